Background: an optimization exercise with open tools, aiming at small area and a short achievable clock period. Do not read the settings as production practice.
RTL that was checked went through simulation tests only; none was proved equivalent to the original.
Order is by start time. A run may have started before the one above it ended, and the first run may already hold edits.
The series may have gaps, and a smaller design here may also do less where the tests do not look.
Only the layout flow was run in runs 3 to 10, 13, 17, 18, 22, 26 and 34; the RTL was not checked for function there.
No activity file was given, so power comes from the tool's default toggle rates.

### flow/run.sh
#!/bin/bash
# synth_recipe.tcl (not shown) runs the flow's synth.tcl, then flattens the netlist and writes it again
# the make line also repeats each setting of config.mk as NAME=value (left out here)
make -C /OpenROAD-flow-scripts/flow DESIGN_CONFIG=/design/flow/config.mk WORK_HOME=/design/flow/orfs CLKGATE_MAP_FILE= SYNTH_SCRIPT=/design/flow/synth_recipe.tcl finish
### flow/config.mk
export PLATFORM = sky130hd
export DESIGN_NAME = pe_array
export DESIGN_NICKNAME = pe_array
export VERILOG_FILES = /design/flow/design.v
export SDC_FILE = /design/flow/constraint.sdc
export NUM_CORES = 4
export LEC_CHECK = 0
export CAP_MARGIN = 20
export CORE_MARGIN = 2
export CORE_UTILIZATION = 40
export SLEW_MARGIN = 20
### flow/constraint.sdc
create_clock -name core_clock -period 4.5 [get_ports {clk}]
set_input_delay 0.9000 -clock core_clock [delete_from_list [all_inputs] [get_ports {clk}]]
set_output_delay 0.9000 -clock core_clock [all_outputs]
set_load 0.01 [all_outputs]
### flow/design.v
`timescale 10ns / 1ns
(* use_dsp = "yes" *) module mac_unit#(parameter WIDTH =4)(    
    input wire [WIDTH-1:0] w,                         
    input wire [WIDTH-1:0] i,                         
    input wire [(WIDTH*3)-1:0] pre_psum,              
    input wire clk,                           
    input wire reset,                         
    output wire [(WIDTH*3)-1:0] new_psum              
    );   
reg [(WIDTH*3)-1:0] acc;                              
reg [(WIDTH*3)-1:0] pre_psum_reg;                     
reg [17:0] w_reg;                                     
reg [17:0] i_reg;                                     
always @(posedge clk) begin
    if (reset) begin                                  
          w_reg <= 18'h0;
          i_reg <= 18'h0;
          acc <= 0;
          pre_psum_reg <= 0;
    end
    else begin
          w_reg <= w;
          i_reg <= i;
          pre_psum_reg <= pre_psum;                   
          acc <= pre_psum_reg + ( w_reg * i_reg) ;    
    end
end
assign new_psum = acc;  
endmodule
`timescale 10ns / 1ns
module pe_array  #(parameter WIDTH =4,k = {WIDTH*3{1'b0}})(       
input wire [WIDTH-1:0] sw_output_1,                             
input wire [WIDTH-1:0] sw_output_2,
input wire [WIDTH-1:0] sw_output_3,
input wire [WIDTH-1:0] sw_output_4,
input wire [WIDTH-1:0] sw_output_5,
input wire [WIDTH-1:0] sw_output_6,
input wire [WIDTH-1:0] sw_output_7,
input wire [WIDTH-1:0] sw_output_8,
input wire [WIDTH-1:0] sw_output_9,
input wire [WIDTH-1:0] sw_output_10,
input wire [WIDTH-1:0] sw_output_11,
input wire [WIDTH-1:0] sw_output_12,
input wire [WIDTH-1:0] sw_output_13,
input wire [WIDTH-1:0] sw_output_14,
input wire [WIDTH-1:0] sw_output_15,
input wire [WIDTH-1:0] sw_output_16,
input wire [WIDTH-1:0] sw_output_17,
input wire [WIDTH-1:0] sw_output_18,
input wire [WIDTH-1:0] sw_output_19,
input wire [WIDTH-1:0] sw_output_20,
input wire [WIDTH-1:0] sw_output_21,
input wire [WIDTH-1:0] sw_output_22,
input wire [WIDTH-1:0] sw_output_23,
input wire [WIDTH-1:0] sw_output_24,
input wire [WIDTH-1:0] sw_output_25,
input wire [WIDTH-1:0] sw_output_26,
input wire [WIDTH-1:0] sw_output_27,
input wire [WIDTH-1:0] sw_output_28,
input wire [WIDTH-1:0] sw_output_29,
input wire [WIDTH-1:0] sw_output_30,
input wire [WIDTH-1:0] sw_output_31,
input wire [WIDTH-1:0] sw_output_32,
input wire [WIDTH-1:0] sw_output_33,
input wire [WIDTH-1:0] sw_output_34,
input wire [WIDTH-1:0] sw_output_35,
input wire [WIDTH-1:0] sw_output_36,
input wire [WIDTH-1:0] sw_output_37,
input wire [WIDTH-1:0] sw_output_38,
input wire [WIDTH-1:0] sw_output_39,
input wire [WIDTH-1:0] sw_output_40,
input wire [WIDTH-1:0] sw_output_41,
input wire [WIDTH-1:0] sw_output_42,
input wire [WIDTH-1:0] sw_output_43,
input wire [WIDTH-1:0] sw_output_44,
input wire [WIDTH-1:0] sw_output_45,
input wire [WIDTH-1:0] sw_output_46,
input wire [WIDTH-1:0] sw_output_47,
input wire [WIDTH-1:0] sw_output_48,
input wire [WIDTH-1:0] sw_output_49,
input wire [WIDTH-1:0] sw_output_50,
input wire [WIDTH-1:0] sw_output_51,
input wire [WIDTH-1:0] sw_output_52,
input wire [WIDTH-1:0] sw_output_53,
input wire [WIDTH-1:0] sw_output_54,
input wire [WIDTH-1:0] sw_output_55,
input wire [WIDTH-1:0] sw_output_56,
input wire [WIDTH-1:0] sw_output_57,
input wire [WIDTH-1:0] sw_output_58,
input wire [WIDTH-1:0] sw_output_59,
input wire [WIDTH-1:0] sw_output_60,
input wire [WIDTH-1:0] sw_output_61,
input wire [WIDTH-1:0] sw_output_62,
input wire [WIDTH-1:0] sw_output_63,
input wire [WIDTH-1:0] sw_output_64,
input wire [WIDTH-1:0] sw_output_65,          
input wire [WIDTH-1:0] sw_output_66,
input wire [WIDTH-1:0] sw_output_67,
input wire [WIDTH-1:0] sw_output_68,
input wire [WIDTH-1:0] sw_output_69,
input wire [WIDTH-1:0] sw_output_70,
input wire [WIDTH-1:0] sw_output_71,
input wire [WIDTH-1:0] sw_output_72,
input wire [WIDTH-1:0] sw_output_73,
input wire [WIDTH-1:0] sw_output_74,
input wire [WIDTH-1:0] sw_output_75,
input wire [WIDTH-1:0] sw_output_76,
input wire [WIDTH-1:0] sw_output_77,
input wire [WIDTH-1:0] sw_output_78,
input wire [WIDTH-1:0] sw_output_79,
input wire [WIDTH-1:0] sw_output_80,
input wire [WIDTH-1:0] sw_output_81,
input wire [WIDTH-1:0] sw_output_82,
input wire [WIDTH-1:0] sw_output_83,
input wire [WIDTH-1:0] sw_output_84,
input wire [WIDTH-1:0] sw_output_85,
input wire [WIDTH-1:0] sw_output_86,
input wire [WIDTH-1:0] sw_output_87,
input wire [WIDTH-1:0] sw_output_88,
input wire [WIDTH-1:0] sw_output_89,
input wire [WIDTH-1:0] sw_output_90,
input wire [WIDTH-1:0] sw_output_91,
input wire [WIDTH-1:0] sw_output_92,
input wire [WIDTH-1:0] sw_output_93,
input wire [WIDTH-1:0] sw_output_94,
input wire [WIDTH-1:0] sw_output_95,
input wire [WIDTH-1:0] sw_output_96,
input wire [WIDTH-1:0] sw_output_97,
input wire [WIDTH-1:0] sw_output_98,
input wire [WIDTH-1:0] sw_output_99,
input wire [WIDTH-1:0] sw_output_100,
input wire [WIDTH-1:0] sw_output_101,
input wire [WIDTH-1:0] sw_output_102,
input wire [WIDTH-1:0] sw_output_103,
input wire [WIDTH-1:0] sw_output_104,
input wire [WIDTH-1:0] sw_output_105,
input wire [WIDTH-1:0] sw_output_106,
input wire [WIDTH-1:0] sw_output_107,
input wire [WIDTH-1:0] sw_output_108,
input wire [WIDTH-1:0] sw_output_109,
input wire [WIDTH-1:0] sw_output_110,
input wire [WIDTH-1:0] sw_output_111,
input wire [WIDTH-1:0] sw_output_112,
input wire [WIDTH-1:0] sw_output_113,
input wire [WIDTH-1:0] sw_output_114,
input wire [WIDTH-1:0] sw_output_115,
input wire [WIDTH-1:0] sw_output_116,
input wire [WIDTH-1:0] sw_output_117,
input wire [WIDTH-1:0] sw_output_118,
input wire [WIDTH-1:0] sw_output_119,
input wire [WIDTH-1:0] sw_output_120,
input wire [WIDTH-1:0] sw_output_121,
input wire [WIDTH-1:0] sw_output_122,
input wire [WIDTH-1:0] sw_output_123,
input wire [WIDTH-1:0] sw_output_124,
input wire [WIDTH-1:0] sw_output_125,
input wire [WIDTH-1:0] sw_output_126,
input wire [WIDTH-1:0] sw_output_127,
input wire [WIDTH-1:0] sw_output_128,
input wire [WIDTH-1:0] sw_output_129,
input wire [WIDTH-1:0] sw_output_130,
input wire [WIDTH-1:0] sw_output_131,
input wire [WIDTH-1:0] sw_output_132,
input wire [WIDTH-1:0] sw_output_133,
input wire [WIDTH-1:0] sw_output_134,
input wire [WIDTH-1:0] sw_output_135,
input wire [WIDTH-1:0] sw_output_136,
input wire [WIDTH-1:0] sw_output_137,
input wire [WIDTH-1:0] sw_output_138,
input wire [WIDTH-1:0] sw_output_139,
input wire [WIDTH-1:0] sw_output_140,
input wire [WIDTH-1:0] sw_output_141,
input wire [WIDTH-1:0] sw_output_142,
input wire [WIDTH-1:0] sw_output_143,
input wire [WIDTH-1:0] sw_output_144,
input wire [WIDTH-1:0] sw_output_145,
input wire [WIDTH-1:0] sw_output_146,
input wire [WIDTH-1:0] sw_output_147,
input wire [WIDTH-1:0] sw_output_148,
input wire [WIDTH-1:0] sw_output_149,
input wire [WIDTH-1:0] sw_output_150,
input wire [WIDTH-1:0] sw_output_151,
input wire [WIDTH-1:0] sw_output_152,
input wire [WIDTH-1:0] sw_output_153,
input wire [WIDTH-1:0] sw_output_154,
input wire [WIDTH-1:0] sw_output_155,
input wire [WIDTH-1:0] sw_output_156,
input wire [WIDTH-1:0] sw_output_157,
input wire [WIDTH-1:0] sw_output_158,
input wire [WIDTH-1:0] sw_output_159,
input wire [WIDTH-1:0] sw_output_160,
input wire [WIDTH-1:0] sw_output_161,
input wire [WIDTH-1:0] sw_output_162, 
input wire clk,
input wire reset,  
input wire pe_array_enable,                                                    
output wire [(WIDTH*3)-1 :0] final_output_1,                                   
output wire [(WIDTH*3)-1:0] final_output_2,
output wire [(WIDTH*3)-1:0] final_output_3,
output wire [(WIDTH*3)-1:0] final_output_4,
output wire [(WIDTH*3)-1:0] final_output_5,
output wire [(WIDTH*3)-1:0] final_output_6,
output wire [(WIDTH*3)-1:0] final_output_7,
output wire [(WIDTH*3)-1:0] final_output_8,
output wire [(WIDTH*3)-1:0] final_output_9
);
wire [(WIDTH*3)-1:0] out_array_1 [8:0];
wire [(WIDTH*3)-1:0] out_array_2 [8:0];
wire [(WIDTH*3)-1:0] out_array_3 [8:0];
wire [(WIDTH*3)-1:0] out_array_4 [8:0];
wire [(WIDTH*3)-1:0] out_array_5 [8:0];
wire [(WIDTH*3)-1:0] out_array_6 [8:0];
wire [(WIDTH*3)-1:0] out_array_7 [8:0];
wire [(WIDTH*3)-1:0] out_array_8 [8:0]; 
wire [(WIDTH*3)-1:0] out_array_9 [8:0];    
  mac_unit mac_unit_1 (                 
    .w(sw_output_1),
    .i(sw_output_82),
    .pre_psum(k),
    .clk(clk),
    .reset(reset),
    .new_psum(out_array_1[0])
  );
    mac_unit mac_unit_2 (                 
    .w(sw_output_2),
    .i(sw_output_83),
    .pre_psum(out_array_1[0]),
    .clk(clk),
    .reset(reset),
    .new_psum(out_array_1[1])
  );
    mac_unit mac_unit_3 (                 
    .w(sw_output_3),
    .i(sw_output_84),
    .pre_psum(out_array_1[1]),
    .clk(clk),
    .reset(reset),
    .new_psum(out_array_1[2])
  ); 
     mac_unit mac_unit_4 (                 
    .w(sw_output_4),
    .i(sw_output_85),
    .pre_psum(out_array_1[2]),
    .clk(clk),
    .reset(reset),
    .new_psum(out_array_1[3])
  );    
       mac_unit mac_unit_5 (                 
    .w(sw_output_5),
    .i(sw_output_86),
    .pre_psum(out_array_1[3]),
    .clk(clk),
    .reset(reset),
    .new_psum(out_array_1[4])
  ); 
       mac_unit mac_unit_6 (                 
    .w(sw_output_6),
    .i(sw_output_87),
    .pre_psum(out_array_1[4]),
    .clk(clk),
    .reset(reset),
    .new_psum(out_array_1[5])
  ); 
       mac_unit mac_unit_7 (                 
    .w(sw_output_7),
    .i(sw_output_88),
    .pre_psum(out_array_1[5]),
    .clk(clk),
    .reset(reset),
    .new_psum(out_array_1[6])
  ); 
       mac_unit mac_unit_8 (                 
    .w(sw_output_8),
    .i(sw_output_89),
    .pre_psum(out_array_1[6]),
    .clk(clk),
    .reset(reset),
    .new_psum(out_array_1[7])
  );   
  mac_unit mac_unit_9 (                 
    .w(sw_output_9),
    .i(sw_output_90),
    .pre_psum(out_array_1[7]),
    .clk(clk),
    .reset(reset),
    .new_psum(out_array_1[8])
  );
    mac_unit mac_unit_10 (                 
    .w(sw_output_10),
    .i(sw_output_91),
    .pre_psum(k),
    .clk(clk),
    .reset(reset),
    .new_psum(out_array_2[0])
  );
    mac_unit mac_unit_11 (                 
    .w(sw_output_11),
    .i(sw_output_92),
    .pre_psum(out_array_2[0]),
    .clk(clk),
    .reset(reset),
    .new_psum(out_array_2[1])
  ); 
     mac_unit mac_unit_12 (                 
    .w(sw_output_12),
    .i(sw_output_93),
    .pre_psum(out_array_2[1]),
    .clk(clk),
    .reset(reset),
    .new_psum(out_array_2[2])
  ); 
       mac_unit mac_unit_13 (                 
    .w(sw_output_13),
    .i(sw_output_94),
    .pre_psum(out_array_2[2]),
    .clk(clk),
    .reset(reset),
    .new_psum(out_array_2[3])
  ); 
       mac_unit mac_unit_14 (                 
    .w(sw_output_14),
    .i(sw_output_95),
    .pre_psum(out_array_2[3]),
    .clk(clk),
    .reset(reset),
    .new_psum(out_array_2[4])
  ); 
       mac_unit mac_unit_15 (                 
    .w(sw_output_15),
    .i(sw_output_96),
    .pre_psum(out_array_2[4]),
    .clk(clk),
    .reset(reset),
    .new_psum(out_array_2[5])
  ); 
       mac_unit mac_unit_16 (                 
    .w(sw_output_16),
    .i(sw_output_97),
    .pre_psum(out_array_2[5]),
    .clk(clk),
    .reset(reset),
    .new_psum(out_array_2[6])
  ); 
  mac_unit mac_unit_17 (                 
    .w(sw_output_17),
    .i(sw_output_98),
    .pre_psum(out_array_2[6]),
    .clk(clk),
    .reset(reset),
    .new_psum(out_array_2[7])
  );
    mac_unit mac_unit_18 (                 
    .w(sw_output_18),
    .i(sw_output_99),
    .pre_psum(out_array_2[7]),
    .clk(clk),
    .reset(reset),
    .new_psum(out_array_2[8])
  );
    mac_unit mac_unit_19 (                 
    .w(sw_output_19),
    .i(sw_output_100),
    .pre_psum(k),
    .clk(clk),
    .reset(reset),
    .new_psum(out_array_3[0])
  ); 
     mac_unit mac_unit_20 (                 
    .w(sw_output_20),
    .i(sw_output_101),
    .pre_psum(out_array_3[0]),
    .clk(clk),
    .reset(reset),
    .new_psum(out_array_3[1])
  ); 
       mac_unit mac_unit_21 (                 
    .w(sw_output_21),
    .i(sw_output_102),
    .pre_psum(out_array_3[1]),
    .clk(clk),
    .reset(reset),
    .new_psum(out_array_3[2])
  ); 
       mac_unit mac_unit_22 (                 
    .w(sw_output_22),
    .i(sw_output_103),
    .pre_psum(out_array_3[2]),
    .clk(clk),
    .reset(reset),
    .new_psum(out_array_3[3])
  ); 
       mac_unit mac_unit_23 (                 
    .w(sw_output_23),
    .i(sw_output_104),
    .pre_psum(out_array_3[3]),
    .clk(clk),
    .reset(reset),
    .new_psum(out_array_3[4])
  ); 
       mac_unit mac_unit_24 (                 
    .w(sw_output_24),
    .i(sw_output_105),
    .pre_psum(out_array_3[4]),
    .clk(clk),
    .reset(reset),
    .new_psum(out_array_3[5])
  ); 
  mac_unit mac_unit_25 (                 
    .w(sw_output_25),
    .i(sw_output_106),
    .pre_psum(out_array_3[5]),
    .clk(clk),
    .reset(reset),
    .new_psum(out_array_3[6])
  );
    mac_unit mac_unit_26 (                 
    .w(sw_output_26),
    .i(sw_output_107),
    .pre_psum(out_array_3[6]),
    .clk(clk),
    .reset(reset),
    .new_psum(out_array_3[7])
  );
    mac_unit mac_unit_27 (                 
    .w(sw_output_27),
    .i(sw_output_108),
    .pre_psum(out_array_3[7]),
    .clk(clk),
    .reset(reset),
    .new_psum(out_array_3[8])
  ); 
     mac_unit mac_unit_28 (                 
    .w(sw_output_28),
    .i(sw_output_109),
    .pre_psum(k),
    .clk(clk),
    .reset(reset),
    .new_psum(out_array_4[0])
  ); 
       mac_unit mac_unit_29 (                 
    .w(sw_output_29),
    .i(sw_output_110),
    .pre_psum(out_array_4[0]),
    .clk(clk),
    .reset(reset),
    .new_psum(out_array_4[1])
  ); 
       mac_unit mac_unit_30 (                 
    .w(sw_output_30),
    .i(sw_output_111),
    .pre_psum(out_array_4[1]),
    .clk(clk),
    .reset(reset),
    .new_psum(out_array_4[2])
  ); 
       mac_unit mac_unit_31 (                 
    .w(sw_output_31),
    .i(sw_output_112),
    .pre_psum(out_array_4[2]),
    .clk(clk),
    .reset(reset),
    .new_psum(out_array_4[3])
  ); 
       mac_unit mac_unit_32 (                 
    .w(sw_output_32),
    .i(sw_output_113),
    .pre_psum(out_array_4[3]),
    .clk(clk),
    .reset(reset),
    .new_psum(out_array_4[4])
  ); 
  mac_unit mac_unit_33 (                 
    .w(sw_output_33),
    .i(sw_output_114),
    .pre_psum(out_array_4[4]),
    .clk(clk),
    .reset(reset),
    .new_psum(out_array_4[5])
  );
    mac_unit mac_unit_34 (                 
    .w(sw_output_34),
    .i(sw_output_115),
    .pre_psum(out_array_4[5]),
    .clk(clk),
    .reset(reset),
    .new_psum(out_array_4[6])
  );
    mac_unit mac_unit_35 (                 
    .w(sw_output_35),
    .i(sw_output_116),
    .pre_psum(out_array_4[6]),
    .clk(clk),
    .reset(reset),
    .new_psum(out_array_4[7])
  ); 
     mac_unit mac_unit_36 (                 
    .w(sw_output_36),
    .i(sw_output_117),
    .pre_psum(out_array_4[7]),
    .clk(clk),
    .reset(reset),
    .new_psum(out_array_4[8])
  );
       mac_unit mac_unit_37 (                 
    .w(sw_output_37),
    .i(sw_output_118),
    .pre_psum(k),
    .clk(clk),
    .reset(reset),
    .new_psum(out_array_5[0])
  ); 
       mac_unit mac_unit_38 (                 
    .w(sw_output_38),
    .i(sw_output_119),
    .pre_psum(out_array_5[0]),
    .clk(clk),
    .reset(reset),
    .new_psum(out_array_5[1])
  ); 
       mac_unit mac_unit_39 (                 
    .w(sw_output_39),
    .i(sw_output_120),
    .pre_psum(out_array_5[1]),
    .clk(clk),
    .reset(reset),
    .new_psum(out_array_5[2])
  ); 
       mac_unit mac_unit_40 (                 
    .w(sw_output_40),
    .i(sw_output_121),
    .pre_psum(out_array_5[2]),
    .clk(clk),
    .reset(reset),
    .new_psum(out_array_5[3])
  ); 
  mac_unit mac_unit_41 (                 
    .w(sw_output_41),
    .i(sw_output_122),
    .pre_psum(out_array_5[3]),
    .clk(clk),
    .reset(reset),
    .new_psum(out_array_5[4])
  );
    mac_unit mac_unit_42 (                 
    .w(sw_output_42),
    .i(sw_output_123),
    .pre_psum(out_array_5[4]),
    .clk(clk),
    .reset(reset),
    .new_psum(out_array_5[5])
  );
    mac_unit mac_unit_43 (                 
    .w(sw_output_43),
    .i(sw_output_124),
    .pre_psum(out_array_5[5]),
    .clk(clk),
    .reset(reset),
    .new_psum(out_array_5[6])
  ); 
     mac_unit mac_unit_44 (                 
    .w(sw_output_44),
    .i(sw_output_125),
    .pre_psum(out_array_5[6]),
    .clk(clk),
    .reset(reset),
    .new_psum(out_array_5[7])
  ); 
       mac_unit mac_unit_45 (                 
    .w(sw_output_45),
    .i(sw_output_126),
    .pre_psum(out_array_5[7]),
    .clk(clk),
    .reset(reset),
    .new_psum(out_array_5[8])
  ); 
       mac_unit mac_unit_46 (                 
    .w(sw_output_46),
    .i(sw_output_127),
    .pre_psum(k),
    .clk(clk),
    .reset(reset),
    .new_psum(out_array_6[0])
  ); 
       mac_unit mac_unit_47 (                 
    .w(sw_output_47),
    .i(sw_output_128),
    .pre_psum(out_array_6[0]),
    .clk(clk),
    .reset(reset),
    .new_psum(out_array_6[1])
  ); 
       mac_unit mac_unit_48 (                 
    .w(sw_output_48),
    .i(sw_output_129),
    .pre_psum(out_array_6[1]),
    .clk(clk),
    .reset(reset),
    .new_psum(out_array_6[2])
  ); 
  mac_unit mac_unit_49 (                 
    .w(sw_output_49),
    .i(sw_output_130),
    .pre_psum(out_array_6[2]),
    .clk(clk),
    .reset(reset),
    .new_psum(out_array_6[3])
  );
    mac_unit mac_unit_50 (                 
    .w(sw_output_50),
    .i(sw_output_131),
    .pre_psum(out_array_6[3]),
    .clk(clk),
    .reset(reset),
    .new_psum(out_array_6[4])
  );
    mac_unit mac_unit_51 (                 
    .w(sw_output_51),
    .i(sw_output_132),
    .pre_psum(out_array_6[4]),
    .clk(clk),
    .reset(reset),
    .new_psum(out_array_6[5])
  ); 
     mac_unit mac_unit_52 (                 
    .w(sw_output_52),
    .i(sw_output_133),
    .pre_psum(out_array_6[5]),
    .clk(clk),
    .reset(reset),
    .new_psum(out_array_6[6])
  ); 
       mac_unit mac_unit_53 (                 
    .w(sw_output_53),
    .i(sw_output_134),
    .pre_psum(out_array_6[6]),
    .clk(clk),
    .reset(reset),
    .new_psum(out_array_6[7])
  ); 
       mac_unit mac_unit_54 (                 
    .w(sw_output_54),
    .i(sw_output_135),
    .pre_psum(out_array_6[7]),
    .clk(clk),
    .reset(reset),
    .new_psum(out_array_6[8])
  ); 
       mac_unit mac_unit_55 (                 
    .w(sw_output_55),
    .i(sw_output_136),
    .pre_psum(k),
    .clk(clk),
    .reset(reset),
    .new_psum(out_array_7[0])
  ); 
       mac_unit mac_unit_56 (                 
    .w(sw_output_56),
    .i(sw_output_137),
    .pre_psum(out_array_7[0]),
    .clk(clk),
    .reset(reset),
    .new_psum(out_array_7[1])
  ); 
  mac_unit mac_unit_57 (                 
    .w(sw_output_57),
    .i(sw_output_138),
    .pre_psum(out_array_7[1]),
    .clk(clk),
    .reset(reset),
    .new_psum(out_array_7[2])
  );
    mac_unit mac_unit_58 (                 
    .w(sw_output_58),
    .i(sw_output_139),
    .pre_psum(out_array_7[2]),
    .clk(clk),
    .reset(reset),
    .new_psum(out_array_7[3])
  );
    mac_unit mac_unit_59 (                 
    .w(sw_output_59),
    .i(sw_output_140),
    .pre_psum(out_array_7[3]),
    .clk(clk),
    .reset(reset),
    .new_psum(out_array_7[4])
  ); 
     mac_unit mac_unit_60 (                 
    .w(sw_output_60),
    .i(sw_output_141),
    .pre_psum(out_array_7[4]),
    .clk(clk),
    .reset(reset),
    .new_psum(out_array_7[5])
  ); 
       mac_unit mac_unit_61 (                 
    .w(sw_output_61),
    .i(sw_output_142),
    .pre_psum(out_array_7[5]),
    .clk(clk),
    .reset(reset),
    .new_psum(out_array_7[6])
  ); 
       mac_unit mac_unit_62 (                 
    .w(sw_output_62),
    .i(sw_output_143),
    .pre_psum(out_array_7[6]),
    .clk(clk),
    .reset(reset),
    .new_psum(out_array_7[7])
  ); 
       mac_unit mac_unit_63 (                 
    .w(sw_output_63),
    .i(sw_output_144),
    .pre_psum(out_array_7[7]),
    .clk(clk),
    .reset(reset),
    .new_psum(out_array_7[8])
  ); 
       mac_unit mac_unit_64 (                 
    .w(sw_output_64),
    .i(sw_output_145),
    .pre_psum(k),
    .clk(clk),
    .reset(reset),
    .new_psum(out_array_8[0])
  ); 
    mac_unit mac_unit_65 (                 
    .w(sw_output_65),
    .i(sw_output_146),
    .pre_psum(out_array_8[0]),
    .clk(clk),
    .reset(reset),
    .new_psum(out_array_8[1])
  ); 
    mac_unit mac_unit_66 (                 
    .w(sw_output_66),
    .i(sw_output_147),
    .pre_psum(out_array_8[1]),
    .clk(clk),
    .reset(reset),
    .new_psum(out_array_8[2])
  ); 
    mac_unit mac_unit_67 (                 
    .w(sw_output_67),
    .i(sw_output_148),
    .pre_psum(out_array_8[2]),
    .clk(clk),
    .reset(reset),
    .new_psum(out_array_8[3])
  ); 
    mac_unit mac_unit_68 (                 
    .w(sw_output_68),
    .i(sw_output_149),
    .pre_psum(out_array_8[3]),
    .clk(clk),
    .reset(reset),
    .new_psum(out_array_8[4])
  ); 
    mac_unit mac_unit_69 (                 
    .w(sw_output_69),
    .i(sw_output_150),
    .pre_psum(out_array_8[4]),
    .clk(clk),
    .reset(reset),
    .new_psum(out_array_8[5])
  ); 
    mac_unit mac_unit_70 (                 
    .w(sw_output_70),
    .i(sw_output_151),
    .pre_psum(out_array_8[5]),
    .clk(clk),
    .reset(reset),
    .new_psum(out_array_8[6])
  ); 
    mac_unit mac_unit_71 (                 
    .w(sw_output_71),
    .i(sw_output_152),
    .pre_psum(out_array_8[6]),
    .clk(clk),
    .reset(reset),
    .new_psum(out_array_8[7])
  ); 
    mac_unit mac_unit_72 (                 
    .w(sw_output_72),
    .i(sw_output_153),
    .pre_psum(out_array_8[7]),
    .clk(clk),
    .reset(reset),
    .new_psum(out_array_8[8])
  ); 
    mac_unit mac_unit_73 (                 
    .w(sw_output_73),
    .i(sw_output_154),
    .pre_psum(k),
    .clk(clk),
    .reset(reset),
    .new_psum(out_array_9[0])
  ); 
    mac_unit mac_unit_74 (                 
    .w(sw_output_74),
    .i(sw_output_155),
    .pre_psum(out_array_9[0]),
    .clk(clk),
    .reset(reset),
    .new_psum(out_array_9[1])
  ); 
    mac_unit mac_unit_75 (                 
    .w(sw_output_75),
    .i(sw_output_156),
    .pre_psum(out_array_9[1]),
    .clk(clk),
    .reset(reset),
    .new_psum(out_array_9[2])
  ); 
    mac_unit mac_unit_76 (                 
    .w(sw_output_76),
    .i(sw_output_157),
    .pre_psum(out_array_9[2]),
    .clk(clk),
    .reset(reset),
    .new_psum(out_array_9[3])
  ); 
    mac_unit mac_unit_77 (                 
    .w(sw_output_77),
    .i(sw_output_158),
    .pre_psum(out_array_9[3]),
    .clk(clk),
    .reset(reset),
    .new_psum(out_array_9[4])
  ); 
    mac_unit mac_unit_78 (                 
    .w(sw_output_78),
    .i(sw_output_159),
    .pre_psum(out_array_9[4]),
    .clk(clk),
    .reset(reset),
    .new_psum(out_array_9[5])
  ); 
    mac_unit mac_unit_79 (                 
    .w(sw_output_79),
    .i(sw_output_160),
    .pre_psum(out_array_9[5]),
    .clk(clk),
    .reset(reset),
    .new_psum(out_array_9[6])
  ); 
    mac_unit mac_unit_80 (                 
    .w(sw_output_80),
    .i(sw_output_161),
    .pre_psum(out_array_9[6]),
    .clk(clk),
    .reset(reset),
    .new_psum(out_array_9[7])
  ); 
    mac_unit mac_unit_81 (                 
    .w(sw_output_81),
    .i(sw_output_162),
    .pre_psum(out_array_9[7]),
    .clk(clk),
    .reset(reset),
    .new_psum(out_array_9[8])
  ); 
assign final_output_1 = (pe_array_enable == 1'b0) ? {(WIDTH*3){1'b0}} : out_array_1[8];      
assign final_output_2 = (pe_array_enable == 1'b0) ? {(WIDTH*3){1'b0}} : out_array_2[8];
assign final_output_3 = (pe_array_enable == 1'b0) ? {(WIDTH*3){1'b0}} : out_array_3[8];  
assign final_output_4 = (pe_array_enable == 1'b0) ? {(WIDTH*3){1'b0}} : out_array_4[8];  
assign final_output_5 = (pe_array_enable == 1'b0) ? {(WIDTH*3){1'b0}} : out_array_5[8];  
assign final_output_6 = (pe_array_enable == 1'b0) ? {(WIDTH*3){1'b0}} : out_array_6[8];  
assign final_output_7 = (pe_array_enable == 1'b0) ? {(WIDTH*3){1'b0}} : out_array_7[8];       
assign final_output_8 = (pe_array_enable == 1'b0) ? {(WIDTH*3){1'b0}} : out_array_8[8];
assign final_output_9 = (pe_array_enable == 1'b0) ? {(WIDTH*3){1'b0}} : out_array_9[8];
endmodule
==> flow_summary_export.csv, run 1 <==
group,metric,value,unit
run_status,status,"no timing/DRC/antenna violations",
clock_tree,clkTransAtPathRegs,0.06,ns
setup_path,arrival,4.87,ns
routing,drt_iter0_markers,2713,
final_layout,drive_gt1_frac,0.04322,
logic_synthesis,syn-cell-area,128500,um2
routing,dr.pass1.iters,5,
logic_synthesis,synthSimpleGateAreaFrac,0.2140,
setup_path,start_kind,"flip-flop",
run,cap_violations,0,
power_and_ir_drop,internal_power,37.81,mW
timing,rsz0062_at_grt,"false",
routing,post_drt_wl_per_cell,14.29,um
timing,fmax,242.8,MHz
timing,post-route-period-util,0.9152,
logic_synthesis,synth_seq_cells,2376,
setup_path,reg2reg_setup_slack,0.38,ns
global_route,grt_use_total,0.1569,
logic_synthesis,ys_warn_count,2,
setup_path,cp-end-kind,"flip-flop",
timing,hold_viol_final,0,
timing,relSlewSlack,0.4034,
logic_synthesis,synth_top_area_share,0.3701,
logic_synthesis,synth_edf_count,0,
timing,fin_tns_setup,0,ns
setup_path,critPathRequiredTime,5.25,ns
clock_tree,cts.sinks,2376,
floorplanning,core.rowCount,208,
floorplanning,die_h,570.8,um
floorplanning,dieWidth,570.8,um
setup_path,path_class,"reg2reg",
floorplanning,dieArea,325800,um2
power_and_ir_drop,power_leakage,71.89,nW
logic_synthesis,yosysTopAreaCell,"dfxtp_1",
timing,maxSlewViolCount,0,
floorplanning,core_area,320400,um2
logic_synthesis,ys_top_cells_by_area,"dfxtp_1, ha_1, fa_1",
global_route,grt_pass1_vias,80880,
power_and_ir_drop,seq_power_share,0.450,
global_route,antenna_found_initial,60,
clock_tree,holdBufCountCts,0,
place,io_buffers,758,
logic_synthesis,synth.most_common_cell,"dfxtp_1",
global_route,grt_pass1_wl,416000,um
logic_synthesis,ys_types,55,
final_layout,syn_to_final_growth,16.94,%
clock_tree,h-tree-depth,5,
logic_synthesis,synth_xor_area_frac,0.01220,
setup_path,crit_chain,"and2_1, fa_1, fa_1, ha_1, ha_1, fa_1, inv_1, fa_1, nor2b_1, o31ai_1, a21oi_1, mux2_2",
clock_tree,post_cts_buffers,0,
timing,period_minus_slack,4.119,ns
logic_synthesis,synth_mux_area_frac,0.006221,
min_path,hold_path.class,"reg2reg",
place,gp_congestion,0.8230,
logic_synthesis,postSynth.asyncResetShare,0,
setup_path,crit_buf_inv,1,
floorplanning,initial_core_util,0.4011,
routing,drtAntennaViolNets,0,
power_and_ir_drop,sw_frac_of_total,0.2364,
setup_path,cp_max_fo,4,
clock_tree,numCtsBuffers,278,
logic_synthesis,yosys-top-cells-count,"dfxtp_1, nor2b_1, ha_1",
power_and_ir_drop,combPwrFrac,0.084,
setup_path,cp_slowest_stage_delay,0.57,ns
power_and_ir_drop,clkPwrFrac,0.466,
clock_tree,clockBufferDepth,4,
routing,drc,0,
logic_synthesis,synth_ff_type,"dfxtp_1",
routing,vias_per_cell,4.495,
final_layout,fin_cells,17890,
routing,routed_wl,255700,um
place,dp_hpwl,201000,um
logic_synthesis,synthesis.instances,12570,
logic_synthesis,synth_adder_area_share,0.2974,
timing,skew,0.02894,ns
logic_synthesis,synth_top_family_by_area,"adder cells",
clock_tree,cts_tree,"built",
global_route,grt_max_degree,139,
setup_path,cp_common_cell,"fa_1",
logic_synthesis,yosysSeqAreaShare,0.3701,
timing,setup_viol_count_final,0,
setup_path,cp_top_family,"adder cells",
final_layout,finalNetCount,16540,
logic_synthesis,synth_area_per_cell,10.22,um2
clock_tree,cts.repair.resized,0,
timing,tightest_slew,0.8950,ns
clock_tree,root_buffer,"clkbuf_16",
power_and_ir_drop,switchingPower,11.71,mW
routing,detailroute.via_count,80410,
global_route,grt_overflow,0,
power_and_ir_drop,p_per_area,329.5,nW/um2
power_and_ir_drop,vdd.ir_drop.worst,293.3,uV
clock_tree,worstSkewPairLatency,0.88,ns
logic_synthesis,synth-compound-area-share,0.04538,
floorplanning,io-pin-count,759,
setup_path,cp_slowest_cell,"fa_1",
place,placed_cells,17370,
kinds of logic after synthesis:
family,after synthesis
AND/OR/NAND/NOR,4711
adder cells (fa/ha/maj),2547
flip-flops,2376
buffers and inverters,1824
AO/OA/AOI/OAI,865
XOR/XNOR,179
multiplexers,72
per-layer routing:
layer / track usage / wire [um]
met5: 0 / 116
met4: 0.04505 / 7142
met3: 0.02506 / 10290
met2: 0.2663 / 118800
met1: 0.2050 / 119400
power by group through the flow:
stage	logic [mW]	clock network, mW	registers, mW
3_5_place_dp	4.22	0	22.8
3_3_place_gp	4.18	0	22.8
4_1_cts	4.28	23.9	22.3
2_1_floorplan	2.81	0	22.6
6_report	4.14	23.1	22.3
5_1_grt	4.85	24.7	22.4
through the flow:
step                cell area (um2)  utilization  power, mW  hold WS, ns  setup WS, ns
floorplan                    128500            -      25.38       0.4138        0.6359
global placement             140800       0.4394      26.94       0.4160        0.4623
detailed placement           140800       0.4394      26.99       0.4204        0.3820
CTS                          150200       0.4689      50.46       0.4125        0.3666
global route                 150300       0.4690      51.91       0.4238        0.1284
finish                       150300       0.4691      49.52       0.4154        0.3815
final timing paths:
| check | from | endpoint | cells past startpoint |
|---|---|---|---|
| setup / recovery | mac_unit_24.w_reg[1] | mac_unit_24.acc[11] | 12 |
| hold / removal | mac_unit_1.acc[5] | mac_unit_2.pre_psum_reg[5] | 1 |
| setup reg to reg | mac_unit_24.w_reg[1] | mac_unit_24.acc[11] | 12 |
| hold reg to reg | mac_unit_1.acc[5] | mac_unit_2.pre_psum_reg[5] | 1 |
layout by cell type, fill, tap and decap left out, types with 21 or more instances in the layout:
master	count
or3_1	37
and2_1	1069
xnor2_1	75
a211oi_1	75
nor2b_1	1950
nand2_1	508
a21o_1	150
clkdlybuf4s50_1	756
clkbuf_1	44
nor2_1	440
ha_1	1701
or4_1	24
o21ai_0	134
mux2_2	63
fa_1	846
dfxtp_1	2376
bufinv_16	27
buf_12	21
clkbuf_8	44
inv_1	1504
o311ai_0	35
nand3_1	88
clkbuf_16	281
o211a_1	31
a21oi_1	235
xor2_1	104
buf_4	33
nor3b_1	112
nor4b_1	126
o21a_1	43
clkinv_2	42
nor3_1	131
nand2b_1	82
and3_1	55
o211ai_1	33
diode_2	25
final cells by class:
class                   count  area (um2)
clock buffers             369        7802
inverters                1504        5645
repair buffers            811        8263
well taps                4305        5386
multi-input cells        8374       73920
diodes                     25       62.56
flip-flops and latches   2376       47570
clock inverters           125        1642
fillers                 30010      170100
==> run 2, diff against run 1 <==
==> flow/design.v (replaced) <==
module mac_unit #(parameter PW = 8, parameter W = 9) (
  input  wire [3:0]    w,
  input  wire [3:0]    i,
  input  wire          kill,    
  input  wire          mask,    
  input  wire [PW-1:0] psum,
  input  wire          clk,
  output reg  [W-1:0]  sum
);
wire [3:0] wk = kill ? 4'd0 : w;
wire [PW-1:0] pk = mask ? {PW{1'b0}} : psum;
always @(posedge clk) sum <= pk + wk * i;
endmodule
module pe_array (
  input wire [3:0] sw_output_1,
  input wire [3:0] sw_output_2,
  input wire [3:0] sw_output_3,
  input wire [3:0] sw_output_4,
  input wire [3:0] sw_output_5,
  input wire [3:0] sw_output_6,
  input wire [3:0] sw_output_7,
  input wire [3:0] sw_output_8,
  input wire [3:0] sw_output_9,
  input wire [3:0] sw_output_10,
  input wire [3:0] sw_output_11,
  input wire [3:0] sw_output_12,
  input wire [3:0] sw_output_13,
  input wire [3:0] sw_output_14,
  input wire [3:0] sw_output_15,
  input wire [3:0] sw_output_16,
  input wire [3:0] sw_output_17,
  input wire [3:0] sw_output_18,
  input wire [3:0] sw_output_19,
  input wire [3:0] sw_output_20,
  input wire [3:0] sw_output_21,
  input wire [3:0] sw_output_22,
  input wire [3:0] sw_output_23,
  input wire [3:0] sw_output_24,
  input wire [3:0] sw_output_25,
  input wire [3:0] sw_output_26,
  input wire [3:0] sw_output_27,
  input wire [3:0] sw_output_28,
  input wire [3:0] sw_output_29,
  input wire [3:0] sw_output_30,
  input wire [3:0] sw_output_31,
  input wire [3:0] sw_output_32,
  input wire [3:0] sw_output_33,
  input wire [3:0] sw_output_34,
  input wire [3:0] sw_output_35,
  input wire [3:0] sw_output_36,
  input wire [3:0] sw_output_37,
  input wire [3:0] sw_output_38,
  input wire [3:0] sw_output_39,
  input wire [3:0] sw_output_40,
  input wire [3:0] sw_output_41,
  input wire [3:0] sw_output_42,
  input wire [3:0] sw_output_43,
  input wire [3:0] sw_output_44,
  input wire [3:0] sw_output_45,
  input wire [3:0] sw_output_46,
  input wire [3:0] sw_output_47,
  input wire [3:0] sw_output_48,
  input wire [3:0] sw_output_49,
  input wire [3:0] sw_output_50,
  input wire [3:0] sw_output_51,
  input wire [3:0] sw_output_52,
  input wire [3:0] sw_output_53,
  input wire [3:0] sw_output_54,
  input wire [3:0] sw_output_55,
  input wire [3:0] sw_output_56,
  input wire [3:0] sw_output_57,
  input wire [3:0] sw_output_58,
  input wire [3:0] sw_output_59,
  input wire [3:0] sw_output_60,
  input wire [3:0] sw_output_61,
  input wire [3:0] sw_output_62,
  input wire [3:0] sw_output_63,
  input wire [3:0] sw_output_64,
  input wire [3:0] sw_output_65,
  input wire [3:0] sw_output_66,
  input wire [3:0] sw_output_67,
  input wire [3:0] sw_output_68,
  input wire [3:0] sw_output_69,
  input wire [3:0] sw_output_70,
  input wire [3:0] sw_output_71,
  input wire [3:0] sw_output_72,
  input wire [3:0] sw_output_73,
  input wire [3:0] sw_output_74,
  input wire [3:0] sw_output_75,
  input wire [3:0] sw_output_76,
  input wire [3:0] sw_output_77,
  input wire [3:0] sw_output_78,
  input wire [3:0] sw_output_79,
  input wire [3:0] sw_output_80,
  input wire [3:0] sw_output_81,
  input wire [3:0] sw_output_82,
  input wire [3:0] sw_output_83,
  input wire [3:0] sw_output_84,
  input wire [3:0] sw_output_85,
  input wire [3:0] sw_output_86,
  input wire [3:0] sw_output_87,
  input wire [3:0] sw_output_88,
  input wire [3:0] sw_output_89,
  input wire [3:0] sw_output_90,
  input wire [3:0] sw_output_91,
  input wire [3:0] sw_output_92,
  input wire [3:0] sw_output_93,
  input wire [3:0] sw_output_94,
  input wire [3:0] sw_output_95,
  input wire [3:0] sw_output_96,
  input wire [3:0] sw_output_97,
  input wire [3:0] sw_output_98,
  input wire [3:0] sw_output_99,
  input wire [3:0] sw_output_100,
  input wire [3:0] sw_output_101,
  input wire [3:0] sw_output_102,
  input wire [3:0] sw_output_103,
  input wire [3:0] sw_output_104,
  input wire [3:0] sw_output_105,
  input wire [3:0] sw_output_106,
  input wire [3:0] sw_output_107,
  input wire [3:0] sw_output_108,
  input wire [3:0] sw_output_109,
  input wire [3:0] sw_output_110,
  input wire [3:0] sw_output_111,
  input wire [3:0] sw_output_112,
  input wire [3:0] sw_output_113,
  input wire [3:0] sw_output_114,
  input wire [3:0] sw_output_115,
  input wire [3:0] sw_output_116,
  input wire [3:0] sw_output_117,
  input wire [3:0] sw_output_118,
  input wire [3:0] sw_output_119,
  input wire [3:0] sw_output_120,
  input wire [3:0] sw_output_121,
  input wire [3:0] sw_output_122,
  input wire [3:0] sw_output_123,
  input wire [3:0] sw_output_124,
  input wire [3:0] sw_output_125,
  input wire [3:0] sw_output_126,
  input wire [3:0] sw_output_127,
  input wire [3:0] sw_output_128,
  input wire [3:0] sw_output_129,
  input wire [3:0] sw_output_130,
  input wire [3:0] sw_output_131,
  input wire [3:0] sw_output_132,
  input wire [3:0] sw_output_133,
  input wire [3:0] sw_output_134,
  input wire [3:0] sw_output_135,
  input wire [3:0] sw_output_136,
  input wire [3:0] sw_output_137,
  input wire [3:0] sw_output_138,
  input wire [3:0] sw_output_139,
  input wire [3:0] sw_output_140,
  input wire [3:0] sw_output_141,
  input wire [3:0] sw_output_142,
  input wire [3:0] sw_output_143,
  input wire [3:0] sw_output_144,
  input wire [3:0] sw_output_145,
  input wire [3:0] sw_output_146,
  input wire [3:0] sw_output_147,
  input wire [3:0] sw_output_148,
  input wire [3:0] sw_output_149,
  input wire [3:0] sw_output_150,
  input wire [3:0] sw_output_151,
  input wire [3:0] sw_output_152,
  input wire [3:0] sw_output_153,
  input wire [3:0] sw_output_154,
  input wire [3:0] sw_output_155,
  input wire [3:0] sw_output_156,
  input wire [3:0] sw_output_157,
  input wire [3:0] sw_output_158,
  input wire [3:0] sw_output_159,
  input wire [3:0] sw_output_160,
  input wire [3:0] sw_output_161,
  input wire [3:0] sw_output_162,
  input wire clk,
  input wire reset,
  input wire pe_array_enable,
  output wire [11:0] final_output_1,
  output wire [11:0] final_output_2,
  output wire [11:0] final_output_3,
  output wire [11:0] final_output_4,
  output wire [11:0] final_output_5,
  output wire [11:0] final_output_6,
  output wire [11:0] final_output_7,
  output wire [11:0] final_output_8,
  output wire [11:0] final_output_9
);
reg reset_d;
always @(posedge clk) reset_d <= reset;
wire mask = reset | reset_d;
wire [7:0] s_0_0;
mac_unit #(.PW(1), .W(8)) pe_0_0 (.w(sw_output_1), .i(sw_output_82), .kill(reset), .mask(mask), .psum(1'b0), .sum(s_0_0), .clk(clk));
reg [7:0] d_0_0;
always @(posedge clk) d_0_0 <= s_0_0;
wire [8:0] s_0_1;
mac_unit #(.PW(8), .W(9)) pe_0_1 (.w(sw_output_2), .i(sw_output_83), .kill(reset), .mask(mask), .psum(d_0_0), .sum(s_0_1), .clk(clk));
reg [8:0] d_0_1;
always @(posedge clk) d_0_1 <= s_0_1;
wire [9:0] s_0_2;
mac_unit #(.PW(9), .W(10)) pe_0_2 (.w(sw_output_3), .i(sw_output_84), .kill(reset), .mask(mask), .psum(d_0_1), .sum(s_0_2), .clk(clk));
reg [9:0] d_0_2;
always @(posedge clk) d_0_2 <= s_0_2;
wire [9:0] s_0_3;
mac_unit #(.PW(10), .W(10)) pe_0_3 (.w(sw_output_4), .i(sw_output_85), .kill(reset), .mask(mask), .psum(d_0_2), .sum(s_0_3), .clk(clk));
reg [9:0] d_0_3;
always @(posedge clk) d_0_3 <= s_0_3;
wire [10:0] s_0_4;
mac_unit #(.PW(10), .W(11)) pe_0_4 (.w(sw_output_5), .i(sw_output_86), .kill(reset), .mask(mask), .psum(d_0_3), .sum(s_0_4), .clk(clk));
reg [10:0] d_0_4;
always @(posedge clk) d_0_4 <= s_0_4;
wire [10:0] s_0_5;
mac_unit #(.PW(11), .W(11)) pe_0_5 (.w(sw_output_6), .i(sw_output_87), .kill(reset), .mask(mask), .psum(d_0_4), .sum(s_0_5), .clk(clk));
reg [10:0] d_0_5;
always @(posedge clk) d_0_5 <= s_0_5;
wire [10:0] s_0_6;
mac_unit #(.PW(11), .W(11)) pe_0_6 (.w(sw_output_7), .i(sw_output_88), .kill(reset), .mask(mask), .psum(d_0_5), .sum(s_0_6), .clk(clk));
reg [10:0] d_0_6;
always @(posedge clk) d_0_6 <= s_0_6;
wire [10:0] s_0_7;
mac_unit #(.PW(11), .W(11)) pe_0_7 (.w(sw_output_8), .i(sw_output_89), .kill(reset), .mask(mask), .psum(d_0_6), .sum(s_0_7), .clk(clk));
reg [10:0] d_0_7;
always @(posedge clk) d_0_7 <= s_0_7;
wire [10:0] s_0_8;
mac_unit #(.PW(11), .W(11)) pe_0_8 (.w(sw_output_9), .i(sw_output_90), .kill(reset), .mask(mask), .psum(d_0_7), .sum(s_0_8), .clk(clk));
reg [10:0] o_0;
always @(posedge clk) o_0 <= reset ? 11'd0 : s_0_8;
assign final_output_1 = {1'b0, o_0 & {11{pe_array_enable}}};
wire [7:0] s_1_0;
mac_unit #(.PW(1), .W(8)) pe_1_0 (.w(sw_output_10), .i(sw_output_91), .kill(reset), .mask(mask), .psum(1'b0), .sum(s_1_0), .clk(clk));
reg [7:0] d_1_0;
always @(posedge clk) d_1_0 <= s_1_0;
wire [8:0] s_1_1;
mac_unit #(.PW(8), .W(9)) pe_1_1 (.w(sw_output_11), .i(sw_output_92), .kill(reset), .mask(mask), .psum(d_1_0), .sum(s_1_1), .clk(clk));
reg [8:0] d_1_1;
always @(posedge clk) d_1_1 <= s_1_1;
wire [9:0] s_1_2;
mac_unit #(.PW(9), .W(10)) pe_1_2 (.w(sw_output_12), .i(sw_output_93), .kill(reset), .mask(mask), .psum(d_1_1), .sum(s_1_2), .clk(clk));
reg [9:0] d_1_2;
always @(posedge clk) d_1_2 <= s_1_2;
wire [9:0] s_1_3;
mac_unit #(.PW(10), .W(10)) pe_1_3 (.w(sw_output_13), .i(sw_output_94), .kill(reset), .mask(mask), .psum(d_1_2), .sum(s_1_3), .clk(clk));
reg [9:0] d_1_3;
always @(posedge clk) d_1_3 <= s_1_3;
wire [10:0] s_1_4;
mac_unit #(.PW(10), .W(11)) pe_1_4 (.w(sw_output_14), .i(sw_output_95), .kill(reset), .mask(mask), .psum(d_1_3), .sum(s_1_4), .clk(clk));
reg [10:0] d_1_4;
always @(posedge clk) d_1_4 <= s_1_4;
wire [10:0] s_1_5;
mac_unit #(.PW(11), .W(11)) pe_1_5 (.w(sw_output_15), .i(sw_output_96), .kill(reset), .mask(mask), .psum(d_1_4), .sum(s_1_5), .clk(clk));
reg [10:0] d_1_5;
always @(posedge clk) d_1_5 <= s_1_5;
wire [10:0] s_1_6;
mac_unit #(.PW(11), .W(11)) pe_1_6 (.w(sw_output_16), .i(sw_output_97), .kill(reset), .mask(mask), .psum(d_1_5), .sum(s_1_6), .clk(clk));
reg [10:0] d_1_6;
always @(posedge clk) d_1_6 <= s_1_6;
wire [10:0] s_1_7;
mac_unit #(.PW(11), .W(11)) pe_1_7 (.w(sw_output_17), .i(sw_output_98), .kill(reset), .mask(mask), .psum(d_1_6), .sum(s_1_7), .clk(clk));
reg [10:0] d_1_7;
always @(posedge clk) d_1_7 <= s_1_7;
wire [10:0] s_1_8;
mac_unit #(.PW(11), .W(11)) pe_1_8 (.w(sw_output_18), .i(sw_output_99), .kill(reset), .mask(mask), .psum(d_1_7), .sum(s_1_8), .clk(clk));
reg [10:0] o_1;
always @(posedge clk) o_1 <= reset ? 11'd0 : s_1_8;
assign final_output_2 = {1'b0, o_1 & {11{pe_array_enable}}};
wire [7:0] s_2_0;
mac_unit #(.PW(1), .W(8)) pe_2_0 (.w(sw_output_19), .i(sw_output_100), .kill(reset), .mask(mask), .psum(1'b0), .sum(s_2_0), .clk(clk));
reg [7:0] d_2_0;
always @(posedge clk) d_2_0 <= s_2_0;
wire [8:0] s_2_1;
mac_unit #(.PW(8), .W(9)) pe_2_1 (.w(sw_output_20), .i(sw_output_101), .kill(reset), .mask(mask), .psum(d_2_0), .sum(s_2_1), .clk(clk));
reg [8:0] d_2_1;
always @(posedge clk) d_2_1 <= s_2_1;
wire [9:0] s_2_2;
mac_unit #(.PW(9), .W(10)) pe_2_2 (.w(sw_output_21), .i(sw_output_102), .kill(reset), .mask(mask), .psum(d_2_1), .sum(s_2_2), .clk(clk));
reg [9:0] d_2_2;
always @(posedge clk) d_2_2 <= s_2_2;
wire [9:0] s_2_3;
mac_unit #(.PW(10), .W(10)) pe_2_3 (.w(sw_output_22), .i(sw_output_103), .kill(reset), .mask(mask), .psum(d_2_2), .sum(s_2_3), .clk(clk));
reg [9:0] d_2_3;
always @(posedge clk) d_2_3 <= s_2_3;
wire [10:0] s_2_4;
mac_unit #(.PW(10), .W(11)) pe_2_4 (.w(sw_output_23), .i(sw_output_104), .kill(reset), .mask(mask), .psum(d_2_3), .sum(s_2_4), .clk(clk));
reg [10:0] d_2_4;
always @(posedge clk) d_2_4 <= s_2_4;
wire [10:0] s_2_5;
mac_unit #(.PW(11), .W(11)) pe_2_5 (.w(sw_output_24), .i(sw_output_105), .kill(reset), .mask(mask), .psum(d_2_4), .sum(s_2_5), .clk(clk));
reg [10:0] d_2_5;
always @(posedge clk) d_2_5 <= s_2_5;
wire [10:0] s_2_6;
mac_unit #(.PW(11), .W(11)) pe_2_6 (.w(sw_output_25), .i(sw_output_106), .kill(reset), .mask(mask), .psum(d_2_5), .sum(s_2_6), .clk(clk));
reg [10:0] d_2_6;
always @(posedge clk) d_2_6 <= s_2_6;
wire [10:0] s_2_7;
mac_unit #(.PW(11), .W(11)) pe_2_7 (.w(sw_output_26), .i(sw_output_107), .kill(reset), .mask(mask), .psum(d_2_6), .sum(s_2_7), .clk(clk));
reg [10:0] d_2_7;
always @(posedge clk) d_2_7 <= s_2_7;
wire [10:0] s_2_8;
mac_unit #(.PW(11), .W(11)) pe_2_8 (.w(sw_output_27), .i(sw_output_108), .kill(reset), .mask(mask), .psum(d_2_7), .sum(s_2_8), .clk(clk));
reg [10:0] o_2;
always @(posedge clk) o_2 <= reset ? 11'd0 : s_2_8;
assign final_output_3 = {1'b0, o_2 & {11{pe_array_enable}}};
wire [7:0] s_3_0;
mac_unit #(.PW(1), .W(8)) pe_3_0 (.w(sw_output_28), .i(sw_output_109), .kill(reset), .mask(mask), .psum(1'b0), .sum(s_3_0), .clk(clk));
reg [7:0] d_3_0;
always @(posedge clk) d_3_0 <= s_3_0;
wire [8:0] s_3_1;
mac_unit #(.PW(8), .W(9)) pe_3_1 (.w(sw_output_29), .i(sw_output_110), .kill(reset), .mask(mask), .psum(d_3_0), .sum(s_3_1), .clk(clk));
reg [8:0] d_3_1;
always @(posedge clk) d_3_1 <= s_3_1;
wire [9:0] s_3_2;
mac_unit #(.PW(9), .W(10)) pe_3_2 (.w(sw_output_30), .i(sw_output_111), .kill(reset), .mask(mask), .psum(d_3_1), .sum(s_3_2), .clk(clk));
reg [9:0] d_3_2;
always @(posedge clk) d_3_2 <= s_3_2;
wire [9:0] s_3_3;
mac_unit #(.PW(10), .W(10)) pe_3_3 (.w(sw_output_31), .i(sw_output_112), .kill(reset), .mask(mask), .psum(d_3_2), .sum(s_3_3), .clk(clk));
reg [9:0] d_3_3;
always @(posedge clk) d_3_3 <= s_3_3;
wire [10:0] s_3_4;
mac_unit #(.PW(10), .W(11)) pe_3_4 (.w(sw_output_32), .i(sw_output_113), .kill(reset), .mask(mask), .psum(d_3_3), .sum(s_3_4), .clk(clk));
reg [10:0] d_3_4;
always @(posedge clk) d_3_4 <= s_3_4;
wire [10:0] s_3_5;
mac_unit #(.PW(11), .W(11)) pe_3_5 (.w(sw_output_33), .i(sw_output_114), .kill(reset), .mask(mask), .psum(d_3_4), .sum(s_3_5), .clk(clk));
reg [10:0] d_3_5;
always @(posedge clk) d_3_5 <= s_3_5;
wire [10:0] s_3_6;
mac_unit #(.PW(11), .W(11)) pe_3_6 (.w(sw_output_34), .i(sw_output_115), .kill(reset), .mask(mask), .psum(d_3_5), .sum(s_3_6), .clk(clk));
reg [10:0] d_3_6;
always @(posedge clk) d_3_6 <= s_3_6;
wire [10:0] s_3_7;
mac_unit #(.PW(11), .W(11)) pe_3_7 (.w(sw_output_35), .i(sw_output_116), .kill(reset), .mask(mask), .psum(d_3_6), .sum(s_3_7), .clk(clk));
reg [10:0] d_3_7;
always @(posedge clk) d_3_7 <= s_3_7;
wire [10:0] s_3_8;
mac_unit #(.PW(11), .W(11)) pe_3_8 (.w(sw_output_36), .i(sw_output_117), .kill(reset), .mask(mask), .psum(d_3_7), .sum(s_3_8), .clk(clk));
reg [10:0] o_3;
always @(posedge clk) o_3 <= reset ? 11'd0 : s_3_8;
assign final_output_4 = {1'b0, o_3 & {11{pe_array_enable}}};
wire [7:0] s_4_0;
mac_unit #(.PW(1), .W(8)) pe_4_0 (.w(sw_output_37), .i(sw_output_118), .kill(reset), .mask(mask), .psum(1'b0), .sum(s_4_0), .clk(clk));
reg [7:0] d_4_0;
always @(posedge clk) d_4_0 <= s_4_0;
wire [8:0] s_4_1;
mac_unit #(.PW(8), .W(9)) pe_4_1 (.w(sw_output_38), .i(sw_output_119), .kill(reset), .mask(mask), .psum(d_4_0), .sum(s_4_1), .clk(clk));
reg [8:0] d_4_1;
always @(posedge clk) d_4_1 <= s_4_1;
wire [9:0] s_4_2;
mac_unit #(.PW(9), .W(10)) pe_4_2 (.w(sw_output_39), .i(sw_output_120), .kill(reset), .mask(mask), .psum(d_4_1), .sum(s_4_2), .clk(clk));
reg [9:0] d_4_2;
always @(posedge clk) d_4_2 <= s_4_2;
wire [9:0] s_4_3;
mac_unit #(.PW(10), .W(10)) pe_4_3 (.w(sw_output_40), .i(sw_output_121), .kill(reset), .mask(mask), .psum(d_4_2), .sum(s_4_3), .clk(clk));
reg [9:0] d_4_3;
always @(posedge clk) d_4_3 <= s_4_3;
wire [10:0] s_4_4;
mac_unit #(.PW(10), .W(11)) pe_4_4 (.w(sw_output_41), .i(sw_output_122), .kill(reset), .mask(mask), .psum(d_4_3), .sum(s_4_4), .clk(clk));
reg [10:0] d_4_4;
always @(posedge clk) d_4_4 <= s_4_4;
wire [10:0] s_4_5;
mac_unit #(.PW(11), .W(11)) pe_4_5 (.w(sw_output_42), .i(sw_output_123), .kill(reset), .mask(mask), .psum(d_4_4), .sum(s_4_5), .clk(clk));
reg [10:0] d_4_5;
always @(posedge clk) d_4_5 <= s_4_5;
wire [10:0] s_4_6;
mac_unit #(.PW(11), .W(11)) pe_4_6 (.w(sw_output_43), .i(sw_output_124), .kill(reset), .mask(mask), .psum(d_4_5), .sum(s_4_6), .clk(clk));
reg [10:0] d_4_6;
always @(posedge clk) d_4_6 <= s_4_6;
wire [10:0] s_4_7;
mac_unit #(.PW(11), .W(11)) pe_4_7 (.w(sw_output_44), .i(sw_output_125), .kill(reset), .mask(mask), .psum(d_4_6), .sum(s_4_7), .clk(clk));
reg [10:0] d_4_7;
always @(posedge clk) d_4_7 <= s_4_7;
wire [10:0] s_4_8;
mac_unit #(.PW(11), .W(11)) pe_4_8 (.w(sw_output_45), .i(sw_output_126), .kill(reset), .mask(mask), .psum(d_4_7), .sum(s_4_8), .clk(clk));
reg [10:0] o_4;
always @(posedge clk) o_4 <= reset ? 11'd0 : s_4_8;
assign final_output_5 = {1'b0, o_4 & {11{pe_array_enable}}};
wire [7:0] s_5_0;
mac_unit #(.PW(1), .W(8)) pe_5_0 (.w(sw_output_46), .i(sw_output_127), .kill(reset), .mask(mask), .psum(1'b0), .sum(s_5_0), .clk(clk));
reg [7:0] d_5_0;
always @(posedge clk) d_5_0 <= s_5_0;
wire [8:0] s_5_1;
mac_unit #(.PW(8), .W(9)) pe_5_1 (.w(sw_output_47), .i(sw_output_128), .kill(reset), .mask(mask), .psum(d_5_0), .sum(s_5_1), .clk(clk));
reg [8:0] d_5_1;
always @(posedge clk) d_5_1 <= s_5_1;
wire [9:0] s_5_2;
mac_unit #(.PW(9), .W(10)) pe_5_2 (.w(sw_output_48), .i(sw_output_129), .kill(reset), .mask(mask), .psum(d_5_1), .sum(s_5_2), .clk(clk));
reg [9:0] d_5_2;
always @(posedge clk) d_5_2 <= s_5_2;
wire [9:0] s_5_3;
mac_unit #(.PW(10), .W(10)) pe_5_3 (.w(sw_output_49), .i(sw_output_130), .kill(reset), .mask(mask), .psum(d_5_2), .sum(s_5_3), .clk(clk));
reg [9:0] d_5_3;
always @(posedge clk) d_5_3 <= s_5_3;
wire [10:0] s_5_4;
mac_unit #(.PW(10), .W(11)) pe_5_4 (.w(sw_output_50), .i(sw_output_131), .kill(reset), .mask(mask), .psum(d_5_3), .sum(s_5_4), .clk(clk));
reg [10:0] d_5_4;
always @(posedge clk) d_5_4 <= s_5_4;
wire [10:0] s_5_5;
mac_unit #(.PW(11), .W(11)) pe_5_5 (.w(sw_output_51), .i(sw_output_132), .kill(reset), .mask(mask), .psum(d_5_4), .sum(s_5_5), .clk(clk));
reg [10:0] d_5_5;
always @(posedge clk) d_5_5 <= s_5_5;
wire [10:0] s_5_6;
mac_unit #(.PW(11), .W(11)) pe_5_6 (.w(sw_output_52), .i(sw_output_133), .kill(reset), .mask(mask), .psum(d_5_5), .sum(s_5_6), .clk(clk));
reg [10:0] d_5_6;
always @(posedge clk) d_5_6 <= s_5_6;
wire [10:0] s_5_7;
mac_unit #(.PW(11), .W(11)) pe_5_7 (.w(sw_output_53), .i(sw_output_134), .kill(reset), .mask(mask), .psum(d_5_6), .sum(s_5_7), .clk(clk));
reg [10:0] d_5_7;
always @(posedge clk) d_5_7 <= s_5_7;
wire [10:0] s_5_8;
mac_unit #(.PW(11), .W(11)) pe_5_8 (.w(sw_output_54), .i(sw_output_135), .kill(reset), .mask(mask), .psum(d_5_7), .sum(s_5_8), .clk(clk));
reg [10:0] o_5;
always @(posedge clk) o_5 <= reset ? 11'd0 : s_5_8;
assign final_output_6 = {1'b0, o_5 & {11{pe_array_enable}}};
wire [7:0] s_6_0;
mac_unit #(.PW(1), .W(8)) pe_6_0 (.w(sw_output_55), .i(sw_output_136), .kill(reset), .mask(mask), .psum(1'b0), .sum(s_6_0), .clk(clk));
reg [7:0] d_6_0;
always @(posedge clk) d_6_0 <= s_6_0;
wire [8:0] s_6_1;
mac_unit #(.PW(8), .W(9)) pe_6_1 (.w(sw_output_56), .i(sw_output_137), .kill(reset), .mask(mask), .psum(d_6_0), .sum(s_6_1), .clk(clk));
reg [8:0] d_6_1;
always @(posedge clk) d_6_1 <= s_6_1;
wire [9:0] s_6_2;
mac_unit #(.PW(9), .W(10)) pe_6_2 (.w(sw_output_57), .i(sw_output_138), .kill(reset), .mask(mask), .psum(d_6_1), .sum(s_6_2), .clk(clk));
reg [9:0] d_6_2;
always @(posedge clk) d_6_2 <= s_6_2;
wire [9:0] s_6_3;
mac_unit #(.PW(10), .W(10)) pe_6_3 (.w(sw_output_58), .i(sw_output_139), .kill(reset), .mask(mask), .psum(d_6_2), .sum(s_6_3), .clk(clk));
reg [9:0] d_6_3;
always @(posedge clk) d_6_3 <= s_6_3;
wire [10:0] s_6_4;
mac_unit #(.PW(10), .W(11)) pe_6_4 (.w(sw_output_59), .i(sw_output_140), .kill(reset), .mask(mask), .psum(d_6_3), .sum(s_6_4), .clk(clk));
reg [10:0] d_6_4;
always @(posedge clk) d_6_4 <= s_6_4;
wire [10:0] s_6_5;
mac_unit #(.PW(11), .W(11)) pe_6_5 (.w(sw_output_60), .i(sw_output_141), .kill(reset), .mask(mask), .psum(d_6_4), .sum(s_6_5), .clk(clk));
reg [10:0] d_6_5;
always @(posedge clk) d_6_5 <= s_6_5;
wire [10:0] s_6_6;
mac_unit #(.PW(11), .W(11)) pe_6_6 (.w(sw_output_61), .i(sw_output_142), .kill(reset), .mask(mask), .psum(d_6_5), .sum(s_6_6), .clk(clk));
reg [10:0] d_6_6;
always @(posedge clk) d_6_6 <= s_6_6;
wire [10:0] s_6_7;
mac_unit #(.PW(11), .W(11)) pe_6_7 (.w(sw_output_62), .i(sw_output_143), .kill(reset), .mask(mask), .psum(d_6_6), .sum(s_6_7), .clk(clk));
reg [10:0] d_6_7;
always @(posedge clk) d_6_7 <= s_6_7;
wire [10:0] s_6_8;
mac_unit #(.PW(11), .W(11)) pe_6_8 (.w(sw_output_63), .i(sw_output_144), .kill(reset), .mask(mask), .psum(d_6_7), .sum(s_6_8), .clk(clk));
reg [10:0] o_6;
always @(posedge clk) o_6 <= reset ? 11'd0 : s_6_8;
assign final_output_7 = {1'b0, o_6 & {11{pe_array_enable}}};
wire [7:0] s_7_0;
mac_unit #(.PW(1), .W(8)) pe_7_0 (.w(sw_output_64), .i(sw_output_145), .kill(reset), .mask(mask), .psum(1'b0), .sum(s_7_0), .clk(clk));
reg [7:0] d_7_0;
always @(posedge clk) d_7_0 <= s_7_0;
wire [8:0] s_7_1;
mac_unit #(.PW(8), .W(9)) pe_7_1 (.w(sw_output_65), .i(sw_output_146), .kill(reset), .mask(mask), .psum(d_7_0), .sum(s_7_1), .clk(clk));
reg [8:0] d_7_1;
always @(posedge clk) d_7_1 <= s_7_1;
wire [9:0] s_7_2;
mac_unit #(.PW(9), .W(10)) pe_7_2 (.w(sw_output_66), .i(sw_output_147), .kill(reset), .mask(mask), .psum(d_7_1), .sum(s_7_2), .clk(clk));
reg [9:0] d_7_2;
always @(posedge clk) d_7_2 <= s_7_2;
wire [9:0] s_7_3;
mac_unit #(.PW(10), .W(10)) pe_7_3 (.w(sw_output_67), .i(sw_output_148), .kill(reset), .mask(mask), .psum(d_7_2), .sum(s_7_3), .clk(clk));
reg [9:0] d_7_3;
always @(posedge clk) d_7_3 <= s_7_3;
wire [10:0] s_7_4;
mac_unit #(.PW(10), .W(11)) pe_7_4 (.w(sw_output_68), .i(sw_output_149), .kill(reset), .mask(mask), .psum(d_7_3), .sum(s_7_4), .clk(clk));
reg [10:0] d_7_4;
always @(posedge clk) d_7_4 <= s_7_4;
wire [10:0] s_7_5;
mac_unit #(.PW(11), .W(11)) pe_7_5 (.w(sw_output_69), .i(sw_output_150), .kill(reset), .mask(mask), .psum(d_7_4), .sum(s_7_5), .clk(clk));
reg [10:0] d_7_5;
always @(posedge clk) d_7_5 <= s_7_5;
wire [10:0] s_7_6;
mac_unit #(.PW(11), .W(11)) pe_7_6 (.w(sw_output_70), .i(sw_output_151), .kill(reset), .mask(mask), .psum(d_7_5), .sum(s_7_6), .clk(clk));
reg [10:0] d_7_6;
always @(posedge clk) d_7_6 <= s_7_6;
wire [10:0] s_7_7;
mac_unit #(.PW(11), .W(11)) pe_7_7 (.w(sw_output_71), .i(sw_output_152), .kill(reset), .mask(mask), .psum(d_7_6), .sum(s_7_7), .clk(clk));
reg [10:0] d_7_7;
always @(posedge clk) d_7_7 <= s_7_7;
wire [10:0] s_7_8;
mac_unit #(.PW(11), .W(11)) pe_7_8 (.w(sw_output_72), .i(sw_output_153), .kill(reset), .mask(mask), .psum(d_7_7), .sum(s_7_8), .clk(clk));
reg [10:0] o_7;
always @(posedge clk) o_7 <= reset ? 11'd0 : s_7_8;
assign final_output_8 = {1'b0, o_7 & {11{pe_array_enable}}};
wire [7:0] s_8_0;
mac_unit #(.PW(1), .W(8)) pe_8_0 (.w(sw_output_73), .i(sw_output_154), .kill(reset), .mask(mask), .psum(1'b0), .sum(s_8_0), .clk(clk));
reg [7:0] d_8_0;
always @(posedge clk) d_8_0 <= s_8_0;
wire [8:0] s_8_1;
mac_unit #(.PW(8), .W(9)) pe_8_1 (.w(sw_output_74), .i(sw_output_155), .kill(reset), .mask(mask), .psum(d_8_0), .sum(s_8_1), .clk(clk));
reg [8:0] d_8_1;
always @(posedge clk) d_8_1 <= s_8_1;
wire [9:0] s_8_2;
mac_unit #(.PW(9), .W(10)) pe_8_2 (.w(sw_output_75), .i(sw_output_156), .kill(reset), .mask(mask), .psum(d_8_1), .sum(s_8_2), .clk(clk));
reg [9:0] d_8_2;
always @(posedge clk) d_8_2 <= s_8_2;
wire [9:0] s_8_3;
mac_unit #(.PW(10), .W(10)) pe_8_3 (.w(sw_output_76), .i(sw_output_157), .kill(reset), .mask(mask), .psum(d_8_2), .sum(s_8_3), .clk(clk));
reg [9:0] d_8_3;
always @(posedge clk) d_8_3 <= s_8_3;
wire [10:0] s_8_4;
mac_unit #(.PW(10), .W(11)) pe_8_4 (.w(sw_output_77), .i(sw_output_158), .kill(reset), .mask(mask), .psum(d_8_3), .sum(s_8_4), .clk(clk));
reg [10:0] d_8_4;
always @(posedge clk) d_8_4 <= s_8_4;
wire [10:0] s_8_5;
mac_unit #(.PW(11), .W(11)) pe_8_5 (.w(sw_output_78), .i(sw_output_159), .kill(reset), .mask(mask), .psum(d_8_4), .sum(s_8_5), .clk(clk));
reg [10:0] d_8_5;
always @(posedge clk) d_8_5 <= s_8_5;
wire [10:0] s_8_6;
mac_unit #(.PW(11), .W(11)) pe_8_6 (.w(sw_output_79), .i(sw_output_160), .kill(reset), .mask(mask), .psum(d_8_5), .sum(s_8_6), .clk(clk));
reg [10:0] d_8_6;
always @(posedge clk) d_8_6 <= s_8_6;
wire [10:0] s_8_7;
mac_unit #(.PW(11), .W(11)) pe_8_7 (.w(sw_output_80), .i(sw_output_161), .kill(reset), .mask(mask), .psum(d_8_6), .sum(s_8_7), .clk(clk));
reg [10:0] d_8_7;
always @(posedge clk) d_8_7 <= s_8_7;
wire [10:0] s_8_8;
mac_unit #(.PW(11), .W(11)) pe_8_8 (.w(sw_output_81), .i(sw_output_162), .kill(reset), .mask(mask), .psum(d_8_7), .sum(s_8_8), .clk(clk));
reg [10:0] o_8;
always @(posedge clk) o_8 <= reset ? 11'd0 : s_8_8;
assign final_output_9 = {1'b0, o_8 & {11{pe_array_enable}}};
endmodule
==> run 2 against run 1 <==
Sequential power decreased by 22%. Utilization up 4.9 points. Die area decreased by 22%. Combinational power up 110%. Flip-flop and latch count down 719. Final cell count is 12% lower. Sequential share of layout area shrank 5.9 points. Critical endpoint is now pe_3_4.sum[9]. Hold slack got worse by 0.13 ns. Clock skew increased by 0.015 ns. First-iteration DRC count decreased by 8.0%. Power fell by 17%. Non-clock buffer count is 1350 higher. Still clean.
==> flow_summary_export.csv, run 2 <==
group,metric,value,unit
setup_path,arrival,4.97,ns
floorplanning,die_h,503.6,um
place,placed_area,122200,um2
routing,vias_per_cell,4.686,
routing,drtAntennaViolNets,0,
clock_tree,root_buffer,"clkbuf_16",
setup_path,crit_chain,"clkdlybuf4s50_1, nor2b_4, nand2_1, fa_2, buf_12, inv_1, fa_1, ha_1, a21o_1, a21oi_2, o21bai_1, a21oi_1, xnor2_1, ha_1, a21oi_1, nor2b_1, a41oi_1, o21ai_1, mux2i_1",
setup_path,cp_slowest_cell,"fa_2",
clock_tree,cts.sinks,1657,
floorplanning,dieWidth,503.6,um
routing,highest_layer,"met5",
final_layout,multi_input_area,64730,um2
logic_synthesis,synth_ff_type,"dfxtp_1",
setup_path,cp_slowest_stage_delay,0.73,ns
place,dp_hpwl,196900,um
logic_synthesis,synth_edf_count,0,
clock_tree,clockBufferDepth,3,
logic_synthesis,synth_top_family_by_area,"adder cells",
clock_tree,worstSkewPairLatency,0.80,ns
final_layout,drive_gt1_frac,0.1521,
setup_path,critPathRequiredTime,5.17,ns
final_layout,syn_to_final_growth,28.84,%
timing,tightest_slew,0.9091,ns
final_layout,final_common_cell,"and2_1",
floorplanning,dieArea,253600,um2
logic_synthesis,syn-cell-area,99830,um2
run,cap_violations,0,
power_and_ir_drop,p_per_area,319.9,nW/um2
power_and_ir_drop,vdd.ir_drop.worst,355.3,uV
global_route,grt_max_degree,85,
logic_synthesis,synthSimpleGateAreaFrac,0.1919,
logic_synthesis,synthesis.instances,10140,
timing,rsz0062_at_grt,"false",
global_route,grt_use_total,0.1857,
timing,fin_tns_setup,0,ns
final_layout,fillCellCount,22380,
floorplanning,initial_core_util,0.4018,
timing,setup_viol_count_final,0,
final_layout,layout_common_cells,"and2_1, dfxtp_1, ha_1",
timing,hold_viol_final,0,
logic_synthesis,synth-compound-area-share,0.1046,
routing,met3RoutedLength,9588,um
clock_tree,clkTransAtPathRegs,0.06,ns
routing,drc,0,
logic_synthesis,ys_types,59,
logic_synthesis,synth_mux_area_frac,0.005026,
logic_synthesis,ys_top_cells_by_area,"dfxtp_1, ha_1, and2_1",
global_route,grt_pass1_vias,77350,
timing,relSlewSlack,0.3939,
clock_tree,holdBufCountCts,0,
timing,period_minus_slack,4.298,ns
final_layout,regArea,33180,um2
global_route,grt_pass1_wl,384300,um
routing,detailroute.via_count,74180,
power_and_ir_drop,power_leakage,64.19,nW
routing,dr.pass1.iters,6,
timing,skew,0.04413,ns
routing,drt_iter0_markers,2497,
logic_synthesis,synth_seq_cells,1657,
logic_synthesis,synth_top_area_share,0.3323,
timing,post-route-period-util,0.9550,
setup_path,cp_max_fo,3,
routing,routed_wl,236500,um
floorplanning,io-pin-count,759,
floorplanning,core_area,248400,um2
clock_tree,post_cts_buffers,0,
logic_synthesis,synth_xor_area_frac,0.06720,
logic_synthesis,synth_area_per_cell,9.849,um2
logic_synthesis,synth.most_common_cell,"and2_1",
final_layout,design_area,128600,um2
setup_path,start_kind,"input port",
min_path,hold_path.class,"reg2reg",
clock_tree,cts.repair.resized,0,
floorplanning,core.rowCount,183,
logic_synthesis,yosysTopAreaCell,"dfxtp_1",
clock_tree,h-tree-depth,4,
setup_path,path_class,"in2reg",
logic_synthesis,yosysSeqAreaShare,0.3323,
place,gp_congestion,0.8788,
global_route,antenna_found_initial,69,
timing,fmax,232.7,MHz
global_route,grt_overflow,0,
run_status,status,"no timing/DRC/antenna violations",
setup_path,cp-end-kind,"flip-flop",
routing,post_drt_wl_per_cell,14.94,um
place,io_buffers,749,
logic_synthesis,postSynth.asyncResetShare,0,
setup_path,reg2reg_setup_slack,1.28,ns
logic_synthesis,yosys-top-cells-count,"and2_1, dfxtp_1, ha_1",
clock_tree,numCtsBuffers,180,
logic_synthesis,ys_warn_count,7,
timing,maxSlewViolCount,0,
clock_tree,cts_tree,"built",
final_layout,finalNetCount,14920,
timing,whs,0.2865,ns
routing,wl_met2,112800,um
routing,met1_length,106000,um
logic_synthesis,synth_adder_area_share,0.2745,
[run 2: cell count changes in the layout (fill, tap and decap cells not counted), moves of 166 or more]
cell / before / now
a21oi_1: 235 / 441
xor2_1: 104 / 279
xnor2_1: 75 / 487
and2_1: 1069 / 1702
o21bai_1: 0 / 166
buf_4: 33 / 1388
inv_1: 1504 / 467
fa_1: 846 / 387
nor2b_1: 1950 / 482
dfxtp_1: 2376 / 1656
[run 2: layout make-up]
class / instances / area share
antenna: 30 / 0.0005837
clock buffer: 238 / 0.03921
clock inverter: 94 / 0.009893
inverter: 467 / 0.01363
multi-input combinational: 7852 / 0.5032
sequential: 1657 / 0.2579
tap: 3330 / 0.03239
timing repair buffer: 2161 / 0.1432
[run 2: report_power, final]
group          leakage [nW]  total, mW  internal [mW]  switching, mW
clock network          3.07       15.4           9.18           6.21
registers              13.7       17.3           16.8          0.456
logic                  47.4       8.49           4.51           3.98
total                  64.2       41.1           30.5           10.6
[run 2: through the flow]
step / utilization / power (mW) / setup slack (ns) / instances
floorplan: - / 22.24 / -0.01603 / 10140
detailed placement: 0.4920 / 26.13 / -0.7293 / 15470
finish: 0.5177 / 41.15 / 0.2024 / 15830
global route: 0.5176 / 43.51 / 0.02490 / 15820
CTS: 0.5174 / 41.78 / 0.1396 / 15800
global placement: 0.4920 / 25.93 / -0.8612 / 15470
[run 2: kinds of logic (layout without fill, tap and decap cells)]
kind of cell | Yosys count | after routing
buf+inv | 635 | 2960
other cells | 1 | 39
compound gates | 1608 | 1608
fa+ha+maj | 1953 | 1953
flops | 1657 | 1657
simple gates | 3466 | 3466
xor+xnor | 766 | 766
mux | 50 | 50
[run 2: critical path: cells and delay by family]
kind                     cells  cell delay (ns)
AO/OA/AOI/OAI                7             0.96
XOR/XNOR                     1             0.18
adder cells (fa/ha/maj)      4             1.82
buffers and inverters        3             0.66
multiplexers                 1             0.14
AND/OR/NAND/NOR              3             0.31
[run 2: worst paths after layout]
path	startpoint	to	cells past startpoint
max	sw_output_113[3]	pe_3_4.sum[9]	19
min	pe_8_1.sum[3]	d_8_1[3]	0
max reg2reg	reset_d	pe_0_8.sum[10]	11
min reg2reg	pe_8_1.sum[3]	d_8_1[3]	0
[run 2: per-layer routing]
| metal | track usage | vias to the layer above |
|---|---|---|
| met5 | 0 | - |
| met3 | 0.03303 | 389 |
| li1 | - | 38450 |
| met2 | 0.3247 | 986 |
| met4 | 0.06124 | 50 |
| met1 | 0.2294 | 34310 |
==> run 3, diff against run 2 <==
==> flow/design.v (replaced) <==
module mac_1_8 (
  input  wire [3:0] w,
  input  wire [3:0] i,
  input  wire [0:0] psum,
  input  wire mask,
  input  wire kill,
  output wire [7:0] sum
);
wire [0:0] pk = mask ? 1'd0 : psum;
wire [15:0] pp;
genvar a, b;
generate for (a = 0; a < 4; a = a + 1) begin : ga
  for (b = 0; b < 4; b = b + 1) begin : gb
    assign pp[4*a+b] = w[a] & i[b] & ~kill;
  end
end endgenerate
wire t1 = pp[3] ^ pp[6];
wire t2 = pp[3] & pp[6];
wire t3 = pp[7] ^ pp[10];
wire t4 = pp[7] & pp[10];
wire t5 = pp[2] ^ pp[5];
wire t6 = pp[2] & pp[5];
wire t7 = pp[9] ^ pp[12] ^ t1;
wire t8 = (pp[9] & pp[12]) | (pp[9] & t1) | (pp[12] & t1);
wire t9 = pp[13] ^ t3 ^ t2;
wire t10 = (pp[13] & t3) | (pp[13] & t2) | (t3 & t2);
wire t11 = pp[11] ^ pp[14] ^ t4;
wire t12 = (pp[11] & pp[14]) | (pp[11] & t4) | (pp[14] & t4);
wire [7:0] r0 = {1'b0, pp[15], t11, t9, t7, pp[8], pp[1], pp[0]};
wire [7:0] r1 = {1'b0, t12, t10, t8, t6, t5, pp[4], pk[0]};
wire t13 = pp[0] ^ pk[0];
wire t14 = pp[0] & pk[0];
wire t15 = pp[1] ^ pp[4] ^ t14;
wire t16 = (pp[1] & pp[4]) | (pp[1] & t14) | (pp[4] & t14);
wire t17 = pp[8] ^ t5 ^ t16;
wire t18 = (pp[8] & t5) | (pp[8] & t16) | (t5 & t16);
wire t19 = t7 ^ t6 ^ t18;
wire t20 = (t7 & t6) | (t7 & t18) | (t6 & t18);
wire t21 = t9 ^ t8 ^ t20;
wire t22 = (t9 & t8) | (t9 & t20) | (t8 & t20);
wire t23 = t11 ^ t10 ^ t22;
wire t24 = (t11 & t10) | (t11 & t22) | (t10 & t22);
wire t25 = pp[15] ^ t12 ^ t24;
wire t26 = (pp[15] & t12) | (pp[15] & t24) | (t12 & t24);
assign sum = {t26, t25, t23, t21, t19, t17, t15, t13};
endmodule
module mac_8_9 (
  input  wire [3:0] w,
  input  wire [3:0] i,
  input  wire [7:0] psum,
  input  wire mask,
  input  wire kill,
  output wire [8:0] sum
);
wire [7:0] pk = mask ? 8'd0 : psum;
wire [15:0] pp;
genvar a, b;
generate for (a = 0; a < 4; a = a + 1) begin : ga
  for (b = 0; b < 4; b = b + 1) begin : gb
    assign pp[4*a+b] = w[a] & i[b] & ~kill;
  end
end endgenerate
wire t1 = pp[3] ^ pp[6];
wire t2 = pp[3] & pp[6];
wire t3 = pp[7] ^ pp[10];
wire t4 = pp[7] & pp[10];
wire t5 = pp[2] ^ pp[5];
wire t6 = pp[2] & pp[5];
wire t7 = pp[9] ^ pp[12] ^ pk[3];
wire t8 = (pp[9] & pp[12]) | (pp[9] & pk[3]) | (pp[12] & pk[3]);
wire t9 = pp[13] ^ pk[4] ^ t3;
wire t10 = (pp[13] & pk[4]) | (pp[13] & t3) | (pk[4] & t3);
wire t11 = pp[11] ^ pp[14] ^ pk[5];
wire t12 = (pp[11] & pp[14]) | (pp[11] & pk[5]) | (pp[14] & pk[5]);
wire t13 = pp[1] ^ pp[4];
wire t14 = pp[1] & pp[4];
wire t15 = pp[8] ^ pk[2] ^ t5;
wire t16 = (pp[8] & pk[2]) | (pp[8] & t5) | (pk[2] & t5);
wire t17 = t1 ^ t7 ^ t6;
wire t18 = (t1 & t7) | (t1 & t6) | (t7 & t6);
wire t19 = t2 ^ t9 ^ t8;
wire t20 = (t2 & t9) | (t2 & t8) | (t9 & t8);
wire t21 = t4 ^ t11 ^ t10;
wire t22 = (t4 & t11) | (t4 & t10) | (t11 & t10);
wire t23 = pp[15] ^ pk[6] ^ t12;
wire t24 = (pp[15] & pk[6]) | (pp[15] & t12) | (pk[6] & t12);
wire [8:0] r0 = {1'b0, pk[7], t23, t21, t19, t17, t15, pk[1], pp[0]};
wire [8:0] r1 = {1'b0, t24, t22, t20, t18, t16, t14, t13, pk[0]};
wire t25 = pp[0] ^ pk[0];
wire t26 = pp[0] & pk[0];
wire t27 = pk[1] ^ t13 ^ t26;
wire t28 = (pk[1] & t13) | (pk[1] & t26) | (t13 & t26);
wire t29 = t15 ^ t14 ^ t28;
wire t30 = (t15 & t14) | (t15 & t28) | (t14 & t28);
wire t31 = t17 ^ t16 ^ t30;
wire t32 = (t17 & t16) | (t17 & t30) | (t16 & t30);
wire t33 = t19 ^ t18 ^ t32;
wire t34 = (t19 & t18) | (t19 & t32) | (t18 & t32);
wire t35 = t21 ^ t20 ^ t34;
wire t36 = (t21 & t20) | (t21 & t34) | (t20 & t34);
wire t37 = t23 ^ t22 ^ t36;
wire t38 = (t23 & t22) | (t23 & t36) | (t22 & t36);
wire t39 = pk[7] ^ t24 ^ t38;
wire t40 = (pk[7] & t24) | (pk[7] & t38) | (t24 & t38);
assign sum = {t40, t39, t37, t35, t33, t31, t29, t27, t25};
endmodule
module mac_9_10 (
  input  wire [3:0] w,
  input  wire [3:0] i,
  input  wire [8:0] psum,
  input  wire mask,
  input  wire kill,
  output wire [9:0] sum
);
wire [8:0] pk = mask ? 9'd0 : psum;
wire [15:0] pp;
genvar a, b;
generate for (a = 0; a < 4; a = a + 1) begin : ga
  for (b = 0; b < 4; b = b + 1) begin : gb
    assign pp[4*a+b] = w[a] & i[b] & ~kill;
  end
end endgenerate
wire t1 = pp[3] ^ pp[6];
wire t2 = pp[3] & pp[6];
wire t3 = pp[7] ^ pp[10];
wire t4 = pp[7] & pp[10];
wire t5 = pp[2] ^ pp[5];
wire t6 = pp[2] & pp[5];
wire t7 = pp[9] ^ pp[12] ^ pk[3];
wire t8 = (pp[9] & pp[12]) | (pp[9] & pk[3]) | (pp[12] & pk[3]);
wire t9 = pp[13] ^ pk[4] ^ t3;
wire t10 = (pp[13] & pk[4]) | (pp[13] & t3) | (pk[4] & t3);
wire t11 = pp[11] ^ pp[14] ^ pk[5];
wire t12 = (pp[11] & pp[14]) | (pp[11] & pk[5]) | (pp[14] & pk[5]);
wire t13 = pp[1] ^ pp[4];
wire t14 = pp[1] & pp[4];
wire t15 = pp[8] ^ pk[2] ^ t5;
wire t16 = (pp[8] & pk[2]) | (pp[8] & t5) | (pk[2] & t5);
wire t17 = t1 ^ t7 ^ t6;
wire t18 = (t1 & t7) | (t1 & t6) | (t7 & t6);
wire t19 = t2 ^ t9 ^ t8;
wire t20 = (t2 & t9) | (t2 & t8) | (t9 & t8);
wire t21 = t4 ^ t11 ^ t10;
wire t22 = (t4 & t11) | (t4 & t10) | (t11 & t10);
wire t23 = pp[15] ^ pk[6] ^ t12;
wire t24 = (pp[15] & pk[6]) | (pp[15] & t12) | (pk[6] & t12);
wire [9:0] r0 = {1'b0, pk[8], pk[7], t23, t21, t19, t17, t15, pk[1], pp[0]};
wire [9:0] r1 = {1'b0, 1'b0, t24, t22, t20, t18, t16, t14, t13, pk[0]};
wire t25 = pp[0] ^ pk[0];
wire t26 = pp[0] & pk[0];
wire t27 = pk[1] ^ t13 ^ t26;
wire t28 = (pk[1] & t13) | (pk[1] & t26) | (t13 & t26);
wire t29 = t15 ^ t14 ^ t28;
wire t30 = (t15 & t14) | (t15 & t28) | (t14 & t28);
wire t31 = t17 ^ t16 ^ t30;
wire t32 = (t17 & t16) | (t17 & t30) | (t16 & t30);
wire t33 = t19 ^ t18 ^ t32;
wire t34 = (t19 & t18) | (t19 & t32) | (t18 & t32);
wire t35 = t21 ^ t20 ^ t34;
wire t36 = (t21 & t20) | (t21 & t34) | (t20 & t34);
wire t37 = t23 ^ t22 ^ t36;
wire t38 = (t23 & t22) | (t23 & t36) | (t22 & t36);
wire t39 = pk[7] ^ t24 ^ t38;
wire t40 = (pk[7] & t24) | (pk[7] & t38) | (t24 & t38);
wire t41 = pk[8] ^ t40;
wire t42 = pk[8] & t40;
assign sum = {t42, t41, t39, t37, t35, t33, t31, t29, t27, t25};
endmodule
module mac_10_10 (
  input  wire [3:0] w,
  input  wire [3:0] i,
  input  wire [9:0] psum,
  input  wire mask,
  input  wire kill,
  output wire [9:0] sum
);
wire [9:0] pk = mask ? 10'd0 : psum;
wire [15:0] pp;
genvar a, b;
generate for (a = 0; a < 4; a = a + 1) begin : ga
  for (b = 0; b < 4; b = b + 1) begin : gb
    assign pp[4*a+b] = w[a] & i[b] & ~kill;
  end
end endgenerate
wire t1 = pp[3] ^ pp[6];
wire t2 = pp[3] & pp[6];
wire t3 = pp[7] ^ pp[10];
wire t4 = pp[7] & pp[10];
wire t5 = pp[2] ^ pp[5];
wire t6 = pp[2] & pp[5];
wire t7 = pp[9] ^ pp[12] ^ pk[3];
wire t8 = (pp[9] & pp[12]) | (pp[9] & pk[3]) | (pp[12] & pk[3]);
wire t9 = pp[13] ^ pk[4] ^ t3;
wire t10 = (pp[13] & pk[4]) | (pp[13] & t3) | (pk[4] & t3);
wire t11 = pp[11] ^ pp[14] ^ pk[5];
wire t12 = (pp[11] & pp[14]) | (pp[11] & pk[5]) | (pp[14] & pk[5]);
wire t13 = pp[1] ^ pp[4];
wire t14 = pp[1] & pp[4];
wire t15 = pp[8] ^ pk[2] ^ t5;
wire t16 = (pp[8] & pk[2]) | (pp[8] & t5) | (pk[2] & t5);
wire t17 = t1 ^ t7 ^ t6;
wire t18 = (t1 & t7) | (t1 & t6) | (t7 & t6);
wire t19 = t2 ^ t9 ^ t8;
wire t20 = (t2 & t9) | (t2 & t8) | (t9 & t8);
wire t21 = t4 ^ t11 ^ t10;
wire t22 = (t4 & t11) | (t4 & t10) | (t11 & t10);
wire t23 = pp[15] ^ pk[6] ^ t12;
wire t24 = (pp[15] & pk[6]) | (pp[15] & t12) | (pk[6] & t12);
wire [9:0] r0 = {pk[9], pk[8], pk[7], t23, t21, t19, t17, t15, pk[1], pp[0]};
wire [9:0] r1 = {1'b0, 1'b0, t24, t22, t20, t18, t16, t14, t13, pk[0]};
wire t25 = pp[0] ^ pk[0];
wire t26 = pp[0] & pk[0];
wire t27 = pk[1] ^ t13 ^ t26;
wire t28 = (pk[1] & t13) | (pk[1] & t26) | (t13 & t26);
wire t29 = t15 ^ t14 ^ t28;
wire t30 = (t15 & t14) | (t15 & t28) | (t14 & t28);
wire t31 = t17 ^ t16 ^ t30;
wire t32 = (t17 & t16) | (t17 & t30) | (t16 & t30);
wire t33 = t19 ^ t18 ^ t32;
wire t34 = (t19 & t18) | (t19 & t32) | (t18 & t32);
wire t35 = t21 ^ t20 ^ t34;
wire t36 = (t21 & t20) | (t21 & t34) | (t20 & t34);
wire t37 = t23 ^ t22 ^ t36;
wire t38 = (t23 & t22) | (t23 & t36) | (t22 & t36);
wire t39 = pk[7] ^ t24 ^ t38;
wire t40 = (pk[7] & t24) | (pk[7] & t38) | (t24 & t38);
wire t41 = pk[8] ^ t40;
wire t42 = pk[8] & t40;
wire t43 = pk[9] ^ t42;
wire t44 = pk[9] & t42;
assign sum = {t43, t41, t39, t37, t35, t33, t31, t29, t27, t25};
endmodule
module mac_10_11 (
  input  wire [3:0] w,
  input  wire [3:0] i,
  input  wire [9:0] psum,
  input  wire mask,
  input  wire kill,
  output wire [10:0] sum
);
wire [9:0] pk = mask ? 10'd0 : psum;
wire [15:0] pp;
genvar a, b;
generate for (a = 0; a < 4; a = a + 1) begin : ga
  for (b = 0; b < 4; b = b + 1) begin : gb
    assign pp[4*a+b] = w[a] & i[b] & ~kill;
  end
end endgenerate
wire t1 = pp[3] ^ pp[6];
wire t2 = pp[3] & pp[6];
wire t3 = pp[7] ^ pp[10];
wire t4 = pp[7] & pp[10];
wire t5 = pp[2] ^ pp[5];
wire t6 = pp[2] & pp[5];
wire t7 = pp[9] ^ pp[12] ^ pk[3];
wire t8 = (pp[9] & pp[12]) | (pp[9] & pk[3]) | (pp[12] & pk[3]);
wire t9 = pp[13] ^ pk[4] ^ t3;
wire t10 = (pp[13] & pk[4]) | (pp[13] & t3) | (pk[4] & t3);
wire t11 = pp[11] ^ pp[14] ^ pk[5];
wire t12 = (pp[11] & pp[14]) | (pp[11] & pk[5]) | (pp[14] & pk[5]);
wire t13 = pp[1] ^ pp[4];
wire t14 = pp[1] & pp[4];
wire t15 = pp[8] ^ pk[2] ^ t5;
wire t16 = (pp[8] & pk[2]) | (pp[8] & t5) | (pk[2] & t5);
wire t17 = t1 ^ t7 ^ t6;
wire t18 = (t1 & t7) | (t1 & t6) | (t7 & t6);
wire t19 = t2 ^ t9 ^ t8;
wire t20 = (t2 & t9) | (t2 & t8) | (t9 & t8);
wire t21 = t4 ^ t11 ^ t10;
wire t22 = (t4 & t11) | (t4 & t10) | (t11 & t10);
wire t23 = pp[15] ^ pk[6] ^ t12;
wire t24 = (pp[15] & pk[6]) | (pp[15] & t12) | (pk[6] & t12);
wire [10:0] r0 = {1'b0, pk[9], pk[8], pk[7], t23, t21, t19, t17, t15, pk[1], pp[0]};
wire [10:0] r1 = {1'b0, 1'b0, 1'b0, t24, t22, t20, t18, t16, t14, t13, pk[0]};
wire t25 = pp[0] ^ pk[0];
wire t26 = pp[0] & pk[0];
wire t27 = pk[1] ^ t13 ^ t26;
wire t28 = (pk[1] & t13) | (pk[1] & t26) | (t13 & t26);
wire t29 = t15 ^ t14 ^ t28;
wire t30 = (t15 & t14) | (t15 & t28) | (t14 & t28);
wire t31 = t17 ^ t16 ^ t30;
wire t32 = (t17 & t16) | (t17 & t30) | (t16 & t30);
wire t33 = t19 ^ t18 ^ t32;
wire t34 = (t19 & t18) | (t19 & t32) | (t18 & t32);
wire t35 = t21 ^ t20 ^ t34;
wire t36 = (t21 & t20) | (t21 & t34) | (t20 & t34);
wire t37 = t23 ^ t22 ^ t36;
wire t38 = (t23 & t22) | (t23 & t36) | (t22 & t36);
wire t39 = pk[7] ^ t24 ^ t38;
wire t40 = (pk[7] & t24) | (pk[7] & t38) | (t24 & t38);
wire t41 = pk[8] ^ t40;
wire t42 = pk[8] & t40;
wire t43 = pk[9] ^ t42;
wire t44 = pk[9] & t42;
assign sum = {t44, t43, t41, t39, t37, t35, t33, t31, t29, t27, t25};
endmodule
module mac_11_11 (
  input  wire [3:0] w,
  input  wire [3:0] i,
  input  wire [10:0] psum,
  input  wire mask,
  input  wire kill,
  output wire [10:0] sum
);
wire [10:0] pk = mask ? 11'd0 : psum;
wire [15:0] pp;
genvar a, b;
generate for (a = 0; a < 4; a = a + 1) begin : ga
  for (b = 0; b < 4; b = b + 1) begin : gb
    assign pp[4*a+b] = w[a] & i[b] & ~kill;
  end
end endgenerate
wire t1 = pp[3] ^ pp[6];
wire t2 = pp[3] & pp[6];
wire t3 = pp[7] ^ pp[10];
wire t4 = pp[7] & pp[10];
wire t5 = pp[2] ^ pp[5];
wire t6 = pp[2] & pp[5];
wire t7 = pp[9] ^ pp[12] ^ pk[3];
wire t8 = (pp[9] & pp[12]) | (pp[9] & pk[3]) | (pp[12] & pk[3]);
wire t9 = pp[13] ^ pk[4] ^ t3;
wire t10 = (pp[13] & pk[4]) | (pp[13] & t3) | (pk[4] & t3);
wire t11 = pp[11] ^ pp[14] ^ pk[5];
wire t12 = (pp[11] & pp[14]) | (pp[11] & pk[5]) | (pp[14] & pk[5]);
wire t13 = pp[1] ^ pp[4];
wire t14 = pp[1] & pp[4];
wire t15 = pp[8] ^ pk[2] ^ t5;
wire t16 = (pp[8] & pk[2]) | (pp[8] & t5) | (pk[2] & t5);
wire t17 = t1 ^ t7 ^ t6;
wire t18 = (t1 & t7) | (t1 & t6) | (t7 & t6);
wire t19 = t2 ^ t9 ^ t8;
wire t20 = (t2 & t9) | (t2 & t8) | (t9 & t8);
wire t21 = t4 ^ t11 ^ t10;
wire t22 = (t4 & t11) | (t4 & t10) | (t11 & t10);
wire t23 = pp[15] ^ pk[6] ^ t12;
wire t24 = (pp[15] & pk[6]) | (pp[15] & t12) | (pk[6] & t12);
wire [10:0] r0 = {pk[10], pk[9], pk[8], pk[7], t23, t21, t19, t17, t15, pk[1], pp[0]};
wire [10:0] r1 = {1'b0, 1'b0, 1'b0, t24, t22, t20, t18, t16, t14, t13, pk[0]};
wire t25 = pp[0] ^ pk[0];
wire t26 = pp[0] & pk[0];
wire t27 = pk[1] ^ t13 ^ t26;
wire t28 = (pk[1] & t13) | (pk[1] & t26) | (t13 & t26);
wire t29 = t15 ^ t14 ^ t28;
wire t30 = (t15 & t14) | (t15 & t28) | (t14 & t28);
wire t31 = t17 ^ t16 ^ t30;
wire t32 = (t17 & t16) | (t17 & t30) | (t16 & t30);
wire t33 = t19 ^ t18 ^ t32;
wire t34 = (t19 & t18) | (t19 & t32) | (t18 & t32);
wire t35 = t21 ^ t20 ^ t34;
wire t36 = (t21 & t20) | (t21 & t34) | (t20 & t34);
wire t37 = t23 ^ t22 ^ t36;
wire t38 = (t23 & t22) | (t23 & t36) | (t22 & t36);
wire t39 = pk[7] ^ t24 ^ t38;
wire t40 = (pk[7] & t24) | (pk[7] & t38) | (t24 & t38);
wire t41 = pk[8] ^ t40;
wire t42 = pk[8] & t40;
wire t43 = pk[9] ^ t42;
wire t44 = pk[9] & t42;
wire t45 = pk[10] ^ t44;
wire t46 = pk[10] & t44;
assign sum = {t45, t43, t41, t39, t37, t35, t33, t31, t29, t27, t25};
endmodule
module pe_array (
  input wire [3:0] sw_output_1,
  input wire [3:0] sw_output_2,
  input wire [3:0] sw_output_3,
  input wire [3:0] sw_output_4,
  input wire [3:0] sw_output_5,
  input wire [3:0] sw_output_6,
  input wire [3:0] sw_output_7,
  input wire [3:0] sw_output_8,
  input wire [3:0] sw_output_9,
  input wire [3:0] sw_output_10,
  input wire [3:0] sw_output_11,
  input wire [3:0] sw_output_12,
  input wire [3:0] sw_output_13,
  input wire [3:0] sw_output_14,
  input wire [3:0] sw_output_15,
  input wire [3:0] sw_output_16,
  input wire [3:0] sw_output_17,
  input wire [3:0] sw_output_18,
  input wire [3:0] sw_output_19,
  input wire [3:0] sw_output_20,
  input wire [3:0] sw_output_21,
  input wire [3:0] sw_output_22,
  input wire [3:0] sw_output_23,
  input wire [3:0] sw_output_24,
  input wire [3:0] sw_output_25,
  input wire [3:0] sw_output_26,
  input wire [3:0] sw_output_27,
  input wire [3:0] sw_output_28,
  input wire [3:0] sw_output_29,
  input wire [3:0] sw_output_30,
  input wire [3:0] sw_output_31,
  input wire [3:0] sw_output_32,
  input wire [3:0] sw_output_33,
  input wire [3:0] sw_output_34,
  input wire [3:0] sw_output_35,
  input wire [3:0] sw_output_36,
  input wire [3:0] sw_output_37,
  input wire [3:0] sw_output_38,
  input wire [3:0] sw_output_39,
  input wire [3:0] sw_output_40,
  input wire [3:0] sw_output_41,
  input wire [3:0] sw_output_42,
  input wire [3:0] sw_output_43,
  input wire [3:0] sw_output_44,
  input wire [3:0] sw_output_45,
  input wire [3:0] sw_output_46,
  input wire [3:0] sw_output_47,
  input wire [3:0] sw_output_48,
  input wire [3:0] sw_output_49,
  input wire [3:0] sw_output_50,
  input wire [3:0] sw_output_51,
  input wire [3:0] sw_output_52,
  input wire [3:0] sw_output_53,
  input wire [3:0] sw_output_54,
  input wire [3:0] sw_output_55,
  input wire [3:0] sw_output_56,
  input wire [3:0] sw_output_57,
  input wire [3:0] sw_output_58,
  input wire [3:0] sw_output_59,
  input wire [3:0] sw_output_60,
  input wire [3:0] sw_output_61,
  input wire [3:0] sw_output_62,
  input wire [3:0] sw_output_63,
  input wire [3:0] sw_output_64,
  input wire [3:0] sw_output_65,
  input wire [3:0] sw_output_66,
  input wire [3:0] sw_output_67,
  input wire [3:0] sw_output_68,
  input wire [3:0] sw_output_69,
  input wire [3:0] sw_output_70,
  input wire [3:0] sw_output_71,
  input wire [3:0] sw_output_72,
  input wire [3:0] sw_output_73,
  input wire [3:0] sw_output_74,
  input wire [3:0] sw_output_75,
  input wire [3:0] sw_output_76,
  input wire [3:0] sw_output_77,
  input wire [3:0] sw_output_78,
  input wire [3:0] sw_output_79,
  input wire [3:0] sw_output_80,
  input wire [3:0] sw_output_81,
  input wire [3:0] sw_output_82,
  input wire [3:0] sw_output_83,
  input wire [3:0] sw_output_84,
  input wire [3:0] sw_output_85,
  input wire [3:0] sw_output_86,
  input wire [3:0] sw_output_87,
  input wire [3:0] sw_output_88,
  input wire [3:0] sw_output_89,
  input wire [3:0] sw_output_90,
  input wire [3:0] sw_output_91,
  input wire [3:0] sw_output_92,
  input wire [3:0] sw_output_93,
  input wire [3:0] sw_output_94,
  input wire [3:0] sw_output_95,
  input wire [3:0] sw_output_96,
  input wire [3:0] sw_output_97,
  input wire [3:0] sw_output_98,
  input wire [3:0] sw_output_99,
  input wire [3:0] sw_output_100,
  input wire [3:0] sw_output_101,
  input wire [3:0] sw_output_102,
  input wire [3:0] sw_output_103,
  input wire [3:0] sw_output_104,
  input wire [3:0] sw_output_105,
  input wire [3:0] sw_output_106,
  input wire [3:0] sw_output_107,
  input wire [3:0] sw_output_108,
  input wire [3:0] sw_output_109,
  input wire [3:0] sw_output_110,
  input wire [3:0] sw_output_111,
  input wire [3:0] sw_output_112,
  input wire [3:0] sw_output_113,
  input wire [3:0] sw_output_114,
  input wire [3:0] sw_output_115,
  input wire [3:0] sw_output_116,
  input wire [3:0] sw_output_117,
  input wire [3:0] sw_output_118,
  input wire [3:0] sw_output_119,
  input wire [3:0] sw_output_120,
  input wire [3:0] sw_output_121,
  input wire [3:0] sw_output_122,
  input wire [3:0] sw_output_123,
  input wire [3:0] sw_output_124,
  input wire [3:0] sw_output_125,
  input wire [3:0] sw_output_126,
  input wire [3:0] sw_output_127,
  input wire [3:0] sw_output_128,
  input wire [3:0] sw_output_129,
  input wire [3:0] sw_output_130,
  input wire [3:0] sw_output_131,
  input wire [3:0] sw_output_132,
  input wire [3:0] sw_output_133,
  input wire [3:0] sw_output_134,
  input wire [3:0] sw_output_135,
  input wire [3:0] sw_output_136,
  input wire [3:0] sw_output_137,
  input wire [3:0] sw_output_138,
  input wire [3:0] sw_output_139,
  input wire [3:0] sw_output_140,
  input wire [3:0] sw_output_141,
  input wire [3:0] sw_output_142,
  input wire [3:0] sw_output_143,
  input wire [3:0] sw_output_144,
  input wire [3:0] sw_output_145,
  input wire [3:0] sw_output_146,
  input wire [3:0] sw_output_147,
  input wire [3:0] sw_output_148,
  input wire [3:0] sw_output_149,
  input wire [3:0] sw_output_150,
  input wire [3:0] sw_output_151,
  input wire [3:0] sw_output_152,
  input wire [3:0] sw_output_153,
  input wire [3:0] sw_output_154,
  input wire [3:0] sw_output_155,
  input wire [3:0] sw_output_156,
  input wire [3:0] sw_output_157,
  input wire [3:0] sw_output_158,
  input wire [3:0] sw_output_159,
  input wire [3:0] sw_output_160,
  input wire [3:0] sw_output_161,
  input wire [3:0] sw_output_162,
  input wire clk,
  input wire reset,
  input wire pe_array_enable,
  output wire [11:0] final_output_1,
  output wire [11:0] final_output_2,
  output wire [11:0] final_output_3,
  output wire [11:0] final_output_4,
  output wire [11:0] final_output_5,
  output wire [11:0] final_output_6,
  output wire [11:0] final_output_7,
  output wire [11:0] final_output_8,
  output wire [11:0] final_output_9
);
reg reset_d;
always @(posedge clk) reset_d <= reset;
wire [7:0] m_0_0;
mac_1_8 pe_0_0 (.w(sw_output_1), .i(sw_output_82), .psum(1'b0), .mask(reset_d), .kill(1'b0), .sum(m_0_0));
reg [7:0] s_0_0;
always @(posedge clk) s_0_0 <= reset ? 8'd0 : m_0_0;
reg [7:0] d_0_0;
always @(posedge clk) d_0_0 <= s_0_0;
wire [8:0] m_0_1;
mac_8_9 pe_0_1 (.w(sw_output_2), .i(sw_output_83), .psum(d_0_0), .mask(reset_d), .kill(1'b0), .sum(m_0_1));
reg [8:0] s_0_1;
always @(posedge clk) s_0_1 <= reset ? 9'd0 : m_0_1;
reg [8:0] d_0_1;
always @(posedge clk) d_0_1 <= s_0_1;
wire [9:0] m_0_2;
mac_9_10 pe_0_2 (.w(sw_output_3), .i(sw_output_84), .psum(d_0_1), .mask(reset_d), .kill(1'b0), .sum(m_0_2));
reg [9:0] s_0_2;
always @(posedge clk) s_0_2 <= reset ? 10'd0 : m_0_2;
reg [9:0] d_0_2;
always @(posedge clk) d_0_2 <= s_0_2;
wire [9:0] m_0_3;
mac_10_10 pe_0_3 (.w(sw_output_4), .i(sw_output_85), .psum(d_0_2), .mask(reset_d), .kill(1'b0), .sum(m_0_3));
reg [9:0] s_0_3;
always @(posedge clk) s_0_3 <= reset ? 10'd0 : m_0_3;
reg [9:0] d_0_3;
always @(posedge clk) d_0_3 <= s_0_3;
wire [10:0] m_0_4;
mac_10_11 pe_0_4 (.w(sw_output_5), .i(sw_output_86), .psum(d_0_3), .mask(reset_d), .kill(1'b0), .sum(m_0_4));
reg [10:0] s_0_4;
always @(posedge clk) s_0_4 <= reset ? 11'd0 : m_0_4;
reg [10:0] d_0_4;
always @(posedge clk) d_0_4 <= s_0_4;
wire [10:0] m_0_5;
mac_11_11 pe_0_5 (.w(sw_output_6), .i(sw_output_87), .psum(d_0_4), .mask(reset_d), .kill(1'b0), .sum(m_0_5));
reg [10:0] s_0_5;
always @(posedge clk) s_0_5 <= reset ? 11'd0 : m_0_5;
reg [10:0] d_0_5;
always @(posedge clk) d_0_5 <= s_0_5;
wire [10:0] m_0_6;
mac_11_11 pe_0_6 (.w(sw_output_7), .i(sw_output_88), .psum(d_0_5), .mask(reset_d), .kill(1'b0), .sum(m_0_6));
reg [10:0] s_0_6;
always @(posedge clk) s_0_6 <= reset ? 11'd0 : m_0_6;
reg [10:0] d_0_6;
always @(posedge clk) d_0_6 <= s_0_6;
wire [10:0] m_0_7;
mac_11_11 pe_0_7 (.w(sw_output_8), .i(sw_output_89), .psum(d_0_6), .mask(reset_d), .kill(1'b0), .sum(m_0_7));
reg [10:0] s_0_7;
always @(posedge clk) s_0_7 <= reset ? 11'd0 : m_0_7;
reg [10:0] d_0_7;
always @(posedge clk) d_0_7 <= s_0_7;
wire [10:0] m_0_8;
mac_11_11 pe_0_8 (.w(sw_output_9), .i(sw_output_90), .psum(d_0_7), .mask(reset_d), .kill(1'b0), .sum(m_0_8));
reg [10:0] s_0_8;
always @(posedge clk) s_0_8 <= reset ? 11'd0 : m_0_8;
reg [10:0] o_0;
always @(posedge clk) o_0 <= reset ? 11'd0 : s_0_8;
assign final_output_1 = {1'b0, o_0 & {11{pe_array_enable}}};
wire [7:0] m_1_0;
mac_1_8 pe_1_0 (.w(sw_output_10), .i(sw_output_91), .psum(1'b0), .mask(reset_d), .kill(1'b0), .sum(m_1_0));
reg [7:0] s_1_0;
always @(posedge clk) s_1_0 <= reset ? 8'd0 : m_1_0;
reg [7:0] d_1_0;
always @(posedge clk) d_1_0 <= s_1_0;
wire [8:0] m_1_1;
mac_8_9 pe_1_1 (.w(sw_output_11), .i(sw_output_92), .psum(d_1_0), .mask(reset_d), .kill(1'b0), .sum(m_1_1));
reg [8:0] s_1_1;
always @(posedge clk) s_1_1 <= reset ? 9'd0 : m_1_1;
reg [8:0] d_1_1;
always @(posedge clk) d_1_1 <= s_1_1;
wire [9:0] m_1_2;
mac_9_10 pe_1_2 (.w(sw_output_12), .i(sw_output_93), .psum(d_1_1), .mask(reset_d), .kill(1'b0), .sum(m_1_2));
reg [9:0] s_1_2;
always @(posedge clk) s_1_2 <= reset ? 10'd0 : m_1_2;
reg [9:0] d_1_2;
always @(posedge clk) d_1_2 <= s_1_2;
wire [9:0] m_1_3;
mac_10_10 pe_1_3 (.w(sw_output_13), .i(sw_output_94), .psum(d_1_2), .mask(reset_d), .kill(1'b0), .sum(m_1_3));
reg [9:0] s_1_3;
always @(posedge clk) s_1_3 <= reset ? 10'd0 : m_1_3;
reg [9:0] d_1_3;
always @(posedge clk) d_1_3 <= s_1_3;
wire [10:0] m_1_4;
mac_10_11 pe_1_4 (.w(sw_output_14), .i(sw_output_95), .psum(d_1_3), .mask(reset_d), .kill(1'b0), .sum(m_1_4));
reg [10:0] s_1_4;
always @(posedge clk) s_1_4 <= reset ? 11'd0 : m_1_4;
reg [10:0] d_1_4;
always @(posedge clk) d_1_4 <= s_1_4;
wire [10:0] m_1_5;
mac_11_11 pe_1_5 (.w(sw_output_15), .i(sw_output_96), .psum(d_1_4), .mask(reset_d), .kill(1'b0), .sum(m_1_5));
reg [10:0] s_1_5;
always @(posedge clk) s_1_5 <= reset ? 11'd0 : m_1_5;
reg [10:0] d_1_5;
always @(posedge clk) d_1_5 <= s_1_5;
wire [10:0] m_1_6;
mac_11_11 pe_1_6 (.w(sw_output_16), .i(sw_output_97), .psum(d_1_5), .mask(reset_d), .kill(1'b0), .sum(m_1_6));
reg [10:0] s_1_6;
always @(posedge clk) s_1_6 <= reset ? 11'd0 : m_1_6;
reg [10:0] d_1_6;
always @(posedge clk) d_1_6 <= s_1_6;
wire [10:0] m_1_7;
mac_11_11 pe_1_7 (.w(sw_output_17), .i(sw_output_98), .psum(d_1_6), .mask(reset_d), .kill(1'b0), .sum(m_1_7));
reg [10:0] s_1_7;
always @(posedge clk) s_1_7 <= reset ? 11'd0 : m_1_7;
reg [10:0] d_1_7;
always @(posedge clk) d_1_7 <= s_1_7;
wire [10:0] m_1_8;
mac_11_11 pe_1_8 (.w(sw_output_18), .i(sw_output_99), .psum(d_1_7), .mask(reset_d), .kill(1'b0), .sum(m_1_8));
reg [10:0] s_1_8;
always @(posedge clk) s_1_8 <= reset ? 11'd0 : m_1_8;
reg [10:0] o_1;
always @(posedge clk) o_1 <= reset ? 11'd0 : s_1_8;
assign final_output_2 = {1'b0, o_1 & {11{pe_array_enable}}};
wire [7:0] m_2_0;
mac_1_8 pe_2_0 (.w(sw_output_19), .i(sw_output_100), .psum(1'b0), .mask(reset_d), .kill(1'b0), .sum(m_2_0));
reg [7:0] s_2_0;
always @(posedge clk) s_2_0 <= reset ? 8'd0 : m_2_0;
reg [7:0] d_2_0;
always @(posedge clk) d_2_0 <= s_2_0;
wire [8:0] m_2_1;
mac_8_9 pe_2_1 (.w(sw_output_20), .i(sw_output_101), .psum(d_2_0), .mask(reset_d), .kill(1'b0), .sum(m_2_1));
reg [8:0] s_2_1;
always @(posedge clk) s_2_1 <= reset ? 9'd0 : m_2_1;
reg [8:0] d_2_1;
always @(posedge clk) d_2_1 <= s_2_1;
wire [9:0] m_2_2;
mac_9_10 pe_2_2 (.w(sw_output_21), .i(sw_output_102), .psum(d_2_1), .mask(reset_d), .kill(1'b0), .sum(m_2_2));
reg [9:0] s_2_2;
always @(posedge clk) s_2_2 <= reset ? 10'd0 : m_2_2;
reg [9:0] d_2_2;
always @(posedge clk) d_2_2 <= s_2_2;
wire [9:0] m_2_3;
mac_10_10 pe_2_3 (.w(sw_output_22), .i(sw_output_103), .psum(d_2_2), .mask(reset_d), .kill(1'b0), .sum(m_2_3));
reg [9:0] s_2_3;
always @(posedge clk) s_2_3 <= reset ? 10'd0 : m_2_3;
reg [9:0] d_2_3;
always @(posedge clk) d_2_3 <= s_2_3;
wire [10:0] m_2_4;
mac_10_11 pe_2_4 (.w(sw_output_23), .i(sw_output_104), .psum(d_2_3), .mask(reset_d), .kill(1'b0), .sum(m_2_4));
reg [10:0] s_2_4;
always @(posedge clk) s_2_4 <= reset ? 11'd0 : m_2_4;
reg [10:0] d_2_4;
always @(posedge clk) d_2_4 <= s_2_4;
wire [10:0] m_2_5;
mac_11_11 pe_2_5 (.w(sw_output_24), .i(sw_output_105), .psum(d_2_4), .mask(reset_d), .kill(1'b0), .sum(m_2_5));
reg [10:0] s_2_5;
always @(posedge clk) s_2_5 <= reset ? 11'd0 : m_2_5;
reg [10:0] d_2_5;
always @(posedge clk) d_2_5 <= s_2_5;
wire [10:0] m_2_6;
mac_11_11 pe_2_6 (.w(sw_output_25), .i(sw_output_106), .psum(d_2_5), .mask(reset_d), .kill(1'b0), .sum(m_2_6));
reg [10:0] s_2_6;
always @(posedge clk) s_2_6 <= reset ? 11'd0 : m_2_6;
reg [10:0] d_2_6;
always @(posedge clk) d_2_6 <= s_2_6;
wire [10:0] m_2_7;
mac_11_11 pe_2_7 (.w(sw_output_26), .i(sw_output_107), .psum(d_2_6), .mask(reset_d), .kill(1'b0), .sum(m_2_7));
reg [10:0] s_2_7;
always @(posedge clk) s_2_7 <= reset ? 11'd0 : m_2_7;
reg [10:0] d_2_7;
always @(posedge clk) d_2_7 <= s_2_7;
wire [10:0] m_2_8;
mac_11_11 pe_2_8 (.w(sw_output_27), .i(sw_output_108), .psum(d_2_7), .mask(reset_d), .kill(1'b0), .sum(m_2_8));
reg [10:0] s_2_8;
always @(posedge clk) s_2_8 <= reset ? 11'd0 : m_2_8;
reg [10:0] o_2;
always @(posedge clk) o_2 <= reset ? 11'd0 : s_2_8;
assign final_output_3 = {1'b0, o_2 & {11{pe_array_enable}}};
wire [7:0] m_3_0;
mac_1_8 pe_3_0 (.w(sw_output_28), .i(sw_output_109), .psum(1'b0), .mask(reset_d), .kill(1'b0), .sum(m_3_0));
reg [7:0] s_3_0;
always @(posedge clk) s_3_0 <= reset ? 8'd0 : m_3_0;
reg [7:0] d_3_0;
always @(posedge clk) d_3_0 <= s_3_0;
wire [8:0] m_3_1;
mac_8_9 pe_3_1 (.w(sw_output_29), .i(sw_output_110), .psum(d_3_0), .mask(reset_d), .kill(1'b0), .sum(m_3_1));
reg [8:0] s_3_1;
always @(posedge clk) s_3_1 <= reset ? 9'd0 : m_3_1;
reg [8:0] d_3_1;
always @(posedge clk) d_3_1 <= s_3_1;
wire [9:0] m_3_2;
mac_9_10 pe_3_2 (.w(sw_output_30), .i(sw_output_111), .psum(d_3_1), .mask(reset_d), .kill(1'b0), .sum(m_3_2));
reg [9:0] s_3_2;
always @(posedge clk) s_3_2 <= reset ? 10'd0 : m_3_2;
reg [9:0] d_3_2;
always @(posedge clk) d_3_2 <= s_3_2;
wire [9:0] m_3_3;
mac_10_10 pe_3_3 (.w(sw_output_31), .i(sw_output_112), .psum(d_3_2), .mask(reset_d), .kill(1'b0), .sum(m_3_3));
reg [9:0] s_3_3;
always @(posedge clk) s_3_3 <= reset ? 10'd0 : m_3_3;
reg [9:0] d_3_3;
always @(posedge clk) d_3_3 <= s_3_3;
wire [10:0] m_3_4;
mac_10_11 pe_3_4 (.w(sw_output_32), .i(sw_output_113), .psum(d_3_3), .mask(reset_d), .kill(1'b0), .sum(m_3_4));
reg [10:0] s_3_4;
always @(posedge clk) s_3_4 <= reset ? 11'd0 : m_3_4;
reg [10:0] d_3_4;
always @(posedge clk) d_3_4 <= s_3_4;
wire [10:0] m_3_5;
mac_11_11 pe_3_5 (.w(sw_output_33), .i(sw_output_114), .psum(d_3_4), .mask(reset_d), .kill(1'b0), .sum(m_3_5));
reg [10:0] s_3_5;
always @(posedge clk) s_3_5 <= reset ? 11'd0 : m_3_5;
reg [10:0] d_3_5;
always @(posedge clk) d_3_5 <= s_3_5;
wire [10:0] m_3_6;
mac_11_11 pe_3_6 (.w(sw_output_34), .i(sw_output_115), .psum(d_3_5), .mask(reset_d), .kill(1'b0), .sum(m_3_6));
reg [10:0] s_3_6;
always @(posedge clk) s_3_6 <= reset ? 11'd0 : m_3_6;
reg [10:0] d_3_6;
always @(posedge clk) d_3_6 <= s_3_6;
wire [10:0] m_3_7;
mac_11_11 pe_3_7 (.w(sw_output_35), .i(sw_output_116), .psum(d_3_6), .mask(reset_d), .kill(1'b0), .sum(m_3_7));
reg [10:0] s_3_7;
always @(posedge clk) s_3_7 <= reset ? 11'd0 : m_3_7;
reg [10:0] d_3_7;
always @(posedge clk) d_3_7 <= s_3_7;
wire [10:0] m_3_8;
mac_11_11 pe_3_8 (.w(sw_output_36), .i(sw_output_117), .psum(d_3_7), .mask(reset_d), .kill(1'b0), .sum(m_3_8));
reg [10:0] s_3_8;
always @(posedge clk) s_3_8 <= reset ? 11'd0 : m_3_8;
reg [10:0] o_3;
always @(posedge clk) o_3 <= reset ? 11'd0 : s_3_8;
assign final_output_4 = {1'b0, o_3 & {11{pe_array_enable}}};
wire [7:0] m_4_0;
mac_1_8 pe_4_0 (.w(sw_output_37), .i(sw_output_118), .psum(1'b0), .mask(reset_d), .kill(1'b0), .sum(m_4_0));
reg [7:0] s_4_0;
always @(posedge clk) s_4_0 <= reset ? 8'd0 : m_4_0;
reg [7:0] d_4_0;
always @(posedge clk) d_4_0 <= s_4_0;
wire [8:0] m_4_1;
mac_8_9 pe_4_1 (.w(sw_output_38), .i(sw_output_119), .psum(d_4_0), .mask(reset_d), .kill(1'b0), .sum(m_4_1));
reg [8:0] s_4_1;
always @(posedge clk) s_4_1 <= reset ? 9'd0 : m_4_1;
reg [8:0] d_4_1;
always @(posedge clk) d_4_1 <= s_4_1;
wire [9:0] m_4_2;
mac_9_10 pe_4_2 (.w(sw_output_39), .i(sw_output_120), .psum(d_4_1), .mask(reset_d), .kill(1'b0), .sum(m_4_2));
reg [9:0] s_4_2;
always @(posedge clk) s_4_2 <= reset ? 10'd0 : m_4_2;
reg [9:0] d_4_2;
always @(posedge clk) d_4_2 <= s_4_2;
wire [9:0] m_4_3;
mac_10_10 pe_4_3 (.w(sw_output_40), .i(sw_output_121), .psum(d_4_2), .mask(reset_d), .kill(1'b0), .sum(m_4_3));
reg [9:0] s_4_3;
always @(posedge clk) s_4_3 <= reset ? 10'd0 : m_4_3;
reg [9:0] d_4_3;
always @(posedge clk) d_4_3 <= s_4_3;
wire [10:0] m_4_4;
mac_10_11 pe_4_4 (.w(sw_output_41), .i(sw_output_122), .psum(d_4_3), .mask(reset_d), .kill(1'b0), .sum(m_4_4));
reg [10:0] s_4_4;
always @(posedge clk) s_4_4 <= reset ? 11'd0 : m_4_4;
reg [10:0] d_4_4;
always @(posedge clk) d_4_4 <= s_4_4;
wire [10:0] m_4_5;
mac_11_11 pe_4_5 (.w(sw_output_42), .i(sw_output_123), .psum(d_4_4), .mask(reset_d), .kill(1'b0), .sum(m_4_5));
reg [10:0] s_4_5;
always @(posedge clk) s_4_5 <= reset ? 11'd0 : m_4_5;
reg [10:0] d_4_5;
always @(posedge clk) d_4_5 <= s_4_5;
wire [10:0] m_4_6;
mac_11_11 pe_4_6 (.w(sw_output_43), .i(sw_output_124), .psum(d_4_5), .mask(reset_d), .kill(1'b0), .sum(m_4_6));
reg [10:0] s_4_6;
always @(posedge clk) s_4_6 <= reset ? 11'd0 : m_4_6;
reg [10:0] d_4_6;
always @(posedge clk) d_4_6 <= s_4_6;
wire [10:0] m_4_7;
mac_11_11 pe_4_7 (.w(sw_output_44), .i(sw_output_125), .psum(d_4_6), .mask(reset_d), .kill(1'b0), .sum(m_4_7));
reg [10:0] s_4_7;
always @(posedge clk) s_4_7 <= reset ? 11'd0 : m_4_7;
reg [10:0] d_4_7;
always @(posedge clk) d_4_7 <= s_4_7;
wire [10:0] m_4_8;
mac_11_11 pe_4_8 (.w(sw_output_45), .i(sw_output_126), .psum(d_4_7), .mask(reset_d), .kill(1'b0), .sum(m_4_8));
reg [10:0] s_4_8;
always @(posedge clk) s_4_8 <= reset ? 11'd0 : m_4_8;
reg [10:0] o_4;
always @(posedge clk) o_4 <= reset ? 11'd0 : s_4_8;
assign final_output_5 = {1'b0, o_4 & {11{pe_array_enable}}};
wire [7:0] m_5_0;
mac_1_8 pe_5_0 (.w(sw_output_46), .i(sw_output_127), .psum(1'b0), .mask(reset_d), .kill(1'b0), .sum(m_5_0));
reg [7:0] s_5_0;
always @(posedge clk) s_5_0 <= reset ? 8'd0 : m_5_0;
reg [7:0] d_5_0;
always @(posedge clk) d_5_0 <= s_5_0;
wire [8:0] m_5_1;
mac_8_9 pe_5_1 (.w(sw_output_47), .i(sw_output_128), .psum(d_5_0), .mask(reset_d), .kill(1'b0), .sum(m_5_1));
reg [8:0] s_5_1;
always @(posedge clk) s_5_1 <= reset ? 9'd0 : m_5_1;
reg [8:0] d_5_1;
always @(posedge clk) d_5_1 <= s_5_1;
wire [9:0] m_5_2;
mac_9_10 pe_5_2 (.w(sw_output_48), .i(sw_output_129), .psum(d_5_1), .mask(reset_d), .kill(1'b0), .sum(m_5_2));
reg [9:0] s_5_2;
always @(posedge clk) s_5_2 <= reset ? 10'd0 : m_5_2;
reg [9:0] d_5_2;
always @(posedge clk) d_5_2 <= s_5_2;
wire [9:0] m_5_3;
mac_10_10 pe_5_3 (.w(sw_output_49), .i(sw_output_130), .psum(d_5_2), .mask(reset_d), .kill(1'b0), .sum(m_5_3));
reg [9:0] s_5_3;
always @(posedge clk) s_5_3 <= reset ? 10'd0 : m_5_3;
reg [9:0] d_5_3;
always @(posedge clk) d_5_3 <= s_5_3;
wire [10:0] m_5_4;
mac_10_11 pe_5_4 (.w(sw_output_50), .i(sw_output_131), .psum(d_5_3), .mask(reset_d), .kill(1'b0), .sum(m_5_4));
reg [10:0] s_5_4;
always @(posedge clk) s_5_4 <= reset ? 11'd0 : m_5_4;
reg [10:0] d_5_4;
always @(posedge clk) d_5_4 <= s_5_4;
wire [10:0] m_5_5;
mac_11_11 pe_5_5 (.w(sw_output_51), .i(sw_output_132), .psum(d_5_4), .mask(reset_d), .kill(1'b0), .sum(m_5_5));
reg [10:0] s_5_5;
always @(posedge clk) s_5_5 <= reset ? 11'd0 : m_5_5;
reg [10:0] d_5_5;
always @(posedge clk) d_5_5 <= s_5_5;
wire [10:0] m_5_6;
mac_11_11 pe_5_6 (.w(sw_output_52), .i(sw_output_133), .psum(d_5_5), .mask(reset_d), .kill(1'b0), .sum(m_5_6));
reg [10:0] s_5_6;
always @(posedge clk) s_5_6 <= reset ? 11'd0 : m_5_6;
reg [10:0] d_5_6;
always @(posedge clk) d_5_6 <= s_5_6;
wire [10:0] m_5_7;
mac_11_11 pe_5_7 (.w(sw_output_53), .i(sw_output_134), .psum(d_5_6), .mask(reset_d), .kill(1'b0), .sum(m_5_7));
reg [10:0] s_5_7;
always @(posedge clk) s_5_7 <= reset ? 11'd0 : m_5_7;
reg [10:0] d_5_7;
always @(posedge clk) d_5_7 <= s_5_7;
wire [10:0] m_5_8;
mac_11_11 pe_5_8 (.w(sw_output_54), .i(sw_output_135), .psum(d_5_7), .mask(reset_d), .kill(1'b0), .sum(m_5_8));
reg [10:0] s_5_8;
always @(posedge clk) s_5_8 <= reset ? 11'd0 : m_5_8;
reg [10:0] o_5;
always @(posedge clk) o_5 <= reset ? 11'd0 : s_5_8;
assign final_output_6 = {1'b0, o_5 & {11{pe_array_enable}}};
wire [7:0] m_6_0;
mac_1_8 pe_6_0 (.w(sw_output_55), .i(sw_output_136), .psum(1'b0), .mask(reset_d), .kill(1'b0), .sum(m_6_0));
reg [7:0] s_6_0;
always @(posedge clk) s_6_0 <= reset ? 8'd0 : m_6_0;
reg [7:0] d_6_0;
always @(posedge clk) d_6_0 <= s_6_0;
wire [8:0] m_6_1;
mac_8_9 pe_6_1 (.w(sw_output_56), .i(sw_output_137), .psum(d_6_0), .mask(reset_d), .kill(1'b0), .sum(m_6_1));
reg [8:0] s_6_1;
always @(posedge clk) s_6_1 <= reset ? 9'd0 : m_6_1;
reg [8:0] d_6_1;
always @(posedge clk) d_6_1 <= s_6_1;
wire [9:0] m_6_2;
mac_9_10 pe_6_2 (.w(sw_output_57), .i(sw_output_138), .psum(d_6_1), .mask(reset_d), .kill(1'b0), .sum(m_6_2));
reg [9:0] s_6_2;
always @(posedge clk) s_6_2 <= reset ? 10'd0 : m_6_2;
reg [9:0] d_6_2;
always @(posedge clk) d_6_2 <= s_6_2;
wire [9:0] m_6_3;
mac_10_10 pe_6_3 (.w(sw_output_58), .i(sw_output_139), .psum(d_6_2), .mask(reset_d), .kill(1'b0), .sum(m_6_3));
reg [9:0] s_6_3;
always @(posedge clk) s_6_3 <= reset ? 10'd0 : m_6_3;
reg [9:0] d_6_3;
always @(posedge clk) d_6_3 <= s_6_3;
wire [10:0] m_6_4;
mac_10_11 pe_6_4 (.w(sw_output_59), .i(sw_output_140), .psum(d_6_3), .mask(reset_d), .kill(1'b0), .sum(m_6_4));
reg [10:0] s_6_4;
always @(posedge clk) s_6_4 <= reset ? 11'd0 : m_6_4;
reg [10:0] d_6_4;
always @(posedge clk) d_6_4 <= s_6_4;
wire [10:0] m_6_5;
mac_11_11 pe_6_5 (.w(sw_output_60), .i(sw_output_141), .psum(d_6_4), .mask(reset_d), .kill(1'b0), .sum(m_6_5));
reg [10:0] s_6_5;
always @(posedge clk) s_6_5 <= reset ? 11'd0 : m_6_5;
reg [10:0] d_6_5;
always @(posedge clk) d_6_5 <= s_6_5;
wire [10:0] m_6_6;
mac_11_11 pe_6_6 (.w(sw_output_61), .i(sw_output_142), .psum(d_6_5), .mask(reset_d), .kill(1'b0), .sum(m_6_6));
reg [10:0] s_6_6;
always @(posedge clk) s_6_6 <= reset ? 11'd0 : m_6_6;
reg [10:0] d_6_6;
always @(posedge clk) d_6_6 <= s_6_6;
wire [10:0] m_6_7;
mac_11_11 pe_6_7 (.w(sw_output_62), .i(sw_output_143), .psum(d_6_6), .mask(reset_d), .kill(1'b0), .sum(m_6_7));
reg [10:0] s_6_7;
always @(posedge clk) s_6_7 <= reset ? 11'd0 : m_6_7;
reg [10:0] d_6_7;
always @(posedge clk) d_6_7 <= s_6_7;
wire [10:0] m_6_8;
mac_11_11 pe_6_8 (.w(sw_output_63), .i(sw_output_144), .psum(d_6_7), .mask(reset_d), .kill(1'b0), .sum(m_6_8));
reg [10:0] s_6_8;
always @(posedge clk) s_6_8 <= reset ? 11'd0 : m_6_8;
reg [10:0] o_6;
always @(posedge clk) o_6 <= reset ? 11'd0 : s_6_8;
assign final_output_7 = {1'b0, o_6 & {11{pe_array_enable}}};
wire [7:0] m_7_0;
mac_1_8 pe_7_0 (.w(sw_output_64), .i(sw_output_145), .psum(1'b0), .mask(reset_d), .kill(1'b0), .sum(m_7_0));
reg [7:0] s_7_0;
always @(posedge clk) s_7_0 <= reset ? 8'd0 : m_7_0;
reg [7:0] d_7_0;
always @(posedge clk) d_7_0 <= s_7_0;
wire [8:0] m_7_1;
mac_8_9 pe_7_1 (.w(sw_output_65), .i(sw_output_146), .psum(d_7_0), .mask(reset_d), .kill(1'b0), .sum(m_7_1));
reg [8:0] s_7_1;
always @(posedge clk) s_7_1 <= reset ? 9'd0 : m_7_1;
reg [8:0] d_7_1;
always @(posedge clk) d_7_1 <= s_7_1;
wire [9:0] m_7_2;
mac_9_10 pe_7_2 (.w(sw_output_66), .i(sw_output_147), .psum(d_7_1), .mask(reset_d), .kill(1'b0), .sum(m_7_2));
reg [9:0] s_7_2;
always @(posedge clk) s_7_2 <= reset ? 10'd0 : m_7_2;
reg [9:0] d_7_2;
always @(posedge clk) d_7_2 <= s_7_2;
wire [9:0] m_7_3;
mac_10_10 pe_7_3 (.w(sw_output_67), .i(sw_output_148), .psum(d_7_2), .mask(reset_d), .kill(1'b0), .sum(m_7_3));
reg [9:0] s_7_3;
always @(posedge clk) s_7_3 <= reset ? 10'd0 : m_7_3;
reg [9:0] d_7_3;
always @(posedge clk) d_7_3 <= s_7_3;
wire [10:0] m_7_4;
mac_10_11 pe_7_4 (.w(sw_output_68), .i(sw_output_149), .psum(d_7_3), .mask(reset_d), .kill(1'b0), .sum(m_7_4));
reg [10:0] s_7_4;
always @(posedge clk) s_7_4 <= reset ? 11'd0 : m_7_4;
reg [10:0] d_7_4;
always @(posedge clk) d_7_4 <= s_7_4;
wire [10:0] m_7_5;
mac_11_11 pe_7_5 (.w(sw_output_69), .i(sw_output_150), .psum(d_7_4), .mask(reset_d), .kill(1'b0), .sum(m_7_5));
reg [10:0] s_7_5;
always @(posedge clk) s_7_5 <= reset ? 11'd0 : m_7_5;
reg [10:0] d_7_5;
always @(posedge clk) d_7_5 <= s_7_5;
wire [10:0] m_7_6;
mac_11_11 pe_7_6 (.w(sw_output_70), .i(sw_output_151), .psum(d_7_5), .mask(reset_d), .kill(1'b0), .sum(m_7_6));
reg [10:0] s_7_6;
always @(posedge clk) s_7_6 <= reset ? 11'd0 : m_7_6;
reg [10:0] d_7_6;
always @(posedge clk) d_7_6 <= s_7_6;
wire [10:0] m_7_7;
mac_11_11 pe_7_7 (.w(sw_output_71), .i(sw_output_152), .psum(d_7_6), .mask(reset_d), .kill(1'b0), .sum(m_7_7));
reg [10:0] s_7_7;
always @(posedge clk) s_7_7 <= reset ? 11'd0 : m_7_7;
reg [10:0] d_7_7;
always @(posedge clk) d_7_7 <= s_7_7;
wire [10:0] m_7_8;
mac_11_11 pe_7_8 (.w(sw_output_72), .i(sw_output_153), .psum(d_7_7), .mask(reset_d), .kill(1'b0), .sum(m_7_8));
reg [10:0] s_7_8;
always @(posedge clk) s_7_8 <= reset ? 11'd0 : m_7_8;
reg [10:0] o_7;
always @(posedge clk) o_7 <= reset ? 11'd0 : s_7_8;
assign final_output_8 = {1'b0, o_7 & {11{pe_array_enable}}};
wire [7:0] m_8_0;
mac_1_8 pe_8_0 (.w(sw_output_73), .i(sw_output_154), .psum(1'b0), .mask(reset_d), .kill(1'b0), .sum(m_8_0));
reg [7:0] s_8_0;
always @(posedge clk) s_8_0 <= reset ? 8'd0 : m_8_0;
reg [7:0] d_8_0;
always @(posedge clk) d_8_0 <= s_8_0;
wire [8:0] m_8_1;
mac_8_9 pe_8_1 (.w(sw_output_74), .i(sw_output_155), .psum(d_8_0), .mask(reset_d), .kill(1'b0), .sum(m_8_1));
reg [8:0] s_8_1;
always @(posedge clk) s_8_1 <= reset ? 9'd0 : m_8_1;
reg [8:0] d_8_1;
always @(posedge clk) d_8_1 <= s_8_1;
wire [9:0] m_8_2;
mac_9_10 pe_8_2 (.w(sw_output_75), .i(sw_output_156), .psum(d_8_1), .mask(reset_d), .kill(1'b0), .sum(m_8_2));
reg [9:0] s_8_2;
always @(posedge clk) s_8_2 <= reset ? 10'd0 : m_8_2;
reg [9:0] d_8_2;
always @(posedge clk) d_8_2 <= s_8_2;
wire [9:0] m_8_3;
mac_10_10 pe_8_3 (.w(sw_output_76), .i(sw_output_157), .psum(d_8_2), .mask(reset_d), .kill(1'b0), .sum(m_8_3));
reg [9:0] s_8_3;
always @(posedge clk) s_8_3 <= reset ? 10'd0 : m_8_3;
reg [9:0] d_8_3;
always @(posedge clk) d_8_3 <= s_8_3;
wire [10:0] m_8_4;
mac_10_11 pe_8_4 (.w(sw_output_77), .i(sw_output_158), .psum(d_8_3), .mask(reset_d), .kill(1'b0), .sum(m_8_4));
reg [10:0] s_8_4;
always @(posedge clk) s_8_4 <= reset ? 11'd0 : m_8_4;
reg [10:0] d_8_4;
always @(posedge clk) d_8_4 <= s_8_4;
wire [10:0] m_8_5;
mac_11_11 pe_8_5 (.w(sw_output_78), .i(sw_output_159), .psum(d_8_4), .mask(reset_d), .kill(1'b0), .sum(m_8_5));
reg [10:0] s_8_5;
always @(posedge clk) s_8_5 <= reset ? 11'd0 : m_8_5;
reg [10:0] d_8_5;
always @(posedge clk) d_8_5 <= s_8_5;
wire [10:0] m_8_6;
mac_11_11 pe_8_6 (.w(sw_output_79), .i(sw_output_160), .psum(d_8_5), .mask(reset_d), .kill(1'b0), .sum(m_8_6));
reg [10:0] s_8_6;
always @(posedge clk) s_8_6 <= reset ? 11'd0 : m_8_6;
reg [10:0] d_8_6;
always @(posedge clk) d_8_6 <= s_8_6;
wire [10:0] m_8_7;
mac_11_11 pe_8_7 (.w(sw_output_80), .i(sw_output_161), .psum(d_8_6), .mask(reset_d), .kill(1'b0), .sum(m_8_7));
reg [10:0] s_8_7;
always @(posedge clk) s_8_7 <= reset ? 11'd0 : m_8_7;
reg [10:0] d_8_7;
always @(posedge clk) d_8_7 <= s_8_7;
wire [10:0] m_8_8;
mac_11_11 pe_8_8 (.w(sw_output_81), .i(sw_output_162), .psum(d_8_7), .mask(reset_d), .kill(1'b0), .sum(m_8_8));
reg [10:0] s_8_8;
always @(posedge clk) s_8_8 <= reset ? 11'd0 : m_8_8;
reg [10:0] o_8;
always @(posedge clk) o_8 <= reset ? 11'd0 : s_8_8;
assign final_output_9 = {1'b0, o_8 & {11{pe_array_enable}}};
endmodule
--- a/flow/config.mk
+++ b/flow/config.mk
@@ -10,2 +10,3 @@
 export CORE_UTILIZATION = 40
+export GPL_TIMING_DRIVEN = 0
 export SLEW_MARGIN = 20
==> run 3 against run 2 <==
The layout now fails its checks (negative setup slack). Die area decreased by 14%. Register-to-register slack got worse by 1.4 ns. Sequential power increased by 5%. Final cell count decreased by 25%. Critical path depth increased by 2. Cell area decreased by 17%. Fmax decreased by 7.7%. Combinational power increased by 21%. Highest routed layer unchanged. Hold slack improved by 0.0079 ns. Area after synthesis decreased by 14%. Utilization decreased by 1.6 points. Non-clock buffer count decreased by 1099.
==> flow_summary_export.csv, run 3 <==
group,metric,value,unit
final_layout,fillCellCount,19310,
clock_tree,clockBufferDepth,3,
global_route,grt_overflow,0,
place,io_buffers,748,
setup_path,cp_slowest_cell,"fa_1",
final_layout,regArea,33170,um2
floorplanning,die_h,467.3,um
place,dp_hpwl,198400,um
setup_path,arrival,5.38,ns
final_layout,layout_common_cells,"dfxtp_1, nor2b_1, and2_1",
clock_tree,h-tree-depth,4,
global_route,grt_max_degree,17,
logic_synthesis,synth_ff_type,"dfxtp_1",
setup_path,critPathRequiredTime,5.22,ns
timing,fmax,214.7,MHz
routing,drtAntennaViolNets,0,
setup_path,crit_buf_inv,9,
final_layout,finalNetCount,11070,
routing,post_drt_wl_per_cell,20.95,um
timing,fin_ws,-0.1576,ns
logic_synthesis,synth_area_per_cell,11.13,um2
setup_path,start_kind,"flip-flop",
timing,hold_viol_final,0,
timing,post-route-period-util,1.035,
final_layout,fin_cells,11830,
power_and_ir_drop,vdd.ir_drop.worst,339.9,uV
place,dp_slack,-1.257,ns
floorplanning,io-pin-count,759,
logic_synthesis,ys_types,15,
timing,fin_tns_setup,-3.105,ns
logic_synthesis,syn-cell-area,85840,um2
routing,dr.pass1.iters,5,
logic_synthesis,yosysSeqAreaShare,0.3864,
clock_tree,worstSkewPairLatency,0.84,ns
setup_path,cp_top_family,"adder cells",
timing,rsz0062_at_grt,"true",
logic_synthesis,ys_top_cells_by_area,"dfxtp_1, fa_1, nor2b_1",
floorplanning,dieArea,218300,um2
setup_path,cp_max_fo,10,
global_route,antenna_found_initial,145,
final_layout,design_area,107400,um2
final_layout,syn_to_final_growth,25.08,%
setup_path,cp-end-kind,"flip-flop",
routing,detailroute.via_count,52450,
run_status,violations,"negative setup slack",
final_layout,multi_input_area,49250,um2
global_route,grt_pass1_wl,361100,um
timing,period_minus_slack,4.658,ns
logic_synthesis,yosys-top-cells-count,"dfxtp_1, fa_1, nor2b_1",
routing,vias_per_cell,4.434,
timing,maxSlewViolCount,0,
setup_path,crit_chain,"buf_12, buf_12, buf_12, buf_12, nand2b_4, fa_1, inv_1, fa_1, inv_1, fa_1, inv_1, fa_2, fa_2, fa_2, inv_2, fa_2, inv_1, ha_2, ha_4, nor2b_1, mux2_4",
clock_tree,root_buffer,"clkbuf_16",
power_and_ir_drop,p_per_area,411.4,nW/um2
routing,routed_wl,247900,um
timing,tightest_slew,1.190,ns
floorplanning,initial_core_util,0.4012,
setup_path,path_class,"reg2reg",
timing,relSlewSlack,0.2067,
logic_synthesis,yosysTopAreaCell,"dfxtp_1",
place,gp_congestion,0.9040,
timing,skew,0.04205,ns
clock_tree,cts.sinks,1657,
logic_synthesis,synth_edf_count,0,
floorplanning,core_area,214000,um2
floorplanning,dieWidth,467.3,um
logic_synthesis,synth.most_common_cell,"dfxtp_1",
run,cap_violations,0,
clock_tree,numCtsBuffers,179,
routing,drc,0,
setup_path,cp_slowest_stage_delay,0.55,ns
logic_synthesis,synthesis.instances,7716,
clock_tree,clkTransAtPathRegs,0.06,ns
place,placed_area,98290,um2
logic_synthesis,synth_seq_cells,1657,
place,placed_cells,11330,
run_status,status,"finished with violations",
clock_tree,holdBufCountCts,0,
logic_synthesis,synth_top_area_share,0.3864,
min_path,hold_path.class,"reg2reg",
global_route,grt_pass1_vias,56180,
timing,whs,0.2944,ns
final_layout,drive_gt1_frac,0.1170,
final_layout,final_common_cell,"dfxtp_1",
global_route,grt_use_total,0.2293,
power_and_ir_drop,power_leakage,47.74,nW
timing,setup_viol_count_final,44,
routing,drt_iter0_markers,2097,
logic_synthesis,ys_warn_count,1,
floorplanning,core.rowCount,170,
clock_tree,cts_tree,"built",
logic_synthesis,postSynth.asyncResetShare,0,
-- run 3: changes by cell type in the layout (fill, tap and decap cells not counted), moves of 216 or more --
cell	delta
nor2_1	-262
fa_2	+223
xor2_1	-279
xnor2_1	-487
and2_1	-658
ha_1	-1101
buf_4	-1298
a21oi_1	-441
nor2b_1	+639
fa_1	+533
o21ai_0	-216
nand2b_1	+242
inv_1	+501
-- run 3: area by class of cell --
type / instances / share of cell area
Timing Repair Buffer: 855 / 0.08255
Clock inverter: 75 / 0.009649
Multi-Input combinational cell: 4806 / 0.4587
Inverter: 1053 / 0.03681
Sequential cell: 1657 / 0.3090
Clock buffer: 255 / 0.04966
Tap cell: 2838 / 0.03307
Antenna cell: 83 / 0.001934
Buffer: 207 / 0.01867
-- run 3: metal layers --
| metal | global-route usage | share of wire |
|---|---|---|
| met5 | 0 | 0.0019 |
| met4 | 0.09526 | 0.041 |
| met3 | 0.04571 | 0.055 |
| met2 | 0.3702 | 0.46 |
| met1 | 0.3004 | 0.44 |
-- run 3: kinds of logic (layout without fill, tap and decap cells) --
kind of cell | after synthesis | count (layout) | share of synthesized area
adder cells (fa/ha/maj) | 1656 | 1656 | 0.3421
buffers and inverters | 1261 | 2445 | 0.05718
multiplexers | 45 | 45 | 0.005903
other | 1 | 92 | 0.00004369
flip-flops | 1657 | 1657 | 0.3864
AND/OR/NAND/NOR | 3096 | 3096 | 0.2083
-- run 3: per-stage QoR --
step	utilization	power, mW
global route	0.5014	47.04
global placement	0.4564	28.36
CTS	0.4955	44.58
floorplan	-	25.12
finish	0.5018	44.17
detailed placement	0.4593	28.63
-- run 3: final timing paths --
kind             from        end  slack, ns  cells past startpoint
max           reset_d  s_0_6[10]      -0.16                     21
min          s_2_0[6]   d_2_0[6]       0.29                      0
min reg2reg  s_2_0[6]   d_2_0[6]       0.29                      0
max reg2reg   reset_d  s_0_6[10]      -0.16                     21
-- run 3: where the power goes --
part | total, mW | switching, mW | internal [mW] | leakage (nW)
Sequential | 18.2 | 0.690 | 17.5 | 13.6
Combinational | 10.3 | 5.24 | 5.07 | 31.0
Clock | 15.6 | 6.20 | 9.42 | 3.13
-- run 3: repair_timing --
action                                 4_1_cts  5_1_grt
setup endpoints to repair                  308      153
gates cloned                                 0        1
endpoints found under the hold margin        0        0
resized for setup                          258      221
setup buffers                               35       50
pin swaps                                   14       67
==> run 4, diff against run 3 <==
--- a/flow/config.mk
+++ b/flow/config.mk
@@ -9,4 +9,5 @@
 export CORE_MARGIN = 2
-export CORE_UTILIZATION = 40
+export CORE_UTILIZATION = 55
 export GPL_TIMING_DRIVEN = 0
+export SETUP_SLACK_MARGIN = 1.0
 export SLEW_MARGIN = 20
==> run 4 against run 3 <==
Still fails the layout checks on negative setup slack. Non-clock buffer count up 90. Critical endpoint is now s_1_4[9]. Combinational power up 8%. Clock power down 3%. Sequential share of layout area down 0.86 points. Fmax down 0.19%. Count of clock-buffer cells in the layout down 20. First-iteration DRC count up 25%.
==> flow_summary_export.csv, run 4 <==
group,metric,value,unit
run_status,status,"finished with violations",
run_status,violations,"negative setup slack",
logic_synthesis,synth_adder_area_share,0.3421,
logic_synthesis,ys_top_cells_by_area,"dfxtp_1, fa_1, nor2b_1",
logic_synthesis,ys_warn_count,1,
place,dp_slack,-1.065,ns
routing,drt_iter0_markers,2612,
final_layout,layout_common_cells,"dfxtp_1, nor2b_1, and2_1",
logic_synthesis,synth_seq_cells,1657,
clock_tree,cts.sinks,1657,
timing,tightest_slew,1.362,ns
min_path,hold_path.class,"reg2reg",
place,dp_hpwl,181900,um
setup_path,rr_worst_depth,22,
routing,post_drt_wl_per_cell,21.41,um
final_layout,final_common_cell,"dfxtp_1",
logic_synthesis,synth_mux_area_frac,0.005903,
timing,setup_viol_count_final,48,
timing,fmax,214.3,MHz
global_route,grt_pass1_vias,56480,
final_layout,fillCellCount,11150,
global_route,antenna_found_initial,124,
power_and_ir_drop,p_per_area,404.4,nW/um2
floorplanning,die_h,399.1,um
logic_synthesis,yosysTopAreaCell,"dfxtp_1",
timing,maxSlewViolCount,0,
logic_synthesis,synthSimpleGateAreaFrac,0.2083,
clock_tree,worstSkewPairLatency,0.81,ns
logic_synthesis,yosys-top-cells-count,"dfxtp_1, fa_1, nor2b_1",
logic_synthesis,yosysSeqAreaShare,0.3864,
routing,highest_layer,"met5",
floorplanning,initial_core_util,0.5553,
timing,period_minus_slack,4.666,ns
setup_path,timing.rr.end,"s_1_4[9]",
floorplanning,dieArea,159200,um2
place,io_buffers,748,
timing,rsz0062_at_grt,"true",
logic_synthesis,synth_xor_area_frac,0,
logic_synthesis,synth_top_family_by_area,"adder cells",
setup_path,cp_max_fo,8,
logic_synthesis,synth-compound-area-share,0,
routing,drtAntennaViolNets,0,
setup_path,reg2reg_setup_slack,-0.17,ns
global_route,grt_overflow,0,
run,cap_violations,0,
logic_synthesis,synth.most_common_cell,"dfxtp_1",
timing,relSlewSlack,0.09198,
timing,post-route-period-util,1.037,
routing,met1_length,98710,um
global_route,grt_max_degree,17,
floorplanning,core.rowCount,144,
setup_path,arrival,5.39,ns
final_layout,fin_cells,11080,
logic_synthesis,synth_edf_count,0,
min_path,hold_start,"s_1_1[3]",
floorplanning,dieWidth,399.1,um
logic_synthesis,ys_types,15,
routing,met3RoutedLength,18070,um
clock_tree,holdBufCountCts,0,
routing,dr.pass1.iters,5,
setup_path,cp-end-kind,"flip-flop",
min_path,hold_path_end,"d_1_1[3]",
logic_synthesis,synth_ff_type,"dfxtp_1",
timing,whs,0.3068,ns
timing,fin_ws,-0.1664,ns
clock_tree,clkTransAtPathRegs,0.06,ns
routing,drc,0,
setup_path,start_kind,"flip-flop",
logic_synthesis,postSynth.asyncResetShare,0,
global_route,grt_pass1_wl,340300,um
clock_tree,numCtsBuffers,176,
logic_synthesis,synth_area_per_cell,11.13,um2
floorplanning,core_area,154600,um2
routing,routed_wl,237300,um
final_layout,finalNetCount,11150,
global_route,grt_use_total,0.2941,
final_layout,drive_gt1_frac,0.2092,
clock_tree,cts_tree,"built",
min_path,whs_path_depth,0,
clock_tree,clockBufferDepth,3,
routing,wl_met2,111400,um
logic_synthesis,synth_top_area_share,0.3864,
routing,detailroute.via_count,53790,
final_layout,syn_to_final_growth,28.67,%
place,gp_congestion,0.9175,
floorplanning,io-pin-count,759,
clock_tree,h-tree-depth,4,
power_and_ir_drop,vdd.ir_drop.worst,413.2,uV
power_and_ir_drop,finalPower,44.67,mW
logic_synthesis,syn-cell-area,85840,um2
setup_path,critPathRequiredTime,5.22,ns
timing,fin_tns_setup,-3.784,ns
routing,vias_per_cell,4.853,
clock_tree,root_buffer,"clkbuf_16",
timing,hold_viol_final,0,
power_and_ir_drop,power_leakage,48.19,nW
setup_path,reg2reg_from,"reset_d",
logic_synthesis,synthesis.instances,7716,
timing,skew,0.02846,ns
place,placed_cells,10530,
setup_path,path_class,"reg2reg",
-- run 4: what timing repair did --
action | CTS | global route
pin swaps | 82 | 271
setup endpoints to repair | 499 | 417
cloned | 3 | 9
setup buffers | 53 | 120
gates resized for setup | 403 | 704
-- run 4: worst max path at each step --
| stage | start | to | slack [ns] | cells past startpoint |
|---|---|---|---|---|
| 6_report | reset_d | s_1_4[9] | -0.17 | 22 |
| 4_1_cts | reset_d | s_6_5[10] | -0.16 | 21 |
| 3_5_place_dp | reset_d | s_6_7[10] | -1.07 | 20 |
| 5_1_grt | reset_d | s_5_6[10] | -0.26 | 21 |
| 2_1_floorplan | sw_output_124[2] | s_4_6[10] | 0.008 | 16 |
| 3_3_place_gp | reset_d | s_5_7[10] | -1.51 | 20 |
-- run 4: layout make-up --
| class | count | area (um2) | share of cell area |
|---|---|---|---|
| sequential | 1657 | 33170 | 0.3003 |
| tap | 2044 | 2557 | 0.02315 |
| clock buffer | 235 | 4979 | 0.04507 |
| inverter | 1053 | 3955 | 0.03581 |
| buffer | 208 | 2217 | 0.02007 |
| antenna | 52 | 130.1 | 0.001178 |
| clock inverter | 85 | 1156 | 0.01047 |
| multi-input combinational | 4806 | 52510 | 0.4754 |
| timing repair buffer | 944 | 9782 | 0.08856 |
-- run 4: cells by family (layout without fill, tap and decap cells) --
logic type               Yosys count  after routing
multiplexers                      45             45
adder cells (fa/ha/maj)         1656           1656
AND/OR/NAND/NOR                 3096           3096
flip-flops                      1657           1657
buffers and inverters           1261           2525
other                              1             61
-- run 4: worst max-delay path: stages, from the launching register on --
cell,delay (ns)
dfxtp_2,0.34
buf_8,0.15
buf_12,0.17
buf_4,0.15
buf_16,0.13
buf_4,0.14
buf_16,0.16
nor2b_1,0.07
ha_1,0.22
fa_2,0.41
fa_2,0.35
inv_2,0.07
fa_2,0.20
inv_2,0.04
fa_2,0.33
fa_2,0.35
fa_2,0.34
inv_2,0.07
fa_2,0.22
inv_2,0.05
ha_4,0.15
ha_2,0.30
nor2b_2,0.17
-- run 4: per-layer routing --
layer / GRT usage / vias to the layer above
met3: 0.07872 / 491
met2: 0.4821 / 1356
met1: 0.3798 / 26800
met4: 0.09472 / 100
li1: - / 25040
met5: 0 / -
-- run 4: metrics by stage --
stage / utilization / cell area [um2]
after floorplan: - / 87780
after global placement: 0.6328 / 97820
after detailed placement: 0.6350 / 98160
after CTS: 0.6892 / 106500
after global routing: 0.7141 / 110400
final: 0.7145 / 110500
-- run 4: power by group --
| part | internal [mW] | total [mW] | switching, mW |
|---|---|---|---|
| Sequential | 17.5 | 18.3 | 0.768 |
| Clock | 9.12 | 15.2 | 6.12 |
| Combinational | 5.64 | 11.1 | 5.46 |
==> run 5: too many edits to list; what changed since run 4 <==
flow/design.v: 1036 -> 1843 lines; modules unchanged: 0
  mac_first: new, 42 lines, not shown
  mac_unit: new, 60 lines, not shown
  pe_array: edited, 674 -> 1741 lines, not shown
  removed: mac_1_8, mac_8_9, mac_9_10, mac_10_10, mac_10_11, mac_11_11
removed: flow/run.sh
==> flow/flow/run.sh (new file) <==
#!/bin/bash
# Standard layout, with plain buffers (instead of delay cells) on the ports.
set -euo pipefail
bash standard.sh "BUFFER_PORTS_ARGS=-buffer_cell sky130_fd_sc_hd__buf_2" finish > standard_flow.log 2>&1
==> flow/standard.sh (new file) <==
#!/bin/bash
# synth_recipe.tcl (not shown) runs the flow's synth.tcl, then flattens the netlist and writes it again
# the make line also repeats each setting of config.mk as NAME=value (left out here)
make -C /OpenROAD-flow-scripts/flow DESIGN_CONFIG=/design/flow/config.mk WORK_HOME=/design/flow/orfs CLKGATE_MAP_FILE= SYNTH_SCRIPT=/design/flow/synth_recipe.tcl "${@:-finish}"
--- a/flow/config.mk
+++ b/flow/config.mk
@@ -9,5 +9,3 @@
 export CORE_MARGIN = 2
-export CORE_UTILIZATION = 55
-export GPL_TIMING_DRIVEN = 0
-export SETUP_SLACK_MARGIN = 1.0
+export CORE_UTILIZATION = 60
 export SLEW_MARGIN = 20
==> run 5 against run 4 <==
Now clean on timing, DRC and antenna. Via count down 13%. Count of clock-buffer cells in the layout is 10 higher. Power fell by 4.4%. Worst setup slack improved by 0.24 ns. Highest routed layer unchanged.
==> flow_summary_export.csv, run 5 <==
group,metric,value,unit
clock_tree,h-tree-depth,4,
global_route,grt_max_degree,100,
clock_tree,cts.sinks,1739,
power_and_ir_drop,p_per_area,441.4,nW/um2
logic_synthesis,synth_seq_cells,1739,
routing,drt_iter0_markers,1574,
timing,rsz0062_at_grt,"true",
floorplanning,initial_core_util,0.6039,
logic_synthesis,ys_types,16,
setup_path,cp-end-kind,"flip-flop",
routing,post_drt_wl_per_cell,16.26,um
final_layout,syn_to_final_growth,18.30,%
floorplanning,dieWidth,373.2,um
place,dp_hpwl,131000,um
timing,skew,0.02702,ns
setup_path,start_kind,"flip-flop",
floorplanning,dieArea,139300,um2
timing,maxSlewViolCount,0,
routing,drtAntennaViolNets,0,
power_and_ir_drop,power_leakage,48.00,nW
setup_path,cp_max_fo,25,
timing,period_minus_slack,4.429,ns
clock_tree,root_buffer,"clkbuf_16",
timing,fmax,225.8,MHz
final_layout,final_common_cell,"dfxtp_1",
logic_synthesis,synth.most_common_cell,"dfxtp_1",
logic_synthesis,syn-cell-area,81800,um2
clock_tree,numCtsBuffers,178,
logic_synthesis,yosysTopAreaCell,"dfxtp_1",
routing,dr.pass1.iters,4,
logic_synthesis,yosysSeqAreaShare,0.4256,
floorplanning,core_area,135500,um2
routing,detailroute.via_count,46530,
floorplanning,io-pin-count,759,
power_and_ir_drop,vdd.ir_drop.worst,298.7,uV
global_route,grt_pass1_vias,50310,
clock_tree,worstSkewPairLatency,0.80,ns
timing,relSlewSlack,0.5823,
final_layout,finalNetCount,10350,
global_route,antenna_found_initial,133,
min_path,hold_path.class,"in2reg",
global_route,grt_pass1_wl,258900,um
logic_synthesis,synth_top_area_share,0.4256,
global_route,grt_overflow,0,
timing,tightest_slew,0.6265,ns
timing,fin_tns_setup,0,ns
timing,setup_viol_count_final,0,
logic_synthesis,synth_area_per_cell,11.87,um2
floorplanning,core.rowCount,135,
global_route,grt_use_total,0.2378,
clock_tree,clkTransAtPathRegs,0.06,ns
timing,whs,0.2774,ns
logic_synthesis,postSynth.asyncResetShare,0,
routing,vias_per_cell,4.642,
logic_synthesis,synth_ff_type,"dfxtp_1",
setup_path,critPathRequiredTime,5.23,ns
logic_synthesis,synth_edf_count,0,
routing,routed_wl,163000,um
run_status,status,"no timing/DRC/antenna violations",
place,gp_congestion,0.8955,
logic_synthesis,ys_warn_count,1,
final_layout,drive_gt1_frac,0.1863,
floorplanning,die_h,373.2,um
final_layout,layout_common_cells,"dfxtp_1, and2_1, inv_1",
logic_synthesis,ys_top_cells_by_area,"dfxtp_1, fa_1, and2_1",
timing,hold_viol_final,0,
clock_tree,cts_tree,"built",
place,io_buffers,749,
logic_synthesis,synthesis.instances,6894,
clock_tree,clockBufferDepth,3,
routing,drc,0,
setup_path,path_class,"reg2reg",
run,cap_violations,0,
logic_synthesis,yosys-top-cells-count,"dfxtp_1, and2_1, fa_1",
timing,post-route-period-util,0.9843,
setup_path,arrival,5.16,ns
[run 5: final timing paths]
path / startpoint / cells past startpoint / slack [ns] / to
worst max-delay path: reset_dd / 15 / 0.07 / s_7_2[7]
worst min-delay path: reset / 1 / 0.28 / reset_d
worst max register to register: reset_dd / 15 / 0.07 / s_7_2[7]
worst min register to register: s_7_1[2] / 0 / 0.31 / d_7_1[2]
[run 5: area by class of cell]
cell class	instances	area [um2]
clock buffer	245	5080
multi-input combinational	3937	42670
tap	1781	2228
inverter	1116	4189
clock inverter	76	993.5
timing repair buffer	1069	6648
sequential	1739	34820
antenna	59	147.6
fill	9903	38690
[run 5: metrics by stage]
step	std cells	setup WS [ns]	power, mW	area, um2	utilization
after floorplan	6902	0.08483	25.29	81830	-
after global placement	9625	-0.2484	27.54	89690	0.6621
after detailed placement	9625	-0.2737	28.00	89690	0.6621
after CTS	9950	-0.008765	43.13	95900	0.7079
after global routing	10010	-0.04430	45.52	96730	0.7140
final	10020	0.07084	42.72	96770	0.7144
[run 5: what timing repair did]
action,CTS,global route
hold buffers,0,0
gates resized for setup,24,161
gates cloned,1,10
pin swaps,1,19
setup endpoints to repair,33,109
setup buffers,3,3
[run 5: kinds of logic after synthesis]
group | Yosys count | share of synthesized area
xor+xnor | 45 | 0.004818
flops | 1739 | 0.4256
simple gates | 2227 | 0.1524
fa+ha+maj | 1656 | 0.3590
buf+inv | 1226 | 0.05811
other cells | 1 | 0.00004584
[run 5: critical path: stages, from the launching register on]
cell	delay, ns
dfxtp_2	0.35
nor2_4	0.07
buf_12	0.13
clkbuf_16	0.17
bufbuf_16	0.31
and2_1	0.18
ha_1	0.22
fa_2	0.40
fa_1	0.41
inv_1	0.08
fa_1	0.17
inv_1	0.06
fa_2	0.39
fa_2	0.40
fa_2	0.40
fa_2	0.58
[run 5: metal layers]
| metal | vias to the layer above | share of wire | track usage |
|---|---|---|---|
| met5 | - | 0.0032 | 0 |
| met1 | 22510 | 0.41 | 0.2965 |
| li1 | 22560 | - | - |
| met4 | 80 | 0.035 | 0.08815 |
| met2 | 991 | 0.48 | 0.3958 |
| met3 | 390 | 0.073 | 0.06669 |
[run 5: power breakdown]
group	switching [mW]	internal, mW	leakage, nW
registers	0.902	19.5	14.4
logic	3.97	3.37	30.6
clock network	6.04	8.96	2.97
total	10.9	31.8	48.0
==> run 6, diff against run 5 <==
--- a/flow/design.v
+++ b/flow/design.v
@@ -28,14 +28,29 @@
 wire t14 = pp[1] & pp[4];
-wire t15 = pp[8] ^ t5 ^ t14;
-wire t16 = (pp[8] & t5) | (pp[8] & t14) | (t5 & t14);
-wire t17 = t7 ^ t6 ^ t16;
-wire t18 = (t7 & t6) | (t7 & t16) | (t6 & t16);
-wire t19 = t9 ^ t8 ^ t18;
-wire t20 = (t9 & t8) | (t9 & t18) | (t8 & t18);
-wire t21 = t11 ^ t10 ^ t20;
-wire t22 = (t11 & t10) | (t11 & t20) | (t10 & t20);
-wire t23 = pp[15] ^ t12 ^ t22;
-wire t24 = (pp[15] & t12) | (pp[15] & t22) | (t12 & t22);
-assign lo = {t24, t23, t21, t19, t17, t15, t13, pp[0]};
-assign cd = 1'b0;
+wire t15 = pp[8] ^ t5;
+wire t16 = pp[8] & t5;
+wire t17 = t7 ^ t6;
+wire t18 = t7 & t6;
+wire t19 = t13 & pp[0];
+wire t20 = t18 | (t17 & t16);
+wire t21 = t17 & t15;
+wire t22 = t16 | (t15 & t14);
+wire t23 = t15 & t19;
+wire t24 = t20 | (t21 & t14);
+wire t25 = t21 & t19;
+wire t26 = t15 ^ t14;
+wire t27 = t17 ^ t22;
+wire t28 = t9 ^ t8;
+wire t29 = t9 & t8;
+wire t30 = t11 ^ t10;
+wire t31 = t11 & t10;
+wire t32 = pp[15] ^ t12;
+wire t33 = pp[15] & t12;
+wire t34 = t31 | (t30 & t29);
+wire t35 = t30 & t28;
+wire t36 = t33 | (t32 & t34);
+wire t37 = t32 & t35;
+wire t38 = t30 ^ t29;
+wire t39 = t32 ^ t34;
+assign lo = {t36, t39, t38, t28, t27, t26, t13, pp[0]};
+assign cd = {t24};
 assign c8 = 1'b0;
@@ -60,4 +75,4 @@
 wire t2 = pp[3] & pp[6];
-wire t3 = pp[7] ^ pp[10];
-wire t4 = pp[7] & pp[10];
+wire t3 = pp[7] ^ pp[10] ^ pp[13];
+wire t4 = (pp[7] & pp[10]) | (pp[7] & pp[13]) | (pp[10] & pp[13]);
 wire t5 = pp[2] ^ pp[5];
@@ -66,4 +81,4 @@
 wire t8 = (pp[9] & pp[12]) | (pp[9] & psum[3]) | (pp[12] & psum[3]);
-wire t9 = pp[13] ^ psum[4] ^ t3;
-wire t10 = (pp[13] & psum[4]) | (pp[13] & t3) | (psum[4] & t3);
+wire t9 = psum[4] ^ cin[0] ^ t3;
+wire t10 = (psum[4] & cin[0]) | (psum[4] & t3) | (cin[0] & t3);
 wire t11 = pp[11] ^ pp[14] ^ psum[5];
@@ -84,19 +99,41 @@
 wire t26 = pp[0] & psum[0];
-wire t27 = psum[1] ^ t13 ^ t26;
-wire t28 = (psum[1] & t13) | (psum[1] & t26) | (t13 & t26);
-wire t29 = t15 ^ t14 ^ t28;
-wire t30 = (t15 & t14) | (t15 & t28) | (t14 & t28);
-wire t31 = t17 ^ t16 ^ t30;
-wire t32 = (t17 & t16) | (t17 & t30) | (t16 & t30);
-wire t33 = t19 ^ t18 ^ t32;
-wire t34 = (t19 & t18) | (t19 & t32) | (t18 & t32);
-wire t35 = t21 ^ t20 ^ t34;
-wire t36 = (t21 & t20) | (t21 & t34) | (t20 & t34);
-wire t37 = t23 ^ t22 ^ t36;
-wire t38 = (t23 & t22) | (t23 & t36) | (t22 & t36);
-wire t39 = psum[7] ^ t24 ^ t38;
-wire t40 = (psum[7] & t24) | (psum[7] & t38) | (t24 & t38);
-assign lo = {t39, t37, t35, t33, t31, t29, t27, t25};
-assign cd = 1'b0;
-assign c8 = t40;
+wire t27 = psum[1] ^ t13;
+wire t28 = psum[1] & t13;
+wire t29 = t15 ^ t14;
+wire t30 = t15 & t14;
+wire t31 = t17 ^ t16;
+wire t32 = t17 & t16;
+wire t33 = t28 | (t27 & t26);
+wire t34 = t27 & t25;
+wire t35 = t32 | (t31 & t30);
+wire t36 = t31 & t29;
+wire t37 = t30 | (t29 & t33);
+wire t38 = t29 & t34;
+wire t39 = t35 | (t36 & t33);
+wire t40 = t36 & t34;
+wire t41 = t27 ^ t26;
+wire t42 = t29 ^ t33;
+wire t43 = t31 ^ t37;
+wire t44 = t19 ^ t18;
+wire t45 = t19 & t18;
+wire t46 = t21 ^ t20;
+wire t47 = t21 & t20;
+wire t48 = t23 ^ t22;
+wire t49 = t23 & t22;
+wire t50 = psum[7] ^ t24;
+wire t51 = psum[7] & t24;
+wire t52 = t47 | (t46 & t45);
+wire t53 = t46 & t44;
+wire t54 = t51 | (t50 & t49);
+wire t55 = t50 & t48;
+wire t56 = t49 | (t48 & t52);
+wire t57 = t48 & t53;
+wire t58 = t54 | (t55 & t52);
+wire t59 = t55 & t53;
+wire t60 = t46 ^ t45;
+wire t61 = t48 ^ t52;
+wire t62 = t50 ^ t56;
+assign lo = {t62, t61, t60, t44, t43, t42, t41, t25};
+assign cd = {t39};
+assign c8 = t58;
 endmodule
@@ -456,3 +493,3 @@
 reg [10:0] o_0;
-always @(posedge clk) o_0 <= oclr ? 11'd0 : {sh_0_8, s_0_8} + {sc8_0_8, 8'd0};
+always @(posedge clk) o_0 <= oclr ? 11'd0 : {sh_0_8, s_0_8} + {sc8_0_8, 8'd0} + (scd_0_8[0] << 4);
 assign final_output_1 = {1'b0, o_0 & {11{pe_array_enable}}};
@@ -629,3 +666,3 @@
 reg [10:0] o_1;
-always @(posedge clk) o_1 <= oclr ? 11'd0 : {sh_1_8, s_1_8} + {sc8_1_8, 8'd0};
+always @(posedge clk) o_1 <= oclr ? 11'd0 : {sh_1_8, s_1_8} + {sc8_1_8, 8'd0} + (scd_1_8[0] << 4);
 assign final_output_2 = {1'b0, o_1 & {11{pe_array_enable}}};
@@ -802,3 +839,3 @@
 reg [10:0] o_2;
-always @(posedge clk) o_2 <= oclr ? 11'd0 : {sh_2_8, s_2_8} + {sc8_2_8, 8'd0};
+always @(posedge clk) o_2 <= oclr ? 11'd0 : {sh_2_8, s_2_8} + {sc8_2_8, 8'd0} + (scd_2_8[0] << 4);
 assign final_output_3 = {1'b0, o_2 & {11{pe_array_enable}}};
@@ -975,3 +1012,3 @@
 reg [10:0] o_3;
-always @(posedge clk) o_3 <= oclr ? 11'd0 : {sh_3_8, s_3_8} + {sc8_3_8, 8'd0};
+always @(posedge clk) o_3 <= oclr ? 11'd0 : {sh_3_8, s_3_8} + {sc8_3_8, 8'd0} + (scd_3_8[0] << 4);
 assign final_output_4 = {1'b0, o_3 & {11{pe_array_enable}}};
@@ -1148,3 +1185,3 @@
 reg [10:0] o_4;
-always @(posedge clk) o_4 <= oclr ? 11'd0 : {sh_4_8, s_4_8} + {sc8_4_8, 8'd0};
+always @(posedge clk) o_4 <= oclr ? 11'd0 : {sh_4_8, s_4_8} + {sc8_4_8, 8'd0} + (scd_4_8[0] << 4);
 assign final_output_5 = {1'b0, o_4 & {11{pe_array_enable}}};
@@ -1321,3 +1358,3 @@
 reg [10:0] o_5;
-always @(posedge clk) o_5 <= oclr ? 11'd0 : {sh_5_8, s_5_8} + {sc8_5_8, 8'd0};
+always @(posedge clk) o_5 <= oclr ? 11'd0 : {sh_5_8, s_5_8} + {sc8_5_8, 8'd0} + (scd_5_8[0] << 4);
 assign final_output_6 = {1'b0, o_5 & {11{pe_array_enable}}};
@@ -1494,3 +1531,3 @@
 reg [10:0] o_6;
-always @(posedge clk) o_6 <= oclr ? 11'd0 : {sh_6_8, s_6_8} + {sc8_6_8, 8'd0};
+always @(posedge clk) o_6 <= oclr ? 11'd0 : {sh_6_8, s_6_8} + {sc8_6_8, 8'd0} + (scd_6_8[0] << 4);
 assign final_output_7 = {1'b0, o_6 & {11{pe_array_enable}}};
@@ -1667,3 +1704,3 @@
 reg [10:0] o_7;
-always @(posedge clk) o_7 <= oclr ? 11'd0 : {sh_7_8, s_7_8} + {sc8_7_8, 8'd0};
+always @(posedge clk) o_7 <= oclr ? 11'd0 : {sh_7_8, s_7_8} + {sc8_7_8, 8'd0} + (scd_7_8[0] << 4);
 assign final_output_8 = {1'b0, o_7 & {11{pe_array_enable}}};
@@ -1840,3 +1877,3 @@
 reg [10:0] o_8;
-always @(posedge clk) o_8 <= oclr ? 11'd0 : {sh_8_8, s_8_8} + {sc8_8_8, 8'd0};
+always @(posedge clk) o_8 <= oclr ? 11'd0 : {sh_8_8, s_8_8} + {sc8_8_8, 8'd0} + (scd_8_8[0] << 4);
 assign final_output_9 = {1'b0, o_8 & {11{pe_array_enable}}};
==> run 6 against run 5 <==
Still clean. Hold slack gained 0.026 ns. Sequential power grew 7%. Critical path depth shrank 3. Area after synthesis grew 12%. Die area grew 12%. First-iteration DRC count grew 23%. Fmax grew 19%. Count of clock-buffer cells in the layout grew 16. Utilization shrank 2.6 points. Critical path type unchanged.
==> flow_summary_export.csv, run 6 <==
group,metric,value,unit
global_route,antenna_found_initial,136,
timing,skew,0.04627,ns
clock_tree,post_cts_buffers,0,
logic_synthesis,yosysTopAreaCell,"dfxtp_1",
clock_tree,worstSkewPairLatency,0.81,ns
routing,drt_iter0_markers,1939,
clock_tree,cts.repair.resized,0,
timing,hold_viol_final,0,
min_path,whs_path_depth,0,
min_path,hold_start,"s_3_1[5]",
final_layout,regArea,37880,um2
clock_tree,cts_tree,"built",
timing,setup_viol_count_final,0,
timing,period_minus_slack,3.735,ns
setup_path,critPathRequiredTime,5.25,ns
clock_tree,clockBufferDepth,3,
clock_tree,root_buffer,"clkbuf_16",
run_status,status,"no timing/DRC/antenna violations",
power_and_ir_drop,vdd.ir_drop.worst,415.5,uV
logic_synthesis,synth_top_area_share,0.4142,
setup_path,reg2reg_setup_slack,0.76,ns
min_path,hold_path_end,"d_3_1[5]",
floorplanning,core_area,151700,um2
final_layout,fin_util,0.6881,
power_and_ir_drop,combPwrFrac,0.177,
logic_synthesis,ys_top_cells_by_area,"dfxtp_1, fa_1, ha_1",
logic_synthesis,postSynth.asyncResetShare,0,
power_and_ir_drop,power_leakage,52.14,nW
global_route,grt_use_total,0.2374,
final_layout,layout_common_cells,"dfxtp_1, and2_1, inv_1",
global_route,grt_pass1_vias,56960,
timing,maxSlewViolCount,0,
floorplanning,dieArea,155500,um2
routing,routed_wl,178100,um
setup_path,rr_worst_depth,12,
final_layout,fillCellCount,11780,
timing,rsz0062_at_grt,"false",
floorplanning,die_h,394.4,um
logic_synthesis,ys_warn_count,1,
routing,vias_per_cell,4.739,
setup_path,start_kind,"flip-flop",
power_and_ir_drop,seq_power_share,0.464,
timing,relSlewSlack,0.4046,
clock_tree,h-tree-depth,4,
clock_tree,numCtsBuffers,194,
logic_synthesis,synth_seq_cells,1892,
final_layout,drive_gt1_frac,0.1215,
setup_path,cp-end-kind,"flip-flop",
logic_synthesis,yosysSeqAreaShare,0.4142,
place,gp_congestion,0.9420,
logic_synthesis,synth_edf_count,0,
power_and_ir_drop,p_per_area,452.5,nW/um2
routing,detailroute.via_count,53300,
routing,post_drt_wl_per_cell,15.83,um
logic_synthesis,yosys-top-cells-count,"dfxtp_1, and2_1, inv_1",
power_and_ir_drop,switchingPower,12.12,mW
place,dp_hpwl,144200,um
run,cap_violations,0,
routing,drc,0,
timing,fin_tns_setup,0,ns
timing,tightest_slew,0.8931,ns
logic_synthesis,synth_ff_type,"dfxtp_1",
final_layout,syn_to_final_growth,14.17,%
logic_synthesis,syn-cell-area,91440,um2
logic_synthesis,synth.most_common_cell,"dfxtp_1",
floorplanning,io-pin-count,759,
clock_tree,cts.sinks,1892,
setup_path,reg2reg_from,"reset_d",
floorplanning,core.rowCount,143,
setup_path,cp_max_fo,63,
global_route,grt_overflow,0,
final_layout,finalNetCount,11450,
setup_path,path_class,"reg2reg",
min_path,hold_path.class,"reg2reg",
floorplanning,dieWidth,394.4,um
place,io_buffers,749,
timing,post-route-period-util,0.8301,
clock_tree,clkTransAtPathRegs,0.06,ns
clock_tree,holdBufCountCts,0,
setup_path,arrival,4.48,ns
logic_synthesis,ys_types,31,
floorplanning,initial_core_util,0.6027,
power_and_ir_drop,internal_power,35.12,mW
power_and_ir_drop,sw_frac_of_total,0.2565,
global_route,grt_pass1_wl,291800,um
setup_path,timing.rr.end,"s_8_4[6]",
routing,dr.pass1.iters,5,
logic_synthesis,synthesis.instances,8128,
routing,drtAntennaViolNets,0,
power_and_ir_drop,clkPwrFrac,0.359,
final_layout,multi_input_area,47790,um2
timing,fmax,267.7,MHz
global_route,grt_max_degree,103,
final_layout,final_common_cell,"dfxtp_1",
logic_synthesis,synth_area_per_cell,11.25,um2
## run 6: cell types whose count changed after synthesis, sizes merged, moves of 76 or more
cell	before	now
o21ai	0	76
a21o	0	162
ha	504	828
dfxtp	1739	1892
fa	1152	990
inv	1116	1332
xnor2	45	198
## run 6: worst max path at each step
stage	from	to	slack [ns]	cells after the start
2_1_floorplan	sw_output_83[1]	s_0_1[6]	0.81	10
3_3_place_gp	sw_output_42[3]	s_4_5[6]	0.45	11
3_5_place_dp	sw_output_45[3]	s_4_8[6]	0.42	11
4_1_cts	reset_d	s_8_4[6]	0.76	12
5_1_grt	reset_d	s_8_4[6]	0.53	12
6_report	reset_d	s_8_4[6]	0.76	12
## run 6: per-layer routing
layer	vias up	wire length, um	GRT usage
li1	26170	-	-
met1	25590	72530	0.2856
met2	996	86530	0.4036
met3	452	11060	0.06032
met4	90	7382	0.1024
met5	-	567	0
## run 6: power by group through the flow
stage / clock, mW / sequential [mW] / combinational [mW]
global placement: 0 / 22.2 / 8.15
finish: 16.9 / 21.9 / 8.37
global route: 18.1 / 22.3 / 9.93
detailed placement: 0 / 22.3 / 8.46
floorplan: 0 / 21.9 / 6.19
CTS: 17.4 / 22.0 / 8.59
## run 6: layout make-up
type                            instances  share of cell area
Sequential cell                      1892              0.3628
Clock buffer                          261             0.05305
Multi-Input combinational cell       4792              0.4577
Timing Repair Buffer                  772             0.03900
Clock inverter                        100             0.01354
Antenna cell                           69            0.001654
Tap cell                             2030             0.02433
Inverter                             1332             0.04789
## run 6: cells by family (layout without fill, tap and decap cells)
group / count (synthesis) / in the layout / synth area share
simple gates: 2470 / 2470 / 0.1504
buf+inv: 1452 / 2465 / 0.06359
mux: 9 / 9 / 0.0009852
xor+xnor: 216 / 216 / 0.02069
flops: 1892 / 1892 / 0.4142
compound gates: 270 / 270 / 0.01998
other cells: 1 / 78 / 0.00004101
fa+ha+maj: 1818 / 1818 / 0.3300
## run 6: stage by stage
step	cells	cell area [um2]	total power, mW	setup slack (ns)	hold WS [ns]
after floorplan	8136	91470	28.08	0.8107	0.3096
after global placement	10820	97270	30.34	0.4472	0.3095
after detailed placement	10820	97270	30.75	0.4243	0.3121
after CTS	11180	104200	47.92	0.7552	0.2678
after global routing	11230	104400	50.32	0.5277	0.2961
final	11250	104400	47.24	0.7647	0.3033
## run 6: worst max-delay path, cell delays in order, from the launching register on
cell	delay (ns)
dfxtp_1	0.33
nor2_4	0.27
buf_12	0.29
buf_4	0.34
nand2_1	0.13
fa_1	0.51
fa_1	0.54
inv_1	0.05
ha_1	0.20
fa_1	0.39
inv_1	0.08
fa_1	0.43
inv_1	0.08
==> run 7: too many edits to list; what changed since run 6 <==
flow/design.v: 1880 -> 1847 lines; modules unchanged: 0
  mac_first: edited, 57 -> 42 lines, not shown
  mac_unit: edited, 82 -> 64 lines, not shown
  pe_array: edited, 1741 -> 1741 lines, not shown
==> run 7 against run 6 <==
Cell area is 1.8% higher. First-iteration DRC count is 5.4% lower. Sequential share of layout area is 2.2 points higher. Clock power rose by 6%. Die area rose by 1.6%. Final cell count is 0.92% lower. Hold slack gained 0.023 ns. Count of clock-buffer cells in the layout rose by 41. Fmax is 22% higher. Flip-flop and latch count rose by 152. Largest cell class unchanged. Largest power group unchanged.
==> flow_summary_export.csv, run 7 <==
group,metric,value,unit
run_status,status,"no timing/DRC/antenna violations",
logic_synthesis,postSynth.asyncResetShare,0,
logic_synthesis,synth_area_per_cell,11.58,um2
logic_synthesis,yosysTopAreaCell,"dfxtp_1",
floorplanning,dieWidth,397.6,um
timing,period_minus_slack,3.063,ns
final_layout,syn_to_final_growth,14.32,%
floorplanning,initial_core_util,0.6040,
power_and_ir_drop,p_per_area,436.2,nW/um2
setup_path,cp-end-kind,"output port",
logic_synthesis,ys_types,27,
routing,routed_wl,172100,um
setup_path,cp_top_family,"buffers and inverters",
final_layout,drive_gt1_frac,0.1310,
final_layout,fillCellCount,11660,
place,io_buffers,749,
clock_tree,numCtsBuffers,208,
clock_tree,worstSkewPairLatency,0.82,ns
timing,setup_viol_count_final,0,
setup_path,critPathRequiredTime,3.60,ns
routing,detailroute.via_count,52030,
clock_tree,root_buffer,"clkbuf_16",
place,placed_cells,10700,
routing,drc,0,
clock_tree,cts.sinks,2044,
logic_synthesis,yosys-top-cells-count,"dfxtp_1, and2_1, inv_1",
clock_tree,holdBufCountCts,0,
setup_path,crit_buf_inv,2,
logic_synthesis,synthesis.instances,8025,
place,dp_slack,0.8820,ns
logic_synthesis,yosysSeqAreaShare,0.4403,
global_route,grt_pass1_vias,55170,
final_layout,fin_util,0.6905,
floorplanning,dieArea,158000,um2
power_and_ir_drop,power_leakage,53.95,nW
power_and_ir_drop,vdd.ir_drop.worst,392.0,uV
timing,rsz0062_at_grt,"false",
routing,drt_iter0_markers,1835,
routing,vias_per_cell,4.668,
setup_path,path_class,"in2out",
timing,maxSlewViolCount,0,
floorplanning,die_h,397.6,um
setup_path,crit_chain,"buf_4, and2_1, buf_2",
logic_synthesis,synth_ff_type,"dfxtp_1",
logic_synthesis,synth_top_area_share,0.4403,
timing,fin_tns_setup,0,ns
timing,hold_viol_final,0,
clock_tree,clockBufferDepth,3,
setup_path,arrival,2.16,ns
timing,fmax,326.5,MHz
min_path,hold_path.class,"reg2reg",
final_layout,finalNetCount,11330,
final_layout,final_common_cell,"dfxtp_1",
clock_tree,post_cts_buffers,0,
clock_tree,h-tree-depth,4,
logic_synthesis,ys_top_cells_by_area,"dfxtp_1, fa_1, and2_1",
floorplanning,io-pin-count,759,
clock_tree,cts.repair.resized,0,
clock_tree,clkTransAtPathRegs,0.06,ns
place,gp_congestion,0.9265,
logic_synthesis,synth_seq_cells,2044,
setup_path,cp_max_fo,81,
timing,skew,0.02960,ns
routing,dr.pass1.iters,5,
logic_synthesis,ys_warn_count,1,
logic_synthesis,syn-cell-area,92930,um2
run,cap_violations,0,
floorplanning,core.rowCount,144,
setup_path,start_kind,"input port",
timing,tightest_slew,1.031,ns
setup_path,cp_slowest_cell,"buf_4",
logic_synthesis,synth.most_common_cell,"dfxtp_1",
global_route,grt_overflow,0,
routing,post_drt_wl_per_cell,15.44,um
final_layout,fin_cells,11150,
place,dp_hpwl,135700,um
timing,relSlewSlack,0.3130,
timing,fin_ws,1.437,ns
global_route,antenna_found_initial,133,
setup_path,cp_slowest_stage_delay,0.60,ns
clock_tree,cts_tree,"built",
timing,post-route-period-util,0.6806,
routing,drtAntennaViolNets,0,
global_route,grt_use_total,0.2257,
global_route,grt_pass1_wl,280400,um
global_route,grt_max_degree,272,
floorplanning,core_area,153900,um2
logic_synthesis,synth_edf_count,0,
final_layout,layout_common_cells,"dfxtp_1, and2_1, inv_1",
[run 7: final cells by class]
| cell class | count | area (um2) | share of cell area |
|---|---|---|---|
| Antenna cell | 58 | 145.1 | 0.001366 |
| Clock buffer | 302 | 6050 | 0.05694 |
| Clock inverter | 87 | 1254 | 0.01180 |
| Inverter | 1368 | 5135 | 0.04833 |
| Multi-Input combinational cell | 4484 | 46310 | 0.4359 |
| Sequential cell | 2044 | 40920 | 0.3852 |
| Tap cell | 2044 | 2557 | 0.02407 |
| Timing Repair Buffer | 758 | 3869 | 0.03641 |
[run 7: report_power, final]
part	switching, mW	total, mW	internal [mW]	leakage, nW
registers	0.734	21.6	20.9	16.8
clock network	7.18	17.9	10.8	3.58
logic	3.73	6.78	3.06	33.6
[run 7: final timing paths]
check,startpoint,to,slack (ns),cells after the start
hold reg to reg,dc8_8_1,sh_8_2,0.33,0
setup reg to reg,dcd_3_7[0],s_3_8[5],1.83,5
hold / removal,dc8_8_1,sh_8_2,0.33,0
setup / recovery,pe_array_enable,final_output_5[10],1.44,3
[run 7: per-stage QoR]
stage	cell area, um2	power, mW	hold slack, ns
final	106200	46.34	0.3258
after global routing	106200	49.23	0.2943
after CTS	106100	47.08	0.2634
after detailed placement	98790	28.93	0.3121
after global placement	98790	28.58	0.3102
after floorplan	92960	26.54	0.3096
[run 7: layer usage]
metal	wire [um]	vias up	track usage	part of all wire
met1	71710	25030	0.2835	0.42
met5	624	-	0	0.0036
met4	5675	100	0.07535	0.033
li1	-	25510	-	-
met3	12790	442	0.06803	0.074
met2	81250	942	0.3721	0.47
[run 7: cell families (layout without fill, tap and decap cells)]
family / count (synthesis) / in the layout / synth area share
multiplexers: 27 / 27 / 0.002908
buffers and inverters: 1505 / 2515 / 0.06166
XOR/XNOR: 63 / 63 / 0.005938
AO/OA/AOI/OAI: 45 / 45 / 0.003635
other: 1 / 67 / 0.00004035
AND/OR/NAND/NOR: 2522 / 2522 / 0.1549
flip-flops: 2044 / 2044 / 0.4403
adder cells (fa/ha/maj): 1818 / 1818 / 0.3306
[run 7: worst register-to-register path, cell delays in order, from the launching register on]
cell and delay [ns]:
dfxtp_1 0.47, fa_1 0.50, fa_1 0.47, ha_1 0.21, fa_1 0.45, fa_1 0.47
==> run 8, diff against run 7 <==
--- a/flow/config.mk
+++ b/flow/config.mk
@@ -10,2 +10,3 @@
 export CORE_UTILIZATION = 60
+export SETUP_SLACK_MARGIN = 1.3
 export SLEW_MARGIN = 20
==> run 8 against run 7 <==
Routed wire length increased by 5.1%. Critical path type unchanged. Largest power group unchanged. Global-route usage increased by 1.2 points. Final cell count about the same. Hold slack about the same. Clock skew decreased by 0.0048 ns. Synthesized cell count unchanged. Critical path depth increased by 1. Count of clock-buffer cells in the layout decreased by 17.
==> flow_summary_export.csv, run 8 <==
group,metric,value,unit
place,dp_hpwl,143500,um
logic_synthesis,postSynth.asyncResetShare,0,
global_route,grt_use_total,0.2380,
logic_synthesis,synth_area_per_cell,11.58,um2
setup_path,crit_cells,4,
place,placed_cells,10700,
routing,vias_per_cell,4.719,
floorplanning,dieArea,158000,um2
timing,relSlewSlack,0.4080,
setup_path,cp-startpoint,"pe_array_enable",
routing,drtAntennaViolNets,0,
routing,drt_iter0_markers,1875,
floorplanning,dieWidth,397.6,um
global_route,grt_pass1_vias,56570,
logic_synthesis,synth.most_common_cell,"dfxtp_1",
power_and_ir_drop,p_per_area,435.5,nW/um2
global_route,grt_overflow,0,
setup_path,rr_worst_depth,7,
setup_path,crit_buf_inv,3,
final_layout,finalNetCount,11330,
final_layout,fin_cells,11140,
power_and_ir_drop,vdd.ir_drop.worst,425.7,uV
power_and_ir_drop,clkPwrFrac,0.386,
setup_path,start_kind,"input port",
logic_synthesis,ys_top_cells_by_area,"dfxtp_1, fa_1, and2_1",
logic_synthesis,synth_edf_count,0,
routing,post_drt_wl_per_cell,16.22,um
logic_synthesis,synth_ff_type,"dfxtp_1",
final_layout,final_common_cell,"dfxtp_1",
run_status,status,"no timing/DRC/antenna violations",
clock_tree,numCtsBuffers,206,
timing,hold_viol_final,0,
logic_synthesis,yosysTopAreaCell,"dfxtp_1",
power_and_ir_drop,power_leakage,53.96,nW
power_and_ir_drop,internal_power,35.04,mW
clock_tree,clockBufferDepth,3,
floorplanning,core.rowCount,144,
clock_tree,worstSkewPairLatency,0.82,ns
logic_synthesis,ys_types,27,
routing,dr.pass1.iters,5,
global_route,antenna_found_initial,125,
logic_synthesis,synth_top_area_share,0.4403,
logic_synthesis,synth_seq_cells,2044,
floorplanning,die_h,397.6,um
timing,fmax,327.8,MHz
final_layout,drive_gt1_frac,0.1592,
min_path,whs_path_depth,0,
global_route,grt_pass1_wl,292600,um
floorplanning,initial_core_util,0.6040,
setup_path,critPathRequiredTime,3.60,ns
routing,drc,0,
min_path,hold_path.class,"reg2reg",
timing,setup_viol_count_final,0,
timing,post-route-period-util,0.6779,
setup_path,path_class,"in2out",
routing,routed_wl,180800,um
logic_synthesis,synthesis.instances,8025,
clock_tree,h-tree-depth,4,
logic_synthesis,yosys-top-cells-count,"dfxtp_1, and2_1, inv_1",
power_and_ir_drop,sw_frac_of_total,0.2500,
clock_tree,cts.repair.resized,0,
setup_path,cp_max_fo,68,
final_layout,regArea,40920,um2
clock_tree,post_cts_buffers,0,
clock_tree,root_buffer,"clkbuf_16",
min_path,hold_start,"dc8_3_1",
logic_synthesis,yosysSeqAreaShare,0.4403,
timing,skew,0.02482,ns
place,gp_congestion,0.9099,
setup_path,cp_slowest_cell,"buf_4",
clock_tree,holdBufCountCts,0,
setup_path,cp_slowest_stage_delay,0.37,ns
final_layout,fillCellCount,11570,
timing,rsz0062_at_grt,"false",
setup_path,reg2reg_from,"d_4_7[5]",
routing,detailroute.via_count,52590,
clock_tree,cts.sinks,2044,
power_and_ir_drop,switchingPower,11.68,mW
timing,period_minus_slack,3.050,ns
global_route,grt_max_degree,257,
setup_path,arrival,2.15,ns
timing,maxSlewViolCount,0,
final_layout,syn_to_final_growth,15.46,%
final_layout,layout_common_cells,"dfxtp_1, and2_1, inv_1",
floorplanning,io-pin-count,759,
power_and_ir_drop,seq_power_share,0.464,
setup_path,cp_top_family,"buffers and inverters",
logic_synthesis,syn-cell-area,92930,um2
final_layout,multi_input_area,47300,um2
clock_tree,cts_tree,"built",
run,cap_violations,0,
setup_path,cp-end-kind,"output port",
timing,fin_tns_setup,0,ns
setup_path,crit_chain,"buf_4, buf_12, and2_1, buf_2",
power_and_ir_drop,combPwrFrac,0.149,
logic_synthesis,ys_warn_count,1,
place,io_buffers,749,
floorplanning,core_area,153900,um2
clock_tree,clkTransAtPathRegs,0.06,ns
timing,tightest_slew,0.8879,ns
-- run 8: cell counts after synthesis --
Identical to the previous run, type by type.
-- run 8: area by class of cell --
class | count | area share
Timing Repair Buffer | 756 | 0.03626
Clock inverter | 90 | 0.01257
Clock buffer | 285 | 0.05562
Multi-Input combinational cell | 4484 | 0.4408
Sequential cell | 2044 | 0.3814
Tap cell | 2044 | 0.02383
Inverter | 1368 | 0.04786
Antenna cell | 73 | 0.001702
-- run 8: worst paths after layout --
| path | endpoint | slack, ns |
|---|---|---|
| max | final_output_7[4] | 1.45 |
| min | sh_3_2 | 0.33 |
| max reg2reg | sc8_4_8 | 1.81 |
| min reg2reg | sh_3_2 | 0.33 |
-- run 8: power groups by stage --
stage               clock (mW)  sequential, mW  combinational, mW
finish                    18.1            21.7               6.98
global route              19.2            22.0               8.37
CTS                       18.5            21.7               7.22
detailed placement           0            22.1               7.11
global placement             0            22.1               6.81
floorplan                    0            21.8               4.89
-- run 8: cell families after synthesis --
logic type	share of synthesized area
AO/OA/AOI/OAI	0.003635
buffers and inverters	0.06166
XOR/XNOR	0.005938
multiplexers	0.002908
adder cells (fa/ha/maj)	0.3306
flip-flops	0.4403
other	0.00004035
AND/OR/NAND/NOR	0.1549
-- run 8: routing by layer --
metal / share of wire / up-vias / track usage
met3: 0.072 / 398 / 0.06942
met4: 0.032 / 76 / 0.08029
met5: 0.0026 / - / 0
met2: 0.50 / 962 / 0.4113
li1: - / 25520 / -
met1: 0.40 / 25640 / 0.2837
-- run 8: worst reg2reg max path, cell delays in order, from the launching register on --
cell,delay (ns)
dfxtp_1,0.31
inv_1,0.14
fa_1,0.57
inv_1,0.05
fa_1,0.54
ha_1,0.29
fa_1,0.41
or2_2,0.27
-- run 8: metrics by stage --
step	power (mW)	area [um2]	utilization	hold slack (ns)	worst slack (ns)
global route	49.56	107200	0.6969	0.2959	1.375
global placement	28.87	99800	0.6486	0.3113	0.9608
CTS	47.43	107100	0.6962	0.2667	1.414
detailed placement	29.21	99800	0.6486	0.3132	0.9615
finish	46.73	107300	0.6974	0.3255	1.450
floorplan	26.65	93950	-	0.3096	1.261
==> run 9, diff against run 8 <==
--- a/flow/config.mk
+++ b/flow/config.mk
@@ -10,3 +10,3 @@
 export CORE_UTILIZATION = 60
-export SETUP_SLACK_MARGIN = 1.3
+export SETUP_SLACK_MARGIN = 2.0
 export SLEW_MARGIN = 20
==> run 9 against run 8 <==
Largest power group unchanged. Area after synthesis unchanged. Clock skew decreased by 0.0037 ns. Die area unchanged. Critical endpoint is now s_8_8[5]. Global-route usage decreased by 0.16 points. Power decreased by 0.31%.
==> flow_summary_export.csv, run 9 <==
group,metric,value,unit
clock_tree,cts_tree,"built",
final_layout,final_common_cell,"dfxtp_1",
clock_tree,clkTransAtPathRegs,0.06,ns
power_and_ir_drop,p_per_area,424.2,nW/um2
logic_synthesis,yosys-top-cells-count,"dfxtp_1, and2_1, inv_1",
logic_synthesis,synthesis.instances,8025,
timing,skew,0.02112,ns
timing,setup_viol_count_final,0,
timing,relSlewSlack,0.3801,
power_and_ir_drop,power_leakage,53.15,nW
place,gp_congestion,0.9112,
timing,fin_ws,1.882,ns
min_path,whs_path_depth,0,
final_layout,drive_gt1_frac,0.2352,
setup_path,reg2reg_from,"d_8_7[3]",
timing,post-route-period-util,0.5818,
run_status,status,"no timing/DRC/antenna violations",
routing,drtAntennaViolNets,0,
clock_tree,cts.sinks,2044,
setup_path,timing.rr.end,"s_8_8[5]",
clock_tree,clockBufferDepth,3,
global_route,grt_use_total,0.2365,
floorplanning,core.rowCount,144,
logic_synthesis,synth_area_per_cell,11.58,um2
floorplanning,dieWidth,397.6,um
place,dp_hpwl,143200,um
logic_synthesis,postSynth.asyncResetShare,0,
min_path,hold_start,"dc8_6_1",
final_layout,syn_to_final_growth,18.17,%
floorplanning,die_h,397.6,um
setup_path,start_kind,"input port",
logic_synthesis,ys_types,27,
setup_path,critPathRequiredTime,5.24,ns
global_route,antenna_found_initial,111,
place,io_buffers,749,
floorplanning,initial_core_util,0.6040,
routing,drt_iter0_markers,1893,
timing,hold_viol_final,0,
routing,detailroute.via_count,52480,
power_and_ir_drop,vdd.ir_drop.worst,359.0,uV
setup_path,arrival,3.36,ns
setup_path,rr_worst_depth,5,
setup_path,cp_common_cell,"fa_2",
clock_tree,numCtsBuffers,207,
logic_synthesis,yosysTopAreaCell,"dfxtp_1",
run,cap_violations,0,
logic_synthesis,ys_top_cells_by_area,"dfxtp_1, fa_1, and2_1",
logic_synthesis,synth_edf_count,0,
logic_synthesis,synth_seq_cells,2044,
routing,post_drt_wl_per_cell,16.32,um
global_route,grt_pass1_vias,56640,
min_path,hold_path_end,"sh_6_2",
final_layout,layout_common_cells,"dfxtp_1, and2_1, inv_1",
logic_synthesis,synth.most_common_cell,"dfxtp_1",
routing,dr.pass1.iters,5,
routing,vias_per_cell,4.712,
setup_path,cp-end-kind,"flip-flop",
logic_synthesis,synth_top_area_share,0.4403,
setup_path,reg2reg_setup_slack,1.96,ns
logic_synthesis,ys_warn_count,1,
timing,fin_tns_setup,0,ns
timing,rsz0062_at_grt,"true",
final_layout,finalNetCount,11340,
clock_tree,worstSkewPairLatency,0.80,ns
final_layout,design_area,109800,um2
global_route,grt_overflow,0,
clock_tree,h-tree-depth,4,
logic_synthesis,synth_ff_type,"dfxtp_1",
min_path,hold_path.class,"reg2reg",
setup_path,crit_chain,"buf_2, and2_4, ha_4, inv_2, fa_2, fa_1, inv_1, fa_2, fa_2",
timing,fmax,382.0,MHz
timing,maxSlewViolCount,0,
routing,routed_wl,181700,um
setup_path,path_class,"in2reg",
floorplanning,core_area,153900,um2
place,placed_area,102100,um2
logic_synthesis,yosysSeqAreaShare,0.4403,
timing,period_minus_slack,2.618,ns
setup_path,cp_max_fo,4,
clock_tree,root_buffer,"clkbuf_16",
global_route,grt_pass1_wl,291300,um
floorplanning,dieArea,158000,um2
power_and_ir_drop,finalPower,46.58,mW
setup_path,cp_slowest_cell,"fa_2",
logic_synthesis,syn-cell-area,92930,um2
routing,drc,0,
timing,tightest_slew,0.9298,ns
place,dp_slack,1.057,ns
setup_path,cp_slowest_stage_delay,0.54,ns
setup_path,cp-startpoint,"sw_output_162[2]",
global_route,grt_max_degree,252,
floorplanning,io-pin-count,759,
[run 9: cell types whose count changed in the layout (fill, tap and decap cells not counted), moves of 82 or more]
cell and change:
ha_2 +102, fa_2 +284, fa_1 -284, ha_4 +82, and2_1 -85, ha_1 -184
and2_4 +82
[run 9: worst max-delay path by stage]
stage | endpoint | slack, ns | depth (start not counted)
floorplan | s_3_3[5] | 1.30 | 8
global placement | scd_2_7[1] | 1.08 | 9
detailed placement | s_7_4[5] | 1.06 | 8
CTS | s_8_8[5] | 1.94 | 9
global route | s_8_8[5] | 1.89 | 9
finish | s_8_8[5] | 1.88 | 9
[run 9: final cells by class]
| type | count | area, um2 |
|---|---|---|
| Sequential cell | 2044 | 40930 |
| Multi-Input combinational cell | 4484 | 49830 |
| Timing Repair Buffer | 765 | 4249 |
| Clock buffer | 289 | 5929 |
| Antenna cell | 58 | 145.1 |
| Clock inverter | 86 | 1031 |
| Fill cell | 11200 | 44050 |
| Tap cell | 2044 | 2557 |
| Inverter | 1368 | 5135 |
[run 9: what timing repair did]
action	CTS	global route
pin swaps	164	92
setup buffers	6	0
hold buffers	0	0
setup endpoints to repair	175	91
gates cloned	1	0
resized for setup	147	70
endpoints found under the hold margin	0	0
[run 9: through the flow]
step                hold WS (ns)  utilization  cells
detailed placement        0.3121       0.6633  10700
CTS                       0.2685       0.7116  11080
floorplan                 0.3096            -   8033
global placement          0.3100       0.6633  10700
global route              0.3039       0.7133  11120
finish                    0.3158       0.7137  11140
[run 9: worst max-delay path, delay by kind of cell]
| family | cells | cell delay [ns] |
|---|---|---|
| fa+ha+maj | 5 | 2.07 |
| simple gates | 1 | 0.16 |
| buf+inv | 3 | 0.22 |
[run 9: cell families after synthesis]
logic type	after synthesis	share of synthesized area
muxes	27	0.002908
adders and majority gates	1818	0.3306
and+or+nand+nor	2522	0.1549
buffers and inverters	1505	0.06166
DFF	2044	0.4403
AOI/OAI and AO/OA	45	0.003635
other	1	0.00004035
xor gates and xnor gates	63	0.005938
[run 9: per-layer routing]
layer  wire, um  global-route usage  vias to the layer above
met5        538                   0                        -
met4       7219             0.08847                       88
met3      11510             0.06172                      417
met2      89020              0.4080                      997
met1      73460              0.2836                    25460
li1           -                   -                    25520
[run 9: report_power, final]
part	total (mW)	leakage (nW)	internal, mW	switching [mW]
sequential	21.7	16.8	20.9	0.778
clock	17.2	3.39	10.2	7.04
combinational	7.69	33.0	3.58	4.11
==> run 10, diff against run 9 <==
--- a/flow/design.v
+++ b/flow/design.v
@@ -14,28 +14,28 @@
 end endgenerate
-wire t1 = pp[3] ^ pp[6];
-wire t2 = pp[3] & pp[6];
-wire t3 = pp[7] ^ pp[10];
-wire t4 = pp[7] & pp[10];
-wire t5 = pp[2] ^ pp[5];
-wire t6 = pp[2] & pp[5];
-wire t7 = pp[9] ^ pp[12] ^ t1;
-wire t8 = (pp[9] & pp[12]) | (pp[9] & t1) | (pp[12] & t1);
-wire t9 = pp[13] ^ t3 ^ t2;
-wire t10 = (pp[13] & t3) | (pp[13] & t2) | (t3 & t2);
-wire t11 = pp[11] ^ pp[14] ^ t4;
-wire t12 = (pp[11] & pp[14]) | (pp[11] & t4) | (pp[14] & t4);
-wire t13 = pp[1] ^ pp[4];
-wire t14 = pp[1] & pp[4];
-wire t15 = pp[8] ^ t5 ^ t14;
-wire t16 = (pp[8] & t5) | (pp[8] & t14) | (t5 & t14);
-wire t17 = t7 ^ t6;
-wire t18 = t7 & t6;
-wire t19 = t9 ^ t8 ^ t18;
-wire t20 = (t9 & t8) | (t9 & t18) | (t8 & t18);
-wire t21 = t11 ^ t10 ^ t20;
-wire t22 = (t11 & t10) | (t11 & t20) | (t10 & t20);
-wire t23 = pp[15] ^ t12;
-wire t24 = pp[15] & t12;
-assign lo = {t24, t23, t21, t19, t17, t15, t13, pp[0]};
-assign cd = {t22, t16};
+wire t1s, t1c;
+ha u1 (.a(pp[3]), .b(pp[6]), .s(t1s), .co(t1c));
+wire t2s, t2c;
+ha u2 (.a(pp[7]), .b(pp[10]), .s(t2s), .co(t2c));
+wire t3s, t3c;
+ha u3 (.a(pp[2]), .b(pp[5]), .s(t3s), .co(t3c));
+wire t4s, t4c;
+fa u4 (.a(pp[9]), .b(pp[12]), .c(t1s), .s(t4s), .co(t4c));
+wire t5s, t5c;
+fa u5 (.a(pp[13]), .b(t2s), .c(t1c), .s(t5s), .co(t5c));
+wire t6s, t6c;
+fa u6 (.a(pp[11]), .b(pp[14]), .c(t2c), .s(t6s), .co(t6c));
+wire t7s, t7c;
+ha u7 (.a(pp[1]), .b(pp[4]), .s(t7s), .co(t7c));
+wire t8s, t8c;
+fa u8 (.a(pp[8]), .b(t3s), .c(t7c), .s(t8s), .co(t8c));
+wire t9s, t9c;
+ha u9 (.a(t4s), .b(t3c), .s(t9s), .co(t9c));
+wire t10s, t10c;
+fa u10 (.a(t5s), .b(t4c), .c(t9c), .s(t10s), .co(t10c));
+wire t11s, t11c;
+fa u11 (.a(t6s), .b(t5c), .c(t10c), .s(t11s), .co(t11c));
+wire t12s, t12c;
+ha u12 (.a(pp[15]), .b(t6c), .s(t12s), .co(t12c));
+assign lo = {t12c, t12s, t11s, t10s, t9s, t8s, t7s, pp[0]};
+assign cd = {t11c, t8c};
 assign c8 = 1'b0;
@@ -58,49 +58,57 @@
 end endgenerate
-wire t1 = pp[3] ^ pp[6] ^ pp[9];
-wire t2 = (pp[3] & pp[6]) | (pp[3] & pp[9]) | (pp[6] & pp[9]);
-wire t3 = pp[7] ^ pp[10];
-wire t4 = pp[7] & pp[10];
-wire t5 = pp[2] ^ pp[5];
-wire t6 = pp[2] & pp[5];
-wire t7 = pp[12] ^ psum[3] ^ cin[0];
-wire t8 = (pp[12] & psum[3]) | (pp[12] & cin[0]) | (psum[3] & cin[0]);
-wire t9 = pp[13] ^ psum[4] ^ t3;
-wire t10 = (pp[13] & psum[4]) | (pp[13] & t3) | (psum[4] & t3);
-wire t11 = pp[11] ^ pp[14] ^ psum[5];
-wire t12 = (pp[11] & pp[14]) | (pp[11] & psum[5]) | (pp[14] & psum[5]);
-wire t13 = pp[15] ^ psum[6];
-wire t14 = pp[15] & psum[6];
-wire t15 = pp[1] ^ pp[4];
-wire t16 = pp[1] & pp[4];
-wire t17 = pp[8] ^ psum[2] ^ t5;
-wire t18 = (pp[8] & psum[2]) | (pp[8] & t5) | (psum[2] & t5);
-wire t19 = t1 ^ t7 ^ t6;
-wire t20 = (t1 & t7) | (t1 & t6) | (t7 & t6);
-wire t21 = t2 ^ t9 ^ t8;
-wire t22 = (t2 & t9) | (t2 & t8) | (t9 & t8);
-wire t23 = t4 ^ t11 ^ t10;
-wire t24 = (t4 & t11) | (t4 & t10) | (t11 & t10);
-wire t25 = cin[1] ^ t13 ^ t12;
-wire t26 = (cin[1] & t13) | (cin[1] & t12) | (t13 & t12);
-wire t27 = psum[7] ^ t14;
-wire t28 = psum[7] & t14;
-wire t29 = pp[0] ^ psum[0];
-wire t30 = pp[0] & psum[0];
-wire t31 = psum[1] ^ t15 ^ t30;
-wire t32 = (psum[1] & t15) | (psum[1] & t30) | (t15 & t30);
-wire t33 = t17 ^ t16 ^ t32;
-wire t34 = (t17 & t16) | (t17 & t32) | (t16 & t32);
-wire t35 = t19 ^ t18;
-wire t36 = t19 & t18;
-wire t37 = t21 ^ t20 ^ t36;
-wire t38 = (t21 & t20) | (t21 & t36) | (t20 & t36);
-wire t39 = t23 ^ t22 ^ t38;
-wire t40 = (t23 & t22) | (t23 & t38) | (t22 & t38);
-wire t41 = t25 ^ t24;
-wire t42 = t25 & t24;
-wire t43 = t27 ^ t26 ^ t42;
-wire t44 = (t27 & t26) | (t27 & t42) | (t26 & t42);
-assign lo = {t43, t41, t39, t37, t35, t33, t31, t29};
-assign cd = {t40, t34};
-assign c8 = t44 | t28;
+wire t1s, t1c;
+fa u1 (.a(pp[3]), .b(pp[6]), .c(pp[9]), .s(t1s), .co(t1c));
+wire t2s, t2c;
+ha u2 (.a(pp[7]), .b(pp[10]), .s(t2s), .co(t2c));
+wire t3s, t3c;
+ha u3 (.a(pp[2]), .b(pp[5]), .s(t3s), .co(t3c));
+wire t4s, t4c;
+fa u4 (.a(pp[12]), .b(psum[3]), .c(cin[0]), .s(t4s), .co(t4c));
+wire t5s, t5c;
+fa u5 (.a(pp[13]), .b(psum[4]), .c(t2s), .s(t5s), .co(t5c));
+wire t6s, t6c;
+fa u6 (.a(pp[11]), .b(pp[14]), .c(psum[5]), .s(t6s), .co(t6c));
+wire t7s, t7c;
+ha u7 (.a(pp[15]), .b(psum[6]), .s(t7s), .co(t7c));
+wire t8s, t8c;
+ha u8 (.a(pp[1]), .b(pp[4]), .s(t8s), .co(t8c));
+wire t9s, t9c;
+fa u9 (.a(pp[8]), .b(psum[2]), .c(t3s), .s(t9s), .co(t9c));
+wire t10s, t10c;
+fa u10 (.a(t1s), .b(t4s), .c(t3c), .s(t10s), .co(t10c));
+wire t11s, t11c;
+fa u11 (.a(t1c), .b(t5s), .c(t4c), .s(t11s), .co(t11c));
+wire t12s, t12c;
+fa u12 (.a(t2c), .b(t6s), .c(t5c), .s(t12s), .co(t12c));
+wire t13s, t13c;
+fa u13 (.a(cin[1]), .b(t7s), .c(t6c), .s(t13s), .co(t13c));
+wire t14s, t14c;
+ha u14 (.a(psum[7]), .b(t7c), .s(t14s), .co(t14c));
+wire t15s, t15c;
+ha u15 (.a(pp[0]), .b(psum[0]), .s(t15s), .co(t15c));
+wire t16s, t16c;
+fa u16 (.a(psum[1]), .b(t8s), .c(t15c), .s(t16s), .co(t16c));
+wire t17s, t17c;
+fa u17 (.a(t9s), .b(t8c), .c(t16c), .s(t17s), .co(t17c));
+wire t18s, t18c;
+ha u18 (.a(t10s), .b(t9c), .s(t18s), .co(t18c));
+wire t19s, t19c;
+fa u19 (.a(t11s), .b(t10c), .c(t18c), .s(t19s), .co(t19c));
+wire t20s, t20c;
+fa u20 (.a(t12s), .b(t11c), .c(t19c), .s(t20s), .co(t20c));
+wire t21s, t21c;
+ha u21 (.a(t13s), .b(t12c), .s(t21s), .co(t21c));
+wire t22s, t22c;
+fa u22 (.a(t14s), .b(t13c), .c(t21c), .s(t22s), .co(t22c));
+assign lo = {t22s, t21s, t20s, t19s, t18s, t17s, t16s, t15s};
+assign cd = {t20c, t17c};
+assign c8 = t22c | t14c;
+endmodule
+module fa (input wire a, input wire b, input wire c, output wire s, output wire co);
+assign s = a ^ b ^ c;
+assign co = (a & b) | (a & c) | (b & c);
+endmodule
+module ha (input wire a, input wire b, output wire s, output wire co);
+assign s = a ^ b;
+assign co = a & b;
 endmodule
--- a/flow/config.mk
+++ b/flow/config.mk
@@ -12 +12,2 @@
 export SLEW_MARGIN = 20
+export SYNTH_HIERARCHICAL = 1
==> run 10 against run 9 <==
Critical path type unchanged. Highest routed layer unchanged. Sequential power barely moved. Cell area fell by 3.6%. Via count shrank 9.3%. Register-to-register slack improved by 0.02 ns. Hold slack worse by 0.00083 ns. Still clean. Clock skew is 0.0041 ns higher. Count of clock-buffer cells in the layout increased by 10. Critical endpoint is now s_1_2[5]. Critical path depth is 2 lower. Non-clock buffer count up 16.
==> flow_summary_export.csv, run 10 <==
group,metric,value,unit
setup_path,critPathRequiredTime,5.24,ns
timing,period_minus_slack,2.609,ns
clock_tree,holdBufCountCts,0,
global_route,grt_overflow,0,
setup_path,rr_worst_depth,5,
power_and_ir_drop,combPwrFrac,0.153,
global_route,grt_max_degree,170,
routing,vias_per_cell,4.845,
final_layout,finalNetCount,10020,
min_path,whs_path_depth,2,
min_path,hold_path.class,"in2reg",
logic_synthesis,ys_warn_count,7,
timing,relSlewSlack,0.4890,
power_and_ir_drop,power_leakage,49.13,nW
timing,fin_tns_setup,0,ns
timing,hold_viol_final,0,
setup_path,cp-end-kind,"flip-flop",
timing,rsz0062_at_grt,"true",
floorplanning,initial_core_util,0.6031,
floorplanning,dieWidth,402.5,um
final_layout,layout_common_cells,"and2_1, dfxtp_1, fa_1",
clock_tree,worstSkewPairLatency,0.82,ns
clock_tree,numCtsBuffers,208,
setup_path,path_class,"in2reg",
setup_path,crit_chain,"buf_8, and2_4, ha_4, fa_1, fa_1, fa_2, fa_2",
clock_tree,root_buffer,"clkbuf_16",
timing,skew,0.02520,ns
power_and_ir_drop,finalPower,46.20,mW
run_status,status,"no timing/DRC/antenna violations",
clock_tree,clkTransAtPathRegs,0.06,ns
place,placed_cells,9391,
final_layout,syn_to_final_growth,11.08,%
clock_tree,h-tree-depth,4,
timing,setup_viol_count_final,0,
place,io_buffers,749,
power_and_ir_drop,switchingPower,11.46,mW
floorplanning,dieArea,162000,um2
timing,fmax,383.3,MHz
routing,drt_iter0_markers,1754,
logic_synthesis,synthesis.instances,7492,
routing,dr.pass1.iters,5,
clock_tree,cts_tree,"built",
place,dp_hpwl,138400,um
logic_synthesis,synth_area_per_cell,12.72,um2
final_layout,fin_cells,9827,
routing,drc,0,
clock_tree,cts.sinks,2044,
routing,routed_wl,176100,um
floorplanning,core_area,158000,um2
clock_tree,clockBufferDepth,3,
setup_path,arrival,3.35,ns
run,cap_violations,0,
global_route,antenna_found_initial,99,
global_route,grt_use_total,0.2240,
floorplanning,io-pin-count,759,
timing,post-route-period-util,0.5798,
final_layout,drive_gt1_frac,0.2445,
power_and_ir_drop,vdd.ir_drop.worst,433.1,uV
setup_path,cp_slowest_cell,"fa_1",
timing,tightest_slew,0.7665,ns
setup_path,cp_slowest_stage_delay,0.55,ns
setup_path,cp_max_fo,4,
routing,detailroute.via_count,47610,
floorplanning,die_h,402.5,um
final_layout,final_common_cell,"and2_1",
power_and_ir_drop,p_per_area,436.4,nW/um2
global_route,grt_pass1_wl,280700,um
power_and_ir_drop,seq_power_share,0.472,
routing,post_drt_wl_per_cell,17.92,um
routing,drtAntennaViolNets,0,
place,gp_congestion,0.8725,
power_and_ir_drop,internal_power,34.74,mW
logic_synthesis,syn-cell-area,95300,um2
timing,maxSlewViolCount,0,
setup_path,start_kind,"input port",
global_route,grt_pass1_vias,51520,
setup_path,reg2reg_setup_slack,1.98,ns
power_and_ir_drop,sw_frac_of_total,0.2480,
power_and_ir_drop,clkPwrFrac,0.376,
floorplanning,core.rowCount,146,
-- run 10: stage by stage --
stage	instance area [um2]	setup WS (ns)	hold WS [ns]	utilization
finish	105900	1.891	0.3150	0.6699
global route	105800	1.907	0.2756	0.6696
CTS	105000	1.961	0.2417	0.6644
detailed placement	97730	1.091	0.3132	0.6185
global placement	97730	1.141	0.3116	0.6185
floorplan	98290	1.248	0.3096	-
-- run 10: worst max-delay path: cells and delay by family --
kind | cells | cell delay, ns
adder cells (fa/ha/maj) | 5 | 2.19
AND/OR/NAND/NOR | 1 | 0.15
buffers and inverters | 1 | 0.10
-- run 10: path summary, 6_finish.rpt --
check / startpoint / endpoint
hold reg to reg: dc8_1_1 / sh_1_2
setup reg to reg: dcd_6_4[0] / s_6_5[5]
setup / recovery: sw_output_93[3] / s_1_2[5]
hold / removal: sw_output_136[0] / s_6_0[0]
-- run 10: power groups by stage --
stage               Combinational, mW  Sequential, mW  Clock [mW]
finish                           7.05            21.8        17.4
global route                     8.28            22.1        18.6
CTS                              7.20            21.8        17.9
detailed placement               7.08            22.2           0
global placement                 6.81            22.1           0
floorplan                        8.50            21.8           0
-- run 10: layout make-up --
class	count	area, um2
fillers	11660	52160
multi-input cells	4502	50270
flip-flops and latches	2044	40950
clock buffers	299	6040
repair buffers	781	4860
well taps	2072	2592
clock inverters	78	998.5
diodes	42	105.1
inverters	9	33.78
-- run 10: layer usage --
layer  global-route usage  wire length (um)  up-vias
met4              0.08726              6907       76
met2               0.3744             84800      949
met1               0.2757             72640    23320
met3              0.06202             11310      407
li1                     -                 -    22860
met5                    0               475        -
-- run 10: timing repair --
item / CTS / global route
gates cloned: 2 / 0
setup endpoints to repair: 139 / 87
pin swaps: 97 / 389
resized for setup: 58 / 203
hold endpoints to repair: 0 / 0
setup buffers: 1 / 13
==> run 11, diff against run 10 <==
--- a/flow/design.v
+++ b/flow/design.v
@@ -15,27 +15,23 @@
 wire t1s, t1c;
-ha u1 (.a(pp[3]), .b(pp[6]), .s(t1s), .co(t1c));
+ha u1 (.a(pp[1]), .b(pp[4]), .s(t1s), .co(t1c));
 wire t2s, t2c;
-ha u2 (.a(pp[7]), .b(pp[10]), .s(t2s), .co(t2c));
+fa u2 (.a(pp[2]), .b(pp[5]), .c(pp[8]), .s(t2s), .co(t2c));
 wire t3s, t3c;
-ha u3 (.a(pp[2]), .b(pp[5]), .s(t3s), .co(t3c));
+ha u3 (.a(t1c), .b(t2s), .s(t3s), .co(t3c));
 wire t4s, t4c;
-fa u4 (.a(pp[9]), .b(pp[12]), .c(t1s), .s(t4s), .co(t4c));
+fa u4 (.a(pp[3]), .b(pp[6]), .c(pp[9]), .s(t4s), .co(t4c));
 wire t5s, t5c;
-fa u5 (.a(pp[13]), .b(t2s), .c(t1c), .s(t5s), .co(t5c));
+fa u5 (.a(pp[12]), .b(t2c), .c(t4s), .s(t5s), .co(t5c));
 wire t6s, t6c;
-fa u6 (.a(pp[11]), .b(pp[14]), .c(t2c), .s(t6s), .co(t6c));
+fa u6 (.a(pp[7]), .b(pp[10]), .c(pp[13]), .s(t6s), .co(t6c));
 wire t7s, t7c;
-ha u7 (.a(pp[1]), .b(pp[4]), .s(t7s), .co(t7c));
+fa u7 (.a(t4c), .b(t6s), .c(t5c), .s(t7s), .co(t7c));
 wire t8s, t8c;
-fa u8 (.a(pp[8]), .b(t3s), .c(t7c), .s(t8s), .co(t8c));
+fa u8 (.a(pp[11]), .b(pp[14]), .c(t6c), .s(t8s), .co(t8c));
 wire t9s, t9c;
-ha u9 (.a(t4s), .b(t3c), .s(t9s), .co(t9c));
+ha u9 (.a(t8s), .b(t7c), .s(t9s), .co(t9c));
 wire t10s, t10c;
-fa u10 (.a(t5s), .b(t4c), .c(t9c), .s(t10s), .co(t10c));
-wire t11s, t11c;
-fa u11 (.a(t6s), .b(t5c), .c(t10c), .s(t11s), .co(t11c));
-wire t12s, t12c;
-ha u12 (.a(pp[15]), .b(t6c), .s(t12s), .co(t12c));
-assign lo = {t12c, t12s, t11s, t10s, t9s, t8s, t7s, pp[0]};
-assign cd = {t11c, t8c};
+ha u10 (.a(pp[15]), .b(t8c), .s(t10s), .co(t10c));
+assign lo = {t10c, t10s, t9s, t7s, t3c, t3s, t1s, pp[0]};
+assign cd = {t9c, t5s};
 assign c8 = 1'b0;
@@ -59,48 +55,44 @@
 wire t1s, t1c;
-fa u1 (.a(pp[3]), .b(pp[6]), .c(pp[9]), .s(t1s), .co(t1c));
+ha u1 (.a(psum[0]), .b(pp[0]), .s(t1s), .co(t1c));
 wire t2s, t2c;
-ha u2 (.a(pp[7]), .b(pp[10]), .s(t2s), .co(t2c));
+fa u2 (.a(psum[1]), .b(pp[1]), .c(pp[4]), .s(t2s), .co(t2c));
 wire t3s, t3c;
-ha u3 (.a(pp[2]), .b(pp[5]), .s(t3s), .co(t3c));
+ha u3 (.a(t1c), .b(t2s), .s(t3s), .co(t3c));
 wire t4s, t4c;
-fa u4 (.a(pp[12]), .b(psum[3]), .c(cin[0]), .s(t4s), .co(t4c));
+fa u4 (.a(psum[2]), .b(pp[2]), .c(pp[5]), .s(t4s), .co(t4c));
 wire t5s, t5c;
-fa u5 (.a(pp[13]), .b(psum[4]), .c(t2s), .s(t5s), .co(t5c));
+fa u5 (.a(pp[8]), .b(t2c), .c(t4s), .s(t5s), .co(t5c));
 wire t6s, t6c;
-fa u6 (.a(pp[11]), .b(pp[14]), .c(psum[5]), .s(t6s), .co(t6c));
+ha u6 (.a(t3c), .b(t5s), .s(t6s), .co(t6c));
 wire t7s, t7c;
-ha u7 (.a(pp[15]), .b(psum[6]), .s(t7s), .co(t7c));
+fa u7 (.a(psum[3]), .b(cin[0]), .c(pp[3]), .s(t7s), .co(t7c));
 wire t8s, t8c;
-ha u8 (.a(pp[1]), .b(pp[4]), .s(t8s), .co(t8c));
+fa u8 (.a(pp[6]), .b(pp[9]), .c(pp[12]), .s(t8s), .co(t8c));
 wire t9s, t9c;
-fa u9 (.a(pp[8]), .b(psum[2]), .c(t3s), .s(t9s), .co(t9c));
+fa u9 (.a(t4c), .b(t7s), .c(t8s), .s(t9s), .co(t9c));
 wire t10s, t10c;
-fa u10 (.a(t1s), .b(t4s), .c(t3c), .s(t10s), .co(t10c));
+ha u10 (.a(t5c), .b(t9s), .s(t10s), .co(t10c));
 wire t11s, t11c;
-fa u11 (.a(t1c), .b(t5s), .c(t4c), .s(t11s), .co(t11c));
+fa u11 (.a(psum[4]), .b(pp[7]), .c(pp[10]), .s(t11s), .co(t11c));
 wire t12s, t12c;
-fa u12 (.a(t2c), .b(t6s), .c(t5c), .s(t12s), .co(t12c));
+fa u12 (.a(pp[13]), .b(t7c), .c(t8c), .s(t12s), .co(t12c));
 wire t13s, t13c;
-fa u13 (.a(cin[1]), .b(t7s), .c(t6c), .s(t13s), .co(t13c));
+fa u13 (.a(t11s), .b(t9c), .c(t12s), .s(t13s), .co(t13c));
 wire t14s, t14c;
-ha u14 (.a(psum[7]), .b(t7c), .s(t14s), .co(t14c));
+ha u14 (.a(t10c), .b(t13s), .s(t14s), .co(t14c));
 wire t15s, t15c;
-ha u15 (.a(pp[0]), .b(psum[0]), .s(t15s), .co(t15c));
+fa u15 (.a(psum[5]), .b(pp[11]), .c(pp[14]), .s(t15s), .co(t15c));
 wire t16s, t16c;
-fa u16 (.a(psum[1]), .b(t8s), .c(t15c), .s(t16s), .co(t16c));
+fa u16 (.a(t11c), .b(t15s), .c(t12c), .s(t16s), .co(t16c));
 wire t17s, t17c;
-fa u17 (.a(t9s), .b(t8c), .c(t16c), .s(t17s), .co(t17c));
+fa u17 (.a(t13c), .b(t16s), .c(t14c), .s(t17s), .co(t17c));
 wire t18s, t18c;
-ha u18 (.a(t10s), .b(t9c), .s(t18s), .co(t18c));
+fa u18 (.a(psum[6]), .b(cin[1]), .c(pp[15]), .s(t18s), .co(t18c));
 wire t19s, t19c;
-fa u19 (.a(t11s), .b(t10c), .c(t18c), .s(t19s), .co(t19c));
+fa u19 (.a(t15c), .b(t18s), .c(t16c), .s(t19s), .co(t19c));
 wire t20s, t20c;
-fa u20 (.a(t12s), .b(t11c), .c(t19c), .s(t20s), .co(t20c));
-wire t21s, t21c;
-ha u21 (.a(t13s), .b(t12c), .s(t21s), .co(t21c));
-wire t22s, t22c;
-fa u22 (.a(t14s), .b(t13c), .c(t21c), .s(t22s), .co(t22c));
-assign lo = {t22s, t21s, t20s, t19s, t18s, t17s, t16s, t15s};
-assign cd = {t20c, t17c};
-assign c8 = t22c | t14c;
+fa u20 (.a(psum[7]), .b(t18c), .c(t19c), .s(t20s), .co(t20c));
+assign lo = {t20s, t19s, t17s, t14s, t6c, t6s, t3s, t1s};
+assign cd = {t17c, t10s};
+assign c8 = t20c;
 endmodule
@@ -290,9 +282,6 @@
 );
-reg reset_d, reset_dd;
-always @(posedge clk) begin
-  reset_d <= reset;
-  reset_dd <= reset_d;
-end
+reg reset_d;
+always @(posedge clk) reset_d <= reset;
 wire dclr = reset | reset_d;
-wire oclr = reset | reset_d;
+wire oclr = dclr;
 wire [7:0] lo_0_0;
==> run 11 against run 10 <==
Still clean on timing, DRC and antenna. Via count shrank 3.0%. Worst setup slack gained 0.043 ns. Final cell count shrank 2.6%. First-iteration DRC count shrank 10%. Sequential share of layout area grew 0.22 points. Clock skew shrank 0.0039 ns. Die area shrank 2.1%. Global-route usage shrank 0.10 points. Clock power grew 4%. Critical path depth is the same. Count of clock-buffer cells in the layout is the same. Routed wire length shrank 3.0%.
==> flow_summary_export.csv, run 11 <==
group,metric,value,unit
routing,drt_iter0_markers,1576,
logic_synthesis,syn-cell-area,93260,um2
min_path,whs_path_depth,0,
setup_path,arrival,3.30,ns
timing,period_minus_slack,2.566,ns
clock_tree,clkTransAtPathRegs,0.06,ns
logic_synthesis,synthesis.instances,7259,
logic_synthesis,ys_warn_count,7,
clock_tree,cts_tree,"built",
final_layout,syn_to_final_growth,12.84,%
floorplanning,dieWidth,398.2,um
routing,detailroute.via_count,46200,
final_layout,fin_util,0.6823,
place,dp_hpwl,132200,um
setup_path,cp-end-kind,"flip-flop",
setup_path,rr_worst_depth,5,
place,placed_area,96830,um2
floorplanning,core_area,154200,um2
timing,fin_tns_setup,0,ns
setup_path,path_class,"in2reg",
power_and_ir_drop,p_per_area,452.3,nW/um2
routing,dr.pass1.iters,5,
final_layout,finalNetCount,9609,
final_layout,final_common_cell,"and2_1",
clock_tree,holdBufCountCts,0,
clock_tree,h-tree-depth,4,
min_path,hold_start,"dc8_5_1",
timing,fmax,389.7,MHz
final_layout,design_area,105200,um2
timing,maxSlewViolCount,0,
place,io_buffers,749,
setup_path,timing.rr.end,"s_4_4[5]",
routing,drc,0,
floorplanning,io-pin-count,759,
setup_path,reg2reg_setup_slack,2.00,ns
clock_tree,root_buffer,"clkbuf_16",
global_route,grt_overflow,0,
global_route,grt_pass1_wl,272900,um
routing,routed_wl,170900,um
run,cap_violations,0,
timing,skew,0.02128,ns
final_layout,layout_common_cells,"and2_1, dfxtp_1, buf_2",
run_status,status,"no timing/DRC/antenna violations",
clock_tree,numCtsBuffers,210,
global_route,antenna_found_initial,99,
timing,relSlewSlack,0.3259,
power_and_ir_drop,power_leakage,46.45,nW
floorplanning,core.rowCount,144,
global_route,grt_max_degree,275,
global_route,grt_use_total,0.2230,
timing,setup_viol_count_final,0,
timing,tightest_slew,1.011,ns
setup_path,start_kind,"input port",
clock_tree,cts.sinks,2044,
final_layout,drive_gt1_frac,0.2806,
setup_path,critPathRequiredTime,5.24,ns
timing,post-route-period-util,0.5702,
min_path,hold_path.class,"reg2reg",
min_path,hold_path_end,"sh_5_2",
timing,rsz0062_at_grt,"true",
routing,drtAntennaViolNets,0,
place,gp_congestion,0.8849,
clock_tree,clockBufferDepth,3,
setup_path,reg2reg_from,"dcd_4_3[0]",
floorplanning,dieArea,158600,um2
power_and_ir_drop,vdd.ir_drop.worst,357.0,uV
floorplanning,die_h,398.2,um
routing,post_drt_wl_per_cell,17.85,um
routing,vias_per_cell,4.826,
floorplanning,initial_core_util,0.6047,
global_route,grt_pass1_vias,51030,
setup_path,cp_max_fo,4,
logic_synthesis,synth_area_per_cell,12.85,um2
clock_tree,worstSkewPairLatency,0.79,ns
timing,hold_viol_final,0,
run 11: cell count changes in the layout (fill, tap and decap cells not counted), sizes merged, moves of 3 or more:
cell	before	now
ha	756	522
fa	1062	1134
or2	73	1
buf	779	765
bufinv	16	29
diode	42	53
inv	17	14
run 11: critical path, stage by stage:
cell and delay (ns):
buf_2 0.12, and2_4 0.16, fa_2 0.39, fa_2 0.57, fa_2 0.47, ha_4 0.18, fa_2 0.52
run 11: power by group:
group | switching, mW | internal [mW]
combinational | 3.72 | 3.97
sequential | 0.921 | 20.9
clock | 7.04 | 11.1
run 11: repair_timing:
action                     CTS  global route
setup endpoints to repair  105            54
resized for setup           75           171
cloned                       6             1
pin swaps                   24           134
setup buffers                0             3
run 11: metal layers:
| layer | vias up | wire length, um | share of wire | GRT usage |
|---|---|---|---|---|
| li1 | 21920 | - | - | - |
| met1 | 22920 | 68610 | 0.40 | 0.2723 |
| met2 | 881 | 84280 | 0.49 | 0.3759 |
| met3 | 414 | 11090 | 0.065 | 0.06100 |
| met4 | 64 | 6490 | 0.038 | 0.08646 |
| met5 | - | 430 | 0.0025 | 0 |
run 11: worst max path at each step:
stage                startpoint            endpoint
6_report       sw_output_122[3]            s_4_4[5]
5_1_grt         sw_output_94[0]            s_1_3[5]
4_1_cts         pe_array_enable  final_output_8[10]
3_5_place_dp    sw_output_45[2]            s_4_8[5]
3_3_place_gp    sw_output_45[1]            s_4_8[5]
2_1_floorplan    sw_output_2[3]            s_0_1[5]
run 11: per-stage QoR:
stage	std cells	hold slack (ns)	setup slack (ns)	power, mW
floorplan	7267	0.3096	1.276	31.30
global placement	9124	0.3117	1.169	29.63
detailed placement	9124	0.3146	1.147	29.95
CTS	9516	0.2871	1.999	48.31
global route	9558	0.3204	1.962	50.43
finish	9573	0.3226	1.934	47.60
run 11: area by class of cell:
type	instances	area, um2
Antenna cell	53	132.6
Timing Repair Buffer	769	4601
Inverter	9	33.78
Fill cell	11380	49000
Clock buffer	299	6095
Multi-Input combinational cell	4268	49590
Tap cell	2044	2557
Clock inverter	87	1282
Sequential cell	2044	40940
==> run 12, diff against run 11 <==
--- a/flow/config.mk
+++ b/flow/config.mk
@@ -10,2 +10,3 @@
 export CORE_UTILIZATION = 60
+export CTS_BUF_LIST = sky130_fd_sc_hd__clkbuf_4
 export SETUP_SLACK_MARGIN = 2.0
==> run 12 against run 11 <==
First-iteration DRC count fell by 8.3%. Power fell by 5.2%. Critical path depth fell by 3. Utilization rose by 1.2 points. Sequential share of layout area fell by 0.63 points. Global-route usage rose by 0.45 points. Sequential power barely moved. Largest cell class unchanged. Count of clock-buffer cells in the layout rose by 476. Register-to-register slack barely moved. Non-clock buffer count rose by 254. Flip-flop and latch count did not move. Highest routed layer unchanged.
==> flow_summary_export.csv, run 12 <==
group,metric,value,unit
setup_path,start_kind,"input port",
setup_path,path_class,"in2out",
setup_path,cp_slowest_stage_delay,0.35,ns
setup_path,cp-startpoint,"pe_array_enable",
final_layout,layout_common_cells,"and2_1, dfxtp_1, clkbuf_4",
min_path,hold_path.class,"in2reg",
min_path,hold_start,"sw_output_161[0]",
setup_path,cp_common_cell,"buf_6",
timing,hold_viol_final,0,
place,dp_hpwl,132200,um
clock_tree,cts_tree,"built",
final_layout,regArea,40990,um2
power_and_ir_drop,power_leakage,48.16,nW
timing,fin_tns_setup,0,ns
final_layout,fillCellCount,11550,
logic_synthesis,synth_area_per_cell,12.85,um2
global_route,grt_overflow,0,
clock_tree,worstSkewPairLatency,1.28,ns
clock_tree,clkTransAtPathRegs,0.06,ns
routing,drt_iter0_markers,1445,
run,cap_violations,0,
timing,period_minus_slack,2.844,ns
timing,maxSlewViolCount,0,
final_layout,final_common_cell,"and2_1",
timing,setup_viol_count_final,0,
power_and_ir_drop,p_per_area,421.4,nW/um2
final_layout,finalNetCount,10210,
clock_tree,numCtsBuffers,557,
power_and_ir_drop,finalPower,45.12,mW
clock_tree,root_buffer,"clkbuf_4",
clock_tree,clockBufferDepth,4,
setup_path,cp_top_family,"buffers and inverters",
floorplanning,initial_core_util,0.6047,
floorplanning,core.rowCount,144,
timing,post-route-period-util,0.6320,
routing,routed_wl,174500,um
global_route,antenna_found_initial,95,
clock_tree,cts.sinks,2044,
logic_synthesis,syn-cell-area,93260,um2
final_layout,syn_to_final_growth,14.82,%
logic_synthesis,ys_warn_count,7,
routing,dr.pass1.iters,5,
setup_path,critPathRequiredTime,3.60,ns
routing,vias_per_cell,4.767,
setup_path,arrival,1.94,ns
floorplanning,dieArea,158600,um2
global_route,grt_use_total,0.2275,
floorplanning,dieWidth,398.2,um
final_layout,multi_input_area,49680,um2
routing,post_drt_wl_per_cell,16.90,um
global_route,grt_pass1_vias,55130,
logic_synthesis,synthesis.instances,7259,
power_and_ir_drop,vdd.ir_drop.worst,266.5,uV
timing,rsz0062_at_grt,"true",
setup_path,crit_chain,"clkbuf_8, buf_6, and2_4, buf_6",
place,gp_congestion,0.8849,
setup_path,reg2reg_from,"d_4_1[3]",
setup_path,cp_slowest_cell,"clkbuf_8",
setup_path,cp_max_fo,42,
place,io_buffers,749,
timing,fmax,351.6,MHz
final_layout,drive_gt1_frac,0.3210,
global_route,grt_max_degree,275,
clock_tree,h-tree-depth,6,
floorplanning,io-pin-count,759,
timing,skew,0.06060,ns
floorplanning,core_area,154200,um2
routing,detailroute.via_count,49230,
floorplanning,die_h,398.2,um
timing,relSlewSlack,0.3068,
timing,tightest_slew,1.040,ns
run_status,status,"no timing/DRC/antenna violations",
routing,drtAntennaViolNets,0,
setup_path,crit_buf_inv,3,
routing,drc,0,
global_route,grt_pass1_wl,280800,um
setup_path,cp-end-kind,"output port",
[run 12: area by class of cell]
class                           count  area share
Multi-Input combinational cell   4268      0.4640
Tap cell                         2044     0.02388
Clock buffer                      775     0.05434
Clock inverter                    101    0.005726
Antenna cell                       62    0.001449
Timing Repair Buffer             1023     0.06748
Inverter                            9   0.0003155
Sequential cell                  2044      0.3828
[run 12: layer usage]
layer | share of wire | track usage | vias up
met5 | 0.0021 | 0 | -
li1 | - | - | 23430
met2 | 0.50 | 0.3801 | 1071
met1 | 0.40 | 0.2684 | 24270
met3 | 0.060 | 0.06836 | 399
met4 | 0.037 | 0.1085 | 58
[run 12: path summary, 6_finish.rpt]
check / end / depth (start not counted) / slack (ns)
setup / recovery: final_output_8[1] / 4 / 1.66
hold / removal: s_8_7[1] / 4 / 0.20
hold reg to reg: sh_4_2 / 0 / 0.32
setup reg to reg: s_4_2[5] / 5 / 2.00
[run 12: worst reg2reg max path: stages, from the launching register on]
cell and delay, ns:
dfxtp_4 0.37, fa_2 0.39, fa_2 0.54, fa_1 0.45, ha_4 0.18, fa_2 0.52
[run 12: power breakdown]
| part | internal [mW] | switching [mW] |
|---|---|---|
| Clock | 8.30 | 7.12 |
| Sequential | 20.9 | 0.921 |
| Combinational | 4.14 | 3.76 |
[run 12: metrics by stage]
| stage | setup slack [ns] | instance area, um2 | cells | hold slack (ns) | utilization |
|---|---|---|---|---|---|
| floorplan | 1.276 | 97620 | 7267 | 0.3096 | - |
| global placement | 1.169 | 96830 | 9124 | 0.3117 | 0.6278 |
| detailed placement | 1.147 | 96830 | 9124 | 0.3146 | 0.6278 |
| CTS | 1.501 | 106500 | 10260 | 0.0006232 | 0.6903 |
| global route | 1.532 | 107000 | 10310 | 0.06509 | 0.6941 |
| finish | 1.656 | 107100 | 10330 | 0.2032 | 0.6943 |
[run 12: repair_timing]
action                                 in CTS  in global routing
hold buffers                              255                  0
buffers inserted                            0                  9
setup endpoints to repair                 106                147
gates resized for setup                   208                143
pin swaps                                  17                153
endpoints found under the hold margin     205                  0
## Run 13: large edit since run 12, in outline
flow/design.v: 1844 -> 1818 lines; modules unchanged: 2
  mac_first: edited, 38 -> 36 lines, not shown
  resolve_0_8_n: new, 18 lines, not shown
  mac_unit: edited, 60 -> 55 lines, not shown
  resolve_0_9: new, 21 lines, not shown
  resolve_1_10: new, 22 lines, not shown
  resolve_2_10: new, 24 lines, not shown
  resolve_2_11: new, 24 lines, not shown
  resolve_3_11: new, 26 lines, not shown
  pe_array: edited, 1738 -> 1584 lines, not shown
--- a/flow/config.mk
+++ b/flow/config.mk
@@ -10,3 +10,2 @@
 export CORE_UTILIZATION = 60
-export CTS_BUF_LIST = sky130_fd_sc_hd__clkbuf_4
 export SETUP_SLACK_MARGIN = 2.0
==> run 13 against run 12 <==
Still clean on timing, DRC and antenna. Combinational power decreased by 8.9%. Non-clock buffer count decreased by 243. Via count decreased by 12%. Register-to-register slack improved by 0.03 ns. Critical endpoint is now s_0_1[7]. Largest cell class unchanged. Largest power group unchanged.
==> flow_summary_export.csv, run 13 <==
group,metric,value,unit
final_layout,finalNetCount,9630,
logic_synthesis,yosysTopAreaCell,"dfxtp_1",
power_and_ir_drop,sw_frac_of_total,0.2470,
run_status,status,"no timing/DRC/antenna violations",
logic_synthesis,ys_top_cells_by_area,"dfxtp_1, fa_1, ha_1",
clock_tree,clockBufferDepth,3,
final_layout,final_common_cell,"dfxtp_1",
timing,rsz0062_at_grt,"true",
floorplanning,core_area,153700,um2
logic_synthesis,synthesis.instances,6916,
logic_synthesis,yosys-top-cells-count,"dfxtp_1, and2_1, fa_1",
setup_path,path_class,"in2reg",
logic_synthesis,yosysSeqAreaShare,0.4030,
floorplanning,core.rowCount,144,
power_and_ir_drop,clkPwrFrac,0.362,
logic_synthesis,syn-cell-area,92590,um2
final_layout,layout_common_cells,"dfxtp_1, and2_1, fa_1",
logic_synthesis,postSynth.asyncResetShare,0,
routing,drt_iter0_markers,1297,
power_and_ir_drop,finalPower,43.61,mW
clock_tree,cts_tree,"built",
clock_tree,numCtsBuffers,194,
final_layout,drive_gt1_frac,0.2485,
global_route,grt_overflow,0,
floorplanning,dieWidth,396.8,um
logic_synthesis,synth_top_area_share,0.4030,
routing,vias_per_cell,4.664,
setup_path,arrival,3.16,ns
global_route,grt_pass1_vias,47030,
place,dp_slack,1.076,ns
final_layout,design_area,99860,um2
power_and_ir_drop,combPwrFrac,0.165,
floorplanning,die_h,396.8,um
logic_synthesis,synth_seq_cells,1864,
clock_tree,worstSkewPairLatency,0.79,ns
global_route,antenna_found_initial,173,
global_route,grt_max_degree,81,
place,gp_congestion,0.8677,
timing,tightest_slew,0.7863,ns
final_layout,syn_to_final_growth,7.853,%
setup_path,critPathRequiredTime,5.16,ns
clock_tree,post_cts_buffers,0,
global_route,grt_use_total,0.2026,
timing,whs,0.2291,ns
routing,dr.pass1.iters,4,
logic_synthesis,synth_edf_count,0,
setup_path,cp_max_fo,4,
logic_synthesis,ys_warn_count,7,
timing,fin_tns_setup,0,ns
min_path,hold_path.class,"in2reg",
routing,drtAntennaViolNets,0,
place,io_buffers,749,
timing,skew,0.02068,ns
timing,setup_viol_count_final,0,
logic_synthesis,synth.most_common_cell,"dfxtp_1",
logic_synthesis,synth_area_per_cell,13.39,um2
global_route,grt_pass1_wl,249800,um
power_and_ir_drop,seq_power_share,0.473,
place,placed_area,92570,um2
power_and_ir_drop,internal_power,32.84,mW
floorplanning,initial_core_util,0.6024,
run,cap_violations,0,
timing,maxSlewViolCount,0,
floorplanning,io-pin-count,759,
logic_synthesis,ys_types,13,
place,placed_cells,8873,
power_and_ir_drop,power_leakage,46.30,nW
routing,routed_wl,155700,um
final_layout,fin_cells,9277,
clock_tree,cts.sinks,1864,
final_layout,fin_util,0.6497,
power_and_ir_drop,p_per_area,436.7,nW/um2
timing,hold_viol_final,0,
power_and_ir_drop,vdd.ir_drop.worst,428.0,uV
clock_tree,clkTransAtPathRegs,0.06,ns
routing,drc,0,
routing,post_drt_wl_per_cell,16.79,um
setup_path,start_kind,"input port",
clock_tree,root_buffer,"clkbuf_16",
timing,relSlewSlack,0.4758,
floorplanning,dieArea,157500,um2
final_layout,fillCellCount,11770,
timing,period_minus_slack,2.505,ns
logic_synthesis,synth_ff_type,"dfxtp_1",
timing,fmax,399.2,MHz
routing,detailroute.via_count,43270,
place,dp_hpwl,125700,um
clock_tree,holdBufCountCts,0,
setup_path,cp-end-kind,"flip-flop",
power_and_ir_drop,switchingPower,10.77,mW
timing,post-route-period-util,0.5567,
clock_tree,h-tree-depth,4,
timing,fin_ws,1.995,ns
-- run 13: cell type report --
type,instances,area [um2],share of cell area
tap,2044,2557,0.02561
clock inverter,55,556.8,0.005576
multi-input combinational,4186,49240,0.4931
antenna,61,152.6,0.001529
timing repair buffer,780,4167,0.04173
clock buffer,287,5856,0.05864
sequential,1864,37320,0.3738
-- run 13: routing by layer --
layer	routed length, um	up-vias	track usage
met5	584	-	0
met3	11230	473	0.06089
met1	67310	20630	0.2628
met4	5624	90	0.07224
li1	-	21160	-
met2	70980	917	0.3224
-- run 13: repair_timing --
action / in CTS / in global routing
pin swaps: 5 / 23
cloned: 0 / 1
endpoints found under the setup margin: 139 / 98
gates resized for setup: 82 / 137
-- run 13: worst paths after layout --
| path | startpoint | slack (ns) | cells past startpoint | endpoint |
|---|---|---|---|---|
| worst min-delay path | reset | 0.23 | 1 | reset_d |
| worst max-delay path | sw_output_2[1] | 1.99 | 7 | s_0_1[7] |
| worst min register to register | d_4_7[10] | 0.32 | 0 | sh_4_8[2] |
| worst max register to register | d_3_3[4] | 2.03 | 5 | s_3_4[7] |
-- run 13: logic make-up (layout without fill, tap and decap cells) --
group / count (synthesis) / in the layout / share of synthesized area
fa+ha+maj: 1953 / 1953 / 0.3559
other cells: 1 / 70 / 0.00004050
flops: 1864 / 1864 / 0.4030
simple gates: 2224 / 2224 / 0.1685
buf+inv: 874 / 1122 / 0.07252
-- run 13: power groups by stage --
stage / Combinational [mW] / Clock [mW] / Sequential (mW)
floorplan: 8.34 / 0 / 20.6
global placement: 7.01 / 0 / 20.9
detailed placement: 7.13 / 0 / 21.0
CTS: 7.37 / 16.2 / 20.7
global route: 8.64 / 16.9 / 20.9
finish: 7.20 / 15.8 / 20.6
-- run 13: per-module statistics from Yosys, one instance, submodules excluded, excerpt --
module / copies in the design / area, um2 / flip-flops and latches / cells inside
resolve_0_8_n: 9 / 50.05 / 0 / 8
resolve_2_11: 9 / 117.6 / 0 / 12
mac_first: 9 / 175.2 / 0 / 26
resolve_0_9: 9 / 56.30 / 0 / 9
mac_unit: 72 / 175.2 / 0 / 26
resolve_3_11: 36 / 117.6 / 0 / 12
fa: 1134 / 20.02 / 0 / 1
ha: 819 / 12.51 / 0 / 1
resolve_1_10: 9 / 62.56 / 0 / 10
-- run 13: critical path: stages --
cell and delay [ns]:
buf_2 0.12, and2_1 0.17, fa_1 0.48, fa_1 0.43
fa_1 0.40, ha_1 0.22, fa_1 0.45
==> run 14, diff against run 13 <==
==> flow/design.v: back to that of run 11 <==
--- a/flow/config.mk
+++ b/flow/config.mk
@@ -10,2 +10,4 @@
 export CORE_UTILIZATION = 60
+export CTS_CLUSTER_DIAMETER = 100
+export CTS_CLUSTER_SIZE = 30
 export SETUP_SLACK_MARGIN = 2.0
==> run 14 against run 13 <==
Combinational power increased by 5.8%. First-iteration DRC count up 33%. Clock power is 45% lower. Worst setup slack lost 0.14 ns. Non-clock buffer count fell by 13. Flip-flop and latch count rose by 180. Global-route usage increased by 1.4 points. Cell area down 0.20%. Hold slack improved by 0.11 ns. Sequential power increased by 6%. Sequential share of layout area increased by 3.7 points. Register-to-register slack worse by 0.07 ns. Critical path type unchanged. Critical endpoint is now s_4_8[5].
==> flow_summary_export.csv, run 14 <==
group,metric,value,unit
min_path,whs_path_depth,0,
timing,fin_tns_setup,0,ns
global_route,grt_max_degree,275,
clock_tree,root_buffer,"clkbuf_16",
setup_path,cp-startpoint,"sw_output_45[1]",
floorplanning,dieWidth,398.2,um
timing,hold_viol_final,0,
setup_path,cp-end-kind,"flip-flop",
final_layout,multi_input_area,49520,um2
floorplanning,die_h,398.2,um
routing,drt_iter0_markers,1731,
routing,routed_wl,166800,um
clock_tree,holdBufCountCts,0,
final_layout,drive_gt1_frac,0.2514,
run_status,status,"no timing/DRC/antenna violations",
power_and_ir_drop,vdd.ir_drop.worst,443.9,uV
timing,rsz0062_at_grt,"true",
floorplanning,core.rowCount,144,
clock_tree,clockBufferDepth,3,
timing,whs,0.3375,ns
setup_path,rr_worst_depth,5,
global_route,grt_pass1_vias,49240,
routing,vias_per_cell,4.853,
setup_path,cp_max_fo,4,
power_and_ir_drop,p_per_area,381.4,nW/um2
logic_synthesis,synth_area_per_cell,12.85,um2
final_layout,syn_to_final_growth,6.864,%
timing,setup_viol_count_final,0,
place,io_buffers,749,
place,dp_hpwl,132200,um
floorplanning,dieArea,158600,um2
clock_tree,clkTransAtPathRegs,0.10,ns
global_route,grt_pass1_wl,265700,um
logic_synthesis,synthesis.instances,7259,
floorplanning,io-pin-count,759,
routing,detailroute.via_count,45010,
floorplanning,initial_core_util,0.6047,
setup_path,start_kind,"input port",
setup_path,reg2reg_from,"d_8_3[3]",
setup_path,path_class,"in2reg",
setup_path,arrival,3.28,ns
timing,tightest_slew,1.021,ns
min_path,hold_path_end,"sh_8_2",
logic_synthesis,ys_warn_count,7,
timing,relSlewSlack,0.3190,
timing,maxSlewViolCount,0,
min_path,hold_path.class,"reg2reg",
final_layout,finalNetCount,9475,
final_layout,fillCellCount,11990,
routing,dr.pass1.iters,5,
clock_tree,numCtsBuffers,78,
global_route,grt_use_total,0.2163,
place,gp_congestion,0.8849,
timing,skew,0.02569,ns
routing,drc,0,
final_layout,layout_common_cells,"and2_1, dfxtp_1, buf_2",
logic_synthesis,syn-cell-area,93260,um2
floorplanning,core_area,154200,um2
routing,post_drt_wl_per_cell,17.98,um
final_layout,regArea,40930,um2
timing,fmax,377.7,MHz
routing,drtAntennaViolNets,0,
setup_path,critPathRequiredTime,5.13,ns
power_and_ir_drop,power_leakage,43.73,nW
clock_tree,cts_tree,"built",
run,cap_violations,0,
global_route,antenna_found_initial,101,
timing,period_minus_slack,2.648,ns
clock_tree,h-tree-depth,3,
final_layout,final_common_cell,"and2_1",
global_route,grt_overflow,0,
timing,post-route-period-util,0.5884,
min_path,hold_start,"dc8_8_1",
setup_path,timing.rr.end,"s_8_4[5]",
clock_tree,cts.sinks,2044,
setup_path,reg2reg_setup_slack,1.96,ns
clock_tree,worstSkewPairLatency,0.70,ns
-- run 14: area by class of cell --
| type | instances | share of cell area |
|---|---|---|
| multi-input combinational | 4268 | 0.4969 |
| antenna | 58 | 0.001456 |
| clock buffer | 82 | 0.02048 |
| tap | 2044 | 0.02566 |
| sequential | 2044 | 0.4107 |
| inverter | 9 | 0.0003390 |
| timing repair buffer | 767 | 0.04399 |
| clock inverter | 3 | 0.0005524 |
-- run 14: worst max path at each step --
stage / cells after the start / end / slack [ns]
3_5_place_dp: 7 / s_4_8[5] / 1.15
5_1_grt: 7 / s_1_4[5] / 1.88
2_1_floorplan: 7 / s_0_1[5] / 1.28
3_3_place_gp: 7 / s_4_8[5] / 1.17
6_report: 7 / s_4_8[5] / 1.85
4_1_cts: 7 / s_4_8[5] / 1.93
-- run 14: what timing repair did --
action	4_1_cts	5_1_grt
gates cloned	6	1
endpoints found under the hold margin	0	0
endpoints found under the setup margin	169	103
buffers inserted	0	1
pin swaps	7	54
resized for setup	57	88
-- run 14: report_power, final --
part	switching [mW]	leakage, nW	internal [mW]	total, mW
Sequential	0.916	16.8	20.8	21.8
Clock	5.29	1.03	3.35	8.64
Combinational	3.69	25.9	3.93	7.62
Total	9.89	43.7	28.1	38.0
-- run 14: per-layer routing --
metal / share of wire / global-route usage
met5: 0.0019 / 0
met4: 0.033 / 0.06961
met2: 0.49 / 0.3690
met3: 0.056 / 0.04676
met1: 0.42 / 0.2743
-- run 14: critical path, cell delays in order --
cell and delay, ns:
buf_2 0.14, and2_4 0.17, fa_2 0.39, fa_2 0.54, fa_1 0.45, ha_4 0.18, fa_2 0.52
-- run 14: metrics by stage --
stage	utilization	setup WS, ns	cells	instance area, um2	total power [mW]
finish	0.6462	1.852	9275	99660	38.01
global route	0.6460	1.882	9261	99620	40.61
CTS	0.6434	1.927	9215	99230	38.70
detailed placement	0.6278	1.147	9124	96830	29.95
global placement	0.6278	1.169	9124	96830	29.63
floorplan	-	1.276	7267	97620	31.30
==> run 15: too many edits to list; what changed since run 14 <==
flow/design.v: 1844 -> 2208 lines; modules unchanged: 2
  mac_first: edited, 38 -> 34 lines, not shown
  resolve_lo_n: new, 18 lines, not shown
  mac_unit: edited, 60 -> 53 lines, not shown
  resolve_lo: new, 19 lines, not shown
  resolve_3_11: new, 24 lines, not shown
  pe_array: edited, 1738 -> 2052 lines, not shown
--- a/flow/config.mk
+++ b/flow/config.mk
@@ -10,4 +10,2 @@
 export CORE_UTILIZATION = 60
-export CTS_CLUSTER_DIAMETER = 100
-export CTS_CLUSTER_SIZE = 30
 export SETUP_SLACK_MARGIN = 2.0
==> run 15 against run 14 <==
Still clean. Count of clock-buffer cells in the layout grew 221. Flip-flop and latch count fell by 63. Combinational power down 11%. Area after synthesis is 0.17% higher. Final cell count is 0.23% lower. Fmax increased by 8.0%. Critical path type is now reg2reg. Critical endpoint is now o_4[10].
==> flow_summary_export.csv, run 15 <==
group,metric,value,unit
run_status,status,"no timing/DRC/antenna violations",
clock_tree,h-tree-depth,4,
timing,fin_tns_setup,0,ns
setup_path,timing.rr.end,"o_4[10]",
setup_path,rr_worst_depth,8,
global_route,grt_use_total,0.2061,
routing,dr.pass1.iters,4,
setup_path,cp_slowest_cell,"fa_2",
power_and_ir_drop,clkPwrFrac,0.372,
logic_synthesis,synth_area_per_cell,13.38,um2
clock_tree,holdBufCountCts,0,
floorplanning,die_h,398.6,um
setup_path,cp_max_fo,1,
timing,fmax,407.9,MHz
clock_tree,cts_tree,"built",
min_path,hold_path.class,"reg2reg",
routing,post_drt_wl_per_cell,17.27,um
floorplanning,dieWidth,398.6,um
logic_synthesis,syn-cell-area,93420,um2
setup_path,cp_slowest_stage_delay,0.41,ns
setup_path,critPathRequiredTime,5.16,ns
power_and_ir_drop,internal_power,34.15,mW
final_layout,final_common_cell,"dfxtp_1",
setup_path,cp-end-kind,"flip-flop",
power_and_ir_drop,sw_frac_of_total,0.2476,
global_route,grt_overflow,0,
timing,post-route-period-util,0.5448,
min_path,hold_start,"dc8_1_1",
routing,drt_iter0_markers,1529,
setup_path,path_class,"reg2reg",
final_layout,layout_common_cells,"dfxtp_1, and2_1, fa_1",
global_route,grt_pass1_vias,47600,
power_and_ir_drop,combPwrFrac,0.149,
min_path,hold_path_end,"sh_1_2",
setup_path,crit_chain,"ha_4, fa_2, fa_2, ha_4, fa_2, ha_4, ha_4, nor2b_4",
floorplanning,core_area,154400,um2
power_and_ir_drop,seq_power_share,0.479,
timing,rsz0062_at_grt,"false",
run,cap_violations,0,
routing,drc,0,
final_layout,design_area,100500,um2
logic_synthesis,ys_warn_count,7,
power_and_ir_drop,p_per_area,451.7,nW/um2
clock_tree,numCtsBuffers,203,
routing,routed_wl,159800,um
clock_tree,clkTransAtPathRegs,0.06,ns
power_and_ir_drop,power_leakage,47.52,nW
timing,period_minus_slack,2.452,ns
min_path,whs_path_depth,0,
routing,drtAntennaViolNets,0,
timing,setup_viol_count_final,0,
global_route,grt_pass1_wl,253900,um
routing,vias_per_cell,4.721,
clock_tree,root_buffer,"clkbuf_16",
timing,tightest_slew,0.9672,ns
place,placed_area,93120,um2
timing,maxSlewViolCount,0,
place,gp_congestion,0.8731,
final_layout,drive_gt1_frac,0.2720,
floorplanning,io-pin-count,759,
final_layout,fillCellCount,11750,
timing,skew,0.01814,ns
place,dp_hpwl,126700,um
global_route,antenna_found_initial,117,
routing,detailroute.via_count,43690,
clock_tree,clockBufferDepth,3,
global_route,grt_max_degree,132,
floorplanning,dieArea,158900,um2
floorplanning,core.rowCount,144,
power_and_ir_drop,vdd.ir_drop.worst,394.1,uV
final_layout,finalNetCount,9406,
final_layout,syn_to_final_growth,7.570,%
clock_tree,worstSkewPairLatency,0.80,ns
floorplanning,initial_core_util,0.6050,
timing,hold_viol_final,0,
setup_path,cp_common_cell,"ha_4",
logic_synthesis,synthesis.instances,6980,
setup_path,reg2reg_from,"s_4_8[4]",
power_and_ir_drop,switchingPower,11.24,mW
timing,relSlewSlack,0.3552,
power_and_ir_drop,finalPower,45.39,mW
setup_path,arrival,3.11,ns
setup_path,start_kind,"flip-flop",
setup_path,reg2reg_setup_slack,2.05,ns
place,io_buffers,749,
clock_tree,cts.sinks,1981,
## run 15: changes by cell type in the layout (fill, tap and decap cells not counted), sizes merged, moves of 126 or more
cell / before / now
and2: 2349 / 1395
and2b: 0 / 513
clkbuf: 83 / 303
nor2b: 0 / 162
ha: 522 / 657
nor3b: 0 / 126
## run 15: area by class of cell
cell class	instances	area, um2	share of cell area
multi-input cells	4060	47290	0.4706
flip-flops and latches	1981	39670	0.3947
clock buffers	303	5937	0.05908
repair buffers	763	4035	0.04015
well taps	2044	2557	0.02545
clock inverters	67	917.1	0.009127
diodes	36	90.09	0.0008965
## run 15: timing repair
action                     CTS  global route
gates resized for setup     54            24
setup endpoints to repair  113           261
pin swaps                   20            21
setup buffers                0             1
cloned                       2             0
## run 15: how the worst max path moves through the flow
stage               end  slack, ns        startpoint
6_report        o_4[10]       2.05          s_4_8[4]
5_1_grt         o_4[10]       1.99          s_4_8[4]
4_1_cts         o_1[10]       1.96        scd_1_8[0]
3_5_place_dp   s_7_3[3]       1.34  sw_output_148[2]
3_3_place_gp   s_7_3[3]       1.36  sw_output_148[2]
2_1_floorplan    o_0[0]       0.45             reset
## run 15: power by group through the flow
stage	sequential [mW]	combinational, mW	clock, mW
after global placement	22.1	6.66	0
after CTS	21.8	6.98	17.4
final	21.7	6.76	16.9
after floorplan	21.8	7.74	0
after global routing	22.1	8.12	18.1
after detailed placement	22.2	6.86	0
## run 15: metal layers
layer / vias up / GRT usage / part of all wire
met3: 423 / 0.06571 / 0.068
met1: 21120 / 0.2601 / 0.43
met2: 855 / 0.3364 / 0.47
met4: 94 / 0.06813 / 0.032
met5: - / 0 / 0.0038
li1: 21190 / - / -
## run 15: worst max-delay path, delay by kind of cell, from the launching register on
kind / cells / cell delay [ns]
flops: 1 / 0.33
simple gates: 1 / 0.11
fa+ha+maj: 7 / 1.89
## run 15: stage by stage
step | instances | utilization | worst slack, ns | hold WS (ns)
floorplan | 6988 | - | 0.4452 | 0.3096
global placement | 8845 | 0.6031 | 1.355 | 0.3117
detailed placement | 8845 | 0.6031 | 1.343 | 0.3121
CTS | 9217 | 0.6493 | 1.955 | 0.2755
global route | 9243 | 0.6506 | 1.992 | 0.3064
finish | 9254 | 0.6508 | 2.048 | 0.3258
==> run 16, diff against run 15 <==
--- a/flow/config.mk
+++ b/flow/config.mk
@@ -10,2 +10,4 @@
 export CORE_UTILIZATION = 60
+export CTS_CLUSTER_DIAMETER = 100
+export CTS_CLUSTER_SIZE = 30
 export SETUP_SLACK_MARGIN = 2.0
==> run 16 against run 15 <==
Worst setup slack worse by 0.015 ns. Flip-flop and latch count is the same. Fmax is 0.60% lower. Sequential share of layout area rose by 1.9 points. Final cell count shrank 3.0%. Critical path type unchanged. Critical endpoint unchanged. Highest routed layer unchanged.
==> flow_summary_export.csv, run 16 <==
group,metric,value,unit
floorplanning,dieWidth,398.6,um
power_and_ir_drop,vdd.ir_drop.worst,280.1,uV
routing,vias_per_cell,4.745,
routing,detailroute.via_count,42580,
setup_path,cp-end-kind,"flip-flop",
timing,setup_viol_count_final,0,
min_path,hold_path_end,"sh_2_2",
floorplanning,die_h,398.6,um
min_path,hold_start,"dc8_2_1",
run,cap_violations,0,
logic_synthesis,synthesis.instances,6980,
final_layout,drive_gt1_frac,0.2504,
final_layout,fillCellCount,12190,
clock_tree,clkTransAtPathRegs,0.11,ns
setup_path,arrival,3.03,ns
floorplanning,core.rowCount,144,
floorplanning,initial_core_util,0.6050,
floorplanning,io-pin-count,759,
global_route,grt_max_degree,132,
power_and_ir_drop,p_per_area,385.6,nW/um2
timing,relSlewSlack,0.3448,
place,dp_hpwl,126700,um
floorplanning,core_area,154400,um2
setup_path,reg2reg_from,"s_4_8[4]",
setup_path,timing.rr.end,"o_4[10]",
clock_tree,numCtsBuffers,76,
final_layout,design_area,95800,um2
logic_synthesis,syn-cell-area,93420,um2
place,io_buffers,749,
clock_tree,worstSkewPairLatency,0.69,ns
power_and_ir_drop,power_leakage,45.19,nW
clock_tree,cts.sinks,1981,
routing,post_drt_wl_per_cell,17.40,um
place,gp_congestion,0.8731,
setup_path,reg2reg_setup_slack,2.03,ns
place,dp_slack,1.343,ns
min_path,hold_path.class,"reg2reg",
timing,maxSlewViolCount,0,
setup_path,critPathRequiredTime,5.07,ns
timing,hold_viol_final,0,
global_route,grt_pass1_wl,248200,um
timing,rsz0062_at_grt,"true",
timing,fin_tns_setup,0,ns
clock_tree,clockBufferDepth,3,
routing,dr.pass1.iters,4,
clock_tree,root_buffer,"clkbuf_16",
min_path,whs_path_depth,0,
global_route,grt_pass1_vias,46270,
routing,drc,0,
routing,drtAntennaViolNets,0,
timing,fin_ws,2.033,ns
timing,tightest_slew,0.9828,ns
routing,drt_iter0_markers,1506,
logic_synthesis,synth_area_per_cell,13.38,um2
setup_path,path_class,"reg2reg",
timing,fmax,405.4,MHz
final_layout,finalNetCount,9279,
final_layout,layout_common_cells,"dfxtp_1, and2_1, fa_1",
global_route,antenna_found_initial,119,
timing,post-route-period-util,0.5481,
global_route,grt_overflow,0,
logic_synthesis,ys_warn_count,7,
floorplanning,dieArea,158900,um2
place,placed_area,93120,um2
timing,skew,0.02188,ns
clock_tree,cts_tree,"built",
setup_path,cp_max_fo,1,
setup_path,start_kind,"flip-flop",
final_layout,final_common_cell,"dfxtp_1",
run_status,status,"no timing/DRC/antenna violations",
final_layout,syn_to_final_growth,2.547,%
routing,routed_wl,156100,um
timing,period_minus_slack,2.467,ns
clock_tree,h-tree-depth,3,
setup_path,rr_worst_depth,8,
global_route,grt_use_total,0.2008,
-- run 16: cell count changes in the layout (fill, tap and decap cells not counted), moves of 16 or more --
cell and change:
bufinv_16 -16, clkbuf_1 -51, clkbuf_16 -122, clkbuf_8 -45, clkinv_2 -29
-- run 16: final cells by class --
class,count,area (um2),area share
antenna,37,92.59,0.0009665
tap,2044,2557,0.02670
clock inverter,5,85.08,0.0008881
sequential,1981,39680,0.4142
timing repair buffer,763,4028,0.04204
multi-input combinational,4060,47310,0.4939
clock buffer,84,2048,0.02138
-- run 16: stage by stage --
| stage | utilization | std cells | power, mW | hold WS, ns |
|---|---|---|---|---|
| floorplan | - | 6988 | 29.55 | 0.3096 |
| global placement | 0.6031 | 8845 | 28.76 | 0.3117 |
| detailed placement | 0.6031 | 8845 | 29.03 | 0.3121 |
| CTS | 0.6189 | 8936 | 37.65 | 0.3393 |
| global route | 0.6202 | 8962 | 39.64 | 0.3447 |
| finish | 0.6204 | 8974 | 36.94 | 0.3340 |
-- run 16: what timing repair did --
action,CTS,global route
setup endpoints to repair,115,60
gates resized for setup,64,22
setup buffers,1,0
gates cloned,1,1
hold buffers,0,0
pin swaps,19,17
-- run 16: worst max-delay path: stages (launching register included) --
cell and delay, ns:
dfxtp_2 0.35, ha_4 0.16, fa_2 0.36, fa_2 0.39
ha_4 0.18, fa_2 0.41, ha_4 0.18, ha_4 0.20
nor2b_4 0.12
-- run 16: power by group --
group / switching [mW] / leakage, nW / internal (mW)
clock network: 5.09 / 1.05 / 3.40
logic: 3.21 / 27.9 / 3.54
registers: 1.26 / 16.3 / 20.4
total: 9.56 / 45.2 / 27.4
-- run 16: how the worst max path moves through the flow --
stage | endpoint | start | cells past startpoint | slack (ns)
floorplan | o_0[0] | reset | 5 | 0.45
global placement | s_7_3[3] | sw_output_148[2] | 6 | 1.36
detailed placement | s_7_3[3] | sw_output_148[2] | 6 | 1.34
CTS | o_1[10] | scd_1_8[0] | 8 | 1.98
global route | o_0[10] | s_0_8[4] | 8 | 1.96
finish | o_4[10] | s_4_8[4] | 8 | 2.03
-- run 16: layer usage --
| layer | track usage | vias to the layer above | wire length [um] |
|---|---|---|---|
| met5 | 0 | - | 595 |
| met1 | 0.2568 | 20700 | 67510 |
| met3 | 0.05747 | 312 | 10450 |
| met4 | 0.05573 | 98 | 4148 |
| met2 | 0.3336 | 721 | 73450 |
| li1 | - | 20740 | - |
==> run 17: too many edits to list; what changed since run 16 <==
flow/design.v: 2208 -> 2209 lines; modules unchanged: 4
  resolve_lo_n: edited, 18 -> 17 lines, not shown
  resolve_lo: edited, 19 -> 18 lines, not shown
  resolve_3_11: edited, 24 -> 23 lines, not shown
  keep_mask: new, 3 lines
  pe_array: edited, 2052 -> 2053 lines, shown in part
==> module keep_mask as of run 17 <==
module keep_mask (input wire a, input wire b, output wire y);
assign y = ~(a | b);
endmodule
==> module pe_array, changes in run 17, first 9 of 1158 lines <==
@@ -178,3 +178,4 @@
 always @(posedge clk) reset_d <= reset;
-wire clr = reset | reset_d;
+wire keep;
+keep_mask km (.a(reset), .b(reset_d), .y(keep));
 wire [7:0] lo_0_0;
@@ -190,3 +191,3 @@
 wire vc8_0_0;
-resolve_lo_n rs_0_0 (.lo(s_0_0), .cd(scd_0_0), .clr(clr), .v(v_0_0), .vc8(vc8_0_0));
--- a/flow/config.mk
+++ b/flow/config.mk
@@ -10,4 +10,4 @@
 export CORE_UTILIZATION = 60
-export CTS_CLUSTER_DIAMETER = 100
-export CTS_CLUSTER_SIZE = 30
+export CTS_CLUSTER_DIAMETER = 80
+export CTS_CLUSTER_SIZE = 24
 export SETUP_SLACK_MARGIN = 2.0
==> run 17 against run 16 <==
Die area up 4.2%. Sequential share of layout area is 1.1 points lower. Combinational power increased by 5.6%. Clock power grew 39%. Worst setup slack lost 0.012 ns. Cell area grew 2.6%. Count of clock-buffer cells in the layout grew 47. Largest cell class unchanged. First-iteration DRC count is 17% higher. Highest routed layer unchanged.
==> flow_summary_export.csv, run 17 <==
group,metric,value,unit
power_and_ir_drop,switchingPower,10.93,mW
setup_path,rr_worst_depth,8,
place,io_buffers,749,
logic_synthesis,synthesis.instances,7777,
timing,fin_tns_setup,0,ns
setup_path,cp-end-kind,"output port",
setup_path,cp_slowest_stage_delay,0.30,ns
setup_path,crit_chain,"bufbuf_16, and2_4, buf_2",
timing,whs,0.3033,ns
clock_tree,worstSkewPairLatency,0.75,ns
power_and_ir_drop,combPwrFrac,0.176,
power_and_ir_drop,power_leakage,45.22,nW
logic_synthesis,synth.most_common_cell,"dfxtp_1",
final_layout,syn_to_final_growth,0.9121,%
power_and_ir_drop,sw_frac_of_total,0.2689,
floorplanning,initial_core_util,0.6052,
logic_synthesis,synth_seq_cells,1981,
timing,hold_viol_final,0,
timing,period_minus_slack,2.478,ns
global_route,grt_pass1_wl,257200,um
clock_tree,cts_tree,"built",
routing,drc,0,
setup_path,cp_slowest_cell,"bufbuf_16",
clock_tree,numCtsBuffers,115,
setup_path,arrival,1.58,ns
setup_path,path_class,"in2out",
logic_synthesis,yosysTopAreaCell,"dfxtp_1",
timing,relSlewSlack,0.5056,
clock_tree,h-tree-depth,3,
global_route,grt_max_degree,187,
final_layout,final_common_cell,"dfxtp_1",
setup_path,critPathRequiredTime,3.60,ns
floorplanning,dieArea,165600,um2
logic_synthesis,synth_top_area_share,0.4072,
timing,rsz0062_at_grt,"true",
logic_synthesis,postSynth.asyncResetShare,0,
power_and_ir_drop,internal_power,29.71,mW
min_path,whs_path_depth,1,
clock_tree,holdBufCountCts,0,
place,placed_area,93880,um2
logic_synthesis,yosysSeqAreaShare,0.4072,
routing,dr.pass1.iters,5,
logic_synthesis,ys_types,15,
logic_synthesis,ys_warn_count,7,
clock_tree,root_buffer,"clkbuf_16",
timing,maxSlewViolCount,0,
timing,setup_viol_count_final,0,
global_route,antenna_found_initial,129,
timing,tightest_slew,0.7398,ns
final_layout,fin_util,0.6107,
run_status,status,"no timing/DRC/antenna violations",
timing,skew,0.01800,ns
logic_synthesis,synth_edf_count,0,
floorplanning,core.rowCount,147,
timing,fin_ws,2.022,ns
run,cap_violations,0,
place,gp_congestion,0.8804,
routing,drtAntennaViolNets,0,
timing,post-route-period-util,0.5507,
global_route,grt_overflow,0,
power_and_ir_drop,seq_power_share,0.534,
final_layout,layout_common_cells,"dfxtp_1, and2_1, buf_2",
floorplanning,dieWidth,406.9,um
floorplanning,io-pin-count,759,
timing,fmax,403.5,MHz
logic_synthesis,yosys-top-cells-count,"dfxtp_1, and2_1, buf_4",
place,dp_hpwl,128600,um
setup_path,start_kind,"input port",
floorplanning,die_h,406.9,um
place,dp_slack,1.435,ns
global_route,grt_use_total,0.2004,
routing,vias_per_cell,4.719,
routing,detailroute.via_count,43820,
logic_synthesis,synth_ff_type,"dfxtp_1",
clock_tree,cts.sinks,1981,
final_layout,finalNetCount,9381,
min_path,hold_path.class,"in2reg",
logic_synthesis,ys_top_cells_by_area,"dfxtp_1, fa_1, and2_1",
final_layout,drive_gt1_frac,0.2735,
global_route,grt_pass1_vias,48270,
power_and_ir_drop,p_per_area,413.4,nW/um2
final_layout,design_area,98290,um2
clock_tree,clkTransAtPathRegs,0.09,ns
routing,drt_iter0_markers,1762,
routing,routed_wl,161300,um
logic_synthesis,syn-cell-area,97400,um2
floorplanning,core_area,160900,um2
clock_tree,clockBufferDepth,3,
setup_path,cp_max_fo,21,
power_and_ir_drop,clkPwrFrac,0.290,
power_and_ir_drop,vdd.ir_drop.worst,388.8,uV
final_layout,fillCellCount,12750,
routing,post_drt_wl_per_cell,17.37,um
logic_synthesis,synth_area_per_cell,12.52,um2
==> run 17: area by class of cell <==
type,count,area (um2),share of cell area
flip-flops and latches,1981,39660,0.4035
multi-input cells,4123,47780,0.4861
clock buffers,131,3050,0.03104
diodes,55,137.6,0.001400
clock inverters,74,902.1,0.009178
well taps,2160,2703,0.02750
repair buffers,763,4054,0.04125
==> run 17: repair_timing <==
| action | 4_1_cts | 5_1_grt |
|---|---|---|
| pin swaps | 7 | 14 |
| resized for setup | 42 | 33 |
| setup buffers | 0 | 0 |
| gates cloned | 1 | 2 |
| endpoints found under the setup margin | 104 | 52 |
==> run 17: worst max-delay path, delay by kind of cell <==
family,cells,cell delay [ns]
buffers and inverters,2,0.44
and+or+nand+nor,1,0.22
==> run 17: path summary, 6_finish.rpt <==
path | endpoint | start | slack [ns]
worst max-delay path | final_output_5[1] | pe_array_enable | 2.02
worst min-delay path | reset_d | reset | 0.30
worst max register to register | o_8[10] | scd_8_8[0] | 2.05
worst min register to register | sh_0_2 | dc8_0_1 | 0.33
==> run 17: per-layer routing <==
layer  vias to the layer above  track usage  routed length, um
li1                      20940            -                  -
met1                     21680       0.2489              66260
met2                       751       0.3367              77800
met3                       356      0.05689              11140
met4                       102      0.06472               5480
met5                         -            0                666
==> run 17: kinds of logic (layout without fill, tap and decap cells) <==
family | count (synthesis) | in the layout | synth area share
adder cells (fa/ha/maj) | 1746 | 1746 | 0.3082
AND/OR/NAND/NOR | 2323 | 2323 | 0.1539
buffers and inverters | 1681 | 968 | 0.1271
other | 10 | 73 | 0.0003854
XOR/XNOR | 36 | 36 | 0.003237
flip-flops | 1981 | 1981 | 0.4072
==> run 17: power by group through the flow <==
stage	logic (mW)	registers (mW)	clock network (mW)
after CTS	7.38	21.8	12.3
after global routing	8.57	22.0	12.9
after global placement	7.10	22.1	0
after floorplan	11.3	21.9	0
after detailed placement	7.28	22.2	0
final	7.14	21.7	11.8
==> run 17: metrics by stage <==
step / std cells / power [mW]
after detailed placement: 9024 / 29.43
final: 9287 / 40.63
after global routing: 9267 / 43.51
after CTS: 9230 / 41.40
after global placement: 9024 / 29.19
after floorplan: 7785 / 33.20
==> run 17: per-module statistics from Yosys, one instance, submodules excluded <==
module        area (um2)  flip-flops and latches  times used  cells
fa                 20.02                       0        1089      1
pe_array           48210                    1981           1   3186
keep_mask          3.754                       0           1      1
resolve_lo_n       60.06                       0           9      8
ha                 12.51                       0         567      1
resolve_lo         66.31                       0          63      9
resolve_3_11       82.58                       0           9     11
mac_first          186.4                       0           9     28
mac_unit           182.7                       0          72     27
==> run 18, diff against run 17 <==
--- a/flow/config.mk
+++ b/flow/config.mk
@@ -10,4 +10,4 @@
 export CORE_UTILIZATION = 60
-export CTS_CLUSTER_DIAMETER = 80
-export CTS_CLUSTER_SIZE = 24
+export CTS_CLUSTER_DIAMETER = 100
+export CTS_CLUSTER_SIZE = 30
 export SETUP_SLACK_MARGIN = 2.0
==> run 18 against run 17 <==
Routed wire length fell by 1.0%. Count of clock-buffer cells in the layout fell by 45. Utilization fell by 1.1 points. Die area did not move. First-iteration DRC count fell by 10%.
==> flow_summary_export.csv, run 18 <==
group,metric,value,unit
logic_synthesis,synth_ff_type,"dfxtp_1",
clock_tree,clkTransAtPathRegs,0.10,ns
routing,dr.pass1.iters,4,
power_and_ir_drop,vdd.ir_drop.worst,416.1,uV
final_layout,fin_cells,9176,
timing,fin_tns_setup,0,ns
setup_path,critPathRequiredTime,3.60,ns
place,dp_hpwl,128600,um
clock_tree,holdBufCountCts,0,
timing,relSlewSlack,0.5040,
floorplanning,io-pin-count,759,
logic_synthesis,synth.most_common_cell,"dfxtp_1",
routing,routed_wl,159700,um
clock_tree,root_buffer,"clkbuf_16",
logic_synthesis,yosysSeqAreaShare,0.4072,
power_and_ir_drop,power_leakage,44.37,nW
floorplanning,initial_core_util,0.6052,
setup_path,cp_slowest_cell,"bufbuf_16",
run_status,status,"no timing/DRC/antenna violations",
logic_synthesis,yosysTopAreaCell,"dfxtp_1",
power_and_ir_drop,finalPower,37.42,mW
floorplanning,die_h,406.9,um
setup_path,cp_slowest_stage_delay,0.31,ns
routing,drtAntennaViolNets,0,
routing,vias_per_cell,4.727,
floorplanning,core.rowCount,147,
timing,hold_viol_final,0,
routing,drc,0,
power_and_ir_drop,seq_power_share,0.580,
clock_tree,clockBufferDepth,3,
setup_path,cp-end-kind,"output port",
final_layout,drive_gt1_frac,0.2619,
clock_tree,worstSkewPairLatency,0.71,ns
power_and_ir_drop,switchingPower,9.893,mW
power_and_ir_drop,p_per_area,387.8,nW/um2
timing,maxSlewViolCount,0,
timing,fmax,403.1,MHz
clock_tree,numCtsBuffers,77,
setup_path,cp-startpoint,"pe_array_enable",
setup_path,timing.rr.end,"o_8[10]",
place,placed_cells,9024,
logic_synthesis,synth_seq_cells,1981,
logic_synthesis,ys_top_cells_by_area,"dfxtp_1, fa_1, and2_1",
run,cap_violations,0,
setup_path,path_class,"in2out",
final_layout,fin_util,0.5996,
power_and_ir_drop,combPwrFrac,0.191,
floorplanning,core_area,160900,um2
setup_path,reg2reg_setup_slack,2.03,ns
clock_tree,cts_tree,"built",
clock_tree,post_cts_buffers,0,
timing,post-route-period-util,0.5513,
floorplanning,dieWidth,406.9,um
setup_path,arrival,1.58,ns
logic_synthesis,synth_edf_count,0,
routing,drt_iter0_markers,1579,
place,gp_congestion,0.8804,
min_path,hold_path.class,"reg2reg",
timing,tightest_slew,0.7440,ns
min_path,hold_path_end,"sh_0_2",
final_layout,final_common_cell,"dfxtp_1",
timing,setup_viol_count_final,0,
global_route,grt_use_total,0.1981,
logic_synthesis,postSynth.asyncResetShare,0,
routing,detailroute.via_count,43370,
setup_path,cp_max_fo,21,
logic_synthesis,ys_types,15,
clock_tree,h-tree-depth,3,
routing,post_drt_wl_per_cell,17.40,um
floorplanning,dieArea,165600,um2
min_path,hold_start,"dc8_0_1",
setup_path,start_kind,"input port",
logic_synthesis,yosys-top-cells-count,"dfxtp_1, and2_1, buf_4",
final_layout,finalNetCount,9343,
clock_tree,cts.sinks,1981,
logic_synthesis,ys_warn_count,7,
timing,period_minus_slack,2.481,ns
power_and_ir_drop,internal_power,27.53,mW
global_route,grt_overflow,0,
setup_path,crit_chain,"bufbuf_16, and2_4, buf_2",
logic_synthesis,synth_top_area_share,0.4072,
logic_synthesis,syn-cell-area,97400,um2
power_and_ir_drop,clkPwrFrac,0.230,
global_route,grt_pass1_wl,254300,um
min_path,whs_path_depth,0,
final_layout,layout_common_cells,"dfxtp_1, and2_1, buf_2",
setup_path,rr_worst_depth,8,
global_route,grt_pass1_vias,47740,
logic_synthesis,synth_area_per_cell,12.52,um2
timing,rsz0062_at_grt,"true",
setup_path,reg2reg_from,"s_8_8[4]",
place,io_buffers,749,
logic_synthesis,synthesis.instances,7777,
final_layout,syn_to_final_growth,-0.9301,%
global_route,antenna_found_initial,129,
power_and_ir_drop,sw_frac_of_total,0.2644,
global_route,grt_max_degree,187,
timing,skew,0.02975,ns
[run 18: critical path: cells and delay by family]
kind | cells | cell delay (ns)
AND/OR/NAND/NOR | 1 | 0.22
buffers and inverters | 2 | 0.45
[run 18: final cells by class]
type                            count  area, um2
Antenna cell                       56      140.1
Clock buffer                       86       2056
Clock inverter                      7      97.59
Fill cell                       12910      64440
Multi-Input combinational cell   4123      47780
Sequential cell                  1981      39670
Tap cell                         2160       2703
Timing Repair Buffer              763       4054
[run 18: routing by layer]
layer | vias up | global-route usage | part of all wire
met5 | - | 0 | 0.0043
met4 | 106 | 0.06368 | 0.033
met3 | 314 | 0.05627 | 0.066
met2 | 674 | 0.3323 | 0.48
met1 | 21510 | 0.2465 | 0.42
li1 | 20770 | - | -
[run 18: stage by stage]
| stage | cell area (um2) | hold WS, ns | worst slack, ns |
|---|---|---|---|
| floorplan | 100200 | 0.3096 | 1.629 |
| global placement | 93880 | 0.3120 | 1.480 |
| detailed placement | 93880 | 0.3143 | 1.435 |
| CTS | 96230 | 0.2889 | 1.972 |
| global route | 96450 | 0.2925 | 1.954 |
| finish | 96490 | 0.3380 | 2.019 |
[run 18: repair_timing]
action | in CTS | in global routing
setup endpoints to repair | 105 | 50
endpoints found under the hold margin | 0 | 0
pin swaps | 11 | 7
cloned | 1 | 2
gates resized for setup | 46 | 27
[run 18: worst max path at each step]
stage                              to  cells after the start  slack, ns
global route                  o_8[10]                      8       1.95
detailed placement  final_output_4[1]                      4       1.44
finish              final_output_5[2]                      3       2.02
global placement    final_output_6[6]                      4       1.48
floorplan                  scd_0_1[0]                      6       1.63
CTS                 final_output_5[1]                      3       1.97
[run 18: cell families (layout without fill, tap and decap cells)]
logic type | Yosys count | in the layout | share of synthesized area
XOR/XNOR | 36 | 36 | 0.003237
other | 10 | 74 | 0.0003854
buffers and inverters | 1681 | 856 | 0.1271
AND/OR/NAND/NOR | 2323 | 2323 | 0.1539
flip-flops | 1981 | 1981 | 0.4072
adder cells (fa/ha/maj) | 1746 | 1746 | 0.3082
[run 18: power by group through the flow]
stage	clock (mW)	combinational [mW]	sequential, mW
after CTS	9.03	7.38	21.8
after floorplan	0	11.3	21.9
after global placement	0	7.10	22.1
final	8.60	7.13	21.7
after detailed placement	0	7.28	22.2
after global routing	9.61	8.57	22.0
[run 18: per-module statistics from Yosys (local to each module, per instance)]
module	copies in the design	cell area, um2	cells
pe_array	1	48210	3186
mac_first	9	186.4	28
mac_unit	72	182.7	27
resolve_3_11	9	82.58	11
resolve_lo	63	66.31	9
resolve_lo_n	9	60.06	8
fa	1089	20.02	1
ha	567	12.51	1
keep_mask	1	3.754	1
==> run 19, diff against run 18 <==
==> flow/design.v: back to that of run 15 <==
--- a/flow/config.mk
+++ b/flow/config.mk
@@ -12,3 +12,3 @@
 export CTS_CLUSTER_SIZE = 30
-export SETUP_SLACK_MARGIN = 2.0
+export SETUP_SLACK_MARGIN = 2.2
 export SLEW_MARGIN = 20
==> run 19 against run 18 <==
Critical path type unchanged. Flip-flop and latch count unchanged. Register-to-register slack better by 0.06 ns. Still clean. Non-clock buffer count up 13.
==> flow_summary_export.csv, run 19 <==
group,metric,value,unit
setup_path,path_class,"in2out",
timing,tightest_slew,0.9622,ns
timing,setup_viol_count_final,0,
timing,skew,0.01905,ns
timing,fmax,405.2,MHz
routing,dr.pass1.iters,5,
global_route,grt_overflow,0,
timing,period_minus_slack,2.468,ns
clock_tree,cts.sinks,1981,
logic_synthesis,ys_warn_count,7,
global_route,grt_pass1_vias,46510,
setup_path,crit_buf_inv,4,
routing,vias_per_cell,4.753,
routing,detailroute.via_count,42720,
floorplanning,initial_core_util,0.6050,
final_layout,final_common_cell,"dfxtp_1",
clock_tree,h-tree-depth,3,
timing,rsz0062_at_grt,"true",
setup_path,crit_cells,5,
global_route,grt_max_degree,132,
power_and_ir_drop,combPwrFrac,0.187,
timing,maxSlewViolCount,0,
setup_path,start_kind,"input port",
floorplanning,io-pin-count,759,
floorplanning,dieArea,158900,um2
global_route,antenna_found_initial,115,
logic_synthesis,syn-cell-area,93420,um2
clock_tree,clockBufferDepth,3,
setup_path,cp_slowest_cell,"buf_16",
logic_synthesis,synthesis.instances,6980,
power_and_ir_drop,clkPwrFrac,0.229,
place,io_buffers,749,
setup_path,critPathRequiredTime,3.60,ns
power_and_ir_drop,power_leakage,45.38,nW
timing,fin_tns_setup,0,ns
timing,hold_viol_final,0,
logic_synthesis,synth_area_per_cell,13.38,um2
routing,drc,0,
global_route,grt_use_total,0.2038,
timing,post-route-period-util,0.5484,
clock_tree,numCtsBuffers,76,
floorplanning,die_h,398.6,um
setup_path,cp-end-kind,"output port",
routing,routed_wl,158800,um
min_path,hold_path.class,"reg2reg",
setup_path,cp_max_fo,8,
run_status,status,"no timing/DRC/antenna violations",
setup_path,rr_worst_depth,8,
routing,drtAntennaViolNets,0,
final_layout,layout_common_cells,"dfxtp_1, and2_1, fa_1",
timing,fin_ws,2.032,ns
final_layout,drive_gt1_frac,0.2736,
setup_path,reg2reg_setup_slack,2.09,ns
power_and_ir_drop,p_per_area,382.8,nW/um2
final_layout,finalNetCount,9293,
setup_path,arrival,1.57,ns
run,cap_violations,0,
clock_tree,root_buffer,"clkbuf_16",
timing,relSlewSlack,0.3586,
floorplanning,dieWidth,398.6,um
power_and_ir_drop,switchingPower,9.622,mW
setup_path,crit_chain,"buf_16, buf_12, buf_16, and2_4, buf_6",
place,dp_hpwl,126700,um
setup_path,reg2reg_from,"scd_3_8[0]",
power_and_ir_drop,seq_power_share,0.585,
setup_path,cp_top_family,"buffers and inverters",
floorplanning,core.rowCount,144,
power_and_ir_drop,vdd.ir_drop.worst,277.2,uV
setup_path,timing.rr.end,"o_3[10]",
routing,post_drt_wl_per_cell,17.67,um
setup_path,cp-startpoint,"pe_array_enable",
global_route,grt_pass1_wl,251100,um
place,dp_slack,1.343,ns
floorplanning,core_area,154400,um2
clock_tree,worstSkewPairLatency,0.69,ns
clock_tree,cts_tree,"built",
routing,drt_iter0_markers,1532,
power_and_ir_drop,sw_frac_of_total,0.2591,
setup_path,cp_common_cell,"buf_16",
place,gp_congestion,0.8731,
power_and_ir_drop,internal_power,27.52,mW
setup_path,cp-endpoint,"final_output_6[7]",
setup_path,cp_slowest_stage_delay,0.14,ns
final_layout,syn_to_final_growth,3.849,%
clock_tree,clkTransAtPathRegs,0.10,ns
[run 19: layout make-up]
cell class                 count  area, um2
timing repair buffer         776       4753
multi-input combinational   4061      47790
tap                         2044       2557
antenna                       37      92.59
fill                       12070      57390
sequential                  1981      39690
clock buffer                  84       2048
clock inverter                 5      85.08
[run 19: metrics by stage]
step / hold WS [ns] / power [mW] / cell area [um2] / instances / utilization
after floorplan: 0.3096 / 29.55 / 93750 / 6988 / -
after detailed placement: 0.3121 / 29.03 / 93120 / 8845 / 0.6031
final: 0.3329 / 37.14 / 97010 / 8988 / 0.6283
after CTS: 0.3393 / 37.78 / 96580 / 8949 / 0.6255
after global routing: 0.3447 / 39.84 / 96980 / 8976 / 0.6281
after global placement: 0.3117 / 28.76 / 93120 / 8845 / 0.6031
[run 19: repair_timing]
action / 4_1_cts / 5_1_grt
pin swaps: 32 / 35
hold buffers: 0 / 0
resized for setup: 236 / 102
buffers inserted: 5 / 1
cloned: 10 / 1
setup endpoints to repair: 584 / 213
hold endpoints to repair: 0 / 0
[run 19: how the worst min path moves through the flow]
stage                        from      to  slack, ns  cells after the start
after floorplan           dc8_0_1  sh_0_2       0.31                      0
after global placement    dc8_5_1  sh_5_2       0.31                      0
after detailed placement  dc8_2_1  sh_2_2       0.31                      0
after CTS                 dc8_3_1  sh_3_2       0.34                      0
after global routing      dc8_3_1  sh_3_2       0.34                      0
final                     dc8_2_1  sh_2_2       0.33                      0
[run 19: layer usage]
layer | part of all wire | up-vias | GRT usage
li1 | - | 20760 | -
met1 | 0.43 | 20830 | 0.2595
met2 | 0.48 | 733 | 0.3410
met3 | 0.066 | 313 | 0.05665
met4 | 0.026 | 90 | 0.05721
met5 | 0.0035 | - | 0
[run 19: power by group through the flow]
stage | registers (mW) | logic [mW] | clock network, mW
final | 21.7 | 6.94 | 8.49
after global routing | 22.1 | 8.29 | 9.49
after CTS | 21.8 | 7.10 | 8.91
after detailed placement | 22.2 | 6.86 | 0
after global placement | 22.1 | 6.66 | 0
after floorplan | 21.8 | 7.74 | 0
==> run 20, diff against run 19 <==
--- a/flow/config.mk
+++ b/flow/config.mk
@@ -9,6 +9,6 @@
 export CORE_MARGIN = 2
-export CORE_UTILIZATION = 60
+export CORE_UTILIZATION = 70
 export CTS_CLUSTER_DIAMETER = 100
 export CTS_CLUSTER_SIZE = 30
-export SETUP_SLACK_MARGIN = 2.2
+export SETUP_SLACK_MARGIN = 2.0
 export SLEW_MARGIN = 20
==> run 20 against run 19 <==
Flip-flop and latch count stayed put. Largest cell class unchanged. Sequential power is essentially flat. Register-to-register slack got worse by 0.02 ns. Still clean on timing, DRC and antenna. Combinational power shrank 3%. Cell area is 1.8% lower. Critical path depth fell by 1. Hold slack improved by 0.0030 ns. First-iteration DRC count grew 1.1%. Power fell by 0.88%. Die area decreased by 14%. Critical path type unchanged. Routed wire length is 3.7% lower. Count of clock-buffer cells in the layout unchanged.
==> flow_summary_export.csv, run 20 <==
group,metric,value,unit
setup_path,start_kind,"input port",
clock_tree,worstSkewPairLatency,0.70,ns
logic_synthesis,syn-cell-area,93420,um2
power_and_ir_drop,vdd.ir_drop.worst,292.1,uV
timing,fin_ws,1.998,ns
floorplanning,core_area,133000,um2
power_and_ir_drop,clkPwrFrac,0.227,
place,dp_slack,1.406,ns
power_and_ir_drop,power_leakage,45.18,nW
routing,dr.pass1.iters,5,
final_layout,regArea,39670,um2
final_layout,layout_common_cells,"dfxtp_1, and2_1, fa_1",
timing,fmax,399.6,MHz
clock_tree,cts_tree,"built",
floorplanning,dieWidth,369.3,um
setup_path,reg2reg_setup_slack,2.07,ns
logic_synthesis,ys_warn_count,7,
power_and_ir_drop,switchingPower,9.546,mW
clock_tree,h-tree-depth,3,
routing,drc,0,
min_path,hold_path.class,"reg2reg",
final_layout,syn_to_final_growth,1.953,%
global_route,grt_use_total,0.2306,
floorplanning,initial_core_util,0.7026,
final_layout,finalNetCount,9283,
final_layout,fillCellCount,9380,
global_route,grt_max_degree,127,
floorplanning,dieArea,136400,um2
timing,whs,0.3359,ns
power_and_ir_drop,p_per_area,386.5,nW/um2
clock_tree,numCtsBuffers,76,
routing,detailroute.via_count,43020,
timing,period_minus_slack,2.502,ns
final_layout,final_common_cell,"dfxtp_1",
timing,rsz0062_at_grt,"true",
logic_synthesis,synth_area_per_cell,13.38,um2
setup_path,cp-end-kind,"output port",
run_status,status,"no timing/DRC/antenna violations",
floorplanning,io-pin-count,759,
timing,skew,0.02644,ns
setup_path,cp_max_fo,28,
routing,routed_wl,152900,um
routing,drt_iter0_markers,1549,
global_route,grt_overflow,0,
clock_tree,cts.sinks,1981,
global_route,antenna_found_initial,105,
place,dp_hpwl,124900,um
clock_tree,clockBufferDepth,3,
power_and_ir_drop,sw_frac_of_total,0.2593,
timing,fin_tns_setup,0,ns
timing,hold_viol_final,0,
routing,post_drt_wl_per_cell,17.56,um
floorplanning,die_h,369.3,um
final_layout,multi_input_area,47140,um2
timing,tightest_slew,0.9635,ns
clock_tree,holdBufCountCts,0,
clock_tree,clkTransAtPathRegs,0.10,ns
place,io_buffers,749,
timing,maxSlewViolCount,0,
clock_tree,root_buffer,"clkbuf_16",
power_and_ir_drop,combPwrFrac,0.183,
global_route,grt_pass1_wl,245900,um
place,gp_congestion,0.9050,
routing,vias_per_cell,4.941,
setup_path,rr_worst_depth,8,
setup_path,arrival,1.60,ns
power_and_ir_drop,seq_power_share,0.590,
setup_path,critPathRequiredTime,3.60,ns
final_layout,drive_gt1_frac,0.2491,
global_route,grt_pass1_vias,46560,
logic_synthesis,synthesis.instances,6980,
routing,drtAntennaViolNets,0,
setup_path,path_class,"in2out",
timing,relSlewSlack,0.3577,
timing,post-route-period-util,0.5560,
floorplanning,core.rowCount,134,
run,cap_violations,0,
power_and_ir_drop,internal_power,27.27,mW
timing,setup_viol_count_final,0,
min_path,whs_path_depth,0,
==> run 20: stage by stage <==
step / power [mW] / instance area (um2) / util / instances
after floorplan: 29.55 / 93750 / - / 6988
final: 36.82 / 95240 / 0.7164 / 8707
after global placement: 28.61 / 92820 / 0.6982 / 8575
after detailed placement: 29.02 / 92820 / 0.6982 / 8575
after CTS: 37.42 / 95070 / 0.7151 / 8661
after global routing: 39.40 / 95210 / 0.7161 / 8693
==> run 20: path summary, 6_finish.rpt <==
| kind | from | to |
|---|---|---|
| hold / removal | dc8_8_1 | sh_8_2 |
| setup / recovery | pe_array_enable | final_output_8[8] |
| hold reg to reg | dc8_8_1 | sh_8_2 |
| setup reg to reg | s_3_8[4] | o_3[10] |
==> run 20: final cells by class <==
cell class,instances,share of cell area
Antenna cell,45,0.001182
Clock buffer,84,0.02151
Clock inverter,2,0.0003678
Multi-Input combinational cell,4061,0.4949
Sequential cell,1981,0.4165
Tap cell,1768,0.02323
Timing Repair Buffer,766,0.04230
==> run 20: per-layer routing <==
| metal | up-vias | global-route usage | routed length [um] |
|---|---|---|---|
| met1 | 21110 | 0.2973 | 64340 |
| met4 | 84 | 0.06130 | 4191 |
| met5 | - | 0 | 518 |
| li1 | 20770 | - | - |
| met2 | 764 | 0.3916 | 74710 |
| met3 | 295 | 0.05463 | 9147 |
==> run 20: timing repair <==
action | in CTS | in global routing
setup buffers | 0 | 0
gates cloned | 0 | 1
endpoints found under the setup margin | 111 | 52
gates resized for setup | 53 | 17
pin swaps | 10 | 11
==> run 20: worst max-delay path, stage by stage <==
cell and delay [ns]:
buf_16 0.16, buf_12 0.16, and2_1 0.21, buf_2 0.16
==> run 20: power by group through the flow <==
stage	Clock (mW)	Sequential, mW	Combinational [mW]
2_1_floorplan	0	21.8	7.74
3_3_place_gp	0	22.1	6.51
3_5_place_dp	0	22.2	6.84
4_1_cts	8.69	21.8	6.94
5_1_grt	9.26	22.1	8.08
6_report	8.35	21.7	6.75
==> run 21, diff against run 20 <==
==> flow/flow/run.sh (replaced) <==
#!/bin/bash
# Standard layout, with plain buffers (instead of delay cells) on the ports.
set -euo pipefail
bash standard.sh "BUFFER_PORTS_ARGS=-buffer_cell sky130_fd_sc_hd__buf_1" finish > standard_flow.log 2>&1
--- a/flow/config.mk
+++ b/flow/config.mk
@@ -9,3 +9,3 @@
 export CORE_MARGIN = 2
-export CORE_UTILIZATION = 70
+export CORE_UTILIZATION = 60
 export CTS_CLUSTER_DIAMETER = 100
==> run 21 against run 20 <==
Still clean on timing, DRC and antenna. Utilization down 10 points. Global-route usage down 3.1 points. First-iteration DRC count down 13%. Clock skew down 0.012 ns. Critical path type unchanged. Critical endpoint is now final_output_6[10]. Largest power group unchanged.
==> flow_summary_export.csv, run 21 <==
group,metric,value,unit
place,dp_hpwl,124400,um
floorplanning,io-pin-count,759,
run_status,status,"no timing/DRC/antenna violations",
timing,period_minus_slack,2.446,ns
floorplanning,core.rowCount,144,
global_route,antenna_found_initial,65,
global_route,grt_pass1_vias,46240,
routing,detailroute.via_count,42350,
power_and_ir_drop,p_per_area,386.9,nW/um2
clock_tree,cts.sinks,1981,
clock_tree,cts_tree,"built",
logic_synthesis,synth_area_per_cell,13.38,um2
setup_path,arrival,1.55,ns
final_layout,regArea,39670,um2
power_and_ir_drop,power_leakage,42.97,nW
place,io_buffers,749,
floorplanning,initial_core_util,0.6050,
logic_synthesis,synthesis.instances,6980,
setup_path,critPathRequiredTime,3.60,ns
routing,routed_wl,154400,um
setup_path,cp_slowest_stage_delay,0.19,ns
floorplanning,dieArea,158900,um2
global_route,grt_overflow,0,
routing,drt_iter0_markers,1349,
clock_tree,clockBufferDepth,3,
global_route,grt_pass1_wl,248000,um
routing,drc,0,
final_layout,layout_common_cells,"dfxtp_1, and2_1, fa_1",
timing,skew,0.01474,ns
clock_tree,numCtsBuffers,76,
setup_path,cp_max_fo,13,
setup_path,crit_chain,"buf_16, clkbuf_16, and2_1, buf_1",
timing,maxSlewViolCount,0,
routing,vias_per_cell,4.725,
timing,setup_viol_count_final,0,
final_layout,fillCellCount,12310,
power_and_ir_drop,vdd.ir_drop.worst,346.6,uV
final_layout,finalNetCount,9282,
setup_path,start_kind,"input port",
final_layout,syn_to_final_growth,1.484,%
timing,post-route-period-util,0.5435,
global_route,grt_max_degree,173,
setup_path,cp_top_family,"buffers and inverters",
setup_path,cp-end-kind,"output port",
min_path,whs_path_depth,0,
floorplanning,die_h,398.6,um
timing,fmax,408.8,MHz
setup_path,crit_cells,4,
setup_path,cp_slowest_cell,"clkbuf_16",
logic_synthesis,ys_warn_count,7,
clock_tree,root_buffer,"clkbuf_16",
routing,wl_met2,72930,um
setup_path,path_class,"in2out",
setup_path,crit_buf_inv,3,
routing,highest_layer,"met5",
routing,met3RoutedLength,10050,um
floorplanning,core_area,154400,um2
run,cap_violations,0,
final_layout,multi_input_area,47320,um2
logic_synthesis,syn-cell-area,93420,um2
clock_tree,clkTransAtPathRegs,0.10,ns
timing,tightest_slew,0.9380,ns
floorplanning,dieWidth,398.6,um
routing,drtAntennaViolNets,0,
min_path,hold_path.class,"reg2reg",
timing,rsz0062_at_grt,"true",
timing,relSlewSlack,0.3746,
place,gp_congestion,0.8804,
global_route,grt_use_total,0.1992,
timing,hold_viol_final,0,
timing,fin_tns_setup,0,ns
final_layout,final_common_cell,"dfxtp_1",
routing,post_drt_wl_per_cell,17.22,um
clock_tree,worstSkewPairLatency,0.69,ns
power_and_ir_drop,finalPower,36.68,mW
routing,met1_length,67700,um
final_layout,drive_gt1_frac,0.1427,
clock_tree,h-tree-depth,3,
setup_path,rr_worst_depth,8,
routing,dr.pass1.iters,5,
-- run 21: cell count changes in the layout (fill, tap and decap cells not counted), moves of 7 or more --
cell,before,now
buf_1,0,744
buf_2,747,1
diode_2,45,22
ha_1,635,628
ha_2,19,10
ha_4,3,19
-- run 21: where the power goes --
part / switching [mW] / total, mW / internal (mW)
combinational: 3.17 / 6.60 / 3.43
sequential: 1.25 / 21.7 / 20.4
clock: 5.12 / 8.40 / 3.28
-- run 21: cell type report --
class / instances / share of cell area
multi-input cells: 4061 / 0.4991
flip-flops and latches: 1981 / 0.4185
repair buffers: 765 / 0.03297
well taps: 2044 / 0.02698
clock buffers: 85 / 0.02154
diodes: 22 / 0.0005807
clock inverters: 5 / 0.0003959
-- run 21: path summary, 6_finish.rpt --
kind | to | slack (ns) | startpoint
min | sh_2_2 | 0.34 | dc8_2_1
max | final_output_6[10] | 2.05 | pe_array_enable
max reg2reg | o_4[10] | 2.07 | s_4_8[4]
min reg2reg | sh_2_2 | 0.34 | dc8_2_1
-- run 21: what timing repair did --
action	4_1_cts	5_1_grt
resized for setup	68	21
cloned	2	3
setup buffers	1	0
hold buffers	0	0
setup endpoints to repair	191	64
pin swaps	20	17
-- run 21: layer usage --
layer / GRT usage / up-vias
li1: - / 20730
met1: 0.2618 / 20690
met2: 0.3296 / 609
met3: 0.05547 / 236
met4: 0.04340 / 86
met5: 0 / -
-- run 21: through the flow --
step | std cells | worst slack, ns | instance area [um2] | utilization | hold slack, ns
finish | 8963 | 2.054 | 94800 | 0.6140 | 0.3366
global route | 8955 | 1.955 | 94780 | 0.6139 | 0.3417
CTS | 8938 | 1.969 | 94590 | 0.6126 | 0.3395
detailed placement | 8845 | 1.187 | 92150 | 0.5968 | 0.3147
global placement | 8845 | 1.276 | 92150 | 0.5968 | 0.3125
floorplan | 6988 | 0.4452 | 93750 | - | 0.3096
==> run 22: too many edits to list; what changed since run 21 <==
flow/design.v: 2208 -> 2394 lines; modules unchanged: 2
  mac_first: edited, 34 -> 34 lines, not shown
  resolve_lo_n: edited, 18 -> 18 lines, not shown
  mac_unit: edited, 53 -> 53 lines, not shown
  resolve_lo: edited, 19 -> 19 lines, not shown
  inc_0_1: new, 6 lines, not shown
  inc_1_2: new, 9 lines, not shown
  inc_2_2: new, 11 lines, not shown
  inc_2_3: new, 11 lines, not shown
  inc_3_3: new, 13 lines, not shown
  resolve_3_11: edited, 24 -> 24 lines, not shown
  hai: new, 4 lines, not shown
  xnor_g: new, 3 lines, not shown
  or_g: new, 3 lines
  pe_array: edited, 2052 -> 2178 lines, not shown
==> module or_g as of run 22 <==
module or_g (input wire a, input wire b, output wire y);
assign y = a | b;
endmodule
==> flow/flow/run.sh (replaced) <==
#!/bin/bash
# Standard layout, with plain buffers (instead of delay cells) on the ports.
set -euo pipefail
bash standard.sh "BUFFER_PORTS_ARGS=-buffer_cell sky130_fd_sc_hd__buf_2" finish > standard_flow.log 2>&1
==> run 22 against run 21 <==
Sequential share of layout area is 1.6 points higher. Highest routed layer unchanged. Synthesized cell count increased by 11%. Power rose by 1.7%. Count of clock-buffer cells in the layout unchanged. Non-clock buffer count stayed put. Largest cell class unchanged. Largest power group unchanged. Cell area down 3.8%. Final cell count up 7.1%.
==> flow_summary_export.csv, run 22 <==
group,metric,value,unit
power_and_ir_drop,vdd.ir_drop.worst,265.3,uV
place,io_buffers,749,
setup_path,critPathRequiredTime,5.07,ns
place,dp_hpwl,120400,um
final_layout,drive_gt1_frac,0.1277,
logic_synthesis,synth_area_per_cell,11.66,um2
global_route,grt_use_total,0.1943,
floorplanning,core.rowCount,142,
clock_tree,clkTransAtPathRegs,0.11,ns
clock_tree,holdBufCountCts,0,
logic_synthesis,ys_warn_count,7,
global_route,grt_pass1_vias,45650,
timing,setup_viol_count_final,0,
timing,skew,0.01937,ns
clock_tree,root_buffer,"clkbuf_16",
floorplanning,io-pin-count,759,
place,gp_congestion,0.8893,
run_status,status,"no timing/DRC/antenna violations",
setup_path,cp_top_family,"adder cells",
clock_tree,cts_tree,"built",
floorplanning,dieWidth,392.6,um
global_route,antenna_found_initial,110,
logic_synthesis,syn-cell-area,90610,um2
routing,drt_iter0_markers,1621,
setup_path,cp_slowest_cell,"fa_2",
final_layout,final_common_cell,"dfxtp_1",
final_layout,layout_common_cells,"dfxtp_1, nand2_1, or2_1",
timing,tightest_slew,0.8885,ns
setup_path,cp_max_fo,2,
final_layout,syn_to_final_growth,0.6697,%
clock_tree,numCtsBuffers,76,
timing,rsz0062_at_grt,"true",
min_path,hold_path.class,"reg2reg",
setup_path,cp_slowest_stage_delay,0.38,ns
clock_tree,clockBufferDepth,3,
routing,drtAntennaViolNets,0,
routing,detailroute.via_count,44270,
power_and_ir_drop,p_per_area,409.1,nW/um2
routing,vias_per_cell,4.610,
setup_path,crit_cells,8,
setup_path,path_class,"reg2reg",
timing,fin_tns_setup,0,ns
setup_path,arrival,3.08,ns
setup_path,cp-end-kind,"flip-flop",
setup_path,rr_worst_depth,8,
timing,relSlewSlack,0.4077,
routing,routed_wl,147200,um
floorplanning,dieArea,154100,um2
routing,post_drt_wl_per_cell,15.33,um
power_and_ir_drop,finalPower,37.32,mW
setup_path,start_kind,"flip-flop",
setup_path,crit_buf_inv,0,
clock_tree,cts.sinks,1981,
global_route,grt_pass1_wl,235600,um
routing,dr.pass1.iters,7,
final_layout,fillCellCount,12580,
timing,period_minus_slack,2.509,ns
setup_path,crit_chain,"or2_4, fa_2, fa_2, or2_1, fa_2, or2_1, xnor2_1, nor2_1",
floorplanning,initial_core_util,0.6042,
floorplanning,die_h,392.6,um
timing,fmax,398.5,MHz
timing,hold_viol_final,0,
global_route,grt_max_degree,127,
clock_tree,worstSkewPairLatency,0.70,ns
logic_synthesis,synthesis.instances,7772,
timing,maxSlewViolCount,0,
final_layout,finalNetCount,9263,
power_and_ir_drop,power_leakage,32.17,nW
min_path,whs_path_depth,0,
routing,drc,0,
run,cap_violations,0,
clock_tree,h-tree-depth,3,
setup_path,cp_common_cell,"fa_2",
floorplanning,core_area,150000,um2
timing,post-route-period-util,0.5576,
global_route,grt_overflow,0,
-- run 22: per-layer routing --
metal  vias up  global-route usage  share of wire
met5         -                   0         0.0044
met4       100             0.05106          0.021
met3       269             0.05597          0.073
met2       741              0.3312           0.48
met1     21090              0.2419           0.42
li1      22070                   -              -
-- run 22: cell type report --
cell class	count	area (um2)	area share
Sequential cell	1981	39670	0.4349
Timing Repair Buffer	765	3969	0.04351
Clock inverter	3	30.03	0.0003292
Multi-Input combinational cell	4699	42830	0.4696
Antenna cell	53	132.6	0.001454
Tap cell	2016	2522	0.02765
Clock buffer	85	2052	0.02250
-- run 22: worst register-to-register path, stage by stage (launching register included) --
cell and delay (ns):
dfxtp_2 0.34, or2_4 0.25, fa_2 0.35, fa_2 0.38
or2_1 0.26, fa_2 0.36, or2_1 0.25, xnor2_1 0.15
nor2_1 0.05
-- run 22: final timing paths --
| kind | slack [ns] | start | end |
|---|---|---|---|
| hold / removal | 0.34 | dc8_1_1 | sh_1_2 |
| hold reg to reg | 0.34 | dc8_1_1 | sh_1_2 |
| setup / recovery | 1.99 | scd_5_8[0] | o_5[10] |
| setup reg to reg | 1.99 | scd_5_8[0] | o_5[10] |
-- run 22: power breakdown --
part | switching (mW) | total (mW) | leakage (nW) | internal, mW
sequential | 1.39 | 21.9 | 16.3 | 20.5
combinational | 3.38 | 7.06 | 14.8 | 3.69
clock | 5.11 | 8.40 | 1.02 | 3.29
total | 9.87 | 37.3 | 32.2 | 27.4
-- run 22: per-stage QoR --
step	utilization	hold WS (ns)	area (um2)	setup slack, ns	std cells
after floorplan	-	0.3627	90640	0.4513	7780
after global placement	0.5927	0.3123	88870	1.457	9459
final	0.6083	0.3376	91210	1.991	9602
after detailed placement	0.5927	0.3121	88870	1.383	9459
after CTS	0.6071	0.3285	91040	1.949	9548
after global routing	0.6079	0.3454	91160	1.912	9580
-- run 22: what timing repair did --
item / 4_1_cts / 5_1_grt
endpoints found under the setup margin: 108 / 99
resized for setup: 30 / 14
setup buffers: 1 / 1
gates cloned: 0 / 0
pin swaps: 6 / 8
==> run 23, diff against run 22 <==
--- a/flow/design.v
+++ b/flow/design.v
@@ -174,3 +174,3 @@
 endmodule
-module resolve_3_11 (
+module resolve_out (
   input  wire [7:0] lo,
@@ -182,17 +182,8 @@
 );
-wire t1s, t1c;
-hai u1 (.a(lo[4]), .b(cd[0]), .s(t1s), .co(t1c));
-wire t2s, t2c;
-fa u2 (.a(lo[5]), .b(cd[1]), .c(t1c), .s(t2s), .co(t2c));
-wire t3s, t3c;
-fa u3 (.a(lo[6]), .b(cd[2]), .c(t2c), .s(t3s), .co(t3c));
-wire t4s, t4c;
-hai u4 (.a(lo[7]), .b(t3c), .s(t4s), .co(t4c));
-wire t5s, t5c;
-fa u5 (.a(c8), .b(hi[0]), .c(t4c), .s(t5s), .co(t5c));
-wire t6s, t6c;
-hai u6 (.a(hi[1]), .b(t5c), .s(t6s), .co(t6c));
-wire t7s, t7c;
-hai u7 (.a(hi[2]), .b(t6c), .s(t7s), .co(t7c));
-assign v = ~{t7s, t6s, t5s, t4s, t3s, t2s, t1s, lo[3], lo[2], lo[1], lo[0]} & {11{~clr}};
+wire [7:0] l = ~lo;
+wire [2:0] h = ~hi;
+wire [4:0] u = {1'b0, l[7:4]} + ({5'd0, ~cd[0]} << 0) + ({5'd0, ~cd[1]} << 1) + ({5'd0, ~cd[2]} << 2);
+wire c = u[4] | ~c8;
+wire [2:0] h1 = h + 3'd1;
+assign v = {c ? h1 : h, u[3:0], l[3:0]} & {11{~clr}};
 endmodule
@@ -613,3 +604,3 @@
 wire [10:0] v_0_8;
-resolve_3_11 rs_0_8 (.lo(s_0_8), .cd(scd_0_8), .c8(sc8_0_8), .hi(sh_0_8), .clr(clr), .v(v_0_8));
+resolve_out rs_0_8 (.lo(s_0_8), .cd(scd_0_8), .c8(sc8_0_8), .hi(sh_0_8), .clr(clr), .v(v_0_8));
 reg [10:0] o_0;
@@ -835,3 +826,3 @@
 wire [10:0] v_1_8;
-resolve_3_11 rs_1_8 (.lo(s_1_8), .cd(scd_1_8), .c8(sc8_1_8), .hi(sh_1_8), .clr(clr), .v(v_1_8));
+resolve_out rs_1_8 (.lo(s_1_8), .cd(scd_1_8), .c8(sc8_1_8), .hi(sh_1_8), .clr(clr), .v(v_1_8));
 reg [10:0] o_1;
@@ -1057,3 +1048,3 @@
 wire [10:0] v_2_8;
-resolve_3_11 rs_2_8 (.lo(s_2_8), .cd(scd_2_8), .c8(sc8_2_8), .hi(sh_2_8), .clr(clr), .v(v_2_8));
+resolve_out rs_2_8 (.lo(s_2_8), .cd(scd_2_8), .c8(sc8_2_8), .hi(sh_2_8), .clr(clr), .v(v_2_8));
 reg [10:0] o_2;
@@ -1279,3 +1270,3 @@
 wire [10:0] v_3_8;
-resolve_3_11 rs_3_8 (.lo(s_3_8), .cd(scd_3_8), .c8(sc8_3_8), .hi(sh_3_8), .clr(clr), .v(v_3_8));
+resolve_out rs_3_8 (.lo(s_3_8), .cd(scd_3_8), .c8(sc8_3_8), .hi(sh_3_8), .clr(clr), .v(v_3_8));
 reg [10:0] o_3;
@@ -1501,3 +1492,3 @@
 wire [10:0] v_4_8;
-resolve_3_11 rs_4_8 (.lo(s_4_8), .cd(scd_4_8), .c8(sc8_4_8), .hi(sh_4_8), .clr(clr), .v(v_4_8));
+resolve_out rs_4_8 (.lo(s_4_8), .cd(scd_4_8), .c8(sc8_4_8), .hi(sh_4_8), .clr(clr), .v(v_4_8));
 reg [10:0] o_4;
@@ -1723,3 +1714,3 @@
 wire [10:0] v_5_8;
-resolve_3_11 rs_5_8 (.lo(s_5_8), .cd(scd_5_8), .c8(sc8_5_8), .hi(sh_5_8), .clr(clr), .v(v_5_8));
+resolve_out rs_5_8 (.lo(s_5_8), .cd(scd_5_8), .c8(sc8_5_8), .hi(sh_5_8), .clr(clr), .v(v_5_8));
 reg [10:0] o_5;
@@ -1945,3 +1936,3 @@
 wire [10:0] v_6_8;
-resolve_3_11 rs_6_8 (.lo(s_6_8), .cd(scd_6_8), .c8(sc8_6_8), .hi(sh_6_8), .clr(clr), .v(v_6_8));
+resolve_out rs_6_8 (.lo(s_6_8), .cd(scd_6_8), .c8(sc8_6_8), .hi(sh_6_8), .clr(clr), .v(v_6_8));
 reg [10:0] o_6;
@@ -2167,3 +2158,3 @@
 wire [10:0] v_7_8;
-resolve_3_11 rs_7_8 (.lo(s_7_8), .cd(scd_7_8), .c8(sc8_7_8), .hi(sh_7_8), .clr(clr), .v(v_7_8));
+resolve_out rs_7_8 (.lo(s_7_8), .cd(scd_7_8), .c8(sc8_7_8), .hi(sh_7_8), .clr(clr), .v(v_7_8));
 reg [10:0] o_7;
@@ -2389,3 +2380,3 @@
 wire [10:0] v_8_8;
-resolve_3_11 rs_8_8 (.lo(s_8_8), .cd(scd_8_8), .c8(sc8_8_8), .hi(sh_8_8), .clr(clr), .v(v_8_8));
+resolve_out rs_8_8 (.lo(s_8_8), .cd(scd_8_8), .c8(sc8_8_8), .hi(sh_8_8), .clr(clr), .v(v_8_8));
 reg [10:0] o_8;
==> run 23 against run 22 <==
Still clean on timing, DRC and antenna. Power rose by 0.43%. Global-route usage about the same. Count of clock-buffer cells in the layout increased by 1. Sequential share of layout area shrank 0.53 points. Utilization down 0.062 points. Clock skew is 0.0046 ns higher. Area after synthesis grew 1.3%. Sequential power about the same. Non-clock buffer count decreased by 7. Critical path type unchanged. Largest cell class unchanged.
==> flow_summary_export.csv, run 23 <==
group,metric,value,unit
run_status,status,"no timing/DRC/antenna violations",
logic_synthesis,synth_area_per_cell,11.54,um2
floorplanning,initial_core_util,0.6041,
place,gp_congestion,0.8955,
timing,skew,0.02400,ns
setup_path,arrival,3.02,ns
power_and_ir_drop,sw_frac_of_total,0.2658,
power_and_ir_drop,internal_power,27.52,mW
clock_tree,numCtsBuffers,76,
routing,drtAntennaViolNets,0,
place,placed_area,90040,um2
final_layout,finalNetCount,9454,
logic_synthesis,syn-cell-area,91770,um2
global_route,grt_pass1_vias,46750,
min_path,hold_path.class,"reg2reg",
routing,drc,0,
routing,met1_length,64230,um
setup_path,cp_max_fo,1,
routing,drt_iter0_markers,1525,
logic_synthesis,ys_warn_count,7,
clock_tree,cts_tree,"built",
timing,post-route-period-util,0.5425,
global_route,grt_pass1_wl,240400,um
clock_tree,h-tree-depth,3,
timing,tightest_slew,0.7981,ns
power_and_ir_drop,power_leakage,33.45,nW
clock_tree,worstSkewPairLatency,0.69,ns
timing,maxSlewViolCount,0,
global_route,grt_max_degree,209,
floorplanning,core_area,151900,um2
clock_tree,root_buffer,"clkbuf_16",
global_route,grt_overflow,0,
power_and_ir_drop,finalPower,37.48,mW
final_layout,multi_input_area,43660,um2
clock_tree,clkTransAtPathRegs,0.11,ns
setup_path,path_class,"reg2reg",
setup_path,crit_chain,"fa_1, fa_1, fa_1, fa_1",
setup_path,critPathRequiredTime,5.08,ns
setup_path,cp_common_cell,"fa_1",
final_layout,final_common_cell,"dfxtp_1",
setup_path,cp_slowest_stage_delay,0.55,ns
timing,hold_viol_final,0,
setup_path,crit_buf_inv,0,
global_route,antenna_found_initial,123,
clock_tree,holdBufCountCts,0,
place,dp_hpwl,122500,um
final_layout,drive_gt1_frac,0.1268,
final_layout,layout_common_cells,"dfxtp_1, nand2_1, or2_1",
place,io_buffers,749,
power_and_ir_drop,seq_power_share,0.582,
setup_path,start_kind,"flip-flop",
timing,setup_viol_count_final,0,
power_and_ir_drop,combPwrFrac,0.194,
routing,routed_wl,150000,um
clock_tree,cts.sinks,1981,
timing,rsz0062_at_grt,"false",
logic_synthesis,synthesis.instances,7952,
power_and_ir_drop,vdd.ir_drop.worst,272.5,uV
floorplanning,die_h,395.1,um
final_layout,regArea,39660,um2
power_and_ir_drop,switchingPower,9.961,mW
setup_path,cp_slowest_cell,"dfxtp_1",
timing,fmax,409.6,MHz
floorplanning,io-pin-count,759,
clock_tree,clockBufferDepth,3,
setup_path,cp-end-kind,"flip-flop",
timing,fin_tns_setup,0,ns
timing,period_minus_slack,2.441,ns
power_and_ir_drop,p_per_area,406.0,nW/um2
routing,post_drt_wl_per_cell,15.31,um
floorplanning,dieWidth,395.1,um
routing,vias_per_cell,4.647,
global_route,grt_use_total,0.1943,
setup_path,cp_top_family,"adder cells",
final_layout,fillCellCount,12590,
routing,highest_layer,"met5",
timing,relSlewSlack,0.4679,
final_layout,fin_util,0.6077,
floorplanning,core.rowCount,143,
run,cap_violations,0,
floorplanning,dieArea,156100,um2
routing,detailroute.via_count,45520,
routing,met3RoutedLength,9747,um
final_layout,syn_to_final_growth,0.5876,%
routing,wl_met2,71010,um
routing,dr.pass1.iters,7,
final_layout,design_area,92310,um2
power_and_ir_drop,clkPwrFrac,0.224,
==> run 23: final timing paths <==
kind / startpoint / slack [ns] / end / depth (start not counted)
min reg2reg: dc8_4_1 / 0.34 / sh_4_2 / 0
max reg2reg: d_0_5[2] / 2.06 / scd_0_6[0] / 4
min: dc8_4_1 / 0.34 / sh_4_2 / 0
max: d_0_5[2] / 2.06 / scd_0_6[0] / 4
==> run 23: area by class of cell <==
cell class | instances | area share
Tap cell | 2030 | 0.02752
Timing Repair Buffer | 758 | 0.04212
Multi-Input combinational cell | 4798 | 0.4730
Clock buffer | 86 | 0.02238
Antenna cell | 61 | 0.001654
Sequential cell | 1981 | 0.4297
Clock inverter | 1 | 0.0003253
Inverter | 81 | 0.003294
==> run 23: power by group through the flow <==
stage                     clock (mW)  sequential [mW]  combinational, mW
after floorplan                    0             21.9               8.51
after global placement             0             22.2               7.18
after detailed placement           0             22.3               7.45
after CTS                       8.82             21.9               7.46
after global routing            9.37             22.2               8.62
final                           8.39             21.8               7.27
==> run 23: through the flow <==
step / worst slack, ns / std cells / hold slack, ns
after floorplan: -0.1243 / 7960 / 0.3627
after global placement: 1.490 / 9648 / 0.3127
final: 2.059 / 9796 / 0.3401
after detailed placement: 1.405 / 9648 / 0.3143
after CTS: 2.025 / 9735 / 0.3251
after global routing: 2.011 / 9777 / 0.3422
==> run 23: per-layer routing <==
metal  global-route usage  vias up
met4              0.05562       96
li1                     -    22670
met2               0.3267      759
met3              0.05594      290
met1               0.2439    21710
met5                    0        -
==> run 23: what timing repair did <==
item | CTS | global route
resized for setup | 3 | 1
pin swaps | 0 | 0
endpoints found under the setup margin | 99 | 99
buffers inserted | 0 | 0
==> run 24, diff against run 23 <==
==> flow/flow/run.sh (replaced) <==
#!/bin/bash
# Standard layout, with plain buffers (instead of delay cells) on the ports.
set -euo pipefail
bash standard.sh "BUFFER_PORTS_ARGS=-buffer_cell sky130_fd_sc_hd__buf_1" finish > standard_flow.log 2>&1
==> run 24 against run 23 <==
Critical path type unchanged. Still clean on timing, DRC and antenna. Combinational power about the same. Critical endpoint unchanged. Critical path depth unchanged. Flip-flop and latch count unchanged.
==> flow_summary_export.csv, run 24 <==
group,metric,value,unit
run_status,status,"no timing/DRC/antenna violations",
setup_path,cp_common_cell,"fa_1",
global_route,grt_overflow,0,
timing,period_minus_slack,2.445,ns
logic_synthesis,synth_area_per_cell,11.54,um2
routing,routed_wl,150400,um
setup_path,rr_worst_depth,4,
min_path,hold_path.class,"reg2reg",
timing,fmax,409.1,MHz
clock_tree,worstSkewPairLatency,0.70,ns
setup_path,cp_max_fo,1,
setup_path,timing.rr.end,"scd_0_6[0]",
timing,setup_viol_count_final,0,
setup_path,reg2reg_setup_slack,2.06,ns
setup_path,crit_chain,"fa_1, fa_1, fa_1, fa_1",
final_layout,fillCellCount,12710,
final_layout,fin_cells,9780,
final_layout,final_common_cell,"dfxtp_1",
logic_synthesis,syn-cell-area,91770,um2
floorplanning,core_area,151900,um2
timing,maxSlewViolCount,0,
setup_path,start_kind,"flip-flop",
global_route,antenna_found_initial,96,
clock_tree,holdBufCountCts,0,
clock_tree,clkTransAtPathRegs,0.11,ns
floorplanning,core.rowCount,143,
setup_path,cp-endpoint,"scd_0_6[0]",
routing,post_drt_wl_per_cell,15.38,um
setup_path,cp-startpoint,"d_0_5[2]",
power_and_ir_drop,finalPower,37.53,mW
power_and_ir_drop,power_leakage,31.29,nW
clock_tree,h-tree-depth,3,
clock_tree,cts.sinks,1981,
run,cap_violations,0,
setup_path,crit_cells,4,
floorplanning,die_h,395.1,um
logic_synthesis,synthesis.instances,7952,
logic_synthesis,ys_warn_count,7,
place,placed_cells,9651,
timing,hold_viol_final,0,
setup_path,reg2reg_from,"d_0_5[2]",
global_route,grt_pass1_vias,46520,
clock_tree,root_buffer,"clkbuf_16",
place,dp_slack,1.199,ns
routing,drt_iter0_markers,1567,
setup_path,critPathRequiredTime,5.08,ns
global_route,grt_use_total,0.1958,
floorplanning,io-pin-count,759,
min_path,hold_start,"dc8_5_1",
timing,rsz0062_at_grt,"true",
setup_path,cp_slowest_cell,"dfxtp_1",
final_layout,syn_to_final_growth,-0.3791,%
place,io_buffers,749,
timing,tightest_slew,0.7593,ns
timing,fin_ws,2.055,ns
timing,post-route-period-util,0.5432,
setup_path,path_class,"reg2reg",
setup_path,cp-end-kind,"flip-flop",
routing,vias_per_cell,4.644,
global_route,grt_pass1_wl,241800,um
setup_path,cp_slowest_stage_delay,0.55,ns
min_path,whs_path_depth,0,
final_layout,fin_util,0.6018,
power_and_ir_drop,vdd.ir_drop.worst,283.9,uV
clock_tree,numCtsBuffers,76,
final_layout,finalNetCount,9459,
floorplanning,initial_core_util,0.6041,
floorplanning,dieArea,156100,um2
floorplanning,dieWidth,395.1,um
timing,skew,0.03616,ns
routing,dr.pass1.iters,5,
setup_path,cp_top_family,"adder cells",
place,dp_hpwl,122100,um
final_layout,layout_common_cells,"dfxtp_1, nand2_1, or2_1",
power_and_ir_drop,p_per_area,410.6,nW/um2
place,gp_congestion,0.8835,
routing,drtAntennaViolNets,0,
setup_path,crit_buf_inv,0,
global_route,grt_max_degree,148,
setup_path,arrival,3.03,ns
routing,detailroute.via_count,45420,
clock_tree,clockBufferDepth,3,
final_layout,drive_gt1_frac,0.03074,
routing,drc,0,
timing,relSlewSlack,0.4938,
clock_tree,cts_tree,"built",
## run 24: cell types whose count changed in the layout (fill, tap and decap cells not counted), moves of 2 or more
cell,change
buf_1,+747
buf_2,-747
diode_2,-22
buf_6,+2
## run 24: worst min-delay path by stage
stage / endpoint / slack [ns]
floorplan: o_0[0] / 0.36
global placement: sh_6_2 / 0.31
detailed placement: sh_7_2 / 0.31
CTS: s_1_0[6] / 0.32
global route: sh_8_2 / 0.35
finish: sh_5_2 / 0.34
## run 24: where the power goes
group	switching [mW]	internal [mW]
clock	5.14	3.36
combinational	3.55	3.69
sequential	1.33	20.5
## run 24: area by class of cell
| class | count | area (um2) | share of cell area |
|---|---|---|---|
| Multi-Input combinational cell | 4799 | 43670 | 0.4777 |
| Inverter | 81 | 304.0 | 0.003326 |
| Timing Repair Buffer | 762 | 3028 | 0.03312 |
| Antenna cell | 39 | 97.59 | 0.001068 |
| Clock inverter | 3 | 55.05 | 0.0006022 |
| Sequential cell | 1981 | 39660 | 0.4338 |
| Tap cell | 2030 | 2540 | 0.02778 |
| Clock buffer | 85 | 2062 | 0.02256 |
## run 24: worst register-to-register path, delay by kind of cell, from the launching register on
kind	cells	cell delay (ns)
fa+ha+maj	4	1.77
flops	1	0.55
## run 24: stage by stage
step,TNS (ns),cell area [um2],hold slack (ns)
final,0,91420,0.3371
after global routing,0,91380,0.3515
after CTS,0,91300,0.3197
after detailed placement,0,89140,0.3121
after global placement,0,89140,0.3126
after floorplan,-3.192,91800,0.3627
## run 24: layer usage
| layer | vias to the layer above | part of all wire | GRT usage | wire length (um) |
|---|---|---|---|---|
| met5 | - | 0.0040 | 0 | 607 |
| met3 | 250 | 0.079 | 0.06051 | 11860 |
| li1 | 22640 | - | - | - |
| met4 | 98 | 0.021 | 0.05173 | 3172 |
| met2 | 766 | 0.48 | 0.3313 | 72340 |
| met1 | 21670 | 0.41 | 0.2430 | 62410 |
## run 24: repair_timing
action | CTS | global route
gates cloned | 1 | 1
pin swaps | 1 | 0
endpoints found under the setup margin | 134 | 92
resized for setup | 6 | 2
setup buffers | 0 | 0
==> run 25, diff against run 24 <==
--- a/flow/config.mk
+++ b/flow/config.mk
@@ -9,3 +9,3 @@
 export CORE_MARGIN = 2
-export CORE_UTILIZATION = 60
+export CORE_UTILIZATION = 70
 export CTS_CLUSTER_DIAMETER = 100
==> run 25 against run 24 <==
Still clean on timing, DRC and antenna. Count of clock-buffer cells in the layout down 2. Utilization up 10 points. Register-to-register slack better by 0.12 ns. First-iteration DRC count up 23%. Area after synthesis unchanged. Flip-flop and latch count unchanged. Non-clock buffer count up 1.
==> flow_summary_export.csv, run 25 <==
group,metric,value,unit
final_layout,final_common_cell,"dfxtp_1",
final_layout,fin_cells,9499,
clock_tree,h-tree-depth,3,
place,placed_cells,9363,
floorplanning,core_area,129800,um2
logic_synthesis,syn-cell-area,91770,um2
clock_tree,post_cts_buffers,0,
logic_synthesis,synth_area_per_cell,11.54,um2
power_and_ir_drop,switchingPower,9.948,mW
run_status,status,"no timing/DRC/antenna violations",
routing,post_drt_wl_per_cell,15.51,um
clock_tree,clockBufferDepth,3,
clock_tree,clkTransAtPathRegs,0.10,ns
timing,relSlewSlack,0.4742,
logic_synthesis,ys_warn_count,7,
setup_path,cp_max_fo,26,
place,dp_hpwl,119700,um
routing,detailroute.via_count,46110,
setup_path,cp-end-kind,"output port",
power_and_ir_drop,seq_power_share,0.584,
global_route,grt_max_degree,128,
clock_tree,root_buffer,"clkbuf_16",
final_layout,drive_gt1_frac,0.03023,
place,placed_area,88790,um2
routing,dr.pass1.iters,5,
power_and_ir_drop,clkPwrFrac,0.221,
place,io_buffers,749,
timing,rsz0062_at_grt,"false",
timing,period_minus_slack,2.429,ns
setup_path,arrival,1.53,ns
global_route,grt_overflow,0,
timing,hold_viol_final,0,
floorplanning,dieArea,134000,um2
clock_tree,holdBufCountCts,0,
final_layout,layout_common_cells,"dfxtp_1, nand2_1, or2_1",
power_and_ir_drop,power_leakage,31.27,nW
logic_synthesis,synthesis.instances,7952,
clock_tree,cts_tree,"built",
final_layout,design_area,91060,um2
timing,setup_viol_count_final,0,
clock_tree,cts.sinks,1981,
power_and_ir_drop,vdd.ir_drop.worst,299.1,uV
power_and_ir_drop,internal_power,27.42,mW
power_and_ir_drop,p_per_area,410.3,nW/um2
routing,drt_iter0_markers,1920,
setup_path,start_kind,"input port",
timing,maxSlewViolCount,0,
routing,vias_per_cell,4.854,
global_route,antenna_found_initial,83,
setup_path,path_class,"in2out",
setup_path,critPathRequiredTime,3.60,ns
floorplanning,core.rowCount,132,
min_path,hold_path.class,"reg2reg",
power_and_ir_drop,combPwrFrac,0.195,
timing,fmax,411.7,MHz
run,cap_violations,0,
routing,drtAntennaViolNets,0,
routing,routed_wl,147300,um
final_layout,finalNetCount,9459,
final_layout,syn_to_final_growth,-0.7704,%
floorplanning,io-pin-count,759,
floorplanning,initial_core_util,0.7069,
timing,post-route-period-util,0.5398,
timing,fin_tns_setup,0,ns
global_route,grt_pass1_wl,238600,um
clock_tree,numCtsBuffers,76,
global_route,grt_use_total,0.2243,
timing,skew,0.03568,ns
timing,tightest_slew,0.7888,ns
global_route,grt_pass1_vias,47550,
place,gp_congestion,0.9192,
floorplanning,dieWidth,366.1,um
clock_tree,worstSkewPairLatency,0.69,ns
power_and_ir_drop,sw_frac_of_total,0.2662,
routing,drc,0,
floorplanning,die_h,366.1,um
==> run 25: final cells by class <==
cell class	instances	area, um2
diodes	50	125.1
flip-flops and latches	1981	39660
repair buffers	763	3060
well taps	1742	2180
clock buffers	83	2034
clock inverters	1	30.03
fillers	9658	38750
inverters	81	304.0
multi-input cells	4798	43660
==> run 25: what timing repair did <==
item | CTS | global route
setup endpoints to repair | 99 | 40
gates resized for setup | 7 | 0
cloned | 1 | 1
endpoints found under the hold margin | 0 | 0
pin swaps | 0 | 0
==> run 25: per-layer routing <==
layer	vias to the layer above	GRT usage	wire length (um)
met3	276	0.06088	10390
met5	-	0	437
li1	22700	-	-
met2	919	0.3828	71830
met1	22140	0.2783	60590
met4	70	0.07004	4084
==> run 25: worst paths after layout <==
path / slack, ns / start / to / cells past startpoint
worst max-delay path: 2.07 / pe_array_enable / final_output_2[8] / 4
worst min-delay path: 0.34 / dc8_5_1 / sh_5_2 / 0
worst max register to register: 2.18 / d_1_3[2] / s_1_4[4] / 4
worst min register to register: 0.34 / dc8_5_1 / sh_5_2 / 0
==> run 25: power groups by stage <==
stage	combinational, mW	sequential [mW]	clock (mW)
final	7.27	21.8	8.27
after global routing	8.59	22.2	9.24
after CTS	7.43	21.9	8.59
after detailed placement	7.41	22.3	0
after floorplan	8.51	21.9	0
after global placement	7.03	22.2	0
==> run 25: worst max-delay path: stages <==
cell	delay [ns]
clkbuf_16	0.17
buf_12	0.16
and2_1	0.14
buf_1	0.15
==> run 25: stage by stage <==
stage | power (mW) | util | worst slack [ns] | hold WS (ns)
2_1_floorplan | 30.46 | - | -0.1243 | 0.3627
3_3_place_gp | 29.23 | 0.6840 | 1.397 | 0.3122
3_5_place_dp | 29.70 | 0.6840 | 1.372 | 0.3212
4_1_cts | 37.90 | 0.7004 | 2.013 | 0.3326
5_1_grt | 40.00 | 0.7012 | 2.017 | 0.3525
6_report | 37.37 | 0.7015 | 2.071 | 0.3441
==> run 26: too many edits to list; what changed since run 25 <==
flow/design.v: 2385 -> 2475 lines; modules unchanged: 5
  mac_first_i: new, 34 lines, not shown
  resolve_lo_n_i: new, 18 lines, not shown
  mac_unit_t: new, 53 lines, not shown
  resolve_lo_t: new, 19 lines, not shown
  mac_unit_i: new, 53 lines, not shown
  inc_0_1_i: new, 6 lines, not shown
  resolve_lo_i: new, 19 lines, not shown
  inc_1_2_t: new, 9 lines, not shown
  inc_2_2_i: new, 11 lines, not shown
  inc_2_3_t: new, 11 lines, not shown
  inc_3_3_i: new, 13 lines, not shown
  inc_3_3_t: new, 13 lines, not shown
  resolve_out_i: new, 15 lines, not shown
  reset_mask: new, 4 lines, not shown
  pe_array: edited, 2178 -> 2179 lines, shown in part
  removed: mac_first, resolve_lo_n, mac_unit, resolve_lo, inc_0_1, inc_1_2, inc_2_2, inc_2_3, inc_3_3, resolve_out
==> module pe_array, changes in run 26, first 4 of 1274 lines <==
@@ -178,6 +178,7 @@
 always @(posedge clk) reset_d <= reset;
-wire clr = reset | reset_d;
+wire clr, keep;
--- a/flow/config.mk
+++ b/flow/config.mk
@@ -9,3 +9,3 @@
 export CORE_MARGIN = 2
-export CORE_UTILIZATION = 70
+export CORE_UTILIZATION = 60
 export CTS_CLUSTER_DIAMETER = 100
==> run 26 against run 25 <==
Worst setup slack lost 0.0044 ns. Area after synthesis rose by 0.40%. Combinational power up 5.6%. Final cell count about the same. Routed wire length grew 4.7%. Power increased by 1.5%. Sequential share of layout area decreased by 1.0 points. Cell area is 2.4% higher. Critical path type unchanged.
==> flow_summary_export.csv, run 26 <==
group,metric,value,unit
run_status,status,"no timing/DRC/antenna violations",
setup_path,cp-end-kind,"output port",
routing,drtAntennaViolNets,0,
timing,fmax,410.9,MHz
clock_tree,worstSkewPairLatency,0.71,ns
floorplanning,die_h,395.9,um
global_route,grt_overflow,0,
final_layout,design_area,93250,um2
power_and_ir_drop,switchingPower,10.43,mW
final_layout,finalNetCount,9483,
clock_tree,cts.sinks,1981,
final_layout,syn_to_final_growth,1.215,%
power_and_ir_drop,clkPwrFrac,0.222,
routing,drt_iter0_markers,1614,
routing,vias_per_cell,4.629,
timing,tightest_slew,0.8430,ns
setup_path,arrival,1.53,ns
routing,dr.pass1.iters,5,
place,dp_slack,1.368,ns
timing,post-route-period-util,0.5408,
final_layout,drive_gt1_frac,0.1252,
global_route,grt_max_degree,114,
floorplanning,io-pin-count,759,
logic_synthesis,synth_area_per_cell,11.94,um2
clock_tree,post_cts_buffers,0,
logic_synthesis,ys_warn_count,7,
setup_path,crit_chain,"clkbuf_16, buf_16, and2_1, buf_1",
power_and_ir_drop,internal_power,27.48,mW
global_route,grt_pass1_vias,46560,
clock_tree,clkTransAtPathRegs,0.10,ns
clock_tree,cts_tree,"built",
power_and_ir_drop,seq_power_share,0.575,
final_layout,final_common_cell,"dfxtp_1",
power_and_ir_drop,finalPower,37.91,mW
power_and_ir_drop,sw_frac_of_total,0.2751,
timing,period_minus_slack,2.433,ns
setup_path,cp_top_family,"buffers and inverters",
setup_path,start_kind,"input port",
timing,fin_tns_setup,0,ns
timing,rsz0062_at_grt,"false",
routing,routed_wl,154200,um
clock_tree,holdBufCountCts,0,
clock_tree,numCtsBuffers,76,
timing,relSlewSlack,0.4380,
global_route,grt_use_total,0.1997,
min_path,hold_path.class,"reg2reg",
timing,skew,0.02044,ns
run,cap_violations,0,
setup_path,path_class,"in2out",
power_and_ir_drop,p_per_area,406.6,nW/um2
clock_tree,clockBufferDepth,3,
floorplanning,initial_core_util,0.6051,
setup_path,critPathRequiredTime,3.60,ns
routing,drc,0,
setup_path,crit_buf_inv,3,
timing,hold_viol_final,0,
clock_tree,root_buffer,"clkbuf_16",
global_route,antenna_found_initial,114,
place,gp_congestion,0.8849,
floorplanning,core_area,152300,um2
floorplanning,dieWidth,395.9,um
setup_path,cp_slowest_stage_delay,0.17,ns
timing,setup_viol_count_final,0,
floorplanning,core.rowCount,143,
place,io_buffers,749,
timing,fin_ws,2.067,ns
routing,detailroute.via_count,43980,
floorplanning,dieArea,156700,um2
power_and_ir_drop,combPwrFrac,0.203,
setup_path,cp_max_fo,29,
timing,maxSlewViolCount,0,
global_route,grt_pass1_wl,246200,um
power_and_ir_drop,power_leakage,36.04,nW
place,placed_area,90980,um2
clock_tree,h-tree-depth,3,
power_and_ir_drop,vdd.ir_drop.worst,334.2,uV
final_layout,layout_common_cells,"dfxtp_1, nand2_1, fa_1",
setup_path,cp_slowest_cell,"clkbuf_16",
place,dp_hpwl,128100,um
logic_synthesis,synthesis.instances,7714,
routing,post_drt_wl_per_cell,16.23,um
logic_synthesis,syn-cell-area,92130,um2
final_layout,fillCellCount,12470,
==> run 26: repair_timing <==
item | 4_1_cts | 5_1_grt
gates cloned | 0 | 3
endpoints found under the hold margin | 0 | 0
gates resized for setup | 7 | 3
setup endpoints to repair | 99 | 58
==> run 26: metal layers <==
layer,part of all wire,vias up,track usage
li1,-,21960,-
met1,0.42,20860,0.2490
met2,0.48,744,0.3347
met3,0.068,324,0.05959
met4,0.027,96,0.06118
met5,0.0040,-,0
==> run 26: cell type report <==
type                       instances  area, um2  area share
antenna                           43      107.6    0.001154
clock buffer                      80       1959     0.02101
clock inverter                     8      106.4    0.001141
inverter                          81      304.0    0.003261
multi-input combinational       4502      45340      0.4863
sequential                      1981      39660      0.4253
tap                             2030       2540     0.02724
timing repair buffer             777       3229     0.03463
==> run 26: power groups by stage <==
stage	registers [mW]	logic (mW)	clock network (mW)
after global routing	22.1	9.06	9.42
after floorplan	22.0	9.10	0
final	21.8	7.68	8.42
after CTS	21.9	7.87	8.83
after global placement	22.2	7.58	0
after detailed placement	22.3	7.82	0
==> run 26: worst paths after layout <==
| kind | slack, ns | cells past startpoint | to | startpoint |
|---|---|---|---|---|
| hold reg to reg | 0.34 | 0 | sh_6_2 | dc8_6_1 |
| hold / removal | 0.34 | 0 | sh_6_2 | dc8_6_1 |
| setup reg to reg | 2.28 | 4 | scd_6_6[0] | d_6_5[2] |
| setup / recovery | 2.07 | 4 | final_output_5[4] | pe_array_enable |
==> run 26: worst register-to-register path: stages, from the launching register on <==
cell     delay [ns]
dfxtp_1        0.46
fa_2           0.48
fa_2           0.36
fa_2           0.36
fa_2           0.51
==> run 26: through the flow <==
step / hold slack [ns] / instances / util
5_1_grt: 0.3210 / 9485 / 0.6121
3_5_place_dp: 0.3143 / 9368 / 0.5976
2_1_floorplan: 0.3506 / 7722 / -
6_report: 0.3383 / 9502 / 0.6124
3_3_place_gp: 0.3129 / 9368 / 0.5976
4_1_cts: 0.2967 / 9456 / 0.6114
==> run 27, diff against run 26 <==
==> flow/design.v: back to that of run 23 <==
--- a/flow/config.mk
+++ b/flow/config.mk
@@ -12,3 +12,3 @@
 export CTS_CLUSTER_SIZE = 30
-export SETUP_SLACK_MARGIN = 2.0
+export SETUP_SLACK_MARGIN = 2.15
 export SLEW_MARGIN = 20
==> run 27 against run 26 <==
Still clean. Synthesized cell count is 3.1% higher. Die area down 0.39%. First-iteration DRC count fell by 7.1%. Power decreased by 0.76%. Area after synthesis decreased by 0.39%. Utilization fell by 0.52 points. Critical path depth is the same. Global-route usage fell by 0.21 points. Worst setup slack improved by 0.067 ns. Register-to-register slack worse by 0.09 ns. Largest cell class unchanged.
==> flow_summary_export.csv, run 27 <==
group,metric,value,unit
run_status,status,"no timing/DRC/antenna violations",
final_layout,final_common_cell,"dfxtp_1",
timing,whs,0.3371,ns
min_path,hold_path.class,"reg2reg",
routing,highest_layer,"met5",
final_layout,syn_to_final_growth,0.5126,%
run,cap_violations,0,
timing,skew,0.03380,ns
global_route,grt_pass1_wl,243700,um
final_layout,layout_common_cells,"dfxtp_1, nand2_1, or2_1",
setup_path,cp_max_fo,8,
timing,fmax,422.6,MHz
place,placed_area,89140,um2
global_route,grt_overflow,0,
routing,detailroute.via_count,45630,
setup_path,crit_chain,"clkbuf_16, buf_12, and2_4, buf_6",
logic_synthesis,synthesis.instances,7952,
power_and_ir_drop,power_leakage,31.98,nW
timing,tightest_slew,0.7565,ns
floorplanning,dieWidth,395.1,um
routing,dr.pass1.iters,5,
global_route,grt_pass1_vias,46770,
setup_path,path_class,"in2out",
power_and_ir_drop,p_per_area,407.9,nW/um2
timing,rsz0062_at_grt,"true",
final_layout,fillCellCount,12590,
place,gp_congestion,0.8835,
logic_synthesis,syn-cell-area,91770,um2
floorplanning,dieArea,156100,um2
timing,maxSlewViolCount,0,
final_layout,drive_gt1_frac,0.05681,
setup_path,cp_slowest_cell,"clkbuf_16",
timing,setup_viol_count_final,0,
floorplanning,initial_core_util,0.6041,
setup_path,start_kind,"input port",
clock_tree,worstSkewPairLatency,0.71,ns
clock_tree,clkTransAtPathRegs,0.10,ns
timing,hold_viol_final,0,
clock_tree,h-tree-depth,3,
floorplanning,core.rowCount,143,
routing,met1_length,62500,um
routing,drtAntennaViolNets,0,
setup_path,arrival,1.47,ns
setup_path,cp_top_family,"buffers and inverters",
setup_path,crit_buf_inv,3,
power_and_ir_drop,vdd.ir_drop.worst,291.5,uV
clock_tree,holdBufCountCts,0,
global_route,antenna_found_initial,98,
logic_synthesis,synth_area_per_cell,11.54,um2
final_layout,fin_util,0.6072,
clock_tree,cts_tree,"built",
place,dp_hpwl,122100,um
final_layout,design_area,92240,um2
routing,routed_wl,152200,um
final_layout,finalNetCount,9475,
setup_path,critPathRequiredTime,3.60,ns
timing,period_minus_slack,2.366,ns
routing,met3RoutedLength,11750,um
clock_tree,root_buffer,"clkbuf_16",
floorplanning,core_area,151900,um2
timing,post-route-period-util,0.5259,
clock_tree,clockBufferDepth,3,
routing,vias_per_cell,4.659,
clock_tree,numCtsBuffers,76,
global_route,grt_use_total,0.1976,
power_and_ir_drop,finalPower,37.62,mW
setup_path,cp_slowest_stage_delay,0.15,ns
place,io_buffers,749,
global_route,grt_max_degree,148,
floorplanning,die_h,395.1,um
timing,relSlewSlack,0.4957,
routing,drt_iter0_markers,1500,
setup_path,cp-end-kind,"output port",
routing,wl_met2,73660,um
clock_tree,cts.sinks,1981,
floorplanning,io-pin-count,759,
logic_synthesis,ys_warn_count,7,
routing,post_drt_wl_per_cell,15.54,um
routing,drc,0,
==> run 27: routing by layer <==
metal,track usage,vias up
li1,-,22680
met1,0.2434,21800
met2,0.3367,776
met3,0.06064,275
met4,0.05241,108
met5,0,-
==> run 27: layout make-up <==
class	count	area, um2	share of cell area
clock inverters	3	55.05	0.0005969
repair buffers	777	3727	0.04041
diodes	37	92.59	0.001004
flip-flops and latches	1981	39680	0.4302
well taps	2030	2540	0.02754
inverters	81	304.0	0.003296
multi-input cells	4800	43770	0.4746
clock buffers	85	2062	0.02236
==> run 27: through the flow <==
stage	setup slack, ns	std cells	setup TNS (ns)
2_1_floorplan	-0.1243	7960	-3.192
3_3_place_gp	1.243	9651	0
3_5_place_dp	1.199	9651	0
4_1_cts	2.097	9747	0
5_1_grt	2.128	9783	0
6_report	2.134	9794	0
==> run 27: worst paths after layout <==
check	cells past startpoint	from	slack (ns)	end
hold reg to reg	0	dc8_5_1	0.34	sh_5_2
setup reg to reg	4	d_0_5[2]	2.19	scd_0_6[0]
hold / removal	0	dc8_5_1	0.34	sh_5_2
setup / recovery	4	pe_array_enable	2.13	final_output_3[4]
==> run 27: timing repair <==
item / in CTS / in global routing
setup endpoints to repair: 246 / 111
endpoints found under the hold margin: 0 / 0
gates resized for setup: 84 / 165
buffers inserted: 1 / 4
pin swaps: 1 / 1
cloned: 7 / 6
==> run 27: report_power, final <==
part	switching [mW]	internal [mW]
sequential	1.34	20.5
combinational	3.57	3.76
clock	5.14	3.36
total	10.0	27.6
--- run 28: outline of the changes from run 27 ---
flow/design.v: 2385 -> 2390 lines; modules unchanged: 5
  mac_first_i: new, 34 lines, not shown
  resolve_lo_n_i_s: new, 18 lines, not shown
  mac_unit_i: new, 53 lines, not shown
  resolve_lo_i_s: new, 19 lines, not shown
  inc_0_1_i: new, 6 lines
  inc_1_2_i: new, 9 lines, not shown
  inc_2_2_i: new, 11 lines, not shown
  inc_2_3_i: new, 11 lines, not shown
  inc_3_3_i: new, 13 lines, not shown
  resolve_out_i: new, 15 lines, not shown
  reset_mask: new, 4 lines, not shown
  pe_array: edited, 2178 -> 2179 lines, shown in part
  removed: mac_first, resolve_lo_n, mac_unit, resolve_lo, inc_0_1, inc_1_2, inc_2_2, inc_2_3, inc_3_3, resolve_out
==> module inc_0_1_i as of run 28 <==
module inc_0_1_i (
  input  wire c,
  output wire [0:0] y
);
assign y = {c};
endmodule
==> module pe_array, changes in run 28, first 4 of 1004 lines <==
@@ -178,6 +178,7 @@
 always @(posedge clk) reset_d <= reset;
-wire clr = reset | reset_d;
+wire clr, keep;
--- a/flow/config.mk
+++ b/flow/config.mk
@@ -12,3 +12,3 @@
 export CTS_CLUSTER_SIZE = 30
-export SETUP_SLACK_MARGIN = 2.15
+export SETUP_SLACK_MARGIN = 2.0
 export SLEW_MARGIN = 20
==> run 28 against run 27 <==
Still clean on timing, DRC and antenna. Count of clock-buffer cells in the layout decreased by 2. Via count decreased by 0.84%. Worst setup slack got worse by 0.075 ns. Critical path depth unchanged. Routed wire length decreased by 1.9%. Cell area decreased by 0.85%. Die area about the same. Fmax decreased by 3.1%. Hold slack got worse by 0.010 ns. First-iteration DRC count increased by 9.7%. Flip-flop and latch count unchanged. Clock skew decreased by 0.015 ns. Highest routed layer unchanged.
==> flow_summary_export.csv, run 28 <==
group,metric,value,unit
run_status,status,"no timing/DRC/antenna violations",
timing,fmax,409.5,MHz
power_and_ir_drop,p_per_area,407.3,nW/um2
logic_synthesis,syn-cell-area,91690,um2
routing,detailroute.via_count,45250,
power_and_ir_drop,vdd.ir_drop.worst,289.8,uV
timing,post-route-period-util,0.5426,
power_and_ir_drop,combPwrFrac,0.185,
power_and_ir_drop,power_leakage,31.24,nW
final_layout,finalNetCount,9457,
setup_path,cp-startpoint,"pe_array_enable",
logic_synthesis,ys_warn_count,7,
routing,drc,0,
timing,rsz0062_at_grt,"false",
timing,hold_viol_final,0,
clock_tree,clkTransAtPathRegs,0.10,ns
final_layout,design_area,91450,um2
timing,skew,0.01916,ns
clock_tree,root_buffer,"clkbuf_16",
power_and_ir_drop,internal_power,27.39,mW
place,placed_area,89130,um2
clock_tree,holdBufCountCts,0,
power_and_ir_drop,clkPwrFrac,0.226,
floorplanning,core.rowCount,143,
clock_tree,cts.repair.resized,12,
timing,setup_viol_count_final,0,
floorplanning,die_h,394.9,um
setup_path,timing.rr.end,"scd_5_7[0]",
setup_path,reg2reg_setup_slack,2.40,ns
timing,tightest_slew,0.6712,ns
final_layout,fin_util,0.6020,
logic_synthesis,synthesis.instances,7938,
routing,dr.pass1.iters,5,
global_route,grt_max_degree,149,
power_and_ir_drop,seq_power_share,0.589,
run,cap_violations,0,
floorplanning,initial_core_util,0.6036,
timing,whs,0.3268,ns
timing,relSlewSlack,0.5525,
timing,fin_tns_setup,0,ns
floorplanning,io-pin-count,759,
final_layout,final_common_cell,"dfxtp_1",
final_layout,drive_gt1_frac,0.04048,
floorplanning,dieArea,156000,um2
clock_tree,numCtsBuffers,76,
routing,post_drt_wl_per_cell,15.28,um
min_path,hold_path_end,"reset_d",
setup_path,arrival,1.54,ns
min_path,hold_path.class,"in2reg",
clock_tree,cts_tree,"built",
global_route,grt_pass1_wl,242700,um
routing,drtAntennaViolNets,0,
min_path,whs_path_depth,1,
setup_path,cp-end-kind,"output port",
power_and_ir_drop,sw_frac_of_total,0.2646,
place,dp_hpwl,122200,um
setup_path,cp_max_fo,29,
routing,drt_iter0_markers,1645,
clock_tree,cts.sinks,1981,
clock_tree,worstSkewPairLatency,0.69,ns
final_layout,layout_common_cells,"dfxtp_1, nand2_1, or2_1",
global_route,grt_pass1_vias,46980,
floorplanning,core_area,151900,um2
min_path,hold_start,"reset",
setup_path,rr_worst_depth,4,
timing,period_minus_slack,2.442,ns
global_route,antenna_found_initial,94,
setup_path,start_kind,"input port",
clock_tree,h-tree-depth,3,
global_route,grt_use_total,0.1963,
clock_tree,post_cts_buffers,0,
setup_path,critPathRequiredTime,3.60,ns
place,gp_congestion,0.8962,
routing,vias_per_cell,4.629,
clock_tree,clockBufferDepth,3,
final_layout,syn_to_final_growth,-0.2606,%
power_and_ir_drop,finalPower,37.24,mW
floorplanning,dieWidth,394.9,um
setup_path,path_class,"in2out",
global_route,grt_overflow,0,
timing,maxSlewViolCount,0,
routing,routed_wl,149400,um
setup_path,reg2reg_from,"d_5_6[2]",
place,io_buffers,749,
logic_synthesis,synth_area_per_cell,11.55,um2
power_and_ir_drop,switchingPower,9.855,mW
==> run 28: per-stage QoR <==
stage	setup WS, ns	instances
after floorplan	0.2051	7946
after global placement	1.387	9648
after detailed placement	1.270	9648
after CTS	2.036	9737
after global routing	2.006	9765
final	2.058	9774
==> run 28: worst max-delay path by stage <==
| stage | to | depth (start not counted) |
|---|---|---|
| after global routing | final_output_2[0] | 4 |
| after floorplan | o_0[8] | 4 |
| after detailed placement | final_output_4[9] | 4 |
| after CTS | final_output_2[9] | 2 |
| final | final_output_2[0] | 4 |
| after global placement | final_output_5[1] | 4 |
==> run 28: critical path, cell delays in order <==
cell and delay (ns):
buf_16 0.16, buf_16 0.17, and2_1 0.14, buf_1 0.16
==> run 28: final cells by class <==
type	count	area (um2)
antenna	37	92.59
fill	12580	60460
timing repair buffer	761	3099
tap	2030	2540
multi-input combinational	4798	43660
clock buffer	83	2044
sequential	1981	39660
inverter	81	304.0
clock inverter	3	55.05
==> run 28: power by group through the flow <==
stage	combinational (mW)	clock, mW	sequential [mW]
final	6.89	8.42	21.9
after global routing	8.23	9.47	22.3
after CTS	7.11	8.86	22.0
after detailed placement	7.08	0	22.4
after global placement	6.85	0	22.4
after floorplan	8.30	0	22.1
==> run 28: per-layer routing <==
layer  wire length [um]  global-route usage
met1              63080              0.2464
met4               3936             0.05241
met3               9985             0.05569
met5                552                   0
met2              71790              0.3330
==> run 29, diff against run 28 <==
--- a/flow/config.mk
+++ b/flow/config.mk
@@ -12,3 +12,3 @@
 export CTS_CLUSTER_SIZE = 30
-export SETUP_SLACK_MARGIN = 2.0
+export SETUP_SLACK_MARGIN = 2.3
 export SLEW_MARGIN = 20
==> run 29 against run 28 <==
Utilization is 0.79 points higher. Clock skew hardly changed. Non-clock buffer count is 8 higher. Critical path type unchanged. Final cell count hardly changed. Cell area is 1.3% higher.
==> flow_summary_export.csv, run 29 <==
group,metric,value,unit
run_status,status,"no timing/DRC/antenna violations",
timing,relSlewSlack,0.6014,
clock_tree,numCtsBuffers,76,
routing,detailroute.via_count,45330,
place,dp_hpwl,122200,um
final_layout,syn_to_final_growth,1.043,%
clock_tree,cts_tree,"built",
setup_path,arrival,1.47,ns
timing,fin_ws,2.133,ns
clock_tree,clkTransAtPathRegs,0.10,ns
setup_path,cp_top_family,"buffers and inverters",
timing,period_minus_slack,2.367,ns
routing,routed_wl,151600,um
place,gp_congestion,0.8962,
clock_tree,holdBufCountCts,0,
timing,post-route-period-util,0.5260,
setup_path,crit_buf_inv,3,
setup_path,crit_chain,"clkbuf_16, buf_16, and2_4, buf_6",
global_route,grt_pass1_vias,47080,
global_route,grt_pass1_wl,243700,um
clock_tree,post_cts_buffers,0,
routing,post_drt_wl_per_cell,15.49,um
global_route,grt_overflow,0,
final_layout,final_common_cell,"dfxtp_1",
routing,drtAntennaViolNets,0,
floorplanning,io-pin-count,759,
timing,fmax,422.5,MHz
final_layout,layout_common_cells,"dfxtp_1, nand2_1, or2_1",
floorplanning,dieArea,156000,um2
setup_path,cp-end-kind,"output port",
power_and_ir_drop,power_leakage,32.12,nW
final_layout,finalNetCount,9466,
floorplanning,initial_core_util,0.6036,
routing,drc,0,
setup_path,cp_slowest_cell,"clkbuf_16",
setup_path,path_class,"in2out",
timing,rsz0062_at_grt,"true",
logic_synthesis,ys_warn_count,7,
setup_path,cp_max_fo,7,
clock_tree,clockBufferDepth,3,
logic_synthesis,syn-cell-area,91690,um2
global_route,grt_max_degree,149,
floorplanning,die_h,394.9,um
timing,maxSlewViolCount,0,
floorplanning,core.rowCount,143,
routing,vias_per_cell,4.634,
final_layout,fin_cells,9783,
power_and_ir_drop,vdd.ir_drop.worst,289.8,uV
timing,hold_viol_final,0,
min_path,hold_path.class,"reg2reg",
place,placed_cells,9648,
setup_path,start_kind,"input port",
final_layout,fin_util,0.6099,
clock_tree,h-tree-depth,3,
setup_path,cp_slowest_stage_delay,0.16,ns
clock_tree,cts.sinks,1981,
floorplanning,core_area,151900,um2
logic_synthesis,synth_area_per_cell,11.55,um2
setup_path,critPathRequiredTime,3.60,ns
power_and_ir_drop,finalPower,37.40,mW
global_route,antenna_found_initial,88,
final_layout,fillCellCount,12420,
routing,drt_iter0_markers,1688,
power_and_ir_drop,p_per_area,403.7,nW/um2
final_layout,regArea,39670,um2
routing,dr.pass1.iters,5,
final_layout,drive_gt1_frac,0.07361,
place,io_buffers,749,
clock_tree,root_buffer,"clkbuf_16",
place,dp_slack,1.270,ns
clock_tree,worstSkewPairLatency,0.69,ns
final_layout,multi_input_area,43880,um2
timing,setup_viol_count_final,0,
global_route,grt_use_total,0.1973,
timing,tightest_slew,0.5980,ns
run,cap_violations,0,
floorplanning,dieWidth,394.9,um
timing,fin_tns_setup,0,ns
logic_synthesis,synthesis.instances,7938,
timing,skew,0.01916,ns
-- run 29: final cells by class --
type / count / share of cell area
Inverter: 81 / 0.003282
Clock buffer: 83 / 0.02207
Clock inverter: 3 / 0.0005942
Timing Repair Buffer: 769 / 0.04378
Multi-Input combinational cell: 4799 / 0.4736
Sequential cell: 1981 / 0.4282
Antenna cell: 37 / 0.0009994
Tap cell: 2030 / 0.02742
-- run 29: report_power, final --
part	switching (mW)	total [mW]	internal [mW]	leakage, nW
Sequential	1.40	21.9	20.5	16.4
Clock	5.07	8.41	3.34	1.03
Combinational	3.41	7.04	3.63	14.7
-- run 29: layer usage --
layer,vias to the layer above,part of all wire,GRT usage
li1,22530,-,-
met1,21690,0.42,0.2469
met2,747,0.49,0.3357
met3,266,0.065,0.05557
met4,92,0.025,0.05289
met5,-,0.0037,0
-- run 29: worst paths after layout --
check | start | end | slack, ns | cells past startpoint
hold reg to reg | dc8_8_1 | sh_8_2 | 0.33 | 0
setup reg to reg | d_5_6[2] | scd_5_7[0] | 2.40 | 4
setup / recovery | pe_array_enable | final_output_3[4] | 2.13 | 4
hold / removal | dc8_8_1 | sh_8_2 | 0.33 | 0
-- run 29: what timing repair did --
item | CTS | global route
setup endpoints to repair | 99 | 138
pin swaps | 0 | 0
cloned | 7 | 5
resized for setup | 184 | 181
-- run 29: metrics by stage --
step / hold WS [ns] / cell area [um2]
floorplan: 0.3627 / 91800
global placement: 0.3098 / 89130
detailed placement: 0.3121 / 89130
CTS: 0.2479 / 91900
global route: 0.3391 / 92620
finish: 0.3322 / 92640
==> run 30, diff against run 29 <==
--- a/flow/config.mk
+++ b/flow/config.mk
@@ -12,3 +12,3 @@
 export CTS_CLUSTER_SIZE = 30
-export SETUP_SLACK_MARGIN = 2.3
+export SETUP_SLACK_MARGIN = 2.15
 export SLEW_MARGIN = 20
==> run 30 against run 29 <==
Hold slack got worse by 0.0055 ns. Non-clock buffer count stayed put. Register-to-register slack hardly changed. Synthesized cell count unchanged. Count of clock-buffer cells in the layout stayed put. Sequential share of layout area rose by 0.11 points. Flip-flop and latch count unchanged. Clock power hardly changed. Area after synthesis did not move. Sequential power about the same. Utilization down 0.16 points.
==> flow_summary_export.csv, run 30 <==
group,metric,value,unit
run_status,status,"no timing/DRC/antenna violations",
timing,skew,0.01904,ns
logic_synthesis,ys_warn_count,7,
final_layout,fin_cells,9785,
final_layout,syn_to_final_growth,0.7751,%
clock_tree,cts.sinks,1981,
final_layout,fin_util,0.6083,
setup_path,cp_slowest_cell,"clkbuf_16",
setup_path,crit_buf_inv,3,
floorplanning,io-pin-count,759,
global_route,grt_pass1_wl,243700,um
setup_path,start_kind,"input port",
timing,post-route-period-util,0.5262,
setup_path,cp-startpoint,"pe_array_enable",
clock_tree,clockBufferDepth,3,
power_and_ir_drop,finalPower,37.37,mW
routing,post_drt_wl_per_cell,15.43,um
setup_path,critPathRequiredTime,3.60,ns
routing,drt_iter0_markers,1714,
place,io_buffers,749,
routing,drtAntennaViolNets,0,
timing,rsz0062_at_grt,"true",
clock_tree,h-tree-depth,3,
clock_tree,holdBufCountCts,0,
setup_path,rr_worst_depth,4,
timing,tightest_slew,0.6721,ns
timing,relSlewSlack,0.5519,
floorplanning,initial_core_util,0.6036,
logic_synthesis,synthesis.instances,7938,
place,dp_hpwl,122200,um
clock_tree,worstSkewPairLatency,0.69,ns
routing,detailroute.via_count,45340,
global_route,grt_use_total,0.1973,
setup_path,cp_max_fo,7,
setup_path,arrival,1.47,ns
floorplanning,dieArea,156000,um2
logic_synthesis,synth_area_per_cell,11.55,um2
setup_path,cp-endpoint,"final_output_3[6]",
clock_tree,cts_tree,"built",
routing,dr.pass1.iters,5,
final_layout,finalNetCount,9465,
final_layout,drive_gt1_frac,0.06442,
global_route,antenna_found_initial,89,
clock_tree,numCtsBuffers,76,
global_route,grt_overflow,0,
min_path,hold_path.class,"in2reg",
timing,hold_viol_final,0,
clock_tree,root_buffer,"clkbuf_16",
clock_tree,clkTransAtPathRegs,0.10,ns
timing,fmax,422.3,MHz
setup_path,crit_chain,"clkbuf_16, buf_16, and2_4, buf_6",
place,placed_cells,9648,
setup_path,cp_top_family,"buffers and inverters",
timing,fin_tns_setup,0,ns
timing,maxSlewViolCount,0,
timing,period_minus_slack,2.368,ns
power_and_ir_drop,p_per_area,404.4,nW/um2
timing,setup_viol_count_final,0,
place,gp_congestion,0.8962,
routing,routed_wl,151000,um
routing,vias_per_cell,4.634,
floorplanning,die_h,394.9,um
floorplanning,core_area,151900,um2
setup_path,reg2reg_setup_slack,2.40,ns
final_layout,final_common_cell,"dfxtp_1",
final_layout,layout_common_cells,"dfxtp_1, nand2_1, or2_1",
run,cap_violations,0,
setup_path,cp-end-kind,"output port",
logic_synthesis,syn-cell-area,91690,um2
routing,drc,0,
global_route,grt_max_degree,149,
floorplanning,core.rowCount,143,
setup_path,cp_slowest_stage_delay,0.16,ns
power_and_ir_drop,power_leakage,31.90,nW
setup_path,crit_cells,4,
setup_path,path_class,"in2out",
power_and_ir_drop,vdd.ir_drop.worst,289.8,uV
setup_path,timing.rr.end,"scd_5_7[0]",
global_route,grt_pass1_vias,47090,
floorplanning,dieWidth,394.9,um
setup_path,reg2reg_from,"d_5_6[2]",
-- run 30: final cells by class --
cell class                 instances  area (um2)
inverter                          81       304.0
antenna                           40       100.1
sequential                      1981       39670
clock buffer                      83        2044
multi-input combinational       4798       43840
clock inverter                     3       55.05
timing repair buffer             769        3845
tap                             2030        2540
fill                           12460       59510
-- run 30: worst reg2reg max path, delay by kind of cell (launching register included) --
kind / cells / cell delay [ns]
fa+ha+maj: 3 / 1.35
simple gates: 1 / 0.26
flops: 1 / 0.40
-- run 30: timing repair --
action                     CTS  global route
cloned                       8             3
resized for setup          164            99
setup buffers                0             0
pin swaps                    0             0
setup endpoints to repair   99            82
-- run 30: stage by stage --
stage / setup WS, ns / hold WS [ns] / instance area [um2]
final: 2.132 / 0.3267 / 92400
after global routing: 2.123 / 0.2607 / 92370
after CTS: 2.094 / 0.2479 / 91880
after detailed placement: 1.270 / 0.3121 / 89130
after global placement: 1.387 / 0.3098 / 89130
after floorplan: 0.2051 / 0.3627 / 91800
-- run 30: worst min-delay path by stage --
stage / startpoint / end / slack, ns / cells after the start
6_report: reset / reset_d / 0.33 / 1
4_1_cts: reset / reset_d / 0.25 / 1
3_5_place_dp: dc8_8_1 / sh_8_2 / 0.31 / 0
2_1_floorplan: s_0_8[0] / o_0[0] / 0.36 / 1
3_3_place_gp: dc8_4_1 / sh_4_2 / 0.31 / 0
5_1_grt: reset / reset_d / 0.26 / 1
-- run 30: routing by layer --
metal / share of wire / vias to the layer above / GRT usage
li1: - / 22530 / -
met1: 0.42 / 21700 / 0.2468
met2: 0.49 / 754 / 0.3360
met3: 0.066 / 265 / 0.05549
met4: 0.026 / 90 / 0.05296
met5: 0.0036 / - / 0
-- run 30: power breakdown --
| group | switching (mW) | total [mW] | internal (mW) | leakage [nW] |
|---|---|---|---|---|
| combinational | 3.41 | 7.01 | 3.61 | 14.5 |
| clock | 5.07 | 8.41 | 3.34 | 1.03 |
| sequential | 1.40 | 21.9 | 20.5 | 16.4 |
==> run 31, diff against run 30 <==
==> flow/flow/run.sh (replaced) <==
#!/bin/bash
# Standard layout, with plain buffers (instead of delay cells) on the ports,
# and the enable and output pins kept together on one edge.
set -euo pipefail
bash standard.sh "BUFFER_PORTS_ARGS=-buffer_cell sky130_fd_sc_hd__buf_1" "IO_CONSTRAINTS=$PWD/flow/io.tcl" finish > standard_flow.log 2>&1
==> flow/flow/io.tcl (new file) <==
# keep the enable and the outputs together on one edge, the enable in the middle
set_io_pin_constraint -region right:* -group -order -pin_names {final_output_1[0] final_output_1[1] final_output_1[2] final_output_1[3] final_output_1[4] final_output_1[5] final_output_1[6] final_output_1[7] final_output_1[8] final_output_1[9] final_output_1[10] final_output_1[11] final_output_2[0] final_output_2[1] final_output_2[2] final_output_2[3] final_output_2[4] final_output_2[5] final_output_2[6] final_output_2[7] final_output_2[8] final_output_2[9] final_output_2[10] final_output_2[11] final_output_3[0] final_output_3[1] final_output_3[2] final_output_3[3] final_output_3[4] final_output_3[5] final_output_3[6] final_output_3[7] final_output_3[8] final_output_3[9] final_output_3[10] final_output_3[11] final_output_4[0] final_output_4[1] final_output_4[2] final_output_4[3] final_output_4[4] final_output_4[5] final_output_4[6] final_output_4[7] final_output_4[8] final_output_4[9] final_output_4[10] final_output_4[11] final_output_5[0] final_output_5[1] final_output_5[2] final_output_5[3] final_output_5[4] final_output_5[5] pe_array_enable final_output_5[6] final_output_5[7] final_output_5[8] final_output_5[9] final_output_5[10] final_output_5[11] final_output_6[0] final_output_6[1] final_output_6[2] final_output_6[3] final_output_6[4] final_output_6[5] final_output_6[6] final_output_6[7] final_output_6[8] final_output_6[9] final_output_6[10] final_output_6[11] final_output_7[0] final_output_7[1] final_output_7[2] final_output_7[3] final_output_7[4] final_output_7[5] final_output_7[6] final_output_7[7] final_output_7[8] final_output_7[9] final_output_7[10] final_output_7[11] final_output_8[0] final_output_8[1] final_output_8[2] final_output_8[3] final_output_8[4] final_output_8[5] final_output_8[6] final_output_8[7] final_output_8[8] final_output_8[9] final_output_8[10] final_output_8[11] final_output_9[0] final_output_9[1] final_output_9[2] final_output_9[3] final_output_9[4] final_output_9[5] final_output_9[6] final_output_9[7] final_output_9[8] final_output_9[9] final_output_9[10] final_output_9[11]}
--- a/flow/config.mk
+++ b/flow/config.mk
@@ -12,3 +12,3 @@
 export CTS_CLUSTER_SIZE = 30
-export SETUP_SLACK_MARGIN = 2.15
+export SETUP_SLACK_MARGIN = 2.3
 export SLEW_MARGIN = 20
==> run 31 against run 30 <==
Cell area increased by 0.35%. Utilization increased by 0.21 points. First-iteration DRC count decreased by 1.6%. Clock skew decreased by 0.0042 ns. Via count increased by 0.98%. Combinational power increased by 2%. Non-clock buffer count increased by 5. Clock power increased by 2%. Die area unchanged. Worst setup slack improved by 0.024 ns. Largest cell class unchanged.
==> flow_summary_export.csv, run 31 <==
group,metric,value,unit
final_layout,multi_input_area,43850,um2
setup_path,path_class,"reg2out",
clock_tree,clkTransAtPathRegs,0.11,ns
floorplanning,dieWidth,394.9,um
final_layout,regArea,39850,um2
routing,vias_per_cell,4.671,
timing,setup_viol_count_final,0,
final_layout,layout_common_cells,"dfxtp_1, nand2_1, or2_1",
logic_synthesis,ys_warn_count,7,
global_route,antenna_found_initial,110,
timing,relSlewSlack,0.3555,
min_path,hold_start,"reset",
setup_path,cp-startpoint,"o_0[1]",
clock_tree,post_cts_buffers,0,
power_and_ir_drop,internal_power,27.66,mW
routing,drc,0,
setup_path,crit_chain,"and2_4, buf_6",
floorplanning,core_area,151900,um2
clock_tree,cts.sinks,1981,
run,cap_violations,0,
clock_tree,holdBufCountCts,0,
setup_path,cp-end-kind,"output port",
final_layout,final_common_cell,"dfxtp_1",
setup_path,rr_worst_depth,3,
power_and_ir_drop,sw_frac_of_total,0.2677,
timing,tightest_slew,0.9632,ns
timing,skew,0.01482,ns
routing,drt_iter0_markers,1687,
timing,period_minus_slack,2.344,ns
logic_synthesis,synthesis.instances,7938,
timing,hold_viol_final,0,
place,io_buffers,749,
timing,maxSlewViolCount,0,
power_and_ir_drop,clkPwrFrac,0.227,
routing,dr.pass1.iters,5,
min_path,whs_path_depth,1,
floorplanning,core.rowCount,143,
final_layout,syn_to_final_growth,1.131,%
timing,rsz0062_at_grt,"true",
global_route,grt_pass1_wl,256300,um
final_layout,drive_gt1_frac,0.08429,
power_and_ir_drop,combPwrFrac,0.190,
clock_tree,h-tree-depth,3,
run_status,status,"no timing/DRC/antenna violations",
global_route,grt_pass1_vias,47900,
setup_path,cp_slowest_cell,"dfxtp_4",
timing,post-route-period-util,0.5209,
global_route,grt_overflow,0,
floorplanning,initial_core_util,0.6036,
timing,whs,0.3225,ns
setup_path,critPathRequiredTime,3.60,ns
logic_synthesis,syn-cell-area,91690,um2
place,gp_congestion,0.9650,
final_layout,fillCellCount,12400,
clock_tree,root_buffer,"clkbuf_16",
final_layout,finalNetCount,9470,
setup_path,timing.rr.end,"o_0[3]",
setup_path,cp_top_family,"flip-flops",
floorplanning,io-pin-count,759,
power_and_ir_drop,seq_power_share,0.583,
place,dp_hpwl,134700,um
min_path,hold_path.class,"in2reg",
setup_path,reg2reg_setup_slack,2.38,ns
logic_synthesis,synth_area_per_cell,11.55,um2
power_and_ir_drop,p_per_area,407.3,nW/um2
timing,fmax,426.6,MHz
power_and_ir_drop,vdd.ir_drop.worst,365.2,uV
global_route,grt_use_total,0.2120,
setup_path,reg2reg_from,"reset_d",
clock_tree,cts_tree,"built",
setup_path,start_kind,"flip-flop",
floorplanning,die_h,394.9,um
routing,routed_wl,164100,um
clock_tree,numCtsBuffers,76,
routing,detailroute.via_count,45790,
setup_path,cp_slowest_stage_delay,0.47,ns
routing,drtAntennaViolNets,0,
power_and_ir_drop,power_leakage,32.14,nW
routing,post_drt_wl_per_cell,16.74,um
floorplanning,dieArea,156000,um2
min_path,hold_path_end,"reset_d",
setup_path,cp_max_fo,1,
global_route,grt_max_degree,162,
setup_path,arrival,1.44,ns
clock_tree,clockBufferDepth,3,
power_and_ir_drop,switchingPower,10.11,mW
timing,fin_tns_setup,0,ns
clock_tree,worstSkewPairLatency,0.70,ns
setup_path,crit_buf_inv,1,
run 31: how the worst max path moves through the flow:
stage	slack [ns]	depth (start not counted)	end
after floorplan	0.21	4	o_0[8]
after global placement	1.60	3	final_output_3[4]
after detailed placement	1.41	3	final_output_2[5]
after CTS	2.10	2	final_output_1[8]
after global routing	2.12	2	final_output_1[2]
final	2.16	2	final_output_1[1]
run 31: per-stage QoR:
step	cells	area, um2	setup WS [ns]	power [mW]	util
6_report	9803	92730	2.156	37.77	0.6104
5_1_grt	9785	92680	2.118	40.42	0.6101
4_1_cts	9751	92070	2.103	38.38	0.6061
3_5_place_dp	9652	89130	1.414	29.72	0.5868
2_1_floorplan	7946	91800	0.2051	30.36	-
3_3_place_gp	9652	89130	1.605	29.42	0.5868
run 31: layout make-up:
type | count | share of cell area
antenna | 50 | 0.001349
clock buffer | 84 | 0.02209
clock inverter | 5 | 0.001160
inverter | 81 | 0.003279
multi-input combinational | 4798 | 0.4729
sequential | 1981 | 0.4298
tap | 2030 | 0.02739
timing repair buffer | 774 | 0.04202
run 31: power by group through the flow:
| stage | registers, mW | logic, mW | clock network (mW) |
|---|---|---|---|
| 2_1_floorplan | 22.1 | 8.30 | 0 |
| 3_3_place_gp | 22.4 | 6.99 | 0 |
| 3_5_place_dp | 22.5 | 7.22 | 0 |
| 4_1_cts | 22.1 | 7.30 | 8.99 |
| 5_1_grt | 22.4 | 8.43 | 9.60 |
| 6_report | 22.0 | 7.18 | 8.57 |
run 31: routing by layer:
layer,global-route usage,share of wire
met1,0.2470,0.39
met2,0.3738,0.50
met3,0.06150,0.070
met4,0.07020,0.032
met5,0,0.0037
run 31: what timing repair did:
action / CTS / global route
resized for setup: 284 / 164
pin swaps: 84 / 10
setup endpoints to repair: 99 / 138
cloned: 10 / 2
endpoints found under the hold margin: 0 / 0
==> run 32, diff against run 31 <==
--- a/flow/config.mk
+++ b/flow/config.mk
@@ -12,3 +12,3 @@
 export CTS_CLUSTER_SIZE = 30
-export SETUP_SLACK_MARGIN = 2.3
+export SETUP_SLACK_MARGIN = 2.15
 export SLEW_MARGIN = 20
==> run 32 against run 31 <==
Largest cell class unchanged. Cell area is 1.2% lower. Count of clock-buffer cells in the layout stayed put. Non-clock buffer count is 11 lower. Worst setup slack better by 0.026 ns.
==> flow_summary_export.csv, run 32 <==
group,metric,value,unit
run_status,status,"no timing/DRC/antenna violations",
floorplanning,die_h,394.9,um
floorplanning,dieArea,156000,um2
routing,vias_per_cell,4.658,
setup_path,path_class,"reg2out",
global_route,grt_pass1_vias,47660,
setup_path,cp_top_family,"flip-flops",
timing,fin_ws,2.182,ns
clock_tree,clockBufferDepth,3,
global_route,grt_max_degree,162,
timing,relSlewSlack,0.4285,
routing,drt_iter0_markers,1622,
power_and_ir_drop,vdd.ir_drop.worst,360.9,uV
logic_synthesis,synthesis.instances,7938,
timing,skew,0.01496,ns
logic_synthesis,ys_warn_count,7,
place,placed_cells,9652,
run,cap_violations,0,
setup_path,cp-end-kind,"output port",
setup_path,reg2reg_from,"d_5_6[2]",
power_and_ir_drop,power_leakage,31.38,nW
timing,fmax,431.4,MHz
setup_path,cp_slowest_stage_delay,0.46,ns
logic_synthesis,syn-cell-area,91690,um2
timing,fin_tns_setup,0,ns
setup_path,cp_slowest_cell,"dfxtp_4",
place,dp_hpwl,134700,um
timing,setup_viol_count_final,0,
setup_path,critPathRequiredTime,3.60,ns
routing,detailroute.via_count,45560,
routing,post_drt_wl_per_cell,16.51,um
final_layout,finalNetCount,9459,
global_route,antenna_found_initial,107,
clock_tree,h-tree-depth,3,
setup_path,arrival,1.42,ns
timing,tightest_slew,0.8542,ns
floorplanning,initial_core_util,0.6036,
clock_tree,holdBufCountCts,0,
power_and_ir_drop,finalPower,37.63,mW
global_route,grt_use_total,0.2102,
setup_path,reg2reg_setup_slack,2.42,ns
clock_tree,cts_tree,"built",
setup_path,timing.rr.end,"scd_5_7[0]",
floorplanning,core.rowCount,143,
floorplanning,dieWidth,394.9,um
timing,hold_viol_final,0,
place,io_buffers,749,
clock_tree,worstSkewPairLatency,0.70,ns
floorplanning,core_area,151900,um2
final_layout,fillCellCount,12560,
clock_tree,numCtsBuffers,76,
place,gp_congestion,0.9650,
timing,maxSlewViolCount,0,
min_path,hold_path_end,"reset_d",
final_layout,fin_cells,9779,
timing,whs,0.3257,ns
clock_tree,cts.sinks,1981,
timing,post-route-period-util,0.5151,
routing,drtAntennaViolNets,0,
power_and_ir_drop,p_per_area,410.6,nW/um2
setup_path,cp-startpoint,"o_0[0]",
floorplanning,io-pin-count,759,
setup_path,crit_buf_inv,1,
setup_path,rr_worst_depth,4,
place,placed_area,89130,um2
min_path,hold_path.class,"in2reg",
timing,period_minus_slack,2.318,ns
timing,rsz0062_at_grt,"true",
logic_synthesis,synth_area_per_cell,11.55,um2
final_layout,drive_gt1_frac,0.05187,
clock_tree,root_buffer,"clkbuf_16",
routing,drc,0,
min_path,whs_path_depth,1,
final_layout,fin_util,0.6034,
setup_path,crit_chain,"and2_4, buf_6",
final_layout,design_area,91650,um2
routing,routed_wl,161500,um
setup_path,cp_max_fo,1,
min_path,hold_start,"reset",
global_route,grt_overflow,0,
place,dp_slack,1.414,ns
routing,dr.pass1.iters,7,
setup_path,start_kind,"flip-flop",
clock_tree,clkTransAtPathRegs,0.11,ns
final_layout,final_common_cell,"dfxtp_1",
final_layout,layout_common_cells,"dfxtp_1, nand2_1, or2_1",
global_route,grt_pass1_wl,254400,um
final_layout,syn_to_final_growth,-0.03821,%
## run 32: routing by layer
layer / wire [um] / vias to the layer above / global-route usage / share of wire
met5: 616 / - / 0 / 0.0038
met4: 4788 / 104 / 0.06564 / 0.030
met3: 11090 / 289 / 0.06187 / 0.069
met2: 80850 / 828 / 0.3699 / 0.50
met1: 64160 / 21820 / 0.2466 / 0.40
li1: - / 22510 / - / -
## run 32: power by group
part           internal (mW)  total [mW]  switching, mW
clock                   3.46        8.57           5.12
sequential              20.5        22.0           1.46
combinational           3.55        7.05           3.50
total                   27.6        37.6           10.1
## run 32: repair_timing
item,4_1_cts,5_1_grt
gates resized for setup,113,12
pin swaps,2,0
gates cloned,1,0
endpoints found under the hold margin,0,0
endpoints found under the setup margin,99,54
buffers inserted,0,0
## run 32: worst max path at each step
stage                              to  slack, ns  depth (start not counted)
finish              final_output_1[0]       2.18                          2
global route        final_output_1[1]       2.13                          2
CTS                 final_output_1[8]       2.10                          2
detailed placement  final_output_2[5]       1.41                          3
global placement    final_output_3[4]       1.60                          3
floorplan                      o_0[8]       0.21                          4
## run 32: layout make-up
cell class / count / area, um2 / share of cell area
antenna: 37 / 92.59 / 0.001010
clock buffer: 84 / 2048 / 0.02235
clock inverter: 5 / 107.6 / 0.001174
inverter: 81 / 304.0 / 0.003317
multi-input combinational: 4798 / 43680 / 0.4766
sequential: 1981 / 39790 / 0.4341
tap: 2030 / 2540 / 0.02771
timing repair buffer: 763 / 3087 / 0.03368
==> run 33, diff against run 32 <==
--- a/flow/config.mk
+++ b/flow/config.mk
@@ -9,3 +9,3 @@
 export CORE_MARGIN = 2
-export CORE_UTILIZATION = 60
+export CORE_UTILIZATION = 70
 export CTS_CLUSTER_DIAMETER = 100
==> run 33 against run 32 <==
Clock skew grew 0.018 ns. Routed wire length down 1.6%. Sequential share of layout area up 0.20 points. Area after synthesis is the same. Largest power group unchanged. Cell area fell by 0.55%. Register-to-register slack about the same. Power fell by 0.80%. First-iteration DRC count is 32% higher. Still clean on timing, DRC and antenna.
==> flow_summary_export.csv, run 33 <==
group,metric,value,unit
setup_path,start_kind,"input port",
routing,vias_per_cell,4.855,
logic_synthesis,ys_warn_count,7,
setup_path,critPathRequiredTime,3.60,ns
place,dp_hpwl,133500,um
timing,post-route-period-util,0.5139,
floorplanning,dieArea,133900,um2
timing,hold_viol_final,0,
routing,post_drt_wl_per_cell,16.74,um
final_layout,finalNetCount,9460,
floorplanning,die_h,365.9,um
run_status,status,"no timing/DRC/antenna violations",
global_route,grt_max_degree,157,
power_and_ir_drop,p_per_area,409.5,nW/um2
clock_tree,h-tree-depth,3,
floorplanning,initial_core_util,0.7063,
global_route,grt_use_total,0.2415,
clock_tree,clkTransAtPathRegs,0.10,ns
power_and_ir_drop,vdd.ir_drop.worst,295.1,uV
clock_tree,clockBufferDepth,3,
setup_path,arrival,1.41,ns
timing,fin_tns_setup,0,ns
clock_tree,root_buffer,"clkbuf_16",
floorplanning,core_area,129800,um2
routing,dr.pass1.iters,5,
routing,routed_wl,159000,um
setup_path,cp-end-kind,"output port",
power_and_ir_drop,power_leakage,31.28,nW
global_route,grt_pass1_wl,251100,um
setup_path,path_class,"in2out",
clock_tree,post_cts_buffers,0,
timing,relSlewSlack,0.4839,
timing,period_minus_slack,2.313,ns
logic_synthesis,syn-cell-area,91690,um2
routing,drt_iter0_markers,2147,
logic_synthesis,synth_area_per_cell,11.55,um2
run,cap_violations,0,
global_route,antenna_found_initial,102,
timing,maxSlewViolCount,0,
final_layout,drive_gt1_frac,0.04801,
timing,setup_viol_count_final,0,
clock_tree,worstSkewPairLatency,0.70,ns
timing,rsz0062_at_grt,"false",
global_route,grt_pass1_vias,48360,
timing,whs,0.3360,ns
clock_tree,numCtsBuffers,76,
routing,drtAntennaViolNets,0,
place,io_buffers,749,
logic_synthesis,synthesis.instances,7938,
final_layout,fillCellCount,9610,
floorplanning,core.rowCount,132,
floorplanning,dieWidth,365.9,um
timing,skew,0.03279,ns
floorplanning,io-pin-count,759,
setup_path,cp_max_fo,50,
global_route,grt_overflow,0,
timing,fmax,432.4,MHz
timing,tightest_slew,0.7741,ns
final_layout,syn_to_final_growth,-0.5868,%
routing,detailroute.via_count,46100,
clock_tree,cts_tree,"built",
min_path,hold_path.class,"reg2reg",
clock_tree,cts.sinks,1981,
final_layout,layout_common_cells,"dfxtp_1, nand2_1, or2_1",
final_layout,final_common_cell,"dfxtp_1",
routing,drc,0,
place,gp_congestion,1.072,
==> run 33: repair_timing <==
action | 4_1_cts | 5_1_grt
hold buffers | 0 | 0
gates cloned | 1 | 0
gates resized for setup | 83 | 9
pin swaps | 4 | 0
endpoints found under the setup margin | 99 | 51
==> run 33: final cells by class <==
cell class	instances	area, um2	area share
multi-input combinational	4798	43680	0.4792
sequential	1981	39750	0.4361
timing repair buffer	764	3115	0.03418
tap	1742	2180	0.02391
clock buffer	79	1956	0.02146
inverter	81	304.0	0.003336
antenna	47	117.6	0.001290
clock inverter	4	50.05	0.0005491
==> run 33: stage by stage <==
step           instances  cell area, um2  total power [mW]    util  setup WS (ns)
6_report            9496           91150             37.33  0.7022          2.187
5_1_grt             9479           91110             39.87  0.7018          2.149
4_1_cts             9449           91010             37.90  0.7011          2.121
3_5_place_dp        9365           88800             29.77  0.6841          1.421
3_3_place_gp        9365           88800             29.35  0.6841          1.516
2_1_floorplan       7946           91800             30.36       -         0.2051
==> run 33: power by group <==
part           switching [mW]  internal [mW]
Sequential               1.49           20.5
Clock                    5.00           3.16
Combinational            3.55           3.58
==> run 33: worst paths after layout <==
| check | slack, ns | cells after the start | endpoint | start |
|---|---|---|---|---|
| max | 2.19 | 3 | final_output_3[8] | pe_array_enable |
| min | 0.34 | 0 | sh_2_2 | dc8_2_1 |
| max reg2reg | 2.42 | 4 | scd_3_1[0] | d_3_0[2] |
| min reg2reg | 0.34 | 0 | sh_2_2 | dc8_2_1 |
==> run 33: layer usage <==
layer,up-vias,global-route usage,wire length [um]
li1,22560,-,-
met1,22220,0.2751,60680
met2,911,0.4329,81140
met3,325,0.06543,10660
met4,90,0.08998,5933
met5,-,0,566
==> run 33: worst max-delay path: stages <==
cell       delay, ns
clkbuf_16       0.19
and2_1          0.16
buf_1           0.16
==> run 34, diff against run 33 <==
--- a/flow/design.v
+++ b/flow/design.v
@@ -4,3 +4,3 @@
   output wire [7:0] lo,
-  output wire [2:0] cd
+  output wire [3:0] cd
 );
@@ -14,21 +14,19 @@
 wire t1s, t1c;
-hai u1 (.a(pp[4]), .b(pp[1]), .s(t1s), .co(t1c));
+hai u1 (.a(pp[1]), .b(pp[4]), .s(t1s), .co(t1c));
 wire t2s, t2c;
-hai u2 (.a(pp[8]), .b(pp[2]), .s(t2s), .co(t2c));
+fa u2 (.a(pp[2]), .b(pp[5]), .c(pp[8]), .s(t2s), .co(t2c));
 wire t3s, t3c;
-fa u3 (.a(pp[5]), .b(t1c), .c(t2s), .s(t3s), .co(t3c));
+hai u3 (.a(t1c), .b(t2s), .s(t3s), .co(t3c));
 wire t4s, t4c;
-fa u4 (.a(pp[9]), .b(pp[12]), .c(pp[3]), .s(t4s), .co(t4c));
+fa u4 (.a(pp[3]), .b(pp[6]), .c(pp[9]), .s(t4s), .co(t4c));
 wire t5s, t5c;
-hai u5 (.a(pp[6]), .b(t2c), .s(t5s), .co(t5c));
+fa u5 (.a(pp[12]), .b(t2c), .c(t4s), .s(t5s), .co(t5c));
 wire t6s, t6c;
-fa u6 (.a(t4s), .b(t5s), .c(t3c), .s(t6s), .co(t6c));
+fa u6 (.a(pp[7]), .b(pp[10]), .c(pp[13]), .s(t6s), .co(t6c));
 wire t7s, t7c;
-fa u7 (.a(pp[13]), .b(pp[10]), .c(pp[7]), .s(t7s), .co(t7c));
+hai u7 (.a(t4c), .b(t6s), .s(t7s), .co(t7c));
 wire t8s, t8c;
-fa u8 (.a(t4c), .b(t5c), .c(t7s), .s(t8s), .co(t8c));
-wire t9s, t9c;
-fa u9 (.a(pp[14]), .b(pp[11]), .c(t7c), .s(t9s), .co(t9c));
-assign lo = {1'b1, pp[15], t8c, t8s, t6s, t3s, t1s, pp[0]};
-assign cd = {t9c, t9s, t6c};
+fa u8 (.a(pp[11]), .b(pp[14]), .c(t6c), .s(t8s), .co(t8c));
+assign lo = {1'b1, pp[15], t7c, t7s, t3c, t3s, t1s, pp[0]};
+assign cd = {t8c, t8s, t5c, t5s};
 endmodule
@@ -36,3 +34,3 @@
   input  wire [7:0] lo,
-  input  wire [2:0] cd,
+  input  wire [3:0] cd,
   input  wire g,
@@ -42,11 +40,13 @@
 wire t1s, t1c;
-hai u1 (.a(lo[4]), .b(cd[0]), .s(t1s), .co(t1c));
+hai u1 (.a(lo[3]), .b(cd[0]), .s(t1s), .co(t1c));
 wire t2s, t2c;
-fa u2 (.a(lo[5]), .b(cd[1]), .c(t1c), .s(t2s), .co(t2c));
+fa u2 (.a(lo[4]), .b(cd[1]), .c(t1c), .s(t2s), .co(t2c));
 wire t3s, t3c;
-fa u3 (.a(lo[6]), .b(cd[2]), .c(t2c), .s(t3s), .co(t3c));
+fa u3 (.a(lo[5]), .b(cd[2]), .c(t2c), .s(t3s), .co(t3c));
 wire t4s, t4c;
-hai u4 (.a(lo[7]), .b(t3c), .s(t4s), .co(t4c));
-assign v = {t4s, t3s, t2s, t1s, lo[3], lo[2], lo[1], lo[0]} | {8{g}};
-assign vc8 = (t4c) | g;
+fa u4 (.a(lo[6]), .b(cd[3]), .c(t3c), .s(t4s), .co(t4c));
+wire t5s, t5c;
+hai u5 (.a(lo[7]), .b(t4c), .s(t5s), .co(t5c));
+assign v = {t5s, t4s, t3s, t2s, t1s, lo[2], lo[1], lo[0]} | {8{g}};
+assign vc8 = (t5c) | g;
 endmodule
@@ -57,3 +57,3 @@
   output wire [7:0] lo,
-  output wire [2:0] cd,
+  output wire [3:0] cd,
   output wire c8
@@ -70,5 +70,5 @@
 wire t2s, t2c;
-hai u2 (.a(psum[1]), .b(pp[4]), .s(t2s), .co(t2c));
+hai u2 (.a(psum[1]), .b(pp[1]), .s(t2s), .co(t2c));
 wire t3s, t3c;
-fa u3 (.a(pp[1]), .b(t1c), .c(t2s), .s(t3s), .co(t3c));
+fa u3 (.a(pp[4]), .b(t1c), .c(t2s), .s(t3s), .co(t3c));
 wire t4s, t4c;
@@ -76,30 +76,28 @@
 wire t5s, t5c;
-fa u5 (.a(pp[2]), .b(pp[8]), .c(t2c), .s(t5s), .co(t5c));
+fa u5 (.a(pp[8]), .b(pp[2]), .c(t2c), .s(t5s), .co(t5c));
 wire t6s, t6c;
-fa u6 (.a(t4s), .b(t3c), .c(t5s), .s(t6s), .co(t6c));
+fa u6 (.a(t4s), .b(t5s), .c(t3c), .s(t6s), .co(t6c));
 wire t7s, t7c;
-fa u7 (.a(psum[3]), .b(pp[3]), .c(pp[12]), .s(t7s), .co(t7c));
+fa u7 (.a(psum[3]), .b(pp[12]), .c(pp[3]), .s(t7s), .co(t7c));
 wire t8s, t8c;
-fa u8 (.a(pp[6]), .b(t4c), .c(pp[9]), .s(t8s), .co(t8c));
+fa u8 (.a(pp[6]), .b(pp[9]), .c(t4c), .s(t8s), .co(t8c));
 wire t9s, t9c;
-fa u9 (.a(t7s), .b(t8s), .c(t5c), .s(t9s), .co(t9c));
+fa u9 (.a(t7s), .b(t5c), .c(t8s), .s(t9s), .co(t9c));
 wire t10s, t10c;
-hai u10 (.a(t9s), .b(t6c), .s(t10s), .co(t10c));
+fa u10 (.a(pp[10]), .b(psum[4]), .c(pp[7]), .s(t10s), .co(t10c));
 wire t11s, t11c;
-fa u11 (.a(pp[10]), .b(pp[7]), .c(pp[13]), .s(t11s), .co(t11c));
+hai u11 (.a(pp[13]), .b(t7c), .s(t11s), .co(t11c));
 wire t12s, t12c;
-fa u12 (.a(psum[4]), .b(t7c), .c(t11s), .s(t12s), .co(t12c));
+fa u12 (.a(t10s), .b(t11s), .c(t8c), .s(t12s), .co(t12c));
 wire t13s, t13c;
-fa u13 (.a(t8c), .b(t12s), .c(t9c), .s(t13s), .co(t13c));
+fa u13 (.a(psum[5]), .b(pp[14]), .c(pp[11]), .s(t13s), .co(t13c));
 wire t14s, t14c;
-fa u14 (.a(psum[5]), .b(pp[11]), .c(pp[14]), .s(t14s), .co(t14c));
+fa u14 (.a(t13s), .b(t10c), .c(t11c), .s(t14s), .co(t14c));
 wire t15s, t15c;
-fa u15 (.a(t11c), .b(t14s), .c(t12c), .s(t15s), .co(t15c));
+fa u15 (.a(pp[15]), .b(psum[6]), .c(t13c), .s(t15s), .co(t15c));
 wire t16s, t16c;
-fa u16 (.a(psum[6]), .b(pp[15]), .c(t14c), .s(t16s), .co(t16c));
-wire t17s, t17c;
-hai u17 (.a(psum[7]), .b(t16c), .s(t17s), .co(t17c));
-assign lo = {t17s, t16s, t15s, t10c, t10s, t6s, t3s, t1s};
-assign cd = {t15c, t13c, t13s};
-assign c8 = t17c;
+hai u16 (.a(psum[7]), .b(t15c), .s(t16s), .co(t16c));
+assign lo = {t16s, t15s, t14s, t9c, t6c, t6s, t3s, t1s};
+assign cd = {t14c, t12c, t12s, t9s};
+assign c8 = t16c;
 endmodule
@@ -107,3 +105,3 @@
   input  wire [7:0] lo,
-  input  wire [2:0] cd,
+  input  wire [3:0] cd,
   input  wire c8,
@@ -114,11 +112,13 @@
 wire t1s, t1c;
-hai u1 (.a(lo[4]), .b(cd[0]), .s(t1s), .co(t1c));
+hai u1 (.a(lo[3]), .b(cd[0]), .s(t1s), .co(t1c));
 wire t2s, t2c;
-fa u2 (.a(lo[5]), .b(cd[1]), .c(t1c), .s(t2s), .co(t2c));
+fa u2 (.a(lo[4]), .b(cd[1]), .c(t1c), .s(t2s), .co(t2c));
 wire t3s, t3c;
-fa u3 (.a(lo[6]), .b(cd[2]), .c(t2c), .s(t3s), .co(t3c));
+fa u3 (.a(lo[5]), .b(cd[2]), .c(t2c), .s(t3s), .co(t3c));
 wire t4s, t4c;
-hai u4 (.a(lo[7]), .b(t3c), .s(t4s), .co(t4c));
-assign v = {t4s, t3s, t2s, t1s, lo[3], lo[2], lo[1], lo[0]} | {8{g}};
-assign vc8 = (t4c & c8) | g;
+fa u4 (.a(lo[6]), .b(cd[3]), .c(t3c), .s(t4s), .co(t4c));
+wire t5s, t5c;
+hai u5 (.a(lo[7]), .b(t4c), .s(t5s), .co(t5c));
+assign v = {t5s, t4s, t3s, t2s, t1s, lo[2], lo[1], lo[0]} | {8{g}};
+assign vc8 = (t5c & c8) | g;
 endmodule
@@ -176,3 +176,3 @@
   input  wire [7:0] lo,
-  input  wire [2:0] cd,
+  input  wire [3:0] cd,
   input  wire c8,
@@ -184,6 +184,6 @@
 wire [2:0] h = ~hi;
-wire [4:0] u = {1'b0, l[7:4]} + ({5'd0, ~cd[0]} << 0) + ({5'd0, ~cd[1]} << 1) + ({5'd0, ~cd[2]} << 2);
-wire c = u[4] | ~c8;
+wire [5:0] u = {1'b0, l[7:3]} + ({6'd0, ~cd[0]} << 0) + ({6'd0, ~cd[1]} << 1) + ({6'd0, ~cd[2]} << 2) + ({6'd0, ~cd[3]} << 3);
+wire c = u[5] | ~c8;
 wire [2:0] h1 = h + 3'd1;
-assign v = {c ? h1 : h, u[3:0], l[3:0]} & {11{~clr}};
+assign v = {c ? h1 : h, u[4:0], l[2:0]} & {11{~clr}};
 endmodule
@@ -392,6 +392,6 @@
 wire [7:0] lo_0_0;
-wire [2:0] cd_0_0;
+wire [3:0] cd_0_0;
 mac_first_i pe_0_0 (.w(sw_output_1), .i(sw_output_82), .lo(lo_0_0), .cd(cd_0_0));
 reg [7:0] s_0_0;
-reg [2:0] scd_0_0;
+reg [3:0] scd_0_0;
 always @(posedge clk) begin
@@ -410,3 +410,3 @@
 wire [7:0] lo_0_1;
-wire [2:0] cd_0_1;
+wire [3:0] cd_0_1;
 wire c8_0_1;
@@ -414,3 +414,3 @@
 reg [7:0] s_0_1;
-reg [2:0] scd_0_1;
+reg [3:0] scd_0_1;
 reg sc8_0_1;
@@ -431,3 +431,3 @@
 wire [7:0] lo_0_2;
-wire [2:0] cd_0_2;
+wire [3:0] cd_0_2;
 wire c8_0_2;
@@ -437,3 +437,3 @@
 reg [7:0] s_0_2;
-reg [2:0] scd_0_2;
+reg [3:0] scd_0_2;
 reg sc8_0_2;
@@ -458,3 +458,3 @@
 wire [7:0] lo_0_3;
-wire [2:0] cd_0_3;
+wire [3:0] cd_0_3;
 wire c8_0_3;
@@ -464,3 +464,3 @@
 reg [7:0] s_0_3;
-reg [2:0] scd_0_3;
+reg [3:0] scd_0_3;
 reg sc8_0_3;
@@ -485,3 +485,3 @@
 wire [7:0] lo_0_4;
-wire [2:0] cd_0_4;
+wire [3:0] cd_0_4;
 wire c8_0_4;
@@ -491,3 +491,3 @@
 reg [7:0] s_0_4;
-reg [2:0] scd_0_4;
+reg [3:0] scd_0_4;
 reg sc8_0_4;
@@ -512,3 +512,3 @@
 wire [7:0] lo_0_5;
-wire [2:0] cd_0_5;
+wire [3:0] cd_0_5;
 wire c8_0_5;
@@ -518,3 +518,3 @@
 reg [7:0] s_0_5;
-reg [2:0] scd_0_5;
+reg [3:0] scd_0_5;
 reg sc8_0_5;
@@ -539,3 +539,3 @@
 wire [7:0] lo_0_6;
-wire [2:0] cd_0_6;
+wire [3:0] cd_0_6;
 wire c8_0_6;
@@ -545,3 +545,3 @@
 reg [7:0] s_0_6;
-reg [2:0] scd_0_6;
+reg [3:0] scd_0_6;
 reg sc8_0_6;
@@ -566,3 +566,3 @@
 wire [7:0] lo_0_7;
-wire [2:0] cd_0_7;
+wire [3:0] cd_0_7;
 wire c8_0_7;
@@ -572,3 +572,3 @@
 reg [7:0] s_0_7;
-reg [2:0] scd_0_7;
+reg [3:0] scd_0_7;
 reg sc8_0_7;
@@ -593,3 +593,3 @@
 wire [7:0] lo_0_8;
-wire [2:0] cd_0_8;
+wire [3:0] cd_0_8;
 wire c8_0_8;
@@ -599,3 +599,3 @@
 reg [7:0] s_0_8;
-reg [2:0] scd_0_8;
+reg [3:0] scd_0_8;
 reg sc8_0_8;
@@ -614,6 +614,6 @@
 wire [7:0] lo_1_0;
-wire [2:0] cd_1_0;
+wire [3:0] cd_1_0;
 mac_first_i pe_1_0 (.w(sw_output_10), .i(sw_output_91), .lo(lo_1_0), .cd(cd_1_0));
 reg [7:0] s_1_0;
-reg [2:0] scd_1_0;
+reg [3:0] scd_1_0;
 always @(posedge clk) begin
@@ -632,3 +632,3 @@
 wire [7:0] lo_1_1;
-wire [2:0] cd_1_1;
+wire [3:0] cd_1_1;
 wire c8_1_1;
@@ -636,3 +636,3 @@
 reg [7:0] s_1_1;
-reg [2:0] scd_1_1;
+reg [3:0] scd_1_1;
 reg sc8_1_1;
@@ -653,3 +653,3 @@
 wire [7:0] lo_1_2;
-wire [2:0] cd_1_2;
+wire [3:0] cd_1_2;
 wire c8_1_2;
@@ -659,3 +659,3 @@
 reg [7:0] s_1_2;
-reg [2:0] scd_1_2;
+reg [3:0] scd_1_2;
 reg sc8_1_2;
@@ -680,3 +680,3 @@
 wire [7:0] lo_1_3;
-wire [2:0] cd_1_3;
+wire [3:0] cd_1_3;
 wire c8_1_3;
@@ -686,3 +686,3 @@
 reg [7:0] s_1_3;
-reg [2:0] scd_1_3;
+reg [3:0] scd_1_3;
 reg sc8_1_3;
@@ -707,3 +707,3 @@
 wire [7:0] lo_1_4;
-wire [2:0] cd_1_4;
+wire [3:0] cd_1_4;
 wire c8_1_4;
@@ -713,3 +713,3 @@
 reg [7:0] s_1_4;
-reg [2:0] scd_1_4;
+reg [3:0] scd_1_4;
 reg sc8_1_4;
@@ -734,3 +734,3 @@
 wire [7:0] lo_1_5;
-wire [2:0] cd_1_5;
+wire [3:0] cd_1_5;
 wire c8_1_5;
@@ -740,3 +740,3 @@
 reg [7:0] s_1_5;
-reg [2:0] scd_1_5;
+reg [3:0] scd_1_5;
 reg sc8_1_5;
@@ -761,3 +761,3 @@
 wire [7:0] lo_1_6;
-wire [2:0] cd_1_6;
+wire [3:0] cd_1_6;
 wire c8_1_6;
@@ -767,3 +767,3 @@
 reg [7:0] s_1_6;
-reg [2:0] scd_1_6;
+reg [3:0] scd_1_6;
 reg sc8_1_6;
@@ -788,3 +788,3 @@
 wire [7:0] lo_1_7;
-wire [2:0] cd_1_7;
+wire [3:0] cd_1_7;
 wire c8_1_7;
@@ -794,3 +794,3 @@
 reg [7:0] s_1_7;
-reg [2:0] scd_1_7;
+reg [3:0] scd_1_7;
 reg sc8_1_7;
@@ -815,3 +815,3 @@
 wire [7:0] lo_1_8;
-wire [2:0] cd_1_8;
+wire [3:0] cd_1_8;
 wire c8_1_8;
@@ -821,3 +821,3 @@
 reg [7:0] s_1_8;
-reg [2:0] scd_1_8;
+reg [3:0] scd_1_8;
 reg sc8_1_8;
@@ -836,6 +836,6 @@
 wire [7:0] lo_2_0;
-wire [2:0] cd_2_0;
+wire [3:0] cd_2_0;
 mac_first_i pe_2_0 (.w(sw_output_19), .i(sw_output_100), .lo(lo_2_0), .cd(cd_2_0));
 reg [7:0] s_2_0;
-reg [2:0] scd_2_0;
+reg [3:0] scd_2_0;
 always @(posedge clk) begin
@@ -854,3 +854,3 @@
 wire [7:0] lo_2_1;
-wire [2:0] cd_2_1;
+wire [3:0] cd_2_1;
 wire c8_2_1;
@@ -858,3 +858,3 @@
 reg [7:0] s_2_1;
-reg [2:0] scd_2_1;
+reg [3:0] scd_2_1;
 reg sc8_2_1;
@@ -875,3 +875,3 @@
 wire [7:0] lo_2_2;
-wire [2:0] cd_2_2;
+wire [3:0] cd_2_2;
 wire c8_2_2;
@@ -881,3 +881,3 @@
 reg [7:0] s_2_2;
-reg [2:0] scd_2_2;
+reg [3:0] scd_2_2;
 reg sc8_2_2;
@@ -902,3 +902,3 @@
 wire [7:0] lo_2_3;
-wire [2:0] cd_2_3;
+wire [3:0] cd_2_3;
 wire c8_2_3;
@@ -908,3 +908,3 @@
 reg [7:0] s_2_3;
-reg [2:0] scd_2_3;
+reg [3:0] scd_2_3;
 reg sc8_2_3;
@@ -929,3 +929,3 @@
 wire [7:0] lo_2_4;
-wire [2:0] cd_2_4;
+wire [3:0] cd_2_4;
 wire c8_2_4;
@@ -935,3 +935,3 @@
 reg [7:0] s_2_4;
-reg [2:0] scd_2_4;
+reg [3:0] scd_2_4;
 reg sc8_2_4;
@@ -956,3 +956,3 @@
 wire [7:0] lo_2_5;
-wire [2:0] cd_2_5;
+wire [3:0] cd_2_5;
 wire c8_2_5;
@@ -962,3 +962,3 @@
 reg [7:0] s_2_5;
-reg [2:0] scd_2_5;
+reg [3:0] scd_2_5;
 reg sc8_2_5;
@@ -983,3 +983,3 @@
 wire [7:0] lo_2_6;
-wire [2:0] cd_2_6;
+wire [3:0] cd_2_6;
 wire c8_2_6;
@@ -989,3 +989,3 @@
 reg [7:0] s_2_6;
-reg [2:0] scd_2_6;
+reg [3:0] scd_2_6;
 reg sc8_2_6;
@@ -1010,3 +1010,3 @@
 wire [7:0] lo_2_7;
-wire [2:0] cd_2_7;
+wire [3:0] cd_2_7;
 wire c8_2_7;
@@ -1016,3 +1016,3 @@
 reg [7:0] s_2_7;
-reg [2:0] scd_2_7;
+reg [3:0] scd_2_7;
 reg sc8_2_7;
@@ -1037,3 +1037,3 @@
 wire [7:0] lo_2_8;
-wire [2:0] cd_2_8;
+wire [3:0] cd_2_8;
 wire c8_2_8;
@@ -1043,3 +1043,3 @@
 reg [7:0] s_2_8;
-reg [2:0] scd_2_8;
+reg [3:0] scd_2_8;
 reg sc8_2_8;
@@ -1058,6 +1058,6 @@
 wire [7:0] lo_3_0;
-wire [2:0] cd_3_0;
+wire [3:0] cd_3_0;
 mac_first_i pe_3_0 (.w(sw_output_28), .i(sw_output_109), .lo(lo_3_0), .cd(cd_3_0));
 reg [7:0] s_3_0;
-reg [2:0] scd_3_0;
+reg [3:0] scd_3_0;
 always @(posedge clk) begin
@@ -1076,3 +1076,3 @@
 wire [7:0] lo_3_1;
-wire [2:0] cd_3_1;
+wire [3:0] cd_3_1;
 wire c8_3_1;
@@ -1080,3 +1080,3 @@
 reg [7:0] s_3_1;
-reg [2:0] scd_3_1;
+reg [3:0] scd_3_1;
 reg sc8_3_1;
@@ -1097,3 +1097,3 @@
 wire [7:0] lo_3_2;
-wire [2:0] cd_3_2;
+wire [3:0] cd_3_2;
 wire c8_3_2;
@@ -1103,3 +1103,3 @@
 reg [7:0] s_3_2;
-reg [2:0] scd_3_2;
+reg [3:0] scd_3_2;
 reg sc8_3_2;
@@ -1124,3 +1124,3 @@
 wire [7:0] lo_3_3;
-wire [2:0] cd_3_3;
+wire [3:0] cd_3_3;
 wire c8_3_3;
@@ -1130,3 +1130,3 @@
 reg [7:0] s_3_3;
-reg [2:0] scd_3_3;
+reg [3:0] scd_3_3;
 reg sc8_3_3;
@@ -1151,3 +1151,3 @@
 wire [7:0] lo_3_4;
-wire [2:0] cd_3_4;
+wire [3:0] cd_3_4;
 wire c8_3_4;
@@ -1157,3 +1157,3 @@
 reg [7:0] s_3_4;
-reg [2:0] scd_3_4;
+reg [3:0] scd_3_4;
 reg sc8_3_4;
@@ -1178,3 +1178,3 @@
 wire [7:0] lo_3_5;
-wire [2:0] cd_3_5;
+wire [3:0] cd_3_5;
 wire c8_3_5;
@@ -1184,3 +1184,3 @@
 reg [7:0] s_3_5;
-reg [2:0] scd_3_5;
+reg [3:0] scd_3_5;
 reg sc8_3_5;
@@ -1205,3 +1205,3 @@
 wire [7:0] lo_3_6;
-wire [2:0] cd_3_6;
+wire [3:0] cd_3_6;
 wire c8_3_6;
@@ -1211,3 +1211,3 @@
 reg [7:0] s_3_6;
-reg [2:0] scd_3_6;
+reg [3:0] scd_3_6;
 reg sc8_3_6;
@@ -1232,3 +1232,3 @@
 wire [7:0] lo_3_7;
-wire [2:0] cd_3_7;
+wire [3:0] cd_3_7;
 wire c8_3_7;
@@ -1238,3 +1238,3 @@
 reg [7:0] s_3_7;
-reg [2:0] scd_3_7;
+reg [3:0] scd_3_7;
 reg sc8_3_7;
@@ -1259,3 +1259,3 @@
 wire [7:0] lo_3_8;
-wire [2:0] cd_3_8;
+wire [3:0] cd_3_8;
 wire c8_3_8;
@@ -1265,3 +1265,3 @@
 reg [7:0] s_3_8;
-reg [2:0] scd_3_8;
+reg [3:0] scd_3_8;
 reg sc8_3_8;
@@ -1280,6 +1280,6 @@
 wire [7:0] lo_4_0;
-wire [2:0] cd_4_0;
+wire [3:0] cd_4_0;
 mac_first_i pe_4_0 (.w(sw_output_37), .i(sw_output_118), .lo(lo_4_0), .cd(cd_4_0));
 reg [7:0] s_4_0;
-reg [2:0] scd_4_0;
+reg [3:0] scd_4_0;
 always @(posedge clk) begin
@@ -1298,3 +1298,3 @@
 wire [7:0] lo_4_1;
-wire [2:0] cd_4_1;
+wire [3:0] cd_4_1;
 wire c8_4_1;
@@ -1302,3 +1302,3 @@
 reg [7:0] s_4_1;
-reg [2:0] scd_4_1;
+reg [3:0] scd_4_1;
 reg sc8_4_1;
@@ -1319,3 +1319,3 @@
 wire [7:0] lo_4_2;
-wire [2:0] cd_4_2;
+wire [3:0] cd_4_2;
 wire c8_4_2;
@@ -1325,3 +1325,3 @@
 reg [7:0] s_4_2;
-reg [2:0] scd_4_2;
+reg [3:0] scd_4_2;
 reg sc8_4_2;
@@ -1346,3 +1346,3 @@
 wire [7:0] lo_4_3;
-wire [2:0] cd_4_3;
+wire [3:0] cd_4_3;
 wire c8_4_3;
@@ -1352,3 +1352,3 @@
 reg [7:0] s_4_3;
-reg [2:0] scd_4_3;
+reg [3:0] scd_4_3;
 reg sc8_4_3;
@@ -1373,3 +1373,3 @@
 wire [7:0] lo_4_4;
-wire [2:0] cd_4_4;
+wire [3:0] cd_4_4;
 wire c8_4_4;
@@ -1379,3 +1379,3 @@
 reg [7:0] s_4_4;
-reg [2:0] scd_4_4;
+reg [3:0] scd_4_4;
 reg sc8_4_4;
@@ -1400,3 +1400,3 @@
 wire [7:0] lo_4_5;
-wire [2:0] cd_4_5;
+wire [3:0] cd_4_5;
 wire c8_4_5;
@@ -1406,3 +1406,3 @@
 reg [7:0] s_4_5;
-reg [2:0] scd_4_5;
+reg [3:0] scd_4_5;
 reg sc8_4_5;
@@ -1427,3 +1427,3 @@
 wire [7:0] lo_4_6;
-wire [2:0] cd_4_6;
+wire [3:0] cd_4_6;
 wire c8_4_6;
@@ -1433,3 +1433,3 @@
 reg [7:0] s_4_6;
-reg [2:0] scd_4_6;
+reg [3:0] scd_4_6;
 reg sc8_4_6;
@@ -1454,3 +1454,3 @@
 wire [7:0] lo_4_7;
-wire [2:0] cd_4_7;
+wire [3:0] cd_4_7;
 wire c8_4_7;
@@ -1460,3 +1460,3 @@
 reg [7:0] s_4_7;
-reg [2:0] scd_4_7;
+reg [3:0] scd_4_7;
 reg sc8_4_7;
@@ -1481,3 +1481,3 @@
 wire [7:0] lo_4_8;
-wire [2:0] cd_4_8;
+wire [3:0] cd_4_8;
 wire c8_4_8;
@@ -1487,3 +1487,3 @@
 reg [7:0] s_4_8;
-reg [2:0] scd_4_8;
+reg [3:0] scd_4_8;
 reg sc8_4_8;
@@ -1502,6 +1502,6 @@
 wire [7:0] lo_5_0;
-wire [2:0] cd_5_0;
+wire [3:0] cd_5_0;
 mac_first_i pe_5_0 (.w(sw_output_46), .i(sw_output_127), .lo(lo_5_0), .cd(cd_5_0));
 reg [7:0] s_5_0;
-reg [2:0] scd_5_0;
+reg [3:0] scd_5_0;
 always @(posedge clk) begin
@@ -1520,3 +1520,3 @@
 wire [7:0] lo_5_1;
-wire [2:0] cd_5_1;
+wire [3:0] cd_5_1;
 wire c8_5_1;
@@ -1524,3 +1524,3 @@
 reg [7:0] s_5_1;
-reg [2:0] scd_5_1;
+reg [3:0] scd_5_1;
 reg sc8_5_1;
@@ -1541,3 +1541,3 @@
 wire [7:0] lo_5_2;
-wire [2:0] cd_5_2;
+wire [3:0] cd_5_2;
 wire c8_5_2;
@@ -1547,3 +1547,3 @@
 reg [7:0] s_5_2;
-reg [2:0] scd_5_2;
+reg [3:0] scd_5_2;
 reg sc8_5_2;
@@ -1568,3 +1568,3 @@
 wire [7:0] lo_5_3;
-wire [2:0] cd_5_3;
+wire [3:0] cd_5_3;
 wire c8_5_3;
@@ -1574,3 +1574,3 @@
 reg [7:0] s_5_3;
-reg [2:0] scd_5_3;
+reg [3:0] scd_5_3;
 reg sc8_5_3;
@@ -1595,3 +1595,3 @@
 wire [7:0] lo_5_4;
-wire [2:0] cd_5_4;
+wire [3:0] cd_5_4;
 wire c8_5_4;
@@ -1601,3 +1601,3 @@
 reg [7:0] s_5_4;
-reg [2:0] scd_5_4;
+reg [3:0] scd_5_4;
 reg sc8_5_4;
@@ -1622,3 +1622,3 @@
 wire [7:0] lo_5_5;
-wire [2:0] cd_5_5;
+wire [3:0] cd_5_5;
 wire c8_5_5;
@@ -1628,3 +1628,3 @@
 reg [7:0] s_5_5;
-reg [2:0] scd_5_5;
+reg [3:0] scd_5_5;
 reg sc8_5_5;
@@ -1649,3 +1649,3 @@
 wire [7:0] lo_5_6;
-wire [2:0] cd_5_6;
+wire [3:0] cd_5_6;
 wire c8_5_6;
@@ -1655,3 +1655,3 @@
 reg [7:0] s_5_6;
-reg [2:0] scd_5_6;
+reg [3:0] scd_5_6;
 reg sc8_5_6;
@@ -1676,3 +1676,3 @@
 wire [7:0] lo_5_7;
-wire [2:0] cd_5_7;
+wire [3:0] cd_5_7;
 wire c8_5_7;
@@ -1682,3 +1682,3 @@
 reg [7:0] s_5_7;
-reg [2:0] scd_5_7;
+reg [3:0] scd_5_7;
 reg sc8_5_7;
@@ -1703,3 +1703,3 @@
 wire [7:0] lo_5_8;
-wire [2:0] cd_5_8;
+wire [3:0] cd_5_8;
 wire c8_5_8;
@@ -1709,3 +1709,3 @@
 reg [7:0] s_5_8;
-reg [2:0] scd_5_8;
+reg [3:0] scd_5_8;
 reg sc8_5_8;
@@ -1724,6 +1724,6 @@
 wire [7:0] lo_6_0;
-wire [2:0] cd_6_0;
+wire [3:0] cd_6_0;
 mac_first_i pe_6_0 (.w(sw_output_55), .i(sw_output_136), .lo(lo_6_0), .cd(cd_6_0));
 reg [7:0] s_6_0;
-reg [2:0] scd_6_0;
+reg [3:0] scd_6_0;
 always @(posedge clk) begin
@@ -1742,3 +1742,3 @@
 wire [7:0] lo_6_1;
-wire [2:0] cd_6_1;
+wire [3:0] cd_6_1;
 wire c8_6_1;
@@ -1746,3 +1746,3 @@
 reg [7:0] s_6_1;
-reg [2:0] scd_6_1;
+reg [3:0] scd_6_1;
 reg sc8_6_1;
@@ -1763,3 +1763,3 @@
 wire [7:0] lo_6_2;
-wire [2:0] cd_6_2;
+wire [3:0] cd_6_2;
 wire c8_6_2;
@@ -1769,3 +1769,3 @@
 reg [7:0] s_6_2;
-reg [2:0] scd_6_2;
+reg [3:0] scd_6_2;
 reg sc8_6_2;
@@ -1790,3 +1790,3 @@
 wire [7:0] lo_6_3;
-wire [2:0] cd_6_3;
+wire [3:0] cd_6_3;
 wire c8_6_3;
@@ -1796,3 +1796,3 @@
 reg [7:0] s_6_3;
-reg [2:0] scd_6_3;
+reg [3:0] scd_6_3;
 reg sc8_6_3;
@@ -1817,3 +1817,3 @@
 wire [7:0] lo_6_4;
-wire [2:0] cd_6_4;
+wire [3:0] cd_6_4;
 wire c8_6_4;
@@ -1823,3 +1823,3 @@
 reg [7:0] s_6_4;
-reg [2:0] scd_6_4;
+reg [3:0] scd_6_4;
 reg sc8_6_4;
@@ -1844,3 +1844,3 @@
 wire [7:0] lo_6_5;
-wire [2:0] cd_6_5;
+wire [3:0] cd_6_5;
 wire c8_6_5;
@@ -1850,3 +1850,3 @@
 reg [7:0] s_6_5;
-reg [2:0] scd_6_5;
+reg [3:0] scd_6_5;
 reg sc8_6_5;
@@ -1871,3 +1871,3 @@
 wire [7:0] lo_6_6;
-wire [2:0] cd_6_6;
+wire [3:0] cd_6_6;
 wire c8_6_6;
@@ -1877,3 +1877,3 @@
 reg [7:0] s_6_6;
-reg [2:0] scd_6_6;
+reg [3:0] scd_6_6;
 reg sc8_6_6;
@@ -1898,3 +1898,3 @@
 wire [7:0] lo_6_7;
-wire [2:0] cd_6_7;
+wire [3:0] cd_6_7;
 wire c8_6_7;
@@ -1904,3 +1904,3 @@
 reg [7:0] s_6_7;
-reg [2:0] scd_6_7;
+reg [3:0] scd_6_7;
 reg sc8_6_7;
@@ -1925,3 +1925,3 @@
 wire [7:0] lo_6_8;
-wire [2:0] cd_6_8;
+wire [3:0] cd_6_8;
 wire c8_6_8;
@@ -1931,3 +1931,3 @@
 reg [7:0] s_6_8;
-reg [2:0] scd_6_8;
+reg [3:0] scd_6_8;
 reg sc8_6_8;
@@ -1946,6 +1946,6 @@
 wire [7:0] lo_7_0;
-wire [2:0] cd_7_0;
+wire [3:0] cd_7_0;
 mac_first_i pe_7_0 (.w(sw_output_64), .i(sw_output_145), .lo(lo_7_0), .cd(cd_7_0));
 reg [7:0] s_7_0;
-reg [2:0] scd_7_0;
+reg [3:0] scd_7_0;
 always @(posedge clk) begin
@@ -1964,3 +1964,3 @@
 wire [7:0] lo_7_1;
-wire [2:0] cd_7_1;
+wire [3:0] cd_7_1;
 wire c8_7_1;
@@ -1968,3 +1968,3 @@
 reg [7:0] s_7_1;
-reg [2:0] scd_7_1;
+reg [3:0] scd_7_1;
 reg sc8_7_1;
@@ -1985,3 +1985,3 @@
 wire [7:0] lo_7_2;
-wire [2:0] cd_7_2;
+wire [3:0] cd_7_2;
 wire c8_7_2;
@@ -1991,3 +1991,3 @@
 reg [7:0] s_7_2;
-reg [2:0] scd_7_2;
+reg [3:0] scd_7_2;
 reg sc8_7_2;
@@ -2012,3 +2012,3 @@
 wire [7:0] lo_7_3;
-wire [2:0] cd_7_3;
+wire [3:0] cd_7_3;
 wire c8_7_3;
@@ -2018,3 +2018,3 @@
 reg [7:0] s_7_3;
-reg [2:0] scd_7_3;
+reg [3:0] scd_7_3;
 reg sc8_7_3;
@@ -2039,3 +2039,3 @@
 wire [7:0] lo_7_4;
-wire [2:0] cd_7_4;
+wire [3:0] cd_7_4;
 wire c8_7_4;
@@ -2045,3 +2045,3 @@
 reg [7:0] s_7_4;
-reg [2:0] scd_7_4;
+reg [3:0] scd_7_4;
 reg sc8_7_4;
@@ -2066,3 +2066,3 @@
 wire [7:0] lo_7_5;
-wire [2:0] cd_7_5;
+wire [3:0] cd_7_5;
 wire c8_7_5;
@@ -2072,3 +2072,3 @@
 reg [7:0] s_7_5;
-reg [2:0] scd_7_5;
+reg [3:0] scd_7_5;
 reg sc8_7_5;
@@ -2093,3 +2093,3 @@
 wire [7:0] lo_7_6;
-wire [2:0] cd_7_6;
+wire [3:0] cd_7_6;
 wire c8_7_6;
@@ -2099,3 +2099,3 @@
 reg [7:0] s_7_6;
-reg [2:0] scd_7_6;
+reg [3:0] scd_7_6;
 reg sc8_7_6;
@@ -2120,3 +2120,3 @@
 wire [7:0] lo_7_7;
-wire [2:0] cd_7_7;
+wire [3:0] cd_7_7;
 wire c8_7_7;
@@ -2126,3 +2126,3 @@
 reg [7:0] s_7_7;
-reg [2:0] scd_7_7;
+reg [3:0] scd_7_7;
 reg sc8_7_7;
@@ -2147,3 +2147,3 @@
 wire [7:0] lo_7_8;
-wire [2:0] cd_7_8;
+wire [3:0] cd_7_8;
 wire c8_7_8;
@@ -2153,3 +2153,3 @@
 reg [7:0] s_7_8;
-reg [2:0] scd_7_8;
+reg [3:0] scd_7_8;
 reg sc8_7_8;
@@ -2168,6 +2168,6 @@
 wire [7:0] lo_8_0;
-wire [2:0] cd_8_0;
+wire [3:0] cd_8_0;
 mac_first_i pe_8_0 (.w(sw_output_73), .i(sw_output_154), .lo(lo_8_0), .cd(cd_8_0));
 reg [7:0] s_8_0;
-reg [2:0] scd_8_0;
+reg [3:0] scd_8_0;
 always @(posedge clk) begin
@@ -2186,3 +2186,3 @@
 wire [7:0] lo_8_1;
-wire [2:0] cd_8_1;
+wire [3:0] cd_8_1;
 wire c8_8_1;
@@ -2190,3 +2190,3 @@
 reg [7:0] s_8_1;
-reg [2:0] scd_8_1;
+reg [3:0] scd_8_1;
 reg sc8_8_1;
@@ -2207,3 +2207,3 @@
 wire [7:0] lo_8_2;
-wire [2:0] cd_8_2;
+wire [3:0] cd_8_2;
 wire c8_8_2;
@@ -2213,3 +2213,3 @@
 reg [7:0] s_8_2;
-reg [2:0] scd_8_2;
+reg [3:0] scd_8_2;
 reg sc8_8_2;
@@ -2234,3 +2234,3 @@
 wire [7:0] lo_8_3;
-wire [2:0] cd_8_3;
+wire [3:0] cd_8_3;
 wire c8_8_3;
@@ -2240,3 +2240,3 @@
 reg [7:0] s_8_3;
-reg [2:0] scd_8_3;
+reg [3:0] scd_8_3;
 reg sc8_8_3;
@@ -2261,3 +2261,3 @@
 wire [7:0] lo_8_4;
-wire [2:0] cd_8_4;
+wire [3:0] cd_8_4;
 wire c8_8_4;
@@ -2267,3 +2267,3 @@
 reg [7:0] s_8_4;
-reg [2:0] scd_8_4;
+reg [3:0] scd_8_4;
 reg sc8_8_4;
@@ -2288,3 +2288,3 @@
 wire [7:0] lo_8_5;
-wire [2:0] cd_8_5;
+wire [3:0] cd_8_5;
 wire c8_8_5;
@@ -2294,3 +2294,3 @@
 reg [7:0] s_8_5;
-reg [2:0] scd_8_5;
+reg [3:0] scd_8_5;
 reg sc8_8_5;
@@ -2315,3 +2315,3 @@
 wire [7:0] lo_8_6;
-wire [2:0] cd_8_6;
+wire [3:0] cd_8_6;
 wire c8_8_6;
@@ -2321,3 +2321,3 @@
 reg [7:0] s_8_6;
-reg [2:0] scd_8_6;
+reg [3:0] scd_8_6;
 reg sc8_8_6;
@@ -2342,3 +2342,3 @@
 wire [7:0] lo_8_7;
-wire [2:0] cd_8_7;
+wire [3:0] cd_8_7;
 wire c8_8_7;
@@ -2348,3 +2348,3 @@
 reg [7:0] s_8_7;
-reg [2:0] scd_8_7;
+reg [3:0] scd_8_7;
 reg sc8_8_7;
@@ -2369,3 +2369,3 @@
 wire [7:0] lo_8_8;
-wire [2:0] cd_8_8;
+wire [3:0] cd_8_8;
 wire c8_8_8;
@@ -2375,3 +2375,3 @@
 reg [7:0] s_8_8;
-reg [2:0] scd_8_8;
+reg [3:0] scd_8_8;
 reg sc8_8_8;
--- a/flow/config.mk
+++ b/flow/config.mk
@@ -9,6 +9,6 @@
 export CORE_MARGIN = 2
-export CORE_UTILIZATION = 70
+export CORE_UTILIZATION = 60
 export CTS_CLUSTER_DIAMETER = 100
 export CTS_CLUSTER_SIZE = 30
-export SETUP_SLACK_MARGIN = 2.15
+export SETUP_SLACK_MARGIN = 2.3
 export SLEW_MARGIN = 20
==> run 34 against run 33 <==
Flip-flop and latch count up 81. Power increased by 4.8%. Area after synthesis rose by 2.6%. First-iteration DRC count fell by 19%. Highest routed layer unchanged.
==> flow_summary_export.csv, run 34 <==
group,metric,value,unit
run_status,status,"no timing/DRC/antenna violations",
setup_path,crit_chain,"and2_4, buf_6",
routing,post_drt_wl_per_cell,16.55,um
floorplanning,die_h,399.9,um
setup_path,cp_max_fo,1,
timing,period_minus_slack,2.339,ns
timing,hold_viol_final,0,
floorplanning,io-pin-count,759,
timing,fin_tns_setup,0,ns
clock_tree,holdBufCountCts,0,
clock_tree,clockBufferDepth,3,
floorplanning,initial_core_util,0.6028,
global_route,grt_use_total,0.2050,
final_layout,fillCellCount,12780,
setup_path,path_class,"reg2out",
timing,tightest_slew,0.7378,ns
min_path,hold_path.class,"in2reg",
logic_synthesis,syn-cell-area,94050,um2
floorplanning,core.rowCount,145,
place,gp_congestion,0.9075,
setup_path,arrival,1.44,ns
setup_path,start_kind,"flip-flop",
timing,post-route-period-util,0.5199,
global_route,grt.met3_usage,0.06919,
timing,rsz0062_at_grt,"true",
clock_tree,clkTransAtPathRegs,0.10,ns
power_and_ir_drop,p_per_area,411.4,nW/um2
logic_synthesis,ys_warn_count,7,
global_route,grt_pass1_wl,253300,um
power_and_ir_drop,vdd.ir_drop.worst,340.2,uV
power_and_ir_drop,power_leakage,32.92,nW
logic_synthesis,synthesis.instances,8127,
final_layout,drive_gt1_frac,0.1058,
floorplanning,dieArea,159900,um2
timing,skew,0.02325,ns
floorplanning,core_area,156000,um2
final_layout,final_common_cell,"dfxtp_1",
global_route,met1_usage,0.2292,
final_layout,design_area,95140,um2
timing,setup_viol_count_final,0,
timing,fmax,427.4,MHz
global_route,busiest_layer,"met2",
run,cap_violations,0,
setup_path,cp_top_family,"flip-flops",
global_route,antenna_found_initial,136,
timing,relSlewSlack,0.5081,
final_layout,syn_to_final_growth,1.156,%
place,dp_hpwl,133800,um
final_layout,layout_common_cells,"dfxtp_1, nand2_1, or2_1",
floorplanning,dieWidth,399.9,um
routing,drt_iter0_markers,1740,
final_layout,finalNetCount,9582,
logic_synthesis,synth_area_per_cell,11.57,um2
place,io_buffers,749,
setup_path,cp_slowest_stage_delay,0.46,ns
routing,vias_per_cell,4.682,
routing,drtAntennaViolNets,0,
setup_path,cp-end-kind,"output port",
setup_path,critPathRequiredTime,3.60,ns
clock_tree,cts.sinks,2062,
routing,detailroute.via_count,46550,
timing,maxSlewViolCount,0,
clock_tree,root_buffer,"clkbuf_16",
global_route,grt_overflow,0,
clock_tree,cts_tree,"built",
setup_path,crit_buf_inv,1,
clock_tree,h-tree-depth,3,
setup_path,cp_slowest_cell,"dfxtp_4",
global_route,grt_use_met2,0.3597,
routing,dr.pass1.iters,5,
routing,routed_wl,164500,um
clock_tree,numCtsBuffers,78,
place,placed_area,90940,um2
global_route,grt_max_degree,190,
routing,drc,0,
clock_tree,worstSkewPairLatency,0.71,ns
global_route,grt_pass1_vias,48080,
==> run 34: changes by cell type in the layout (fill, tap and decap cells not counted), sizes merged, moves of 20 or more <==
cell	before	now
nor2b	45	18
dfxtp	1981	2062
inv	83	103
mux2	27	0
==> run 34: cell type report <==
class                      count  area [um2]  share of cell area
antenna                       51       127.6            0.001341
timing repair buffer         776        3965             0.04168
tap                         2058        2575             0.02707
clock buffer                  83        2044             0.02149
clock inverter                 5       42.54           0.0004471
inverter                      99       371.6            0.003906
multi-input combinational   4807       44460              0.4673
sequential                  2062       41550              0.4367
==> run 34: routing by layer <==
metal,vias up,part of all wire
li1,22910,-
met1,22300,0.38
met2,858,0.50
met3,359,0.083
met4,126,0.036
met5,-,0.0049
==> run 34: what timing repair did <==
item / in CTS / in global routing
gates resized for setup: 474 / 201
buffers inserted: 2 / 1
hold endpoints to repair: 0 / 0
pin swaps: 105 / 27
cloned: 12 / 2
endpoints found under the setup margin: 191 / 171
==> run 34: path summary, 6_finish.rpt <==
kind	endpoint	slack, ns	startpoint	cells past startpoint
worst min-delay path	reset_d	0.32	reset	1
worst max-delay path	final_output_1[7]	2.16	o_0[7]	2
worst max register to register	d_7_3[7]	2.29	s_7_3[3]	6
worst min register to register	sh_0_2	0.34	dc8_0_1	0
==> run 34: where the power goes <==
group          internal (mW)  total [mW]  switching (mW)
clock network           3.29        8.60            5.31
registers               21.4        23.1            1.72
logic                   3.80        7.46            3.66
total                   28.5        39.1            10.7
==> run 34: stage by stage <==
step           setup slack [ns]  power, mW  cells  utilization  hold WS, ns
6_report                  2.161      39.14   9941       0.6098       0.3226
5_1_grt                   2.095      41.96   9916       0.6094       0.2794
4_1_cts                   2.074      39.71   9887       0.6048       0.2574
3_5_place_dp              1.390      30.82   9785       0.5828       0.3121
3_3_place_gp              1.617      30.51   9785       0.5828       0.3136
2_1_floorplan            0.6290      31.22   8135            -       0.3682
==> run 35, diff against run 34 <==
==> flow/design.v: back to that of run 28 <==
--- a/flow/config.mk
+++ b/flow/config.mk
@@ -12,3 +12,3 @@
 export CTS_CLUSTER_SIZE = 30
-export SETUP_SLACK_MARGIN = 2.3
+export SETUP_SLACK_MARGIN = 2.0
 export SLEW_MARGIN = 20
==> run 35 against run 34 <==
Still clean on timing, DRC and antenna. Non-clock buffer count down 14. Clock skew down 0.0097 ns. Cell area down 3.9%. Power fell by 3.9%. Global-route usage up 0.49 points. Utilization shrank 0.77 points. Routed wire length shrank 2.0%. Count of clock-buffer cells in the layout up 1. Critical path depth is the same. Final cell count shrank 1.5%. Hold slack better by 0.0038 ns. Via count fell by 2.2%. Critical path type unchanged. Critical endpoint is now final_output_6[9]. Largest power group unchanged.
==> flow_summary_export.csv, run 35 <==
group,metric,value,unit
setup_path,cp-end-kind,"output port",
final_layout,final_common_cell,"dfxtp_1",
timing,relSlewSlack,0.4163,
global_route,grt_max_degree,162,
clock_tree,cts.sinks,1981,
routing,detailroute.via_count,45540,
global_route,grt_overflow,0,
final_layout,layout_common_cells,"dfxtp_1, nand2_1, or2_1",
floorplanning,core_area,151900,um2
floorplanning,core.rowCount,143,
logic_synthesis,syn-cell-area,91690,um2
logic_synthesis,synthesis.instances,7938,
power_and_ir_drop,p_per_area,411.2,nW/um2
routing,drt_iter0_markers,1733,
clock_tree,clockBufferDepth,3,
final_layout,finalNetCount,9458,
floorplanning,die_h,394.9,um
place,gp_congestion,0.9650,
floorplanning,initial_core_util,0.6036,
setup_path,start_kind,"flip-flop",
timing,period_minus_slack,2.419,ns
min_path,hold_path.class,"in2reg",
final_layout,syn_to_final_growth,-0.2538,%
place,io_buffers,749,
floorplanning,dieArea,156000,um2
setup_path,arrival,1.52,ns
clock_tree,worstSkewPairLatency,0.70,ns
global_route,grt_pass1_vias,47570,
routing,post_drt_wl_per_cell,16.46,um
place,dp_hpwl,134700,um
clock_tree,cts_tree,"built",
routing,drc,0,
timing,tightest_slew,0.8723,ns
timing,setup_viol_count_final,0,
setup_path,cp_max_fo,1,
routing,vias_per_cell,4.651,
clock_tree,clkTransAtPathRegs,0.10,ns
logic_synthesis,ys_warn_count,7,
global_route,antenna_found_initial,111,
logic_synthesis,synth_area_per_cell,11.55,um2
timing,skew,0.01353,ns
final_layout,fillCellCount,12580,
floorplanning,io-pin-count,759,
clock_tree,h-tree-depth,3,
routing,routed_wl,161200,um
place,placed_cells,9652,
timing,rsz0062_at_grt,"false",
timing,post-route-period-util,0.5376,
power_and_ir_drop,vdd.ir_drop.worst,361.5,uV
setup_path,cp_slowest_cell,"dfxtp_1",
setup_path,crit_buf_inv,1,
setup_path,path_class,"reg2out",
timing,fmax,413.4,MHz
clock_tree,post_cts_buffers,0,
setup_path,crit_chain,"and2_1, buf_1",
timing,maxSlewViolCount,0,
clock_tree,numCtsBuffers,76,
run,cap_violations,0,
run_status,status,"no timing/DRC/antenna violations",
routing,drtAntennaViolNets,0,
final_layout,fin_util,0.6021,
setup_path,critPathRequiredTime,3.60,ns
final_layout,drive_gt1_frac,0.04189,
setup_path,cp_slowest_stage_delay,0.49,ns
final_layout,fin_cells,9791,
clock_tree,root_buffer,"clkbuf_16",
global_route,grt_pass1_wl,253900,um
floorplanning,dieWidth,394.9,um
routing,dr.pass1.iters,6,
timing,fin_tns_setup,0,ns
timing,hold_viol_final,0,
setup_path,cp_top_family,"flip-flops",
global_route,grt_use_total,0.2098,
power_and_ir_drop,power_leakage,31.22,nW
-- run 35: path summary, 6_finish.rpt --
path,start,endpoint,slack (ns),depth (start not counted)
worst max-delay path,o_5[9],final_output_6[9],2.08,2
worst min-delay path,reset,reset_d,0.33,1
worst max register to register,d_5_6[2],scd_5_7[0],2.43,4
worst min register to register,dc8_3_1,sh_3_2,0.33,0
-- run 35: per-stage QoR --
step           cell area (um2)  setup slack [ns]  hold slack (ns)  power [mW]
2_1_floorplan            91800            0.2051           0.3627       30.36
3_3_place_gp             89130             1.605           0.3112       29.42
3_5_place_dp             89130             1.414           0.3143       29.72
4_1_cts                  91330             2.002           0.2555       38.31
5_1_grt                  91430             2.014           0.2868       40.27
6_report                 91460             2.081           0.3265       37.60
-- run 35: power breakdown --
part	internal, mW	switching [mW]	total (mW)
registers	20.5	1.46	22.0
clock network	3.45	5.11	8.56
logic	3.54	3.50	7.04
-- run 35: what timing repair did --
item | CTS | global route
setup endpoints to repair | 99 | 0
hold buffers | 0 | 0
resized for setup | 17 | 0
-- run 35: routing by layer --
layer,GRT usage,wire [um]
met1,0.2463,64050
met2,0.3683,80580
met3,0.06249,11210
met4,0.06618,4710
met5,0,624
-- run 35: area by class of cell --
cell class                 instances  area (um2)  share of cell area
sequential                      1981       39680              0.4339
multi-input combinational       4798       43660              0.4773
inverter                          81       304.0            0.003324
timing repair buffer             762        2993             0.03272
tap                             2030        2540             0.02777
clock buffer                      84        2048             0.02240
antenna                           50       125.1            0.001368
clock inverter                     5       107.6            0.001177
==> run 36, diff against run 35 <==
--- a/flow/config.mk
+++ b/flow/config.mk
@@ -12,3 +12,4 @@
 export CTS_CLUSTER_SIZE = 30
-export SETUP_SLACK_MARGIN = 2.0
+export GPL_TIMING_DRIVEN = 0
+export SETUP_SLACK_MARGIN = 2.15
 export SLEW_MARGIN = 20
==> run 36 against run 35 <==
Power increased by 7.7%. Cell area increased by 9.5%. Synthesized cell count unchanged.
==> flow_summary_export.csv, run 36 <==
group,metric,value,unit
clock_tree,root_buffer,"clkbuf_16",
timing,skew,0.02972,ns
routing,drtAntennaViolNets,0,
place,placed_area,97380,um2
timing,relSlewSlack,0.6112,
place,io_buffers,748,
clock_tree,clkTransAtPathRegs,0.11,ns
timing,tightest_slew,0.5810,ns
run,cap_violations,0,
routing,vias_per_cell,4.562,
global_route,grt_use_total,0.2137,
global_route,antenna_found_initial,116,
timing,period_minus_slack,2.373,ns
global_route,grt_pass1_vias,51200,
min_path,hold_path.class,"reg2reg",
floorplanning,dieWidth,394.9,um
power_and_ir_drop,power_leakage,36.60,nW
logic_synthesis,syn-cell-area,91690,um2
timing,hold_viol_final,0,
setup_path,start_kind,"input port",
final_layout,layout_common_cells,"dfxtp_1, nand2_1, or2_1",
clock_tree,clockBufferDepth,3,
final_layout,fin_util,0.6593,
setup_path,path_class,"in2reg",
clock_tree,holdBufCountCts,0,
clock_tree,cts_tree,"built",
floorplanning,io-pin-count,759,
timing,post-route-period-util,0.5273,
power_and_ir_drop,p_per_area,404.4,nW/um2
routing,post_drt_wl_per_cell,15.15,um
setup_path,cp-end-kind,"flip-flop",
clock_tree,cts.sinks,1981,
floorplanning,dieArea,156000,um2
timing,fmax,421.5,MHz
logic_synthesis,ys_warn_count,7,
timing,maxSlewViolCount,0,
setup_path,arrival,2.98,ns
floorplanning,initial_core_util,0.6036,
floorplanning,die_h,394.9,um
routing,routed_wl,164700,um
routing,drt_iter0_markers,1755,
final_layout,finalNetCount,10550,
floorplanning,core_area,151900,um2
timing,fin_ws,2.127,ns
global_route,grt_max_degree,89,
place,placed_cells,10730,
final_layout,design_area,100200,um2
global_route,grt_pass1_wl,261100,um
final_layout,drive_gt1_frac,0.1787,
final_layout,final_common_cell,"dfxtp_1",
timing,setup_viol_count_final,0,
place,dp_hpwl,136500,um
global_route,grt_overflow,0,
clock_tree,h-tree-depth,3,
logic_synthesis,synth_area_per_cell,11.55,um2
final_layout,syn_to_final_growth,9.229,%
place,dp_slack,1.100,ns
clock_tree,numCtsBuffers,76,
final_layout,fin_cells,10870,
routing,dr.pass1.iters,5,
power_and_ir_drop,vdd.ir_drop.worst,263.5,uV
floorplanning,core.rowCount,143,
clock_tree,worstSkewPairLatency,0.70,ns
routing,drc,0,
place,gp_congestion,0.9363,
run_status,status,"no timing/DRC/antenna violations",
logic_synthesis,synthesis.instances,7938,
routing,detailroute.via_count,49600,
timing,rsz0062_at_grt,"true",
setup_path,critPathRequiredTime,5.10,ns
setup_path,cp_max_fo,4,
[run 36: worst max-delay path: stages]
cell     delay, ns
buf_1         0.17
nand2_1       0.12
or2_1         0.26
fa_1          0.50
fa_1          0.42
fa_1          0.45
buf_4         0.14
[run 36: report_power, final]
part / switching [mW] / leakage (nW) / internal [mW] / total (mW)
registers: 1.41 / 16.4 / 20.6 / 22.0
clock network: 5.09 / 1.03 / 3.30 / 8.40
logic: 3.96 / 19.2 / 6.18 / 10.1
[run 36: repair_timing]
item,CTS,global route
endpoints found under the setup margin,103,103
hold endpoints to repair,0,0
setup buffers,1,0
pin swaps,2,0
gates cloned,4,2
gates resized for setup,156,74
[run 36: through the flow]
step            TNS, ns  hold slack (ns)  power (mW)
2_1_floorplan         0           0.3627       30.36
3_3_place_gp   -1575.06           0.3700       32.34
3_5_place_dp          0           0.3708       32.74
4_1_cts               0           0.3788       41.17
5_1_grt               0           0.3873       43.38
6_report              0           0.3772       40.50
[run 36: area by class of cell]
cell class,count,area [um2]
Fill cell,12120,51750
Multi-Input combinational cell,4800,43760
Sequential cell,1981,39770
Buffer,1086,8202
Timing Repair Buffer,762,3367
Tap cell,2030,2540
Clock buffer,86,2066
Inverter,81,304.0
Antenna cell,46,115.1
Clock inverter,2,27.53
[run 36: path summary, 6_finish.rpt]
check	slack, ns	start	end	depth (start not counted)
max	2.13	sw_output_24[1]	scd_2_5[0]	7
min	0.38	s_7_8[3]	o_7[3]	1
max reg2reg	2.29	reset_d	o_0[0]	6
min reg2reg	0.38	s_7_8[3]	o_7[3]	1
[run 36: metal layers]
metal | share of wire | wire (um) | track usage
met1 | 0.38 | 62990 | 0.2379
met2 | 0.51 | 83560 | 0.3844
met3 | 0.068 | 11270 | 0.06640
met4 | 0.038 | 6209 | 0.07388
met5 | 0.0041 | 676 | 0

==> static timing again, ports no longer ideal <==
No port has a modelled driver above. Below, the same layouts with a new extraction and two added sets of constraints. Step 1: set_driving_cell puts a clkbuf_16 on clk and a buf_2 on each other input, an assumption about the parent block. Step 2 adds t to the input delays and takes it off the output delays; t is the mean of the earliest and latest rising clock arrival at the registers after step 1. Input paths then give back, and output paths get back, about the clock's delay inside the block. Three values: no drivers, after step 1, after step 2; two values: the first two.
| run | t, ns | setup slack, ns | worst hold slack (ns) | worst register clock-pin slew, ns |
|---|---|---|---|---|
| run 1 | 0.966 | 0.381 / 0.381 / 0.381 | 0.415 / 0.415 / 0.415 | 0.06 / 0.06 |
| run 2 | 0.881 | 0.202 / 0.270 / -0.610 | 0.287 / 0.287 / 0.287 | 0.07 / 0.07 |
| run 3 | 0.908 | -0.158 / -0.187 / -0.918 | 0.294 / 0.294 / 0.294 | 0.07 / 0.07 |
| run 4 | 0.880 | -0.166 / -0.166 / -0.806 | 0.307 / 0.307 / 0.307 | 0.07 / 0.07 |
| run 5 | 0.869 | 0.071 / 0.071 / -0.243 | 0.277 / 0.275 / 0.310 | 0.06 / 0.06 |
| run 6 | 0.869 | 0.765 / 0.765 / 0.394 | 0.303 / 0.275 / 0.303 | 0.07 / 0.07 |
| run 7 | 0.893 | 1.437 / 1.411 / 0.842 | 0.326 / 0.265 / 0.326 | 0.07 / 0.07 |
| run 8 | 0.889 | 1.450 / 1.425 / 0.916 | 0.326 / 0.279 / 0.326 | 0.06 / 0.06 |
| run 9 | 0.871 | 1.882 / 1.684 / 1.033 | 0.316 / 0.277 / 0.316 | 0.07 / 0.07 |
| run 10 | 0.895 | 1.891 / 1.636 / 1.028 | 0.315 / 0.251 / 0.326 | 0.07 / 0.07 |
| run 11 | 0.870 | 1.934 / 1.703 / 1.088 | 0.323 / 0.291 / 0.323 | 0.06 / 0.06 |
| run 12 | 1.335 | 1.656 / 1.618 / 0.590 | 0.203 / 0.145 / 0.324 | 0.07 / 0.07 |
| run 13 | 0.861 | 1.995 / 1.965 / 1.148 | 0.229 / 0.171 / 0.317 | 0.06 / 0.06 |
| run 14 | 0.774 | 1.852 / 1.713 / 1.094 | 0.338 / 0.338 / 0.338 | 0.12 / 0.12 |
| run 15 | 0.872 | 2.048 / 1.919 / 1.349 | 0.326 / 0.289 / 0.326 | 0.06 / 0.06 |
| run 16 | 0.766 | 2.033 / 1.897 / 1.352 | 0.334 / 0.334 / 0.334 | 0.11 / 0.11 |
| run 17 | 0.822 | 2.022 / 1.671 / 1.421 | 0.303 / 0.319 / 0.332 | 0.10 / 0.10 |
| run 18 | 0.770 | 2.019 / 1.669 / 1.398 | 0.338 / 0.338 / 0.338 | 0.11 / 0.11 |
| run 19 | 0.768 | 2.032 / 1.691 / 1.438 | 0.333 / 0.333 / 0.333 | 0.11 / 0.11 |
| run 20 | 0.760 | 1.998 / 1.907 / 1.396 | 0.336 / 0.336 / 0.336 | 0.12 / 0.12 |
| run 21 | 0.766 | 2.054 / 1.833 / 1.342 | 0.337 / 0.337 / 0.337 | 0.12 / 0.12 |
| run 22 | 0.778 | 1.991 / 1.991 / 1.399 | 0.338 / 0.331 / 0.338 | 0.11 / 0.11 |
| run 23 | 0.767 | 2.059 / 2.059 / 1.363 | 0.340 / 0.332 / 0.340 | 0.12 / 0.12 |
| run 24 | 0.766 | 2.055 / 1.953 / 1.328 | 0.337 / 0.333 / 0.337 | 0.12 / 0.12 |
| run 25 | 0.762 | 2.071 / 1.943 / 1.312 | 0.344 / 0.341 / 0.344 | 0.11 / 0.11 |
| run 26 | 0.787 | 2.067 / 1.914 / 1.269 | 0.338 / 0.316 / 0.338 | 0.11 / 0.11 |
| run 27 | 0.769 | 2.134 / 1.908 / 1.328 | 0.337 / 0.331 / 0.337 | 0.12 / 0.12 |
| run 28 | 0.766 | 2.058 / 1.919 / 1.485 | 0.327 / 0.269 / 0.333 | 0.12 / 0.12 |
| run 29 | 0.765 | 2.133 / 1.880 / 1.507 | 0.332 / 0.332 / 0.332 | 0.11 / 0.11 |
| run 30 | 0.765 | 2.132 / 1.858 / 1.475 | 0.327 / 0.269 / 0.332 | 0.12 / 0.12 |
| run 31 | 0.773 | 2.156 / 1.771 / 1.513 | 0.322 / 0.264 / 0.331 | 0.11 / 0.11 |
| run 32 | 0.773 | 2.182 / 2.077 / 1.473 | 0.326 / 0.267 / 0.331 | 0.11 / 0.11 |
| run 33 | 0.762 | 2.187 / 2.078 / 1.418 | 0.336 / 0.336 / 0.336 | 0.12 / 0.12 |
| run 34 | 0.775 | 2.161 / 1.681 / 1.681 | 0.323 / 0.267 / 0.335 | 0.12 / 0.12 |
| run 35 | 0.772 | 2.081 / 2.001 / 1.465 | 0.326 / 0.268 / 0.330 | 0.11 / 0.11 |
| run 36 | 0.772 | 2.127 / 1.969 / 1.355 | 0.377 / 0.377 / 0.377 | 0.11 / 0.11 |
With both steps, setup timing fails in run 2 and run 5, where it was met with ideal ports. For run 12, which loses most, drivers alone change the setup slack by -0.038 ns; drivers and shift together by -1.066 ns.
